This design comes from an exercise in tuning for small area on the open sky130 flow, not from production work.
Where RTL was checked, it was by simulation tests only, not by an equivalence proof against the original.
Order is by start time. A run may have started before the one above it ended, and the first run may already hold edits.
Some runs may be left out. An edit can pass the tests and still lose a function that they never use.
For runs 4 to 8 and 10 to 14, only the layout was checked, not whether the RTL still works.
Power and IR drop assume default switching activity.

**flow/run.sh**
```bash
#!/bin/bash
# synth_recipe.tcl (not shown) runs the flow's synth.tcl, then flattens the netlist and writes it again
# the make line also repeats each setting of config.mk as NAME=value (left out here)
make -C /OpenROAD-flow-scripts/flow DESIGN_CONFIG=/design/flow/config.mk WORK_HOME=/design/flow/orfs CLKGATE_MAP_FILE= SYNTH_SCRIPT=/design/flow/synth_recipe.tcl finish
```
**flow/config.mk**
```make
export PLATFORM = sky130hd
export DESIGN_NAME = cpu
export DESIGN_NICKNAME = cpu
export VERILOG_FILES = /design/flow/design.v
export SDC_FILE = /design/flow/constraint.sdc
export NUM_CORES = 4
export LEC_CHECK = 0
export CAP_MARGIN = 20
export CORE_MARGIN = 2
export CORE_UTILIZATION = 40
export SLEW_MARGIN = 20
```
**flow/constraint.sdc**
```tcl
create_clock -name core_clock -period 7.0 [get_ports {clk}]
set_input_delay 1.4000 -clock core_clock [delete_from_list [all_inputs] [get_ports {clk}]]
set_output_delay 1.4000 -clock core_clock [all_outputs]
set_load 0.01 [all_outputs]
```
**flow/design.v**
```verilog
module alu # (
	parameter 	REG_WIDTH=16)(
	input	wire	clk,
	input	wire	[REG_WIDTH-1:0]	i_R_alu_in1,
	input	wire	[REG_WIDTH-1:0]	i_R_alu_in2,
	input	wire 	[4:0]		i_5_alu_opcode,
	output 	reg	[REG_WIDTH-1:0]	or_R_alu_out,
	output 	reg			or_1_alu_zero);
	localparam 	NULL	= 5'b00000;
	localparam 	ADDSP	= 5'b00001;
	localparam	SUBSP	= 5'b00010;
	localparam	MOVS	= 5'b00011;
	localparam	MOV	= 5'b00100;
	localparam	ADDS	= 5'b00101;
	localparam	LDRPC	= 5'b00110;
	localparam	LDR	= 5'b00111;
	localparam	BN	= 5'b01001;
	localparam	CMP	= 5'b10000;
	localparam	BLEN	= 5'b11000;
	always @(posedge clk) begin
		case (i_5_alu_opcode)
			ADDSP	: begin
					or_R_alu_out 	<= i_R_alu_in1 + ({{REG_WIDTH-8}*{1'b0},i_R_alu_in2[7:0]}<<2);
					or_1_alu_zero 	<= 0;
			end
            		SUBSP  	: begin
					or_R_alu_out 	<= i_R_alu_in1 - {{REG_WIDTH-7}*{1'b0},(i_R_alu_in2[6:0]<<2)};
					or_1_alu_zero 	<= 0;
			end
            		MOVS  	: begin
					or_R_alu_out 	<= {{REG_WIDTH-8}*{1'b0},i_R_alu_in2[7:0]};
					or_1_alu_zero	<= 0;
			end
			MOV  	: begin
					or_R_alu_out 	<= i_R_alu_in2;
					or_1_alu_zero	<= 0;
			end
			ADDS  	: begin
					or_R_alu_out 	<= i_R_alu_in1+ {{REG_WIDTH-3}*{1'b0},i_R_alu_in2[8:6]};
					or_1_alu_zero	<= 0;
			end
			LDRPC	: begin
					if ((i_R_alu_in2[1]) || (i_R_alu_in2[3]&&(!i_R_alu_in2[0]))) begin
						or_R_alu_out 	<= i_R_alu_in1 + ({{REG_WIDTH-8}*{1'b0},i_R_alu_in2[7:0]}<<2)+2;
					end
					else begin
						or_R_alu_out 	<= i_R_alu_in1 + ({{REG_WIDTH-8}*{1'b0},i_R_alu_in2[7:0]}<<2);
					end
					or_1_alu_zero 	<= 0;
			end
			LDR	: begin
					or_R_alu_out 	<= i_R_alu_in1 + {{REG_WIDTH-7}*{1'b0},i_R_alu_in2[10:6],2'b00};
					or_1_alu_zero 	<= 0;
			end
			BN	: begin
					or_R_alu_out 	<= 0;
					or_1_alu_zero 	<= 1;
			end
			CMP	: begin
					if(i_R_alu_in2[7:0]>i_R_alu_in1[7:0]) begin
						or_1_alu_zero 	<=0;
						or_R_alu_out	<=0;
					end 
					else begin
						or_1_alu_zero 	<=1;
						or_R_alu_out	<=0;
					end
			end
			BLEN	: begin
					or_R_alu_out 	<= 0;
					or_1_alu_zero 	<= 1;
			end
			default : begin 
					or_R_alu_out 	<= 'h0;
					or_1_alu_zero 	<= 'h0;
			end
		endcase
	end
endmodule
module execute # (
	parameter	REG_WIDTH=16)(
	input	wire 	clk,
	input  	wire 	rst,
	input	wire			i_1_alu_in2_sel, 				
	input	wire	[4:0]		i_5_alu_control,			
	input	wire			i_1_branch,
	input	wire			i_1_mem_wr_en,   	
	input	wire			i_1_mem2reg_sel, 
	input	wire			i_1_reg_wr_en, 
	input	wire			i_1_mem_addr_sel,
	input	wire 	[REG_WIDTH-1:0] i_R_rd1_data,
	input	wire 	[REG_WIDTH-1:0] i_R_rd2_data,
	input	wire	[3:0] 		i_4_reg_wr_addr,
	input	wire	[REG_WIDTH-1:0] i_R_sign_imm,
	input 	wire	[REG_WIDTH-1:0] i_R_pcplus,
	output	wire			o_1_alu_zero,
	output	wire	[REG_WIDTH-1:0]	o_R_alu_out,
	output	reg	[REG_WIDTH-1:0]	or_R_wr_data,
	output	reg	[3:0]		or_4_reg_wr_addr,
	output	reg	[REG_WIDTH-1:0]	or_R_pc_branch,
	output	reg			or_1_mem_addr_sel,
	output	reg			or_1_reg_wr_en,
	output	reg			or_1_mem2reg_sel,
	output	reg			or_1_mem_wr_en,
	output	reg			or_1_branch);
	wire	[REG_WIDTH-1:0]	w_R_alu_in2;
	assign	w_R_alu_in2	= (i_1_alu_in2_sel) ? i_R_sign_imm : i_R_rd2_data ;
	alu # (
		.REG_WIDTH(REG_WIDTH))
	u_alu (
		.clk(clk),
		.i_R_alu_in1	(i_R_rd1_data),
		.i_R_alu_in2	(w_R_alu_in2),
		.i_5_alu_opcode	(i_5_alu_control),
		.or_R_alu_out	(o_R_alu_out),
		.or_1_alu_zero	(o_1_alu_zero)
	);
	always @ (posedge clk) begin
		if(rst==1) begin
			or_R_wr_data		<= 'h0; 
			or_4_reg_wr_addr	<= 'h0;
			or_R_pc_branch		<= 'h0;
			or_1_mem_addr_sel	<= 'h0;
			or_1_reg_wr_en		<= 'h0;
			or_1_mem2reg_sel	<= 'h0;
			or_1_mem_wr_en		<= 'h0;
			or_1_branch		<= 'h0;
		end
		else begin
			or_R_wr_data		<= i_R_rd2_data;
			or_4_reg_wr_addr	<= i_4_reg_wr_addr;
			if (i_5_alu_control[4:3]== 2'b10) begin		 
				or_R_pc_branch		<= i_R_pcplus + 2;  
			end
			else if (i_5_alu_control[4:3]== 2'b11) begin 	 
				or_R_pc_branch		<= {7'b1111111,i_R_sign_imm[7:0],1'b0 } + i_R_pcplus +2;	 
			end
			else begin
				or_R_pc_branch		<= (i_R_sign_imm << 1) + i_R_pcplus +2;	 
			end
			or_1_mem_addr_sel	<=i_1_mem_addr_sel;
			or_1_reg_wr_en		<=i_1_reg_wr_en;
			or_1_mem2reg_sel	<=i_1_mem2reg_sel;
			or_1_mem_wr_en		<=i_1_mem_wr_en;
			or_1_branch		<=i_1_branch;
		end
	end
endmodule
module registers # (
	parameter	REG_WIDTH=16)(
	input 	wire	clk,				 
	input 	wire	rst,				 
	input	wire	[3:0]		i_4_rd1_addr,
	input	wire	[3:0]		i_4_rd2_addr,
	input 	wire	[3:0] 		i_4_wr_addr,
	input 	wire 	[REG_WIDTH-1:0] i_R_wr_data,
	input	wire			i_1_reg_wr_en,
	input	wire 	[REG_WIDTH-1:0] i_R_pcplus,
	output	reg	[REG_WIDTH-1:0] or_R_rd1_data,
	output	reg	[REG_WIDTH-1:0] or_R_rd2_data
	);
 	reg	[REG_WIDTH-1:0] reg_array[15:0];
	integer i,j;
	always @ (posedge clk) begin
		if(rst == 1) begin
			or_R_rd1_data	<= 'h0;
			or_R_rd2_data	<= 'h0;
			reg_array[0] <= 0;	
			reg_array[1] <= 0;	
			reg_array[2] <= 1;	
			reg_array[3] <= 1;	
			reg_array[4] <= 0;	
			reg_array[5] <= 0;	
			reg_array[6] <= 0;	
			reg_array[7] <= 0;	
			reg_array[8] <= 0;	
			reg_array[9] <= 0;	
			reg_array[10] <= 0;	
			reg_array[11] <= 0;	
			reg_array[12] <= 0;	
			reg_array[13] <= 16'ha0;	 
			reg_array[14] <= 0;	 
		end
		else begin
			if(i_1_reg_wr_en == 0) begin
				or_R_rd1_data	<= (i_4_rd1_addr == 4'b1111) ? i_R_pcplus : reg_array[i_4_rd1_addr];
				or_R_rd2_data	<= (i_4_rd2_addr == 4'b1111) ? i_R_pcplus : reg_array[i_4_rd2_addr];
			end
			else begin
				reg_array[i_4_wr_addr] <= i_R_wr_data;
			end	
		end
	end
endmodule 
module reg_rd_wr # (
	parameter	REG_WIDTH=16)(
	input 	wire	clk,				 
	input 	wire	rst,				 
	input	wire	[3:0]	i_4_fwd_wr_addr_from_cu,
	input 	wire 	[3:0]	i_4_rd1_addr_from_cu,
	input	wire		i_1_rd1_addr_sel,
	input	wire		i_1_rd2_addr_sel,
	input	wire 	[1:0]	i_2_fwd_wr_sel,
	input	wire		i_1_alu_in2_sel,
	input	wire 	[4:0]	i_5_alu_control,
	input	wire		i_1_branch,
	input 	wire		i_1_mem_wr_en,
	input 	wire		i_1_mem2reg_sel,
	input	wire		i_1_reg_wr_en,
	input	wire		i_1_mem_addr_sel,	
	output 	reg		or_1_alu_in2_sel, 				
	output	reg	[4:0]	or_5_alu_control,			
	output	reg		or_1_branch,
	output	reg		or_1_mem_wr_en,   	
	output	reg		or_1_mem2reg_sel, 
	output	reg		or_1_reg_wr_en, 
	output	reg		or_1_mem_addr_sel,
	input	wire	[3:0]		i_4_rd1_addr1,
	input	wire 	[3:0]		i_4_rd2_addr1,
	input	wire	[3:0]		i_4_rd2_addr2,
	input	wire	[REG_WIDTH-1:0]	i_R_wr_data,
	input	wire	[3:0]		i_4_reg_wr_addr,
	input	wire			i_1_reg_wr_en_2,
	input	wire	[3:0] 		i_4_fwd_wr_addr1,
	input	wire	[3:0] 		i_4_fwd_wr_addr2,
	input	wire	[10:0]		i_11_imm,
	input	wire	[REG_WIDTH-1:0]	i_R_pcplus,
	output	wire 	[REG_WIDTH-1:0] o_R_rd1_data,
	output	wire 	[REG_WIDTH-1:0] o_R_rd2_data,
	output	reg 	[3:0] 		or_4_reg_wr_addr,
	output	reg 	[REG_WIDTH-1:0] or_R_sign_imm,
	output 	reg	[REG_WIDTH-1:0] or_R_pcplus);
	wire 	[3:0]	w_4_rd1_addr;
	wire 	[3:0]	w_4_rd2_addr;
	assign	w_4_rd1_addr	= (i_1_rd1_addr_sel) ? i_4_rd1_addr_from_cu : i_4_rd1_addr1;
	assign	w_4_rd2_addr	= (i_1_rd2_addr_sel) ? i_4_rd2_addr1 : i_4_rd2_addr2;
	always @ (posedge clk) begin
		if(rst == 1) begin
			or_1_alu_in2_sel	<= 'h0;
			or_5_alu_control	<= 'h0;
			or_1_branch		<= 'h0;	
			or_1_mem_wr_en		<= 'h0;
			or_1_mem2reg_sel	<= 'h0;
			or_1_reg_wr_en		<= 'h0;
			or_1_mem_addr_sel	<= 'h0;
			or_4_reg_wr_addr	<= 'h0;	
			or_R_sign_imm		<= 'h0;
			or_R_pcplus		<= 'h0;
		end
		else begin
			or_1_alu_in2_sel	<= i_1_alu_in2_sel;
			or_5_alu_control	<= i_5_alu_control;
			or_1_branch		<= i_1_branch;	
			or_1_mem_wr_en		<= i_1_mem_wr_en;
			or_1_mem2reg_sel	<= i_1_mem2reg_sel;
			or_1_reg_wr_en		<= i_1_reg_wr_en;
			or_1_mem_addr_sel	<= i_1_mem_addr_sel;
				if(i_2_fwd_wr_sel == 2'b01) 		or_4_reg_wr_addr	<= i_4_fwd_wr_addr2;
				else if (i_2_fwd_wr_sel == 2'b10)	or_4_reg_wr_addr	<= i_4_fwd_wr_addr_from_cu;
				else			 		or_4_reg_wr_addr	<= i_4_fwd_wr_addr1;
			or_R_sign_imm		<= {5'b00000,i_11_imm};  
			or_R_pcplus		<= i_R_pcplus;
		end
	end
	registers # (
		.REG_WIDTH(REG_WIDTH))
	u_registers (
		.clk(clk),
		.rst(rst),
		.i_4_rd1_addr	(w_4_rd1_addr),
		.i_4_rd2_addr	(w_4_rd2_addr),
		.i_4_wr_addr	(i_4_reg_wr_addr),
		.i_R_wr_data	(i_R_wr_data),
		.i_1_reg_wr_en	(i_1_reg_wr_en_2),
		.i_R_pcplus	(i_R_pcplus),
		.or_R_rd1_data	(o_R_rd1_data),
		.or_R_rd2_data	(o_R_rd2_data)
	);
endmodule 
module decode (
	input	wire	[15:0] 	decode_in,
	output	reg	[4:0] 	decoded_opcode,
	output	reg	[7:0] 	decoded_imm);
	localparam	NULL 	= 5'b00000;
	localparam	ADDSP	= 5'b00001;
	localparam	SUBSP	= 5'b00010;
	localparam	MOVS	= 5'b00011;
	localparam	MOV	= 5'b00100;
	localparam	ADDS	= 5'b00101;
	localparam	LDRPC	= 5'b00110;
	localparam	LDR	= 5'b00111;
	localparam	STR	= 5'b01000;
	localparam	BN	= 5'b01001;
	localparam	CMP	= 5'b10000;	 
	localparam	BLEN	= 5'b11000;	 
	localparam	POP  	= 5'b01010;
	localparam	PUSH 	= 5'b01011;
	always @ (decode_in) begin
		casez (decode_in[15:10])
		6'b10101?: begin  
				decoded_opcode	= ADDSP;
				decoded_imm	= 'h0; 
			end
		6'b101100: begin
				decoded_opcode	= SUBSP;
				decoded_imm	= 'h0;
			end	
		6'b00100?: begin
				decoded_opcode	= MOVS;
				decoded_imm	= 'h0;
			end		
		6'b010001: begin
				decoded_opcode	= MOV;
				decoded_imm	= {4'b0000,decode_in[7],decode_in[2:0]};
			end		
		6'b000111: begin
				decoded_opcode	= ADDS;
				decoded_imm	= 'h0;
			end
		6'b01001?: begin
				decoded_opcode	= LDRPC;
				decoded_imm	= 'h0;
			end	
		6'b01101?: begin
				decoded_opcode	= LDR;
				decoded_imm	= 'h0;
			end
		6'b01100?: begin
				decoded_opcode	= STR;
				decoded_imm	= 'h0;
			end
		6'b11100?: begin
				decoded_opcode	= BN;
				decoded_imm	= 'h0;
			end		
		6'b00101?: begin
				decoded_opcode	= CMP;
				decoded_imm	= {5'b00000,decode_in[10:8]};
			end	
		6'b10110?: begin
				decoded_opcode	= PUSH;
				decoded_imm	= decode_in[7:0]; 
			end
		6'b10111?: begin
				decoded_opcode	= POP;
				decoded_imm	= decode_in[7:0]; 
			end
		6'b110111: begin
				decoded_opcode	= BLEN;
				decoded_imm	= decode_in[7:0]; 
			end
		default: begin
				decoded_opcode	= NULL;
				decoded_imm	= 'h0; 				
			end
		endcase
	end
endmodule 
module control (
	input  	wire 	clk,
	input  	wire 	rst,
	input	wire 	[4:0]	i_5_control_opcode,
	input	wire	[7:0]	i_8_control_imm,
	output	reg	[3:0]	or_4_fwd_wr_addr_from_cu,	 
	output	reg 	[3:0]	or_4_rd1_addr_from_cu,
	output	reg 		or_1_rd1_addr_sel,
	output	reg 		or_1_rd2_addr_sel,
	output	reg 	[1:0]	or_2_fwd_wr_sel,		 
	output	reg		or_1_alu_in2_sel,
	output	reg	[4:0]	or_5_alu_control,		 
	output	reg		or_1_branch,
	output	reg		or_1_mem_wr_en,
	output	reg		or_1_mem2reg_sel,
	output	reg		or_1_reg_wr_en,
	output	reg		or_1_mem_addr_sel);  
	reg	[4:0]	current_state;
	reg	[4:0]	next_state;
	localparam	SP   = 13;	 
	localparam	INIT 	= 5'b00000;
	localparam	ADDSP 	= 5'b00001;
	localparam	SUBSP  	= 5'b00010;
	localparam	MOVS	= 5'b00011;
	localparam	MOV	= 5'b00100;
	localparam	ADDS	= 5'b00101;
	localparam	LDRPC	= 5'b00110;
	localparam	LDR	= 5'b00111;
	localparam	STR	= 5'b01000;
	localparam	BN	= 5'b01001;
	localparam	CMP	= 5'b10000;
	localparam	BLEN	= 5'b11000;
	localparam	POP  	= 5'b01010;
	localparam	PUSH 	= 5'b01011;
	always @ (posedge clk) begin
		if(rst == 1) begin
			current_state	<= INIT;
		end
		else begin
			current_state	<= next_state;
		end
	end
	always @ ( posedge clk) begin
		case (current_state)
			INIT	: begin
				if (i_5_control_opcode == ADDSP) begin
					next_state		<= ADDSP;
					or_4_fwd_wr_addr_from_cu<='h0;
					or_4_rd1_addr_from_cu	<= SP; 	
					or_1_rd1_addr_sel    	<= 1;	
					or_1_rd2_addr_sel    	<= 'h0;
					or_2_fwd_wr_sel	     	<= 2'b01;
					or_1_alu_in2_sel     	<= 1;
					or_5_alu_control     	<= ADDSP;
					or_1_branch	     	<= 'h0;
					or_1_mem_wr_en	     	<= 'h0;
					or_1_mem2reg_sel     	<= 'h0;
					or_1_reg_wr_en	     	<= 1;
					or_1_mem_addr_sel    	<= 'h0;
				end
				else if (i_5_control_opcode == SUBSP) begin
					next_state		<= SUBSP;
					or_4_fwd_wr_addr_from_cu<= SP;
					or_4_rd1_addr_from_cu	<= SP; 	
					or_1_rd1_addr_sel    	<= 1;	
					or_1_rd2_addr_sel    	<= 'h0;
					or_2_fwd_wr_sel	     	<= 2'b10;
					or_1_alu_in2_sel     	<= 1;
					or_5_alu_control     	<= SUBSP;
					or_1_branch	     	<= 'h0;
					or_1_mem_wr_en	     	<= 'h0;
					or_1_mem2reg_sel     	<= 'h0;
					or_1_reg_wr_en	     	<= 1;
					or_1_mem_addr_sel    	<= 'h0;
				end
				else if (i_5_control_opcode == MOVS) begin
					next_state		<= MOVS;
					or_4_fwd_wr_addr_from_cu<= 'h0;
					or_4_rd1_addr_from_cu	<= 'h0; 	
					or_1_rd1_addr_sel    	<= 0;	
					or_1_rd2_addr_sel    	<= 'h0;
					or_2_fwd_wr_sel	     	<= 2'b01;
					or_1_alu_in2_sel     	<= 1;
					or_5_alu_control     	<= MOVS;
					or_1_branch	     	<= 'h0;
					or_1_mem_wr_en	     	<= 'h0;
					or_1_mem2reg_sel     	<= 'h0;
					or_1_reg_wr_en	     	<= 1;
					or_1_mem_addr_sel    	<= 'h0;
				end
				else if (i_5_control_opcode == MOV) begin
					next_state		<= MOV;
					or_4_fwd_wr_addr_from_cu<= i_8_control_imm[3:0];
					or_4_rd1_addr_from_cu	<= 'h0; 	
					or_1_rd1_addr_sel    	<= 0;	
					or_1_rd2_addr_sel    	<= 1;
					or_2_fwd_wr_sel	     	<= 2'b10;
					or_1_alu_in2_sel     	<= 0;
					or_5_alu_control     	<= MOV;
					or_1_branch	     	<= 'h0;
					or_1_mem_wr_en	     	<= 'h0;
					or_1_mem2reg_sel     	<= 'h0;
					or_1_reg_wr_en	     	<= 1;
					or_1_mem_addr_sel    	<= 'h0;
				end
				else if (i_5_control_opcode == ADDS) begin
					next_state		<= ADDS;
					or_4_fwd_wr_addr_from_cu<= 'h0;
					or_4_rd1_addr_from_cu	<= 'h0; 	
					or_1_rd1_addr_sel    	<= 0;	
					or_1_rd2_addr_sel    	<= 'h0;
					or_2_fwd_wr_sel	     	<= 2'b00;
					or_1_alu_in2_sel     	<= 1;
					or_5_alu_control     	<= ADDS;
					or_1_branch	     	<= 'h0;
					or_1_mem_wr_en	     	<= 'h0;
					or_1_mem2reg_sel     	<= 'h0;
					or_1_reg_wr_en	     	<= 1;
					or_1_mem_addr_sel    	<= 'h0;
				end
				else if (i_5_control_opcode == LDRPC) begin
					next_state		<= LDRPC;
					or_4_fwd_wr_addr_from_cu<= 'h0;
					or_4_rd1_addr_from_cu	<= 4'hf; 	 
					or_1_rd1_addr_sel    	<= 1;	
					or_1_rd2_addr_sel    	<= 'h0;
					or_2_fwd_wr_sel	     	<= 2'b01;
					or_1_alu_in2_sel     	<= 1;
					or_5_alu_control     	<= LDRPC;
					or_1_branch	     	<= 'h0;
					or_1_mem_wr_en	     	<= 'h0;
					or_1_mem2reg_sel     	<= 1;
					or_1_reg_wr_en	     	<= 1;
					or_1_mem_addr_sel    	<= 1;
				end
				else if (i_5_control_opcode == LDR) begin
					next_state		<= LDR;
					or_4_fwd_wr_addr_from_cu<= 'h0;
					or_4_rd1_addr_from_cu	<= 0;
					or_1_rd1_addr_sel    	<= 0;	
					or_1_rd2_addr_sel    	<= 'h0;
					or_2_fwd_wr_sel	     	<= 2'b00;
					or_1_alu_in2_sel     	<= 1;
					or_5_alu_control     	<= LDR;
					or_1_branch	     	<= 'h0;
					or_1_mem_wr_en	     	<= 'h0;
					or_1_mem2reg_sel     	<= 1;
					or_1_reg_wr_en	     	<= 1;
					or_1_mem_addr_sel    	<= 1;
				end
				else if (i_5_control_opcode == STR) begin
					next_state		<= STR;
					or_4_fwd_wr_addr_from_cu<= 'h0;
					or_4_rd1_addr_from_cu	<= 0;
					or_1_rd1_addr_sel    	<= 0;	
					or_1_rd2_addr_sel    	<= 0;
					or_2_fwd_wr_sel	     	<= 2'b00;
					or_1_alu_in2_sel     	<= 1;
					or_5_alu_control     	<= LDR;  
					or_1_branch	     	<= 'h0;
					or_1_mem_wr_en	     	<= 1;  
					or_1_mem2reg_sel     	<= 0;
					or_1_reg_wr_en	     	<= 0;
					or_1_mem_addr_sel    	<= 1;
				end
				else if (i_5_control_opcode == BN) begin
					next_state		<= BN;
					or_4_fwd_wr_addr_from_cu<= 'h0;
					or_4_rd1_addr_from_cu	<= 0;
					or_1_rd1_addr_sel    	<= 0;	
					or_1_rd2_addr_sel    	<= 0;
					or_2_fwd_wr_sel	     	<= 2'b00;
					or_1_alu_in2_sel     	<= 0;
					or_5_alu_control     	<= BN;
					or_1_branch	     	<= 1;
					or_1_mem_wr_en	     	<= 0; 
					or_1_mem2reg_sel     	<= 0;
					or_1_reg_wr_en	     	<= 0;
					or_1_mem_addr_sel    	<= 0;
				end
				else if (i_5_control_opcode == CMP) begin
					next_state		<= CMP;
					or_4_fwd_wr_addr_from_cu<= 'h0;
					or_4_rd1_addr_from_cu	<= i_8_control_imm[2:0];
					or_1_rd1_addr_sel    	<= 1;	
					or_1_rd2_addr_sel    	<= 0;
					or_2_fwd_wr_sel	     	<= 2'b00;
					or_1_alu_in2_sel     	<= 1;
					or_5_alu_control     	<= CMP;
					or_1_branch	     	<= 1;
					or_1_mem_wr_en	     	<= 0; 
					or_1_mem2reg_sel     	<= 0;
					or_1_reg_wr_en	     	<= 0;
					or_1_mem_addr_sel    	<= 0;
				end
				else if (i_5_control_opcode == BLEN) begin
					next_state		<= BLEN;
					or_4_fwd_wr_addr_from_cu<= 'h0;
					or_4_rd1_addr_from_cu	<= 0;
					or_1_rd1_addr_sel    	<= 0;	
					or_1_rd2_addr_sel    	<= 0;
					or_2_fwd_wr_sel	     	<= 2'b00;
					or_1_alu_in2_sel     	<= 0;
					or_5_alu_control     	<= BLEN;
					or_1_branch	     	<= 1;
					or_1_mem_wr_en	     	<= 0; 
					or_1_mem2reg_sel     	<= 0;
					or_1_reg_wr_en	     	<= 0;
					or_1_mem_addr_sel    	<= 0;
				end
				else begin
					next_state		<= INIT;
					or_4_fwd_wr_addr_from_cu<= 'h0;
					or_4_rd1_addr_from_cu	<= 'h0;
					or_1_rd1_addr_sel	<= 'h0;
					or_1_rd2_addr_sel	<= 'h0;
					or_2_fwd_wr_sel		<= 'h0;
					or_1_alu_in2_sel	<= 'h0;
					or_5_alu_control	<= 'h0;
					or_1_branch		<= 'h0;
					or_1_mem_wr_en		<= 'h0;
					or_1_mem2reg_sel	<= 'h0;
					or_1_reg_wr_en		<= 'h0;
					or_1_mem_addr_sel	<= 'h0; 	
				end
			end
			ADDSP	: begin
				if (i_5_control_opcode == ADDSP) begin
					next_state		<= ADDSP;
					or_4_fwd_wr_addr_from_cu<='h0;
					or_4_rd1_addr_from_cu	<= SP; 	
					or_1_rd1_addr_sel    	<= 1;	
					or_1_rd2_addr_sel    	<= 'h0;
					or_2_fwd_wr_sel	     	<= 2'b01;
					or_1_alu_in2_sel     	<= 1;
					or_5_alu_control     	<= ADDSP;
					or_1_branch	     	<= 'h0;
					or_1_mem_wr_en	     	<= 'h0;
					or_1_mem2reg_sel     	<= 'h0;
					or_1_reg_wr_en	     	<= 1;
					or_1_mem_addr_sel    	<= 'h0;
				end
				else if (i_5_control_opcode == SUBSP) begin
					next_state		<= SUBSP;
					or_4_fwd_wr_addr_from_cu<= SP;
					or_4_rd1_addr_from_cu	<= SP; 	
					or_1_rd1_addr_sel    	<= 1;	
					or_1_rd2_addr_sel    	<= 'h0;
					or_2_fwd_wr_sel	     	<= 2'b10;
					or_1_alu_in2_sel     	<= 1;
					or_5_alu_control     	<= SUBSP;
					or_1_branch	     	<= 'h0;
					or_1_mem_wr_en	     	<= 'h0;
					or_1_mem2reg_sel     	<= 'h0;
					or_1_reg_wr_en	     	<= 1;
					or_1_mem_addr_sel    	<= 'h0;
				end
				else if (i_5_control_opcode == MOVS) begin
					next_state		<= MOVS;
					or_4_fwd_wr_addr_from_cu<= 'h0;
					or_4_rd1_addr_from_cu	<= 'h0; 	
					or_1_rd1_addr_sel    	<= 0;	
					or_1_rd2_addr_sel    	<= 'h0;
					or_2_fwd_wr_sel	     	<= 2'b01;
					or_1_alu_in2_sel     	<= 1;
					or_5_alu_control     	<= MOVS;
					or_1_branch	     	<= 'h0;
					or_1_mem_wr_en	     	<= 'h0;
					or_1_mem2reg_sel     	<= 'h0;
					or_1_reg_wr_en	     	<= 1;
					or_1_mem_addr_sel    	<= 'h0;
				end
				else if (i_5_control_opcode == MOV) begin
					next_state		<= MOV;
					or_4_fwd_wr_addr_from_cu<= i_8_control_imm[3:0];
					or_4_rd1_addr_from_cu	<= 'h0; 	
					or_1_rd1_addr_sel    	<= 0;	
					or_1_rd2_addr_sel    	<= 1;
					or_2_fwd_wr_sel	     	<= 2'b10;
					or_1_alu_in2_sel     	<= 0;
					or_5_alu_control     	<= MOV;
					or_1_branch	     	<= 'h0;
					or_1_mem_wr_en	     	<= 'h0;
					or_1_mem2reg_sel     	<= 'h0;
					or_1_reg_wr_en	     	<= 1;
					or_1_mem_addr_sel    	<= 'h0;
				end
				else if (i_5_control_opcode == ADDS) begin
					next_state		<= ADDS;
					or_4_fwd_wr_addr_from_cu<= 'h0;
					or_4_rd1_addr_from_cu	<= 'h0; 	
					or_1_rd1_addr_sel    	<= 0;	
					or_1_rd2_addr_sel    	<= 'h0;
					or_2_fwd_wr_sel	     	<= 2'b00;
					or_1_alu_in2_sel     	<= 1;
					or_5_alu_control     	<= ADDS;
					or_1_branch	     	<= 'h0;
					or_1_mem_wr_en	     	<= 'h0;
					or_1_mem2reg_sel     	<= 'h0;
					or_1_reg_wr_en	     	<= 1;
					or_1_mem_addr_sel    	<= 'h0;
				end
				else if (i_5_control_opcode == LDRPC) begin
					next_state		<= LDRPC;
					or_4_fwd_wr_addr_from_cu<= 'h0;
					or_4_rd1_addr_from_cu	<= 4'hf; 	 
					or_1_rd1_addr_sel    	<= 1;	
					or_1_rd2_addr_sel    	<= 'h0;
					or_2_fwd_wr_sel	     	<= 2'b01;
					or_1_alu_in2_sel     	<= 1;
					or_5_alu_control     	<= LDRPC;
					or_1_branch	     	<= 'h0;
					or_1_mem_wr_en	     	<= 'h0;
					or_1_mem2reg_sel     	<= 1;
					or_1_reg_wr_en	     	<= 1;
					or_1_mem_addr_sel    	<= 1;
				end
				else if (i_5_control_opcode == LDR) begin
					next_state		<= LDR;
					or_4_fwd_wr_addr_from_cu<= 'h0;
					or_4_rd1_addr_from_cu	<= 0;
					or_1_rd1_addr_sel    	<= 0;	
					or_1_rd2_addr_sel    	<= 'h0;
					or_2_fwd_wr_sel	     	<= 2'b00;
					or_1_alu_in2_sel     	<= 1;
					or_5_alu_control     	<= LDR;
					or_1_branch	     	<= 'h0;
					or_1_mem_wr_en	     	<= 'h0;
					or_1_mem2reg_sel     	<= 1;
					or_1_reg_wr_en	     	<= 1;
					or_1_mem_addr_sel    	<= 1;
				end
				else if (i_5_control_opcode == STR) begin
					next_state		<= STR;
					or_4_fwd_wr_addr_from_cu<= 'h0;
					or_4_rd1_addr_from_cu	<= 0;
					or_1_rd1_addr_sel    	<= 0;	
					or_1_rd2_addr_sel    	<= 0;
					or_2_fwd_wr_sel	     	<= 2'b00;
					or_1_alu_in2_sel     	<= 1;
					or_5_alu_control     	<= LDR;  
					or_1_branch	     	<= 'h0;
					or_1_mem_wr_en	     	<= 1;  
					or_1_mem2reg_sel     	<= 0;
					or_1_reg_wr_en	     	<= 0;
					or_1_mem_addr_sel    	<= 1;
				end
				else if (i_5_control_opcode == BN) begin
					next_state		<= BN;
					or_4_fwd_wr_addr_from_cu<= 'h0;
					or_4_rd1_addr_from_cu	<= 0;
					or_1_rd1_addr_sel    	<= 0;	
					or_1_rd2_addr_sel    	<= 0;
					or_2_fwd_wr_sel	     	<= 2'b00;
					or_1_alu_in2_sel     	<= 0;
					or_5_alu_control     	<= BN;
					or_1_branch	     	<= 1;
					or_1_mem_wr_en	     	<= 0; 
					or_1_mem2reg_sel     	<= 0;
					or_1_reg_wr_en	     	<= 0;
					or_1_mem_addr_sel    	<= 0;
				end
				else if (i_5_control_opcode == CMP) begin
					next_state		<= CMP;
					or_4_fwd_wr_addr_from_cu<= 'h0;
					or_4_rd1_addr_from_cu	<= i_8_control_imm[2:0];
					or_1_rd1_addr_sel    	<= 1;	
					or_1_rd2_addr_sel    	<= 0;
					or_2_fwd_wr_sel	     	<= 2'b00;
					or_1_alu_in2_sel     	<= 1;
					or_5_alu_control     	<= CMP;
					or_1_branch	     	<= 1;
					or_1_mem_wr_en	     	<= 0; 
					or_1_mem2reg_sel     	<= 0;
					or_1_reg_wr_en	     	<= 0;
					or_1_mem_addr_sel    	<= 0;
				end
				else if (i_5_control_opcode == BLEN) begin
					next_state		<= BLEN;
					or_4_fwd_wr_addr_from_cu<= 'h0;
					or_4_rd1_addr_from_cu	<= 0;
					or_1_rd1_addr_sel    	<= 0;	
					or_1_rd2_addr_sel    	<= 0;
					or_2_fwd_wr_sel	     	<= 2'b00;
					or_1_alu_in2_sel     	<= 0;
					or_5_alu_control     	<= BLEN;
					or_1_branch	     	<= 1;
					or_1_mem_wr_en	     	<= 0; 
					or_1_mem2reg_sel     	<= 0;
					or_1_reg_wr_en	     	<= 0;
					or_1_mem_addr_sel    	<= 0;
				end
				else begin
					next_state		<= INIT;
					or_4_fwd_wr_addr_from_cu<= 'h0;
					or_4_rd1_addr_from_cu	<= 'h0;
					or_1_rd1_addr_sel	<= 'h0;
					or_1_rd2_addr_sel	<= 'h0;
					or_2_fwd_wr_sel		<= 'h0;
					or_1_alu_in2_sel	<= 'h0;
					or_5_alu_control	<= 'h0;
					or_1_branch		<= 'h0;
					or_1_mem_wr_en		<= 'h0;
					or_1_mem2reg_sel	<= 'h0;
					or_1_reg_wr_en		<= 'h0;
					or_1_mem_addr_sel	<= 'h0; 	
				end	
			end
			SUBSP	: begin
							if (i_5_control_opcode == ADDSP) begin
					next_state		<= ADDSP;
					or_4_fwd_wr_addr_from_cu<='h0;
					or_4_rd1_addr_from_cu	<= SP; 	
					or_1_rd1_addr_sel    	<= 1;	
					or_1_rd2_addr_sel    	<= 'h0;
					or_2_fwd_wr_sel	     	<= 2'b01;
					or_1_alu_in2_sel     	<= 1;
					or_5_alu_control     	<= ADDSP;
					or_1_branch	     	<= 'h0;
					or_1_mem_wr_en	     	<= 'h0;
					or_1_mem2reg_sel     	<= 'h0;
					or_1_reg_wr_en	     	<= 1;
					or_1_mem_addr_sel    	<= 'h0;
				end
				else if (i_5_control_opcode == SUBSP) begin
					next_state		<= SUBSP;
					or_4_fwd_wr_addr_from_cu<= SP;
					or_4_rd1_addr_from_cu	<= SP; 	
					or_1_rd1_addr_sel    	<= 1;	
					or_1_rd2_addr_sel    	<= 'h0;
					or_2_fwd_wr_sel	     	<= 2'b10;
					or_1_alu_in2_sel     	<= 1;
					or_5_alu_control     	<= SUBSP;
					or_1_branch	     	<= 'h0;
					or_1_mem_wr_en	     	<= 'h0;
					or_1_mem2reg_sel     	<= 'h0;
					or_1_reg_wr_en	     	<= 1;
					or_1_mem_addr_sel    	<= 'h0;
				end
				else if (i_5_control_opcode == MOVS) begin
					next_state		<= MOVS;
					or_4_fwd_wr_addr_from_cu<= 'h0;
					or_4_rd1_addr_from_cu	<= 'h0; 	
					or_1_rd1_addr_sel    	<= 0;	
					or_1_rd2_addr_sel    	<= 'h0;
					or_2_fwd_wr_sel	     	<= 2'b01;
					or_1_alu_in2_sel     	<= 1;
					or_5_alu_control     	<= MOVS;
					or_1_branch	     	<= 'h0;
					or_1_mem_wr_en	     	<= 'h0;
					or_1_mem2reg_sel     	<= 'h0;
					or_1_reg_wr_en	     	<= 1;
					or_1_mem_addr_sel    	<= 'h0;
				end
				else if (i_5_control_opcode == MOV) begin
					next_state		<= MOV;
					or_4_fwd_wr_addr_from_cu<= i_8_control_imm[3:0];
					or_4_rd1_addr_from_cu	<= 'h0; 	
					or_1_rd1_addr_sel    	<= 0;	
					or_1_rd2_addr_sel    	<= 1;
					or_2_fwd_wr_sel	     	<= 2'b10;
					or_1_alu_in2_sel     	<= 0;
					or_5_alu_control     	<= MOV;
					or_1_branch	     	<= 'h0;
					or_1_mem_wr_en	     	<= 'h0;
					or_1_mem2reg_sel     	<= 'h0;
					or_1_reg_wr_en	     	<= 1;
					or_1_mem_addr_sel    	<= 'h0;
				end
				else if (i_5_control_opcode == ADDS) begin
					next_state		<= ADDS;
					or_4_fwd_wr_addr_from_cu<= 'h0;
					or_4_rd1_addr_from_cu	<= 'h0; 	
					or_1_rd1_addr_sel    	<= 0;	
					or_1_rd2_addr_sel    	<= 'h0;
					or_2_fwd_wr_sel	     	<= 2'b00;
					or_1_alu_in2_sel     	<= 1;
					or_5_alu_control     	<= ADDS;
					or_1_branch	     	<= 'h0;
					or_1_mem_wr_en	     	<= 'h0;
					or_1_mem2reg_sel     	<= 'h0;
					or_1_reg_wr_en	     	<= 1;
					or_1_mem_addr_sel    	<= 'h0;
				end
				else if (i_5_control_opcode == LDRPC) begin
					next_state		<= LDRPC;
					or_4_fwd_wr_addr_from_cu<= 'h0;
					or_4_rd1_addr_from_cu	<= 4'hf; 	 
					or_1_rd1_addr_sel    	<= 1;	
					or_1_rd2_addr_sel    	<= 'h0;
					or_2_fwd_wr_sel	     	<= 2'b01;
					or_1_alu_in2_sel     	<= 1;
					or_5_alu_control     	<= LDRPC;
					or_1_branch	     	<= 'h0;
					or_1_mem_wr_en	     	<= 'h0;
					or_1_mem2reg_sel     	<= 1;
					or_1_reg_wr_en	     	<= 1;
					or_1_mem_addr_sel    	<= 1;
				end
				else if (i_5_control_opcode == LDR) begin
					next_state		<= LDR;
					or_4_fwd_wr_addr_from_cu<= 'h0;
					or_4_rd1_addr_from_cu	<= 0;
					or_1_rd1_addr_sel    	<= 0;	
					or_1_rd2_addr_sel    	<= 'h0;
					or_2_fwd_wr_sel	     	<= 2'b00;
					or_1_alu_in2_sel     	<= 1;
					or_5_alu_control     	<= LDR;
					or_1_branch	     	<= 'h0;
					or_1_mem_wr_en	     	<= 'h0;
					or_1_mem2reg_sel     	<= 1;
					or_1_reg_wr_en	     	<= 1;
					or_1_mem_addr_sel    	<= 1;
				end
				else if (i_5_control_opcode == STR) begin
					next_state		<= STR;
					or_4_fwd_wr_addr_from_cu<= 'h0;
					or_4_rd1_addr_from_cu	<= 0;
					or_1_rd1_addr_sel    	<= 0;	
					or_1_rd2_addr_sel    	<= 0;
					or_2_fwd_wr_sel	     	<= 2'b00;
					or_1_alu_in2_sel     	<= 1;
					or_5_alu_control     	<= LDR;  
					or_1_branch	     	<= 'h0;
					or_1_mem_wr_en	     	<= 1;  
					or_1_mem2reg_sel     	<= 0;
					or_1_reg_wr_en	     	<= 0;
					or_1_mem_addr_sel    	<= 1;
				end
				else if (i_5_control_opcode == BN) begin
					next_state		<= BN;
					or_4_fwd_wr_addr_from_cu<= 'h0;
					or_4_rd1_addr_from_cu	<= 0;
					or_1_rd1_addr_sel    	<= 0;	
					or_1_rd2_addr_sel    	<= 0;
					or_2_fwd_wr_sel	     	<= 2'b00;
					or_1_alu_in2_sel     	<= 0;
					or_5_alu_control     	<= BN;
					or_1_branch	     	<= 1;
					or_1_mem_wr_en	     	<= 0; 
					or_1_mem2reg_sel     	<= 0;
					or_1_reg_wr_en	     	<= 0;
					or_1_mem_addr_sel    	<= 0;
				end
				else if (i_5_control_opcode == CMP) begin
					next_state		<= CMP;
					or_4_fwd_wr_addr_from_cu<= 'h0;
					or_4_rd1_addr_from_cu	<= i_8_control_imm[2:0];
					or_1_rd1_addr_sel    	<= 1;	
					or_1_rd2_addr_sel    	<= 0;
					or_2_fwd_wr_sel	     	<= 2'b00;
					or_1_alu_in2_sel     	<= 1;
					or_5_alu_control     	<= CMP;
					or_1_branch	     	<= 1;
					or_1_mem_wr_en	     	<= 0; 
					or_1_mem2reg_sel     	<= 0;
					or_1_reg_wr_en	     	<= 0;
					or_1_mem_addr_sel    	<= 0;
				end
				else if (i_5_control_opcode == BLEN) begin
					next_state		<= BLEN;
					or_4_fwd_wr_addr_from_cu<= 'h0;
					or_4_rd1_addr_from_cu	<= 0;
					or_1_rd1_addr_sel    	<= 0;	
					or_1_rd2_addr_sel    	<= 0;
					or_2_fwd_wr_sel	     	<= 2'b00;
					or_1_alu_in2_sel     	<= 0;
					or_5_alu_control     	<= BLEN;
					or_1_branch	     	<= 1;
					or_1_mem_wr_en	     	<= 0; 
					or_1_mem2reg_sel     	<= 0;
					or_1_reg_wr_en	     	<= 0;
					or_1_mem_addr_sel    	<= 0;
				end
				else begin
					next_state		<= INIT;
					or_4_fwd_wr_addr_from_cu<= 'h0;
					or_4_rd1_addr_from_cu	<= 'h0;
					or_1_rd1_addr_sel	<= 'h0;
					or_1_rd2_addr_sel	<= 'h0;
					or_2_fwd_wr_sel		<= 'h0;
					or_1_alu_in2_sel	<= 'h0;
					or_5_alu_control	<= 'h0;
					or_1_branch		<= 'h0;
					or_1_mem_wr_en		<= 'h0;
					or_1_mem2reg_sel	<= 'h0;
					or_1_reg_wr_en		<= 'h0;
					or_1_mem_addr_sel	<= 'h0; 	
				end	
			end
			MOVS	: begin
							if (i_5_control_opcode == ADDSP) begin
					next_state		<= ADDSP;
					or_4_fwd_wr_addr_from_cu<='h0;
					or_4_rd1_addr_from_cu	<= SP; 	
					or_1_rd1_addr_sel    	<= 1;	
					or_1_rd2_addr_sel    	<= 'h0;
					or_2_fwd_wr_sel	     	<= 2'b01;
					or_1_alu_in2_sel     	<= 1;
					or_5_alu_control     	<= ADDSP;
					or_1_branch	     	<= 'h0;
					or_1_mem_wr_en	     	<= 'h0;
					or_1_mem2reg_sel     	<= 'h0;
					or_1_reg_wr_en	     	<= 1;
					or_1_mem_addr_sel    	<= 'h0;
				end
				else if (i_5_control_opcode == SUBSP) begin
					next_state		<= SUBSP;
					or_4_fwd_wr_addr_from_cu<= SP;
					or_4_rd1_addr_from_cu	<= SP; 	
					or_1_rd1_addr_sel    	<= 1;	
					or_1_rd2_addr_sel    	<= 'h0;
					or_2_fwd_wr_sel	     	<= 2'b10;
					or_1_alu_in2_sel     	<= 1;
					or_5_alu_control     	<= SUBSP;
					or_1_branch	     	<= 'h0;
					or_1_mem_wr_en	     	<= 'h0;
					or_1_mem2reg_sel     	<= 'h0;
					or_1_reg_wr_en	     	<= 1;
					or_1_mem_addr_sel    	<= 'h0;
				end
				else if (i_5_control_opcode == MOVS) begin
					next_state		<= MOVS;
					or_4_fwd_wr_addr_from_cu<= 'h0;
					or_4_rd1_addr_from_cu	<= 'h0; 	
					or_1_rd1_addr_sel    	<= 0;	
					or_1_rd2_addr_sel    	<= 'h0;
					or_2_fwd_wr_sel	     	<= 2'b01;
					or_1_alu_in2_sel     	<= 1;
					or_5_alu_control     	<= MOVS;
					or_1_branch	     	<= 'h0;
					or_1_mem_wr_en	     	<= 'h0;
					or_1_mem2reg_sel     	<= 'h0;
					or_1_reg_wr_en	     	<= 1;
					or_1_mem_addr_sel    	<= 'h0;
				end
				else if (i_5_control_opcode == MOV) begin
					next_state		<= MOV;
					or_4_fwd_wr_addr_from_cu<= i_8_control_imm[3:0];
					or_4_rd1_addr_from_cu	<= 'h0; 	
					or_1_rd1_addr_sel    	<= 0;	
					or_1_rd2_addr_sel    	<= 1;
					or_2_fwd_wr_sel	     	<= 2'b10;
					or_1_alu_in2_sel     	<= 0;
					or_5_alu_control     	<= MOV;
					or_1_branch	     	<= 'h0;
					or_1_mem_wr_en	     	<= 'h0;
					or_1_mem2reg_sel     	<= 'h0;
					or_1_reg_wr_en	     	<= 1;
					or_1_mem_addr_sel    	<= 'h0;
				end
				else if (i_5_control_opcode == ADDS) begin
					next_state		<= ADDS;
					or_4_fwd_wr_addr_from_cu<= 'h0;
					or_4_rd1_addr_from_cu	<= 'h0; 	
					or_1_rd1_addr_sel    	<= 0;	
					or_1_rd2_addr_sel    	<= 'h0;
					or_2_fwd_wr_sel	     	<= 2'b00;
					or_1_alu_in2_sel     	<= 1;
					or_5_alu_control     	<= ADDS;
					or_1_branch	     	<= 'h0;
					or_1_mem_wr_en	     	<= 'h0;
					or_1_mem2reg_sel     	<= 'h0;
					or_1_reg_wr_en	     	<= 1;
					or_1_mem_addr_sel    	<= 'h0;
				end
				else if (i_5_control_opcode == LDRPC) begin
					next_state		<= LDRPC;
					or_4_fwd_wr_addr_from_cu<= 'h0;
					or_4_rd1_addr_from_cu	<= 4'hf; 	 
					or_1_rd1_addr_sel    	<= 1;	
					or_1_rd2_addr_sel    	<= 'h0;
					or_2_fwd_wr_sel	     	<= 2'b01;
					or_1_alu_in2_sel     	<= 1;
					or_5_alu_control     	<= LDRPC;
					or_1_branch	     	<= 'h0;
					or_1_mem_wr_en	     	<= 'h0;
					or_1_mem2reg_sel     	<= 1;
					or_1_reg_wr_en	     	<= 1;
					or_1_mem_addr_sel    	<= 1;
				end
				else if (i_5_control_opcode == LDR) begin
					next_state		<= LDR;
					or_4_fwd_wr_addr_from_cu<= 'h0;
					or_4_rd1_addr_from_cu	<= 0;
					or_1_rd1_addr_sel    	<= 0;	
					or_1_rd2_addr_sel    	<= 'h0;
					or_2_fwd_wr_sel	     	<= 2'b00;
					or_1_alu_in2_sel     	<= 1;
					or_5_alu_control     	<= LDR;
					or_1_branch	     	<= 'h0;
					or_1_mem_wr_en	     	<= 'h0;
					or_1_mem2reg_sel     	<= 1;
					or_1_reg_wr_en	     	<= 1;
					or_1_mem_addr_sel    	<= 1;
				end
				else if (i_5_control_opcode == STR) begin
					next_state		<= STR;
					or_4_fwd_wr_addr_from_cu<= 'h0;
					or_4_rd1_addr_from_cu	<= 0;
					or_1_rd1_addr_sel    	<= 0;	
					or_1_rd2_addr_sel    	<= 0;
					or_2_fwd_wr_sel	     	<= 2'b00;
					or_1_alu_in2_sel     	<= 1;
					or_5_alu_control     	<= LDR;  
					or_1_branch	     	<= 'h0;
					or_1_mem_wr_en	     	<= 1;  
					or_1_mem2reg_sel     	<= 0;
					or_1_reg_wr_en	     	<= 0;
					or_1_mem_addr_sel    	<= 1;
				end
				else if (i_5_control_opcode == BN) begin
					next_state		<= BN;
					or_4_fwd_wr_addr_from_cu<= 'h0;
					or_4_rd1_addr_from_cu	<= 0;
					or_1_rd1_addr_sel    	<= 0;	
					or_1_rd2_addr_sel    	<= 0;
					or_2_fwd_wr_sel	     	<= 2'b00;
					or_1_alu_in2_sel     	<= 0;
					or_5_alu_control     	<= BN;
					or_1_branch	     	<= 1;
					or_1_mem_wr_en	     	<= 0; 
					or_1_mem2reg_sel     	<= 0;
					or_1_reg_wr_en	     	<= 0;
					or_1_mem_addr_sel    	<= 0;
				end
				else if (i_5_control_opcode == CMP) begin
					next_state		<= CMP;
					or_4_fwd_wr_addr_from_cu<= 'h0;
					or_4_rd1_addr_from_cu	<= i_8_control_imm[2:0];
					or_1_rd1_addr_sel    	<= 1;	
					or_1_rd2_addr_sel    	<= 0;
					or_2_fwd_wr_sel	     	<= 2'b00;
					or_1_alu_in2_sel     	<= 1;
					or_5_alu_control     	<= CMP;
					or_1_branch	     	<= 1;
					or_1_mem_wr_en	     	<= 0; 
					or_1_mem2reg_sel     	<= 0;
					or_1_reg_wr_en	     	<= 0;
					or_1_mem_addr_sel    	<= 0;
				end
				else if (i_5_control_opcode == BLEN) begin
					next_state		<= BLEN;
					or_4_fwd_wr_addr_from_cu<= 'h0;
					or_4_rd1_addr_from_cu	<= 0;
					or_1_rd1_addr_sel    	<= 0;	
					or_1_rd2_addr_sel    	<= 0;
					or_2_fwd_wr_sel	     	<= 2'b00;
					or_1_alu_in2_sel     	<= 0;
					or_5_alu_control     	<= BLEN;
					or_1_branch	     	<= 1;
					or_1_mem_wr_en	     	<= 0; 
					or_1_mem2reg_sel     	<= 0;
					or_1_reg_wr_en	     	<= 0;
					or_1_mem_addr_sel    	<= 0;
				end
				else begin
					next_state		<= INIT;
					or_4_fwd_wr_addr_from_cu<= 'h0;
					or_4_rd1_addr_from_cu	<= 'h0;
					or_1_rd1_addr_sel	<= 'h0;
					or_1_rd2_addr_sel	<= 'h0;
					or_2_fwd_wr_sel		<= 'h0;
					or_1_alu_in2_sel	<= 'h0;
					or_5_alu_control	<= 'h0;
					or_1_branch		<= 'h0;
					or_1_mem_wr_en		<= 'h0;
					or_1_mem2reg_sel	<= 'h0;
					or_1_reg_wr_en		<= 'h0;
					or_1_mem_addr_sel	<= 'h0; 	
				end	
			end
			MOV	: begin
							if (i_5_control_opcode == ADDSP) begin
					next_state		<= ADDSP;
					or_4_fwd_wr_addr_from_cu<='h0;
					or_4_rd1_addr_from_cu	<= SP; 	
					or_1_rd1_addr_sel    	<= 1;	
					or_1_rd2_addr_sel    	<= 'h0;
					or_2_fwd_wr_sel	     	<= 2'b01;
					or_1_alu_in2_sel     	<= 1;
					or_5_alu_control     	<= ADDSP;
					or_1_branch	     	<= 'h0;
					or_1_mem_wr_en	     	<= 'h0;
					or_1_mem2reg_sel     	<= 'h0;
					or_1_reg_wr_en	     	<= 1;
					or_1_mem_addr_sel    	<= 'h0;
				end
				else if (i_5_control_opcode == SUBSP) begin
					next_state		<= SUBSP;
					or_4_fwd_wr_addr_from_cu<= SP;
					or_4_rd1_addr_from_cu	<= SP; 	
					or_1_rd1_addr_sel    	<= 1;	
					or_1_rd2_addr_sel    	<= 'h0;
					or_2_fwd_wr_sel	     	<= 2'b10;
					or_1_alu_in2_sel     	<= 1;
					or_5_alu_control     	<= SUBSP;
					or_1_branch	     	<= 'h0;
					or_1_mem_wr_en	     	<= 'h0;
					or_1_mem2reg_sel     	<= 'h0;
					or_1_reg_wr_en	     	<= 1;
					or_1_mem_addr_sel    	<= 'h0;
				end
				else if (i_5_control_opcode == MOVS) begin
					next_state		<= MOVS;
					or_4_fwd_wr_addr_from_cu<= 'h0;
					or_4_rd1_addr_from_cu	<= 'h0; 	
					or_1_rd1_addr_sel    	<= 0;	
					or_1_rd2_addr_sel    	<= 'h0;
					or_2_fwd_wr_sel	     	<= 2'b01;
					or_1_alu_in2_sel     	<= 1;
					or_5_alu_control     	<= MOVS;
					or_1_branch	     	<= 'h0;
					or_1_mem_wr_en	     	<= 'h0;
					or_1_mem2reg_sel     	<= 'h0;
					or_1_reg_wr_en	     	<= 1;
					or_1_mem_addr_sel    	<= 'h0;
				end
				else if (i_5_control_opcode == MOV) begin
					next_state		<= MOV;
					or_4_fwd_wr_addr_from_cu<= i_8_control_imm[3:0];
					or_4_rd1_addr_from_cu	<= 'h0; 	
					or_1_rd1_addr_sel    	<= 0;	
					or_1_rd2_addr_sel    	<= 1;
					or_2_fwd_wr_sel	     	<= 2'b10;
					or_1_alu_in2_sel     	<= 0;
					or_5_alu_control     	<= MOV;
					or_1_branch	     	<= 'h0;
					or_1_mem_wr_en	     	<= 'h0;
					or_1_mem2reg_sel     	<= 'h0;
					or_1_reg_wr_en	     	<= 1;
					or_1_mem_addr_sel    	<= 'h0;
				end
				else if (i_5_control_opcode == ADDS) begin
					next_state		<= ADDS;
					or_4_fwd_wr_addr_from_cu<= 'h0;
					or_4_rd1_addr_from_cu	<= 'h0; 	
					or_1_rd1_addr_sel    	<= 0;	
					or_1_rd2_addr_sel    	<= 'h0;
					or_2_fwd_wr_sel	     	<= 2'b00;
					or_1_alu_in2_sel     	<= 1;
					or_5_alu_control     	<= ADDS;
					or_1_branch	     	<= 'h0;
					or_1_mem_wr_en	     	<= 'h0;
					or_1_mem2reg_sel     	<= 'h0;
					or_1_reg_wr_en	     	<= 1;
					or_1_mem_addr_sel    	<= 'h0;
				end
				else if (i_5_control_opcode == LDRPC) begin
					next_state		<= LDRPC;
					or_4_fwd_wr_addr_from_cu<= 'h0;
					or_4_rd1_addr_from_cu	<= 4'hf; 	 
					or_1_rd1_addr_sel    	<= 1;	
					or_1_rd2_addr_sel    	<= 'h0;
					or_2_fwd_wr_sel	     	<= 2'b01;
					or_1_alu_in2_sel     	<= 1;
					or_5_alu_control     	<= LDRPC;
					or_1_branch	     	<= 'h0;
					or_1_mem_wr_en	     	<= 'h0;
					or_1_mem2reg_sel     	<= 1;
					or_1_reg_wr_en	     	<= 1;
					or_1_mem_addr_sel    	<= 1;
				end
				else if (i_5_control_opcode == LDR) begin
					next_state		<= LDR;
					or_4_fwd_wr_addr_from_cu<= 'h0;
					or_4_rd1_addr_from_cu	<= 0;
					or_1_rd1_addr_sel    	<= 0;	
					or_1_rd2_addr_sel    	<= 'h0;
					or_2_fwd_wr_sel	     	<= 2'b00;
					or_1_alu_in2_sel     	<= 1;
					or_5_alu_control     	<= LDR;
					or_1_branch	     	<= 'h0;
					or_1_mem_wr_en	     	<= 'h0;
					or_1_mem2reg_sel     	<= 1;
					or_1_reg_wr_en	     	<= 1;
					or_1_mem_addr_sel    	<= 1;
				end
				else if (i_5_control_opcode == STR) begin
					next_state		<= STR;
					or_4_fwd_wr_addr_from_cu<= 'h0;
					or_4_rd1_addr_from_cu	<= 0;
					or_1_rd1_addr_sel    	<= 0;	
					or_1_rd2_addr_sel    	<= 0;
					or_2_fwd_wr_sel	     	<= 2'b00;
					or_1_alu_in2_sel     	<= 1;
					or_5_alu_control     	<= LDR;  
					or_1_branch	     	<= 'h0;
					or_1_mem_wr_en	     	<= 1;  
					or_1_mem2reg_sel     	<= 0;
					or_1_reg_wr_en	     	<= 0;
					or_1_mem_addr_sel    	<= 1;
				end
				else if (i_5_control_opcode == BN) begin
					next_state		<= BN;
					or_4_fwd_wr_addr_from_cu<= 'h0;
					or_4_rd1_addr_from_cu	<= 0;
					or_1_rd1_addr_sel    	<= 0;	
					or_1_rd2_addr_sel    	<= 0;
					or_2_fwd_wr_sel	     	<= 2'b00;
					or_1_alu_in2_sel     	<= 0;
					or_5_alu_control     	<= BN;
					or_1_branch	     	<= 1;
					or_1_mem_wr_en	     	<= 0; 
					or_1_mem2reg_sel     	<= 0;
					or_1_reg_wr_en	     	<= 0;
					or_1_mem_addr_sel    	<= 0;
				end
				else if (i_5_control_opcode == CMP) begin
					next_state		<= CMP;
					or_4_fwd_wr_addr_from_cu<= 'h0;
					or_4_rd1_addr_from_cu	<= i_8_control_imm[2:0];
					or_1_rd1_addr_sel    	<= 1;	
					or_1_rd2_addr_sel    	<= 0;
					or_2_fwd_wr_sel	     	<= 2'b00;
					or_1_alu_in2_sel     	<= 1;
					or_5_alu_control     	<= CMP;
					or_1_branch	     	<= 1;
					or_1_mem_wr_en	     	<= 0; 
					or_1_mem2reg_sel     	<= 0;
					or_1_reg_wr_en	     	<= 0;
					or_1_mem_addr_sel    	<= 0;
				end
				else if (i_5_control_opcode == BLEN) begin
					next_state		<= BLEN;
					or_4_fwd_wr_addr_from_cu<= 'h0;
					or_4_rd1_addr_from_cu	<= 0;
					or_1_rd1_addr_sel    	<= 0;	
					or_1_rd2_addr_sel    	<= 0;
					or_2_fwd_wr_sel	     	<= 2'b00;
					or_1_alu_in2_sel     	<= 0;
					or_5_alu_control     	<= BLEN;
					or_1_branch	     	<= 1;
					or_1_mem_wr_en	     	<= 0; 
					or_1_mem2reg_sel     	<= 0;
					or_1_reg_wr_en	     	<= 0;
					or_1_mem_addr_sel    	<= 0;
				end
				else begin
					next_state		<= INIT;
					or_4_fwd_wr_addr_from_cu<= 'h0;
					or_4_rd1_addr_from_cu	<= 'h0;
					or_1_rd1_addr_sel	<= 'h0;
					or_1_rd2_addr_sel	<= 'h0;
					or_2_fwd_wr_sel		<= 'h0;
					or_1_alu_in2_sel	<= 'h0;
					or_5_alu_control	<= 'h0;
					or_1_branch		<= 'h0;
					or_1_mem_wr_en		<= 'h0;
					or_1_mem2reg_sel	<= 'h0;
					or_1_reg_wr_en		<= 'h0;
					or_1_mem_addr_sel	<= 'h0; 	
				end	
			end
			ADDS	: begin
						if (i_5_control_opcode == ADDSP) begin
					next_state		<= ADDSP;
					or_4_fwd_wr_addr_from_cu<='h0;
					or_4_rd1_addr_from_cu	<= SP; 	
					or_1_rd1_addr_sel    	<= 1;	
					or_1_rd2_addr_sel    	<= 'h0;
					or_2_fwd_wr_sel	     	<= 2'b01;
					or_1_alu_in2_sel     	<= 1;
					or_5_alu_control     	<= ADDSP;
					or_1_branch	     	<= 'h0;
					or_1_mem_wr_en	     	<= 'h0;
					or_1_mem2reg_sel     	<= 'h0;
					or_1_reg_wr_en	     	<= 1;
					or_1_mem_addr_sel    	<= 'h0;
				end
				else if (i_5_control_opcode == SUBSP) begin
					next_state		<= SUBSP;
					or_4_fwd_wr_addr_from_cu<= SP;
					or_4_rd1_addr_from_cu	<= SP; 	
					or_1_rd1_addr_sel    	<= 1;	
					or_1_rd2_addr_sel    	<= 'h0;
					or_2_fwd_wr_sel	     	<= 2'b10;
					or_1_alu_in2_sel     	<= 1;
					or_5_alu_control     	<= SUBSP;
					or_1_branch	     	<= 'h0;
					or_1_mem_wr_en	     	<= 'h0;
					or_1_mem2reg_sel     	<= 'h0;
					or_1_reg_wr_en	     	<= 1;
					or_1_mem_addr_sel    	<= 'h0;
				end
				else if (i_5_control_opcode == MOVS) begin
					next_state		<= MOVS;
					or_4_fwd_wr_addr_from_cu<= 'h0;
					or_4_rd1_addr_from_cu	<= 'h0; 	
					or_1_rd1_addr_sel    	<= 0;	
					or_1_rd2_addr_sel    	<= 'h0;
					or_2_fwd_wr_sel	     	<= 2'b01;
					or_1_alu_in2_sel     	<= 1;
					or_5_alu_control     	<= MOVS;
					or_1_branch	     	<= 'h0;
					or_1_mem_wr_en	     	<= 'h0;
					or_1_mem2reg_sel     	<= 'h0;
					or_1_reg_wr_en	     	<= 1;
					or_1_mem_addr_sel    	<= 'h0;
				end
				else if (i_5_control_opcode == MOV) begin
					next_state		<= MOV;
					or_4_fwd_wr_addr_from_cu<= i_8_control_imm[3:0];
					or_4_rd1_addr_from_cu	<= 'h0; 	
					or_1_rd1_addr_sel    	<= 0;	
					or_1_rd2_addr_sel    	<= 1;
					or_2_fwd_wr_sel	     	<= 2'b10;
					or_1_alu_in2_sel     	<= 0;
					or_5_alu_control     	<= MOV;
					or_1_branch	     	<= 'h0;
					or_1_mem_wr_en	     	<= 'h0;
					or_1_mem2reg_sel     	<= 'h0;
					or_1_reg_wr_en	     	<= 1;
					or_1_mem_addr_sel    	<= 'h0;
				end
				else if (i_5_control_opcode == ADDS) begin
					next_state		<= ADDS;
					or_4_fwd_wr_addr_from_cu<= 'h0;
					or_4_rd1_addr_from_cu	<= 'h0; 	
					or_1_rd1_addr_sel    	<= 0;	
					or_1_rd2_addr_sel    	<= 'h0;
					or_2_fwd_wr_sel	     	<= 2'b00;
					or_1_alu_in2_sel     	<= 1;
					or_5_alu_control     	<= ADDS;
					or_1_branch	     	<= 'h0;
					or_1_mem_wr_en	     	<= 'h0;
					or_1_mem2reg_sel     	<= 'h0;
					or_1_reg_wr_en	     	<= 1;
					or_1_mem_addr_sel    	<= 'h0;
				end
				else if (i_5_control_opcode == LDRPC) begin
					next_state		<= LDRPC;
					or_4_fwd_wr_addr_from_cu<= 'h0;
					or_4_rd1_addr_from_cu	<= 4'hf; 	 
					or_1_rd1_addr_sel    	<= 1;	
					or_1_rd2_addr_sel    	<= 'h0;
					or_2_fwd_wr_sel	     	<= 2'b01;
					or_1_alu_in2_sel     	<= 1;
					or_5_alu_control     	<= LDRPC;
					or_1_branch	     	<= 'h0;
					or_1_mem_wr_en	     	<= 'h0;
					or_1_mem2reg_sel     	<= 1;
					or_1_reg_wr_en	     	<= 1;
					or_1_mem_addr_sel    	<= 1;
				end
				else if (i_5_control_opcode == LDR) begin
					next_state		<= LDR;
					or_4_fwd_wr_addr_from_cu<= 'h0;
					or_4_rd1_addr_from_cu	<= 0;
					or_1_rd1_addr_sel    	<= 0;	
					or_1_rd2_addr_sel    	<= 'h0;
					or_2_fwd_wr_sel	     	<= 2'b00;
					or_1_alu_in2_sel     	<= 1;
					or_5_alu_control     	<= LDR;
					or_1_branch	     	<= 'h0;
					or_1_mem_wr_en	     	<= 'h0;
					or_1_mem2reg_sel     	<= 1;
					or_1_reg_wr_en	     	<= 1;
					or_1_mem_addr_sel    	<= 1;
				end
				else if (i_5_control_opcode == STR) begin
					next_state		<= STR;
					or_4_fwd_wr_addr_from_cu<= 'h0;
					or_4_rd1_addr_from_cu	<= 0;
					or_1_rd1_addr_sel    	<= 0;	
					or_1_rd2_addr_sel    	<= 0;
					or_2_fwd_wr_sel	     	<= 2'b00;
					or_1_alu_in2_sel     	<= 1;
					or_5_alu_control     	<= LDR;  
					or_1_branch	     	<= 'h0;
					or_1_mem_wr_en	     	<= 1;  
					or_1_mem2reg_sel     	<= 0;
					or_1_reg_wr_en	     	<= 0;
					or_1_mem_addr_sel    	<= 1;
				end
				else if (i_5_control_opcode == BN) begin
					next_state		<= BN;
					or_4_fwd_wr_addr_from_cu<= 'h0;
					or_4_rd1_addr_from_cu	<= 0;
					or_1_rd1_addr_sel    	<= 0;	
					or_1_rd2_addr_sel    	<= 0;
					or_2_fwd_wr_sel	     	<= 2'b00;
					or_1_alu_in2_sel     	<= 0;
					or_5_alu_control     	<= BN;
					or_1_branch	     	<= 1;
					or_1_mem_wr_en	     	<= 0; 
					or_1_mem2reg_sel     	<= 0;
					or_1_reg_wr_en	     	<= 0;
					or_1_mem_addr_sel    	<= 0;
				end
				else if (i_5_control_opcode == CMP) begin
					next_state		<= CMP;
					or_4_fwd_wr_addr_from_cu<= 'h0;
					or_4_rd1_addr_from_cu	<= i_8_control_imm[2:0];
					or_1_rd1_addr_sel    	<= 1;	
					or_1_rd2_addr_sel    	<= 0;
					or_2_fwd_wr_sel	     	<= 2'b00;
					or_1_alu_in2_sel     	<= 1;
					or_5_alu_control     	<= CMP;
					or_1_branch	     	<= 1;
					or_1_mem_wr_en	     	<= 0; 
					or_1_mem2reg_sel     	<= 0;
					or_1_reg_wr_en	     	<= 0;
					or_1_mem_addr_sel    	<= 0;
				end
				else if (i_5_control_opcode == BLEN) begin
					next_state		<= BLEN;
					or_4_fwd_wr_addr_from_cu<= 'h0;
					or_4_rd1_addr_from_cu	<= 0;
					or_1_rd1_addr_sel    	<= 0;	
					or_1_rd2_addr_sel    	<= 0;
					or_2_fwd_wr_sel	     	<= 2'b00;
					or_1_alu_in2_sel     	<= 0;
					or_5_alu_control     	<= BLEN;
					or_1_branch	     	<= 1;
					or_1_mem_wr_en	     	<= 0; 
					or_1_mem2reg_sel     	<= 0;
					or_1_reg_wr_en	     	<= 0;
					or_1_mem_addr_sel    	<= 0;
				end
				else begin
					next_state		<= INIT;
					or_4_fwd_wr_addr_from_cu<= 'h0;
					or_4_rd1_addr_from_cu	<= 'h0;
					or_1_rd1_addr_sel	<= 'h0;
					or_1_rd2_addr_sel	<= 'h0;
					or_2_fwd_wr_sel		<= 'h0;
					or_1_alu_in2_sel	<= 'h0;
					or_5_alu_control	<= 'h0;
					or_1_branch		<= 'h0;
					or_1_mem_wr_en		<= 'h0;
					or_1_mem2reg_sel	<= 'h0;
					or_1_reg_wr_en		<= 'h0;
					or_1_mem_addr_sel	<= 'h0; 	
				end	
			end
			LDRPC	: begin
				if (i_5_control_opcode == ADDSP) begin
					next_state		<= ADDSP;
					or_4_fwd_wr_addr_from_cu<='h0;
					or_4_rd1_addr_from_cu	<= SP; 	
					or_1_rd1_addr_sel    	<= 1;	
					or_1_rd2_addr_sel    	<= 'h0;
					or_2_fwd_wr_sel	     	<= 2'b01;
					or_1_alu_in2_sel     	<= 1;
					or_5_alu_control     	<= ADDSP;
					or_1_branch	     	<= 'h0;
					or_1_mem_wr_en	     	<= 'h0;
					or_1_mem2reg_sel     	<= 'h0;
					or_1_reg_wr_en	     	<= 1;
					or_1_mem_addr_sel    	<= 'h0;
				end
				else if (i_5_control_opcode == SUBSP) begin
					next_state		<= SUBSP;
					or_4_fwd_wr_addr_from_cu<= SP;
					or_4_rd1_addr_from_cu	<= SP; 	
					or_1_rd1_addr_sel    	<= 1;	
					or_1_rd2_addr_sel    	<= 'h0;
					or_2_fwd_wr_sel	     	<= 2'b10;
					or_1_alu_in2_sel     	<= 1;
					or_5_alu_control     	<= SUBSP;
					or_1_branch	     	<= 'h0;
					or_1_mem_wr_en	     	<= 'h0;
					or_1_mem2reg_sel     	<= 'h0;
					or_1_reg_wr_en	     	<= 1;
					or_1_mem_addr_sel    	<= 'h0;
				end
				else if (i_5_control_opcode == MOVS) begin
					next_state		<= MOVS;
					or_4_fwd_wr_addr_from_cu<= 'h0;
					or_4_rd1_addr_from_cu	<= 'h0; 	
					or_1_rd1_addr_sel    	<= 0;	
					or_1_rd2_addr_sel    	<= 'h0;
					or_2_fwd_wr_sel	     	<= 2'b01;
					or_1_alu_in2_sel     	<= 1;
					or_5_alu_control     	<= MOVS;
					or_1_branch	     	<= 'h0;
					or_1_mem_wr_en	     	<= 'h0;
					or_1_mem2reg_sel     	<= 'h0;
					or_1_reg_wr_en	     	<= 1;
					or_1_mem_addr_sel    	<= 'h0;
				end
				else if (i_5_control_opcode == MOV) begin
					next_state		<= MOV;
					or_4_fwd_wr_addr_from_cu<= i_8_control_imm[3:0];
					or_4_rd1_addr_from_cu	<= 'h0; 	
					or_1_rd1_addr_sel    	<= 0;	
					or_1_rd2_addr_sel    	<= 1;
					or_2_fwd_wr_sel	     	<= 2'b10;
					or_1_alu_in2_sel     	<= 0;
					or_5_alu_control     	<= MOV;
					or_1_branch	     	<= 'h0;
					or_1_mem_wr_en	     	<= 'h0;
					or_1_mem2reg_sel     	<= 'h0;
					or_1_reg_wr_en	     	<= 1;
					or_1_mem_addr_sel    	<= 'h0;
				end
				else if (i_5_control_opcode == ADDS) begin
					next_state		<= ADDS;
					or_4_fwd_wr_addr_from_cu<= 'h0;
					or_4_rd1_addr_from_cu	<= 'h0; 	
					or_1_rd1_addr_sel    	<= 0;	
					or_1_rd2_addr_sel    	<= 'h0;
					or_2_fwd_wr_sel	     	<= 2'b00;
					or_1_alu_in2_sel     	<= 1;
					or_5_alu_control     	<= ADDS;
					or_1_branch	     	<= 'h0;
					or_1_mem_wr_en	     	<= 'h0;
					or_1_mem2reg_sel     	<= 'h0;
					or_1_reg_wr_en	     	<= 1;
					or_1_mem_addr_sel    	<= 'h0;
				end
				else if (i_5_control_opcode == LDRPC) begin
					next_state		<= LDRPC;
					or_4_fwd_wr_addr_from_cu<= 'h0;
					or_4_rd1_addr_from_cu	<= 4'hf; 	 
					or_1_rd1_addr_sel    	<= 1;	
					or_1_rd2_addr_sel    	<= 'h0;
					or_2_fwd_wr_sel	     	<= 2'b01;
					or_1_alu_in2_sel     	<= 1;
					or_5_alu_control     	<= LDRPC;
					or_1_branch	     	<= 'h0;
					or_1_mem_wr_en	     	<= 'h0;
					or_1_mem2reg_sel     	<= 1;
					or_1_reg_wr_en	     	<= 1;
					or_1_mem_addr_sel    	<= 1;
				end
				else if (i_5_control_opcode == LDR) begin
					next_state		<= LDR;
					or_4_fwd_wr_addr_from_cu<= 'h0;
					or_4_rd1_addr_from_cu	<= 0;
					or_1_rd1_addr_sel    	<= 0;	
					or_1_rd2_addr_sel    	<= 'h0;
					or_2_fwd_wr_sel	     	<= 2'b00;
					or_1_alu_in2_sel     	<= 1;
					or_5_alu_control     	<= LDR;
					or_1_branch	     	<= 'h0;
					or_1_mem_wr_en	     	<= 'h0;
					or_1_mem2reg_sel     	<= 1;
					or_1_reg_wr_en	     	<= 1;
					or_1_mem_addr_sel    	<= 1;
				end
				else if (i_5_control_opcode == STR) begin
					next_state		<= STR;
					or_4_fwd_wr_addr_from_cu<= 'h0;
					or_4_rd1_addr_from_cu	<= 0;
					or_1_rd1_addr_sel    	<= 0;	
					or_1_rd2_addr_sel    	<= 0;
					or_2_fwd_wr_sel	     	<= 2'b00;
					or_1_alu_in2_sel     	<= 1;
					or_5_alu_control     	<= LDR;  
					or_1_branch	     	<= 'h0;
					or_1_mem_wr_en	     	<= 1;  
					or_1_mem2reg_sel     	<= 0;
					or_1_reg_wr_en	     	<= 0;
					or_1_mem_addr_sel    	<= 1;
				end
				else if (i_5_control_opcode == BN) begin
					next_state		<= BN;
					or_4_fwd_wr_addr_from_cu<= 'h0;
					or_4_rd1_addr_from_cu	<= 0;
					or_1_rd1_addr_sel    	<= 0;	
					or_1_rd2_addr_sel    	<= 0;
					or_2_fwd_wr_sel	     	<= 2'b00;
					or_1_alu_in2_sel     	<= 0;
					or_5_alu_control     	<= BN;
					or_1_branch	     	<= 1;
					or_1_mem_wr_en	     	<= 0; 
					or_1_mem2reg_sel     	<= 0;
					or_1_reg_wr_en	     	<= 0;
					or_1_mem_addr_sel    	<= 0;
				end
				else if (i_5_control_opcode == CMP) begin
					next_state		<= CMP;
					or_4_fwd_wr_addr_from_cu<= 'h0;
					or_4_rd1_addr_from_cu	<= i_8_control_imm[2:0];
					or_1_rd1_addr_sel    	<= 1;	
					or_1_rd2_addr_sel    	<= 0;
					or_2_fwd_wr_sel	     	<= 2'b00;
					or_1_alu_in2_sel     	<= 1;
					or_5_alu_control     	<= CMP;
					or_1_branch	     	<= 1;
					or_1_mem_wr_en	     	<= 0; 
					or_1_mem2reg_sel     	<= 0;
					or_1_reg_wr_en	     	<= 0;
					or_1_mem_addr_sel    	<= 0;
				end
				else if (i_5_control_opcode == BLEN) begin
					next_state		<= BLEN;
					or_4_fwd_wr_addr_from_cu<= 'h0;
					or_4_rd1_addr_from_cu	<= 0;
					or_1_rd1_addr_sel    	<= 0;	
					or_1_rd2_addr_sel    	<= 0;
					or_2_fwd_wr_sel	     	<= 2'b00;
					or_1_alu_in2_sel     	<= 0;
					or_5_alu_control     	<= BLEN;
					or_1_branch	     	<= 1;
					or_1_mem_wr_en	     	<= 0; 
					or_1_mem2reg_sel     	<= 0;
					or_1_reg_wr_en	     	<= 0;
					or_1_mem_addr_sel    	<= 0;
				end
				else begin
					next_state		<= INIT;
					or_4_fwd_wr_addr_from_cu<= 'h0;
					or_4_rd1_addr_from_cu	<= 'h0;
					or_1_rd1_addr_sel	<= 'h0;
					or_1_rd2_addr_sel	<= 'h0;
					or_2_fwd_wr_sel		<= 'h0;
					or_1_alu_in2_sel	<= 'h0;
					or_5_alu_control	<= 'h0;
					or_1_branch		<= 'h0;
					or_1_mem_wr_en		<= 'h0;
					or_1_mem2reg_sel	<= 'h0;
					or_1_reg_wr_en		<= 'h0;
					or_1_mem_addr_sel	<= 'h0; 	
				end	
			end
			LDR	: begin
							if (i_5_control_opcode == ADDSP) begin
					next_state		<= ADDSP;
					or_4_fwd_wr_addr_from_cu<='h0;
					or_4_rd1_addr_from_cu	<= SP; 	
					or_1_rd1_addr_sel    	<= 1;	
					or_1_rd2_addr_sel    	<= 'h0;
					or_2_fwd_wr_sel	     	<= 2'b01;
					or_1_alu_in2_sel     	<= 1;
					or_5_alu_control     	<= ADDSP;
					or_1_branch	     	<= 'h0;
					or_1_mem_wr_en	     	<= 'h0;
					or_1_mem2reg_sel     	<= 'h0;
					or_1_reg_wr_en	     	<= 1;
					or_1_mem_addr_sel    	<= 'h0;
				end
				else if (i_5_control_opcode == SUBSP) begin
					next_state		<= SUBSP;
					or_4_fwd_wr_addr_from_cu<= SP;
					or_4_rd1_addr_from_cu	<= SP; 	
					or_1_rd1_addr_sel    	<= 1;	
					or_1_rd2_addr_sel    	<= 'h0;
					or_2_fwd_wr_sel	     	<= 2'b10;
					or_1_alu_in2_sel     	<= 1;
					or_5_alu_control     	<= SUBSP;
					or_1_branch	     	<= 'h0;
					or_1_mem_wr_en	     	<= 'h0;
					or_1_mem2reg_sel     	<= 'h0;
					or_1_reg_wr_en	     	<= 1;
					or_1_mem_addr_sel    	<= 'h0;
				end
				else if (i_5_control_opcode == MOVS) begin
					next_state		<= MOVS;
					or_4_fwd_wr_addr_from_cu<= 'h0;
					or_4_rd1_addr_from_cu	<= 'h0; 	
					or_1_rd1_addr_sel    	<= 0;	
					or_1_rd2_addr_sel    	<= 'h0;
					or_2_fwd_wr_sel	     	<= 2'b01;
					or_1_alu_in2_sel     	<= 1;
					or_5_alu_control     	<= MOVS;
					or_1_branch	     	<= 'h0;
					or_1_mem_wr_en	     	<= 'h0;
					or_1_mem2reg_sel     	<= 'h0;
					or_1_reg_wr_en	     	<= 1;
					or_1_mem_addr_sel    	<= 'h0;
				end
				else if (i_5_control_opcode == MOV) begin
					next_state		<= MOV;
					or_4_fwd_wr_addr_from_cu<= i_8_control_imm[3:0];
					or_4_rd1_addr_from_cu	<= 'h0; 	
					or_1_rd1_addr_sel    	<= 0;	
					or_1_rd2_addr_sel    	<= 1;
					or_2_fwd_wr_sel	     	<= 2'b10;
					or_1_alu_in2_sel     	<= 0;
					or_5_alu_control     	<= MOV;
					or_1_branch	     	<= 'h0;
					or_1_mem_wr_en	     	<= 'h0;
					or_1_mem2reg_sel     	<= 'h0;
					or_1_reg_wr_en	     	<= 1;
					or_1_mem_addr_sel    	<= 'h0;
				end
				else if (i_5_control_opcode == ADDS) begin
					next_state		<= ADDS;
					or_4_fwd_wr_addr_from_cu<= 'h0;
					or_4_rd1_addr_from_cu	<= 'h0; 	
					or_1_rd1_addr_sel    	<= 0;	
					or_1_rd2_addr_sel    	<= 'h0;
					or_2_fwd_wr_sel	     	<= 2'b00;
					or_1_alu_in2_sel     	<= 1;
					or_5_alu_control     	<= ADDS;
					or_1_branch	     	<= 'h0;
					or_1_mem_wr_en	     	<= 'h0;
					or_1_mem2reg_sel     	<= 'h0;
					or_1_reg_wr_en	     	<= 1;
					or_1_mem_addr_sel    	<= 'h0;
				end
				else if (i_5_control_opcode == LDRPC) begin
					next_state		<= LDRPC;
					or_4_fwd_wr_addr_from_cu<= 'h0;
					or_4_rd1_addr_from_cu	<= 4'hf; 	 
					or_1_rd1_addr_sel    	<= 1;	
					or_1_rd2_addr_sel    	<= 'h0;
					or_2_fwd_wr_sel	     	<= 2'b01;
					or_1_alu_in2_sel     	<= 1;
					or_5_alu_control     	<= LDRPC;
					or_1_branch	     	<= 'h0;
					or_1_mem_wr_en	     	<= 'h0;
					or_1_mem2reg_sel     	<= 1;
					or_1_reg_wr_en	     	<= 1;
					or_1_mem_addr_sel    	<= 1;
				end
				else if (i_5_control_opcode == LDR) begin
					next_state		<= LDR;
					or_4_fwd_wr_addr_from_cu<= 'h0;
					or_4_rd1_addr_from_cu	<= 0;
					or_1_rd1_addr_sel    	<= 0;	
					or_1_rd2_addr_sel    	<= 'h0;
					or_2_fwd_wr_sel	     	<= 2'b00;
					or_1_alu_in2_sel     	<= 1;
					or_5_alu_control     	<= LDR;
					or_1_branch	     	<= 'h0;
					or_1_mem_wr_en	     	<= 'h0;
					or_1_mem2reg_sel     	<= 1;
					or_1_reg_wr_en	     	<= 1;
					or_1_mem_addr_sel    	<= 1;
				end
				else if (i_5_control_opcode == STR) begin
					next_state		<= STR;
					or_4_fwd_wr_addr_from_cu<= 'h0;
					or_4_rd1_addr_from_cu	<= 0;
					or_1_rd1_addr_sel    	<= 0;	
					or_1_rd2_addr_sel    	<= 0;
					or_2_fwd_wr_sel	     	<= 2'b00;
					or_1_alu_in2_sel     	<= 1;
					or_5_alu_control     	<= LDR;  
					or_1_branch	     	<= 'h0;
					or_1_mem_wr_en	     	<= 1;  
					or_1_mem2reg_sel     	<= 0;
					or_1_reg_wr_en	     	<= 0;
					or_1_mem_addr_sel    	<= 1;
				end
				else if (i_5_control_opcode == BN) begin
					next_state		<= BN;
					or_4_fwd_wr_addr_from_cu<= 'h0;
					or_4_rd1_addr_from_cu	<= 0;
					or_1_rd1_addr_sel    	<= 0;	
					or_1_rd2_addr_sel    	<= 0;
					or_2_fwd_wr_sel	     	<= 2'b00;
					or_1_alu_in2_sel     	<= 0;
					or_5_alu_control     	<= BN;
					or_1_branch	     	<= 1;
					or_1_mem_wr_en	     	<= 0; 
					or_1_mem2reg_sel     	<= 0;
					or_1_reg_wr_en	     	<= 0;
					or_1_mem_addr_sel    	<= 0;
				end
				else if (i_5_control_opcode == CMP) begin
					next_state		<= CMP;
					or_4_fwd_wr_addr_from_cu<= 'h0;
					or_4_rd1_addr_from_cu	<= i_8_control_imm[2:0];
					or_1_rd1_addr_sel    	<= 1;	
					or_1_rd2_addr_sel    	<= 0;
					or_2_fwd_wr_sel	     	<= 2'b00;
					or_1_alu_in2_sel     	<= 1;
					or_5_alu_control     	<= CMP;
					or_1_branch	     	<= 1;
					or_1_mem_wr_en	     	<= 0; 
					or_1_mem2reg_sel     	<= 0;
					or_1_reg_wr_en	     	<= 0;
					or_1_mem_addr_sel    	<= 0;
				end
				else if (i_5_control_opcode == BLEN) begin
					next_state		<= BLEN;
					or_4_fwd_wr_addr_from_cu<= 'h0;
					or_4_rd1_addr_from_cu	<= 0;
					or_1_rd1_addr_sel    	<= 0;	
					or_1_rd2_addr_sel    	<= 0;
					or_2_fwd_wr_sel	     	<= 2'b00;
					or_1_alu_in2_sel     	<= 0;
					or_5_alu_control     	<= BLEN;
					or_1_branch	     	<= 1;
					or_1_mem_wr_en	     	<= 0; 
					or_1_mem2reg_sel     	<= 0;
					or_1_reg_wr_en	     	<= 0;
					or_1_mem_addr_sel    	<= 0;
				end
				else begin
					next_state		<= INIT;
					or_4_fwd_wr_addr_from_cu<= 'h0;
					or_4_rd1_addr_from_cu	<= 'h0;
					or_1_rd1_addr_sel	<= 'h0;
					or_1_rd2_addr_sel	<= 'h0;
					or_2_fwd_wr_sel		<= 'h0;
					or_1_alu_in2_sel	<= 'h0;
					or_5_alu_control	<= 'h0;
					or_1_branch		<= 'h0;
					or_1_mem_wr_en		<= 'h0;
					or_1_mem2reg_sel	<= 'h0;
					or_1_reg_wr_en		<= 'h0;
					or_1_mem_addr_sel	<= 'h0; 	
				end	
			end
			STR	: begin
						if (i_5_control_opcode == ADDSP) begin
					next_state		<= ADDSP;
					or_4_fwd_wr_addr_from_cu<='h0;
					or_4_rd1_addr_from_cu	<= SP; 	
					or_1_rd1_addr_sel    	<= 1;	
					or_1_rd2_addr_sel    	<= 'h0;
					or_2_fwd_wr_sel	     	<= 2'b01;
					or_1_alu_in2_sel     	<= 1;
					or_5_alu_control     	<= ADDSP;
					or_1_branch	     	<= 'h0;
					or_1_mem_wr_en	     	<= 'h0;
					or_1_mem2reg_sel     	<= 'h0;
					or_1_reg_wr_en	     	<= 1;
					or_1_mem_addr_sel    	<= 'h0;
				end
				else if (i_5_control_opcode == SUBSP) begin
					next_state		<= SUBSP;
					or_4_fwd_wr_addr_from_cu<= SP;
					or_4_rd1_addr_from_cu	<= SP; 	
					or_1_rd1_addr_sel    	<= 1;	
					or_1_rd2_addr_sel    	<= 'h0;
					or_2_fwd_wr_sel	     	<= 2'b10;
					or_1_alu_in2_sel     	<= 1;
					or_5_alu_control     	<= SUBSP;
					or_1_branch	     	<= 'h0;
					or_1_mem_wr_en	     	<= 'h0;
					or_1_mem2reg_sel     	<= 'h0;
					or_1_reg_wr_en	     	<= 1;
					or_1_mem_addr_sel    	<= 'h0;
				end
				else if (i_5_control_opcode == MOVS) begin
					next_state		<= MOVS;
					or_4_fwd_wr_addr_from_cu<= 'h0;
					or_4_rd1_addr_from_cu	<= 'h0; 	
					or_1_rd1_addr_sel    	<= 0;	
					or_1_rd2_addr_sel    	<= 'h0;
					or_2_fwd_wr_sel	     	<= 2'b01;
					or_1_alu_in2_sel     	<= 1;
					or_5_alu_control     	<= MOVS;
					or_1_branch	     	<= 'h0;
					or_1_mem_wr_en	     	<= 'h0;
					or_1_mem2reg_sel     	<= 'h0;
					or_1_reg_wr_en	     	<= 1;
					or_1_mem_addr_sel    	<= 'h0;
				end
				else if (i_5_control_opcode == MOV) begin
					next_state		<= MOV;
					or_4_fwd_wr_addr_from_cu<= i_8_control_imm[3:0];
					or_4_rd1_addr_from_cu	<= 'h0; 	
					or_1_rd1_addr_sel    	<= 0;	
					or_1_rd2_addr_sel    	<= 1;
					or_2_fwd_wr_sel	     	<= 2'b10;
					or_1_alu_in2_sel     	<= 0;
					or_5_alu_control     	<= MOV;
					or_1_branch	     	<= 'h0;
					or_1_mem_wr_en	     	<= 'h0;
					or_1_mem2reg_sel     	<= 'h0;
					or_1_reg_wr_en	     	<= 1;
					or_1_mem_addr_sel    	<= 'h0;
				end
				else if (i_5_control_opcode == ADDS) begin
					next_state		<= ADDS;
					or_4_fwd_wr_addr_from_cu<= 'h0;
					or_4_rd1_addr_from_cu	<= 'h0; 	
					or_1_rd1_addr_sel    	<= 0;	
					or_1_rd2_addr_sel    	<= 'h0;
					or_2_fwd_wr_sel	     	<= 2'b00;
					or_1_alu_in2_sel     	<= 1;
					or_5_alu_control     	<= ADDS;
					or_1_branch	     	<= 'h0;
					or_1_mem_wr_en	     	<= 'h0;
					or_1_mem2reg_sel     	<= 'h0;
					or_1_reg_wr_en	     	<= 1;
					or_1_mem_addr_sel    	<= 'h0;
				end
				else if (i_5_control_opcode == LDRPC) begin
					next_state		<= LDRPC;
					or_4_fwd_wr_addr_from_cu<= 'h0;
					or_4_rd1_addr_from_cu	<= 4'hf; 	 
					or_1_rd1_addr_sel    	<= 1;	
					or_1_rd2_addr_sel    	<= 'h0;
					or_2_fwd_wr_sel	     	<= 2'b01;
					or_1_alu_in2_sel     	<= 1;
					or_5_alu_control     	<= LDRPC;
					or_1_branch	     	<= 'h0;
					or_1_mem_wr_en	     	<= 'h0;
					or_1_mem2reg_sel     	<= 1;
					or_1_reg_wr_en	     	<= 1;
					or_1_mem_addr_sel    	<= 1;
				end
				else if (i_5_control_opcode == LDR) begin
					next_state		<= LDR;
					or_4_fwd_wr_addr_from_cu<= 'h0;
					or_4_rd1_addr_from_cu	<= 0;
					or_1_rd1_addr_sel    	<= 0;	
					or_1_rd2_addr_sel    	<= 'h0;
					or_2_fwd_wr_sel	     	<= 2'b00;
					or_1_alu_in2_sel     	<= 1;
					or_5_alu_control     	<= LDR;
					or_1_branch	     	<= 'h0;
					or_1_mem_wr_en	     	<= 'h0;
					or_1_mem2reg_sel     	<= 1;
					or_1_reg_wr_en	     	<= 1;
					or_1_mem_addr_sel    	<= 1;
				end
				else if (i_5_control_opcode == STR) begin
					next_state		<= STR;
					or_4_fwd_wr_addr_from_cu<= 'h0;
					or_4_rd1_addr_from_cu	<= 0;
					or_1_rd1_addr_sel    	<= 0;	
					or_1_rd2_addr_sel    	<= 0;
					or_2_fwd_wr_sel	     	<= 2'b00;
					or_1_alu_in2_sel     	<= 1;
					or_5_alu_control     	<= LDR;  
					or_1_branch	     	<= 'h0;
					or_1_mem_wr_en	     	<= 1;  
					or_1_mem2reg_sel     	<= 0;
					or_1_reg_wr_en	     	<= 0;
					or_1_mem_addr_sel    	<= 1;
				end
				else if (i_5_control_opcode == BN) begin
					next_state		<= BN;
					or_4_fwd_wr_addr_from_cu<= 'h0;
					or_4_rd1_addr_from_cu	<= 0;
					or_1_rd1_addr_sel    	<= 0;	
					or_1_rd2_addr_sel    	<= 0;
					or_2_fwd_wr_sel	     	<= 2'b00;
					or_1_alu_in2_sel     	<= 0;
					or_5_alu_control     	<= BN;
					or_1_branch	     	<= 1;
					or_1_mem_wr_en	     	<= 0; 
					or_1_mem2reg_sel     	<= 0;
					or_1_reg_wr_en	     	<= 0;
					or_1_mem_addr_sel    	<= 0;
				end
				else if (i_5_control_opcode == CMP) begin
					next_state		<= CMP;
					or_4_fwd_wr_addr_from_cu<= 'h0;
					or_4_rd1_addr_from_cu	<= i_8_control_imm[2:0];
					or_1_rd1_addr_sel    	<= 1;	
					or_1_rd2_addr_sel    	<= 0;
					or_2_fwd_wr_sel	     	<= 2'b00;
					or_1_alu_in2_sel     	<= 1;
					or_5_alu_control     	<= CMP;
					or_1_branch	     	<= 1;
					or_1_mem_wr_en	     	<= 0; 
					or_1_mem2reg_sel     	<= 0;
					or_1_reg_wr_en	     	<= 0;
					or_1_mem_addr_sel    	<= 0;
				end
				else if (i_5_control_opcode == BLEN) begin
					next_state		<= BLEN;
					or_4_fwd_wr_addr_from_cu<= 'h0;
					or_4_rd1_addr_from_cu	<= 0;
					or_1_rd1_addr_sel    	<= 0;	
					or_1_rd2_addr_sel    	<= 0;
					or_2_fwd_wr_sel	     	<= 2'b00;
					or_1_alu_in2_sel     	<= 0;
					or_5_alu_control     	<= BLEN;
					or_1_branch	     	<= 1;
					or_1_mem_wr_en	     	<= 0; 
					or_1_mem2reg_sel     	<= 0;
					or_1_reg_wr_en	     	<= 0;
					or_1_mem_addr_sel    	<= 0;
				end
				else begin
					next_state		<= INIT;
					or_4_fwd_wr_addr_from_cu<= 'h0;
					or_4_rd1_addr_from_cu	<= 'h0;
					or_1_rd1_addr_sel	<= 'h0;
					or_1_rd2_addr_sel	<= 'h0;
					or_2_fwd_wr_sel		<= 'h0;
					or_1_alu_in2_sel	<= 'h0;
					or_5_alu_control	<= 'h0;
					or_1_branch		<= 'h0;
					or_1_mem_wr_en		<= 'h0;
					or_1_mem2reg_sel	<= 'h0;
					or_1_reg_wr_en		<= 'h0;
					or_1_mem_addr_sel	<= 'h0; 	
				end	
			end	
			BN	: begin
						if (i_5_control_opcode == ADDSP) begin
					next_state		<= ADDSP;
					or_4_fwd_wr_addr_from_cu<='h0;
					or_4_rd1_addr_from_cu	<= SP; 	
					or_1_rd1_addr_sel    	<= 1;	
					or_1_rd2_addr_sel    	<= 'h0;
					or_2_fwd_wr_sel	     	<= 2'b01;
					or_1_alu_in2_sel     	<= 1;
					or_5_alu_control     	<= ADDSP;
					or_1_branch	     	<= 'h0;
					or_1_mem_wr_en	     	<= 'h0;
					or_1_mem2reg_sel     	<= 'h0;
					or_1_reg_wr_en	     	<= 1;
					or_1_mem_addr_sel    	<= 'h0;
				end
				else if (i_5_control_opcode == SUBSP) begin
					next_state		<= SUBSP;
					or_4_fwd_wr_addr_from_cu<= SP;
					or_4_rd1_addr_from_cu	<= SP; 	
					or_1_rd1_addr_sel    	<= 1;	
					or_1_rd2_addr_sel    	<= 'h0;
					or_2_fwd_wr_sel	     	<= 2'b10;
					or_1_alu_in2_sel     	<= 1;
					or_5_alu_control     	<= SUBSP;
					or_1_branch	     	<= 'h0;
					or_1_mem_wr_en	     	<= 'h0;
					or_1_mem2reg_sel     	<= 'h0;
					or_1_reg_wr_en	     	<= 1;
					or_1_mem_addr_sel    	<= 'h0;
				end
				else if (i_5_control_opcode == MOVS) begin
					next_state		<= MOVS;
					or_4_fwd_wr_addr_from_cu<= 'h0;
					or_4_rd1_addr_from_cu	<= 'h0; 	
					or_1_rd1_addr_sel    	<= 0;	
					or_1_rd2_addr_sel    	<= 'h0;
					or_2_fwd_wr_sel	     	<= 2'b01;
					or_1_alu_in2_sel     	<= 1;
					or_5_alu_control     	<= MOVS;
					or_1_branch	     	<= 'h0;
					or_1_mem_wr_en	     	<= 'h0;
					or_1_mem2reg_sel     	<= 'h0;
					or_1_reg_wr_en	     	<= 1;
					or_1_mem_addr_sel    	<= 'h0;
				end
				else if (i_5_control_opcode == MOV) begin
					next_state		<= MOV;
					or_4_fwd_wr_addr_from_cu<= i_8_control_imm[3:0];
					or_4_rd1_addr_from_cu	<= 'h0; 	
					or_1_rd1_addr_sel    	<= 0;	
					or_1_rd2_addr_sel    	<= 1;
					or_2_fwd_wr_sel	     	<= 2'b10;
					or_1_alu_in2_sel     	<= 0;
					or_5_alu_control     	<= MOV;
					or_1_branch	     	<= 'h0;
					or_1_mem_wr_en	     	<= 'h0;
					or_1_mem2reg_sel     	<= 'h0;
					or_1_reg_wr_en	     	<= 1;
					or_1_mem_addr_sel    	<= 'h0;
				end
				else if (i_5_control_opcode == ADDS) begin
					next_state		<= ADDS;
					or_4_fwd_wr_addr_from_cu<= 'h0;
					or_4_rd1_addr_from_cu	<= 'h0; 	
					or_1_rd1_addr_sel    	<= 0;	
					or_1_rd2_addr_sel    	<= 'h0;
					or_2_fwd_wr_sel	     	<= 2'b00;
					or_1_alu_in2_sel     	<= 1;
					or_5_alu_control     	<= ADDS;
					or_1_branch	     	<= 'h0;
					or_1_mem_wr_en	     	<= 'h0;
					or_1_mem2reg_sel     	<= 'h0;
					or_1_reg_wr_en	     	<= 1;
					or_1_mem_addr_sel    	<= 'h0;
				end
				else if (i_5_control_opcode == LDRPC) begin
					next_state		<= LDRPC;
					or_4_fwd_wr_addr_from_cu<= 'h0;
					or_4_rd1_addr_from_cu	<= 4'hf; 	 
					or_1_rd1_addr_sel    	<= 1;	
					or_1_rd2_addr_sel    	<= 'h0;
					or_2_fwd_wr_sel	     	<= 2'b01;
					or_1_alu_in2_sel     	<= 1;
					or_5_alu_control     	<= LDRPC;
					or_1_branch	     	<= 'h0;
					or_1_mem_wr_en	     	<= 'h0;
					or_1_mem2reg_sel     	<= 1;
					or_1_reg_wr_en	     	<= 1;
					or_1_mem_addr_sel    	<= 1;
				end
				else if (i_5_control_opcode == LDR) begin
					next_state		<= LDR;
					or_4_fwd_wr_addr_from_cu<= 'h0;
					or_4_rd1_addr_from_cu	<= 0;
					or_1_rd1_addr_sel    	<= 0;	
					or_1_rd2_addr_sel    	<= 'h0;
					or_2_fwd_wr_sel	     	<= 2'b00;
					or_1_alu_in2_sel     	<= 1;
					or_5_alu_control     	<= LDR;
					or_1_branch	     	<= 'h0;
					or_1_mem_wr_en	     	<= 'h0;
					or_1_mem2reg_sel     	<= 1;
					or_1_reg_wr_en	     	<= 1;
					or_1_mem_addr_sel    	<= 1;
				end
				else if (i_5_control_opcode == STR) begin
					next_state		<= STR;
					or_4_fwd_wr_addr_from_cu<= 'h0;
					or_4_rd1_addr_from_cu	<= 0;
					or_1_rd1_addr_sel    	<= 0;	
					or_1_rd2_addr_sel    	<= 0;
					or_2_fwd_wr_sel	     	<= 2'b00;
					or_1_alu_in2_sel     	<= 1;
					or_5_alu_control     	<= LDR;  
					or_1_branch	     	<= 'h0;
					or_1_mem_wr_en	     	<= 1;  
					or_1_mem2reg_sel     	<= 0;
					or_1_reg_wr_en	     	<= 0;
					or_1_mem_addr_sel    	<= 1;
				end
				else if (i_5_control_opcode == BN) begin
					next_state		<= BN;
					or_4_fwd_wr_addr_from_cu<= 'h0;
					or_4_rd1_addr_from_cu	<= 0;
					or_1_rd1_addr_sel    	<= 0;	
					or_1_rd2_addr_sel    	<= 0;
					or_2_fwd_wr_sel	     	<= 2'b00;
					or_1_alu_in2_sel     	<= 0;
					or_5_alu_control     	<= BN;
					or_1_branch	     	<= 1;
					or_1_mem_wr_en	     	<= 0; 
					or_1_mem2reg_sel     	<= 0;
					or_1_reg_wr_en	     	<= 0;
					or_1_mem_addr_sel    	<= 0;
				end
				else if (i_5_control_opcode == CMP) begin
					next_state		<= CMP;
					or_4_fwd_wr_addr_from_cu<= 'h0;
					or_4_rd1_addr_from_cu	<= i_8_control_imm[2:0];
					or_1_rd1_addr_sel    	<= 1;	
					or_1_rd2_addr_sel    	<= 0;
					or_2_fwd_wr_sel	     	<= 2'b00;
					or_1_alu_in2_sel     	<= 1;
					or_5_alu_control     	<= CMP;
					or_1_branch	     	<= 1;
					or_1_mem_wr_en	     	<= 0; 
					or_1_mem2reg_sel     	<= 0;
					or_1_reg_wr_en	     	<= 0;
					or_1_mem_addr_sel    	<= 0;
				end
				else if (i_5_control_opcode == BLEN) begin
					next_state		<= BLEN;
					or_4_fwd_wr_addr_from_cu<= 'h0;
					or_4_rd1_addr_from_cu	<= 0;
					or_1_rd1_addr_sel    	<= 0;	
					or_1_rd2_addr_sel    	<= 0;
					or_2_fwd_wr_sel	     	<= 2'b00;
					or_1_alu_in2_sel     	<= 0;
					or_5_alu_control     	<= BLEN;
					or_1_branch	     	<= 1;
					or_1_mem_wr_en	     	<= 0; 
					or_1_mem2reg_sel     	<= 0;
					or_1_reg_wr_en	     	<= 0;
					or_1_mem_addr_sel    	<= 0;
				end
				else begin
					next_state		<= INIT;
					or_4_fwd_wr_addr_from_cu<= 'h0;
					or_4_rd1_addr_from_cu	<= 'h0;
					or_1_rd1_addr_sel	<= 'h0;
					or_1_rd2_addr_sel	<= 'h0;
					or_2_fwd_wr_sel		<= 'h0;
					or_1_alu_in2_sel	<= 'h0;
					or_5_alu_control	<= 'h0;
					or_1_branch		<= 'h0;
					or_1_mem_wr_en		<= 'h0;
					or_1_mem2reg_sel	<= 'h0;
					or_1_reg_wr_en		<= 'h0;
					or_1_mem_addr_sel	<= 'h0; 	
				end	
			end
			CMP	: begin
						if (i_5_control_opcode == ADDSP) begin
					next_state		<= ADDSP;
					or_4_fwd_wr_addr_from_cu<='h0;
					or_4_rd1_addr_from_cu	<= SP; 	
					or_1_rd1_addr_sel    	<= 1;	
					or_1_rd2_addr_sel    	<= 'h0;
					or_2_fwd_wr_sel	     	<= 2'b01;
					or_1_alu_in2_sel     	<= 1;
					or_5_alu_control     	<= ADDSP;
					or_1_branch	     	<= 'h0;
					or_1_mem_wr_en	     	<= 'h0;
					or_1_mem2reg_sel     	<= 'h0;
					or_1_reg_wr_en	     	<= 1;
					or_1_mem_addr_sel    	<= 'h0;
				end
				else if (i_5_control_opcode == SUBSP) begin
					next_state		<= SUBSP;
					or_4_fwd_wr_addr_from_cu<= SP;
					or_4_rd1_addr_from_cu	<= SP; 	
					or_1_rd1_addr_sel    	<= 1;	
					or_1_rd2_addr_sel    	<= 'h0;
					or_2_fwd_wr_sel	     	<= 2'b10;
					or_1_alu_in2_sel     	<= 1;
					or_5_alu_control     	<= SUBSP;
					or_1_branch	     	<= 'h0;
					or_1_mem_wr_en	     	<= 'h0;
					or_1_mem2reg_sel     	<= 'h0;
					or_1_reg_wr_en	     	<= 1;
					or_1_mem_addr_sel    	<= 'h0;
				end
				else if (i_5_control_opcode == MOVS) begin
					next_state		<= MOVS;
					or_4_fwd_wr_addr_from_cu<= 'h0;
					or_4_rd1_addr_from_cu	<= 'h0; 	
					or_1_rd1_addr_sel    	<= 0;	
					or_1_rd2_addr_sel    	<= 'h0;
					or_2_fwd_wr_sel	     	<= 2'b01;
					or_1_alu_in2_sel     	<= 1;
					or_5_alu_control     	<= MOVS;
					or_1_branch	     	<= 'h0;
					or_1_mem_wr_en	     	<= 'h0;
					or_1_mem2reg_sel     	<= 'h0;
					or_1_reg_wr_en	     	<= 1;
					or_1_mem_addr_sel    	<= 'h0;
				end
				else if (i_5_control_opcode == MOV) begin
					next_state		<= MOV;
					or_4_fwd_wr_addr_from_cu<= i_8_control_imm[3:0];
					or_4_rd1_addr_from_cu	<= 'h0; 	
					or_1_rd1_addr_sel    	<= 0;	
					or_1_rd2_addr_sel    	<= 1;
					or_2_fwd_wr_sel	     	<= 2'b10;
					or_1_alu_in2_sel     	<= 0;
					or_5_alu_control     	<= MOV;
					or_1_branch	     	<= 'h0;
					or_1_mem_wr_en	     	<= 'h0;
					or_1_mem2reg_sel     	<= 'h0;
					or_1_reg_wr_en	     	<= 1;
					or_1_mem_addr_sel    	<= 'h0;
				end
				else if (i_5_control_opcode == ADDS) begin
					next_state		<= ADDS;
					or_4_fwd_wr_addr_from_cu<= 'h0;
					or_4_rd1_addr_from_cu	<= 'h0; 	
					or_1_rd1_addr_sel    	<= 0;	
					or_1_rd2_addr_sel    	<= 'h0;
					or_2_fwd_wr_sel	     	<= 2'b00;
					or_1_alu_in2_sel     	<= 1;
					or_5_alu_control     	<= ADDS;
					or_1_branch	     	<= 'h0;
					or_1_mem_wr_en	     	<= 'h0;
					or_1_mem2reg_sel     	<= 'h0;
					or_1_reg_wr_en	     	<= 1;
					or_1_mem_addr_sel    	<= 'h0;
				end
				else if (i_5_control_opcode == LDRPC) begin
					next_state		<= LDRPC;
					or_4_fwd_wr_addr_from_cu<= 'h0;
					or_4_rd1_addr_from_cu	<= 4'hf; 	 
					or_1_rd1_addr_sel    	<= 1;	
					or_1_rd2_addr_sel    	<= 'h0;
					or_2_fwd_wr_sel	     	<= 2'b01;
					or_1_alu_in2_sel     	<= 1;
					or_5_alu_control     	<= LDRPC;
					or_1_branch	     	<= 'h0;
					or_1_mem_wr_en	     	<= 'h0;
					or_1_mem2reg_sel     	<= 1;
					or_1_reg_wr_en	     	<= 1;
					or_1_mem_addr_sel    	<= 1;
				end
				else if (i_5_control_opcode == LDR) begin
					next_state		<= LDR;
					or_4_fwd_wr_addr_from_cu<= 'h0;
					or_4_rd1_addr_from_cu	<= 0;
					or_1_rd1_addr_sel    	<= 0;	
					or_1_rd2_addr_sel    	<= 'h0;
					or_2_fwd_wr_sel	     	<= 2'b00;
					or_1_alu_in2_sel     	<= 1;
					or_5_alu_control     	<= LDR;
					or_1_branch	     	<= 'h0;
					or_1_mem_wr_en	     	<= 'h0;
					or_1_mem2reg_sel     	<= 1;
					or_1_reg_wr_en	     	<= 1;
					or_1_mem_addr_sel    	<= 1;
				end
				else if (i_5_control_opcode == STR) begin
					next_state		<= STR;
					or_4_fwd_wr_addr_from_cu<= 'h0;
					or_4_rd1_addr_from_cu	<= 0;
					or_1_rd1_addr_sel    	<= 0;	
					or_1_rd2_addr_sel    	<= 0;
					or_2_fwd_wr_sel	     	<= 2'b00;
					or_1_alu_in2_sel     	<= 1;
					or_5_alu_control     	<= LDR;  
					or_1_branch	     	<= 'h0;
					or_1_mem_wr_en	     	<= 1;  
					or_1_mem2reg_sel     	<= 0;
					or_1_reg_wr_en	     	<= 0;
					or_1_mem_addr_sel    	<= 1;
				end
				else if (i_5_control_opcode == BN) begin
					next_state		<= BN;
					or_4_fwd_wr_addr_from_cu<= 'h0;
					or_4_rd1_addr_from_cu	<= 0;
					or_1_rd1_addr_sel    	<= 0;	
					or_1_rd2_addr_sel    	<= 0;
					or_2_fwd_wr_sel	     	<= 2'b00;
					or_1_alu_in2_sel     	<= 0;
					or_5_alu_control     	<= BN;
					or_1_branch	     	<= 1;
					or_1_mem_wr_en	     	<= 0; 
					or_1_mem2reg_sel     	<= 0;
					or_1_reg_wr_en	     	<= 0;
					or_1_mem_addr_sel    	<= 0;
				end
				else if (i_5_control_opcode == CMP) begin
					next_state		<= CMP;
					or_4_fwd_wr_addr_from_cu<= 'h0;
					or_4_rd1_addr_from_cu	<= i_8_control_imm[2:0];
					or_1_rd1_addr_sel    	<= 1;	
					or_1_rd2_addr_sel    	<= 0;
					or_2_fwd_wr_sel	     	<= 2'b00;
					or_1_alu_in2_sel     	<= 1;
					or_5_alu_control     	<= CMP;
					or_1_branch	     	<= 1;
					or_1_mem_wr_en	     	<= 0; 
					or_1_mem2reg_sel     	<= 0;
					or_1_reg_wr_en	     	<= 0;
					or_1_mem_addr_sel    	<= 0;
				end
				else if (i_5_control_opcode == BLEN) begin
					next_state		<= BLEN;
					or_4_fwd_wr_addr_from_cu<= 'h0;
					or_4_rd1_addr_from_cu	<= 0;
					or_1_rd1_addr_sel    	<= 0;	
					or_1_rd2_addr_sel    	<= 0;
					or_2_fwd_wr_sel	     	<= 2'b00;
					or_1_alu_in2_sel     	<= 0;
					or_5_alu_control     	<= BLEN;
					or_1_branch	     	<= 1;
					or_1_mem_wr_en	     	<= 0; 
					or_1_mem2reg_sel     	<= 0;
					or_1_reg_wr_en	     	<= 0;
					or_1_mem_addr_sel    	<= 0;
				end
				else begin
					next_state		<= INIT;
					or_4_fwd_wr_addr_from_cu<= 'h0;
					or_4_rd1_addr_from_cu	<= 'h0;
					or_1_rd1_addr_sel	<= 'h0;
					or_1_rd2_addr_sel	<= 'h0;
					or_2_fwd_wr_sel		<= 'h0;
					or_1_alu_in2_sel	<= 'h0;
					or_5_alu_control	<= 'h0;
					or_1_branch		<= 'h0;
					or_1_mem_wr_en		<= 'h0;
					or_1_mem2reg_sel	<= 'h0;
					or_1_reg_wr_en		<= 'h0;
					or_1_mem_addr_sel	<= 'h0; 	
				end	
			end
			BLEN	: begin
				if (i_5_control_opcode == ADDSP) begin
					next_state		<= ADDSP;
					or_4_fwd_wr_addr_from_cu<='h0;
					or_4_rd1_addr_from_cu	<= SP; 	
					or_1_rd1_addr_sel    	<= 1;	
					or_1_rd2_addr_sel    	<= 'h0;
					or_2_fwd_wr_sel	     	<= 2'b01;
					or_1_alu_in2_sel     	<= 1;
					or_5_alu_control     	<= ADDSP;
					or_1_branch	     	<= 'h0;
					or_1_mem_wr_en	     	<= 'h0;
					or_1_mem2reg_sel     	<= 'h0;
					or_1_reg_wr_en	     	<= 1;
					or_1_mem_addr_sel    	<= 'h0;
				end
				else if (i_5_control_opcode == SUBSP) begin
					next_state		<= SUBSP;
					or_4_fwd_wr_addr_from_cu<= SP;
					or_4_rd1_addr_from_cu	<= SP; 	
					or_1_rd1_addr_sel    	<= 1;	
					or_1_rd2_addr_sel    	<= 'h0;
					or_2_fwd_wr_sel	     	<= 2'b10;
					or_1_alu_in2_sel     	<= 1;
					or_5_alu_control     	<= SUBSP;
					or_1_branch	     	<= 'h0;
					or_1_mem_wr_en	     	<= 'h0;
					or_1_mem2reg_sel     	<= 'h0;
					or_1_reg_wr_en	     	<= 1;
					or_1_mem_addr_sel    	<= 'h0;
				end
				else if (i_5_control_opcode == MOVS) begin
					next_state		<= MOVS;
					or_4_fwd_wr_addr_from_cu<= 'h0;
					or_4_rd1_addr_from_cu	<= 'h0; 	
					or_1_rd1_addr_sel    	<= 0;	
					or_1_rd2_addr_sel    	<= 'h0;
					or_2_fwd_wr_sel	     	<= 2'b01;
					or_1_alu_in2_sel     	<= 1;
					or_5_alu_control     	<= MOVS;
					or_1_branch	     	<= 'h0;
					or_1_mem_wr_en	     	<= 'h0;
					or_1_mem2reg_sel     	<= 'h0;
					or_1_reg_wr_en	     	<= 1;
					or_1_mem_addr_sel    	<= 'h0;
				end
				else if (i_5_control_opcode == MOV) begin
					next_state		<= MOV;
					or_4_fwd_wr_addr_from_cu<= i_8_control_imm[3:0];
					or_4_rd1_addr_from_cu	<= 'h0; 	
					or_1_rd1_addr_sel    	<= 0;	
					or_1_rd2_addr_sel    	<= 1;
					or_2_fwd_wr_sel	     	<= 2'b10;
					or_1_alu_in2_sel     	<= 0;
					or_5_alu_control     	<= MOV;
					or_1_branch	     	<= 'h0;
					or_1_mem_wr_en	     	<= 'h0;
					or_1_mem2reg_sel     	<= 'h0;
					or_1_reg_wr_en	     	<= 1;
					or_1_mem_addr_sel    	<= 'h0;
				end
				else if (i_5_control_opcode == ADDS) begin
					next_state		<= ADDS;
					or_4_fwd_wr_addr_from_cu<= 'h0;
					or_4_rd1_addr_from_cu	<= 'h0; 	
					or_1_rd1_addr_sel    	<= 0;	
					or_1_rd2_addr_sel    	<= 'h0;
					or_2_fwd_wr_sel	     	<= 2'b00;
					or_1_alu_in2_sel     	<= 1;
					or_5_alu_control     	<= ADDS;
					or_1_branch	     	<= 'h0;
					or_1_mem_wr_en	     	<= 'h0;
					or_1_mem2reg_sel     	<= 'h0;
					or_1_reg_wr_en	     	<= 1;
					or_1_mem_addr_sel    	<= 'h0;
				end
				else if (i_5_control_opcode == LDRPC) begin
					next_state		<= LDRPC;
					or_4_fwd_wr_addr_from_cu<= 'h0;
					or_4_rd1_addr_from_cu	<= 4'hf; 	 
					or_1_rd1_addr_sel    	<= 1;	
					or_1_rd2_addr_sel    	<= 'h0;
					or_2_fwd_wr_sel	     	<= 2'b01;
					or_1_alu_in2_sel     	<= 1;
					or_5_alu_control     	<= LDRPC;
					or_1_branch	     	<= 'h0;
					or_1_mem_wr_en	     	<= 'h0;
					or_1_mem2reg_sel     	<= 1;
					or_1_reg_wr_en	     	<= 1;
					or_1_mem_addr_sel    	<= 1;
				end
				else if (i_5_control_opcode == LDR) begin
					next_state		<= LDR;
					or_4_fwd_wr_addr_from_cu<= 'h0;
					or_4_rd1_addr_from_cu	<= 0;
					or_1_rd1_addr_sel    	<= 0;	
					or_1_rd2_addr_sel    	<= 'h0;
					or_2_fwd_wr_sel	     	<= 2'b00;
					or_1_alu_in2_sel     	<= 1;
					or_5_alu_control     	<= LDR;
					or_1_branch	     	<= 'h0;
					or_1_mem_wr_en	     	<= 'h0;
					or_1_mem2reg_sel     	<= 1;
					or_1_reg_wr_en	     	<= 1;
					or_1_mem_addr_sel    	<= 1;
				end
				else if (i_5_control_opcode == STR) begin
					next_state		<= STR;
					or_4_fwd_wr_addr_from_cu<= 'h0;
					or_4_rd1_addr_from_cu	<= 0;
					or_1_rd1_addr_sel    	<= 0;	
					or_1_rd2_addr_sel    	<= 0;
					or_2_fwd_wr_sel	     	<= 2'b00;
					or_1_alu_in2_sel     	<= 1;
					or_5_alu_control     	<= LDR;  
					or_1_branch	     	<= 'h0;
					or_1_mem_wr_en	     	<= 1;  
					or_1_mem2reg_sel     	<= 0;
					or_1_reg_wr_en	     	<= 0;
					or_1_mem_addr_sel    	<= 1;
				end
				else if (i_5_control_opcode == BN) begin
					next_state		<= BN;
					or_4_fwd_wr_addr_from_cu<= 'h0;
					or_4_rd1_addr_from_cu	<= 0;
					or_1_rd1_addr_sel    	<= 0;	
					or_1_rd2_addr_sel    	<= 0;
					or_2_fwd_wr_sel	     	<= 2'b00;
					or_1_alu_in2_sel     	<= 0;
					or_5_alu_control     	<= BN;
					or_1_branch	     	<= 1;
					or_1_mem_wr_en	     	<= 0; 
					or_1_mem2reg_sel     	<= 0;
					or_1_reg_wr_en	     	<= 0;
					or_1_mem_addr_sel    	<= 0;
				end
				else if (i_5_control_opcode == CMP) begin
					next_state		<= CMP;
					or_4_fwd_wr_addr_from_cu<= 'h0;
					or_4_rd1_addr_from_cu	<= i_8_control_imm[2:0];
					or_1_rd1_addr_sel    	<= 1;	
					or_1_rd2_addr_sel    	<= 0;
					or_2_fwd_wr_sel	     	<= 2'b00;
					or_1_alu_in2_sel     	<= 1;
					or_5_alu_control     	<= CMP;
					or_1_branch	     	<= 1;
					or_1_mem_wr_en	     	<= 0; 
					or_1_mem2reg_sel     	<= 0;
					or_1_reg_wr_en	     	<= 0;
					or_1_mem_addr_sel    	<= 0;
				end
				else if (i_5_control_opcode == BLEN) begin
					next_state		<= BLEN;
					or_4_fwd_wr_addr_from_cu<= 'h0;
					or_4_rd1_addr_from_cu	<= 0;
					or_1_rd1_addr_sel    	<= 0;	
					or_1_rd2_addr_sel    	<= 0;
					or_2_fwd_wr_sel	     	<= 2'b00;
					or_1_alu_in2_sel     	<= 0;
					or_5_alu_control     	<= BLEN;
					or_1_branch	     	<= 1;
					or_1_mem_wr_en	     	<= 0; 
					or_1_mem2reg_sel     	<= 0;
					or_1_reg_wr_en	     	<= 0;
					or_1_mem_addr_sel    	<= 0;
				end
				else begin
					next_state		<= INIT;
					or_4_fwd_wr_addr_from_cu<= 'h0;
					or_4_rd1_addr_from_cu	<= 'h0;
					or_1_rd1_addr_sel	<= 'h0;
					or_1_rd2_addr_sel	<= 'h0;
					or_2_fwd_wr_sel		<= 'h0;
					or_1_alu_in2_sel	<= 'h0;
					or_5_alu_control	<= 'h0;
					or_1_branch		<= 'h0;
					or_1_mem_wr_en		<= 'h0;
					or_1_mem2reg_sel	<= 'h0;
					or_1_reg_wr_en		<= 'h0;
					or_1_mem_addr_sel	<= 'h0; 	
				end	
			end
			default	: begin
						if (i_5_control_opcode == ADDSP) begin
					next_state		<= ADDSP;
					or_4_fwd_wr_addr_from_cu<='h0;
					or_4_rd1_addr_from_cu	<= SP; 	
					or_1_rd1_addr_sel    	<= 1;	
					or_1_rd2_addr_sel    	<= 'h0;
					or_2_fwd_wr_sel	     	<= 2'b01;
					or_1_alu_in2_sel     	<= 1;
					or_5_alu_control     	<= ADDSP;
					or_1_branch	     	<= 'h0;
					or_1_mem_wr_en	     	<= 'h0;
					or_1_mem2reg_sel     	<= 'h0;
					or_1_reg_wr_en	     	<= 1;
					or_1_mem_addr_sel    	<= 'h0;
				end
				else if (i_5_control_opcode == SUBSP) begin
					next_state		<= SUBSP;
					or_4_fwd_wr_addr_from_cu<= SP;
					or_4_rd1_addr_from_cu	<= SP; 	
					or_1_rd1_addr_sel    	<= 1;	
					or_1_rd2_addr_sel    	<= 'h0;
					or_2_fwd_wr_sel	     	<= 2'b10;
					or_1_alu_in2_sel     	<= 1;
					or_5_alu_control     	<= SUBSP;
					or_1_branch	     	<= 'h0;
					or_1_mem_wr_en	     	<= 'h0;
					or_1_mem2reg_sel     	<= 'h0;
					or_1_reg_wr_en	     	<= 1;
					or_1_mem_addr_sel    	<= 'h0;
				end
				else if (i_5_control_opcode == MOVS) begin
					next_state		<= MOVS;
					or_4_fwd_wr_addr_from_cu<= 'h0;
					or_4_rd1_addr_from_cu	<= 'h0; 	
					or_1_rd1_addr_sel    	<= 0;	
					or_1_rd2_addr_sel    	<= 'h0;
					or_2_fwd_wr_sel	     	<= 2'b01;
					or_1_alu_in2_sel     	<= 1;
					or_5_alu_control     	<= MOVS;
					or_1_branch	     	<= 'h0;
					or_1_mem_wr_en	     	<= 'h0;
					or_1_mem2reg_sel     	<= 'h0;
					or_1_reg_wr_en	     	<= 1;
					or_1_mem_addr_sel    	<= 'h0;
				end
				else if (i_5_control_opcode == MOV) begin
					next_state		<= MOV;
					or_4_fwd_wr_addr_from_cu<= i_8_control_imm[3:0];
					or_4_rd1_addr_from_cu	<= 'h0; 	
					or_1_rd1_addr_sel    	<= 0;	
					or_1_rd2_addr_sel    	<= 1;
					or_2_fwd_wr_sel	     	<= 2'b10;
					or_1_alu_in2_sel     	<= 0;
					or_5_alu_control     	<= MOV;
					or_1_branch	     	<= 'h0;
					or_1_mem_wr_en	     	<= 'h0;
					or_1_mem2reg_sel     	<= 'h0;
					or_1_reg_wr_en	     	<= 1;
					or_1_mem_addr_sel    	<= 'h0;
				end
				else if (i_5_control_opcode == ADDS) begin
					next_state		<= ADDS;
					or_4_fwd_wr_addr_from_cu<= 'h0;
					or_4_rd1_addr_from_cu	<= 'h0; 	
					or_1_rd1_addr_sel    	<= 0;	
					or_1_rd2_addr_sel    	<= 'h0;
					or_2_fwd_wr_sel	     	<= 2'b00;
					or_1_alu_in2_sel     	<= 1;
					or_5_alu_control     	<= ADDS;
					or_1_branch	     	<= 'h0;
					or_1_mem_wr_en	     	<= 'h0;
					or_1_mem2reg_sel     	<= 'h0;
					or_1_reg_wr_en	     	<= 1;
					or_1_mem_addr_sel    	<= 'h0;
				end
				else if (i_5_control_opcode == LDRPC) begin
					next_state		<= LDRPC;
					or_4_fwd_wr_addr_from_cu<= 'h0;
					or_4_rd1_addr_from_cu	<= 4'hf; 	 
					or_1_rd1_addr_sel    	<= 1;	
					or_1_rd2_addr_sel    	<= 'h0;
					or_2_fwd_wr_sel	     	<= 2'b01;
					or_1_alu_in2_sel     	<= 1;
					or_5_alu_control     	<= LDRPC;
					or_1_branch	     	<= 'h0;
					or_1_mem_wr_en	     	<= 'h0;
					or_1_mem2reg_sel     	<= 1;
					or_1_reg_wr_en	     	<= 1;
					or_1_mem_addr_sel    	<= 1;
				end
				else if (i_5_control_opcode == LDR) begin
					next_state		<= LDR;
					or_4_fwd_wr_addr_from_cu<= 'h0;
					or_4_rd1_addr_from_cu	<= 0;
					or_1_rd1_addr_sel    	<= 0;	
					or_1_rd2_addr_sel    	<= 'h0;
					or_2_fwd_wr_sel	     	<= 2'b00;
					or_1_alu_in2_sel     	<= 1;
					or_5_alu_control     	<= LDR;
					or_1_branch	     	<= 'h0;
					or_1_mem_wr_en	     	<= 'h0;
					or_1_mem2reg_sel     	<= 1;
					or_1_reg_wr_en	     	<= 1;
					or_1_mem_addr_sel    	<= 1;
				end
				else if (i_5_control_opcode == STR) begin
					next_state		<= STR;
					or_4_fwd_wr_addr_from_cu<= 'h0;
					or_4_rd1_addr_from_cu	<= 0;
					or_1_rd1_addr_sel    	<= 0;	
					or_1_rd2_addr_sel    	<= 0;
					or_2_fwd_wr_sel	     	<= 2'b00;
					or_1_alu_in2_sel     	<= 1;
					or_5_alu_control     	<= LDR;  
					or_1_branch	     	<= 'h0;
					or_1_mem_wr_en	     	<= 1;  
					or_1_mem2reg_sel     	<= 0;
					or_1_reg_wr_en	     	<= 0;
					or_1_mem_addr_sel    	<= 1;
				end
				else if (i_5_control_opcode == BN) begin
					next_state		<= BN;
					or_4_fwd_wr_addr_from_cu<= 'h0;
					or_4_rd1_addr_from_cu	<= 0;
					or_1_rd1_addr_sel    	<= 0;	
					or_1_rd2_addr_sel    	<= 0;
					or_2_fwd_wr_sel	     	<= 2'b00;
					or_1_alu_in2_sel     	<= 0;
					or_5_alu_control     	<= BN;
					or_1_branch	     	<= 1;
					or_1_mem_wr_en	     	<= 0; 
					or_1_mem2reg_sel     	<= 0;
					or_1_reg_wr_en	     	<= 0;
					or_1_mem_addr_sel    	<= 0;
				end
				else if (i_5_control_opcode == CMP) begin
					next_state		<= CMP;
					or_4_fwd_wr_addr_from_cu<= 'h0;
					or_4_rd1_addr_from_cu	<= i_8_control_imm[2:0];
					or_1_rd1_addr_sel    	<= 1;	
					or_1_rd2_addr_sel    	<= 0;
					or_2_fwd_wr_sel	     	<= 2'b00;
					or_1_alu_in2_sel     	<= 1;
					or_5_alu_control     	<= CMP;
					or_1_branch	     	<= 1;
					or_1_mem_wr_en	     	<= 0; 
					or_1_mem2reg_sel     	<= 0;
					or_1_reg_wr_en	     	<= 0;
					or_1_mem_addr_sel    	<= 0;
				end
				else if (i_5_control_opcode == BLEN) begin
					next_state		<= BLEN;
					or_4_fwd_wr_addr_from_cu<= 'h0;
					or_4_rd1_addr_from_cu	<= 0;
					or_1_rd1_addr_sel    	<= 0;	
					or_1_rd2_addr_sel    	<= 0;
					or_2_fwd_wr_sel	     	<= 2'b00;
					or_1_alu_in2_sel     	<= 0;
					or_5_alu_control     	<= BLEN;
					or_1_branch	     	<= 1;
					or_1_mem_wr_en	     	<= 0; 
					or_1_mem2reg_sel     	<= 0;
					or_1_reg_wr_en	     	<= 0;
					or_1_mem_addr_sel    	<= 0;
				end
				else begin
					next_state		<= INIT;
					or_4_fwd_wr_addr_from_cu<= 'h0;
					or_4_rd1_addr_from_cu	<= 'h0;
					or_1_rd1_addr_sel	<= 'h0;
					or_1_rd2_addr_sel	<= 'h0;
					or_2_fwd_wr_sel		<= 'h0;
					or_1_alu_in2_sel	<= 'h0;
					or_5_alu_control	<= 'h0;
					or_1_branch		<= 'h0;
					or_1_mem_wr_en		<= 'h0;
					or_1_mem2reg_sel	<= 'h0;
					or_1_reg_wr_en		<= 'h0;
					or_1_mem_addr_sel	<= 'h0; 	
				end	
			end
		endcase
	end
endmodule	
module decode_control # (
	parameter	REG_WIDTH=16)(
	input 	wire	clk,				 
	input 	wire	rst,				 
	input	wire	[15:0] 		i_16_data_mem2cpu,
	input 	wire	[REG_WIDTH-1:0] i_R_pcplus,
	input	wire	[REG_WIDTH-1:0] i_R_alu_out,
	input 	wire 			i_1_mem2reg_sel,
	input	wire	[3:0] 		i_4_reg_wr_addr,
	input	wire			i_1_reg_wr_en,
	output 	wire 	[3:0] 		o_4_fwd_wr_addr_from_cu,
	output 	wire 	[3:0] 		o_4_rd1_addr_from_cu,
	output	wire			o_1_rd1_addr_sel,
	output	wire			o_1_rd2_addr_sel,
	output  wire 	[1:0]		o_2_fwd_wr_sel,
	output	wire			o_1_alu_in2_sel,
	output	wire 	[4:0]		o_5_alu_control,
	output	wire			o_1_branch,
	output 	wire			o_1_mem_wr_en,
	output 	wire			o_1_mem2reg_sel,
	output	wire			o_1_reg_wr_en,
	output	wire			o_1_mem_addr_sel,	
	output	reg	[3:0]		or_4_rd1_addr1,
	output	reg	[3:0]		or_4_rd2_addr1,
	output	reg	[3:0]		or_4_rd2_addr2,
	output	reg	[REG_WIDTH-1:0]	or_R_wr_data,
	output	reg	[3:0]		or_4_reg_wr_addr,
	output	reg 			or_1_reg_wr_en,
	output	reg	[3:0] 		or_4_fwd_wr_addr1,
	output	reg	[3:0] 		or_4_fwd_wr_addr2,
	output	reg	[10:0]		or_11_imm,
	output	reg 	[REG_WIDTH-1:0]	or_R_pcplus
	);
	wire	[4:0]	w_5_decoded_opcode;
	wire 	[7:0]	w_8_decoded_imm;
	wire 	[15:0]	w_16_data_mem2cpu;
	assign w_16_data_mem2cpu = (i_1_mem2reg_sel) ? 0 : i_16_data_mem2cpu;
	always @ (posedge clk) begin
		if(rst == 1) begin
			or_4_rd1_addr1		<= 'h0;
			or_4_rd2_addr1		<= 'h0;
			or_4_rd2_addr2		<= 'h0;
			or_R_wr_data		<= 'h0; 
			or_4_reg_wr_addr	<= 'h0; 
			or_1_reg_wr_en		<= 'h0; 
			or_4_fwd_wr_addr1	<= 'h0; 
			or_4_fwd_wr_addr2	<= 'h0; 
			or_11_imm		<= 'h0; 
			or_R_pcplus		<= 'h0; 
		end
		else begin
			or_4_rd1_addr1		<= {1'b0,w_16_data_mem2cpu[5:3]};           
			or_4_rd2_addr1		<= {w_16_data_mem2cpu[6:3]};
			or_4_rd2_addr2		<= {1'b0,w_16_data_mem2cpu[2:0]};
			or_R_wr_data		<= (i_1_mem2reg_sel) ? i_16_data_mem2cpu : i_R_alu_out;
			or_4_reg_wr_addr	<= i_4_reg_wr_addr;
			or_1_reg_wr_en		<= i_1_reg_wr_en;
			or_4_fwd_wr_addr1	<= {1'b0,w_16_data_mem2cpu[2:0]};
			or_4_fwd_wr_addr2	<= {1'b0,w_16_data_mem2cpu[10:8]};
			or_11_imm		<= w_16_data_mem2cpu[10:0];
			or_R_pcplus		<= i_R_pcplus;
		end
	end
	decode	u_decode (
		.decode_in(w_16_data_mem2cpu), 
		.decoded_opcode(w_5_decoded_opcode), 
		.decoded_imm(w_8_decoded_imm));
	control	u_control (
		.clk(clk),
		.rst(rst),
		.i_5_control_opcode	(w_5_decoded_opcode),
		.i_8_control_imm	(w_8_decoded_imm),
		.or_4_fwd_wr_addr_from_cu(o_4_fwd_wr_addr_from_cu),
		.or_4_rd1_addr_from_cu	(o_4_rd1_addr_from_cu),	
		.or_1_rd1_addr_sel	(o_1_rd1_addr_sel),	
		.or_1_rd2_addr_sel	(o_1_rd2_addr_sel),	
		.or_2_fwd_wr_sel	(o_2_fwd_wr_sel),  	
		.or_1_alu_in2_sel	(o_1_alu_in2_sel), 	
		.or_5_alu_control	(o_5_alu_control), 	
		.or_1_branch		(o_1_branch),     
		.or_1_mem_wr_en		(o_1_mem_wr_en),   	
		.or_1_mem2reg_sel	(o_1_mem2reg_sel), 	
		.or_1_reg_wr_en		(o_1_reg_wr_en),   	
		.or_1_mem_addr_sel	(o_1_mem_addr_sel)	 
		);
endmodule 
module fetch_mem_wr #(
	parameter	ADDR_WIDTH=12,
	parameter	REG_WIDTH=16)(
	input 	wire	clk,
	input 	wire	rst,
	output	wire	[15:0] 		o_16_data_mem2cpu, 	 
	output	reg	[REG_WIDTH-1:0] or_R_pcplus,	
	output	reg	[REG_WIDTH-1:0]	or_R_alu_out,
	output	reg			or_1_mem2reg_sel,
	output	reg	[3:0] 		or_4_reg_wr_addr,
	output	reg			or_1_reg_wr_en,
	input	wire 			i_1_alu_zero,
	input	wire 	[REG_WIDTH-1:0]	i_R_alu_out,
	input	wire	[REG_WIDTH-1:0]	i_R_wr_data,
	input	wire	[3:0]		i_4_reg_wr_addr,
	input	wire  	[REG_WIDTH-1:0]	i_R_pc_branch,
	input	wire			i_1_mem_addr_sel,
	input	wire			i_1_reg_wr_en,
	input	wire			i_1_mem2reg_sel,
	input	wire			i_1_mem_wr_en,
	input	wire			i_1_branch,
	input	wire	[15:0] 		i_16_data_mem2cpu,
	output	wire			o_1_mem_en,
	output	wire			o_1_mem_rd_en,
	output	wire			o_1_mem_wr_en,
	output	wire	[15:0]		o_16_data_cpu2mem,
	output	wire	[ADDR_WIDTH-1:0]o_A_addr_cpu2mem);
	reg	[2:0] counter;	 
	always @ (posedge clk) begin
		if (rst == 1 || counter == 3'b100 || (i_1_alu_zero&& i_1_branch)) begin
			counter	<= 'h0;
		end
		else	begin
			counter <= counter + 1;
		end
	end
	wire 	[15:0] w_16_data_mem2cpu;
	assign	w_16_data_mem2cpu = {i_16_data_mem2cpu[7:0], i_16_data_mem2cpu[15:8]};
	reg	[REG_WIDTH-1:0] pc;
	always @ (posedge clk) begin
		if (rst == 1)	pc <= 'h0;
		else begin
			if(i_1_alu_zero && i_1_branch) begin 
				pc <= i_R_pc_branch;	 
			end 
			else if(counter == 4) pc <= pc+2;			 
			else pc <= pc;
		end
	end
	reg loading_from_memory;
	always @ (posedge clk) begin
		if( i_1_mem_addr_sel == 1 && i_1_mem_wr_en == 0)
			loading_from_memory <=1;
		else 
			loading_from_memory <=0;
	end
	assign	o_16_data_mem2cpu	= (counter == 1 || loading_from_memory == 1) ? w_16_data_mem2cpu : 'h0 ;  
	assign	o_A_addr_cpu2mem	= (i_1_mem_addr_sel) ? i_R_alu_out[ADDR_WIDTH-1:0]>>1 : pc[ADDR_WIDTH-1:0]>>1;	 
	assign 	o_16_data_cpu2mem	= {i_R_wr_data[7:0],i_R_wr_data[15:8]};  
	assign 	o_1_mem_en		= 1'b1;		 
	assign	o_1_mem_rd_en		= ~(i_1_mem_wr_en);	 
	assign	o_1_mem_wr_en		= i_1_mem_wr_en;	 
	always @ (posedge clk)  begin
		or_R_pcplus	<= pc+2;  
		or_R_alu_out	<= i_R_alu_out;
		or_1_mem2reg_sel<= i_1_mem2reg_sel;
		or_4_reg_wr_addr<= i_4_reg_wr_addr;
		or_1_reg_wr_en	<= i_1_reg_wr_en;
	end	
endmodule 
module cpu # (
	parameter	ADDR_WIDTH = 12,
	parameter 	REG_WIDTH = 16 
	)(
	input  wire	clk,				 
	input  wire	rst,				 
	input  wire	[15:0] data_mem2cpu,		 
	output wire	[15:0] data_cpu2mem,		 
	output wire	[ADDR_WIDTH-1:0] addr_cpu2mem,	 
	output wire	mem_en, 			 
	output wire	mem_rd_en, 			 
	output wire	mem_wr_en 			 
	);
	wire	[15:0] 		w_16_f_d_data_mem2cpu;
	wire 	[REG_WIDTH-1:0] w_R_f_d_pcplus;
	wire	[REG_WIDTH-1:0] w_R_f_d_alu_out;
	wire			w_1_f_d_mem2reg_sel;
	wire	[3:0] 		w_4_f_d_reg_wr_addr;
	wire			w_1_f_d_reg_wr_en;
	wire			w_1_d_r_mem_addr_sel;
	wire			w_1_d_r_reg_wr_en;
	wire			w_1_d_r_mem2reg_sel;
	wire			w_1_d_r_mem_wr_en;
	wire			w_1_d_r_branch;
	wire	[4:0]		w_5_d_r_alu_control;
	wire			w_1_d_r_alu_in2_sel;
	wire	[1:0]		w_2_d_r_fwd_wr_sel;
	wire			w_1_d_r_rd1_addr_sel;
	wire			w_1_d_r_rd2_addr_sel;
	wire	[3:0]		w_4_d_r_rd1_addr_from_cu;
	wire	[3:0]		w_4_d_r_fwd_wr_addr_from_cu;
	wire	[3:0]		w_4_d_r_rd1_addr1;
	wire	[3:0]		w_4_d_r_rd2_addr1;
	wire	[3:0]		w_4_d_r_rd2_addr2;
	wire	[3:0]		w_4_d_r_reg_wr_addr;
	wire	[REG_WIDTH-1:0]	w_R_d_r_wr_data;
	wire			w_1_d_r_reg_wr_en_2;	 
	wire	[3:0]		w_4_d_r_fwd_wr_addr1;
	wire	[3:0]		w_4_d_r_fwd_wr_addr2;
	wire	[10:0]		w_11_d_r_imm;
	wire	[REG_WIDTH-1:0] w_R_d_r_pcplus;
	wire			w_1_r_e_mem_addr_sel;
	wire			w_1_r_e_reg_wr_en;
	wire			w_1_r_e_mem2reg_sel;
	wire			w_1_r_e_mem_wr_en;
	wire			w_1_r_e_branch;
	wire	[4:0]		w_5_r_e_alu_control;
	wire			w_1_r_e_alu_in2_sel;
	wire	[REG_WIDTH-1:0] w_R_r_e_rd1_data;
	wire	[REG_WIDTH-1:0] w_R_r_e_rd2_data;
	wire 	[3:0]		w_4_r_e_reg_wr_addr;	
	wire	[REG_WIDTH-1:0] w_R_r_e_sign_imm;
	wire	[REG_WIDTH-1:0] w_R_r_e_pcplus;
	wire			w_1_e_f_mem_addr_sel;
	wire			w_1_e_f_reg_wr_en;
	wire			w_1_e_f_mem2reg_sel;
	wire			w_1_e_f_mem_wr_en;
	wire			w_1_e_f_branch;
	wire			w_1_e_f_alu_zero;
	wire	[REG_WIDTH-1:0] w_R_e_f_alu_out;
	wire	[REG_WIDTH-1:0] w_R_e_f_wr_data;
	wire	[3:0]		w_4_e_f_reg_wr_addr;
	wire	[REG_WIDTH-1:0]	w_R_e_f_pc_branch;
	fetch_mem_wr #(	
	.ADDR_WIDTH(ADDR_WIDTH),
	.REG_WIDTH(REG_WIDTH))
	u_fetch_mem_wr(
	.clk(clk),
	.rst(rst),
	.o_16_data_mem2cpu	(w_16_f_d_data_mem2cpu),
	.or_R_pcplus		(w_R_f_d_pcplus),
	.or_R_alu_out		(w_R_f_d_alu_out),
	.or_1_mem2reg_sel	(w_1_f_d_mem2reg_sel),
	.or_4_reg_wr_addr	(w_4_f_d_reg_wr_addr),
	.or_1_reg_wr_en		(w_1_f_d_reg_wr_en),
	.i_1_alu_zero		(w_1_e_f_alu_zero),
	.i_R_alu_out		(w_R_e_f_alu_out),
	.i_R_wr_data		(w_R_e_f_wr_data),
	.i_4_reg_wr_addr	(w_4_e_f_reg_wr_addr),
	.i_R_pc_branch		(w_R_e_f_pc_branch),
	.i_1_mem_addr_sel	(w_1_e_f_mem_addr_sel),
	.i_1_reg_wr_en		(w_1_e_f_reg_wr_en),
	.i_1_mem2reg_sel	(w_1_e_f_mem2reg_sel),
	.i_1_mem_wr_en		(w_1_e_f_mem_wr_en),
	.i_1_branch		(w_1_e_f_branch),
	.i_16_data_mem2cpu	(data_mem2cpu),
	.o_1_mem_en		(mem_en),
	.o_1_mem_rd_en		(mem_rd_en),
	.o_1_mem_wr_en		(mem_wr_en),
	.o_16_data_cpu2mem	(data_cpu2mem),
	.o_A_addr_cpu2mem	(addr_cpu2mem)
	);
	decode_control # (
	.REG_WIDTH(REG_WIDTH))
	u_decode_control(
	.clk(clk),				 
	.rst(rst),				 
	.i_16_data_mem2cpu	(w_16_f_d_data_mem2cpu),
	.i_R_pcplus		(w_R_f_d_pcplus),
	.i_R_alu_out		(w_R_f_d_alu_out),
	.i_1_mem2reg_sel	(w_1_f_d_mem2reg_sel),
	.i_4_reg_wr_addr	(w_4_f_d_reg_wr_addr),
	.i_1_reg_wr_en		(w_1_f_d_reg_wr_en),
	.o_4_fwd_wr_addr_from_cu(w_4_d_r_fwd_wr_addr_from_cu),
	.o_4_rd1_addr_from_cu	(w_4_d_r_rd1_addr_from_cu),
	.o_1_rd1_addr_sel	(w_1_d_r_rd1_addr_sel),
	.o_1_rd2_addr_sel	(w_1_d_r_rd2_addr_sel),
	.o_2_fwd_wr_sel		(w_2_d_r_fwd_wr_sel),
	.o_1_alu_in2_sel	(w_1_d_r_alu_in2_sel),
	.o_5_alu_control	(w_5_d_r_alu_control),
	.o_1_branch		(w_1_d_r_branch),
	.o_1_mem_wr_en		(w_1_d_r_mem_wr_en),
	.o_1_mem2reg_sel	(w_1_d_r_mem2reg_sel),
	.o_1_reg_wr_en		(w_1_d_r_reg_wr_en),
	.o_1_mem_addr_sel	(w_1_d_r_mem_addr_sel),	
	.or_4_rd1_addr1		(w_4_d_r_rd1_addr1),
	.or_4_rd2_addr1		(w_4_d_r_rd2_addr1),
	.or_4_rd2_addr2		(w_4_d_r_rd2_addr2),
	.or_R_wr_data		(w_R_d_r_wr_data),
	.or_4_reg_wr_addr	(w_4_d_r_reg_wr_addr),
	.or_1_reg_wr_en		(w_1_d_r_reg_wr_en_2),
	.or_4_fwd_wr_addr1	(w_4_d_r_fwd_wr_addr1),
	.or_4_fwd_wr_addr2	(w_4_d_r_fwd_wr_addr2),
	.or_11_imm		(w_11_d_r_imm),
	.or_R_pcplus      	(w_R_d_r_pcplus)      
	);
	reg_rd_wr # (
	.REG_WIDTH(REG_WIDTH))
	u_reg_rd_wr(
	.clk(clk),				 
	.rst(rst),				 
	.i_4_fwd_wr_addr_from_cu(w_4_d_r_fwd_wr_addr_from_cu),
	.i_4_rd1_addr_from_cu	(w_4_d_r_rd1_addr_from_cu),
	.i_1_rd1_addr_sel	(w_1_d_r_rd1_addr_sel),
	.i_1_rd2_addr_sel	(w_1_d_r_rd2_addr_sel),
	.i_2_fwd_wr_sel		(w_2_d_r_fwd_wr_sel),
	.i_1_alu_in2_sel	(w_1_d_r_alu_in2_sel),
	.i_5_alu_control	(w_5_d_r_alu_control),
	.i_1_branch		(w_1_d_r_branch),
	.i_1_mem_wr_en		(w_1_d_r_mem_wr_en),
	.i_1_mem2reg_sel	(w_1_d_r_mem2reg_sel),
	.i_1_reg_wr_en		(w_1_d_r_reg_wr_en),
	.i_1_mem_addr_sel	(w_1_d_r_mem_addr_sel),
	.or_1_alu_in2_sel	(w_1_r_e_alu_in2_sel),  
	.or_5_alu_control	(w_5_r_e_alu_control),  
	.or_1_branch		(w_1_r_e_branch),       
	.or_1_mem_wr_en		(w_1_r_e_mem_wr_en),    
	.or_1_mem2reg_sel	(w_1_r_e_mem2reg_sel),  
	.or_1_reg_wr_en		(w_1_r_e_reg_wr_en),    
	.or_1_mem_addr_sel	(w_1_r_e_mem_addr_sel), 
	.i_4_rd1_addr1		(w_4_d_r_rd1_addr1),  
	.i_4_rd2_addr1		(w_4_d_r_rd2_addr1),  
	.i_4_rd2_addr2		(w_4_d_r_rd2_addr2),  
	.i_R_wr_data		(w_R_d_r_wr_data),    
	.i_4_reg_wr_addr	(w_4_d_r_reg_wr_addr),    
	.i_1_reg_wr_en_2	(w_1_d_r_reg_wr_en_2),   
	.i_4_fwd_wr_addr1	(w_4_d_r_fwd_wr_addr1),
	.i_4_fwd_wr_addr2	(w_4_d_r_fwd_wr_addr2),
	.i_11_imm		(w_11_d_r_imm),        
	.i_R_pcplus     	(w_R_d_r_pcplus),      
	.o_R_rd1_data		(w_R_r_e_rd1_data),
	.o_R_rd2_data		(w_R_r_e_rd2_data),
	.or_4_reg_wr_addr	(w_4_r_e_reg_wr_addr),
	.or_R_sign_imm		(w_R_r_e_sign_imm),
	.or_R_pcplus		(w_R_r_e_pcplus)       
);
	execute # (
	.REG_WIDTH(REG_WIDTH))
	u_execute(
	.clk(clk),
	.rst(rst),
	.i_1_alu_in2_sel	(w_1_r_e_alu_in2_sel),   
	.i_5_alu_control	(w_5_r_e_alu_control),   
	.i_1_mem_addr_sel	(w_1_r_e_mem_addr_sel),
	.i_1_reg_wr_en		(w_1_r_e_reg_wr_en),
	.i_1_mem2reg_sel	(w_1_r_e_mem2reg_sel),
	.i_1_mem_wr_en		(w_1_r_e_mem_wr_en),
	.i_1_branch		(w_1_r_e_branch),
	.i_R_rd1_data		(w_R_r_e_rd1_data),    
	.i_R_rd2_data		(w_R_r_e_rd2_data),    
	.i_4_reg_wr_addr	(w_4_r_e_reg_wr_addr),    	 
	.i_R_sign_imm		(w_R_r_e_sign_imm),
	.i_R_pcplus		(w_R_r_e_pcplus),
	.o_1_alu_zero		(w_1_e_f_alu_zero),   
	.o_R_alu_out		(w_R_e_f_alu_out),    
	.or_R_wr_data		(w_R_e_f_wr_data),    
	.or_4_reg_wr_addr	(w_4_e_f_reg_wr_addr),
	.or_R_pc_branch 	(w_R_e_f_pc_branch),  
	.or_1_mem_addr_sel	(w_1_e_f_mem_addr_sel),
	.or_1_reg_wr_en		(w_1_e_f_reg_wr_en),   
	.or_1_mem2reg_sel	(w_1_e_f_mem2reg_sel), 
	.or_1_mem_wr_en		(w_1_e_f_mem_wr_en),   
	.or_1_branch		(w_1_e_f_branch)
);
endmodule 
```
==> results.tsv, run 1 <==
stage	metric	value	unit
outcome	status	no timing/DRC/antenna violations	
sta	final worst-path cycle share	57.9	%
routing	First-pass DRT Iterations	7	
floorplan	Core Area	64200	sq um
routing	Post-Route WL	77900	um
clocking	Post-CTS Setup Inserts	0	
floorplan	Initial Util	40.3	%
clocking	Sink Count	517	
sta	final hold viol count	0	
final_layout	layout cells sized above 1	15.6	%
sta	RSZ-0062 raised after global routing	no	
setup_path	worst path required time	7.48	ns
global_routing	gr usage total	23.4	%
final_layout	ant diodes	0	
sta	Slew Limit Headroom	23.3	%
final_layout	commonest cells after routing, fill and taps aside	dfxtp_1 (260), edfxtp_1 (256), and2_1 (252)	
routing	DR WL/cell	25.3	um
hold_path	Hold WC Path Type	register to register	
sta	clock skew	0.0164	ns
floorplan	Die H	258	um
run	max cap viols	0	
pwr	post-layout total power	0.00710	W
pwr	pwr dens	245	nW/um^2
synth	Yosys reg bits	517	
setup_path	CP Data Arrival Time	4.53	ns
clocking	clk buf depth	3	
floorplan	site row count	93	
final_layout	final std cells w/o fill	3076	
setup_path	crit-path max cell delay	0.74	ns
global_routing	first-pass GRT wire length	117000	um
final_layout	layout net count	2272	
synth	sequential fraction of the synthesis area	49.9	%
clocking	hold_buf cts	0	
placement	Port-buffer cells	46	
clocking	H-tree depth	2	
synth	post-synth net total	2275	
global_routing	most used routing layer	met2	
global_routing	largest net degree at the start of global routing	94	
sta	f_max	0.247	GHz
global_routing	met2 usage	35.3	%
synth	Cell variety after synth	86	
synth	Avg Cell Area, Syn	11.9	sq um
floorplan	die width	258	um
final_layout	commonest non-fill, non-tap cell in the layout	dfxtp_1	
clocking	total CTS buffers	55	
setup_path	crit path max fanout	12	
placement	Detailed Place HPWL	55900	um
setup_path	startpoint types	register	
global_routing	met1 Track Usage GR	32.8	%
sta	max-slew violations	0	
synth	Post-synth ARST share	0	%
global_routing	GRT overflow	0	
clocking	root buffer cell	clkbuf_16	
global_routing	initial antenna violation count	0	
sta	setup TNS	0	ns
sta	Worst-Margin Slew	1.14	ns
synth	YS warnings	8	
sta	minimum clock period	4.05	ns
floorplan	I/O Pins	49	
clocking	Clk Latency, worst-skew pair	0.62	ns
floorplan	DIE AREA	66700	sq um
global_routing	number of global-route vias before repair	17500	
global_routing	grt met3 use	5.67	%
routing	number of remaining DRC errors	0	
setup_path	Crit. End Element	register	
setup_path	Crit-path slowest cell	dfxtp_1	
routing	routed vias	17800	
sta	final setup violation count	0	
pwr	VDD IR-drop max	0.175	mV
setup_path	critical path cell sequence	mux2i_2 > inv_2 > ha_1 > fa_1 > a21oi_1 > o221ai_1 > xor2_1 > and4_4 > nand4_2 > nor4_2 > xnor2_1 > o211ai_2	
clocking	Clock transition at path regs	0.06	ns
routing	Final ANT Viol Nets	0	
setup_path	Crit Path Class	register to register	
clocking	CTS resizes	0	
routing	Vias per Instance	5.79	
clocking	CTS tree	built	
pwr	leakage	10.8	nW
synth	Post-synth EDFFs	256	
placement	Final GP Congestion	0.937	
final_layout	synthesis-to-finish area growth	12.0	%
placement	placed cells	2973	
routing	DRT iter0 DRCs	1905	
synth	Synth Instances	2180	
synth	Synth Cell Area	25900	sq um
synth	Synth Flop Type	dfxtp_1	
## per-layer routing
layer	part of all wire, %	vias to the layer above
met4	3.9	0
met2	44	821
met5	0	-
met3	9.4	149
met1	43	8888
li1	-	7945
## critical path, delay by kind of cell, from the launching register on
kind / cells / cell delay [ns]
AND/OR/NAND/NOR: 3 / 0.76
flip-flops: 1 / 0.74
adder cells (fa/ha/maj): 2 / 0.71
XOR/XNOR: 2 / 0.60
AO/OA/AOI/OAI: 3 / 0.53
multiplexers: 1 / 0.44
buffers and inverters: 1 / 0.12
## registers in the layout (all words and copies together) (netlist names), 5 cells and up
register / cells
u_reg_rd_wr.u_registers.reg_array: 256
u_decode_control.or_R_pcplus: 16
u_decode_control.or_R_wr_data: 16
u_execute.or_R_pc_branch: 16
u_execute.or_R_wr_data: 16
u_execute.u_alu.or_R_alu_out: 16
u_fetch_mem_wr.or_R_alu_out: 16
u_fetch_mem_wr.or_R_pcplus: 16
u_fetch_mem_wr.pc: 16
u_reg_rd_wr.or_R_pcplus: 16
u_reg_rd_wr.u_registers.or_R_rd1_data: 16
u_reg_rd_wr.u_registers.or_R_rd2_data: 16
u_decode_control.or_11_imm: 11
u_reg_rd_wr.or_R_sign_imm: 11
u_decode_control.u_control.or_5_alu_control: 5
u_reg_rd_wr.or_5_alu_control: 5
## final cells by class
type,instances,area (sq um)
clock buffer,67,1440
multi-input combinational,1479,12300
timing repair buffer,75,711
inverter,49,184
clock inverter,34,413
tap,855,1070
fill,5867,35200
sequential,517,12900
## where the power goes
| group | total, W | internal (W) | switching [W] | leakage (nW) |
|---|---|---|---|---|
| combinational | 0.000684 | 0.000300 | 0.000384 | 5.20 |
| sequential | 0.00337 | 0.00326 | 0.000107 | 4.73 |
| clock | 0.00304 | 0.00177 | 0.00128 | 0.919 |
## final timing paths
check,startpoint,end,slack [ns],cells after the start
hold / removal,u_execute.or_1_mem2reg_sel,u_fetch_mem_wr.or_1_mem2reg_sel,0.33,0
hold reg to reg,u_execute.or_1_mem2reg_sel,u_fetch_mem_wr.or_1_mem2reg_sel,0.33,0
setup / recovery,u_reg_rd_wr.or_1_alu_in2_sel,u_execute.u_alu.or_R_alu_out[15],2.95,12
setup reg to reg,u_reg_rd_wr.or_1_alu_in2_sel,u_execute.u_alu.or_R_alu_out[15],2.95,12
## logic make-up after synthesis
family / count (synthesis) / share of synthesized area, %
other cells: 2 / 0.0290
flops: 517 / 49.9
xor+xnor: 93 / 3.15
mux: 194 / 15.3
simple gates: 799 / 16.8
buf+inv: 184 / 3.12
compound gates: 314 / 7.80
fa+ha+maj: 77 / 3.84
## metrics by stage
stage          hold WS, ns  area (sq um)  setup slack, ns  util (%)
2_1_floorplan        0.310         25900             3.75         -
3_3_place_gp         0.313         27100             2.64      42.1
3_5_place_dp         0.314         27100             2.88      42.2
4_1_cts              0.331         28900             2.99      45.1
5_1_grt              0.343         29000             2.60      45.1
6_report             0.329         29000             2.95      45.1
## synth_stat cells (44+ instances only)
cell type  count  area share, %
edfxtp_1     256             30
mux4_2       160             14
nor2_1       116            1.7
xnor2_1       51            1.7
nand3_1       47           0.91
dfxtp_1      261             20
and2_1       252            6.1
clkbuf_1      91            1.3
nand2_1      137            2.0
o21ai_0       44           0.85
ha_1          73            3.5
nor2b_1       96            2.3
inv_1         47           0.68
a21oi_1      127            2.5
==> run 2: changes to the inputs <==
==> flow/design.v (replaced) <==
module cpu # (
	parameter	ADDR_WIDTH = 12,
	parameter 	REG_WIDTH = 16
	)(
	input  wire	clk,
	input  wire	rst,
	input  wire	[15:0] data_mem2cpu,
	output wire	[15:0] data_cpu2mem,
	output wire	[ADDR_WIDTH-1:0] addr_cpu2mem,
	output wire	mem_en,
	output wire	mem_rd_en,
	output wire	mem_wr_en
	);
	localparam [3:0] C_NULL  = 4'd0;
	localparam [3:0] C_ADDSP = 4'd1;
	localparam [3:0] C_SUBSP = 4'd2;
	localparam [3:0] C_MOVS  = 4'd3;
	localparam [3:0] C_MOV   = 4'd4;
	localparam [3:0] C_ADDS  = 4'd5;
	localparam [3:0] C_LDRPC = 4'd6;
	localparam [3:0] C_LDR   = 4'd7;
	localparam [3:0] C_STR   = 4'd8;
	localparam [3:0] C_BN    = 4'd9;
	localparam [3:0] C_CMP   = 4'd10;
	localparam [3:0] C_BLEN  = 4'd11;
	localparam [1:0] E_NULL = 2'b00;
	localparam [1:0] E_WR   = 2'b01;
	localparam [1:0] E_LD   = 2'b11;
	localparam [1:0] E_ST   = 2'b10;
	wire [15:0] din = {data_mem2cpu[7:0], data_mem2cpu[15:8]};
	reg  [2:0]  cnt;
	reg  [15:1] pc;
	reg  [15:1] f_pcp;		 
	reg  [15:0] f_alu;
	reg         f_m2r;		 
	reg  [3:0]  f_wa;
	reg         f_we;
	reg  [3:0]  c_op;
	reg  [10:0] wq;
	reg         dR;			 
	reg         d_we;		 
	reg  [3:0]  r_op;
	reg  [3:0]  r_wa;
	reg  [10:0] r_imm;
	reg  [15:1] r_pcp;
	reg  [15:0] rd1, rd2;
	reg  [15:0] alu;
	reg         tb;			 
	reg  [15:0] e_wd;
	reg  [3:0]  e_wa;
	reg  [15:1] e_pcb;
	reg  [1:0]  e_cls;
	reg  [15:0] rf0, rf1, rf2, rf3, rf4, rf5, rf6, rf7;
	reg  [15:0] rf8, rf9, rf10, rf11, rf12, rf13, rf14;
	wire        cnt4  = (cnt == 3'd4);
	wire [15:1] pcinc = pc + 15'd1;
	always @(posedge clk) begin
		if (rst || cnt4 || tb) cnt <= 3'd0;
		else                   cnt <= cnt + 3'd1;
		if (rst)       pc <= 15'd0;
		else if (tb)   pc <= e_pcb;
		else if (cnt4) pc <= pcinc;
		f_pcp <= pcinc;
		f_alu <= alu;
		f_m2r <= (e_cls == E_LD);
		f_wa  <= e_wa;
		f_we  <= e_cls[0];
	end
	assign addr_cpu2mem = e_cls[1] ? {1'b0, alu[11:1]} : {1'b0, pc[11:1]};
	assign data_cpu2mem = {e_wd[7:0], e_wd[15:8]};
	assign mem_en       = 1'b1;
	assign mem_wr_en    = (e_cls == E_ST);
	assign mem_rd_en    = ~mem_wr_en;
	wire        fetch = (cnt == 3'd1) && !f_m2r;
	reg  [3:0]  cls;
	always @(*) begin
		casez (din[15:10])
			6'b10101?: cls = C_ADDSP;
			6'b101100: cls = C_SUBSP;
			6'b00100?: cls = C_MOVS;
			6'b010001: cls = C_MOV;
			6'b000111: cls = C_ADDS;
			6'b01001?: cls = C_LDRPC;
			6'b01101?: cls = C_LDR;
			6'b01100?: cls = C_STR;
			6'b11100?: cls = C_BN;
			6'b00101?: cls = C_CMP;
			6'b110111: cls = C_BLEN;
			default:   cls = C_NULL;
		endcase
	end
	always @(posedge clk) begin
		c_op <= fetch ? cls : C_NULL;
		wq   <= fetch ? din[10:0] : 11'd0;
		dR   <= rst;
		d_we <= rst ? 1'b0 : f_we;
	end
	wire [15:0] wd = f_m2r ? din : f_alu;
	wire        wen = f_we && !rst;
	always @(posedge clk) begin
		if (rst) begin
			rf0 <= 16'd0; rf1 <= 16'd0; rf2 <= 16'd1; rf3 <= 16'd1;
			rf4 <= 16'd0; rf5 <= 16'd0; rf6 <= 16'd0; rf7 <= 16'd0;
			rf8 <= 16'd0; rf9 <= 16'd0; rf10 <= 16'd0; rf11 <= 16'd0;
			rf12 <= 16'd0; rf13 <= 16'h00a0; rf14 <= 16'd0;
		end else if (f_we) begin
			case (f_wa)
				4'd0:  rf0  <= wd;
				4'd1:  rf1  <= wd;
				4'd2:  rf2  <= wd;
				4'd3:  rf3  <= wd;
				4'd4:  rf4  <= wd;
				4'd5:  rf5  <= wd;
				4'd6:  rf6  <= wd;
				4'd7:  rf7  <= wd;
				4'd8:  rf8  <= wd;
				4'd9:  rf9  <= wd;
				4'd10: rf10 <= wd;
				4'd11: rf11 <= wd;
				4'd12: rf12 <= wd;
				4'd13: rf13 <= wd;
				4'd14: rf14 <= wd;
				default: ;
			endcase
		end
	end
	wire [10:0] d_imm = dR ? 11'd0 : wq;
	wire [15:0] pcv   = dR ? 16'd0 : {f_pcp, 1'b0};
	wire        c_sp  = (c_op == C_ADDSP) || (c_op == C_SUBSP);
	reg  [15:0] lo1;
	always @(*) begin
		case ((c_op == C_CMP) ? wq[10:8] : d_imm[5:3])
			3'd0: lo1 = rf0;
			3'd1: lo1 = rf1;
			3'd2: lo1 = rf2;
			3'd3: lo1 = rf3;
			3'd4: lo1 = rf4;
			3'd5: lo1 = rf5;
			3'd6: lo1 = rf6;
			default: lo1 = rf7;
		endcase
	end
	wire [15:0] v1 = c_sp ? rf13 : (c_op == C_LDRPC) ? pcv : lo1;
	wire [3:0]  a2 = (c_op == C_MOV) ? d_imm[6:3] : {1'b0, d_imm[2:0]};
	reg  [15:0] v2;
	always @(*) begin
		case (a2)
			4'd0:  v2 = rf0;
			4'd1:  v2 = rf1;
			4'd2:  v2 = rf2;
			4'd3:  v2 = rf3;
			4'd4:  v2 = rf4;
			4'd5:  v2 = rf5;
			4'd6:  v2 = rf6;
			4'd7:  v2 = rf7;
			4'd8:  v2 = rf8;
			4'd9:  v2 = rf9;
			4'd10: v2 = rf10;
			4'd11: v2 = rf11;
			4'd12: v2 = rf12;
			4'd13: v2 = rf13;
			4'd14: v2 = rf14;
			default: v2 = pcv;
		endcase
	end
	reg [3:0] wa_n;
	always @(*) begin
		case (c_op)
			C_ADDSP, C_MOVS, C_LDRPC: wa_n = {1'b0, d_imm[10:8]};
			C_SUBSP:                  wa_n = 4'd13;
			C_MOV:                    wa_n = {wq[7], wq[2:0]};
			default:                  wa_n = {1'b0, d_imm[2:0]};
		endcase
	end
	always @(posedge clk) begin
		if (!d_we) rd1 <= v1;
		if (rst)        rd2 <= 16'd0;
		else if (!d_we) rd2 <= v2;
		r_op  <= rst ? C_NULL : c_op;
		r_wa  <= wa_n;
		r_imm <= d_imm;
		r_pcp <= dR ? 15'd0 : f_pcp;
	end
	wire [10:0] b = r_imm;
	wire ldpc_c = b[1] | (b[3] & ~b[0]);
	reg  [15:0] opa, opb;
	reg         cin;
	always @(*) begin
		opa = rd1; opb = 16'd0; cin = 1'b0;
		case (r_op)
			C_ADDSP: opb = {6'd0, b[7:0], 2'b00};
			C_SUBSP: begin opb = ~{9'd0, b[4:0], 2'b00}; cin = 1'b1; end
			C_MOVS:  begin opa = 16'd0; opb = {8'd0, b[7:0]}; end
			C_MOV:   begin opa = 16'd0; opb = rd2; end
			C_ADDS:  opb = {13'd0, b[8:6]};
			C_LDRPC: opb = {6'd0, b[7:0], ldpc_c, 1'b0};
			C_LDR, C_STR: opb = {9'd0, b[10:6], 2'b00};
			C_CMP:   begin opb = {8'd0, ~b[7:0]}; cin = 1'b1; end
			default: ;
		endcase
	end
	wire [15:0] sum = opa + opb + {15'd0, cin};
	wire        ge  = sum[8] ^ rd1[8];	 
	wire        is_res = (r_op != C_NULL) && (r_op != C_BN) && (r_op != C_CMP) && (r_op != C_BLEN);
	wire        take = (r_op == C_BN) || (r_op == C_BLEN) || ((r_op == C_CMP) && ge);
	reg [14:0] tx;
	always @(*) begin
		case (r_op)
			C_CMP:   tx = 15'd0;
			C_BLEN:  tx = {7'h7f, b[7:0]};
			default: tx = {4'd0, b[10:0]};
		endcase
	end
	reg [1:0] ecls_n;
	always @(*) begin
		case (r_op)
			C_ADDSP, C_SUBSP, C_MOVS, C_MOV, C_ADDS: ecls_n = E_WR;
			C_LDRPC, C_LDR: ecls_n = E_LD;
			C_STR:          ecls_n = E_ST;
			default:        ecls_n = E_NULL;
		endcase
	end
	always @(posedge clk) begin
		alu   <= is_res ? sum : 16'd0;
		tb    <= rst ? 1'b0 : take;
		e_wd  <= rst ? 16'd0 : rd2;
		e_wa  <= r_wa;
		e_pcb <= r_pcp + tx + 15'd1;
		e_cls <= rst ? E_NULL : ecls_n;
	end
endmodule
==> results.tsv, run 2 <==
stage	metric	value	unit
floorplan	Initial Util	40.6	%
global_routing	first-pass GRT wire length	111000	um
sta	final setup violation count	0	
floorplan	Die H	227	um
setup_path	Crit-path slowest cell	nor2_1	
final_layout	layout cells sized above 1	8.77	%
floorplan	die width	227	um
clocking	CTS resizes	0	
synth	Yosys reg bits	432	
synth	YS warnings	1	
synth	top cells by area, synth	dfxtp_1 (42%), a211oi_1 (9.3%), nor2_1 (7.3%)	
synth	Synth Flop Type	dfxtp_1	
sta	max-slew violations	0	
floorplan	site row count	81	
routing	routed vias	17600	
placement	Port-buffer cells	46	
synth	post-synth top area cell	dfxtp_1	
global_routing	gr usage total	28.8	%
clocking	Sink Count	432	
clocking	H-tree depth	2	
floorplan	I/O Pins	49	
synth	post-synth net total	2355	
placement	Detailed Place HPWL	52700	um
synth	Post-synth EDFFs	16	
floorplan	DIE AREA	51800	sq um
final_layout	commonest cells after routing, fill and taps aside	dfxtp_1 (415), nor2_1 (378), a211oi_1 (248)	
sta	Slew Limit Headroom	20.5	%
routing	DRT iter0 DRCs	2034	
pwr	internal power	0.00410	W
sta	final worst-path cycle share	62.7	%
routing	Post-Route WL	74500	um
setup_path	startpoint types	register	
synth	Synth Instances	2302	
synth	Cell variety after synth	81	
pwr	Sw Ratio	23.5	%
pwr	Seq pwr share	47.3	%
pwr	pwr dens	236	nW/um^2
final_layout	FILL cells	4814	
final_layout	ant diodes	0	
routing	number of remaining DRC errors	0	
sta	setup TNS	0	ns
global_routing	largest net degree at the start of global routing	166	
floorplan	Core Area	49200	sq um
synth	Avg Cell Area, Syn	8.68	sq um
outcome	status	no timing/DRC/antenna violations	
synth	sequential fraction of the synthesis area	44.1	%
sta	Worst-Margin Slew	1.16	ns
hold_path	Hold WC Path Type	register to register	
setup_path	worst path required time	7.47	ns
routing	Final ANT Viol Nets	0	
sta	RSZ-0062 raised after global routing	no	
setup_path	Crit Path Class	register to register	
synth	Post-synth top cells	dfxtp_1 (416), nor2_1 (389), a211oi_1 (248), clkbuf_1 (165), a21oi_1 (126)	
routing	DR WL/cell	25.1	um
clocking	CTS tree	built	
global_routing	number of global-route vias before repair	16600	
setup_path	Most common cell on crit path	nor2_1	
clocking	root buffer cell	clkbuf_16	
setup_path	Buf/Inv on CP	0	
sta	fin worst setup slack	2.61	ns
sta	final hold viol count	0	
clocking	Clk Latency, worst-skew pair	0.58	ns
global_routing	initial antenna violation count	0	
final_layout	synthesis-to-finish area growth	13.5	%
placement	DP Worst Slack	2.70	ns
sta	clock skew	0.0173	ns
routing	Vias per Instance	5.94	
pwr	VDD IR-drop max	0.180	mV
routing	First-pass DRT Iterations	6	
placement	Final GP Congestion	1.01	
final_layout	commonest non-fill, non-tap cell in the layout	dfxtp_1	
run	max cap viols	0	
setup_path	CP Data Arrival Time	4.86	ns
setup_path	Crit. End Element	register	
clocking	total CTS buffers	47	
pwr	P_sw	0.00126	W
global_routing	GRT overflow	0	
synth	Post-synth ARST share	0	%
setup_path	critical path cell sequence	nand2_1 > nor2_1 > a21oi_1 > nor2_1 > nor2b_1 > fa_1 > fa_1 > a21o_1 > a21oi_1 > o31ai_1 > o31a_1 > a31oi_1 > xor2_1 > nor2_1	
clocking	hold_buf cts	0	
sta	minimum clock period	4.39	ns
pwr	combinational group share of total power	5.0	%
final_layout	layout net count	2318	
clocking	Clock transition at path regs	0.06	ns
setup_path	reg2reg setup slack	2.61	ns
setup_path	crit-path max cell delay	0.73	ns
synth	share of the synthesized area in the top cell type	41.7	%
synth	Synth Cell Area	20000	sq um
clocking	clk buf depth	3	
pwr	leakage	7.79	nW
sta	f_max	0.228	GHz
clocking	Post-CTS Setup Inserts	0	
pwr	Clock power frac	47.7	%
pwr	post-layout total power	0.00536	W
setup_path	crit-path leading delay family	simple AND/OR/NAND/NOR gates	
setup_path	crit path max fanout	18	
synth	top-count cell post-synth	dfxtp_1	
-- run 2: cell count changes after synthesis, sizes merged, moves of 49 or more --
| cell | previous run | this run |
|---|---|---|
| nor2 | 117 | 391 |
| dfxtp | 261 | 416 |
| clkbuf | 93 | 165 |
| o21ai | 47 | 97 |
| and2 | 252 | 21 |
| a211oi | 29 | 250 |
| a22oi | 4 | 84 |
| edfxtp | 256 | 16 |
| mux4 | 160 | 0 |
| mux2i | 22 | 71 |
-- run 2: cells by family (layout without fill, tap and decap cells) --
logic type | count (synthesis) | count (layout) | share of synthesized area (%)
multiplexers | 89 | 89 | 4.57
other | 2 | 2 | 0.0376
buffers and inverters | 217 | 219 | 4.28
AO/OA/AOI/OAI | 709 | 709 | 24.6
adder cells (fa/ha/maj) | 35 | 35 | 2.30
flip-flops | 432 | 432 | 44.1
AND/OR/NAND/NOR | 767 | 767 | 17.9
XOR/XNOR | 51 | 51 | 2.24
-- run 2: cell type report --
type	count	area [sq um]	share of cell area [%]
Timing Repair Buffer	100	883	3.89
Multi-Input combinational cell	1653	10500	46.1
Sequential cell	432	8810	38.8
Clock inverter	14	189	0.833
Clock buffer	74	1400	6.16
Tap cell	664	831	3.66
Inverter	31	116	0.513
-- run 2: path summary, 6_finish.rpt --
path	start	end	cells past startpoint
worst max-delay path	r_op[1]	alu[14]	14
worst min register to register	e_wa[2]	f_wa[2]	0
worst min-delay path	e_wa[2]	f_wa[2]	0
worst max register to register	r_op[1]	alu[14]	14
-- run 2: worst reg2reg max path: cells and delay by family (launching register included) --
family / cells / cell delay (ns)
adders and majority gates: 2 / 0.94
AOI/OAI and AO/OA: 6 / 1.07
xor gates and xnor gates: 1 / 0.18
and+or+nand+nor: 5 / 1.37
DFF: 1 / 0.72
-- run 2: metal layers --
metal / routed length (um) / part of all wire [%] / track usage (%) / vias to the layer above
met5: 0 / 0 / 0 / -
met4: 3250 / 4.4 / 12.6 / 0
met3: 5560 / 7.5 / 5.09 / 181
met2: 33500 / 45 / 46.0 / 750
met1: 32100 / 43 / 38.2 / 8398
li1: - / - / - / 8297
-- run 2: power groups by stage --
stage | sequential, W | clock, W | combinational [W]
floorplan | 0.00257 | 0 | 0.000167
CTS | 0.00253 | 0.00260 | 0.000262
global route | 0.00253 | 0.00270 | 0.000283
global placement | 0.00259 | 0 | 0.000259
finish | 0.00253 | 0.00256 | 0.000269
detailed placement | 0.00259 | 0 | 0.000261
-- run 2: through the flow --
stage | util, % | cell area, sq um | hold WS, ns | std cells
6_report | 46.2 | 22700 | 0.324 | 2968
2_1_floorplan | - | 20000 | 0.310 | 2302
3_3_place_gp | 42.9 | 21100 | 0.313 | 2879
3_5_place_dp | 42.9 | 21100 | 0.312 | 2879
4_1_cts | 46.1 | 22700 | 0.326 | 2967
5_1_grt | 46.2 | 22700 | 0.333 | 2968
==> run 3: changes to the inputs <==
--- a/flow/design.v
+++ b/flow/design.v
@@ -95,34 +95,31 @@
 		dR   <= rst;
 		d_we <= rst ? 1'b0 : f_we;
 	end
-	wire [15:0] wd = f_m2r ? din : f_alu;
-	wire        wen = f_we && !rst;
-	always @(posedge clk) begin
-		if (rst) begin
-			rf0 <= 16'd0; rf1 <= 16'd0; rf2 <= 16'd1; rf3 <= 16'd1;
-			rf4 <= 16'd0; rf5 <= 16'd0; rf6 <= 16'd0; rf7 <= 16'd0;
-			rf8 <= 16'd0; rf9 <= 16'd0; rf10 <= 16'd0; rf11 <= 16'd0;
-			rf12 <= 16'd0; rf13 <= 16'h00a0; rf14 <= 16'd0;
-		end else if (f_we) begin
-			case (f_wa)
-				4'd0:  rf0  <= wd;
-				4'd1:  rf1  <= wd;
-				4'd2:  rf2  <= wd;
-				4'd3:  rf3  <= wd;
-				4'd4:  rf4  <= wd;
-				4'd5:  rf5  <= wd;
-				4'd6:  rf6  <= wd;
-				4'd7:  rf7  <= wd;
-				4'd8:  rf8  <= wd;
-				4'd9:  rf9  <= wd;
-				4'd10: rf10 <= wd;
-				4'd11: rf11 <= wd;
-				4'd12: rf12 <= wd;
-				4'd13: rf13 <= wd;
-				4'd14: rf14 <= wd;
-				default: ;
-			endcase
-		end
+	wire [15:0] wd  = f_m2r ? din : f_alu;
+	wire [15:0] wdz = wd & {16{~rst}};		 
+	wire [15:0] wd1 = {wdz[15:1], wd[0] | rst};	 
+	wire [15:0] wda = {wdz[15:8], wd[7] | rst, wdz[6], wd[5] | rst, wdz[4:0]};	 
+	wire [14:0] wsel;
+	genvar gi;
+	generate for (gi = 0; gi < 15; gi = gi + 1) begin : g_we
+		assign wsel[gi] = rst | (f_we & (f_wa == gi));
+	end endgenerate
+	always @(posedge clk) begin
+		if (wsel[0])  rf0  <= wdz;
+		if (wsel[1])  rf1  <= wdz;
+		if (wsel[2])  rf2  <= wd1;
+		if (wsel[3])  rf3  <= wd1;
+		if (wsel[4])  rf4  <= wdz;
+		if (wsel[5])  rf5  <= wdz;
+		if (wsel[6])  rf6  <= wdz;
+		if (wsel[7])  rf7  <= wdz;
+		if (wsel[8])  rf8  <= wdz;
+		if (wsel[9])  rf9  <= wdz;
+		if (wsel[10]) rf10 <= wdz;
+		if (wsel[11]) rf11 <= wdz;
+		if (wsel[12]) rf12 <= wdz;
+		if (wsel[13]) rf13 <= wda;
+		if (wsel[14]) rf14 <= wdz;
 	end
 	wire [10:0] d_imm = dR ? 11'd0 : wq;
 	wire [15:0] pcv   = dR ? 16'd0 : {f_pcp, 1'b0};
==> results.tsv, run 3 <==
stage	metric	value	unit
outcome	status	no timing/DRC/antenna violations	
setup_path	worst path required time	7.44	ns
final_layout	synthesis-to-finish area growth	15.1	%
routing	DR WL/cell	27.6	um
setup_path	CP Data Arrival Time	5.01	ns
global_routing	first-pass GRT wire length	93400	um
sta	clock skew	0.0252	ns
routing	Post-Route WL	63800	um
pwr	leakage	7.91	nW
synth	Synth Cell Area	18700	sq um
clocking	total CTS buffers	45	
synth	sequential fraction of the synthesis area	59.9	%
floorplan	Initial Util	40.4	%
synth	Cell variety after synth	77	
floorplan	die width	220	um
placement	Final GP Congestion	0.959	
sta	Slew Limit Headroom	14.1	%
global_routing	gr usage total	26.6	%
sta	f_max	0.219	GHz
clocking	Clock transition at path regs	0.06	ns
synth	post-synth net total	1677	
clocking	root buffer cell	clkbuf_16	
routing	First-pass DRT Iterations	9	
global_routing	met2 usage	41.3	%
setup_path	depth of the worst register-to-register path	14	
final_layout	commonest cells after routing, fill and taps aside	edfxtp_1 (256), dfxtp_1 (176), nor2_1 (117)	
pwr	pwr dens	263	nW/um^2
pwr	VDD IR-drop max	0.175	mV
sta	RSZ-0062 raised after global routing	no	
synth	Post-synth EDFFs	256	
routing	Final ANT Viol Nets	0	
sta	minimum clock period	4.57	ns
global_routing	number of global-route vias before repair	13500	
pwr	post-layout total power	0.00567	W
setup_path	crit path max fanout	20	
routing	DRT iter0 DRCs	2102	
placement	Port-buffer cells	46	
floorplan	Die H	220	um
synth	Yosys reg bits	432	
run	max cap viols	0	
synth	share of the synthesized area in the top cell type	41.0	%
clocking	H-tree depth	2	
synth	Post-synth top cells	edfxtp_1 (256), dfxtp_1 (176), nor2_1 (127), nand2_1 (112), o21ai_0 (80)	
clocking	clk buf depth	3	
routing	number of remaining DRC errors	0	
synth	post-synth top area cell	edfxtp_1	
final_layout	FILL cells	4229	
global_routing	initial antenna violation count	1	
floorplan	site row count	79	
global_routing	grt met3 use	5.83	%
sta	final hold viol count	0	
global_routing	met1 Track Usage GR	36.5	%
setup_path	reg2reg setup slack	2.43	ns
setup_path	Crit. End Element	register	
synth	Avg Cell Area, Syn	11.5	sq um
sta	final worst-path cycle share	65.3	%
synth	top cells by area, synth	edfxtp_1 (41%), dfxtp_1 (19%), a22oi_1 (3.2%)	
global_routing	GRT overflow	0	
sta	max-slew violations	0	
final_layout	layout cells sized above 1	10.6	%
placement	Detailed Place HPWL	44000	um
clocking	hold_buf cts	0	
final_layout	layout net count	1721	
setup_path	Crit Path Class	register to register	
clocking	Post-CTS Setup Inserts	0	
synth	Synth Instances	1624	
sta	Worst-Margin Slew	1.28	ns
synth	top-count cell post-synth	edfxtp_1	
synth	Post-synth ARST share	0	%
final_layout	register area	11200	sq um
clocking	Clk Latency, worst-skew pair	0.60	ns
global_routing	most used routing layer	met2	
final_layout	area of the multi-input gates	7200	sq um
floorplan	I/O Pins	49	
floorplan	DIE AREA	48600	sq um
routing	Vias per Instance	6.04	
hold_path	WHS Path Cells	0	
clocking	CTS tree	built	
clocking	Sink Count	432	
sta	final setup violation count	0	
clocking	CTS resizes	0	
global_routing	largest net degree at the start of global routing	61	
synth	Synth Flop Type	edfxtp_1	
floorplan	Core Area	46400	sq um
final_layout	commonest non-fill, non-tap cell in the layout	edfxtp_1	
setup_path	startpoint types	register	
routing	routed vias	14000	
hold_path	Hold WC Path Type	register to register	
sta	setup TNS	0	ns
synth	YS warnings	1	
run 3: kinds of logic (layout without fill, tap and decap cells):
| family | Yosys count | in the layout | synth area share (%) |
|---|---|---|---|
| AOI/OAI and AO/OA | 423 | 423 | 15.9 |
| xor gates and xnor gates | 46 | 46 | 2.22 |
| adders and majority gates | 35 | 35 | 2.46 |
| buffers and inverters | 127 | 208 | 2.82 |
| DFF | 432 | 432 | 59.9 |
| muxes | 49 | 49 | 2.77 |
| other | 2 | 3 | 0.0401 |
| and+or+nand+nor | 510 | 510 | 14.0 |
run 3: final timing paths:
kind            from   endpoint
max          r_op[1]         tb
min          alu[15]  f_alu[15]
max reg2reg  r_op[1]         tb
min reg2reg  alu[15]  f_alu[15]
run 3: where the power goes:
part	total [W]	internal (W)	switching, W
clock	0.00243	0.00140	0.00102
sequential	0.00288	0.00280	0.0000827
combinational	0.000367	0.000128	0.000238
total	0.00567	0.00433	0.00135
run 3: layer usage:
| layer | up-vias | routed length (um) |
|---|---|---|
| met5 | - | 18 |
| met2 | 771 | 28300 |
| met4 | 2 | 2630 |
| met1 | 6813 | 26800 |
| li1 | 6230 | - |
| met3 | 144 | 5990 |
run 3: final cells by class:
| cell class | instances | area share, % |
|---|---|---|
| multi-input combinational | 1065 | 33.4 |
| tap | 607 | 3.52 |
| clock inverter | 27 | 1.34 |
| clock buffer | 57 | 5.53 |
| timing repair buffer | 90 | 3.64 |
| antenna | 1 | 0.0116 |
| inverter | 34 | 0.592 |
| sequential | 432 | 52.0 |
run 3: through the flow:
step / instance area (sq um) / hold slack (ns) / std cells / util [%] / setup WS [ns]
floorplan: 18700 / 0.310 / 1624 / - / 3.41
global placement: 20000 / 0.314 / 2227 / 43.2 / 2.52
detailed placement: 20000 / 0.315 / 2228 / 43.2 / 2.50
CTS: 21500 / 0.330 / 2312 / 46.4 / 2.50
global route: 21600 / 0.336 / 2312 / 46.5 / 2.04
finish: 21600 / 0.328 / 2313 / 46.5 / 2.43
run 3: worst max-delay path: stages, from the launching register on:
cell and delay (ns):
dfxtp_1 0.80, nand2_1 0.23, nor2_1 0.14, a21oi_1 0.06, nor2_1 0.68, nor2b_1 0.15
fa_1 0.47, fa_1 0.48, a21o_1 0.19, a21boi_0 0.32, o21ai_0 0.15, a31oi_1 0.28
xnor3_1 0.26, a21oi_1 0.16, nor3_1 0.06
==> run 4: changes to the inputs <==
--- a/flow/design.v
+++ b/flow/design.v
@@ -39,16 +39,15 @@
 	reg  [10:0] wq;
 	reg         dR;			 
 	reg         d_we;		 
-	reg  [3:0]  r_op;
+	reg  [15:0] r_res;
+	reg         r_take;
 	reg  [3:0]  r_wa;
-	reg  [10:0] r_imm;
-	reg  [15:1] r_pcp;
-	reg  [15:0] rd1, rd2;
+	reg  [1:0]  r_cls;
+	reg  [15:0] rd2;
 	reg  [15:0] alu;
 	reg         tb;			 
 	reg  [15:0] e_wd;
 	reg  [3:0]  e_wa;
-	reg  [15:1] e_pcb;
 	reg  [1:0]  e_cls;
 	reg  [15:0] rf0, rf1, rf2, rf3, rf4, rf5, rf6, rf7;
 	reg  [15:0] rf8, rf9, rf10, rf11, rf12, rf13, rf14;
@@ -58,7 +57,7 @@
 		if (rst || cnt4 || tb) cnt <= 3'd0;
 		else                   cnt <= cnt + 3'd1;
 		if (rst)       pc <= 15'd0;
-		else if (tb)   pc <= e_pcb;
+		else if (tb)   pc <= alu[15:1];
 		else if (cnt4) pc <= pcinc;
 		f_pcp <= pcinc;
 		f_alu <= alu;
@@ -121,8 +120,9 @@
 		if (wsel[13]) rf13 <= wda;
 		if (wsel[14]) rf14 <= wdz;
 	end
+	wire        c_mov = (c_op == C_MOV);
 	wire [10:0] d_imm = dR ? 11'd0 : wq;
-	wire [15:0] pcv   = dR ? 16'd0 : {f_pcp, 1'b0};
+	wire [15:1] pcp   = dR ? 15'd0 : f_pcp;
 	wire        c_sp  = (c_op == C_ADDSP) || (c_op == C_SUBSP);
 	reg  [15:0] lo1;
 	always @(*) begin
@@ -137,29 +137,39 @@
 			default: lo1 = rf7;
 		endcase
 	end
-	wire [15:0] v1 = c_sp ? rf13 : (c_op == C_LDRPC) ? pcv : lo1;
-	wire [3:0]  a2 = (c_op == C_MOV) ? d_imm[6:3] : {1'b0, d_imm[2:0]};
+	wire        ge = (lo1[7:0] >= d_imm[7:0]);	 
+	wire [3:0]  a2 = c_mov ? d_imm[6:3] : {1'b0, d_imm[2:0]};
+	wire [255:0] rfa = {{pcp,1'b0}, rf14, rf13, rf12, rf11, rf10, rf9, rf8, rf7, rf6, rf5, rf4, rf3, rf2, rf1, rf0};
 	reg  [15:0] v2;
-	always @(*) begin
-		case (a2)
-			4'd0:  v2 = rf0;
-			4'd1:  v2 = rf1;
-			4'd2:  v2 = rf2;
-			4'd3:  v2 = rf3;
-			4'd4:  v2 = rf4;
-			4'd5:  v2 = rf5;
-			4'd6:  v2 = rf6;
-			4'd7:  v2 = rf7;
-			4'd8:  v2 = rf8;
-			4'd9:  v2 = rf9;
-			4'd10: v2 = rf10;
-			4'd11: v2 = rf11;
-			4'd12: v2 = rf12;
-			4'd13: v2 = rf13;
-			4'd14: v2 = rf14;
-			default: v2 = pcv;
-		endcase
-	end
+	integer k;
+	always @(*) begin
+		v2 = 16'd0;
+		for (k = 0; k < 16; k = k + 1)
+			v2 = v2 | (rfa[k*16 +: 16] & {16{a2 == k}});
+	end
+	wire [15:0] rd2_n = d_we ? rd2 : v2;	 
+	wire [10:0] b = d_imm;
+	wire ldpc_c = b[1] | (b[3] & ~b[0]);
+	reg  [15:0] opa, opb;
+	reg         cin;
+	always @(*) begin
+		opa = lo1; opb = 16'd0; cin = 1'b0;
+		case (c_op)
+			C_ADDSP: begin opa = rf13; opb = {6'd0, b[7:0], 2'b00}; end
+			C_SUBSP: begin opa = rf13; opb = ~{9'd0, b[4:0], 2'b00}; cin = 1'b1; end
+			C_MOVS:  begin opa = 16'd0; opb = {8'd0, b[7:0]}; end
+			C_MOV:   begin opa = 16'd0; opb = rd2_n; end
+			C_ADDS:  opb = {13'd0, b[8:6]};
+			C_LDRPC: begin opa = {pcp, 1'b0}; opb = {6'd0, b[7:0], ldpc_c, 1'b0}; end
+			C_LDR, C_STR: opb = {9'd0, b[10:6], 2'b00};
+			C_BN:    begin opa = {pcp, 1'b0}; opb = {4'd0, b[10:0], 1'b1}; cin = 1'b1; end
+			C_BLEN:  begin opa = {pcp, 1'b0}; opb = {7'h7f, b[7:0], 1'b1}; cin = 1'b1; end
+			C_CMP:   begin opa = {pcp, 1'b0}; opb = 16'd1; cin = 1'b1; end
+			default: ;
+		endcase
+	end
+	wire [15:0] sum  = opa + opb + {15'd0, cin};
+	wire        take = (c_op == C_BN) || (c_op == C_BLEN) || ((c_op == C_CMP) && ge);
 	reg [3:0] wa_n;
 	always @(*) begin
 		case (c_op)
@@ -169,48 +179,9 @@
 			default:                  wa_n = {1'b0, d_imm[2:0]};
 		endcase
 	end
-	always @(posedge clk) begin
-		if (!d_we) rd1 <= v1;
-		if (rst)        rd2 <= 16'd0;
-		else if (!d_we) rd2 <= v2;
-		r_op  <= rst ? C_NULL : c_op;
-		r_wa  <= wa_n;
-		r_imm <= d_imm;
-		r_pcp <= dR ? 15'd0 : f_pcp;
-	end
-	wire [10:0] b = r_imm;
-	wire ldpc_c = b[1] | (b[3] & ~b[0]);
-	reg  [15:0] opa, opb;
-	reg         cin;
-	always @(*) begin
-		opa = rd1; opb = 16'd0; cin = 1'b0;
-		case (r_op)
-			C_ADDSP: opb = {6'd0, b[7:0], 2'b00};
-			C_SUBSP: begin opb = ~{9'd0, b[4:0], 2'b00}; cin = 1'b1; end
-			C_MOVS:  begin opa = 16'd0; opb = {8'd0, b[7:0]}; end
-			C_MOV:   begin opa = 16'd0; opb = rd2; end
-			C_ADDS:  opb = {13'd0, b[8:6]};
-			C_LDRPC: opb = {6'd0, b[7:0], ldpc_c, 1'b0};
-			C_LDR, C_STR: opb = {9'd0, b[10:6], 2'b00};
-			C_CMP:   begin opb = {8'd0, ~b[7:0]}; cin = 1'b1; end
-			default: ;
-		endcase
-	end
-	wire [15:0] sum = opa + opb + {15'd0, cin};
-	wire        ge  = sum[8] ^ rd1[8];	 
-	wire        is_res = (r_op != C_NULL) && (r_op != C_BN) && (r_op != C_CMP) && (r_op != C_BLEN);
-	wire        take = (r_op == C_BN) || (r_op == C_BLEN) || ((r_op == C_CMP) && ge);
-	reg [14:0] tx;
-	always @(*) begin
-		case (r_op)
-			C_CMP:   tx = 15'd0;
-			C_BLEN:  tx = {7'h7f, b[7:0]};
-			default: tx = {4'd0, b[10:0]};
-		endcase
-	end
 	reg [1:0] ecls_n;
 	always @(*) begin
-		case (r_op)
+		case (c_op)
 			C_ADDSP, C_SUBSP, C_MOVS, C_MOV, C_ADDS: ecls_n = E_WR;
 			C_LDRPC, C_LDR: ecls_n = E_LD;
 			C_STR:          ecls_n = E_ST;
@@ -218,11 +189,17 @@
 		endcase
 	end
 	always @(posedge clk) begin
-		alu   <= is_res ? sum : 16'd0;
-		tb    <= rst ? 1'b0 : take;
+		rd2   <= rst ? 16'd0 : rd2_n;
+		r_res <= sum;
+		r_take <= rst ? 1'b0 : take;
+		r_wa  <= wa_n;
+		r_cls <= rst ? E_NULL : ecls_n;
+	end
+	always @(posedge clk) begin
+		alu   <= r_res;
+		tb    <= rst ? 1'b0 : r_take;
 		e_wd  <= rst ? 16'd0 : rd2;
 		e_wa  <= r_wa;
-		e_pcb <= r_pcp + tx + 15'd1;
-		e_cls <= rst ? E_NULL : ecls_n;
+		e_cls <= rst ? E_NULL : r_cls;
 	end
 endmodule
--- a/flow/config.mk
+++ b/flow/config.mk
@@ -7,5 +7,9 @@
 export LEC_CHECK = 0
 export CAP_MARGIN = 20
 export CORE_MARGIN = 2
-export CORE_UTILIZATION = 40
+export CORE_UTILIZATION = 55
+export CTS_BUF_LIST = sky130_fd_sc_hd__clkbuf_16
+export CTS_CLUSTER_DIAMETER = 100
+export CTS_CLUSTER_SIZE = 30
+export PLACE_DENSITY = 0.7
 export SLEW_MARGIN = 20
==> results.tsv, run 4 <==
stage	metric	value	unit
setup_path	worst path required time	7.43	ns
setup_path	Worst Setup EP	r_res[14]	
floorplan	I/O Pins	49	
clocking	root buffer cell	clkbuf_16	
floorplan	Initial Util	56.2	%
floorplan	die width	182	um
synth	Avg Cell Area, Syn	11.3	sq um
clocking	H-tree depth	1	
routing	DRT iter0 DRCs	2356	
routing	DR WL/cell	30.5	um
routing	routed vias	13600	
floorplan	Die H	182	um
setup_path	crit path max fanout	25	
global_routing	initial antenna violation count	2	
clocking	CTS tree	built	
clocking	clk buf depth	3	
clocking	hold_buf cts	0	
hold_path	Hold WC Path Type	register to register	
pwr	Sw Ratio	27.7	%
global_routing	first-pass GRT wire length	86400	um
sta	max-slew violations	0	
setup_path	Crit. End Element	register	
synth	post-synth net total	1578	
routing	First-pass DRT Iterations	6	
final_layout	commonest cells after routing, fill and taps aside	edfxtp_1 (240), dfxtp_1 (149), nand2_1 (132)	
final_layout	layout cells sized above 1	9.14	%
synth	Cell variety after synth	88	
global_routing	number of global-route vias before repair	12700	
synth	YS warnings	1	
global_routing	largest net degree at the start of global routing	56	
final_layout	final std cells w/o fill	1973	
pwr	post-layout total power	0.00476	W
sta	final setup violation count	0	
setup_path	Critical Path Start	c_op[3]	
sta	clock skew	0.0293	ns
global_routing	GRT overflow	0	
pwr	VDD IR-drop max	0.221	mV
clocking	Clk Latency, worst-skew pair	0.55	ns
sta	Slew Limit Headroom	19.5	%
final_layout	area of the multi-input gates	6660	sq um
clocking	Post-CTS Setup Inserts	0	
synth	Synth Flop Type	edfxtp_1	
sta	RSZ-0062 raised after global routing	no	
final_layout	synthesis-to-finish area growth	9.36	%
setup_path	depth of the worst register-to-register path	16	
synth	Synth Cell Area	17300	sq um
floorplan	Core Area	30800	sq um
routing	Final ANT Viol Nets	0	
synth	top-count cell post-synth	edfxtp_1	
setup_path	RR Startpoint	c_op[3]	
setup_path	reg2reg setup slack	0.84	ns
clocking	CTS resizes	0	
sta	Worst-Margin Slew	1.20	ns
floorplan	DIE AREA	32900	sq um
sta	setup TNS	0	ns
pwr	leakage	6.87	nW
synth	share of the synthesized area in the top cell type	41.6	%
placement	Port-buffer cells	46	
setup_path	startpoint types	register	
final_layout	commonest non-fill, non-tap cell in the layout	edfxtp_1	
final_layout	FILL cells	2534	
floorplan	site row count	64	
clocking	Clock transition at path regs	0.11	ns
synth	post-synth top area cell	edfxtp_1	
clocking	total CTS buffers	17	
final_layout	final non-filler cell area	19000	sq um
pwr	pwr dens	251	nW/um^2
pwr	combinational group share of total power	13.8	%
pwr	internal power	0.00344	W
placement	DP Worst Slack	1.03	ns
global_routing	gr usage total	36.2	%
setup_path	Crit Path Class	register to register	
sta	fin worst setup slack	0.836	ns
pwr	P_sw	0.00132	W
sta	minimum clock period	6.16	ns
run	max cap viols	0	
pwr	Seq pwr share	61.2	%
synth	sequential fraction of the synthesis area	58.9	%
sta	final worst-path cycle share	88.1	%
synth	Post-synth ARST share	0	%
final_layout	register area	10200	sq um
setup_path	r2r endpoint	r_res[14]	
final_layout	layout net count	1610	
routing	number of remaining DRC errors	0	
synth	Post-synth top cells	edfxtp_1 (240), dfxtp_1 (150), nand2_1 (133), nor2_1 (109), a21oi_1 (80)	
placement	Detailed Place HPWL	42400	um
placement	placed cells	1942	
outcome	status	no timing/DRC/antenna violations	
pwr	Clock power frac	24.9	%
synth	Yosys reg bits	390	
setup_path	CP Data Arrival Time	6.60	ns
routing	Vias per Instance	6.88	
placement	Final GP Congestion	0.986	
clocking	Sink Count	390	
synth	top cells by area, synth	edfxtp_1 (42%), dfxtp_1 (17%), nand2_1 (2.9%)	
synth	Synth Instances	1533	
placement	Post-DP Area	18400	sq um
sta	f_max	0.162	GHz
sta	final hold viol count	0	
routing	Post-Route WL	60200	um
synth	Post-synth EDFFs	240	
-- run 4: worst max-delay path: stages, from the launching register on --
cell	delay [ns]
dfxtp_1	0.58
or4b_4	0.84
or3_4	0.44
o22ai_2	0.79
a22oi_1	0.22
and3_1	0.23
a32oi_1	0.44
a211oi_1	0.18
fa_1	0.50
fa_1	0.48
nor2b_1	0.13
o21a_1	0.15
o21a_1	0.16
o211ai_1	0.11
a21oi_1	0.24
o31ai_1	0.18
o311ai_0	0.36
-- run 4: how the worst min path moves through the flow --
stage	start	end	slack (ns)	depth (start not counted)
2_1_floorplan	r_res[0]	alu[0]	0.31	0
3_3_place_gp	r_wa[0]	e_wa[0]	0.31	0
3_5_place_dp	r_res[7]	alu[7]	0.31	0
4_1_cts	r_res[7]	alu[7]	0.34	0
5_1_grt	r_res[9]	alu[9]	0.34	0
6_report	r_res[9]	alu[9]	0.34	0
-- run 4: through the flow --
stage	hold slack (ns)	util [%]
floorplan	0.310	-
global placement	0.310	59.8
detailed placement	0.313	59.8
CTS	0.339	61.4
global route	0.340	61.5
finish	0.338	61.5
-- run 4: per-layer routing --
layer / global-route usage [%] / wire length (um) / vias up
li1: - / - / 5852
met1: 52.7 / 24300 / 6568
met2: 53.3 / 25700 / 987
met3: 6.04 / 6910 / 173
met4: 16.8 / 3250 / 0
met5: 0 / 0 / -
-- run 4: area by class of cell --
type                    instances  share of cell area (%)
repair buffers                109                    4.90
diodes                          1                  0.0132
well taps                     396                    2.61
clock inverters                13                   0.423
inverters                      39                   0.772
clock buffers                  17                    2.24
multi-input cells            1008                    35.2
flip-flops and latches        390                    53.9
-- run 4: kinds of logic after synthesis --
logic type | Yosys count | share of synthesized area, %
mux | 54 | 3.26
compound gates | 407 | 16.7
buf+inv | 135 | 3.26
fa+ha+maj | 27 | 2.04
xor+xnor | 38 | 1.92
flops | 390 | 58.9
simple gates | 480 | 13.9
other cells | 2 | 0.0433
-- run 4: power by group through the flow --
| stage | Combinational [W] | Clock [W] | Sequential [W] |
|---|---|---|---|
| detailed placement | 0.000636 | 0 | 0.00295 |
| global route | 0.000691 | 0.00127 | 0.00293 |
| finish | 0.000657 | 0.00119 | 0.00291 |
| global placement | 0.000632 | 0 | 0.00296 |
| floorplan | 0.000378 | 0 | 0.00288 |
| CTS | 0.000638 | 0.00119 | 0.00291 |
==> run 5: changes to the inputs <==
--- a/flow/config.mk
+++ b/flow/config.mk
@@ -9,7 +9,9 @@
 export CORE_MARGIN = 2
 export CORE_UTILIZATION = 55
 export CTS_BUF_LIST = sky130_fd_sc_hd__clkbuf_16
-export CTS_CLUSTER_DIAMETER = 100
-export CTS_CLUSTER_SIZE = 30
+export CTS_CLUSTER_DIAMETER = 80
+export CTS_CLUSTER_SIZE = 24
+export GPL_ROUTABILITY_DRIVEN = 0
+export GPL_TIMING_DRIVEN = 0
 export PLACE_DENSITY = 0.7
 export SLEW_MARGIN = 20
==> results.tsv, run 5 <==
stage	metric	value	unit
sta	RSZ-0062 raised after global routing	no	
synth	top-count cell post-synth	edfxtp_1	
setup_path	crit-path max cell delay	0.83	ns
setup_path	depth of the worst register-to-register path	18	
sta	fin worst setup slack	0.240	ns
routing	DR WL/cell	30.2	um
setup_path	CP Data Arrival Time	7.21	ns
clocking	total CTS buffers	21	
setup_path	RR Startpoint	c_op[3]	
clocking	root buffer cell	clkbuf_16	
synth	Yosys reg bits	390	
setup_path	Critical Path Start	c_op[3]	
routing	DRT iter0 DRCs	2832	
routing	Vias per Instance	7.04	
final_layout	fin util	62.3	%
synth	Compound-Gate Fraction of Synth Area	16.7	%
sta	minimum clock period	6.76	ns
setup_path	crit path max fanout	10	
synth	Avg Cell Area, Syn	11.3	sq um
floorplan	Core Area	30800	sq um
final_layout	layout cells sized above 1	7.26	%
final_layout	ant diodes	0	
setup_path	Crit. End Element	register	
setup_path	reg2reg setup slack	0.24	ns
routing	number of remaining DRC errors	0	
global_routing	GRT overflow	0	
clocking	Clk Latency, worst-skew pair	0.56	ns
final_layout	commonest cells after routing, fill and taps aside	edfxtp_1 (240), dfxtp_1 (150), nand2_1 (131)	
setup_path	Crit-path slowest cell	o21ai_0	
setup_path	Crit Path Class	register to register	
synth	mux share of post-synthesis cell area	3.26	%
setup_path	critical path cell sequence	buf_2 > nor4b_4 > o21ai_0 > o21ai_0 > buf_2 > a221oi_1 > and3_1 > a32oi_1 > a211oi_1 > fa_1 > fa_1 > nor2b_1 > o21a_1 > o21a_1 > o211ai_1 > a21oi_1 > o31ai_1 > o311ai_0	
synth	largest family of logic cells by synthesized area	compound AO/OA/AOI/OAI gates	
clocking	hold_buf cts	0	
global_routing	first-pass GRT wire length	86900	um
synth	post-synth top area cell	edfxtp_1	
placement	Detailed Place HPWL	44000	um
pwr	leakage	6.92	nW
routing	First-pass DRT Iterations	13	
routing	routed vias	14200	
clocking	H-tree depth	1	
global_routing	largest net degree at the start of global routing	26	
clocking	CTS tree	built	
sta	max-slew violations	0	
outcome	status	no timing/DRC/antenna violations	
synth	Post-synth EDFFs	240	
synth	YS warnings	1	
run	max cap viols	0	
global_routing	number of global-route vias before repair	12900	
floorplan	DIE AREA	32900	sq um
final_layout	commonest non-fill, non-tap cell in the layout	edfxtp_1	
pwr	pwr dens	255	nW/um^2
placement	DP Worst Slack	0.647	ns
sta	Worst-Margin Slew	1.23	ns
floorplan	site row count	64	
synth	Synth Instances	1533	
clocking	clk buf depth	3	
synth	post-synth net total	1578	
setup_path	Worst Setup EP	r_res[14]	
floorplan	Die H	182	um
final_layout	synthesis-to-finish area growth	10.8	%
synth	Post-synth ARST share	0	%
synth	sequential fraction of the synthesis area	58.9	%
floorplan	Initial Util	56.2	%
sta	clock skew	0.0135	ns
synth	Synth Cell Area	17300	sq um
synth	top cells by area, synth	edfxtp_1 (42%), dfxtp_1 (17%), nand2_1 (2.9%)	
placement	Port-buffer cells	45	
sta	setup TNS	0	ns
sta	Slew Limit Headroom	17.7	%
synth	Synth Flop Type	edfxtp_1	
synth	Cell variety after synth	88	
sta	final setup violation count	0	
synth	post-synthesis xor/xnor area fraction	1.92	%
setup_path	worst path required time	7.45	ns
clocking	Sink Count	390	
sta	Hold Slack	0.333	ns
floorplan	die width	182	um
clocking	Post-CTS Setup Inserts	0	
routing	Final ANT Viol Nets	0	
clocking	Clock transition at path regs	0.09	ns
pwr	VDD IR-drop max	0.252	mV
sta	final worst-path cycle share	96.6	%
routing	Post-Route WL	60900	um
global_routing	gr usage total	36.3	%
floorplan	I/O Pins	49	
setup_path	startpoint types	register	
synth	share of the synthesized area in the top cell type	41.6	%
synth	Post-synth top cells	edfxtp_1 (240), dfxtp_1 (150), nand2_1 (133), nor2_1 (109), a21oi_1 (80)	
synth	adder-cell area share of the yosys netlist	2.04	%
clocking	CTS resizes	0	
global_routing	initial antenna violation count	3	
final_layout	layout net count	1655	
setup_path	r2r endpoint	r_res[14]	
synth	Post-Synth Simple-Gate Area	13.9	%
hold_path	Hold WC Path Type	register to register	
sta	final hold viol count	0	
sta	f_max	0.148	GHz
-- run 5: changes by cell type in the layout (fill, tap and decap cells not counted), moves of 4 or more --
cell / previous run / this run
buf_4: 63 / 3
o21ai_4: 0 / 7
buf_6: 0 / 6
clkbuf_1: 0 / 58
buf_8: 0 / 4
inv_1: 43 / 47
buf_1: 0 / 12
o21ai_2: 9 / 3
clkbuf_16: 17 / 21
buf_2: 1 / 19
-- run 5: kinds of logic after synthesis --
logic type / count (synthesis)
other: 2
multiplexers: 54
AND/OR/NAND/NOR: 480
AO/OA/AOI/OAI: 407
adder cells (fa/ha/maj): 27
flip-flops: 390
XOR/XNOR: 38
buffers and inverters: 135
-- run 5: critical path: cells and delay by family, from the launching register on --
| family | cells | cell delay [ns] |
|---|---|---|
| AOI/OAI and AO/OA | 11 | 3.55 |
| and+or+nand+nor | 3 | 1.08 |
| adders and majority gates | 2 | 0.97 |
| buffers and inverters | 2 | 0.69 |
| DFF | 1 | 0.34 |
-- run 5: final cells by class --
cell class	count	area, sq um
Fill cell	2481	11600
Clock inverter	17	103
Buffer	96	419
Inverter	39	146
Sequential cell	390	10200
Clock buffer	21	526
Tap cell	396	495
Timing Repair Buffer	54	599
Multi-Input combinational cell	1008	6710
-- run 5: power by group --
part | internal (W) | leakage [nW] | switching [W]
clock | 0.000567 | 0.351 | 0.000775
sequential | 0.00276 | 3.68 | 0.000131
combinational | 0.000213 | 2.89 | 0.000455
total | 0.00354 | 6.92 | 0.00136
-- run 5: metal layers --
layer  up-vias  global-route usage (%)  routed length (um)
met3       258                    9.67                8670
met5         -                       0                  11
met2      1159                    53.8               25700
met1      6850                    50.4               23000
met4         2                    16.3                3540
li1       5963                       -                   -
-- run 5: stage by stage --
| stage | power [W] | std cells | instance area (sq um) |
|---|---|---|---|
| after floorplan | 0.00326 | 1533 | 17300 |
| after global placement | 0.00354 | 1974 | 18300 |
| after detailed placement | 0.00357 | 1983 | 18600 |
| after CTS | 0.00485 | 2021 | 19200 |
| after global routing | 0.00502 | 2021 | 19200 |
| final | 0.00490 | 2021 | 19200 |
-- run 5: how the worst min path moves through the flow --
stage | cells past startpoint | start | slack, ns | to
6_report | 0 | r_wa[0] | 0.33 | e_wa[0]
5_1_grt | 0 | r_res[11] | 0.34 | alu[11]
4_1_cts | 0 | r_wa[3] | 0.33 | e_wa[3]
3_5_place_dp | 0 | r_res[15] | 0.31 | alu[15]
3_3_place_gp | 0 | r_wa[3] | 0.31 | e_wa[3]
2_1_floorplan | 0 | r_res[0] | 0.31 | alu[0]
==> run 6: changes to the inputs <==
--- a/flow/design.v
+++ b/flow/design.v
@@ -37,6 +37,7 @@
 	reg         f_we;
 	reg  [3:0]  c_op;
 	reg  [10:0] wq;
+	reg         fv;			 
 	reg         dR;			 
 	reg         d_we;		 
 	reg  [15:0] r_res;
@@ -90,7 +91,8 @@
 	end
 	always @(posedge clk) begin
 		c_op <= fetch ? cls : C_NULL;
-		wq   <= fetch ? din[10:0] : 11'd0;
+		wq   <= din[10:0];
+		fv   <= fetch;
 		dR   <= rst;
 		d_we <= rst ? 1'b0 : f_we;
 	end
@@ -121,22 +123,12 @@
 		if (wsel[14]) rf14 <= wdz;
 	end
 	wire        c_mov = (c_op == C_MOV);
-	wire [10:0] d_imm = dR ? 11'd0 : wq;
+	wire [10:0] d_imm = (dR || !fv) ? 11'd0 : wq;
 	wire [15:1] pcp   = dR ? 15'd0 : f_pcp;
 	wire        c_sp  = (c_op == C_ADDSP) || (c_op == C_SUBSP);
-	reg  [15:0] lo1;
-	always @(*) begin
-		case ((c_op == C_CMP) ? wq[10:8] : d_imm[5:3])
-			3'd0: lo1 = rf0;
-			3'd1: lo1 = rf1;
-			3'd2: lo1 = rf2;
-			3'd3: lo1 = rf3;
-			3'd4: lo1 = rf4;
-			3'd5: lo1 = rf5;
-			3'd6: lo1 = rf6;
-			default: lo1 = rf7;
-		endcase
-	end
+	wire [2:0]  a1 = (c_op == C_CMP) ? wq[10:8] : d_imm[5:3];
+	wire [15:0] lo1 = (rf0 & {16{a1 == 3'd0}}) | (rf1 & {16{a1 == 3'd1}}) | (rf2 & {16{a1 == 3'd2}}) | (rf3 & {16{a1 == 3'd3}})
+	                | (rf4 & {16{a1 == 3'd4}}) | (rf5 & {16{a1 == 3'd5}}) | (rf6 & {16{a1 == 3'd6}}) | (rf7 & {16{a1 == 3'd7}});
 	wire        ge = (lo1[7:0] >= d_imm[7:0]);	 
 	wire [3:0]  a2 = c_mov ? d_imm[6:3] : {1'b0, d_imm[2:0]};
 	wire [255:0] rfa = {{pcp,1'b0}, rf14, rf13, rf12, rf11, rf10, rf9, rf8, rf7, rf6, rf5, rf4, rf3, rf2, rf1, rf0};
@@ -147,7 +139,6 @@
 		for (k = 0; k < 16; k = k + 1)
 			v2 = v2 | (rfa[k*16 +: 16] & {16{a2 == k}});
 	end
-	wire [15:0] rd2_n = d_we ? rd2 : v2;	 
 	wire [10:0] b = d_imm;
 	wire ldpc_c = b[1] | (b[3] & ~b[0]);
 	reg  [15:0] opa, opb;
@@ -158,7 +149,7 @@
 			C_ADDSP: begin opa = rf13; opb = {6'd0, b[7:0], 2'b00}; end
 			C_SUBSP: begin opa = rf13; opb = ~{9'd0, b[4:0], 2'b00}; cin = 1'b1; end
 			C_MOVS:  begin opa = 16'd0; opb = {8'd0, b[7:0]}; end
-			C_MOV:   begin opa = 16'd0; opb = rd2_n; end
+			C_MOV:   begin opa = 16'd0; opb = v2; end
 			C_ADDS:  opb = {13'd0, b[8:6]};
 			C_LDRPC: begin opa = {pcp, 1'b0}; opb = {6'd0, b[7:0], ldpc_c, 1'b0}; end
 			C_LDR, C_STR: opb = {9'd0, b[10:6], 2'b00};
@@ -189,7 +180,7 @@
 		endcase
 	end
 	always @(posedge clk) begin
-		rd2   <= rst ? 16'd0 : rd2_n;
+		if (rst || !d_we) rd2 <= v2 & {16{~rst}};	 
 		r_res <= sum;
 		r_take <= rst ? 1'b0 : take;
 		r_wa  <= wa_n;
==> flow/flow/run.sh (new file) <==
#!/bin/bash
# Own layout flow: the standard flow (standard.sh) with
#  - port buffers: the smallest buffer cell
#  - clock tree: large sink clusters driven by clkbuf_16, no dummy loads
# Each make run's full output goes to a log file in the work folder.
set -euo pipefail
W=$(pwd)
cat > "$W/area_synth.tcl" <<EOF
proc abc {args} {
  set out {}
  set skip 0
  foreach a \$args {
    if {\$skip} {
      set skip 0
      if {[string match *retime* \$a]} { lappend out -script \$a } else { lappend out -script $W/flow/area.abc }
      continue
    }
    if {\$a eq "-script"} { set skip 1; continue }
    lappend out \$a
  }
  yosys abc {*}\$out
}
source $W/synth_recipe.tcl
EOF
sed "s#SYNTH_SCRIPT=[^ ]*#SYNTH_SCRIPT=$W/area_synth.tcl#" "$W/standard.sh" > "$W/area_standard.sh"
grep -q "SYNTH_SCRIPT=$W/area_synth.tcl" "$W/area_standard.sh"
export BUFFER_PORTS_ARGS="-buffer_cell sky130_fd_sc_hd__buf_1"
export CTS_ARGS="-sink_clustering_enable -repair_clock_nets -dont_use_dummy_load -sink_clustering_size 30 -sink_clustering_max_diameter 100 -buf_list sky130_fd_sc_hd__clkbuf_16"
bash "$W/area_standard.sh" > "$W/flow_make.log" 2>&1
==> flow/flow/area.abc (new file) <==
strash
&get -n
&fraig -x
&put
scorr
dc2
strash
&get -n
&dch -f
&nf -R 1000
&put
==> flow/standard.sh (new file) <==
#!/bin/bash
# synth_recipe.tcl (not shown) runs the flow's synth.tcl, then flattens the netlist and writes it again
# the make line also repeats each setting of config.mk as NAME=value (left out here)
make -C /OpenROAD-flow-scripts/flow DESIGN_CONFIG=/design/flow/config.mk WORK_HOME=/design/flow/orfs CLKGATE_MAP_FILE= SYNTH_SCRIPT=/design/flow/synth_recipe.tcl "${@:-finish}"
==> flow/config.mk (replaced) <==
export PLATFORM = sky130hd
export DESIGN_NAME = cpu
export DESIGN_NICKNAME = cpu
export VERILOG_FILES = /design/flow/design.v
export SDC_FILE = /design/flow/constraint.sdc
export NUM_CORES = 4
export LEC_CHECK = 0
export CAP_MARGIN = 20
export CORE_MARGIN = 2
export CORE_UTILIZATION = 55
export PLACE_DENSITY = 0.7
export SLEW_MARGIN = 20
removed: flow/run.sh
==> results.tsv, run 6 <==
stage	metric	value	unit
outcome	status	no timing/DRC/antenna violations	
sta	final worst-path cycle share	87.1	%
clocking	Clk Latency, worst-skew pair	0.54	ns
floorplan	Core Area	27600	sq um
pwr	internal power	0.00349	W
setup_path	Most common cell on crit path	a21oi_1	
clocking	H-tree depth	1	
placement	Detailed Place HPWL	31400	um
setup_path	CP Data Arrival Time	6.52	ns
clocking	CTS tree	built	
pwr	VDD IR-drop max	0.295	mV
hold_path	Hold WC Path Type	register to register	
final_layout	layout net count	1299	
pwr	Clock power frac	23.2	%
synth	YS warnings	1	
clocking	Post-CTS Setup Inserts	0	
global_routing	first-pass GRT wire length	69200	um
pwr	combinational group share of total power	12.4	%
placement	Port-buffer cells	46	
clocking	CTS resizes	0	
routing	First-pass DRT Iterations	12	
sta	setup TNS	0	ns
pwr	pwr dens	281	nW/um^2
final_layout	synthesis-to-finish area growth	9.54	%
sta	Worst-Margin Slew	1.22	ns
synth	share of the synthesized area in the top cell type	50.1	%
synth	sequential fraction of the synthesis area	67.7	%
routing	Final ANT Viol Nets	0	
synth	Synth Instances	1146	
setup_path	Crit Path Class	register to register	
sta	clock skew	0.0668	ns
floorplan	Initial Util	55.6	%
pwr	Seq pwr share	64.4	%
final_layout	ant diodes	0	
placement	Final GP Congestion	1.01	
setup_path	crit-path leading delay family	compound AO/OA/AOI/OAI gates	
synth	post-synth net total	1191	
synth	top-count cell post-synth	edfxtp_1	
synth	Post-synth EDFFs	256	
run	max cap viols	0	
sta	max-slew violations	0	
clocking	clk buf depth	3	
global_routing	largest net degree at the start of global routing	48	
setup_path	crit path max fanout	16	
routing	DRT iter0 DRCs	2218	
synth	post-synth top area cell	edfxtp_1	
synth	Post-synth top cells	edfxtp_1 (256), dfxtp_1 (135), nor2_1 (109), nand2_1 (95), a222oi_1 (93)	
setup_path	startpoint types	register	
global_routing	number of global-route vias before repair	10600	
clocking	hold_buf cts	0	
global_routing	gr usage total	32.8	%
synth	Avg Cell Area, Syn	13.4	sq um
sta	final setup violation count	0	
sta	RSZ-0062 raised after global routing	no	
global_routing	initial antenna violation count	0	
final_layout	commonest non-fill, non-tap cell in the layout	edfxtp_1	
synth	Yosys reg bits	391	
final_layout	fin util	60.9	%
clocking	Clock transition at path regs	0.12	ns
sta	Slew Limit Headroom	18.2	%
floorplan	die width	171	um
setup_path	Buf/Inv on CP	1	
floorplan	I/O Pins	49	
floorplan	site row count	61	
pwr	Sw Ratio	26.2	%
routing	number of remaining DRC errors	0	
synth	Synth Cell Area	15300	sq um
clocking	total CTS buffers	17	
synth	top cells by area, synth	edfxtp_1 (50%), dfxtp_1 (18%), a222oi_1 (6.1%)	
synth	Synth Flop Type	edfxtp_1	
clocking	root buffer cell	clkbuf_16	
routing	Post-Route WL	47600	um
sta	final hold viol count	0	
synth	Post-synth ARST share	0	%
clocking	Sink Count	391	
pwr	leakage	6.05	nW
pwr	P_sw	0.00124	W
setup_path	Crit-path slowest cell	dfxtp_1	
floorplan	DIE AREA	29300	sq um
routing	routed vias	11300	
final_layout	commonest cells after routing, fill and taps aside	edfxtp_1 (256), dfxtp_1 (135), nor2_1 (107)	
final_layout	layout cells sized above 1	6.55	%
setup_path	worst path required time	7.43	ns
synth	Cell variety after synth	50	
sta	minimum clock period	6.10	ns
setup_path	Crit. End Element	register	
routing	Vias per Instance	6.92	
floorplan	Die H	171	um
setup_path	crit-path max cell delay	0.47	ns
routing	DR WL/cell	29.2	um
sta	f_max	0.164	GHz
global_routing	GRT overflow	0	
[run 6: cell types whose count changed after synthesis, sizes merged, moves of 19 or more]
| cell | delta |
|---|---|
| a21oi | -46 |
| a222oi | +78 |
| buf | -35 |
| clkbuf | -59 |
| inv | -36 |
| mux2i | -21 |
| nand2 | -38 |
| nand3 | -19 |
| o21ai | -48 |
| o21bai | +19 |
[run 6: final cells by class]
type | count | area (sq um)
clock buffer | 17 | 425
fill | 2211 | 10800
inverter | 21 | 78.8
multi-input combinational | 732 | 4930
sequential | 391 | 10400
tap | 378 | 473
timing repair buffer | 91 | 512
[run 6: layer usage]
metal	global-route usage [%]	part of all wire (%)	wire length (um)	vias to the layer above
li1	-	-	-	4789
met1	45.7	38	18100	5416
met2	50.8	45	21300	906
met3	6.57	12	5830	166
met4	13.0	5.0	2400	0
met5	0	0	0	-
[run 6: cell families after synthesis]
group	Yosys count	share of synthesized area, %
AO/OA/AOI/OAI	298	15.3
XOR/XNOR	26	1.48
adder cells (fa/ha/maj)	27	2.30
buffers and inverters	23	0.611
flip-flops	391	67.7
multiplexers	26	1.78
other	2	0.0489
AND/OR/NAND/NOR	353	10.8
[run 6: power groups by stage]
stage	registers (W)	logic, W	clock network [W]
after floorplan	0.00302	0.000335	0
after global placement	0.00309	0.000564	0
after detailed placement	0.00309	0.000570	0
after CTS	0.00304	0.000572	0.00111
after global routing	0.00307	0.000630	0.00118
final	0.00305	0.000588	0.00110
[run 6: final timing paths]
path,endpoint,slack (ns),cells past startpoint,from
setup / recovery,r_res[15],0.90,27,c_op[2]
hold / removal,f_wa[0],0.33,0,e_wa[0]
setup reg to reg,r_res[15],0.90,27,c_op[2]
hold reg to reg,f_wa[0],0.33,0,e_wa[0]
[run 6: worst register-to-register path, stage by stage (launching register included)]
cell      delay (ns)
dfxtp_1         0.47
nor2b_1         0.33
nand2_1         0.35
nor2_1          0.25
a21oi_1         0.08
nand2_1         0.17
nor2_1          0.07
buf_4           0.25
a222oi_1        0.38
nand2_1         0.09
nor3_1          0.44
o221ai_1        0.24
fa_1            0.46
a21o_1          0.17
a21oi_1         0.22
o21bai_1        0.10
a21oi_1         0.25
o21bai_1        0.09
a21oi_1         0.23
o21bai_1        0.10
a21oi_1         0.25
o21bai_1        0.10
a21oi_1         0.24
o21bai_1        0.10
a21oi_1         0.24
o21bai_1        0.09
a21oi_1         0.17
xnor2_1         0.09
[run 6: stage by stage]
| stage | power [W] | hold slack, ns | setup slack, ns | area, sq um | cells |
|---|---|---|---|---|---|
| floorplan | 0.00335 | 0.310 | 1.05 | 15300 | 1146 |
| global placement | 0.00365 | 0.310 | 1.23 | 16400 | 1613 |
| detailed placement | 0.00366 | 0.313 | 1.06 | 16400 | 1613 |
| CTS | 0.00472 | 0.335 | 1.05 | 16800 | 1630 |
| global route | 0.00488 | 0.341 | 0.246 | 16800 | 1630 |
| finish | 0.00473 | 0.330 | 0.905 | 16800 | 1630 |
==> run 7: changes to the inputs <==
--- a/flow/design.v
+++ b/flow/design.v
@@ -11,18 +11,18 @@
 	output wire	mem_rd_en,
 	output wire	mem_wr_en
 	);
-	localparam [3:0] C_NULL  = 4'd0;
-	localparam [3:0] C_ADDSP = 4'd1;
-	localparam [3:0] C_SUBSP = 4'd2;
-	localparam [3:0] C_MOVS  = 4'd3;
-	localparam [3:0] C_MOV   = 4'd4;
-	localparam [3:0] C_ADDS  = 4'd5;
-	localparam [3:0] C_LDRPC = 4'd6;
-	localparam [3:0] C_LDR   = 4'd7;
-	localparam [3:0] C_STR   = 4'd8;
-	localparam [3:0] C_BN    = 4'd9;
-	localparam [3:0] C_CMP   = 4'd10;
-	localparam [3:0] C_BLEN  = 4'd11;
+	localparam [3:0] C_NULL  = 4'b0000;
+	localparam [3:0] C_MOVS  = 4'b0001;
+	localparam [3:0] C_MOV   = 4'b0010;
+	localparam [3:0] C_ADDS  = 4'b0100;
+	localparam [3:0] C_LDR   = 4'b0101;
+	localparam [3:0] C_STR   = 4'b0110;
+	localparam [3:0] C_ADDSP = 4'b1000;
+	localparam [3:0] C_SUBSP = 4'b1001;
+	localparam [3:0] C_LDRPC = 4'b1100;
+	localparam [3:0] C_BN    = 4'b1101;
+	localparam [3:0] C_BLEN  = 4'b1110;
+	localparam [3:0] C_CMP   = 4'b1111;
 	localparam [1:0] E_NULL = 2'b00;
 	localparam [1:0] E_WR   = 2'b01;
 	localparam [1:0] E_LD   = 2'b11;
@@ -141,21 +141,22 @@
 	end
 	wire [10:0] b = d_imm;
 	wire ldpc_c = b[1] | (b[3] & ~b[0]);
-	reg  [15:0] opa, opb;
+	reg  [15:0] opb;
+	wire [15:0] opa = c_op[3] ? (c_op[2] ? {pcp, 1'b0} : rf13) : (c_op[2] ? lo1 : 16'd0);
 	reg         cin;
 	always @(*) begin
-		opa = lo1; opb = 16'd0; cin = 1'b0;
+		opb = 16'd0; cin = 1'b0;
 		case (c_op)
-			C_ADDSP: begin opa = rf13; opb = {6'd0, b[7:0], 2'b00}; end
-			C_SUBSP: begin opa = rf13; opb = ~{9'd0, b[4:0], 2'b00}; cin = 1'b1; end
-			C_MOVS:  begin opa = 16'd0; opb = {8'd0, b[7:0]}; end
-			C_MOV:   begin opa = 16'd0; opb = v2; end
+			C_ADDSP: begin opb = {6'd0, b[7:0], 2'b00}; end
+			C_SUBSP: begin opb = ~{9'd0, b[4:0], 2'b00}; cin = 1'b1; end
+			C_MOVS:  begin opb = {8'd0, b[7:0]}; end
+			C_MOV:   begin opb = v2; end
 			C_ADDS:  opb = {13'd0, b[8:6]};
-			C_LDRPC: begin opa = {pcp, 1'b0}; opb = {6'd0, b[7:0], ldpc_c, 1'b0}; end
+			C_LDRPC: begin opb = {6'd0, b[7:0], ldpc_c, 1'b0}; end
 			C_LDR, C_STR: opb = {9'd0, b[10:6], 2'b00};
-			C_BN:    begin opa = {pcp, 1'b0}; opb = {4'd0, b[10:0], 1'b1}; cin = 1'b1; end
-			C_BLEN:  begin opa = {pcp, 1'b0}; opb = {7'h7f, b[7:0], 1'b1}; cin = 1'b1; end
-			C_CMP:   begin opa = {pcp, 1'b0}; opb = 16'd1; cin = 1'b1; end
+			C_BN:    begin opb = {4'd0, b[10:0], 1'b1}; cin = 1'b1; end
+			C_BLEN:  begin opb = {7'h7f, b[7:0], 1'b1}; cin = 1'b1; end
+			C_CMP:   begin opb = 16'd1; cin = 1'b1; end
 			default: ;
 		endcase
 	end
--- a/flow/flow/run.sh
+++ b/flow/flow/run.sh
@@ -25,5 +25,5 @@
 sed "s#SYNTH_SCRIPT=[^ ]*#SYNTH_SCRIPT=$W/area_synth.tcl#" "$W/standard.sh" > "$W/area_standard.sh"
 grep -q "SYNTH_SCRIPT=$W/area_synth.tcl" "$W/area_standard.sh"
 export BUFFER_PORTS_ARGS="-buffer_cell sky130_fd_sc_hd__buf_1"
-export CTS_ARGS="-sink_clustering_enable -repair_clock_nets -dont_use_dummy_load -sink_clustering_size 30 -sink_clustering_max_diameter 100 -buf_list sky130_fd_sc_hd__clkbuf_16"
+export CTS_ARGS="-sink_clustering_enable -repair_clock_nets -dont_use_dummy_load -sink_clustering_size 24 -sink_clustering_max_diameter 80 -buf_list sky130_fd_sc_hd__clkbuf_16"
 bash "$W/area_standard.sh" > "$W/flow_make.log" 2>&1
==> results.tsv, run 7 <==
stage	metric	value	unit
outcome	status	no timing/DRC/antenna violations	
hold_path	worst hold path startpoint	r_res[6]	
final_layout	commonest cells after routing, fill and taps aside	edfxtp_1 (256), dfxtp_1 (134), nor2_1 (120)	
sta	final setup violation count	0	
routing	First-pass DRT Iterations	11	
setup_path	RR Startpoint	c_op[0]	
sta	clock skew	0.0467	ns
synth	post-synth net total	1191	
floorplan	die width	171	um
synth	Avg Cell Area, Syn	13.4	sq um
hold_path	Min-Delay Endpoint	alu[6]	
routing	Final ANT Viol Nets	0	
pwr	leakage	6.16	nW
clocking	CTS resizes	0	
routing	number of remaining DRC errors	0	
clocking	hold_buf cts	0	
setup_path	worst path required time	7.47	ns
clocking	clk buf depth	3	
run	max cap viols	0	
setup_path	CP Data Arrival Time	6.76	ns
floorplan	I/O Pins	49	
global_routing	first-pass GRT wire length	67600	um
final_layout	commonest non-fill, non-tap cell in the layout	edfxtp_1	
setup_path	Crit. End Element	register	
synth	Compound-Gate Fraction of Synth Area	15.2	%
setup_path	crit path max fanout	10	
routing	Vias per Instance	6.82	
hold_path	WHS Path Cells	0	
sta	max-slew violations	0	
sta	minimum clock period	6.29	ns
routing	Post-Route WL	46600	um
sta	final worst-path cycle share	89.9	%
global_routing	largest net degree at the start of global routing	47	
synth	Synth Cell Area	15300	sq um
floorplan	Initial Util	55.5	%
clocking	H-tree depth	1	
synth	Post-synth ARST share	0	%
floorplan	Die H	171	um
setup_path	reg2reg setup slack	0.71	ns
sta	setup TNS	0	ns
clocking	Sink Count	391	
clocking	root buffer cell	clkbuf_16	
routing	routed vias	11100	
floorplan	DIE AREA	29200	sq um
synth	share of the synthesized area in the top cell type	50.1	%
sta	fin worst setup slack	0.709	ns
routing	DRT iter0 DRCs	2150	
sta	Worst-Margin Slew	1.23	ns
placement	Detailed Place HPWL	31100	um
synth	post-synthesis xor/xnor area fraction	1.48	%
global_routing	GRT overflow	0	
final_layout	synthesis-to-finish area growth	9.97	%
synth	Synth Instances	1143	
synth	Post-synth top cells	edfxtp_1 (256), dfxtp_1 (135), nor2_1 (121), a222oi_1 (103), nand2_1 (79)	
global_routing	gr usage total	31.9	%
sta	final hold viol count	0	
synth	Yosys reg bits	391	
placement	Port-buffer cells	46	
sta	Slew Limit Headroom	17.5	%
setup_path	r2r endpoint	r_res[15]	
final_layout	layout cells sized above 1	6.41	%
synth	top cells by area, synth	edfxtp_1 (50%), dfxtp_1 (18%), a222oi_1 (6.7%)	
clocking	total CTS buffers	20	
placement	Final GP Congestion	1.01	
synth	sequential fraction of the synthesis area	67.7	%
floorplan	site row count	61	
clocking	Clock transition at path regs	0.10	ns
setup_path	startpoint types	register	
global_routing	initial antenna violation count	1	
sta	RSZ-0062 raised after global routing	no	
pwr	pwr dens	257	nW/um^2
routing	DR WL/cell	28.6	um
sta	f_max	0.159	GHz
synth	Post-Synth Simple-Gate Area	10.7	%
synth	top-count cell post-synth	edfxtp_1	
synth	largest family of logic cells by synthesized area	compound AO/OA/AOI/OAI gates	
synth	Cell variety after synth	47	
final_layout	FILL cells	2186	
pwr	VDD IR-drop max	0.257	mV
placement	DP Worst Slack	0.963	ns
synth	Post-synth EDFFs	256	
clocking	Post-CTS Setup Inserts	0	
synth	Synth Flop Type	edfxtp_1	
setup_path	depth of the worst register-to-register path	27	
synth	mux share of post-synthesis cell area	1.78	%
hold_path	Hold WC Path Type	register to register	
final_layout	layout net count	1299	
synth	post-synth top area cell	edfxtp_1	
clocking	Clk Latency, worst-skew pair	0.55	ns
synth	YS warnings	1	
setup_path	Crit Path Class	register to register	
global_routing	number of global-route vias before repair	10600	
floorplan	Core Area	27600	sq um
clocking	CTS tree	built	
synth	adder-cell area share of the yosys netlist	2.54	%
[run 7: cell families (layout without fill, tap and decap cells)]
group,after synthesis,in the layout
mux,26,26
other cells,2,4
simple gates,352,352
flops,391,391
compound gates,299,299
xor+xnor,26,26
buf+inv,17,123
fa+ha+maj,30,30
[run 7: area by class of cell]
cell class / count / area [sq um] / area share, %
flip-flops and latches: 391 / 10400 / 61.6
multi-input cells: 735 / 4950 / 29.3
clock buffers: 20 / 500 / 2.97
repair buffers: 88 / 493 / 2.92
well taps: 378 / 473 / 2.80
inverters: 15 / 56.3 / 0.334
diodes: 2 / 5.00 / 0.0297
[run 7: worst max-delay path, cell delays in order (launching register included)]
cell,delay [ns]
dfxtp_1,0.39
clkinv_1,0.11
ha_1,0.27
and2_0,0.37
nand3_1,0.37
nand2_1,0.18
nor2_1,0.97
a222oi_1,0.29
nand3_1,0.18
o21ai_0,0.11
nand3_1,0.14
ha_1,0.23
nor2b_1,0.12
o21ai_0,0.25
nand2b_1,0.14
a21o_1,0.19
a21o_1,0.19
a21o_1,0.17
a21o_1,0.19
a21o_1,0.17
a21oi_1,0.22
o21bai_1,0.09
a21o_1,0.20
nand3_1,0.09
nand2_1,0.08
a21o_1,0.18
a21oi_1,0.18
xnor2_1,0.13
[run 7: metrics by stage]
step                total power (W)  util, %  instance area [sq um]  hold WS, ns  cells
finish                      0.00433     61.1                  16900        0.331   1629
global route                0.00446     61.0                  16900        0.337   1627
CTS                         0.00434     61.0                  16800        0.331   1626
detailed placement          0.00318     59.2                  16300        0.312   1606
global placement            0.00317     59.1                  16300        0.310   1606
floorplan                   0.00297        -                  15300        0.310   1143
[run 7: report_power, final]
part | total, W | internal, W | switching [W]
clock network | 0.00119 | 0.000512 | 0.000674
logic | 0.000414 | 0.000119 | 0.000295
registers | 0.00273 | 0.00265 | 0.0000867
[run 7: how the worst max path moves through the flow]
| stage | from | endpoint | slack (ns) | depth (start not counted) |
|---|---|---|---|---|
| final | c_op[0] | r_res[15] | 0.71 | 27 |
| after global routing | c_op[0] | r_res[14] | 0.45 | 27 |
| after CTS | c_op[0] | r_res[15] | 0.92 | 27 |
| after detailed placement | c_op[0] | r_res[15] | 0.96 | 27 |
| after global placement | c_op[0] | r_res[15] | 1.08 | 27 |
| after floorplan | c_op[3] | r_res[15] | 1.26 | 27 |
[run 7: layer usage]
layer	up-vias	routed length, um	GRT usage, %
li1	4783	-	-
met4	0	2290	14.4
met1	5351	17600	45.0
met5	-	0	0
met2	834	20700	48.8
met3	145	5950	5.41
==> run 8: changes to the inputs <==
--- a/flow/config.mk
+++ b/flow/config.mk
@@ -5,8 +5,8 @@
 export SDC_FILE = /design/flow/constraint.sdc
 export NUM_CORES = 4
 export LEC_CHECK = 0
-export CAP_MARGIN = 20
+export CAP_MARGIN = 0
 export CORE_MARGIN = 2
 export CORE_UTILIZATION = 55
 export PLACE_DENSITY = 0.7
-export SLEW_MARGIN = 20
+export SLEW_MARGIN = 0
==> results.tsv, run 8 <==
stage	metric	value	unit
synth	Cell variety after synth	47	
sta	final worst-path cycle share	89.4	%
routing	DR WL/cell	28.5	um
pwr	leakage	6.16	nW
setup_path	CP Data Arrival Time	6.73	ns
final_layout	commonest cells after routing, fill and taps aside	edfxtp_1 (256), dfxtp_1 (135), nor2_1 (121)	
placement	Final GP Congestion	1.01	
synth	Post-synth EDFFs	256	
final_layout	layout net count	1298	
setup_path	worst path required time	7.47	ns
routing	Vias per Instance	6.86	
routing	number of remaining DRC errors	0	
setup_path	startpoint types	register	
clocking	Post-CTS Setup Inserts	0	
sta	RSZ-0062 raised after global routing	no	
pwr	post-layout total power	0.00433	W
sta	minimum clock period	6.26	ns
global_routing	initial antenna violation count	1	
routing	DRT iter0 DRCs	2248	
floorplan	I/O Pins	49	
clocking	CTS tree	built	
sta	final hold viol count	0	
placement	Post-DP Area	16300	sq um
setup_path	crit-path max cell delay	0.60	ns
synth	Post-synth top cells	edfxtp_1 (256), dfxtp_1 (135), nor2_1 (121), a222oi_1 (103), nand2_1 (79)	
synth	top cells by area, synth	edfxtp_1 (50%), dfxtp_1 (18%), a222oi_1 (6.7%)	
final_layout	synthesis-to-finish area growth	9.80	%
final_layout	fin util	61.0	%
final_layout	commonest non-fill, non-tap cell in the layout	edfxtp_1	
clocking	hold_buf cts	0	
floorplan	Core Area	27600	sq um
clocking	Clock transition at path regs	0.09	ns
synth	Synth Flop Type	edfxtp_1	
final_layout	final non-filler cell area	16800	sq um
global_routing	GRT overflow	0	
global_routing	gr usage total	31.9	%
clocking	H-tree depth	1	
synth	post-synth net total	1191	
clocking	Clk Latency, worst-skew pair	0.55	ns
clocking	Sink Count	391	
routing	Post-Route WL	46400	um
synth	Synth Cell Area	15300	sq um
synth	Post-synth ARST share	0	%
outcome	status	no timing/DRC/antenna violations	
clocking	clk buf depth	3	
global_routing	number of global-route vias before repair	10600	
floorplan	Die H	171	um
global_routing	first-pass GRT wire length	67800	um
sta	Slew Limit Headroom	8.03	%
setup_path	Crit. End Element	register	
sta	Worst-Margin Slew	1.38	ns
sta	f_max	0.160	GHz
setup_path	Crit-path slowest cell	nor3_1	
routing	routed vias	11200	
clocking	total CTS buffers	20	
floorplan	die width	171	um
floorplan	Initial Util	55.5	%
floorplan	DIE AREA	29200	sq um
synth	Yosys reg bits	391	
sta	clock skew	0.0540	ns
setup_path	crit path max fanout	15	
pwr	pwr dens	257	nW/um^2
clocking	CTS resizes	0	
setup_path	Crit Path Class	register to register	
final_layout	layout cells sized above 1	6.17	%
routing	First-pass DRT Iterations	8	
synth	post-synth top area cell	edfxtp_1	
run	max cap viols	0	
placement	Detailed Place HPWL	31000	um
sta	setup TNS	0	ns
setup_path	Most common cell on crit path	a21o_1	
global_routing	largest net degree at the start of global routing	47	
pwr	VDD IR-drop max	0.196	mV
sta	max-slew violations	0	
sta	final setup violation count	0	
synth	YS warnings	1	
placement	Port-buffer cells	46	
synth	Synth Instances	1143	
synth	sequential fraction of the synthesis area	67.7	%
floorplan	site row count	61	
hold_path	Hold WC Path Type	register to register	
synth	Avg Cell Area, Syn	13.4	sq um
synth	share of the synthesized area in the top cell type	50.1	%
routing	Final ANT Viol Nets	0	
clocking	root buffer cell	clkbuf_16	
synth	top-count cell post-synth	edfxtp_1	
-- run 8: cell counts after synthesis --
Identical to the previous run, type by type.
-- run 8: stage by stage --
step	hold WS, ns	setup slack, ns	std cells
3_5_place_dp	0.312	0.989	1606
2_1_floorplan	0.310	1.26	1143
4_1_cts	0.331	0.933	1626
5_1_grt	0.338	0.483	1626
3_3_place_gp	0.310	1.08	1606
6_report	0.330	0.740	1627
-- run 8: power by group --
part	switching (W)	internal, W
Sequential	0.0000875	0.00265
Clock	0.000676	0.000512
Combinational	0.000292	0.000118
Total	0.00106	0.00328
-- run 8: logic make-up (layout without fill, tap and decap cells) --
family,after synthesis,in the layout,share of synthesized area (%)
fa+ha+maj,30,30,2.54
buf+inv,17,122,0.465
compound gates,299,299,15.2
xor+xnor,26,26,1.48
flops,391,391,67.7
simple gates,352,352,10.7
other cells,2,3,0.0490
mux,26,26,1.78
-- run 8: worst paths after layout --
check / from / end / slack [ns] / depth (start not counted)
min: r_res[0] / alu[0] / 0.33 / 0
max: c_op[0] / r_res[15] / 0.74 / 27
min reg2reg: r_res[0] / alu[0] / 0.33 / 0
max reg2reg: c_op[0] / r_res[15] / 0.74 / 27
-- run 8: final cells by class --
cell class	instances	area (sq um)
inverter	15	56.3
multi-input combinational	735	4940
tap	378	473
timing repair buffer	87	482
antenna	1	2.50
sequential	391	10400
clock buffer	20	500
fill	2205	10800
-- run 8: critical path, delay by kind of cell (launching register included) --
family | cells | cell delay, ns
AOI/OAI and AO/OA | 14 | 2.76
and+or+nand+nor | 8 | 2.03
adders and majority gates | 2 | 0.59
DFF | 1 | 0.35
buffers and inverters | 2 | 0.32
xor gates and xnor gates | 1 | 0.14
-- run 8: per-layer routing --
metal	global-route usage, %	vias up	wire length [um]	part of all wire (%)
li1	-	4793	-	-
met1	45.2	5318	17700	38
met2	48.9	866	20400	44
met3	5.04	187	5620	12
met4	14.3	0	2670	5.7
met5	0	-	0	0
==> run 9: changes to the inputs <==
--- a/flow/design.v
+++ b/flow/design.v
@@ -45,10 +45,8 @@
 	reg  [3:0]  r_wa;
 	reg  [1:0]  r_cls;
 	reg  [15:0] rd2;
-	reg  [15:0] alu;
 	reg         tb;			 
 	reg  [15:0] e_wd;
-	reg  [3:0]  e_wa;
 	reg  [1:0]  e_cls;
 	reg  [15:0] rf0, rf1, rf2, rf3, rf4, rf5, rf6, rf7;
 	reg  [15:0] rf8, rf9, rf10, rf11, rf12, rf13, rf14;
@@ -58,15 +56,15 @@
 		if (rst || cnt4 || tb) cnt <= 3'd0;
 		else                   cnt <= cnt + 3'd1;
 		if (rst)       pc <= 15'd0;
-		else if (tb)   pc <= alu[15:1];
+		else if (tb)   pc <= r_res[15:1];
 		else if (cnt4) pc <= pcinc;
 		f_pcp <= pcinc;
-		f_alu <= alu;
+		f_alu <= r_res;
 		f_m2r <= (e_cls == E_LD);
-		f_wa  <= e_wa;
+		f_wa  <= r_wa;
 		f_we  <= e_cls[0];
 	end
-	assign addr_cpu2mem = e_cls[1] ? {1'b0, alu[11:1]} : {1'b0, pc[11:1]};
+	assign addr_cpu2mem = e_cls[1] ? {1'b0, r_res[11:1]} : {1'b0, pc[11:1]};
 	assign data_cpu2mem = {e_wd[7:0], e_wd[15:8]};
 	assign mem_en       = 1'b1;
 	assign mem_wr_en    = (e_cls == E_ST);
@@ -182,16 +180,16 @@
 	end
 	always @(posedge clk) begin
 		if (rst || !d_we) rd2 <= v2 & {16{~rst}};	 
-		r_res <= sum;
+		if (c_op != C_NULL) begin
+			r_res <= sum;
+			r_wa  <= wa_n;
+		end
 		r_take <= rst ? 1'b0 : take;
-		r_wa  <= wa_n;
 		r_cls <= rst ? E_NULL : ecls_n;
 	end
 	always @(posedge clk) begin
-		alu   <= r_res;
 		tb    <= rst ? 1'b0 : r_take;
 		e_wd  <= rst ? 16'd0 : rd2;
-		e_wa  <= r_wa;
 		e_cls <= rst ? E_NULL : r_cls;
 	end
 endmodule
==> results.tsv, run 9 <==
stage	metric	value	unit
pwr	leakage	6.00	nW
routing	First-pass DRT Iterations	14	
placement	Detailed Place HPWL	31000	um
sta	RSZ-0062 raised after global routing	no	
placement	Post-DP Area	16100	sq um
sta	Worst-Margin Slew	1.27	ns
pwr	VDD IR-drop max	0.250	mV
global_routing	first-pass GRT wire length	68000	um
floorplan	Initial Util	56.0	%
floorplan	die width	170	um
final_layout	final non-filler cell area	16600	sq um
setup_path	depth of the worst register-to-register path	25	
global_routing	number of global-route vias before repair	10300	
clocking	CTS tree	built	
synth	Synth Instances	1118	
placement	Port-buffer cells	46	
sta	Slew Limit Headroom	15.4	%
synth	top-count cell post-synth	edfxtp_1	
run	max cap viols	0	
clocking	Clk Latency, worst-skew pair	0.55	ns
synth	Cell variety after synth	50	
synth	sequential fraction of the synthesis area	67.3	%
synth	Synth Flop Type	edfxtp_1	
setup_path	RR Startpoint	dR	
setup_path	CP Data Arrival Time	6.45	ns
outcome	status	no timing/DRC/antenna violations	
synth	top cells by area, synth	edfxtp_1 (55%), dfxtp_1 (13%), a222oi_1 (6.5%)	
clocking	root buffer cell	clkbuf_16	
synth	Yosys reg bits	371	
final_layout	FILL cells	2100	
floorplan	Core Area	27000	sq um
setup_path	worst path required time	7.26	ns
sta	final worst-path cycle share	88.5	%
final_layout	synthesis-to-finish area growth	9.51	%
pwr	pwr dens	250	nW/um^2
final_layout	register area	10200	sq um
setup_path	Crit. End Element	register	
clocking	H-tree depth	1	
hold_path	Hold WC Path Type	register to register	
routing	number of remaining DRC errors	0	
sta	setup TNS	0	ns
sta	final setup violation count	0	
routing	Final ANT Viol Nets	0	
global_routing	gr usage total	32.4	%
final_layout	ant diodes	0	
synth	post-synth top area cell	edfxtp_1	
routing	DR WL/cell	29.6	um
final_layout	commonest cells after routing, fill and taps aside	edfxtp_1 (276), nor2_1 (122), a222oi_1 (98)	
routing	routed vias	11100	
sta	final hold viol count	0	
global_routing	GRT overflow	0	
synth	Avg Cell Area, Syn	13.5	sq um
clocking	Sink Count	371	
routing	Vias per Instance	7.07	
setup_path	Crit-path slowest cell	nor2b_2	
pwr	post-layout total power	0.00414	W
final_layout	fin util	61.4	%
floorplan	DIE AREA	28900	sq um
hold_path	WHS Path Cells	0	
setup_path	Most common cell on crit path	a21o_1	
final_layout	commonest non-fill, non-tap cell in the layout	edfxtp_1	
global_routing	initial antenna violation count	0	
setup_path	reg2reg setup slack	0.81	ns
sta	max-slew violations	0	
synth	Synth Cell Area	15100	sq um
routing	DRT iter0 DRCs	2327	
setup_path	Crit Path Class	register to register	
synth	YS warnings	1	
setup_path	crit-path max cell delay	0.50	ns
clocking	Clock transition at path regs	0.09	ns
placement	Final GP Congestion	0.985	
setup_path	Critical Path Start	dR	
global_routing	largest net degree at the start of global routing	41	
sta	f_max	0.161	GHz
final_layout	area of the multi-input gates	4920	sq um
synth	share of the synthesized area in the top cell type	54.7	%
hold_path	worst hold path startpoint	r_wa[0]	
synth	Post-synth top cells	edfxtp_1 (276), nor2_1 (122), a222oi_1 (98), dfxtp_1 (95), nand2_1 (83)	
clocking	hold_buf cts	0	
routing	Post-Route WL	46400	um
setup_path	startpoint types	register	
floorplan	Die H	170	um
clocking	total CTS buffers	19	
final_layout	layout cells sized above 1	6.20	%
final_layout	layout net count	1276	
sta	minimum clock period	6.19	ns
floorplan	site row count	60	
clocking	clk buf depth	3	
synth	Post-synth ARST share	0	%
synth	Post-synth EDFFs	276	
sta	clock skew	0.0563	ns
floorplan	I/O Pins	49	
setup_path	crit path max fanout	15	
synth	post-synth net total	1166	
## run 9: cells by family (layout without fill, tap and decap cells)
group / after synthesis / after routing / share of synthesized area (%)
compound gates: 300 / 300 / 15.5
xor+xnor: 26 / 26 / 1.50
fa+ha+maj: 31 / 31 / 2.64
buf+inv: 18 / 126 / 0.496
flops: 371 / 371 / 67.3
mux: 26 / 26 / 1.80
other cells: 2 / 2 / 0.0496
simple gates: 344 / 344 / 10.7
## run 9: worst max-delay path, delay by kind of cell (launching register included)
kind,cells,cell delay [ns]
AO/OA/AOI/OAI,14,3.23
flip-flops,1,0.43
AND/OR/NAND/NOR,9,1.84
adder cells (fa/ha/maj),1,0.30
XOR/XNOR,1,0.10
## run 9: final timing paths
check | to
setup / recovery | r_res[15]
setup reg to reg | r_res[15]
hold / removal | f_wa[0]
hold reg to reg | f_wa[0]
## run 9: stage by stage
step                      worst slack [ns]  hold WS [ns]  instances
final                                0.808         0.352       1567
after global routing                 0.359         0.365       1567
after CTS                            0.622         0.355       1567
after detailed placement             0.691         0.334       1548
after global placement               0.833         0.326       1548
after floorplan                       1.35         0.323       1118
## run 9: layout make-up
| type | count | area share (%) |
|---|---|---|
| timing repair buffer | 91 | 3.09 |
| tap | 341 | 2.57 |
| clock buffer | 19 | 2.87 |
| sequential | 371 | 61.5 |
| multi-input combinational | 729 | 29.7 |
| inverter | 16 | 0.362 |
## run 9: power by group
| group | switching [W] | internal [W] | total [W] |
|---|---|---|---|
| clock | 0.000648 | 0.000486 | 0.00113 |
| combinational | 0.000273 | 0.000105 | 0.000378 |
| sequential | 0.0000804 | 0.00255 | 0.00263 |
## run 9: metal layers
layer	routed length, um	track usage (%)	up-vias	part of all wire (%)
li1	-	-	4736	-
met1	18000	47.2	5338	39
met2	20600	49.3	862	44
met3	5580	5.14	142	12
met4	2210	12.6	0	4.8
met5	0	0	-	0
## run 9: what timing repair did
action	CTS	global route
buffers inserted	0	0
resized for setup	0	1
endpoints found under the setup margin	0	1
==> run 10: changes to the inputs <==
--- a/flow/design.v
+++ b/flow/design.v
@@ -189,7 +189,7 @@
 	end
 	always @(posedge clk) begin
 		tb    <= rst ? 1'b0 : r_take;
-		e_wd  <= rst ? 16'd0 : rd2;
+		e_wd  <= rd2;	 
 		e_cls <= rst ? E_NULL : r_cls;
 	end
 endmodule
==> flow/flow/area.abc (replaced) <==
strash
dc2
dc2
&get -n
&deepsyn -T 60
&put
&get -n
&dch -f
&nf -R 1000
&put
==> results.tsv, run 10 <==
stage	metric	value	unit
routing	Vias per Instance	7.14	
synth	post-synthesis xor/xnor area fraction	1.29	%
clocking	Clock transition at path regs	0.09	ns
sta	final worst-path cycle share	89.2	%
setup_path	crit-path max cell delay	0.39	ns
routing	routed vias	10700	
synth	Synth Cell Area	14900	sq um
synth	post-synth top area cell	edfxtp_1	
synth	Compound-Gate Fraction of Synth Area	17.3	%
clocking	root buffer cell	clkbuf_16	
global_routing	number of global-route vias before repair	10300	
setup_path	startpoint types	register	
synth	largest family of logic cells by synthesized area	compound AO/OA/AOI/OAI gates	
synth	Synth Flop Type	edfxtp_1	
clocking	Sink Count	371	
clocking	clk buf depth	3	
floorplan	site row count	60	
synth	adder-cell area share of the yosys netlist	2.62	%
synth	Post-synth top cells	edfxtp_1 (276), a222oi_1 (101), dfxtp_1 (95), nor2_1 (74), nand2_1 (69)	
clocking	total CTS buffers	20	
synth	YS warnings	1	
routing	First-pass DRT Iterations	10	
setup_path	Critical Path Start	c_op[0]	
setup_path	depth of the worst register-to-register path	29	
setup_path	r2r endpoint	r_res[15]	
synth	Yosys reg bits	371	
routing	number of remaining DRC errors	0	
pwr	VDD IR-drop max	0.175	mV
setup_path	Crit-path slowest cell	dfxtp_1	
sta	setup TNS	0	ns
setup_path	CP Data Arrival Time	6.56	ns
final_layout	layout cells sized above 1	6.45	%
synth	Post-synth ARST share	0	%
clocking	CTS tree	built	
sta	final hold viol count	0	
clocking	H-tree depth	1	
placement	Detailed Place HPWL	31300	um
final_layout	FILL cells	2049	
pwr	post-layout total power	0.00409	W
floorplan	Core Area	26800	sq um
sta	final setup violation count	0	
synth	top-count cell post-synth	edfxtp_1	
placement	Port-buffer cells	46	
sta	Worst-Margin Slew	1.21	ns
final_layout	layout net count	1212	
synth	Avg Cell Area, Syn	14.1	sq um
setup_path	Most common cell on crit path	a21o_1	
setup_path	Crit Path Class	register to register	
synth	mux share of post-synthesis cell area	0.891	%
synth	sequential fraction of the synthesis area	68.4	%
sta	f_max	0.160	GHz
global_routing	first-pass GRT wire length	68100	um
setup_path	worst path required time	7.31	ns
placement	Final GP Congestion	0.948	
setup_path	reg2reg setup slack	0.75	ns
setup_path	Crit. End Element	register	
floorplan	die width	169	um
final_layout	commonest non-fill, non-tap cell in the layout	edfxtp_1	
synth	share of the synthesized area in the top cell type	55.7	%
synth	post-synth net total	1101	
sta	RSZ-0062 raised after global routing	no	
routing	DR WL/cell	30.9	um
sta	Slew Limit Headroom	19.3	%
final_layout	ant diodes	0	
synth	top cells by area, synth	edfxtp_1 (56%), dfxtp_1 (13%), a222oi_1 (6.8%)	
setup_path	Buf/Inv on CP	2	
synth	Synth Instances	1053	
setup_path	CP Depth	29	
clocking	CTS resizes	0	
setup_path	RR Startpoint	c_op[0]	
synth	Post-synth EDFFs	276	
routing	Post-Route WL	46400	um
setup_path	crit-path leading delay family	compound AO/OA/AOI/OAI gates	
global_routing	gr usage total	32.8	%
global_routing	GRT overflow	0	
hold_path	Hold WC Path Type	register to register	
global_routing	initial antenna violation count	1	
sta	clock skew	0.0885	ns
routing	DRT iter0 DRCs	1984	
clocking	Post-CTS Setup Inserts	0	
outcome	status	no timing/DRC/antenna violations	
setup_path	Worst Setup EP	r_res[15]	
global_routing	largest net degree at the start of global routing	29	
pwr	pwr dens	250	nW/um^2
clocking	Clk Latency, worst-skew pair	0.56	ns
setup_path	crit path max fanout	15	
synth	Post-Synth Simple-Gate Area	8.56	%
run	max cap viols	0	
final_layout	commonest cells after routing, fill and taps aside	edfxtp_1 (276), a222oi_1 (101), dfxtp_1 (95)	
sta	max-slew violations	0	
sta	minimum clock period	6.25	ns
final_layout	synthesis-to-finish area growth	9.90	%
floorplan	I/O Pins	49	
clocking	hold_buf cts	0	
floorplan	Initial Util	55.5	%
floorplan	DIE AREA	28400	sq um
routing	Final ANT Viol Nets	0	
floorplan	Die H	169	um
pwr	leakage	6.13	nW
synth	Cell variety after synth	48	
[run 10: area by class of cell]
class / instances / area (sq um) / area share [%]
clock buffer: 20 / 500 / 3.06
tap: 341 / 427 / 2.61
sequential: 371 / 10200 / 62.3
inverter: 30 / 113 / 0.688
multi-input combinational: 650 / 4620 / 28.2
timing repair buffer: 91 / 510 / 3.12
[run 10: worst min path at each step]
stage	end	slack, ns	cells past startpoint	start
floorplan	e_wd[0]	0.32	0	rd2[0]
global placement	e_wd[0]	0.32	0	rd2[0]
detailed placement	e_wd[13]	0.33	0	rd2[13]
CTS	e_wd[8]	0.35	0	rd2[8]
global route	e_wd[10]	0.35	0	rd2[10]
finish	e_wd[10]	0.35	0	rd2[10]
[run 10: where the power goes]
group | switching (W) | internal [W]
clock network | 0.000655 | 0.000510
logic | 0.000231 | 0.0000917
registers | 0.0000774 | 0.00252
total | 0.000964 | 0.00312
[run 10: per-layer routing]
metal / track usage, % / part of all wire [%] / wire length (um) / up-vias
met5: 0 / 0.028 / 13 / -
met4: 16.2 / 5.2 / 2440 / 2
met3: 4.42 / 10 / 4680 / 137
met2: 51.0 / 45 / 21100 / 748
met1: 46.1 / 39 / 18200 / 5276
li1: - / - / - / 4563
[run 10: worst reg2reg max path: cells and delay by family, from the launching register on]
family	cells	cell delay, ns
compound gates	15	2.97
simple gates	8	1.41
fa+ha+maj	2	0.50
flops	1	0.39
buf+inv	2	0.34
mux	1	0.34
xor+xnor	1	0.10
[run 10: cells by family after synthesis]
logic type               Yosys count
XOR/XNOR                          22
multiplexers                      12
buffers and inverters             32
flip-flops                       371
other                              2
adder cells (fa/ha/maj)           30
AO/OA/AOI/OAI                    316
AND/OR/NAND/NOR                  268
[run 10: stage by stage]
stage,instances,utilization (%),area (sq um),worst slack [ns],hold slack [ns]
2_1_floorplan,1053,-,14900,0.787,0.323
3_3_place_gp,1483,59.2,15900,0.951,0.324
3_5_place_dp,1483,59.2,15900,0.863,0.328
4_1_cts,1503,61.0,16400,0.887,0.346
5_1_grt,1503,61.0,16400,0.282,0.355
6_report,1503,61.0,16400,0.754,0.345
==> run 11: changes to the inputs <==
--- a/flow/flow/run.sh
+++ b/flow/flow/run.sh
@@ -25,5 +25,5 @@
 sed "s#SYNTH_SCRIPT=[^ ]*#SYNTH_SCRIPT=$W/area_synth.tcl#" "$W/standard.sh" > "$W/area_standard.sh"
 grep -q "SYNTH_SCRIPT=$W/area_synth.tcl" "$W/area_standard.sh"
 export BUFFER_PORTS_ARGS="-buffer_cell sky130_fd_sc_hd__buf_1"
-export CTS_ARGS="-sink_clustering_enable -repair_clock_nets -dont_use_dummy_load -sink_clustering_size 24 -sink_clustering_max_diameter 80 -buf_list sky130_fd_sc_hd__clkbuf_16"
+export CTS_ARGS="-sink_clustering_enable -repair_clock_nets -dont_use_dummy_load -sink_clustering_size 16 -sink_clustering_max_diameter 60 -buf_list sky130_fd_sc_hd__clkbuf_8"
 bash "$W/area_standard.sh" > "$W/flow_make.log" 2>&1
==> results.tsv, run 11 <==
stage	metric	value	unit
outcome	status	no timing/DRC/antenna violations	
sta	minimum clock period	6.19	ns
setup_path	CP Data Arrival Time	6.56	ns
setup_path	crit path max fanout	15	
pwr	P_sw	0.000952	W
sta	final setup violation count	0	
floorplan	Initial Util	55.5	%
final_layout	FILL cells	2077	
routing	Vias per Instance	7.09	
floorplan	site row count	60	
synth	Cell variety after synth	48	
hold_path	worst hold path startpoint	rd2[12]	
synth	post-synth net total	1101	
synth	top-count cell post-synth	edfxtp_1	
final_layout	commonest cells after routing, fill and taps aside	edfxtp_1 (276), a222oi_1 (101), dfxtp_1 (95)	
final_layout	commonest non-fill, non-tap cell in the layout	edfxtp_1	
sta	final hold viol count	0	
synth	post-synth top area cell	edfxtp_1	
run	max cap viols	0	
synth	Synth Flop Type	edfxtp_1	
setup_path	worst path required time	7.36	ns
routing	DRT iter0 DRCs	1976	
setup_path	Crit Path Class	register to register	
routing	DR WL/cell	30.7	um
sta	f_max	0.161	GHz
synth	YS warnings	1	
routing	routed vias	10700	
clocking	Post-CTS Setup Inserts	0	
floorplan	die width	169	um
final_layout	ant diodes	0	
sta	setup TNS	0	ns
synth	Yosys reg bits	371	
routing	number of remaining DRC errors	0	
floorplan	Die H	169	um
clocking	CTS tree	built	
global_routing	initial antenna violation count	0	
setup_path	Crit-path slowest cell	dfxtp_1	
clocking	CTS resizes	0	
sta	Worst-Margin Slew	1.18	ns
clocking	Clock transition at path regs	0.09	ns
synth	Post-synth top cells	edfxtp_1 (276), a222oi_1 (101), dfxtp_1 (95), nor2_1 (74), nand2_1 (69)	
pwr	combinational group share of total power	8.2	%
synth	Avg Cell Area, Syn	14.1	sq um
synth	Synth Instances	1053	
global_routing	first-pass GRT wire length	67900	um
synth	sequential fraction of the synthesis area	68.4	%
floorplan	DIE AREA	28400	sq um
clocking	total CTS buffers	30	
final_layout	synthesis-to-finish area growth	9.31	%
clocking	hold_buf cts	0	
pwr	leakage	6.10	nW
sta	final worst-path cycle share	88.5	%
synth	top cells by area, synth	edfxtp_1 (56%), dfxtp_1 (13%), a222oi_1 (6.8%)	
final_layout	area of the multi-input gates	4620	sq um
routing	Final ANT Viol Nets	0	
synth	Post-synth ARST share	0	%
global_routing	gr usage total	32.7	%
final_layout	layout net count	1222	
pwr	Clock power frac	25.9	%
floorplan	Core Area	26800	sq um
clocking	clk buf depth	3	
pwr	Sw Ratio	24.1	%
floorplan	I/O Pins	49	
hold_path	Hold WC Path Type	register to register	
pwr	pwr dens	243	nW/um^2
clocking	Sink Count	371	
final_layout	register area	10200	sq um
clocking	root buffer cell	clkbuf_8	
synth	share of the synthesized area in the top cell type	55.7	%
setup_path	reg2reg setup slack	0.81	ns
setup_path	Most common cell on crit path	a21o_1	
sta	RSZ-0062 raised after global routing	no	
sta	max-slew violations	0	
synth	Post-synth EDFFs	276	
pwr	VDD IR-drop max	0.180	mV
hold_path	WHS Path Cells	0	
synth	Synth Cell Area	14900	sq um
global_routing	largest net degree at the start of global routing	29	
hold_path	Min-Delay Endpoint	e_wd[12]	
sta	clock skew	0.0750	ns
placement	Port-buffer cells	46	
global_routing	number of global-route vias before repair	10300	
setup_path	startpoint types	register	
placement	Final GP Congestion	0.948	
setup_path	crit-path max cell delay	0.38	ns
clocking	Clk Latency, worst-skew pair	0.62	ns
setup_path	depth of the worst register-to-register path	29	
sta	Hold Slack	0.328	ns
pwr	internal power	0.00299	W
clocking	H-tree depth	1	
setup_path	r2r endpoint	r_res[15]	
sta	Slew Limit Headroom	21.2	%
placement	Detailed Place HPWL	31300	um
pwr	Seq pwr share	65.9	%
setup_path	RR Startpoint	c_op[0]	
global_routing	GRT overflow	0	
final_layout	layout cells sized above 1	7.25	%
routing	Post-Route WL	46500	um
setup_path	Crit. End Element	register	
routing	First-pass DRT Iterations	9	
run 11: cell count changes in the layout (fill, tap and decap cells not counted):
cell,change
clkbuf_8,+30
clkbuf_16,-20
run 11: logic make-up after synthesis:
group                    share of synthesized area, %
flip-flops                                       68.4
AO/OA/AOI/OAI                                    17.3
AND/OR/NAND/NOR                                  8.56
buffers and inverters                           0.857
adder cells (fa/ha/maj)                          2.62
XOR/XNOR                                         1.29
multiplexers                                    0.891
other                                          0.0504
run 11: power by group through the flow:
stage | clock [W] | sequential, W | combinational, W
finish | 0.00102 | 0.00260 | 0.000324
global route | 0.00111 | 0.00261 | 0.000345
CTS | 0.00104 | 0.00260 | 0.000317
detailed placement | 0 | 0.00265 | 0.000315
global placement | 0 | 0.00264 | 0.000312
floorplan | 0 | 0.00262 | 0.000173
run 11: metrics by stage:
| step | util, % | cell area (sq um) | total power [W] | instances | setup slack (ns) |
|---|---|---|---|---|---|
| global route | 60.7 | 16300 | 0.00406 | 1513 | 0.303 |
| detailed placement | 59.2 | 15900 | 0.00296 | 1483 | 0.863 |
| CTS | 60.7 | 16300 | 0.00395 | 1513 | 0.833 |
| global placement | 59.2 | 15900 | 0.00296 | 1483 | 0.951 |
| finish | 60.7 | 16300 | 0.00395 | 1513 | 0.806 |
| floorplan | - | 14900 | 0.00279 | 1053 | 0.787 |
run 11: worst max-delay path: cells and delay by family, from the launching register on:
| family | cells | cell delay (ns) |
|---|---|---|
| compound gates | 15 | 2.94 |
| simple gates | 8 | 1.36 |
| fa+ha+maj | 2 | 0.51 |
| flops | 1 | 0.38 |
| buf+inv | 2 | 0.34 |
| mux | 1 | 0.34 |
| xor+xnor | 1 | 0.09 |
run 11: per-layer routing:
layer / GRT usage (%) / wire length, um
met5: 0 / 0
met4: 15.5 / 2680
met3: 4.70 / 5020
met2: 50.9 / 20900
met1: 45.8 / 17900
run 11: area by class of cell:
class / instances / share of cell area (%)
inverter: 30 / 0.692
tap: 341 / 2.62
multi-input combinational: 650 / 28.4
timing repair buffer: 91 / 3.14
sequential: 371 / 62.6
clock buffer: 30 / 2.54
run 11: worst max-delay path by stage:
| stage | startpoint | end | slack, ns | cells past startpoint |
|---|---|---|---|---|
| final | c_op[0] | r_res[15] | 0.81 | 29 |
| after global placement | c_op[0] | r_res[15] | 0.95 | 28 |
| after global routing | c_op[2] | r_res[15] | 0.30 | 29 |
| after CTS | c_op[0] | r_res[15] | 0.83 | 28 |
| after floorplan | fv | r_res[15] | 0.79 | 26 |
| after detailed placement | c_op[0] | r_res[15] | 0.86 | 28 |
==> run 12: changes to the inputs <==
--- a/flow/design.v
+++ b/flow/design.v
@@ -51,14 +51,13 @@
 	reg  [15:0] rf0, rf1, rf2, rf3, rf4, rf5, rf6, rf7;
 	reg  [15:0] rf8, rf9, rf10, rf11, rf12, rf13, rf14;
 	wire        cnt4  = (cnt == 3'd4);
-	wire [15:1] pcinc = pc + 15'd1;
 	always @(posedge clk) begin
 		if (rst || cnt4 || tb) cnt <= 3'd0;
 		else                   cnt <= cnt + 3'd1;
 		if (rst)       pc <= 15'd0;
 		else if (tb)   pc <= r_res[15:1];
-		else if (cnt4) pc <= pcinc;
-		f_pcp <= pcinc;
+		else if (cnt4) pc <= sum[15:1];
+		f_pcp <= sum[15:1];
 		f_alu <= r_res;
 		f_m2r <= (e_cls == E_LD);
 		f_wa  <= r_wa;
@@ -140,7 +139,7 @@
 	wire [10:0] b = d_imm;
 	wire ldpc_c = b[1] | (b[3] & ~b[0]);
 	reg  [15:0] opb;
-	wire [15:0] opa = c_op[3] ? (c_op[2] ? {pcp, 1'b0} : rf13) : (c_op[2] ? lo1 : 16'd0);
+	wire [15:0] opa = c_op[3] ? (c_op[2] ? {pcp, 1'b0} : rf13) : (c_op[2] ? lo1 : (c_op[1:0] == 2'b00) ? {pc, 1'b0} : 16'd0);
 	reg         cin;
 	always @(*) begin
 		opb = 16'd0; cin = 1'b0;
@@ -155,6 +154,7 @@
 			C_BN:    begin opb = {4'd0, b[10:0], 1'b1}; cin = 1'b1; end
 			C_BLEN:  begin opb = {7'h7f, b[7:0], 1'b1}; cin = 1'b1; end
 			C_CMP:   begin opb = 16'd1; cin = 1'b1; end
+			C_NULL:  opb = 16'd2;
 			default: ;
 		endcase
 	end
--- a/flow/flow/run.sh
+++ b/flow/flow/run.sh
@@ -25,5 +25,5 @@
 sed "s#SYNTH_SCRIPT=[^ ]*#SYNTH_SCRIPT=$W/area_synth.tcl#" "$W/standard.sh" > "$W/area_standard.sh"
 grep -q "SYNTH_SCRIPT=$W/area_synth.tcl" "$W/area_standard.sh"
 export BUFFER_PORTS_ARGS="-buffer_cell sky130_fd_sc_hd__buf_1"
-export CTS_ARGS="-sink_clustering_enable -repair_clock_nets -dont_use_dummy_load -sink_clustering_size 16 -sink_clustering_max_diameter 60 -buf_list sky130_fd_sc_hd__clkbuf_8"
+export CTS_ARGS="-sink_clustering_enable -repair_clock_nets -dont_use_dummy_load -sink_clustering_size 24 -sink_clustering_max_diameter 80 -buf_list sky130_fd_sc_hd__clkbuf_16"
 bash "$W/area_standard.sh" > "$W/flow_make.log" 2>&1
==> results.tsv, run 12 <==
stage	metric	value	unit
sta	max-slew violations	0	
pwr	P_sw	0.000989	W
clocking	Sink Count	371	
setup_path	crit path max fanout	12	
final_layout	synthesis-to-finish area growth	9.96	%
final_layout	fin util	61.1	%
synth	post-synth top area cell	edfxtp_1	
setup_path	Crit Path Class	register to register	
routing	DRT iter0 DRCs	2079	
sta	minimum clock period	6.41	ns
outcome	status	no timing/DRC/antenna violations	
setup_path	crit-path max cell delay	0.63	ns
sta	final hold viol count	0	
routing	routed vias	10700	
floorplan	Initial Util	55.5	%
synth	share of the synthesized area in the top cell type	55.8	%
clocking	total CTS buffers	19	
final_layout	layout cells sized above 1	6.91	%
setup_path	Crit. End Element	register	
global_routing	largest net degree at the start of global routing	34	
clocking	Clk Latency, worst-skew pair	0.54	ns
synth	Post-synth top cells	edfxtp_1 (276), nand2_1 (98), dfxtp_1 (95), a22oi_1 (68), a222oi_1 (61)	
synth	Post-synth EDFFs	276	
clocking	H-tree depth	1	
placement	Detailed Place HPWL	31100	um
setup_path	startpoint types	register	
sta	Worst-Margin Slew	1.33	ns
floorplan	Die H	168	um
clocking	root buffer cell	clkbuf_16	
setup_path	CP Data Arrival Time	6.81	ns
synth	Synth Flop Type	edfxtp_1	
setup_path	Crit-path slowest cell	nor3_2	
clocking	clk buf depth	3	
global_routing	first-pass GRT wire length	66700	um
synth	sequential fraction of the synthesis area	68.7	%
sta	setup TNS	0	ns
floorplan	site row count	60	
pwr	Sw Ratio	24.1	%
sta	Slew Limit Headroom	11.6	%
setup_path	reg2reg setup slack	0.59	ns
final_layout	ant diodes	0	
final_layout	commonest cells after routing, fill and taps aside	edfxtp_1 (276), nand2_1 (98), dfxtp_1 (95)	
pwr	post-layout total power	0.00411	W
pwr	combinational group share of total power	8.5	%
final_layout	FILL cells	2066	
run	max cap viols	0	
synth	Yosys reg bits	371	
setup_path	worst path required time	7.40	ns
synth	Synth Cell Area	14800	sq um
clocking	CTS tree	built	
floorplan	DIE AREA	28300	sq um
synth	Synth Instances	1069	
clocking	hold_buf cts	0	
synth	Post-synth ARST share	0	%
final_layout	commonest non-fill, non-tap cell in the layout	edfxtp_1	
hold_path	Hold WC Path Type	register to register	
clocking	Post-CTS Setup Inserts	0	
pwr	pwr dens	252	nW/um^2
clocking	Clock transition at path regs	0.10	ns
global_routing	initial antenna violation count	0	
final_layout	layout net count	1221	
routing	Vias per Instance	7.07	
pwr	internal power	0.00312	W
sta	RSZ-0062 raised after global routing	no	
routing	number of remaining DRC errors	0	
pwr	Seq pwr share	63.9	%
setup_path	Most common cell on crit path	a21oi_1	
synth	top-count cell post-synth	edfxtp_1	
routing	Final ANT Viol Nets	0	
synth	Cell variety after synth	47	
pwr	Clock power frac	27.6	%
final_layout	final std cells w/o fill	1513	
placement	placed cells	1494	
routing	First-pass DRT Iterations	8	
routing	DR WL/cell	30.3	um
sta	final setup violation count	0	
routing	Post-Route WL	45800	um
synth	Avg Cell Area, Syn	13.9	sq um
global_routing	GRT overflow	0	
floorplan	die width	168	um
sta	clock skew	0.0368	ns
synth	post-synth net total	1116	
floorplan	Core Area	26700	sq um
global_routing	number of global-route vias before repair	10100	
global_routing	gr usage total	32.1	%
floorplan	I/O Pins	49	
placement	Port-buffer cells	46	
pwr	leakage	5.80	nW
placement	Final GP Congestion	0.955	
pwr	VDD IR-drop max	0.200	mV
synth	top cells by area, synth	edfxtp_1 (56%), dfxtp_1 (13%), a222oi_1 (4.1%)	
sta	final worst-path cycle share	91.6	%
sta	Hold Slack	0.349	ns
synth	YS warnings	1	
sta	f_max	0.156	GHz
-- run 12: changes by cell type in the layout (fill, tap and decap cells not counted), moves of 12 or more --
cell and change:
a22o_1 +13, nor2_1 -16, clkbuf_16 +19, nand4_1 +13
a21o_1 -24, nand3_1 -12, clkbuf_8 -30, a21oi_1 +15
nand2_1 +29, a222oi_1 -40, a22oi_1 +38
-- run 12: power by group through the flow --
stage                     clock [W]  sequential (W)  combinational, W
after floorplan                   0         0.00264          0.000188
after global placement            0         0.00267          0.000335
after detailed placement          0         0.00267          0.000339
after CTS                   0.00114         0.00262          0.000341
after global routing        0.00122         0.00264          0.000373
final                       0.00113         0.00263          0.000350
-- run 12: path summary, 6_finish.rpt --
| kind | cells past startpoint | start | to |
|---|---|---|---|
| setup / recovery | 31 | c_op[3] | pc[14] |
| hold / removal | 0 | rd2[12] | e_wd[12] |
| setup reg to reg | 31 | c_op[3] | pc[14] |
| hold reg to reg | 0 | rd2[12] | e_wd[12] |
-- run 12: cells by family after synthesis --
| logic type | Yosys count | share of synthesized area, % |
|---|---|---|
| other | 2 | 0.0506 |
| muxes | 11 | 0.835 |
| adders and majority gates | 29 | 2.55 |
| and+or+nand+nor | 267 | 8.37 |
| xor gates and xnor gates | 17 | 1.00 |
| buffers and inverters | 37 | 0.986 |
| AOI/OAI and AO/OA | 335 | 17.6 |
| DFF | 371 | 68.7 |
-- run 12: layout make-up --
class / count / area, sq um / area share, %
flip-flops and latches: 371 / 10200 / 62.4
clock buffers: 19 / 475 / 2.91
repair buffers: 86 / 474 / 2.91
inverters: 35 / 131 / 0.805
well taps: 341 / 427 / 2.61
multi-input cells: 661 / 4620 / 28.3
-- run 12: routing by layer --
metal | GRT usage, % | routed length [um] | part of all wire (%)
met1 | 47.4 | 18700 | 41
met2 | 49.2 | 20300 | 44
met3 | 6.11 | 5320 | 12
met4 | 8.96 | 1430 | 3.1
met5 | 0 | 0 | 0
-- run 12: what timing repair did --
| action | in CTS | in global routing |
|---|---|---|
| endpoints found under the setup margin | 0 | 1 |
| resized for setup | 0 | 2 |
| endpoints found under the hold margin | 0 | 0 |
-- run 12: metrics by stage --
step | cell area [sq um] | worst slack [ns]
3_5_place_dp | 15800 | 0.676
3_3_place_gp | 15800 | 0.878
6_report | 16300 | 0.586
2_1_floorplan | 14800 | 0.926
5_1_grt | 16300 | 0.113
4_1_cts | 16300 | 0.616
-- run 12: critical path, delay by kind of cell (launching register included) --
family          cells  cell delay [ns]
buf+inv             4             0.58
xor+xnor            1             0.16
compound gates     17             2.68
flops               1             0.43
simple gates        7             1.72
fa+ha+maj           2             0.71
==> run 13: changes to the inputs <==
--- a/flow/flow/run.sh
+++ b/flow/flow/run.sh
@@ -25,5 +25,5 @@
 sed "s#SYNTH_SCRIPT=[^ ]*#SYNTH_SCRIPT=$W/area_synth.tcl#" "$W/standard.sh" > "$W/area_standard.sh"
 grep -q "SYNTH_SCRIPT=$W/area_synth.tcl" "$W/area_standard.sh"
 export BUFFER_PORTS_ARGS="-buffer_cell sky130_fd_sc_hd__buf_1"
-export CTS_ARGS="-sink_clustering_enable -repair_clock_nets -dont_use_dummy_load -sink_clustering_size 24 -sink_clustering_max_diameter 80 -buf_list sky130_fd_sc_hd__clkbuf_16"
+export CTS_ARGS="-sink_clustering_enable -repair_clock_nets -dont_use_dummy_load -sink_clustering_size 10 -sink_clustering_max_diameter 40 -buf_list sky130_fd_sc_hd__clkbuf_4"
 bash "$W/area_standard.sh" > "$W/flow_make.log" 2>&1
==> results.tsv, run 13 <==
stage	metric	value	unit
placement	DP Worst Slack	0.877	ns
clocking	Post-CTS Setup Inserts	0	
sta	fin worst setup slack	0.805	ns
run	max cap viols	0	
setup_path	startpoint types	register	
synth	Synth Cell Area	14800	sq um
synth	top-count cell post-synth	edfxtp_1	
placement	Final GP Congestion	0.976	
placement	placed cells	1482	
outcome	status	no timing/DRC/antenna violations	
synth	Post-synth top cells	edfxtp_1 (276), dfxtp_1 (95), a222oi_1 (83), nand2_1 (80), a22oi_1 (51)	
sta	setup TNS	0	ns
routing	DRT iter0 DRCs	2228	
routing	First-pass DRT Iterations	13	
sta	max-slew violations	0	
global_routing	number of global-route vias before repair	10300	
floorplan	Die H	168	um
final_layout	layout cells sized above 1	9.20	%
pwr	leakage	5.83	nW
sta	RSZ-0062 raised after global routing	no	
synth	post-synth net total	1095	
routing	routed vias	10900	
sta	Worst-Margin Slew	1.14	ns
sta	f_max	0.161	GHz
sta	final hold viol count	0	
global_routing	first-pass GRT wire length	64900	um
floorplan	Core Area	26200	sq um
sta	clock skew	0.0758	ns
setup_path	Most common cell on crit path	a21oi_1	
synth	YS warnings	1	
setup_path	Crit Path Class	register to register	
floorplan	I/O Pins	49	
sta	final worst-path cycle share	88.5	%
global_routing	gr usage total	31.3	%
synth	sequential fraction of the synthesis area	69.0	%
global_routing	initial antenna violation count	1	
synth	Cell variety after synth	50	
global_routing	largest net degree at the start of global routing	33	
sta	minimum clock period	6.19	ns
floorplan	die width	168	um
final_layout	commonest cells after routing, fill and taps aside	edfxtp_1 (276), dfxtp_1 (95), a222oi_1 (83)	
global_routing	GRT overflow	0	
clocking	hold_buf cts	0	
clocking	H-tree depth	2	
pwr	VDD IR-drop max	0.141	mV
placement	Detailed Place HPWL	30900	um
clocking	CTS resizes	0	
final_layout	synthesis-to-finish area growth	9.41	%
clocking	Clock transition at path regs	0.10	ns
routing	number of remaining DRC errors	0	
sta	final setup violation count	0	
synth	Synth Instances	1048	
setup_path	crit-path max cell delay	0.44	ns
clocking	Clk Latency, worst-skew pair	0.71	ns
synth	post-synth top area cell	edfxtp_1	
synth	Post-synth ARST share	0	%
synth	Avg Cell Area, Syn	14.1	sq um
clocking	root buffer cell	clkbuf_4	
sta	Slew Limit Headroom	24.1	%
final_layout	commonest non-fill, non-tap cell in the layout	edfxtp_1	
hold_path	WHS Path Cells	0	
final_layout	layout net count	1245	
setup_path	depth of the worst register-to-register path	30	
pwr	pwr dens	243	nW/um^2
setup_path	crit path max fanout	9	
clocking	clk buf depth	3	
final_layout	fin util	61.7	%
clocking	Sink Count	371	
setup_path	CP Data Arrival Time	6.77	ns
setup_path	Crit. End Element	register	
synth	share of the synthesized area in the top cell type	56.1	%
final_layout	final std cells w/o fill	1532	
floorplan	site row count	59	
setup_path	worst path required time	7.58	ns
synth	Yosys reg bits	371	
synth	top cells by area, synth	edfxtp_1 (56%), dfxtp_1 (13%), a222oi_1 (5.6%)	
routing	DR WL/cell	28.9	um
setup_path	Crit-path slowest cell	a211oi_1	
clocking	total CTS buffers	49	
routing	Vias per Instance	7.11	
synth	Post-synth EDFFs	276	
placement	Port-buffer cells	46	
floorplan	DIE AREA	28200	sq um
routing	Final ANT Viol Nets	0	
hold_path	Hold WC Path Type	register to register	
synth	Synth Flop Type	edfxtp_1	
floorplan	Initial Util	56.4	%
routing	Post-Route WL	44300	um
clocking	CTS tree	built	
run 13: logic make-up (layout without fill, tap and decap cells):
| family | Yosys count | count (layout) | share of synthesized area, % |
|---|---|---|---|
| compound gates | 341 | 341 | 17.9 |
| xor+xnor | 16 | 16 | 0.948 |
| fa+ha+maj | 29 | 29 | 2.56 |
| buf+inv | 37 | 185 | 0.991 |
| flops | 371 | 371 | 69.0 |
| mux | 13 | 13 | 0.974 |
| other cells | 2 | 3 | 0.0508 |
| simple gates | 239 | 239 | 7.61 |
run 13: power breakdown:
group          switching, W  internal (W)  total, W
Combinational      0.000246     0.0000939  0.000339
Clock              0.000658      0.000321  0.000978
Sequential        0.0000822       0.00253   0.00262
Total              0.000985       0.00295   0.00393
run 13: through the flow:
stage | hold WS [ns] | area [sq um] | total power, W
finish | 0.345 | 16200 | 0.00393
global route | 0.349 | 16200 | 0.00407
CTS | 0.347 | 16200 | 0.00394
detailed placement | 0.327 | 15800 | 0.00299
global placement | 0.324 | 15800 | 0.00298
floorplan | 0.323 | 14800 | 0.00281
run 13: worst max-delay path: cells and delay by family (launching register included):
kind	cells	cell delay (ns)
compound gates	18	3.50
fa+ha+maj	2	0.54
buf+inv	3	0.40
xor+xnor	1	0.12
simple gates	6	1.09
flops	1	0.42
run 13: metal layers:
metal	vias to the layer above	wire length [um]	track usage [%]
met5	-	0	0
met4	0	2400	15.7
met3	151	5260	5.85
met2	842	19300	47.2
met1	5276	17300	44.0
li1	4629	-	-
run 13: path summary, 6_finish.rpt:
check	start	end	slack, ns
min reg2reg	r_res[0]	f_alu[0]	0.34
max reg2reg	c_op[1]	pc[15]	0.81
max	c_op[1]	pc[15]	0.81
min	r_res[0]	f_alu[0]	0.34
run 13: final cells by class:
type / count / area, sq um
Antenna cell: 1 / 2.50
Clock buffer: 49 / 368
Fill cell: 1987 / 10000
Inverter: 35 / 131
Multi-Input combinational cell: 640 / 4470
Sequential cell: 371 / 10200
Tap cell: 335 / 419
Timing Repair Buffer: 101 / 586
==> run 14: changes to the inputs <==
--- a/flow/config.mk
+++ b/flow/config.mk
@@ -7,6 +7,6 @@
 export LEC_CHECK = 0
 export CAP_MARGIN = 0
 export CORE_MARGIN = 2
-export CORE_UTILIZATION = 55
-export PLACE_DENSITY = 0.7
+export CORE_UTILIZATION = 65
+export PLACE_DENSITY = 0.8
 export SLEW_MARGIN = 0
==> results.tsv, run 14 <==
stage	metric	value	unit
outcome	status	no timing/DRC/antenna violations	
global_routing	first-pass GRT wire length	64300	um
global_routing	largest net degree at the start of global routing	33	
placement	DP Worst Slack	0.635	ns
pwr	combinational group share of total power	8.7	%
setup_path	Crit Path Class	register to register	
global_routing	GRT overflow	0	
clocking	Post-CTS Setup Inserts	0	
sta	final worst-path cycle share	90.8	%
synth	Synth Instances	1048	
synth	Post-synth EDFFs	276	
sta	final hold viol count	0	
placement	Post-DP Area	15700	sq um
sta	Slew Limit Headroom	8.98	%
pwr	Seq pwr share	67.0	%
setup_path	crit-path max cell delay	0.50	ns
pwr	leakage	5.79	nW
setup_path	Crit-path slowest cell	a222oi_1	
synth	Avg Cell Area, Syn	14.1	sq um
synth	post-synth net total	1095	
setup_path	crit-path leading delay family	compound AO/OA/AOI/OAI gates	
placement	placed cells	1426	
placement	Detailed Place HPWL	29700	um
pwr	P_sw	0.000977	W
routing	routed vias	10900	
final_layout	final non-filler cell area	16000	sq um
routing	First-pass DRT Iterations	9	
global_routing	gr usage total	36.6	%
pwr	Sw Ratio	25.0	%
routing	Vias per Instance	7.43	
floorplan	DIE AREA	24000	sq um
run	max cap viols	0	
sta	max-slew violations	0	
synth	Synth Flop Type	edfxtp_1	
hold_path	worst hold path startpoint	r_wa[2]	
sta	final setup violation count	0	
sta	setup TNS	0	ns
setup_path	crit path max fanout	13	
placement	Final GP Congestion	0.974	
floorplan	Core Area	22500	sq um
setup_path	Most common cell on crit path	a21oi_1	
routing	DRT iter0 DRCs	2132	
global_routing	initial antenna violation count	1	
synth	Post-synth ARST share	0	%
final_layout	layout net count	1236	
final_layout	layout cells sized above 1	8.68	%
routing	Final ANT Viol Nets	0	
setup_path	Crit. End Element	register	
floorplan	die width	155	um
clocking	H-tree depth	2	
clocking	root buffer cell	clkbuf_4	
sta	minimum clock period	6.36	ns
setup_path	Buf/Inv on CP	3	
sta	f_max	0.157	GHz
sta	fin worst setup slack	0.642	ns
synth	post-synth top area cell	edfxtp_1	
synth	top-count cell post-synth	edfxtp_1	
synth	sequential fraction of the synthesis area	69.0	%
synth	Yosys reg bits	371	
setup_path	worst path required time	7.61	ns
routing	number of remaining DRC errors	0	
routing	Post-Route WL	43800	um
synth	share of the synthesized area in the top cell type	56.1	%
floorplan	site row count	55	
sta	Worst-Margin Slew	1.36	ns
clocking	clk buf depth	3	
hold_path	Hold WC Path Type	register to register	
global_routing	number of global-route vias before repair	10300	
clocking	CTS tree	built	
final_layout	synthesis-to-finish area growth	8.58	%
setup_path	startpoint types	register	
floorplan	I/O Pins	49	
setup_path	Critical Path Start	c_op[0]	
clocking	CTS resizes	0	
pwr	VDD IR-drop max	0.186	mV
synth	Synth Cell Area	14800	sq um
clocking	Clock transition at path regs	0.10	ns
final_layout	commonest non-fill, non-tap cell in the layout	edfxtp_1	
final_layout	fin util	71.3	%
floorplan	Initial Util	65.7	%
sta	clock skew	0.0957	ns
synth	YS warnings	1	
setup_path	CP Data Arrival Time	6.97	ns
synth	Post-synth top cells	edfxtp_1 (276), dfxtp_1 (95), a222oi_1 (83), nand2_1 (80), a22oi_1 (51)	
clocking	total CTS buffers	46	
synth	Cell variety after synth	50	
final_layout	commonest cells after routing, fill and taps aside	edfxtp_1 (276), dfxtp_1 (95), a222oi_1 (83)	
floorplan	Die H	155	um
final_layout	final std cells w/o fill	1473	
clocking	Clk Latency, worst-skew pair	0.73	ns
setup_path	RR Startpoint	c_op[0]	
synth	top cells by area, synth	edfxtp_1 (56%), dfxtp_1 (13%), a222oi_1 (5.6%)	
placement	Port-buffer cells	46	
pwr	pwr dens	243	nW/um^2
sta	RSZ-0062 raised after global routing	no	
pwr	internal power	0.00293	W
clocking	hold_buf cts	0	
routing	DR WL/cell	29.8	um
pwr	Clock power frac	24.3	%
clocking	Sink Count	371	
-- run 14: cell counts after synthesis --
Identical to the previous run, type by type.
-- run 14: final timing paths --
path              slack, ns      end  cells after the start
hold / removal         0.31  f_wa[2]                      0
hold reg to reg        0.31  f_wa[2]                      0
setup / recovery       0.64   pc[15]                     29
setup reg to reg       0.64   pc[15]                     29
-- run 14: logic make-up after synthesis --
kind of cell,Yosys count,share of synthesized area (%)
xor gates and xnor gates,16,0.948
DFF,371,69.0
AOI/OAI and AO/OA,341,17.9
buffers and inverters,37,0.991
other,2,0.0508
adders and majority gates,29,2.56
and+or+nand+nor,239,7.61
muxes,13,0.974
-- run 14: cell type report --
| class | count | area (sq um) |
|---|---|---|
| Antenna cell | 1 | 2.50 |
| Fill cell | 1530 | 6460 |
| Inverter | 35 | 131 |
| Timing Repair Buffer | 95 | 541 |
| Clock buffer | 46 | 345 |
| Sequential cell | 371 | 10200 |
| Tap cell | 285 | 357 |
| Multi-Input combinational cell | 640 | 4480 |
-- run 14: layer usage --
layer	share of wire, %	global-route usage, %	vias to the layer above	wire length [um]
met5	0	0	-	0
met4	5.9	18.8	0	2580
met3	14	7.73	159	5930
met2	44	55.2	970	19400
met1	36	51.0	5189	15900
li1	-	-	4623	-
-- run 14: stage by stage --
stage          hold WS [ns]  power [W]
6_report              0.315    0.00391
5_1_grt               0.330    0.00402
4_1_cts               0.318    0.00390
3_5_place_dp          0.329    0.00299
3_3_place_gp          0.324    0.00298
2_1_floorplan         0.323    0.00281
-- run 14: power by group through the flow --
stage | sequential [W] | combinational [W] | clock, W
final | 0.00262 | 0.000341 | 0.000948
after global routing | 0.00263 | 0.000357 | 0.00104
after detailed placement | 0.00266 | 0.000327 | 0
after CTS | 0.00261 | 0.000328 | 0.000959
after global placement | 0.00266 | 0.000323 | 0
after floorplan | 0.00263 | 0.000177 | 0
==> run 15: changes to the inputs <==
--- a/flow/design.v
+++ b/flow/design.v
@@ -48,6 +48,7 @@
 	reg         tb;			 
 	reg  [15:0] e_wd;
 	reg  [1:0]  e_cls;
+	wire [15:0] sum;		 
 	reg  [15:0] rf0, rf1, rf2, rf3, rf4, rf5, rf6, rf7;
 	reg  [15:0] rf8, rf9, rf10, rf11, rf12, rf13, rf14;
 	wire        cnt4  = (cnt == 3'd4);
@@ -158,7 +159,7 @@
 			default: ;
 		endcase
 	end
-	wire [15:0] sum  = opa + opb + {15'd0, cin};
+	assign sum = opa + opb + {15'd0, cin};
 	wire        take = (c_op == C_BN) || (c_op == C_BLEN) || ((c_op == C_CMP) && ge);
 	reg [3:0] wa_n;
 	always @(*) begin
--- a/flow/flow/run.sh
+++ b/flow/flow/run.sh
@@ -1,7 +1,7 @@
 #!/bin/bash
 # Own layout flow: the standard flow (standard.sh) with
 #  - port buffers: the smallest buffer cell
-#  - clock tree: large sink clusters driven by clkbuf_16, no dummy loads
+#  - clock tree: small sink clusters driven by clkbuf_4, no dummy loads
 # Each make run's full output goes to a log file in the work folder.
 set -euo pipefail
 W=$(pwd)
==> results.tsv, run 15 <==
stage	metric	value	unit
floorplan	DIE AREA	24000	sq um
placement	Port-buffer cells	46	
sta	Worst-Margin Slew	1.17	ns
setup_path	Crit Path Class	register to register	
floorplan	I/O Pins	49	
sta	minimum clock period	6.27	ns
routing	Final ANT Viol Nets	0	
outcome	status	no timing/DRC/antenna violations	
pwr	leakage	5.80	nW
setup_path	Crit-path slowest cell	or3_1	
synth	share of the synthesized area in the top cell type	56.1	%
synth	Synth Cell Area	14800	sq um
final_layout	final non-filler cell area	16100	sq um
sta	Hold Slack	0.300	ns
synth	Avg Cell Area, Syn	14.1	sq um
final_layout	layout net count	1238	
clocking	CTS tree	built	
synth	post-synth net total	1095	
routing	Vias per Instance	7.41	
hold_path	Min-Delay Endpoint	e_wd[11]	
global_routing	gr usage total	36.8	%
floorplan	Core Area	22500	sq um
clocking	Clk Latency, worst-skew pair	0.72	ns
final_layout	commonest non-fill, non-tap cell in the layout	edfxtp_1	
synth	Synth Instances	1048	
sta	final worst-path cycle share	89.5	%
sta	final setup violation count	0	
floorplan	Die H	155	um
pwr	post-layout total power	0.00392	W
global_routing	GRT overflow	0	
placement	Detailed Place HPWL	29900	um
sta	f_max	0.160	GHz
clocking	Sink Count	371	
synth	top cells by area, synth	edfxtp_1 (56%), dfxtp_1 (13%), a222oi_1 (5.6%)	
floorplan	Initial Util	65.7	%
pwr	internal power	0.00294	W
setup_path	worst path required time	7.60	ns
clocking	total CTS buffers	47	
placement	Final GP Congestion	1.02	
clocking	H-tree depth	2	
sta	setup TNS	0	ns
synth	Yosys reg bits	371	
run	max cap viols	0	
synth	Post-synth top cells	edfxtp_1 (276), dfxtp_1 (95), a222oi_1 (83), nand2_1 (80), a22oi_1 (51)	
global_routing	number of global-route vias before repair	10300	
routing	routed vias	10900	
clocking	hold_buf cts	0	
setup_path	startpoint types	register	
routing	number of remaining DRC errors	0	
floorplan	die width	155	um
sta	Slew Limit Headroom	22.2	%
pwr	pwr dens	244	nW/um^2
clocking	root buffer cell	clkbuf_4	
final_layout	layout cells sized above 1	8.83	%
synth	post-synth top area cell	edfxtp_1	
pwr	Clock power frac	24.5	%
synth	top-count cell post-synth	edfxtp_1	
synth	Post-synth EDFFs	276	
clocking	clk buf depth	3	
pwr	Seq pwr share	66.8	%
placement	Post-DP Area	15700	sq um
sta	fin worst setup slack	0.732	ns
synth	YS warnings	1	
global_routing	largest net degree at the start of global routing	33	
synth	Synth Flop Type	edfxtp_1	
pwr	P_sw	0.000984	W
synth	Cell variety after synth	50	
setup_path	RR Startpoint	c_op[0]	
setup_path	crit-path max cell delay	0.41	ns
pwr	VDD IR-drop max	0.210	mV
sta	clock skew	0.104	ns
sta	max-slew violations	0	
routing	DRT iter0 DRCs	2207	
setup_path	reg2reg setup slack	0.73	ns
setup_path	Crit. End Element	register	
sta	final hold viol count	0	
floorplan	site row count	55	
hold_path	WHS Path Cells	0	
global_routing	initial antenna violation count	1	
setup_path	CP Data Arrival Time	6.87	ns
routing	Post-Route WL	43700	um
routing	DR WL/cell	29.6	um
final_layout	commonest cells after routing, fill and taps aside	edfxtp_1 (276), dfxtp_1 (95), a222oi_1 (83)	
placement	DP Worst Slack	0.734	ns
global_routing	first-pass GRT wire length	64800	um
setup_path	Most common cell on crit path	a21oi_1	
final_layout	synthesis-to-finish area growth	8.70	%
hold_path	worst hold path startpoint	rd2[11]	
pwr	Sw Ratio	25.1	%
clocking	Clock transition at path regs	0.10	ns
synth	Post-synth ARST share	0	%
pwr	combinational group share of total power	8.7	%
setup_path	r2r endpoint	pc[15]	
synth	sequential fraction of the synthesis area	69.0	%
setup_path	depth of the worst register-to-register path	29	
setup_path	crit path max fanout	11	
routing	First-pass DRT Iterations	10	
hold_path	Hold WC Path Type	register to register	
sta	RSZ-0062 raised after global routing	no	
## run 15: critical path, delay by kind of cell, from the launching register on
family | cells | cell delay, ns
AO/OA/AOI/OAI | 18 | 3.35
flip-flops | 1 | 0.38
buffers and inverters | 3 | 0.38
adder cells (fa/ha/maj) | 2 | 0.67
multiplexers | 1 | 0.34
AND/OR/NAND/NOR | 4 | 1.01
XOR/XNOR | 1 | 0.12
## run 15: worst max-delay path by stage
| stage | startpoint | endpoint | cells past startpoint |
|---|---|---|---|
| after floorplan | dR | pc[14] | 28 |
| after global placement | c_op[0] | pc[15] | 32 |
| after detailed placement | c_op[0] | pc[15] | 31 |
| after CTS | c_op[1] | pc[15] | 31 |
| after global routing | c_op[2] | pc[15] | 31 |
| final | c_op[0] | pc[15] | 29 |
## run 15: power by group through the flow
stage          registers [W]  logic, W  clock network (W)
2_1_floorplan        0.00263  0.000177                  0
3_3_place_gp         0.00266  0.000324                  0
3_5_place_dp         0.00266  0.000328                  0
4_1_cts              0.00261  0.000329           0.000964
5_1_grt              0.00263  0.000360            0.00105
6_report             0.00262  0.000342           0.000961
## run 15: metal layers
layer / GRT usage, % / vias up / part of all wire (%)
li1: - / 4622 / -
met3: 8.15 / 163 / 15
met1: 52.6 / 5114 / 36
met2: 54.8 / 1034 / 44
met5: 0 / - / 0
met4: 16.8 / 0 / 5.4
## run 15: area by class of cell
type / count / area [sq um]
Antenna cell: 2 / 5.00
Multi-Input combinational cell: 640 / 4480
Inverter: 35 / 131
Fill cell: 1535 / 6440
Timing Repair Buffer: 96 / 548
Tap cell: 285 / 357
Sequential cell: 371 / 10200
Clock buffer: 47 / 353
## run 15: cells by family after synthesis
group                      count (synthesis)  share of synthesized area [%]
adders and majority gates                 29                           2.56
AOI/OAI and AO/OA                        341                           17.9
DFF                                      371                           69.0
muxes                                     13                          0.974
and+or+nand+nor                          239                           7.61
xor gates and xnor gates                  16                          0.948
other                                      2                         0.0508
buffers and inverters                     37                          0.991
## run 15: per-stage QoR
stage,util (%),cells
5_1_grt,71.4,1475
4_1_cts,71.3,1474
3_5_place_dp,69.8,1427
3_3_place_gp,69.8,1427
2_1_floorplan,-,1048
6_report,71.4,1476
## run 15: timing repair
action / CTS / global route
buffers inserted: 0 / 0
endpoints found under the setup margin: 0 / 1
gates resized for setup: 0 / 1
==> run 16: changes to the inputs <==
--- a/flow/config.mk
+++ b/flow/config.mk
@@ -8,5 +8,6 @@
 export CAP_MARGIN = 0
 export CORE_MARGIN = 2
 export CORE_UTILIZATION = 65
+export GPL_TIMING_DRIVEN = 0
 export PLACE_DENSITY = 0.8
 export SLEW_MARGIN = 0
==> results.tsv, run 16 <==
stage	metric	value	unit
floorplan	DIE AREA	24000	sq um
final_layout	layout net count	1223	
routing	DR WL/cell	29.2	um
routing	First-pass DRT Iterations	11	
routing	Final ANT Viol Nets	0	
routing	routed vias	11000	
final_layout	final non-filler cell area	16300	sq um
hold_path	Hold WC Path Type	register to register	
clocking	H-tree depth	2	
global_routing	number of global-route vias before repair	10400	
synth	post-synth top area cell	edfxtp_1	
final_layout	FILL cells	1445	
setup_path	crit-path max cell delay	0.47	ns
global_routing	first-pass GRT wire length	61800	um
placement	Port-buffer cells	46	
routing	number of remaining DRC errors	0	
global_routing	initial antenna violation count	1	
clocking	root buffer cell	clkbuf_4	
sta	max-slew violations	0	
synth	YS warnings	1	
synth	top cells by area, synth	edfxtp_1 (56%), dfxtp_1 (13%), a222oi_1 (5.6%)	
clocking	total CTS buffers	48	
clocking	clk buf depth	3	
final_layout	layout cells sized above 1	11.8	%
sta	final hold viol count	0	
clocking	CTS tree	built	
pwr	internal power	0.00295	W
setup_path	Crit-path slowest cell	dfxtp_1	
synth	share of the synthesized area in the top cell type	56.1	%
clocking	Clk Latency, worst-skew pair	0.70	ns
global_routing	GRT overflow	0	
sta	Worst-Margin Slew	1.33	ns
setup_path	startpoint types	register	
routing	Post-Route WL	42600	um
sta	Slew Limit Headroom	10.9	%
pwr	combinational group share of total power	8.9	%
final_layout	synthesis-to-finish area growth	10.6	%
floorplan	Initial Util	65.7	%
floorplan	site row count	55	
global_routing	gr usage total	35.1	%
setup_path	Crit Path Class	register to register	
pwr	Seq pwr share	66.6	%
synth	Post-synth EDFFs	276	
pwr	Clock power frac	24.5	%
synth	Post-synth ARST share	0	%
clocking	Sink Count	371	
clocking	Clock transition at path regs	0.10	ns
floorplan	I/O Pins	49	
placement	Detailed Place HPWL	28300	um
pwr	Sw Ratio	24.9	%
synth	top-count cell post-synth	edfxtp_1	
sta	final worst-path cycle share	96.5	%
pwr	leakage	5.78	nW
synth	Post-synth top cells	edfxtp_1 (276), dfxtp_1 (95), a222oi_1 (83), nand2_1 (80), a22oi_1 (51)	
setup_path	CP Data Arrival Time	7.32	ns
final_layout	final std cells w/o fill	1461	
pwr	P_sw	0.000978	W
setup_path	Most common cell on crit path	o21bai_1	
outcome	status	no timing/DRC/antenna violations	
pwr	VDD IR-drop max	0.204	mV
sta	clock skew	0.0881	ns
placement	Post-DP Area	15700	sq um
pwr	pwr dens	240	nW/um^2
final_layout	fin util	72.6	%
sta	minimum clock period	6.75	ns
setup_path	crit path max fanout	11	
synth	post-synth net total	1095	
routing	DRT iter0 DRCs	2149	
global_routing	largest net degree at the start of global routing	33	
sta	f_max	0.148	GHz
final_layout	commonest non-fill, non-tap cell in the layout	edfxtp_1	
placement	Final GP Congestion	1.00	
routing	Vias per Instance	7.55	
sta	Hold Slack	0.308	ns
synth	Yosys reg bits	371	
synth	Synth Instances	1048	
synth	Avg Cell Area, Syn	14.1	sq um
clocking	hold_buf cts	0	
placement	placed cells	1398	
final_layout	area of the multi-input gates	4750	sq um
final_layout	register area	10200	sq um
run	max cap viols	0	
synth	Synth Flop Type	edfxtp_1	
setup_path	worst path required time	7.57	ns
floorplan	die width	155	um
floorplan	Die H	155	um
sta	final setup violation count	0	
setup_path	Crit. End Element	register	
synth	Cell variety after synth	50	
synth	Synth Cell Area	14800	sq um
synth	sequential fraction of the synthesis area	69.0	%
final_layout	commonest cells after routing, fill and taps aside	edfxtp_1 (276), dfxtp_1 (94), a222oi_1 (83)	
floorplan	Core Area	22500	sq um
-- run 16: cells by family (layout without fill, tap and decap cells) --
family / count (synthesis) / in the layout / synth area share, %
flops: 371 / 371 / 69.0
compound gates: 341 / 341 / 17.9
buf+inv: 37 / 163 / 0.991
simple gates: 239 / 239 / 7.61
mux: 13 / 13 / 0.974
xor+xnor: 16 / 16 / 0.948
other cells: 2 / 4 / 0.0508
fa+ha+maj: 29 / 29 / 2.56
-- run 16: routing by layer --
metal	global-route usage, %	routed length [um]	part of all wire [%]	vias up
li1	-	-	-	4590
met1	47.4	15000	35	5284
met2	54.0	19500	46	961
met3	8.04	5690	13	192
met4	17.9	2400	5.6	0
met5	0	0	0	-
-- run 16: final cells by class --
| class | instances | share of cell area [%] |
|---|---|---|
| repair inverters | 1 | 0.0306 |
| plain buffers | 2 | 0.0919 |
| inverters | 35 | 0.827 |
| multi-input cells | 640 | 29.0 |
| diodes | 2 | 0.0306 |
| flip-flops and latches | 371 | 62.4 |
| repair buffers | 77 | 3.23 |
| clock buffers | 48 | 2.20 |
| well taps | 285 | 2.18 |
-- run 16: path summary, 6_finish.rpt --
check             startpoint  cells after the start       end  slack, ns
setup / recovery     c_op[1]                     29    pc[15]       0.25
hold / removal       rd2[13]                      0  e_wd[13]       0.31
setup reg to reg     c_op[1]                     29    pc[15]       0.25
hold reg to reg      rd2[13]                      0  e_wd[13]       0.31
-- run 16: repair_timing --
action	CTS	global route
pin swaps	0	7
setup buffers	0	12
gates cloned	0	1
resized for setup	9	39
endpoints found under the setup margin	11	11
-- run 16: power groups by stage --
stage                     sequential (W)  combinational (W)  clock (W)
after detailed placement         0.00266           0.000324          0
after CTS                        0.00261           0.000327   0.000962
after floorplan                  0.00263           0.000177          0
after global placement           0.00265           0.000296          0
after global routing             0.00263           0.000367    0.00106
final                            0.00261           0.000351   0.000961
-- run 16: critical path, delay by kind of cell, from the launching register on --
kind	cells	cell delay [ns]
AOI/OAI and AO/OA	18	3.62
and+or+nand+nor	6	1.43
adders and majority gates	2	0.71
DFF	1	0.47
buffers and inverters	2	0.29
xor gates and xnor gates	1	0.12
-- run 16: metrics by stage --
stage / power [W] / setup TNS (ns) / setup slack, ns
floorplan: 0.00281 / 0 / 0.866
global placement: 0.00295 / -23.27 / -1.64
detailed placement: 0.00298 / -2.02 / -0.473
CTS: 0.00390 / 0 / 0.00513
global route: 0.00405 / -0.0111 / -0.0111
finish: 0.00393 / 0 / 0.247
==> run 17: changes to the inputs <==
--- a/flow/config.mk
+++ b/flow/config.mk
@@ -7,7 +7,6 @@
 export LEC_CHECK = 0
 export CAP_MARGIN = 0
 export CORE_MARGIN = 2
-export CORE_UTILIZATION = 65
-export GPL_TIMING_DRIVEN = 0
-export PLACE_DENSITY = 0.8
+export CORE_UTILIZATION = 70
+export PLACE_DENSITY = 0.85
 export SLEW_MARGIN = 0
==> results.tsv, run 17 <==
stage	metric	value	unit
outcome	status	no timing/DRC/antenna violations	
setup_path	Crit Path Class	register to register	
synth	Synth Flop Type	edfxtp_1	
global_routing	gr usage total	41.6	%
synth	Avg Cell Area, Syn	13.9	sq um
sta	Hold Slack	0.347	ns
global_routing	initial antenna violation count	2	
hold_path	Hold WC Path Type	register to register	
sta	setup TNS	0	ns
final_layout	synthesis-to-finish area growth	8.44	%
setup_path	worst path required time	7.58	ns
floorplan	Die H	150	um
sta	Slew Limit Headroom	6.02	%
setup_path	reg2reg setup slack	0.57	ns
floorplan	DIE AREA	22400	sq um
sta	RSZ-0062 raised after global routing	no	
final_layout	layout cells sized above 1	8.60	%
synth	post-synth net total	1116	
routing	Final ANT Viol Nets	0	
synth	Synth Instances	1069	
sta	Worst-Margin Slew	1.41	ns
final_layout	FILL cells	1282	
global_routing	largest net degree at the start of global routing	21	
placement	Detailed Place HPWL	32200	um
synth	largest family of logic cells by synthesized area	compound AO/OA/AOI/OAI gates	
routing	DRT iter0 DRCs	2073	
synth	mux share of post-synthesis cell area	0.835	%
hold_path	worst hold path startpoint	rd2[5]	
global_routing	number of global-route vias before repair	10800	
clocking	clk buf depth	3	
hold_path	Min-Delay Endpoint	e_wd[5]	
synth	top cells by area, synth	edfxtp_1 (56%), dfxtp_1 (13%), a222oi_1 (4.1%)	
synth	Compound-Gate Fraction of Synth Area	17.6	%
pwr	leakage	5.77	nW
synth	Cell variety after synth	47	
final_layout	commonest non-fill, non-tap cell in the layout	edfxtp_1	
sta	final worst-path cycle share	91.8	%
synth	YS warnings	1	
routing	routed vias	11300	
pwr	pwr dens	245	nW/um^2
setup_path	CP Data Arrival Time	7.01	ns
clocking	root buffer cell	clkbuf_4	
hold_path	WHS Path Cells	0	
synth	Post-synth EDFFs	276	
global_routing	GRT overflow	0	
setup_path	Most common cell on crit path	a21oi_1	
synth	post-synth top area cell	edfxtp_1	
final_layout	area of the multi-input gates	4610	sq um
floorplan	site row count	53	
synth	Synth Cell Area	14800	sq um
setup_path	startpoint types	register	
routing	Vias per Instance	7.68	
sta	minimum clock period	6.43	ns
routing	First-pass DRT Iterations	11	
synth	Post-Synth Simple-Gate Area	8.37	%
floorplan	die width	150	um
synth	adder-cell area share of the yosys netlist	2.55	%
clocking	H-tree depth	2	
sta	clock skew	0.0852	ns
synth	Post-synth ARST share	0	%
synth	Yosys reg bits	371	
synth	share of the synthesized area in the top cell type	55.8	%
sta	final hold viol count	0	
sta	max-slew violations	0	
setup_path	crit path max fanout	16	
global_routing	first-pass GRT wire length	67200	um
routing	Post-Route WL	45800	um
setup_path	Crit. End Element	register	
synth	sequential fraction of the synthesis area	68.7	%
setup_path	Crit-path slowest cell	a222oi_1	
routing	number of remaining DRC errors	0	
final_layout	layout net count	1247	
sta	f_max	0.156	GHz
synth	top-count cell post-synth	edfxtp_1	
clocking	Sink Count	371	
placement	Final GP Congestion	0.984	
run	max cap viols	0	
pwr	VDD IR-drop max	0.204	mV
synth	post-synthesis xor/xnor area fraction	1.00	%
clocking	Clock transition at path regs	0.11	ns
routing	DR WL/cell	31.0	um
floorplan	Core Area	20900	sq um
floorplan	I/O Pins	49	
setup_path	crit-path max cell delay	0.50	ns
final_layout	register area	10200	sq um
final_layout	commonest cells after routing, fill and taps aside	edfxtp_1 (276), nand2_1 (98), dfxtp_1 (95)	
setup_path	RR Startpoint	c_op[0]	
floorplan	Initial Util	71.1	%
synth	Post-synth top cells	edfxtp_1 (276), nand2_1 (98), dfxtp_1 (95), a22oi_1 (68), a222oi_1 (61)	
placement	Port-buffer cells	46	
setup_path	depth of the worst register-to-register path	30	
clocking	total CTS buffers	46	
sta	final setup violation count	0	
clocking	CTS tree	built	
setup_path	r2r endpoint	pc[15]	
clocking	Clk Latency, worst-skew pair	0.73	ns
## run 17: cells by family (layout without fill, tap and decap cells)
| logic type | count (synthesis) | in the layout |
|---|---|---|
| compound gates | 335 | 335 |
| xor+xnor | 17 | 17 |
| fa+ha+maj | 29 | 29 |
| buf+inv | 37 | 166 |
| flops | 371 | 371 |
| mux | 11 | 11 |
| other cells | 2 | 4 |
| simple gates | 267 | 267 |
## run 17: per-stage QoR
stage | setup slack [ns] | area (sq um) | instances | util [%] | total power, W
final | 0.574 | 16100 | 1475 | 77.1 | 0.00394
after global routing | 0.0340 | 16100 | 1474 | 77.0 | 0.00404
after floorplan | 0.926 | 14800 | 1069 | - | 0.00282
after CTS | 0.677 | 16100 | 1473 | 77.0 | 0.00392
after detailed placement | 0.702 | 15700 | 1427 | 75.3 | 0.00301
after global placement | 0.932 | 15700 | 1427 | 75.3 | 0.00300
## run 17: worst max path at each step
stage               depth (start not counted)     from  endpoint
CTS                                        29  c_op[3]    pc[14]
detailed placement                         29  c_op[3]    pc[14]
global route                               26  c_op[3]    pc[15]
finish                                     30  c_op[0]    pc[15]
global placement                           29  c_op[3]    pc[15]
floorplan                                  28  c_op[3]    pc[14]
## run 17: cell type report
class,instances,share of cell area [%]
Inverter,35,0.816
Timing Repair Buffer,85,2.89
Sequential cell,371,63.3
Tap cell,275,2.14
Antenna cell,2,0.0311
Clock buffer,46,2.15
Multi-Input combinational cell,661,28.7
## run 17: metal layers
| layer | track usage (%) | share of wire (%) |
|---|---|---|
| met1 | 54.8 | 33 |
| met2 | 66.8 | 47 |
| met3 | 6.83 | 14 |
| met4 | 22.8 | 6.7 |
| met5 | 0 | 0 |
## run 17: report_power, final
| part | leakage [nW] | total, W | internal, W | switching [W] |
|---|---|---|---|---|
| Combinational | 1.95 | 0.000357 | 0.0000957 | 0.000261 |
| Clock | 0.212 | 0.000953 | 0.000302 | 0.000652 |
| Sequential | 3.60 | 0.00263 | 0.00254 | 0.0000896 |
## run 17: worst max-delay path: cells and delay by family (launching register included)
kind                       cells  cell delay (ns)
AOI/OAI and AO/OA             17             3.44
xor gates and xnor gates       1             0.14
adders and majority gates      2             0.70
buffers and inverters          4             0.58
DFF                            1             0.38
and+or+nand+nor                6             1.06
## run 17: timing repair
item / CTS / global route
resized for setup: 0 / 3
hold buffers: 0 / 0
endpoints found under the setup margin: 0 / 1
setup buffers: 0 / 0
==> run 18: changes to the inputs <==
--- a/flow/design.v
+++ b/flow/design.v
@@ -190,7 +190,7 @@
 	end
 	always @(posedge clk) begin
 		tb    <= rst ? 1'b0 : r_take;
-		e_wd  <= rd2;	 
+		e_wd  <= rst ? 16'd0 : rd2;
 		e_cls <= rst ? E_NULL : r_cls;
 	end
 endmodule
--- a/flow/config.mk
+++ b/flow/config.mk
@@ -7,6 +7,6 @@
 export LEC_CHECK = 0
 export CAP_MARGIN = 0
 export CORE_MARGIN = 2
-export CORE_UTILIZATION = 70
-export PLACE_DENSITY = 0.85
+export CORE_UTILIZATION = 65
+export PLACE_DENSITY = 0.8
 export SLEW_MARGIN = 0
==> results.tsv, run 18 <==
stage	metric	value	unit
outcome	status	no timing/DRC/antenna violations	
setup_path	depth of the worst register-to-register path	28	
sta	f_max	0.158	GHz
routing	routed vias	11200	
hold_path	Hold WC Path Type	register to register	
final_layout	final std cells w/o fill	1503	
synth	Post-synth EDFFs	276	
synth	Post-Synth Simple-Gate Area	9.22	%
setup_path	crit-path max cell delay	0.55	ns
hold_path	Min-Delay Endpoint	f_wa[2]	
final_layout	area of the multi-input gates	4610	sq um
sta	Hold Slack	0.337	ns
final_layout	commonest cells after routing, fill and taps aside	edfxtp_1 (276), nand2_1 (104), dfxtp_1 (95)	
run	max cap viols	0	
synth	YS warnings	1	
setup_path	crit-path leading delay family	compound AO/OA/AOI/OAI gates	
synth	Compound-Gate Fraction of Synth Area	16.8	%
synth	share of the synthesized area in the top cell type	55.8	%
clocking	H-tree depth	2	
clocking	total CTS buffers	48	
setup_path	reg2reg setup slack	0.67	ns
synth	largest family of logic cells by synthesized area	compound AO/OA/AOI/OAI gates	
final_layout	register area	10200	sq um
pwr	post-layout total power	0.00397	W
synth	post-synthesis xor/xnor area fraction	1.00	%
sta	Worst-Margin Slew	1.29	ns
synth	Yosys reg bits	371	
setup_path	Crit. End Element	register	
sta	Slew Limit Headroom	14.3	%
routing	DRT iter0 DRCs	2108	
hold_path	WHS Path Cells	0	
setup_path	worst path required time	7.57	ns
floorplan	Initial Util	65.8	%
synth	adder-cell area share of the yosys netlist	2.54	%
floorplan	DIE AREA	24100	sq um
hold_path	worst hold path startpoint	r_wa[2]	
routing	Post-Route WL	45700	um
global_routing	first-pass GRT wire length	66700	um
global_routing	gr usage total	38.1	%
pwr	VDD IR-drop max	0.178	mV
routing	Final ANT Viol Nets	0	
floorplan	Die H	155	um
pwr	leakage	5.89	nW
global_routing	GRT overflow	0	
setup_path	startpoint types	register	
sta	clock skew	0.111	ns
sta	RSZ-0062 raised after global routing	no	
synth	Post-synth top cells	edfxtp_1 (276), nand2_1 (104), dfxtp_1 (95), a222oi_1 (92), nor2_1 (58)	
final_layout	fin util	71.8	%
sta	max-slew violations	0	
setup_path	RR Startpoint	dR	
clocking	CTS tree	built	
global_routing	largest net degree at the start of global routing	46	
routing	number of remaining DRC errors	0	
synth	Post-synth ARST share	0	%
sta	final hold viol count	0	
synth	Synth Instances	1075	
synth	top cells by area, synth	edfxtp_1 (56%), dfxtp_1 (13%), a222oi_1 (6.2%)	
setup_path	crit path max fanout	10	
final_layout	layout cells sized above 1	9.53	%
synth	sequential fraction of the synthesis area	68.6	%
clocking	Clk Latency, worst-skew pair	0.72	ns
synth	Synth Cell Area	14900	sq um
sta	minimum clock period	6.33	ns
synth	Avg Cell Area, Syn	13.8	sq um
clocking	Clock transition at path regs	0.10	ns
synth	top-count cell post-synth	edfxtp_1	
setup_path	CP Data Arrival Time	6.90	ns
synth	mux share of post-synthesis cell area	0.833	%
sta	final worst-path cycle share	90.4	%
synth	post-synth net total	1122	
routing	DR WL/cell	30.4	um
clocking	clk buf depth	3	
final_layout	commonest non-fill, non-tap cell in the layout	edfxtp_1	
placement	Port-buffer cells	46	
floorplan	Core Area	22600	sq um
sta	final setup violation count	0	
synth	post-synth top area cell	edfxtp_1	
floorplan	I/O Pins	49	
global_routing	initial antenna violation count	1	
routing	First-pass DRT Iterations	10	
floorplan	die width	155	um
final_layout	FILL cells	1522	
global_routing	number of global-route vias before repair	10800	
setup_path	r2r endpoint	pc[14]	
final_layout	layout net count	1266	
setup_path	Crit-path slowest cell	nor2_1	
pwr	pwr dens	245	nW/um^2
synth	Cell variety after synth	47	
setup_path	Crit Path Class	register to register	
placement	placed cells	1454	
final_layout	synthesis-to-finish area growth	9.05	%
routing	Vias per Instance	7.43	
sta	setup TNS	0	ns
floorplan	site row count	55	
setup_path	Buf/Inv on CP	4	
clocking	root buffer cell	clkbuf_4	
synth	Synth Flop Type	edfxtp_1	
placement	Final GP Congestion	1.02	
placement	Detailed Place HPWL	31300	um
clocking	Sink Count	371	
setup_path	Most common cell on crit path	a21oi_1	
## run 18: cell types whose count changed after synthesis, moves of 11 or more
cell      change
a221oi_1     -14
a222oi_1     +31
a22o_1       -22
a22oi_1      -14
nand4_1      -11
nor2b_1      +16
## run 18: routing by layer
layer / up-vias / GRT usage (%) / part of all wire, %
li1: 4682 / - / -
met1: 5240 / 52.4 / 35
met2: 1040 / 58.5 / 44
met3: 202 / 8.05 / 14
met4: 0 / 18.8 / 6.0
met5: - / 0 / 0
## run 18: timing repair
action / CTS / global route
resized for setup: 0 / 3
buffers inserted: 0 / 0
endpoints found under the hold margin: 0 / 0
hold buffers: 0 / 0
endpoints found under the setup margin: 0 / 1
## run 18: cells by family after synthesis
kind of cell	Yosys count
DFF	371
other	2
AOI/OAI and AO/OA	317
adders and majority gates	29
and+or+nand+nor	290
xor gates and xnor gates	17
buffers and inverters	38
muxes	11
## run 18: worst max path at each step
stage,from,endpoint,depth (start not counted)
final,dR,pc[14],28
after detailed placement,dR,pc[15],31
after global routing,fv,pc[15],27
after floorplan,fv,pc[15],28
after CTS,c_op[0],pc[15],29
after global placement,c_op[0],pc[15],29
## run 18: power breakdown
part           leakage [nW]  switching [W]  internal [W]
Sequential             3.60      0.0000865       0.00254
Combinational          2.07       0.000275      0.000105
Clock                 0.221       0.000650      0.000314
Total                  5.89        0.00101       0.00295
## run 18: final cells by class
cell class / instances / area share [%]
antenna: 1 / 0.0154
clock buffer: 48 / 2.22
inverter: 36 / 0.834
multi-input combinational: 666 / 28.5
sequential: 371 / 62.9
tap: 285 / 2.20
timing repair buffer: 96 / 3.39
## run 18: worst reg2reg max path, delay by kind of cell (launching register included)
kind	cells	cell delay, ns
xor gates and xnor gates	1	0.16
buffers and inverters	4	0.52
AOI/OAI and AO/OA	16	2.82
adders and majority gates	2	0.73
and+or+nand+nor	5	1.69
DFF	1	0.33
## run 18: through the flow
stage | worst slack [ns] | instance area, sq um
finish | 0.674 | 16200
global route | 0.132 | 16200
CTS | 0.600 | 16200
detailed placement | 0.587 | 15800
global placement | 0.741 | 15800
floorplan | 1.21 | 14900

==> afterwards: timing with drivers on the ports <==
No port has a modelled driver above. Below, the same layouts with a new extraction and two added sets of constraints.
Step 1: set_driving_cell puts a clkbuf_16 on clk and a buf_2 on each other input, an assumption about the parent block.
Step 2 moves the port delays by t, midway between the first and last clock arrival at a register: inputs arrive t later, outputs are due t later. That takes back most of the time a late clock gives input paths.
Three values: ideal, step 1, step 2; two values: the first two.
run	t (ns)	setup slack, ns	cell pins on the clock port's net
run 1	0.676	2.950 / 2.950 / 2.854	1
run 2	0.635	2.612 / 2.612 / 2.612	1
run 3	0.643	2.429 / 2.429 / 2.429	1
run 4	0.593	0.836 / 0.836 / 0.836	1
run 5	0.609	0.240 / 0.240 / 0.240	1
run 6	0.552	0.905 / 0.905 / 0.905	1
run 7	0.573	0.709 / 0.709 / 0.709	1
run 8	0.577	0.740 / 0.740 / 0.740	1
run 9	0.578	0.808 / 0.808 / 0.808	1
run 10	0.573	0.754 / 0.754 / 0.754	1
run 11	0.631	0.806 / 0.806 / 0.806	1
run 12	0.570	0.586 / 0.586 / 0.586	1
run 13	0.715	0.805 / 0.805 / 0.805	1
run 14	0.725	0.642 / 0.642 / 0.642	1
run 15	0.714	0.732 / 0.732 / 0.732	1
run 16	0.706	0.247 / 0.247 / 0.247	1
run 17	0.725	0.574 / 0.574 / 0.574	1
run 18	0.711	0.674 / 0.674 / 0.674	1
After both steps every run listed still meets setup and hold. The setup slack of run 1, which loses most, moves by 0.000 ns with the drivers and by -0.096 ns with both steps.
